Context: an optimization exercise on an open-source flow, tuned for small area. The choices shown serve that exercise and are no tape-out recipe. At most, simulation tests tie the RTL to the original design; equivalence was not proved. Runs are listed by start time; runs that overlapped did not see each other's results, and the first one shown may already differ from the original design. Some runs may be left out. An edit can pass the tests and still lose a function that they never use. Only the layout flow was run in runs 2 to 5, 8 to 13, 17 and 23 to 26; the RTL was not checked for function there.

### design.v
module MAC (
  input  wire        clk    ,
  input  wire        rst    ,
  input  wire [ 7:0] a_in   ,
  input  wire [ 7:0] w_in   ,
  input  wire [23:0] sum_in ,
  output reg  [23:0] sum_out,
  output wire [ 7:0] a_out  ,
  output wire [ 7:0] w_out
);
  reg [7:0] a_reg, w_reg;
  wire [23:0] sum    ;
  wire [15:0] product;
  assign product = a_reg * w_reg;
  assign sum     = sum_in + product;
  assign a_out   = a_reg;
  assign w_out   = w_reg;
  always @(posedge clk) begin
    a_reg   <= a_in;
    w_reg   <= w_in;
    sum_out <= sum;
  end
endmodule
module Quantization (
  input  wire [23:0] data_in ,
  output wire [ 7:0] data_out
);
  assign data_out = data_in < 255 ? data_in : 255;
endmodule
module Activation (
  input  wire [7:0] data_in ,
  input  wire [7:0] thresh  ,
  output wire [7:0] data_out
);
  assign data_out = data_in < thresh ? 0 : data_in;
endmodule
module Array #(parameter N = 4) (
  input  wire       clk          ,
  input  wire       rst          ,
  input  wire       start        ,
  input  wire [8*N-1:0] a_in    ,
  input  wire [8*N-1:0] w_in    ,
  output wire [8*N-1:0] y_out   ,
  output wire       ready        ,
  output wire       done
);
  wire [ 7:0] mac_a_in   [0:N-1][0:N-1];
  wire [ 7:0] mac_w_in   [0:N-1][0:N-1];
  wire [23:0] mac_sum_in [0:N-1][0:N-1];
  wire [23:0] mac_sum_out[0:N-1][0:N-1];
  wire [ 7:0] mac_a_out  [0:N-1][0:N-1];
  wire [ 7:0] mac_w_out  [0:N-1][0:N-1];
  wire [7:0] quantization[0:N-1];
  wire [7:0] activation  [0:N-1];
  parameter IDLE         = 2'b00;
  parameter LOAD_WEIGHTS = 2'b01;
  parameter COMPUTE      = 2'b10;
  parameter DONE         = 2'b11;
  reg [ 1:0] state, next_state;
  reg [31:0] counter;
  always @(posedge clk or posedge rst) begin
    if (rst) begin
      state <= IDLE;
    end else begin
      state <= next_state;
    end
  end
  always @(*) begin
    case (state)
      IDLE : begin
        next_state <= start ? LOAD_WEIGHTS : IDLE;
      end
      LOAD_WEIGHTS : begin
        next_state <= counter == N-1 ? COMPUTE : LOAD_WEIGHTS;
      end
      COMPUTE : begin
        next_state <= counter == 4*N-1 ? DONE : COMPUTE;
      end
      DONE : begin
        next_state <= IDLE;
      end
      default : next_state <= IDLE;
    endcase
  end
  assign ready = state == IDLE;
  assign done  = state == DONE;
  always @(posedge clk or posedge rst) begin
    if (rst) begin
      counter <= 0;
    end else begin
      if (state == IDLE) begin
        counter <= 0;
      end else begin
        counter <= counter + 1;
      end
    end
  end
  generate
    for (genvar i = 0; i < N; i = i + 1) begin
      for (genvar j = 0; j < N; j = j + 1) begin
        MAC mac_i_j (
          .clk(clk),
          .rst(rst),
          .a_in(mac_a_in[i][j]),
          .w_in(mac_w_in[i][j]),
          .sum_in(mac_sum_in[i][j]),
          .sum_out(mac_sum_out[i][j]),
          .a_out(mac_a_out[i][j]),
          .w_out(mac_w_out[i][j])
        );
        if (j != N-1) begin
          assign mac_a_in[i][j+1] = mac_a_out[i][j];
        end
        if (i != N-1) begin
          assign mac_sum_in[i+1][j] = mac_sum_out[i][j];
        end
        if (i > 0)
          assign mac_w_in[i][j] = state == LOAD_WEIGHTS ? mac_w_out[i-1][j] : mac_w_out[i][j];
      end
      assign mac_sum_in[0][i] = 0;
      assign mac_a_in[i][0]   = a_in[8*i+:8];
      assign mac_w_in[0][i]   = state == LOAD_WEIGHTS ? w_in[8*i+:8] : mac_w_out[0][i];
    end
  endgenerate
  generate
    for (genvar i = 0; i < N; i = i + 1) begin
      Quantization quantization_i (
        .data_in(mac_sum_out[N-1][i]),
        .data_out(quantization[i])
      );
      Activation activation_i (
        .data_in (quantization[i]),
        .thresh  (10             ),
        .data_out(activation[i]  )
      );
      assign y_out[8*i+:8] = activation[i];
    end
  endgenerate
endmodule
module top #(parameter N = 4) (
  input  wire           clk  ,
  input  wire           rst  ,
  input  wire           start,
  input  wire [8*N-1:0] a_in ,
  input  wire [8*N-1:0] w_in ,
  output wire [8*N-1:0] y_out,
  output wire           ready,
  output wire           done
);
  Array #(.N(N)) dut (
    .clk  (clk  ),
    .rst  (rst  ),
    .start(start),
    .a_in (a_in ),
    .w_in (w_in ),
    .y_out(y_out),
    .ready(ready),
    .done (done )
  );
endmodule
### run.sh
#!/bin/bash
# synth_recipe.tcl (not shown) runs the flow's synth.tcl, then flattens the netlist and writes it again
# the make line also repeats each setting of config.mk as NAME=value (left out here)
make -C /OpenROAD-flow-scripts/flow DESIGN_CONFIG=/design/flow/config.mk WORK_HOME=/design/flow/orfs CLKGATE_MAP_FILE= SYNTH_SCRIPT=/design/flow/synth_recipe.tcl finish
### config.mk
export PLATFORM = sky130hd
export DESIGN_NAME = top
export DESIGN_NICKNAME = top
export VERILOG_FILES = /design/flow/design.v
export SDC_FILE = /design/flow/constraint.sdc
export NUM_CORES = 4
export LEC_CHECK = 0
export CAP_MARGIN = 20
export CORE_MARGIN = 2
export CORE_UTILIZATION = 40
export SLEW_MARGIN = 20
### constraint.sdc
create_clock -name core_clock -period 5.0 [get_ports {clk}]
set_input_delay 1.0000 -clock core_clock [delete_from_list [all_inputs] [get_ports {clk}]]
set_output_delay 1.0000 -clock core_clock [all_outputs]
set_load 0.01 [all_outputs]
==> results of run 1 <==
==> worst max-delay path by stage <==
stage                                                     from                                       endpoint  slack, ps  cells after the start
finish              dut.genblk1[3].genblk1[2].mac_i_j.w_reg[2]  dut.genblk1[3].genblk1[2].mac_i_j.sum_out[16]        260                     17
global route        dut.genblk1[3].genblk1[2].mac_i_j.w_reg[2]  dut.genblk1[3].genblk1[2].mac_i_j.sum_out[17]         50                     17
CTS                 dut.genblk1[3].genblk1[2].mac_i_j.w_reg[2]  dut.genblk1[3].genblk1[2].mac_i_j.sum_out[16]        260                     17
detailed placement  dut.genblk1[3].genblk1[2].mac_i_j.w_reg[2]  dut.genblk1[3].genblk1[2].mac_i_j.sum_out[16]        290                     17
floorplan           dut.genblk1[3].genblk1[2].mac_i_j.w_reg[2]  dut.genblk1[3].genblk1[2].mac_i_j.sum_out[16]        580                     17
global placement    dut.genblk1[3].genblk1[2].mac_i_j.w_reg[2]  dut.genblk1[3].genblk1[2].mac_i_j.sum_out[16]        320                     17
==> logic make-up (layout without fill, tap and decap cells) <==
group                      after synthesis  after routing  synth area share [%]
AOI/OAI and AO/OA                      453            453                 5.612
xor gates and xnor gates               187            187                 3.055
adders and majority gates             1361           1361                 42.23
buffers and inverters                 1406           1627                 9.850
DFF                                    570            570                 23.99
muxes                                    5              5               0.09568
and+or+nand+nor                       1551           1551                 15.17
==> area by class of cell <==
type | instances | area share [%]
repair buffers | 113 | 1.867
flip-flops and latches | 570 | 21.62
clock buffers | 100 | 3.695
well taps | 1768 | 3.718
clock inverters | 36 | 0.7676
inverters | 1378 | 8.694
multi-input cells | 3557 | 59.64
==> cells in the mapped netlist (24+ instances only) <==
library cell	number
and2_1	652
xor2_1	65
nand2_1	488
fa_1	748
nor4_1	36
edfxtp_1	128
clkbuf_1	27
nor2b_1	37
nand3_1	29
o21bai_1	24
nand2b_1	29
o21a_1	29
inv_1	1378
o21ai_1	26
xnor2_1	122
nor3_1	50
dfxtp_1	408
nor2_1	145
a21oi_1	132
o21ai_0	67
ha_1	613
a21o_1	54
dfrtp_1	34
==> metal layers <==
metal  track usage [%]  wire [um]
met1             21.54      50120
met2             26.36      46810
met3             1.975       3176
met4             3.948       1883
met5                 0          0
==> through the flow <==
stage | setup slack, ps | hold slack (ps) | area (sq um)
after floorplan | 575.0 | 329.0 | 53620
after detailed placement | 286.9 | 441.4 | 56840
after CTS | 264.8 | 443.1 | 59500
after global routing | 50.42 | 449.8 | 59500
after global placement | 319.9 | 428.1 | 56840
final | 264.7 | 443.2 | 59500
==> impl_metrics.tcl, run 1 <==
set metrics [dict create \
    critPathBufInv 4 \
    first_iter_violations 1358 \
    core_area_sq_um 133300 \
    hold_end "dut.genblk1[3].genblk1[3].mac_i_j.a_reg[5]" \
    ys_ff_latch 570 \
    grt_max_degree 130 \
    min_path_cells 0 \
    yosysSeqAreaShare_pct 23.99 \
    drive_gt1_share_pct 3.094 \
    post-route-min-period_ps 4735 \
    final_common_cell "inv_1" \
    cts_buffers 74 \
    worstPathRequired_ps 5570 \
    drc 0 \
    area_growth_pct 10.97 \
    synth.top_cells.by_area "fa_1 28%, dfxtp_1 15%, ha_1 14%, inv_1 9.6%, and2_1 7.6%" \
    clock_latency_ps 670 \
    ant_nets 0 \
    fmax_mhz 211.2 \
    numPlacedInstances 7386 \
    start_util_pct 40.23 \
    rows 134 \
    final_util_pct 44.64 \
    slew_violations 0 \
    synth_edf_count 128 \
    tns_ps 0 \
    clock_skew_ps 27.90 \
    yosysUniqueCellTypes 76 \
    seq_area_sq_um 12860 \
    async_reset_ff_share_pct 5.965 \
    multi_input_area_sq_um 35480 \
    slowest_delay_ps 550 \
    htree_levels 3 \
    hp-class "reg -> reg" \
    cp-end-kind "flop" \
    die_w_um 370.1 \
    worstRegToRegCells 17 \
    synth_top_cell_area_share_pct 27.93 \
    r2r_slack_ps 260 \
    r2r_end "dut.genblk1[3].genblk1[2].mac_i_j.sum_out[16]" \
    cts-resized-gates 0 \
    synth_ff_type "dfxtp_1" \
    synth_area_leader_cell "fa_1" \
    place_congestion 0.8139 \
    antennaDiodeCount 0 \
    drt-total-wl_um 102000 \
    fillCellCount 12810 \
    die_h_um 370.1 \
    cp_cell_sequence "and2_1 -> fa_1 -> inv_1 -> fa_1 -> inv_1 -> fa_1 -> inv_1 -> fa_1 -> inv_1 -> ha_1 -> o21ai_1 -> nand2b_1 -> a31o_2 -> a311o_1 -> a21o_1 -> a21oi_2 -> xnor2_1" \
    fin_crit_sh_pct 94.71 \
    syn_inst 5533 \
    grt_use_total_pct 15.73 \
    fin_nets 7122 \
    cts_tree "yes" \
    cts-root-buf "clkbuf_16" \
    cp_max_fo 8 \
    gr-total-overflow 0 \
    postCtsSetupRepairBufs 0 \
    wl_per_cell_um 13.56 \
    min_from "dut.genblk1[3].genblk1[2].mac_i_j.a_reg[5]" \
    relSlewSlack_pct 42.23 \
    rsz0062_at_grt "no" \
    grt_pass1_wl_um 179800 \
    final_cells 7522 \
    num_vias 34800 \
    avgSynthCellArea_sq_um 9.691 \
    crit_type "reg -> reg" \
    largest_register_ffs 280 \
    r2r_start "dut.genblk1[3].genblk1[2].mac_i_j.w_reg[2]" \
    start_kind "flop" \
    synth_nets 6961 \
    io_pins 101 \
    worstMarginPinSlew_ps 866.6 \
    final_cell_mix "1378 x inv_1, 748 x fa_1, 652 x and2_1, 613 x ha_1, 488 x nand2_1" \
    synthesis.area_sq_um 53620 \
    clkTransAtPathRegs_ps 60 \
    dieArea_sq_um 137000 \
    setup_viol 0 \
    cts.sinks 570 \
    cts_hold_buf 0 \
    slowest_stage "fa_1" \
    post-dp-hpwl_um 83290 \
    status "complete, no violations" \
    grt_pass1_vias 37360 \
    cp_data_arrival_time_ps 5310 \
    cts_buffer_depth 3 \
    hold_viol 0 \
    crit_family "adder cells" \
    antenna_found_initial 1 \
    yosys_warnings 2 \
    cap_violations 0 \
    io_buffers 100 \
    first_pass_iters 5 \
    viasPerCell 4.626 \
]
Power of run 1 is not shown: default switching activity piles up to over one toggle a cycle in this logic, so the estimate is an artifact.
==> inputs of run 2 (changes only) <==
==> design.v (replaced) <==
module Column (
  input  wire [7:0] x0, x1, x2, x3,
  input  wire [7:0] w0, w1, w2, w3,
  output wire [7:0] y
);
  wire p0_0_0 = (x0[0] & w0[0]);
  wire p0_0_1 = (x0[0] & w0[1]);
  wire p0_0_2 = (x0[0] & w0[2]);
  wire p0_0_3 = (x0[0] & w0[3]);
  wire p0_0_4 = (x0[0] & w0[4]);
  wire p0_0_5 = (x0[0] & w0[5]);
  wire p0_0_6 = (x0[0] & w0[6]);
  wire p0_0_7 = (x0[0] & w0[7]);
  wire p0_1_0 = (x0[1] & w0[0]);
  wire p0_1_1 = (x0[1] & w0[1]);
  wire p0_1_2 = (x0[1] & w0[2]);
  wire p0_1_3 = (x0[1] & w0[3]);
  wire p0_1_4 = (x0[1] & w0[4]);
  wire p0_1_5 = (x0[1] & w0[5]);
  wire p0_1_6 = (x0[1] & w0[6]);
  wire p0_2_0 = (x0[2] & w0[0]);
  wire p0_2_1 = (x0[2] & w0[1]);
  wire p0_2_2 = (x0[2] & w0[2]);
  wire p0_2_3 = (x0[2] & w0[3]);
  wire p0_2_4 = (x0[2] & w0[4]);
  wire p0_2_5 = (x0[2] & w0[5]);
  wire p0_3_0 = (x0[3] & w0[0]);
  wire p0_3_1 = (x0[3] & w0[1]);
  wire p0_3_2 = (x0[3] & w0[2]);
  wire p0_3_3 = (x0[3] & w0[3]);
  wire p0_3_4 = (x0[3] & w0[4]);
  wire p0_4_0 = (x0[4] & w0[0]);
  wire p0_4_1 = (x0[4] & w0[1]);
  wire p0_4_2 = (x0[4] & w0[2]);
  wire p0_4_3 = (x0[4] & w0[3]);
  wire p0_5_0 = (x0[5] & w0[0]);
  wire p0_5_1 = (x0[5] & w0[1]);
  wire p0_5_2 = (x0[5] & w0[2]);
  wire p0_6_0 = (x0[6] & w0[0]);
  wire p0_6_1 = (x0[6] & w0[1]);
  wire p0_7_0 = (x0[7] & w0[0]);
  wire p1_0_0 = (x1[0] & w1[0]);
  wire p1_0_1 = (x1[0] & w1[1]);
  wire p1_0_2 = (x1[0] & w1[2]);
  wire p1_0_3 = (x1[0] & w1[3]);
  wire p1_0_4 = (x1[0] & w1[4]);
  wire p1_0_5 = (x1[0] & w1[5]);
  wire p1_0_6 = (x1[0] & w1[6]);
  wire p1_0_7 = (x1[0] & w1[7]);
  wire p1_1_0 = (x1[1] & w1[0]);
  wire p1_1_1 = (x1[1] & w1[1]);
  wire p1_1_2 = (x1[1] & w1[2]);
  wire p1_1_3 = (x1[1] & w1[3]);
  wire p1_1_4 = (x1[1] & w1[4]);
  wire p1_1_5 = (x1[1] & w1[5]);
  wire p1_1_6 = (x1[1] & w1[6]);
  wire p1_2_0 = (x1[2] & w1[0]);
  wire p1_2_1 = (x1[2] & w1[1]);
  wire p1_2_2 = (x1[2] & w1[2]);
  wire p1_2_3 = (x1[2] & w1[3]);
  wire p1_2_4 = (x1[2] & w1[4]);
  wire p1_2_5 = (x1[2] & w1[5]);
  wire p1_3_0 = (x1[3] & w1[0]);
  wire p1_3_1 = (x1[3] & w1[1]);
  wire p1_3_2 = (x1[3] & w1[2]);
  wire p1_3_3 = (x1[3] & w1[3]);
  wire p1_3_4 = (x1[3] & w1[4]);
  wire p1_4_0 = (x1[4] & w1[0]);
  wire p1_4_1 = (x1[4] & w1[1]);
  wire p1_4_2 = (x1[4] & w1[2]);
  wire p1_4_3 = (x1[4] & w1[3]);
  wire p1_5_0 = (x1[5] & w1[0]);
  wire p1_5_1 = (x1[5] & w1[1]);
  wire p1_5_2 = (x1[5] & w1[2]);
  wire p1_6_0 = (x1[6] & w1[0]);
  wire p1_6_1 = (x1[6] & w1[1]);
  wire p1_7_0 = (x1[7] & w1[0]);
  wire p2_0_0 = (x2[0] & w2[0]);
  wire p2_0_1 = (x2[0] & w2[1]);
  wire p2_0_2 = (x2[0] & w2[2]);
  wire p2_0_3 = (x2[0] & w2[3]);
  wire p2_0_4 = (x2[0] & w2[4]);
  wire p2_0_5 = (x2[0] & w2[5]);
  wire p2_0_6 = (x2[0] & w2[6]);
  wire p2_0_7 = (x2[0] & w2[7]);
  wire p2_1_0 = (x2[1] & w2[0]);
  wire p2_1_1 = (x2[1] & w2[1]);
  wire p2_1_2 = (x2[1] & w2[2]);
  wire p2_1_3 = (x2[1] & w2[3]);
  wire p2_1_4 = (x2[1] & w2[4]);
  wire p2_1_5 = (x2[1] & w2[5]);
  wire p2_1_6 = (x2[1] & w2[6]);
  wire p2_2_0 = (x2[2] & w2[0]);
  wire p2_2_1 = (x2[2] & w2[1]);
  wire p2_2_2 = (x2[2] & w2[2]);
  wire p2_2_3 = (x2[2] & w2[3]);
  wire p2_2_4 = (x2[2] & w2[4]);
  wire p2_2_5 = (x2[2] & w2[5]);
  wire p2_3_0 = (x2[3] & w2[0]);
  wire p2_3_1 = (x2[3] & w2[1]);
  wire p2_3_2 = (x2[3] & w2[2]);
  wire p2_3_3 = (x2[3] & w2[3]);
  wire p2_3_4 = (x2[3] & w2[4]);
  wire p2_4_0 = (x2[4] & w2[0]);
  wire p2_4_1 = (x2[4] & w2[1]);
  wire p2_4_2 = (x2[4] & w2[2]);
  wire p2_4_3 = (x2[4] & w2[3]);
  wire p2_5_0 = (x2[5] & w2[0]);
  wire p2_5_1 = (x2[5] & w2[1]);
  wire p2_5_2 = (x2[5] & w2[2]);
  wire p2_6_0 = (x2[6] & w2[0]);
  wire p2_6_1 = (x2[6] & w2[1]);
  wire p2_7_0 = (x2[7] & w2[0]);
  wire p3_0_0 = (x3[0] & w3[0]);
  wire p3_0_1 = (x3[0] & w3[1]);
  wire p3_0_2 = (x3[0] & w3[2]);
  wire p3_0_3 = (x3[0] & w3[3]);
  wire p3_0_4 = (x3[0] & w3[4]);
  wire p3_0_5 = (x3[0] & w3[5]);
  wire p3_0_6 = (x3[0] & w3[6]);
  wire p3_0_7 = (x3[0] & w3[7]);
  wire p3_1_0 = (x3[1] & w3[0]);
  wire p3_1_1 = (x3[1] & w3[1]);
  wire p3_1_2 = (x3[1] & w3[2]);
  wire p3_1_3 = (x3[1] & w3[3]);
  wire p3_1_4 = (x3[1] & w3[4]);
  wire p3_1_5 = (x3[1] & w3[5]);
  wire p3_1_6 = (x3[1] & w3[6]);
  wire p3_2_0 = (x3[2] & w3[0]);
  wire p3_2_1 = (x3[2] & w3[1]);
  wire p3_2_2 = (x3[2] & w3[2]);
  wire p3_2_3 = (x3[2] & w3[3]);
  wire p3_2_4 = (x3[2] & w3[4]);
  wire p3_2_5 = (x3[2] & w3[5]);
  wire p3_3_0 = (x3[3] & w3[0]);
  wire p3_3_1 = (x3[3] & w3[1]);
  wire p3_3_2 = (x3[3] & w3[2]);
  wire p3_3_3 = (x3[3] & w3[3]);
  wire p3_3_4 = (x3[3] & w3[4]);
  wire p3_4_0 = (x3[4] & w3[0]);
  wire p3_4_1 = (x3[4] & w3[1]);
  wire p3_4_2 = (x3[4] & w3[2]);
  wire p3_4_3 = (x3[4] & w3[3]);
  wire p3_5_0 = (x3[5] & w3[0]);
  wire p3_5_1 = (x3[5] & w3[1]);
  wire p3_5_2 = (x3[5] & w3[2]);
  wire p3_6_0 = (x3[6] & w3[0]);
  wire p3_6_1 = (x3[6] & w3[1]);
  wire p3_7_0 = (x3[7] & w3[0]);
  wire s1;
  wire c2;
  assign s1 = p0_0_0 ^ p1_0_0 ^ p2_0_0;
  assign c2 = (p0_0_0 & p1_0_0) | (p0_0_0 & p2_0_0) | (p1_0_0 & p2_0_0);
  wire s3;
  wire c4;
  assign s3 = p3_0_0 ^ s1;
  assign c4 = p3_0_0 & s1;
  wire s5;
  wire c6;
  assign s5 = p0_0_1 ^ p0_1_0 ^ p1_0_1;
  assign c6 = (p0_0_1 & p0_1_0) | (p0_0_1 & p1_0_1) | (p0_1_0 & p1_0_1);
  wire s7;
  wire c8;
  assign s7 = p1_1_0 ^ p2_0_1 ^ p2_1_0;
  assign c8 = (p1_1_0 & p2_0_1) | (p1_1_0 & p2_1_0) | (p2_0_1 & p2_1_0);
  wire s9;
  wire c10;
  assign s9 = p3_0_1 ^ p3_1_0 ^ c2;
  assign c10 = (p3_0_1 & p3_1_0) | (p3_0_1 & c2) | (p3_1_0 & c2);
  wire s11;
  wire c12;
  assign s11 = s5 ^ s7 ^ c4;
  assign c12 = (s5 & s7) | (s5 & c4) | (s7 & c4);
  wire s13;
  wire c14;
  assign s13 = s9 ^ s11;
  assign c14 = s9 & s11;
  wire s15;
  wire c16;
  assign s15 = p0_0_2 ^ p0_1_1 ^ p0_2_0;
  assign c16 = (p0_0_2 & p0_1_1) | (p0_0_2 & p0_2_0) | (p0_1_1 & p0_2_0);
  wire s17;
  wire c18;
  assign s17 = p1_0_2 ^ p1_1_1 ^ p1_2_0;
  assign c18 = (p1_0_2 & p1_1_1) | (p1_0_2 & p1_2_0) | (p1_1_1 & p1_2_0);
  wire s19;
  wire c20;
  assign s19 = p2_0_2 ^ p2_1_1 ^ p2_2_0;
  assign c20 = (p2_0_2 & p2_1_1) | (p2_0_2 & p2_2_0) | (p2_1_1 & p2_2_0);
  wire s21;
  wire c22;
  assign s21 = p3_0_2 ^ p3_1_1 ^ p3_2_0;
  assign c22 = (p3_0_2 & p3_1_1) | (p3_0_2 & p3_2_0) | (p3_1_1 & p3_2_0);
  wire s23;
  wire c24;
  assign s23 = c6 ^ c8 ^ s15;
  assign c24 = (c6 & c8) | (c6 & s15) | (c8 & s15);
  wire s25;
  wire c26;
  assign s25 = s17 ^ s19 ^ s21;
  assign c26 = (s17 & s19) | (s17 & s21) | (s19 & s21);
  wire s27;
  wire c28;
  assign s27 = c10 ^ s23 ^ s25;
  assign c28 = (c10 & s23) | (c10 & s25) | (s23 & s25);
  wire s29;
  wire c30;
  assign s29 = c12 ^ s27 ^ c14;
  assign c30 = (c12 & s27) | (c12 & c14) | (s27 & c14);
  wire s31;
  wire c32;
  assign s31 = p0_0_3 ^ p0_1_2 ^ p0_2_1;
  assign c32 = (p0_0_3 & p0_1_2) | (p0_0_3 & p0_2_1) | (p0_1_2 & p0_2_1);
  wire s33;
  wire c34;
  assign s33 = p0_3_0 ^ p1_0_3 ^ p1_1_2;
  assign c34 = (p0_3_0 & p1_0_3) | (p0_3_0 & p1_1_2) | (p1_0_3 & p1_1_2);
  wire s35;
  wire c36;
  assign s35 = p1_2_1 ^ p1_3_0 ^ p2_0_3;
  assign c36 = (p1_2_1 & p1_3_0) | (p1_2_1 & p2_0_3) | (p1_3_0 & p2_0_3);
  wire s37;
  wire c38;
  assign s37 = p2_1_2 ^ p2_2_1 ^ p2_3_0;
  assign c38 = (p2_1_2 & p2_2_1) | (p2_1_2 & p2_3_0) | (p2_2_1 & p2_3_0);
  wire s39;
  wire c40;
  assign s39 = p3_0_3 ^ p3_1_2 ^ p3_2_1;
  assign c40 = (p3_0_3 & p3_1_2) | (p3_0_3 & p3_2_1) | (p3_1_2 & p3_2_1);
  wire s41;
  wire c42;
  assign s41 = p3_3_0 ^ c16 ^ c18;
  assign c42 = (p3_3_0 & c16) | (p3_3_0 & c18) | (c16 & c18);
  wire s43;
  wire c44;
  assign s43 = c20 ^ c22 ^ s31;
  assign c44 = (c20 & c22) | (c20 & s31) | (c22 & s31);
  wire s45;
  wire c46;
  assign s45 = s33 ^ s35 ^ s37;
  assign c46 = (s33 & s35) | (s33 & s37) | (s35 & s37);
  wire s47;
  wire c48;
  assign s47 = s39 ^ s41 ^ c24;
  assign c48 = (s39 & s41) | (s39 & c24) | (s41 & c24);
  wire s49;
  wire c50;
  assign s49 = c26 ^ s43 ^ s45;
  assign c50 = (c26 & s43) | (c26 & s45) | (s43 & s45);
  wire s51;
  wire c52;
  assign s51 = c28 ^ s47 ^ s49;
  assign c52 = (c28 & s47) | (c28 & s49) | (s47 & s49);
  wire s53;
  wire c54;
  assign s53 = c30 ^ s51;
  assign c54 = c30 & s51;
  wire s55;
  wire c56;
  assign s55 = p0_0_4 ^ p0_1_3 ^ p0_2_2;
  assign c56 = (p0_0_4 & p0_1_3) | (p0_0_4 & p0_2_2) | (p0_1_3 & p0_2_2);
  wire s57;
  wire c58;
  assign s57 = p0_3_1 ^ p0_4_0 ^ p1_0_4;
  assign c58 = (p0_3_1 & p0_4_0) | (p0_3_1 & p1_0_4) | (p0_4_0 & p1_0_4);
  wire s59;
  wire c60;
  assign s59 = p1_1_3 ^ p1_2_2 ^ p1_3_1;
  assign c60 = (p1_1_3 & p1_2_2) | (p1_1_3 & p1_3_1) | (p1_2_2 & p1_3_1);
  wire s61;
  wire c62;
  assign s61 = p1_4_0 ^ p2_0_4 ^ p2_1_3;
  assign c62 = (p1_4_0 & p2_0_4) | (p1_4_0 & p2_1_3) | (p2_0_4 & p2_1_3);
  wire s63;
  wire c64;
  assign s63 = p2_2_2 ^ p2_3_1 ^ p2_4_0;
  assign c64 = (p2_2_2 & p2_3_1) | (p2_2_2 & p2_4_0) | (p2_3_1 & p2_4_0);
  wire s65;
  wire c66;
  assign s65 = p3_0_4 ^ p3_1_3 ^ p3_2_2;
  assign c66 = (p3_0_4 & p3_1_3) | (p3_0_4 & p3_2_2) | (p3_1_3 & p3_2_2);
  wire s67;
  wire c68;
  assign s67 = p3_3_1 ^ p3_4_0 ^ c32;
  assign c68 = (p3_3_1 & p3_4_0) | (p3_3_1 & c32) | (p3_4_0 & c32);
  wire s69;
  wire c70;
  assign s69 = c34 ^ c36 ^ c38;
  assign c70 = (c34 & c36) | (c34 & c38) | (c36 & c38);
  wire s71;
  wire c72;
  assign s71 = c40 ^ s55 ^ s57;
  assign c72 = (c40 & s55) | (c40 & s57) | (s55 & s57);
  wire s73;
  wire c74;
  assign s73 = s59 ^ s61 ^ s63;
  assign c74 = (s59 & s61) | (s59 & s63) | (s61 & s63);
  wire s75;
  wire c76;
  assign s75 = s65 ^ c42 ^ s67;
  assign c76 = (s65 & c42) | (s65 & s67) | (c42 & s67);
  wire s77;
  wire c78;
  assign s77 = s69 ^ c44 ^ c46;
  assign c78 = (s69 & c44) | (s69 & c46) | (c44 & c46);
  wire s79;
  wire c80;
  assign s79 = s71 ^ s73 ^ c48;
  assign c80 = (s71 & s73) | (s71 & c48) | (s73 & c48);
  wire s81;
  wire c82;
  assign s81 = c50 ^ s75 ^ s77;
  assign c82 = (c50 & s75) | (c50 & s77) | (s75 & s77);
  wire s83;
  wire c84;
  assign s83 = s79 ^ c52 ^ s81;
  assign c84 = (s79 & c52) | (s79 & s81) | (c52 & s81);
  wire s85;
  wire c86;
  assign s85 = c54 ^ s83;
  assign c86 = c54 & s83;
  wire s87;
  wire c88;
  assign s87 = p0_0_5 ^ p0_1_4 ^ p0_2_3;
  assign c88 = (p0_0_5 & p0_1_4) | (p0_0_5 & p0_2_3) | (p0_1_4 & p0_2_3);
  wire s89;
  wire c90;
  assign s89 = p0_3_2 ^ p0_4_1 ^ p0_5_0;
  assign c90 = (p0_3_2 & p0_4_1) | (p0_3_2 & p0_5_0) | (p0_4_1 & p0_5_0);
  wire s91;
  wire c92;
  assign s91 = p1_0_5 ^ p1_1_4 ^ p1_2_3;
  assign c92 = (p1_0_5 & p1_1_4) | (p1_0_5 & p1_2_3) | (p1_1_4 & p1_2_3);
  wire s93;
  wire c94;
  assign s93 = p1_3_2 ^ p1_4_1 ^ p1_5_0;
  assign c94 = (p1_3_2 & p1_4_1) | (p1_3_2 & p1_5_0) | (p1_4_1 & p1_5_0);
  wire s95;
  wire c96;
  assign s95 = p2_0_5 ^ p2_1_4 ^ p2_2_3;
  assign c96 = (p2_0_5 & p2_1_4) | (p2_0_5 & p2_2_3) | (p2_1_4 & p2_2_3);
  wire s97;
  wire c98;
  assign s97 = p2_3_2 ^ p2_4_1 ^ p2_5_0;
  assign c98 = (p2_3_2 & p2_4_1) | (p2_3_2 & p2_5_0) | (p2_4_1 & p2_5_0);
  wire s99;
  wire c100;
  assign s99 = p3_0_5 ^ p3_1_4 ^ p3_2_3;
  assign c100 = (p3_0_5 & p3_1_4) | (p3_0_5 & p3_2_3) | (p3_1_4 & p3_2_3);
  wire s101;
  wire c102;
  assign s101 = p3_3_2 ^ p3_4_1 ^ p3_5_0;
  assign c102 = (p3_3_2 & p3_4_1) | (p3_3_2 & p3_5_0) | (p3_4_1 & p3_5_0);
  wire s103;
  wire c104;
  assign s103 = c56 ^ c58 ^ c60;
  assign c104 = (c56 & c58) | (c56 & c60) | (c58 & c60);
  wire s105;
  wire c106;
  assign s105 = c62 ^ c64 ^ c66;
  assign c106 = (c62 & c64) | (c62 & c66) | (c64 & c66);
  wire s107;
  wire c108;
  assign s107 = s101 ^ s87 ^ s89;
  assign c108 = (s101 & s87) | (s101 & s89) | (s87 & s89);
  wire s109;
  wire c110;
  assign s109 = s91 ^ s93 ^ s95;
  assign c110 = (s91 & s93) | (s91 & s95) | (s93 & s95);
  wire s111;
  wire c112;
  assign s111 = s97 ^ s99 ^ c68;
  assign c112 = (s97 & s99) | (s97 & c68) | (s99 & c68);
  wire s113;
  wire c114;
  assign s113 = c70 ^ s103 ^ s105;
  assign c114 = (c70 & s103) | (c70 & s105) | (s103 & s105);
  wire s115;
  wire c116;
  assign s115 = c72 ^ c74 ^ s107;
  assign c116 = (c72 & c74) | (c72 & s107) | (c74 & s107);
  wire s117;
  wire c118;
  assign s117 = s109 ^ s111 ^ c76;
  assign c118 = (s109 & s111) | (s109 & c76) | (s111 & c76);
  wire s119;
  wire c120;
  assign s119 = c78 ^ s113 ^ s115;
  assign c120 = (c78 & s113) | (c78 & s115) | (s113 & s115);
  wire s121;
  wire c122;
  assign s121 = c80 ^ c82 ^ s117;
  assign c122 = (c80 & c82) | (c80 & s117) | (c82 & s117);
  wire s123;
  wire c124;
  assign s123 = s119 ^ c84 ^ s121;
  assign c124 = (s119 & c84) | (s119 & s121) | (c84 & s121);
  wire s125;
  wire c126;
  assign s125 = c86 ^ s123;
  assign c126 = c86 & s123;
  wire s127;
  wire c128;
  assign s127 = p0_0_6 ^ p0_1_5 ^ p0_2_4;
  assign c128 = (p0_0_6 & p0_1_5) | (p0_0_6 & p0_2_4) | (p0_1_5 & p0_2_4);
  wire s129;
  wire c130;
  assign s129 = p0_3_3 ^ p0_4_2 ^ p0_5_1;
  assign c130 = (p0_3_3 & p0_4_2) | (p0_3_3 & p0_5_1) | (p0_4_2 & p0_5_1);
  wire s131;
  wire c132;
  assign s131 = p0_6_0 ^ p1_0_6 ^ p1_1_5;
  assign c132 = (p0_6_0 & p1_0_6) | (p0_6_0 & p1_1_5) | (p1_0_6 & p1_1_5);
  wire s133;
  wire c134;
  assign s133 = p1_2_4 ^ p1_3_3 ^ p1_4_2;
  assign c134 = (p1_2_4 & p1_3_3) | (p1_2_4 & p1_4_2) | (p1_3_3 & p1_4_2);
  wire s135;
  wire c136;
  assign s135 = p1_5_1 ^ p1_6_0 ^ p2_0_6;
  assign c136 = (p1_5_1 & p1_6_0) | (p1_5_1 & p2_0_6) | (p1_6_0 & p2_0_6);
  wire s137;
  wire c138;
  assign s137 = p2_1_5 ^ p2_2_4 ^ p2_3_3;
  assign c138 = (p2_1_5 & p2_2_4) | (p2_1_5 & p2_3_3) | (p2_2_4 & p2_3_3);
  wire s139;
  wire c140;
  assign s139 = p2_4_2 ^ p2_5_1 ^ p2_6_0;
  assign c140 = (p2_4_2 & p2_5_1) | (p2_4_2 & p2_6_0) | (p2_5_1 & p2_6_0);
  wire s141;
  wire c142;
  assign s141 = p3_0_6 ^ p3_1_5 ^ p3_2_4;
  assign c142 = (p3_0_6 & p3_1_5) | (p3_0_6 & p3_2_4) | (p3_1_5 & p3_2_4);
  wire s143;
  wire c144;
  assign s143 = p3_3_3 ^ p3_4_2 ^ p3_5_1;
  assign c144 = (p3_3_3 & p3_4_2) | (p3_3_3 & p3_5_1) | (p3_4_2 & p3_5_1);
  wire s145;
  wire c146;
  assign s145 = p3_6_0 ^ c100 ^ c102;
  assign c146 = (p3_6_0 & c100) | (p3_6_0 & c102) | (c100 & c102);
  wire s147;
  wire c148;
  assign s147 = c88 ^ c90 ^ c92;
  assign c148 = (c88 & c90) | (c88 & c92) | (c90 & c92);
  wire s149;
  wire c150;
  assign s149 = c94 ^ c96 ^ c98;
  assign c150 = (c94 & c96) | (c94 & c98) | (c96 & c98);
  wire s151;
  wire c152;
  assign s151 = s127 ^ s129 ^ s131;
  assign c152 = (s127 & s129) | (s127 & s131) | (s129 & s131);
  wire s153;
  wire c154;
  assign s153 = s133 ^ s135 ^ s137;
  assign c154 = (s133 & s135) | (s133 & s137) | (s135 & s137);
  wire s155;
  wire c156;
  assign s155 = s139 ^ s141 ^ s143;
  assign c156 = (s139 & s141) | (s139 & s143) | (s141 & s143);
  wire s157;
  wire c158;
  assign s157 = c104 ^ c106 ^ s145;
  assign c158 = (c104 & c106) | (c104 & s145) | (c106 & s145);
  wire s159;
  wire c160;
  assign s159 = s147 ^ s149 ^ c108;
  assign c160 = (s147 & s149) | (s147 & c108) | (s149 & c108);
  wire s161;
  wire c162;
  assign s161 = c110 ^ s151 ^ s153;
  assign c162 = (c110 & s151) | (c110 & s153) | (s151 & s153);
  wire s163;
  wire c164;
  assign s163 = s155 ^ c112 ^ c114;
  assign c164 = (s155 & c112) | (s155 & c114) | (c112 & c114);
  wire s165;
  wire c166;
  assign s165 = c116 ^ s157 ^ s159;
  assign c166 = (c116 & s157) | (c116 & s159) | (s157 & s159);
  wire s167;
  wire c168;
  assign s167 = s161 ^ c118 ^ s163;
  assign c168 = (s161 & c118) | (s161 & s163) | (c118 & s163);
  wire s169;
  wire c170;
  assign s169 = c120 ^ s165 ^ c122;
  assign c170 = (c120 & s165) | (c120 & c122) | (s165 & c122);
  wire s171;
  wire c172;
  assign s171 = s167 ^ c124 ^ s169;
  assign c172 = (s167 & c124) | (s167 & s169) | (c124 & s169);
  wire s173;
  wire c174;
  assign s173 = c126 ^ s171;
  assign c174 = c126 & s171;
  wire s175;
  wire c176;
  assign s175 = p0_0_7 ^ p0_1_6 ^ p0_2_5;
  assign c176 = (p0_0_7 & p0_1_6) | (p0_0_7 & p0_2_5) | (p0_1_6 & p0_2_5);
  wire s177;
  wire c178;
  assign s177 = p0_3_4 ^ p0_4_3 ^ p0_5_2;
  assign c178 = (p0_3_4 & p0_4_3) | (p0_3_4 & p0_5_2) | (p0_4_3 & p0_5_2);
  wire s179;
  wire c180;
  assign s179 = p0_6_1 ^ p0_7_0 ^ p1_0_7;
  assign c180 = (p0_6_1 & p0_7_0) | (p0_6_1 & p1_0_7) | (p0_7_0 & p1_0_7);
  wire s181;
  wire c182;
  assign s181 = p1_1_6 ^ p1_2_5 ^ p1_3_4;
  assign c182 = (p1_1_6 & p1_2_5) | (p1_1_6 & p1_3_4) | (p1_2_5 & p1_3_4);
  wire s183;
  wire c184;
  assign s183 = p1_4_3 ^ p1_5_2 ^ p1_6_1;
  assign c184 = (p1_4_3 & p1_5_2) | (p1_4_3 & p1_6_1) | (p1_5_2 & p1_6_1);
  wire s185;
  wire c186;
  assign s185 = p1_7_0 ^ p2_0_7 ^ p2_1_6;
  assign c186 = (p1_7_0 & p2_0_7) | (p1_7_0 & p2_1_6) | (p2_0_7 & p2_1_6);
  wire s187;
  wire c188;
  assign s187 = p2_2_5 ^ p2_3_4 ^ p2_4_3;
  assign c188 = (p2_2_5 & p2_3_4) | (p2_2_5 & p2_4_3) | (p2_3_4 & p2_4_3);
  wire s189;
  wire c190;
  assign s189 = p2_5_2 ^ p2_6_1 ^ p2_7_0;
  assign c190 = (p2_5_2 & p2_6_1) | (p2_5_2 & p2_7_0) | (p2_6_1 & p2_7_0);
  wire s191;
  wire c192;
  assign s191 = p3_0_7 ^ p3_1_6 ^ p3_2_5;
  assign c192 = (p3_0_7 & p3_1_6) | (p3_0_7 & p3_2_5) | (p3_1_6 & p3_2_5);
  wire s193;
  wire c194;
  assign s193 = p3_3_4 ^ p3_4_3 ^ p3_5_2;
  assign c194 = (p3_3_4 & p3_4_3) | (p3_3_4 & p3_5_2) | (p3_4_3 & p3_5_2);
  wire s195;
  wire c196;
  assign s195 = p3_6_1 ^ p3_7_0 ^ c128;
  assign c196 = (p3_6_1 & p3_7_0) | (p3_6_1 & c128) | (p3_7_0 & c128);
  wire s197;
  wire c198;
  assign s197 = c130 ^ c132 ^ c134;
  assign c198 = (c130 & c132) | (c130 & c134) | (c132 & c134);
  wire s199;
  wire c200;
  assign s199 = c136 ^ c138 ^ c140;
  assign c200 = (c136 & c138) | (c136 & c140) | (c138 & c140);
  wire s201;
  wire c202;
  assign s201 = c142 ^ c144 ^ s175;
  assign c202 = (c142 & c144) | (c142 & s175) | (c144 & s175);
  wire s203;
  wire c204;
  assign s203 = s177 ^ s179 ^ s181;
  assign c204 = (s177 & s179) | (s177 & s181) | (s179 & s181);
  wire s205;
  wire c206;
  assign s205 = s183 ^ s185 ^ s187;
  assign c206 = (s183 & s185) | (s183 & s187) | (s185 & s187);
  wire s207;
  wire c208;
  assign s207 = s189 ^ s191 ^ s193;
  assign c208 = (s189 & s191) | (s189 & s193) | (s191 & s193);
  wire s209;
  wire c210;
  assign s209 = c146 ^ c148 ^ c150;
  assign c210 = (c146 & c148) | (c146 & c150) | (c148 & c150);
  wire s211;
  wire c212;
  assign s211 = s195 ^ s197 ^ s199;
  assign c212 = (s195 & s197) | (s195 & s199) | (s197 & s199);
  wire s213;
  wire c214;
  assign s213 = c152 ^ c154 ^ c156;
  assign c214 = (c152 & c154) | (c152 & c156) | (c154 & c156);
  wire s215;
  wire c216;
  assign s215 = s201 ^ s203 ^ s205;
  assign c216 = (s201 & s203) | (s201 & s205) | (s203 & s205);
  wire s217;
  wire c218;
  assign s217 = s207 ^ s209 ^ c158;
  assign c218 = (s207 & s209) | (s207 & c158) | (s209 & c158);
  wire s219;
  wire c220;
  assign s219 = c160 ^ c162 ^ s211;
  assign c220 = (c160 & c162) | (c160 & s211) | (c162 & s211);
  wire s221;
  wire c222;
  assign s221 = s213 ^ s215 ^ c164;
  assign c222 = (s213 & s215) | (s213 & c164) | (s215 & c164);
  wire s223;
  wire c224;
  assign s223 = c166 ^ s217 ^ s219;
  assign c224 = (c166 & s217) | (c166 & s219) | (s217 & s219);
  wire s225;
  wire c226;
  assign s225 = c168 ^ s221 ^ s223;
  assign c226 = (c168 & s221) | (c168 & s223) | (s221 & s223);
  wire s227;
  wire c228;
  assign s227 = c170 ^ s225 ^ c172;
  assign c228 = (c170 & s225) | (c170 & c172) | (s225 & c172);
  wire s229;
  wire c230;
  assign s229 = c174 ^ s227;
  assign c230 = c174 & s227;
  wire [7:0] low = {s229, s173, s125, s85, s53, s29, s13, s3};
  wire cout = c176 | c178 | c180 | c182 | c184 | c186 | c188 | c190 | c192 | c194 | c196 | c198 | c200 | c202 | c204 | c206 | c208 | c210 | c212 | c214 | c216 | c218 | c220 | c222 | c224 | c226 | c228 | c230;
  wire hi = (x0[1] & (|w0[7:7])) |
    (x0[2] & (|w0[7:6])) |
    (x0[3] & (|w0[7:5])) |
    (x0[4] & (|w0[7:4])) |
    (x0[5] & (|w0[7:3])) |
    (x0[6] & (|w0[7:2])) |
    (x0[7] & (|w0[7:1])) |
    (x1[1] & (|w1[7:7])) |
    (x1[2] & (|w1[7:6])) |
    (x1[3] & (|w1[7:5])) |
    (x1[4] & (|w1[7:4])) |
    (x1[5] & (|w1[7:3])) |
    (x1[6] & (|w1[7:2])) |
    (x1[7] & (|w1[7:1])) |
    (x2[1] & (|w2[7:7])) |
    (x2[2] & (|w2[7:6])) |
    (x2[3] & (|w2[7:5])) |
    (x2[4] & (|w2[7:4])) |
    (x2[5] & (|w2[7:3])) |
    (x2[6] & (|w2[7:2])) |
    (x2[7] & (|w2[7:1])) |
    (x3[1] & (|w3[7:7])) |
    (x3[2] & (|w3[7:6])) |
    (x3[3] & (|w3[7:5])) |
    (x3[4] & (|w3[7:4])) |
    (x3[5] & (|w3[7:3])) |
    (x3[6] & (|w3[7:2])) |
    (x3[7] & (|w3[7:1]));
  wire [7:0] q;
  Quantization qz (.sat(cout | hi), .data_in(low), .data_out(q));
  Activation act (.data_in(q), .thresh(8'd10), .data_out(y));
endmodule
module Quantization (
  input  wire       sat     ,
  input  wire [7:0] data_in ,
  output wire [7:0] data_out
);
  assign data_out = sat ? 8'd255 : data_in;
endmodule
module Activation (
  input  wire [7:0] data_in ,
  input  wire [7:0] thresh  ,
  output wire [7:0] data_out
);
  assign data_out = data_in < thresh ? 8'd0 : data_in;
endmodule
module Array (
  input  wire        clk  ,
  input  wire        rst  ,
  input  wire        start,
  input  wire [31:0] a_in ,
  input  wire [31:0] w_in ,
  output wire [31:0] y_out,
  output wire        ready,
  output wire        done
);
  reg [4:0] cnt;
  always @(posedge clk or posedge rst) begin
    if (rst) cnt <= 5'd0;
    else if (cnt == 5'd0) cnt <= start ? 5'd1 : 5'd0;
    else if (cnt == 5'd17) cnt <= 5'd0;
    else cnt <= cnt + 5'd1;
  end
  assign ready = cnt == 5'd0;
  assign done  = cnt == 5'd17;
  wire load = (cnt >= 5'd1) && (cnt <= 5'd4);
  reg [7:0] w [0:3][0:3];
  always @(posedge clk) begin
    if (load) begin
      for (int j = 0; j < 4; j++) begin
        w[0][j] <= w_in[8*j+:8];
        for (int i = 1; i < 4; i++) w[i][j] <= w[i-1][j];
      end
    end
  end
  reg [7:0] a0d1, a0d2, a0d3, a0d4, a1d1, a1d2, a1d3, a2d1, a2d2, a3d1;
  always @(posedge clk) begin
    a0d1 <= a_in[7:0];   a0d2 <= a0d1; a0d3 <= a0d2; a0d4 <= a0d3;
    a1d1 <= a_in[15:8];  a1d2 <= a1d1; a1d3 <= a1d2;
    a2d1 <= a_in[23:16]; a2d2 <= a2d1;
    a3d1 <= a_in[31:24];
  end
  wire [7:0] yv [0:3];
  genvar j;
  generate
    for (j = 0; j < 4; j = j + 1) begin : col
      Column c (
        .x0(a0d4), .x1(a1d3), .x2(a2d2), .x3(a3d1),
        .w0(w[0][j]), .w1(w[1][j]), .w2(w[2][j]), .w3(w[3][j]),
        .y(yv[j])
      );
    end
  endgenerate
  reg [7:0] r0, r1a, r1b, r2a, r2b, r2c, r3a, r3b, r3c, r3d;
  always @(posedge clk) begin
    r0  <= yv[0];
    r1a <= yv[1]; r1b <= r1a;
    r2a <= yv[2]; r2b <= r2a; r2c <= r2b;
    r3a <= yv[3]; r3b <= r3a; r3c <= r3b; r3d <= r3c;
  end
  assign y_out = {r3d, r2c, r1b, r0};
endmodule
module top #(parameter N = 4) (
  input  wire           clk  ,
  input  wire           rst  ,
  input  wire           start,
  input  wire [8*N-1:0] a_in ,
  input  wire [8*N-1:0] w_in ,
  output wire [8*N-1:0] y_out,
  output wire           ready,
  output wire           done
);
  Array dut (
    .clk  (clk  ),
    .rst  (rst  ),
    .start(start),
    .a_in (a_in ),
    .w_in (w_in ),
    .y_out(y_out),
    .ready(ready),
    .done (done )
  );
endmodule
==> impl_metrics.tcl, run 2 <==
set metrics [dict create \
    synthSimpleGateAreaFrac_pct 17.21 \
    cts_buffers 35 \
    synth_edf_count 128 \
    syn_inst 2015 \
    rows 86 \
    start_kind "flop" \
    ant_nets 0 \
    synth.top_cells.by_area "fa_1 38%, edfxtp_1 17%, dfxtp_1 14%, and2_1 9.1%, inv_1 6.2%" \
    grt_max_degree 64 \
    synth-xor-area-share_pct 0.07774 \
    cts-root-buf "clkbuf_16" \
    synth_top_cell_area_share_pct 38.38 \
    largest_register_ffs 128 \
    top_register "dut.w" \
    status "failed layout checks" \
    io_pins 101 \
    num_vias 16450 \
    htree_levels 2 \
    async_reset_ff_share_pct 1.706 \
    grt_pass1_vias 18060 \
    tns_ps -28990 \
    stdcell_area_sq_um 29230 \
    drc 0 \
    worstPathRequired_ps 5440 \
    antenna_found_initial 4 \
    first_pass_iters 5 \
    clock_latency_ps 570 \
    drt-total-wl_um 71290 \
    first_iter_violations 1154 \
    io_buffers 100 \
    synth_compound_area_share_pct 3.454 \
    synth_nets 2545 \
    wl_per_cell_um 22.06 \
    fmax_mhz 166.2 \
    synth_top_family_by_area "adder cells" \
    fin_ws_ps -1017 \
    yosysSeqAreaShare_pct 31.83 \
    hold_viol 0 \
    synth_area_leader_cell "fa_1" \
    relSlewSlack_pct 35.06 \
    ys_top_cells_by_count "432 x fa_1, 370 x inv_1, 327 x and2_1" \
    avgSynthCellArea_sq_um 11.18 \
    viasPerCell 5.091 \
    clock_skew_ps 23.77 \
    cp_data_arrival_time_ps 6460 \
    fillCellCount 4840 \
    whs_ps 319.2 \
    grt_pass1_wl_um 107500 \
    grt_use_total_pct 25.41 \
    synth.most_common_cell "fa_1" \
    start_util_pct 40.66 \
    synth_ff_type "dfxtp_1" \
    clkTransAtPathRegs_ps 70 \
    post-route-min-period_ps 6017 \
    fin_nets 2986 \
    final_common_cell "fa_1" \
    yosysUniqueCellTypes 49 \
    rsz0062_at_grt "yes" \
    hp-class "reg -> reg" \
    cts.sinks 293 \
    synthesis.area_sq_um 22530 \
    gr-total-overflow 0 \
    cp-end-kind "flop" \
    cts_tree "yes" \
    multi_input_area_sq_um 14070 \
    die_h_um 241.3 \
    fin_crit_sh_pct 120.3 \
    cts_buffer_depth 3 \
    place_congestion 0.9884 \
    crit_type "reg -> reg" \
    synth_fa_ha_area_share_pct 40.10 \
    area_growth_pct 29.72 \
    die_w_um 241.3 \
    ys_ff_latch 293 \
    core_area_sq_um 55420 \
    cap_violations 0 \
    worstMarginPinSlew_ps 974.2 \
    yosys_warnings 3 \
    final_cell_mix "351 x fa_1, 339 x inv_1, 301 x buf_4, 300 x and2_1, 262 x nand2_1" \
    seq_area_sq_um 7217 \
    slew_violations 0 \
    post-dp-hpwl_um 56310 \
    dieArea_sq_um 58240 \
    muxShareOfSynthArea_pct 0 \
    failed_checks "setup timing" \
    drive_gt1_share_pct 24.42 \
    cp_max_fo 6 \
    setup_viol 32 \
    placed_area_sq_um 27090 \
]
## run 2: changes by cell type after synthesis, sizes merged, moves of 38 or more
cell    change
dfxtp     -248
nor3       -49
and2      -324
inv      -1008
o21ai      -58
nor2      -137
nand2     -225
a21o       -54
clkbuf     +38
xnor2     -120
ha        -582
a21oi     -130
fa        -316
xor2       -65
## run 2: path summary, 6_finish.rpt
check / start / to / slack (ps) / cells past startpoint
worst max register to register: dut.a2d2[0] / dut.r1a[0] / -1020 / 20
worst min register to register: dut.r3a[6] / dut.r3b[6] / 320 / 0
min in group asynchronous: rst / dut.cnt[1] / 650 / 2
worst max-delay path: dut.a2d2[0] / dut.r1a[0] / -1020 / 20
max in group asynchronous: rst / dut.cnt[3] / 4170 / 2
worst min-delay path: dut.r3a[6] / dut.r3b[6] / 320 / 0
## run 2: worst max-delay path: stages, from the launching register on
cell and delay (ps):
dfxtp_4 360, buf_4 150, clkbuf_16 180, buf_6 140
and2_4 160, fa_2 380, fa_1 510, inv_1 60
fa_2 350, fa_1 510, fa_1 560, fa_1 460
fa_2 550, inv_2 40, ha_4 160, nand4b_1 170
nor2_1 90, nand4_1 100, a2111o_1 550, buf_6 180
a211o_1 210
## run 2: area by class of cell
type	count	area share, %
Inverter	370	4.752
Clock buffer	44	3.510
Timing Repair Buffer	471	15.09
Antenna cell	1	0.008562
Tap cell	748	3.202
Sequential cell	293	24.69
Clock inverter	19	0.5908
Multi-Input combinational cell	1285	48.15
## run 2: kinds of logic (layout without fill, tap and decap cells)
| family | count (synthesis) | count (layout) |
|---|---|---|
| adder cells (fa/ha/maj) | 463 | 463 |
| AO/OA/AOI/OAI | 107 | 107 |
| flip-flops | 293 | 293 |
| buffers and inverters | 437 | 904 |
| AND/OR/NAND/NOR | 713 | 713 |
| other | 0 | 1 |
| XOR/XNOR | 2 | 2 |
## run 2: what timing repair did
item | 4_1_cts | 5_1_grt
gates cloned | 1 | 1
pin swaps | 34 | 47
gates resized for setup | 127 | 59
endpoints found under the setup margin | 32 | 32
setup buffers | 37 | 11
hold buffers | 0 | 0
## run 2: metal layers
metal / GRT usage (%) / vias to the layer above / routed length (um)
met5: 0 / - / 13
met3: 5.891 / 175 / 6088
met2: 41.20 / 780 / 33600
li1: - / 7126 / -
met1: 32.61 / 8367 / 28290
met4: 11.30 / 2 / 3290
## run 2: metrics by stage
stage	instances	worst slack [ps]	utilization [%]
after global routing	3230	-1233	52.74
after floorplan	2015	-727.0	-
after detailed placement	3118	-1234	48.88
after CTS	3218	-1038	52.26
after global placement	3118	-1136	48.88
final	3231	-1017	52.74
Power of run 2 is left out for the same reason.
==> inputs of run 3 (changes only) <==
==> design.v (replaced) <==
module Column (
  input  wire [7:0] x0, x1, x2, x3,
  input  wire [7:0] w0, w1, w2, w3,
  output wire [7:0] low,
  output wire       sat
);
  wire p0_0_0 = ~(x0[0] & w0[0]);
  wire p0_0_1 = ~(x0[0] & w0[1]);
  wire p0_0_2 = ~(x0[0] & w0[2]);
  wire p0_0_3 = ~(x0[0] & w0[3]);
  wire p0_0_4 = ~(x0[0] & w0[4]);
  wire p0_0_5 = ~(x0[0] & w0[5]);
  wire p0_0_6 = ~(x0[0] & w0[6]);
  wire p0_0_7 = ~(x0[0] & w0[7]);
  wire p0_1_0 = ~(x0[1] & w0[0]);
  wire p0_1_1 = ~(x0[1] & w0[1]);
  wire p0_1_2 = ~(x0[1] & w0[2]);
  wire p0_1_3 = ~(x0[1] & w0[3]);
  wire p0_1_4 = ~(x0[1] & w0[4]);
  wire p0_1_5 = ~(x0[1] & w0[5]);
  wire p0_1_6 = ~(x0[1] & w0[6]);
  wire p0_2_0 = ~(x0[2] & w0[0]);
  wire p0_2_1 = ~(x0[2] & w0[1]);
  wire p0_2_2 = ~(x0[2] & w0[2]);
  wire p0_2_3 = ~(x0[2] & w0[3]);
  wire p0_2_4 = ~(x0[2] & w0[4]);
  wire p0_2_5 = ~(x0[2] & w0[5]);
  wire p0_3_0 = ~(x0[3] & w0[0]);
  wire p0_3_1 = ~(x0[3] & w0[1]);
  wire p0_3_2 = ~(x0[3] & w0[2]);
  wire p0_3_3 = ~(x0[3] & w0[3]);
  wire p0_3_4 = ~(x0[3] & w0[4]);
  wire p0_4_0 = ~(x0[4] & w0[0]);
  wire p0_4_1 = ~(x0[4] & w0[1]);
  wire p0_4_2 = ~(x0[4] & w0[2]);
  wire p0_4_3 = ~(x0[4] & w0[3]);
  wire p0_5_0 = ~(x0[5] & w0[0]);
  wire p0_5_1 = ~(x0[5] & w0[1]);
  wire p0_5_2 = ~(x0[5] & w0[2]);
  wire p0_6_0 = ~(x0[6] & w0[0]);
  wire p0_6_1 = ~(x0[6] & w0[1]);
  wire p0_7_0 = ~(x0[7] & w0[0]);
  wire p1_0_0 = ~(x1[0] & w1[0]);
  wire p1_0_1 = ~(x1[0] & w1[1]);
  wire p1_0_2 = ~(x1[0] & w1[2]);
  wire p1_0_3 = ~(x1[0] & w1[3]);
  wire p1_0_4 = ~(x1[0] & w1[4]);
  wire p1_0_5 = ~(x1[0] & w1[5]);
  wire p1_0_6 = ~(x1[0] & w1[6]);
  wire p1_0_7 = ~(x1[0] & w1[7]);
  wire p1_1_0 = ~(x1[1] & w1[0]);
  wire p1_1_1 = ~(x1[1] & w1[1]);
  wire p1_1_2 = ~(x1[1] & w1[2]);
  wire p1_1_3 = ~(x1[1] & w1[3]);
  wire p1_1_4 = ~(x1[1] & w1[4]);
  wire p1_1_5 = ~(x1[1] & w1[5]);
  wire p1_1_6 = ~(x1[1] & w1[6]);
  wire p1_2_0 = ~(x1[2] & w1[0]);
  wire p1_2_1 = ~(x1[2] & w1[1]);
  wire p1_2_2 = ~(x1[2] & w1[2]);
  wire p1_2_3 = ~(x1[2] & w1[3]);
  wire p1_2_4 = ~(x1[2] & w1[4]);
  wire p1_2_5 = ~(x1[2] & w1[5]);
  wire p1_3_0 = ~(x1[3] & w1[0]);
  wire p1_3_1 = ~(x1[3] & w1[1]);
  wire p1_3_2 = ~(x1[3] & w1[2]);
  wire p1_3_3 = ~(x1[3] & w1[3]);
  wire p1_3_4 = ~(x1[3] & w1[4]);
  wire p1_4_0 = ~(x1[4] & w1[0]);
  wire p1_4_1 = ~(x1[4] & w1[1]);
  wire p1_4_2 = ~(x1[4] & w1[2]);
  wire p1_4_3 = ~(x1[4] & w1[3]);
  wire p1_5_0 = ~(x1[5] & w1[0]);
  wire p1_5_1 = ~(x1[5] & w1[1]);
  wire p1_5_2 = ~(x1[5] & w1[2]);
  wire p1_6_0 = ~(x1[6] & w1[0]);
  wire p1_6_1 = ~(x1[6] & w1[1]);
  wire p1_7_0 = ~(x1[7] & w1[0]);
  wire p2_0_0 = ~(x2[0] & w2[0]);
  wire p2_0_1 = ~(x2[0] & w2[1]);
  wire p2_0_2 = ~(x2[0] & w2[2]);
  wire p2_0_3 = ~(x2[0] & w2[3]);
  wire p2_0_4 = ~(x2[0] & w2[4]);
  wire p2_0_5 = ~(x2[0] & w2[5]);
  wire p2_0_6 = ~(x2[0] & w2[6]);
  wire p2_0_7 = ~(x2[0] & w2[7]);
  wire p2_1_0 = ~(x2[1] & w2[0]);
  wire p2_1_1 = ~(x2[1] & w2[1]);
  wire p2_1_2 = ~(x2[1] & w2[2]);
  wire p2_1_3 = ~(x2[1] & w2[3]);
  wire p2_1_4 = ~(x2[1] & w2[4]);
  wire p2_1_5 = ~(x2[1] & w2[5]);
  wire p2_1_6 = ~(x2[1] & w2[6]);
  wire p2_2_0 = ~(x2[2] & w2[0]);
  wire p2_2_1 = ~(x2[2] & w2[1]);
  wire p2_2_2 = ~(x2[2] & w2[2]);
  wire p2_2_3 = ~(x2[2] & w2[3]);
  wire p2_2_4 = ~(x2[2] & w2[4]);
  wire p2_2_5 = ~(x2[2] & w2[5]);
  wire p2_3_0 = ~(x2[3] & w2[0]);
  wire p2_3_1 = ~(x2[3] & w2[1]);
  wire p2_3_2 = ~(x2[3] & w2[2]);
  wire p2_3_3 = ~(x2[3] & w2[3]);
  wire p2_3_4 = ~(x2[3] & w2[4]);
  wire p2_4_0 = ~(x2[4] & w2[0]);
  wire p2_4_1 = ~(x2[4] & w2[1]);
  wire p2_4_2 = ~(x2[4] & w2[2]);
  wire p2_4_3 = ~(x2[4] & w2[3]);
  wire p2_5_0 = ~(x2[5] & w2[0]);
  wire p2_5_1 = ~(x2[5] & w2[1]);
  wire p2_5_2 = ~(x2[5] & w2[2]);
  wire p2_6_0 = ~(x2[6] & w2[0]);
  wire p2_6_1 = ~(x2[6] & w2[1]);
  wire p2_7_0 = ~(x2[7] & w2[0]);
  wire p3_0_0 = ~(x3[0] & w3[0]);
  wire p3_0_1 = ~(x3[0] & w3[1]);
  wire p3_0_2 = ~(x3[0] & w3[2]);
  wire p3_0_3 = ~(x3[0] & w3[3]);
  wire p3_0_4 = ~(x3[0] & w3[4]);
  wire p3_0_5 = ~(x3[0] & w3[5]);
  wire p3_0_6 = ~(x3[0] & w3[6]);
  wire p3_0_7 = ~(x3[0] & w3[7]);
  wire p3_1_0 = ~(x3[1] & w3[0]);
  wire p3_1_1 = ~(x3[1] & w3[1]);
  wire p3_1_2 = ~(x3[1] & w3[2]);
  wire p3_1_3 = ~(x3[1] & w3[3]);
  wire p3_1_4 = ~(x3[1] & w3[4]);
  wire p3_1_5 = ~(x3[1] & w3[5]);
  wire p3_1_6 = ~(x3[1] & w3[6]);
  wire p3_2_0 = ~(x3[2] & w3[0]);
  wire p3_2_1 = ~(x3[2] & w3[1]);
  wire p3_2_2 = ~(x3[2] & w3[2]);
  wire p3_2_3 = ~(x3[2] & w3[3]);
  wire p3_2_4 = ~(x3[2] & w3[4]);
  wire p3_2_5 = ~(x3[2] & w3[5]);
  wire p3_3_0 = ~(x3[3] & w3[0]);
  wire p3_3_1 = ~(x3[3] & w3[1]);
  wire p3_3_2 = ~(x3[3] & w3[2]);
  wire p3_3_3 = ~(x3[3] & w3[3]);
  wire p3_3_4 = ~(x3[3] & w3[4]);
  wire p3_4_0 = ~(x3[4] & w3[0]);
  wire p3_4_1 = ~(x3[4] & w3[1]);
  wire p3_4_2 = ~(x3[4] & w3[2]);
  wire p3_4_3 = ~(x3[4] & w3[3]);
  wire p3_5_0 = ~(x3[5] & w3[0]);
  wire p3_5_1 = ~(x3[5] & w3[1]);
  wire p3_5_2 = ~(x3[5] & w3[2]);
  wire p3_6_0 = ~(x3[6] & w3[0]);
  wire p3_6_1 = ~(x3[6] & w3[1]);
  wire p3_7_0 = ~(x3[7] & w3[0]);
  wire s1;
  wire c2;
  FullAdder fa2 (.a(p0_0_0), .b(p1_0_0), .c(p2_0_0), .s(s1), .co(c2));
  wire s3;
  wire c4;
  HalfAdderN ha4 (.an(p3_0_0), .bn(s1), .s(s3), .co(c4));
  wire s5;
  wire c6;
  FullAdder fa6 (.a(p0_0_1), .b(p0_1_0), .c(p1_0_1), .s(s5), .co(c6));
  wire s7;
  wire c8;
  FullAdder fa8 (.a(p1_1_0), .b(p2_0_1), .c(p2_1_0), .s(s7), .co(c8));
  wire s9;
  wire c10;
  FullAdder fa10 (.a(p3_0_1), .b(p3_1_0), .c(c2), .s(s9), .co(c10));
  wire s11;
  wire c12;
  FullAdder fa12 (.a(s5), .b(s7), .c(s9), .s(s11), .co(c12));
  wire i13;
  assign i13 = ~s11;
  wire s14;
  wire c15;
  HalfAdder ha15 (.a(c4), .b(i13), .s(s14), .co(c15));
  wire s16;
  wire c17;
  FullAdder fa17 (.a(p0_0_2), .b(p0_1_1), .c(p0_2_0), .s(s16), .co(c17));
  wire s18;
  wire c19;
  FullAdder fa19 (.a(p1_0_2), .b(p1_1_1), .c(p1_2_0), .s(s18), .co(c19));
  wire s20;
  wire c21;
  FullAdder fa21 (.a(p2_0_2), .b(p2_1_1), .c(p2_2_0), .s(s20), .co(c21));
  wire s22;
  wire c23;
  FullAdder fa23 (.a(p3_0_2), .b(p3_1_1), .c(p3_2_0), .s(s22), .co(c23));
  wire s24;
  wire c25;
  FullAdder fa25 (.a(c6), .b(c8), .c(s16), .s(s24), .co(c25));
  wire s26;
  wire c27;
  FullAdder fa27 (.a(s18), .b(s20), .c(s22), .s(s26), .co(c27));
  wire s28;
  wire c29;
  FullAdder fa29 (.a(c10), .b(s24), .c(s26), .s(s28), .co(c29));
  wire i30;
  assign i30 = ~c15;
  wire s31;
  wire c32;
  FullAdder fa32 (.a(c12), .b(s28), .c(i30), .s(s31), .co(c32));
  wire s33;
  wire c34;
  FullAdder fa34 (.a(p0_0_3), .b(p0_1_2), .c(p0_2_1), .s(s33), .co(c34));
  wire s35;
  wire c36;
  FullAdder fa36 (.a(p0_3_0), .b(p1_0_3), .c(p1_1_2), .s(s35), .co(c36));
  wire s37;
  wire c38;
  FullAdder fa38 (.a(p1_2_1), .b(p1_3_0), .c(p2_0_3), .s(s37), .co(c38));
  wire s39;
  wire c40;
  FullAdder fa40 (.a(p2_1_2), .b(p2_2_1), .c(p2_3_0), .s(s39), .co(c40));
  wire s41;
  wire c42;
  FullAdder fa42 (.a(p3_0_3), .b(p3_1_2), .c(p3_2_1), .s(s41), .co(c42));
  wire s43;
  wire c44;
  FullAdder fa44 (.a(p3_3_0), .b(c17), .c(c19), .s(s43), .co(c44));
  wire s45;
  wire c46;
  FullAdder fa46 (.a(c21), .b(c23), .c(s33), .s(s45), .co(c46));
  wire s47;
  wire c48;
  FullAdder fa48 (.a(s35), .b(s37), .c(s39), .s(s47), .co(c48));
  wire s49;
  wire c50;
  FullAdder fa50 (.a(s41), .b(s43), .c(c25), .s(s49), .co(c50));
  wire s51;
  wire c52;
  FullAdder fa52 (.a(c27), .b(s45), .c(s47), .s(s51), .co(c52));
  wire s53;
  wire c54;
  FullAdder fa54 (.a(c29), .b(s49), .c(s51), .s(s53), .co(c54));
  wire s55;
  wire c56;
  HalfAdderN ha56 (.an(s53), .bn(c32), .s(s55), .co(c56));
  wire s57;
  wire c58;
  FullAdder fa58 (.a(p0_0_4), .b(p0_1_3), .c(p0_2_2), .s(s57), .co(c58));
  wire s59;
  wire c60;
  FullAdder fa60 (.a(p0_3_1), .b(p0_4_0), .c(p1_0_4), .s(s59), .co(c60));
  wire s61;
  wire c62;
  FullAdder fa62 (.a(p1_1_3), .b(p1_2_2), .c(p1_3_1), .s(s61), .co(c62));
  wire s63;
  wire c64;
  FullAdder fa64 (.a(p1_4_0), .b(p2_0_4), .c(p2_1_3), .s(s63), .co(c64));
  wire s65;
  wire c66;
  FullAdder fa66 (.a(p2_2_2), .b(p2_3_1), .c(p2_4_0), .s(s65), .co(c66));
  wire s67;
  wire c68;
  FullAdder fa68 (.a(p3_0_4), .b(p3_1_3), .c(p3_2_2), .s(s67), .co(c68));
  wire s69;
  wire c70;
  FullAdder fa70 (.a(p3_3_1), .b(p3_4_0), .c(c34), .s(s69), .co(c70));
  wire s71;
  wire c72;
  FullAdder fa72 (.a(c36), .b(c38), .c(c40), .s(s71), .co(c72));
  wire s73;
  wire c74;
  FullAdder fa74 (.a(c42), .b(s57), .c(s59), .s(s73), .co(c74));
  wire s75;
  wire c76;
  FullAdder fa76 (.a(s61), .b(s63), .c(s65), .s(s75), .co(c76));
  wire s77;
  wire c78;
  FullAdder fa78 (.a(s67), .b(c44), .c(s69), .s(s77), .co(c78));
  wire s79;
  wire c80;
  FullAdder fa80 (.a(s71), .b(c46), .c(c48), .s(s79), .co(c80));
  wire s81;
  wire c82;
  FullAdder fa82 (.a(s73), .b(s75), .c(c50), .s(s81), .co(c82));
  wire s83;
  wire c84;
  FullAdder fa84 (.a(c52), .b(s77), .c(s79), .s(s83), .co(c84));
  wire s85;
  wire c86;
  FullAdder fa86 (.a(s81), .b(c54), .c(s83), .s(s85), .co(c86));
  wire i87;
  assign i87 = ~s85;
  wire s88;
  wire c89;
  HalfAdder ha89 (.a(i87), .b(c56), .s(s88), .co(c89));
  wire s90;
  wire c91;
  FullAdder fa91 (.a(p0_0_5), .b(p0_1_4), .c(p0_2_3), .s(s90), .co(c91));
  wire s92;
  wire c93;
  FullAdder fa93 (.a(p0_3_2), .b(p0_4_1), .c(p0_5_0), .s(s92), .co(c93));
  wire s94;
  wire c95;
  FullAdder fa95 (.a(p1_0_5), .b(p1_1_4), .c(p1_2_3), .s(s94), .co(c95));
  wire s96;
  wire c97;
  FullAdder fa97 (.a(p1_3_2), .b(p1_4_1), .c(p1_5_0), .s(s96), .co(c97));
  wire s98;
  wire c99;
  FullAdder fa99 (.a(p2_0_5), .b(p2_1_4), .c(p2_2_3), .s(s98), .co(c99));
  wire s100;
  wire c101;
  FullAdder fa101 (.a(p2_3_2), .b(p2_4_1), .c(p2_5_0), .s(s100), .co(c101));
  wire s102;
  wire c103;
  FullAdder fa103 (.a(p3_0_5), .b(p3_1_4), .c(p3_2_3), .s(s102), .co(c103));
  wire s104;
  wire c105;
  FullAdder fa105 (.a(p3_3_2), .b(p3_4_1), .c(p3_5_0), .s(s104), .co(c105));
  wire s106;
  wire c107;
  FullAdder fa107 (.a(c58), .b(c60), .c(c62), .s(s106), .co(c107));
  wire s108;
  wire c109;
  FullAdder fa109 (.a(c64), .b(c66), .c(c68), .s(s108), .co(c109));
  wire s110;
  wire c111;
  FullAdder fa111 (.a(s100), .b(s102), .c(s104), .s(s110), .co(c111));
  wire s112;
  wire c113;
  FullAdder fa113 (.a(s90), .b(s92), .c(s94), .s(s112), .co(c113));
  wire s114;
  wire c115;
  FullAdder fa115 (.a(s96), .b(s98), .c(c70), .s(s114), .co(c115));
  wire s116;
  wire c117;
  FullAdder fa117 (.a(c72), .b(s106), .c(s108), .s(s116), .co(c117));
  wire s118;
  wire c119;
  FullAdder fa119 (.a(c74), .b(c76), .c(s110), .s(s118), .co(c119));
  wire s120;
  wire c121;
  FullAdder fa121 (.a(s112), .b(s114), .c(c78), .s(s120), .co(c121));
  wire s122;
  wire c123;
  FullAdder fa123 (.a(c80), .b(s116), .c(s118), .s(s122), .co(c123));
  wire s124;
  wire c125;
  FullAdder fa125 (.a(c82), .b(c84), .c(s120), .s(s124), .co(c125));
  wire s126;
  wire c127;
  FullAdder fa127 (.a(s122), .b(c86), .c(s124), .s(s126), .co(c127));
  wire i128;
  assign i128 = ~s126;
  wire s129;
  wire c130;
  HalfAdder ha130 (.a(i128), .b(c89), .s(s129), .co(c130));
  wire s131;
  wire c132;
  FullAdder fa132 (.a(p0_0_6), .b(p0_1_5), .c(p0_2_4), .s(s131), .co(c132));
  wire s133;
  wire c134;
  FullAdder fa134 (.a(p0_3_3), .b(p0_4_2), .c(p0_5_1), .s(s133), .co(c134));
  wire s135;
  wire c136;
  FullAdder fa136 (.a(p0_6_0), .b(p1_0_6), .c(p1_1_5), .s(s135), .co(c136));
  wire s137;
  wire c138;
  FullAdder fa138 (.a(p1_2_4), .b(p1_3_3), .c(p1_4_2), .s(s137), .co(c138));
  wire s139;
  wire c140;
  FullAdder fa140 (.a(p1_5_1), .b(p1_6_0), .c(p2_0_6), .s(s139), .co(c140));
  wire s141;
  wire c142;
  FullAdder fa142 (.a(p2_1_5), .b(p2_2_4), .c(p2_3_3), .s(s141), .co(c142));
  wire s143;
  wire c144;
  FullAdder fa144 (.a(p2_4_2), .b(p2_5_1), .c(p2_6_0), .s(s143), .co(c144));
  wire s145;
  wire c146;
  FullAdder fa146 (.a(p3_0_6), .b(p3_1_5), .c(p3_2_4), .s(s145), .co(c146));
  wire s147;
  wire c148;
  FullAdder fa148 (.a(p3_3_3), .b(p3_4_2), .c(p3_5_1), .s(s147), .co(c148));
  wire s149;
  wire c150;
  FullAdder fa150 (.a(p3_6_0), .b(c101), .c(c103), .s(s149), .co(c150));
  wire s151;
  wire c152;
  FullAdder fa152 (.a(c105), .b(c91), .c(c93), .s(s151), .co(c152));
  wire s153;
  wire c154;
  FullAdder fa154 (.a(c95), .b(c97), .c(c99), .s(s153), .co(c154));
  wire s155;
  wire c156;
  FullAdder fa156 (.a(s131), .b(s133), .c(s135), .s(s155), .co(c156));
  wire s157;
  wire c158;
  FullAdder fa158 (.a(s137), .b(s139), .c(s141), .s(s157), .co(c158));
  wire s159;
  wire c160;
  FullAdder fa160 (.a(s143), .b(s145), .c(s147), .s(s159), .co(c160));
  wire s161;
  wire c162;
  FullAdder fa162 (.a(c107), .b(c109), .c(s149), .s(s161), .co(c162));
  wire s163;
  wire c164;
  FullAdder fa164 (.a(s151), .b(s153), .c(c111), .s(s163), .co(c164));
  wire s165;
  wire c166;
  FullAdder fa166 (.a(c113), .b(s155), .c(s157), .s(s165), .co(c166));
  wire s167;
  wire c168;
  FullAdder fa168 (.a(s159), .b(c115), .c(c117), .s(s167), .co(c168));
  wire s169;
  wire c170;
  FullAdder fa170 (.a(c119), .b(s161), .c(s163), .s(s169), .co(c170));
  wire s171;
  wire c172;
  FullAdder fa172 (.a(s165), .b(c121), .c(s167), .s(s171), .co(c172));
  wire s173;
  wire c174;
  FullAdder fa174 (.a(c123), .b(s169), .c(c125), .s(s173), .co(c174));
  wire s175;
  wire c176;
  FullAdder fa176 (.a(s171), .b(c127), .c(s173), .s(s175), .co(c176));
  wire i177;
  assign i177 = ~s175;
  wire s178;
  wire c179;
  HalfAdder ha179 (.a(c130), .b(i177), .s(s178), .co(c179));
  wire s180;
  wire c181;
  FullAdder fa181 (.a(p0_0_7), .b(p0_1_6), .c(p0_2_5), .s(s180), .co(c181));
  wire s182;
  wire c183;
  FullAdder fa183 (.a(p0_3_4), .b(p0_4_3), .c(p0_5_2), .s(s182), .co(c183));
  wire s184;
  wire c185;
  FullAdder fa185 (.a(p0_6_1), .b(p0_7_0), .c(p1_0_7), .s(s184), .co(c185));
  wire s186;
  wire c187;
  FullAdder fa187 (.a(p1_1_6), .b(p1_2_5), .c(p1_3_4), .s(s186), .co(c187));
  wire s188;
  wire c189;
  FullAdder fa189 (.a(p1_4_3), .b(p1_5_2), .c(p1_6_1), .s(s188), .co(c189));
  wire s190;
  wire c191;
  FullAdder fa191 (.a(p1_7_0), .b(p2_0_7), .c(p2_1_6), .s(s190), .co(c191));
  wire s192;
  wire c193;
  FullAdder fa193 (.a(p2_2_5), .b(p2_3_4), .c(p2_4_3), .s(s192), .co(c193));
  wire s194;
  wire c195;
  FullAdder fa195 (.a(p2_5_2), .b(p2_6_1), .c(p2_7_0), .s(s194), .co(c195));
  wire s196;
  wire c197;
  FullAdder fa197 (.a(p3_0_7), .b(p3_1_6), .c(p3_2_5), .s(s196), .co(c197));
  wire s198;
  wire c199;
  FullAdder fa199 (.a(p3_3_4), .b(p3_4_3), .c(p3_5_2), .s(s198), .co(c199));
  wire s200;
  wire c201;
  FullAdder fa201 (.a(p3_6_1), .b(p3_7_0), .c(c132), .s(s200), .co(c201));
  wire s202;
  wire c203;
  FullAdder fa203 (.a(c134), .b(c136), .c(c138), .s(s202), .co(c203));
  wire s204;
  wire c205;
  FullAdder fa205 (.a(c140), .b(c142), .c(c144), .s(s204), .co(c205));
  wire s206;
  wire c207;
  FullAdder fa207 (.a(c146), .b(c148), .c(s180), .s(s206), .co(c207));
  wire s208;
  wire c209;
  FullAdder fa209 (.a(s182), .b(s184), .c(s186), .s(s208), .co(c209));
  wire s210;
  wire c211;
  FullAdder fa211 (.a(s188), .b(s190), .c(s192), .s(s210), .co(c211));
  wire s212;
  wire c213;
  FullAdder fa213 (.a(s194), .b(s196), .c(s198), .s(s212), .co(c213));
  wire s214;
  wire c215;
  FullAdder fa215 (.a(c150), .b(c152), .c(c154), .s(s214), .co(c215));
  wire s216;
  wire c217;
  FullAdder fa217 (.a(s200), .b(s202), .c(s204), .s(s216), .co(c217));
  wire s218;
  wire c219;
  FullAdder fa219 (.a(c156), .b(c158), .c(c160), .s(s218), .co(c219));
  wire s220;
  wire c221;
  FullAdder fa221 (.a(s206), .b(s208), .c(s210), .s(s220), .co(c221));
  wire s222;
  wire c223;
  FullAdder fa223 (.a(s212), .b(s214), .c(c162), .s(s222), .co(c223));
  wire s224;
  wire c225;
  FullAdder fa225 (.a(c164), .b(c166), .c(s216), .s(s224), .co(c225));
  wire s226;
  wire c227;
  FullAdder fa227 (.a(s218), .b(s220), .c(c168), .s(s226), .co(c227));
  wire s228;
  wire c229;
  FullAdder fa229 (.a(c170), .b(s222), .c(s224), .s(s228), .co(c229));
  wire s230;
  wire c231;
  FullAdder fa231 (.a(c172), .b(s226), .c(s228), .s(s230), .co(c231));
  wire s232;
  wire c233;
  FullAdder fa233 (.a(c174), .b(s230), .c(c176), .s(s232), .co(c233));
  wire i234;
  assign i234 = ~s232;
  wire s235;
  wire c236;
  HalfAdder ha236 (.a(c179), .b(i234), .s(s235), .co(c236));
  assign low = {s235, s178, s129, s88, s55, ~s31, s14, s3};
  wire cout = ~c181 | ~c183 | ~c185 | ~c187 | ~c189 | ~c191 | ~c193 | ~c195 | ~c197 | ~c199 | ~c201 | ~c203 | ~c205 | ~c207 | ~c209 | ~c211 | ~c213 | ~c215 | ~c217 | ~c219 | ~c221 | ~c223 | ~c225 | ~c227 | ~c229 | ~c231 | ~c233 | c236;
  wire hi = (x0[1] & (|w0[7:7])) |
    (x0[2] & (|w0[7:6])) |
    (x0[3] & (|w0[7:5])) |
    (x0[4] & (|w0[7:4])) |
    (x0[5] & (|w0[7:3])) |
    (x0[6] & (|w0[7:2])) |
    (x0[7] & (|w0[7:1])) |
    (x1[1] & (|w1[7:7])) |
    (x1[2] & (|w1[7:6])) |
    (x1[3] & (|w1[7:5])) |
    (x1[4] & (|w1[7:4])) |
    (x1[5] & (|w1[7:3])) |
    (x1[6] & (|w1[7:2])) |
    (x1[7] & (|w1[7:1])) |
    (x2[1] & (|w2[7:7])) |
    (x2[2] & (|w2[7:6])) |
    (x2[3] & (|w2[7:5])) |
    (x2[4] & (|w2[7:4])) |
    (x2[5] & (|w2[7:3])) |
    (x2[6] & (|w2[7:2])) |
    (x2[7] & (|w2[7:1])) |
    (x3[1] & (|w3[7:7])) |
    (x3[2] & (|w3[7:6])) |
    (x3[3] & (|w3[7:5])) |
    (x3[4] & (|w3[7:4])) |
    (x3[5] & (|w3[7:3])) |
    (x3[6] & (|w3[7:2])) |
    (x3[7] & (|w3[7:1]));
  assign sat = cout | hi;
endmodule
module FullAdder (
  input  wire a, b, c,
  output wire s, co
);
  assign s  = a ^ b ^ c;
  assign co = (a & b) | (a & c) | (b & c);
endmodule
module HalfAdder (
  input  wire a, b,
  output wire s, co
);
  assign s  = a ^ b;
  assign co = a & b;
endmodule
module HalfAdderN (
  input  wire an, bn,
  output wire s, co
);
  assign s  = an ^ bn;
  assign co = ~(an | bn);
endmodule
module Activation (
  input  wire       sat,
  input  wire [7:0] low,
  output wire [7:0] y
);
  wire keep = (|low[7:4]) | (low[3] & (low[2] | low[1]));
  assign y = {8{sat}} | (low & {8{keep}});
endmodule
module Array (
  input  wire        clk  ,
  input  wire        rst  ,
  input  wire        start,
  input  wire [31:0] a_in ,
  input  wire [31:0] w_in ,
  output wire [31:0] y_out,
  output wire        ready,
  output wire        done
);
  reg [4:0] cnt;
  always @(posedge clk or posedge rst) begin
    if (rst) cnt <= 5'd0;
    else if (cnt == 5'd0) cnt <= start ? 5'd1 : 5'd0;
    else if (cnt == 5'd17) cnt <= 5'd0;
    else cnt <= cnt + 5'd1;
  end
  assign ready = cnt == 5'd0;
  assign done  = cnt == 5'd17;
  wire load = (cnt >= 5'd1) && (cnt <= 5'd4);
  reg [7:0] w [0:3][0:3];
  always @(posedge clk) begin
    if (load) begin
      for (int j = 0; j < 4; j++) begin
        w[0][j] <= w_in[8*j+:8];
        for (int i = 1; i < 4; i++) w[i][j] <= w[i-1][j];
      end
    end
  end
  reg [7:0] a0d1, a0d2, a0d3, a0d4, a1d1, a1d2, a1d3, a2d1, a2d2, a3d1;
  always @(posedge clk) begin
    a0d1 <= a_in[7:0];   a0d2 <= a0d1; a0d3 <= a0d2; a0d4 <= a0d3;
    a1d1 <= a_in[15:8];  a1d2 <= a1d1; a1d3 <= a1d2;
    a2d1 <= a_in[23:16]; a2d2 <= a2d1;
    a3d1 <= a_in[31:24];
  end
  wire [7:0] yv [0:3];
  genvar j;
  generate
    for (j = 0; j < 4; j = j + 1) begin : col
      wire [7:0] low;
      wire       sat;
      Column c (
        .x0(a0d4), .x1(a1d3), .x2(a2d2), .x3(a3d1),
        .w0(w[0][j]), .w1(w[1][j]), .w2(w[2][j]), .w3(w[3][j]),
        .low(low), .sat(sat)
      );
      Activation act (.sat(sat), .low(low), .y(yv[j]));
    end
  endgenerate
  reg [7:0] r0, r1a, r1b, r2a, r2b, r2c, r3a, r3b, r3c, r3d;
  always @(posedge clk) begin
    r0  <= yv[0];
    r1a <= yv[1]; r1b <= r1a;
    r2a <= yv[2]; r2b <= r2a; r2c <= r2b;
    r3a <= yv[3]; r3b <= r3a; r3c <= r3b; r3d <= r3c;
  end
  assign y_out = {r3d, r2c, r1b, r0};
endmodule
module top #(parameter N = 4) (
  input  wire           clk  ,
  input  wire           rst  ,
  input  wire           start,
  input  wire [8*N-1:0] a_in ,
  input  wire [8*N-1:0] w_in ,
  output wire [8*N-1:0] y_out,
  output wire           ready,
  output wire           done
);
  Array dut (
    .clk  (clk  ),
    .rst  (rst  ),
    .start(start),
    .a_in (a_in ),
    .w_in (w_in ),
    .y_out(y_out),
    .ready(ready),
    .done (done )
  );
endmodule
--- a/config.mk
+++ b/config.mk
@@ -9,3 +9,4 @@
 export CORE_MARGIN = 2
 export CORE_UTILIZATION = 40
 export SLEW_MARGIN = 20
+export SYNTH_HIERARCHICAL = 1
==> impl_metrics.tcl, run 3 <==
set metrics [dict create \
    grt_use_met1_pct 32.93 \
    yosys_warnings 9 \
    synth_fa_ha_area_share_pct 43.31 \
    cp_max_fo 5 \
    post-route-min-period_ps 5934 \
    wl_per_cell_um 23.24 \
    relSlewSlack_pct 43.69 \
    start_util_pct 40.58 \
    cts.sinks 293 \
    worstRegToRegCells 17 \
    status "failed layout checks" \
    async_reset_ff_share_pct 1.706 \
    rows 83 \
    synth_top_cell_area_share_pct 41.45 \
    grt_max_degree 129 \
    muxShareOfSynthArea_pct 0.09596 \
    core_area_sq_um 51410 \
    grt_pass1_wl_um 101100 \
    clock_latency_ps 560 \
    r2r_end "dut.r0[4]" \
    num_vias 15310 \
    synth.top_cells.by_area "fa_1 41%, edfxtp_1 18%, dfxtp_1 15%, nand2_1 11%, ha_1 1.9%" \
    cts_buffers 34 \
    grt_pass1_vias 17020 \
    dieArea_sq_um 54000 \
    place_congestion 0.9501 \
    ys_top_cells_by_count "584 x nand2_1, 432 x fa_1, 160 x dfxtp_1" \
    synth_ff_type "dfxtp_1" \
    cts_tree "yes" \
    failed_checks "setup timing" \
    clkTransAtPathRegs_ps 60 \
    first_pass_iters 5 \
    setup_viol 32 \
    fmax_mhz 168.5 \
    synth_top_family_by_area "adder cells" \
    synth.most_common_cell "nand2_1" \
    yosysSeqAreaShare_pct 34.38 \
    worstMarginPinSlew_ps 844.7 \
    worstPathRequired_ps 5450 \
    antenna_found_initial 0 \
    io_pins 101 \
    fin_crit_sh_pct 118.7 \
    synth_area_leader_cell "fa_1" \
    slew_violations 0 \
    cp_data_arrival_time_ps 6380 \
    rsz0062_at_grt "yes" \
    seq_area_sq_um 7248 \
    fin_ws_ps -933.7 \
    synth_nets 2278 \
    viasPerCell 5.333 \
    r2r_start "dut.w[4][0]" \
    crit_path_end "dut.r0[4]" \
    ys_ff_latch 293 \
    antennaDiodeCount 0 \
    cap_violations 0 \
    r2r_slack_ps -930 \
    gr-total-overflow 0 \
    drc 0 \
    cts_hold_buf 0 \
    grt_use_met3_pct 4.718 \
    ant_nets 0 \
    min_from "dut.r2b[7]" \
    clock_skew_ps 17.95 \
    synthSimpleGateAreaFrac_pct 14.96 \
    syn_inst 1748 \
    drive_gt1_share_pct 29.04 \
    post-dp-hpwl_um 49950 \
    final_common_cell "nand2_1" \
    area_growth_pct 32.28 \
    grt_use_total_pct 25.67 \
    multi_input_area_sq_um 13540 \
    yosysUniqueCellTypes 46 \
    grtUsageMet2_pct 41.65 \
    busiest_layer "met2" \
    htree_levels 2 \
    first_iter_violations 1492 \
    top_register "dut.w" \
    fillCellCount 4427 \
    startpoint "dut.w[4][0]" \
    final_cell_mix "563 x nand2_1, 336 x fa_1, 303 x buf_4, 138 x dfxtp_1, 128 x edfxtp_1" \
    die_h_um 232.4 \
    io_buffers 100 \
    drt-total-wl_um 66700 \
    hold_viol 0 \
    largest_register_ffs 128 \
    cts_buffer_depth 3 \
    cp-end-kind "flop" \
    start_kind "flop" \
    crit_type "reg -> reg" \
    synth-xor-area-share_pct 0.04198 \
    cts-root-buf "clkbuf_16" \
    hp-class "reg -> reg" \
    avgSynthCellArea_sq_um 11.94 \
    die_w_um 232.4 \
    synthesis.area_sq_um 20860 \
    fin_nets 2694 \
    synth_edf_count 128 \
    final_util_pct 53.68 \
    synth_compound_area_share_pct 3.856 \
]
==> run 3: changes by cell type after synthesis, sizes merged, moves of 11 or more <==
cell   previous run  this run
a21oi             3        14
or2               3        16
or3              15         0
inv             370        61
and2            328         0
nor2              8        22
nand2           263       584
buf               2        35
nor4             10        25
==> run 3: logic make-up after synthesis <==
logic type | after synthesis
mux | 2
xor+xnor | 1
buf+inv | 152
compound gates | 112
simple gates | 725
flops | 293
fa+ha+maj | 463
==> run 3: cell type report <==
class / instances / area share [%]
Clock buffer: 47 / 3.944
Timing Repair Buffer: 471 / 16.36
Clock inverter: 15 / 0.4489
Sequential cell: 293 / 26.26
Inverter: 61 / 0.8297
Multi-Input combinational cell: 1303 / 49.07
Tap cell: 680 / 3.083
==> run 3: per-stage QoR <==
stage	hold WS, ps	setup slack, ps	instance area (sq um)	TNS [ps]	cells
finish	318.0	-933.7	27600	-27290	2870
global route	323.3	-1084	27600	-33060	2870
CTS	312.6	-914.7	27310	-26960	2854
detailed placement	312.0	-1108	25260	-31310	2741
global placement	310.0	-969.2	25260	-28320	2741
floorplan	308.9	-584.2	21590	-83230	1748
==> run 3: timing repair <==
action | in CTS | in global routing
endpoints found under the setup margin | 32 | 32
gates resized for setup | 68 | 38
buffers inserted | 48 | 14
pin swaps | 17 | 12
cloned | 3 | 2
endpoints found under the hold margin | 0 | 0
==> run 3: worst max-delay path: stages (launching register included) <==
cell and delay, ps:
edfxtp_1 520, buf_6 170, nand2_4 40, fa_2 350
fa_1 600, fa_1 450, fa_1 510, fa_1 520
fa_1 430, fa_1 520, inv_1 50, ha_2 170
nand4b_1 160, or4_4 430, nor4_4 140, nand4_1 280
buf_6 240, or2_4 230
==> run 3: how the worst min path moves through the flow <==
stage / end / slack, ps / cells after the start
4_1_cts: dut.r2c[7] / 310 / 0
6_report: dut.r2c[7] / 320 / 0
5_1_grt: dut.r3b[2] / 320 / 0
3_3_place_gp: dut.a0d2[4] / 310 / 0
3_5_place_dp: dut.a1d3[0] / 310 / 0
2_1_floorplan: dut.a0d4[2] / 310 / 0
==> run 3: modules after synthesis (local to each module, per instance), a selection <==
module | cells inside | flops+latches | times used
Activation | 16 | 0 | 4
HalfAdderN | 3 | 0 | 8
HalfAdder | 1 | 0 | 20
FullAdder | 1 | 0 | 432
Column | 221 | 0 | 4
Array | 324 | 293 | 1
==> run 3: routing by layer <==
metal	vias to the layer above	part of all wire, %
met2	735	47
met5	-	0
li1	6532	-
met1	7839	39
met3	200	7.9
met4	0	5.8
Power of run 3 is left out for the same reason.
==> inputs of run 4 (changes only) <==
--- a/design.v
+++ b/design.v
@@ -602,28 +602,37 @@
     a2d1 <= a_in[23:16]; a2d2 <= a2d1;
     a3d1 <= a_in[31:24];
   end
-  wire [7:0] yv [0:3];
+  wire [7:0] low [0:3];
+  wire [3:0] sat;
   genvar j;
   generate
     for (j = 0; j < 4; j = j + 1) begin : col
-      wire [7:0] low;
-      wire       sat;
       Column c (
         .x0(a0d4), .x1(a1d3), .x2(a2d2), .x3(a3d1),
         .w0(w[0][j]), .w1(w[1][j]), .w2(w[2][j]), .w3(w[3][j]),
-        .low(low), .sat(sat)
+        .low(low[j]), .sat(sat[j])
       );
-      Activation act (.sat(sat), .low(low), .y(yv[j]));
     end
   endgenerate
-  reg [7:0] r0, r1a, r1b, r2a, r2b, r2c, r3a, r3b, r3c, r3d;
+  reg [8:0] s0, s1, s2, s3;
   always @(posedge clk) begin
-    r0  <= yv[0];
-    r1a <= yv[1]; r1b <= r1a;
-    r2a <= yv[2]; r2b <= r2a; r2c <= r2b;
-    r3a <= yv[3]; r3b <= r3a; r3c <= r3b; r3d <= r3c;
+    s0 <= {sat[0], low[0]};
+    s1 <= {sat[1], low[1]};
+    s2 <= {sat[2], low[2]};
+    s3 <= {sat[3], low[3]};
   end
-  assign y_out = {r3d, r2c, r1b, r0};
+  wire [7:0] y0, y1, y2, y3;
+  Activation act0 (.sat(s0[8]), .low(s0[7:0]), .y(y0));
+  Activation act1 (.sat(s1[8]), .low(s1[7:0]), .y(y1));
+  Activation act2 (.sat(s2[8]), .low(s2[7:0]), .y(y2));
+  Activation act3 (.sat(s3[8]), .low(s3[7:0]), .y(y3));
+  reg [7:0] r1b, r2b, r2c, r3b, r3c, r3d;
+  always @(posedge clk) begin
+    r1b <= y1;
+    r2b <= y2; r2c <= r2b;
+    r3b <= y3; r3c <= r3b; r3d <= r3c;
+  end
+  assign y_out = {r3d, r2c, r1b, y0};
 endmodule
 module top #(parameter N = 4) (
   input  wire           clk  ,
==> impl_metrics.tcl, run 4 <==
set metrics [dict create \
    status "failed layout checks" \
    failed_checks "setup timing" \
    synth_top_cell_area_share_pct 41.30 \
    ant_nets 0 \
    io_pins 101 \
    cts.sinks 297 \
    post-dp-hpwl_um 51580 \
    synth.top_cells.by_area "fa_1 41%, edfxtp_1 18%, dfxtp_1 16%, nand2_1 10%, ha_1 1.9%" \
    synth_ff_type "dfxtp_1" \
    startpoint "dut.a1d3[0]" \
    synth-xor-area-share_pct 0.04182 \
    min_from "dut.a1d1[7]" \
    start_util_pct 40.66 \
    clock_latency_ps 560 \
    drive_gt1_share_pct 26.41 \
    htree_levels 2 \
    antennaDiodeCount 0 \
    dieArea_sq_um 54200 \
    die_h_um 232.8 \
    cts-root-buf "clkbuf_16" \
    synth_edf_count 128 \
    ys_top_cells_by_count "584 x nand2_1, 432 x fa_1, 164 x dfxtp_1" \
    syn_inst 1752 \
    place_ws_ps -1138 \
    drt-total-wl_um 65850 \
    hp-class "reg -> reg" \
    yosysUniqueCellTypes 46 \
    top_register "dut.w" \
    cts_tree "yes" \
    die_w_um 232.8 \
    fillCellCount 4544 \
    place_congestion 0.9593 \
    cts_buffers 36 \
    synth_compound_area_share_pct 3.842 \
    yosysSeqAreaShare_pct 34.63 \
    viasPerCell 5.331 \
    worstMarginPinSlew_ps 845.0 \
    first_iter_violations 1183 \
    final_cell_mix "575 x nand2_1, 335 x fa_1, 264 x buf_4, 139 x dfxtp_1, 128 x edfxtp_1" \
    grt_pass1_vias 16800 \
    synth_top_family_by_area "adder cells" \
    cp_data_arrival_time_ps 5920 \
    hold_viol 0 \
    fin_ws_ps -502.6 \
    synthSimpleGateAreaFrac_pct 14.91 \
    relSlewSlack_pct 43.66 \
    clock_skew_ps 29.30 \
    synth.most_common_cell "nand2_1" \
    synthesis.area_sq_um 20940 \
    crit_type "reg -> reg" \
    area_growth_pct 28.95 \
    avgSynthCellArea_sq_um 11.95 \
    synth_area_leader_cell "fa_1" \
    async_reset_ff_share_pct 1.684 \
    muxShareOfSynthArea_pct 0.09559 \
    wl_per_cell_um 23.26 \
    final_common_cell "nand2_1" \
    drc 0 \
    antenna_found_initial 0 \
    slew_violations 0 \
    cap_violations 0 \
    rows 83 \
    synth_nets 2282 \
    largest_register_ffs 128 \
    worstPathRequired_ps 5420 \
    first_pass_iters 5 \
    post-route-min-period_ps 5503 \
    core_area_sq_um 51510 \
    clkTransAtPathRegs_ps 60 \
    grt_max_degree 129 \
    yosys_warnings 9 \
    grt_use_total_pct 25.51 \
    r2r_start "dut.a1d3[0]" \
    fmax_mhz 181.7 \
    synth_fa_ha_area_share_pct 43.15 \
    r2r_slack_ps -500 \
    cp-end-kind "flop" \
    start_kind "flop" \
    tns_ps -1777 \
    rsz0062_at_grt "yes" \
    setup_viol 4 \
    gr-total-overflow 0 \
    cts_buffer_depth 3 \
    cp_max_fo 3 \
    num_vias 15090 \
    ys_ff_latch 297 \
    fin_nets 2653 \
    io_buffers 100 \
    grt_pass1_wl_um 101000 \
    fin_crit_sh_pct 110.1 \
]
-- run 4: changes by cell type after synthesis --
cell,before,now
dfxtp_1,160,164
-- run 4: kinds of logic after synthesis --
family | count (synthesis)
xor gates and xnor gates | 1
DFF | 297
adders and majority gates | 463
and+or+nand+nor | 725
muxes | 2
AOI/OAI and AO/OA | 112
buffers and inverters | 152
-- run 4: final timing paths --
path | end | depth (start not counted)
min in group asynchronous | dut.cnt[0] | 2
min reg2reg | dut.a1d2[7] | 0
max | dut.s1[8] | 18
max in group asynchronous | dut.cnt[0] | 2
min | dut.a1d2[7] | 0
max reg2reg | dut.s1[8] | 18
-- run 4: per-layer routing --
metal	vias to the layer above	global-route usage (%)	part of all wire [%]
met5	-	0	0
met2	724	42.49	48
met1	7741	32.66	39
met4	0	10.43	4.6
met3	176	5.074	7.8
li1	6451	-	-
-- run 4: stage by stage --
stage / utilization [%] / hold WS (ps) / area [sq um] / std cells
CTS: 51.94 / 316.9 / 26750 / 2822
global placement: 48.15 / 309.6 / 24800 / 2721
floorplan: - / 308.9 / 21330 / 1752
finish: 52.43 / 316.5 / 27010 / 2831
global route: 52.43 / 321.8 / 27010 / 2831
detailed placement: 48.15 / 311.8 / 24800 / 2721
-- run 4: area by class of cell --
type | instances | area (sq um) | share of cell area [%]
clock buffer | 48 | 1051 | 3.892
clock inverter | 18 | 153.9 | 0.5699
inverter | 61 | 229.0 | 0.8479
multi-input combinational | 1303 | 13410 | 49.64
sequential | 297 | 7322 | 27.11
tap | 680 | 850.8 | 3.150
timing repair buffer | 424 | 3994 | 14.79
-- run 4: Yosys stat by module (local to each module, per instance), a selection --
module,copies in the design,flip-flops and latches,cells inside,area [sq um]
Activation,4,0,16,100.1
Array,1,297,328,7480
Column,4,0,221,1001
FullAdder,432,0,1,20.02
HalfAdder,20,0,1,12.51
HalfAdderN,8,0,3,20.02
-- run 4: what timing repair did --
item                       CTS  global route
setup endpoints to repair    8             4
hold buffers                 0             0
pin swaps                   40            37
gates cloned                 2             0
resized for setup           95            55
buffers inserted            34             9
-- run 4: critical path, stage by stage (launching register included) --
cell and delay, ps:
dfxtp_4 360, buf_12 130, buf_16 130, buf_12 130
buf_4 140, nand2_2 50, fa_1 450, fa_1 490
fa_2 360, fa_1 510, fa_1 540, fa_1 440
fa_1 520, inv_1 60, ha_4 160, nand4b_1 170
or4_4 440, nor4_4 150, nand4_1 120
Power of run 4 is left out for the same reason.
==> inputs of run 5 (changes only) <==
--- a/config.mk
+++ b/config.mk
@@ -7,6 +7,7 @@
 export LEC_CHECK = 0
 export CAP_MARGIN = 20
 export CORE_MARGIN = 2
-export CORE_UTILIZATION = 40
+export CORE_UTILIZATION = 60
+export GPL_TIMING_DRIVEN = 0
 export SLEW_MARGIN = 20
 export SYNTH_HIERARCHICAL = 1
==> impl_metrics.tcl, run 5 <==
set metrics [dict create \
    top_register "dut.w" \
    rsz0062_at_grt "yes" \
    synth_area_leader_cell "fa_1" \
    cp-end-kind "flop" \
    num_vias 15070 \
    slowest_stage "dfxtp_1" \
    die_w_um 190.8 \
    synth.top_cells.by_area "fa_1 41%, edfxtp_1 18%, dfxtp_1 16%, nand2_1 10%, ha_1 1.9%" \
    clkTransAtPathRegs_ps 60 \
    slowest_delay_ps 960 \
    hold_viol 0 \
    die_h_um 190.8 \
    drt-total-wl_um 62460 \
    status "failed layout checks" \
    yosysSeqAreaShare_pct 34.63 \
    ys_top_cells_by_count "584 x nand2_1, 432 x fa_1, 164 x dfxtp_1" \
    wl_met3_um 7848 \
    dr_wl_met2_um 29300 \
    gr-total-overflow 0 \
    grt_use_total_pct 35.97 \
    cp_cell_sequence "nand2_1 -> fa_1 -> fa_1 -> fa_1 -> fa_1 -> fa_1 -> fa_1 -> inv_2 -> ha_4 -> nand4b_1 -> or4_4 -> nor4_4 -> nand4_1" \
    rows 68 \
    final_cell_mix "573 x nand2_1, 346 x fa_1, 137 x dfxtp_1, 128 x edfxtp_1, 120 x buf_4" \
    cap_violations 0 \
    first_pass_iters 6 \
    fillCellCount 2318 \
    setup_viol 4 \
    cp_max_fo 16 \
    ant_nets 0 \
    final_common_cell "nand2_1" \
    grt_pass1_wl_um 95250 \
    avgSynthCellArea_sq_um 11.95 \
    grt_pass1_vias 16730 \
    synth.most_common_cell "nand2_1" \
    place_congestion 0.9431 \
    cts_tree "yes" \
    viasPerCell 6.104 \
    area_growth_pct 21.92 \
    synth_ff_type "dfxtp_1" \
    async_reset_ff_share_pct 1.684 \
    slew_violations 0 \
    fin_nets 2519 \
    crit_type "reg -> reg" \
    worstMarginPinSlew_ps 979.6 \
    top_layer "met5" \
    multi_input_area_sq_um 13390 \
    start_util_pct 60.78 \
    cts_buffers 30 \
    io_pins 101 \
    post-dp-hpwl_um 41670 \
    synth_nets 2282 \
    yosys_warnings 9 \
    synth_top_cell_area_share_pct 41.30 \
    first_iter_violations 1385 \
    fin_crit_sh_pct 115.4 \
    cts-root-buf "clkbuf_16" \
    core_area_sq_um 34460 \
    drc 0 \
    hp-class "reg -> reg" \
    largest_register_ffs 128 \
    relSlewSlack_pct 34.60 \
    dieArea_sq_um 36410 \
    cp_data_arrival_time_ps 6140 \
    synthesis.area_sq_um 20940 \
    wl_per_cell_um 25.31 \
    clock_skew_ps 40.81 \
    cts_buffer_depth 3 \
    whs_ps 305.4 \
    fin_ws_ps -771.6 \
    seq_area_sq_um 7350 \
    failed_checks "setup timing" \
    clock_latency_ps 610 \
    start_kind "flop" \
    cts.sinks 297 \
    ys_ff_latch 297 \
    post-route-min-period_ps 5772 \
    antennaDiodeCount 0 \
    yosysUniqueCellTypes 46 \
    fmax_mhz 173.3 \
    grt_max_degree 29 \
    drive_gt1_share_pct 21.36 \
    htree_levels 1 \
    antenna_found_initial 2 \
    syn_inst 1752 \
    path_common_cell "fa_1" \
    io_buffers 100 \
    synth_edf_count 128 \
    worstPathRequired_ps 5370 \
    wl_met1_um 21330 \
]
run 5: changes by cell type in the layout (fill, tap and decap cells not counted), moves of 5 or more:
| cell | delta |
|---|---|
| buf_12 | -20 |
| buf_4 | -144 |
| buf_6 | -8 |
| clkbuf_16 | -5 |
| clkbuf_4 | +7 |
| clkbuf_8 | +29 |
| clkinv_4 | -6 |
| dfxtp_2 | -8 |
| dfxtp_4 | +10 |
| fa_1 | +11 |
| fa_2 | -11 |
run 5: routing by layer:
layer,vias up,track usage [%]
met5,-,0
met4,4,18.46
met3,306,11.45
met2,1007,57.53
met1,7585,44.13
li1,6163,-
run 5: cells by family after synthesis:
group,after synthesis,synth area share [%]
buf+inv,152,3.340
mux,2,0.09559
fa+ha+maj,463,43.15
xor+xnor,1,0.04183
flops,297,34.63
simple gates,725,14.91
compound gates,112,3.842
run 5: repair_timing:
| action | 4_1_cts | 5_1_grt |
|---|---|---|
| gates cloned | 0 | 0 |
| buffers inserted | 80 | 18 |
| endpoints found under the setup margin | 8 | 5 |
| hold buffers | 0 | 0 |
| pin swaps | 40 | 33 |
| gates resized for setup | 147 | 50 |
run 5: metrics by stage:
step	utilization [%]	worst slack, ps	cell area [sq um]	TNS [ps]	instances
global placement	66.45	-2475	22900	-319270	2307
floorplan	-	-513.2	21330	-66760	1752
global route	74.10	-891.2	25530	-3335	2468
finish	74.10	-771.6	25530	-2933	2468
CTS	73.34	-844.1	25270	-3099	2452
detailed placement	66.76	-1388	23000	-6340	2320
run 5: layout make-up:
class	count	share of cell area, %
multi-input combinational	1303	52.42
sequential	297	28.78
timing repair buffer	211	8.179
buffer	85	3.538
clock buffer	37	3.288
tap	455	2.230
inverter	61	0.8968
clock inverter	19	0.6615
run 5: worst paths after layout:
check / endpoint / start / slack (ps) / depth (start not counted)
min: dut.a1d2[5] / dut.a1d1[5] / 310 / 0
min in group asynchronous: dut.cnt[4] / rst / 630 / 2
max: dut.s3[8] / dut.a0d4[7] / -770 / 13
max in group asynchronous: dut.cnt[0] / rst / 4180 / 2
max reg2reg: dut.s3[8] / dut.a0d4[7] / -770 / 13
min reg2reg: dut.a1d2[5] / dut.a1d1[5] / 310 / 0
run 5: worst max-delay path: cells and delay by family (launching register included):
family | cells | cell delay (ps)
DFF | 1 | 960
buffers and inverters | 1 | 60
and+or+nand+nor | 5 | 1250
adders and majority gates | 7 | 3270
run 5: modules after synthesis, one instance, submodules excluded, a selection:
module | cell area [sq um] | cells inside | flops+latches | times used
Column | 1001 | 221 | 0 | 4
FullAdder | 20.02 | 1 | 0 | 432
HalfAdder | 12.51 | 1 | 0 | 20
Array | 7480 | 328 | 297 | 1
Activation | 100.1 | 16 | 0 | 4
HalfAdderN | 20.02 | 3 | 0 | 8
Power of run 5 is left out for the same reason.
==> inputs of run 6 (changes only) <==
--- a/design.v
+++ b/design.v
@@ -1,8 +1,9 @@
 module Column (
   input  wire [7:0] x0, x1, x2, x3,
   input  wire [7:0] w0, w1, w2, w3,
-  output wire [7:0] low,
-  output wire       sat
+  output wire [7:0] lowr,
+  output wire       sat_a,
+  output wire       sat_b
 );
   wire p0_0_0 = ~(x0[0] & w0[0]);
   wire p0_0_1 = ~(x0[0] & w0[1]);
@@ -223,10 +224,10 @@
   FullAdder fa48 (.a(s35), .b(s37), .c(s39), .s(s47), .co(c48));
   wire s49;
   wire c50;
-  FullAdder fa50 (.a(s41), .b(s43), .c(c25), .s(s49), .co(c50));
+  FullAdder fa50 (.a(s41), .b(c25), .c(c27), .s(s49), .co(c50));
   wire s51;
   wire c52;
-  FullAdder fa52 (.a(c27), .b(s45), .c(s47), .s(s51), .co(c52));
+  FullAdder fa52 (.a(s43), .b(s45), .c(s47), .s(s51), .co(c52));
   wire s53;
   wire c54;
   FullAdder fa54 (.a(c29), .b(s49), .c(s51), .s(s53), .co(c54));
@@ -265,10 +266,10 @@
   FullAdder fa76 (.a(s61), .b(s63), .c(s65), .s(s75), .co(c76));
   wire s77;
   wire c78;
-  FullAdder fa78 (.a(s67), .b(c44), .c(s69), .s(s77), .co(c78));
+  FullAdder fa78 (.a(s67), .b(c44), .c(c46), .s(s77), .co(c78));
   wire s79;
   wire c80;
-  FullAdder fa80 (.a(s71), .b(c46), .c(c48), .s(s79), .co(c80));
+  FullAdder fa80 (.a(c48), .b(s69), .c(s71), .s(s79), .co(c80));
   wire s81;
   wire c82;
   FullAdder fa82 (.a(s73), .b(s75), .c(c50), .s(s81), .co(c82));
@@ -324,16 +325,16 @@
   FullAdder fa115 (.a(s96), .b(s98), .c(c70), .s(s114), .co(c115));
   wire s116;
   wire c117;
-  FullAdder fa117 (.a(c72), .b(s106), .c(s108), .s(s116), .co(c117));
+  FullAdder fa117 (.a(c72), .b(c74), .c(c76), .s(s116), .co(c117));
   wire s118;
   wire c119;
-  FullAdder fa119 (.a(c74), .b(c76), .c(s110), .s(s118), .co(c119));
+  FullAdder fa119 (.a(s106), .b(s108), .c(s110), .s(s118), .co(c119));
   wire s120;
   wire c121;
-  FullAdder fa121 (.a(s112), .b(s114), .c(c78), .s(s120), .co(c121));
+  FullAdder fa121 (.a(s112), .b(c78), .c(c80), .s(s120), .co(c121));
   wire s122;
   wire c123;
-  FullAdder fa123 (.a(c80), .b(s116), .c(s118), .s(s122), .co(c123));
+  FullAdder fa123 (.a(s114), .b(s116), .c(s118), .s(s122), .co(c123));
   wire s124;
   wire c125;
   FullAdder fa125 (.a(c82), .b(c84), .c(s120), .s(s124), .co(c125));
@@ -344,7 +345,7 @@
   assign i128 = ~s126;
   wire s129;
   wire c130;
-  HalfAdder ha130 (.a(i128), .b(c89), .s(s129), .co(c130));
+  HalfAdder ha130 (.a(c89), .b(i128), .s(s129), .co(c130));
   wire s131;
   wire c132;
   FullAdder fa132 (.a(p0_0_6), .b(p0_1_5), .c(p0_2_4), .s(s131), .co(c132));
@@ -392,13 +393,13 @@
   FullAdder fa160 (.a(s143), .b(s145), .c(s147), .s(s159), .co(c160));
   wire s161;
   wire c162;
-  FullAdder fa162 (.a(c107), .b(c109), .c(s149), .s(s161), .co(c162));
+  FullAdder fa162 (.a(c107), .b(c109), .c(c111), .s(s161), .co(c162));
   wire s163;
   wire c164;
-  FullAdder fa164 (.a(s151), .b(s153), .c(c111), .s(s163), .co(c164));
+  FullAdder fa164 (.a(c113), .b(s149), .c(s151), .s(s163), .co(c164));
   wire s165;
   wire c166;
-  FullAdder fa166 (.a(c113), .b(s155), .c(s157), .s(s165), .co(c166));
+  FullAdder fa166 (.a(s153), .b(s155), .c(s157), .s(s165), .co(c166));
   wire s167;
   wire c168;
   FullAdder fa168 (.a(s159), .b(c115), .c(c117), .s(s167), .co(c168));
@@ -475,19 +476,19 @@
   FullAdder fa215 (.a(c150), .b(c152), .c(c154), .s(s214), .co(c215));
   wire s216;
   wire c217;
-  FullAdder fa217 (.a(s200), .b(s202), .c(s204), .s(s216), .co(c217));
+  FullAdder fa217 (.a(c156), .b(c158), .c(c160), .s(s216), .co(c217));
   wire s218;
   wire c219;
-  FullAdder fa219 (.a(c156), .b(c158), .c(c160), .s(s218), .co(c219));
+  FullAdder fa219 (.a(s200), .b(s202), .c(s204), .s(s218), .co(c219));
   wire s220;
   wire c221;
   FullAdder fa221 (.a(s206), .b(s208), .c(s210), .s(s220), .co(c221));
   wire s222;
   wire c223;
-  FullAdder fa223 (.a(s212), .b(s214), .c(c162), .s(s222), .co(c223));
+  FullAdder fa223 (.a(s212), .b(c162), .c(c164), .s(s222), .co(c223));
   wire s224;
   wire c225;
-  FullAdder fa225 (.a(c164), .b(c166), .c(s216), .s(s224), .co(c225));
+  FullAdder fa225 (.a(s214), .b(c166), .c(s216), .s(s224), .co(c225));
   wire s226;
   wire c227;
   FullAdder fa227 (.a(s218), .b(s220), .c(c168), .s(s226), .co(c227));
@@ -505,9 +506,33 @@
   wire s235;
   wire c236;
   HalfAdder ha236 (.a(c179), .b(i234), .s(s235), .co(c236));
-  assign low = {s235, s178, s129, s88, s55, ~s31, s14, s3};
-  wire cout = ~c181 | ~c183 | ~c185 | ~c187 | ~c189 | ~c191 | ~c193 | ~c195 | ~c197 | ~c199 | ~c201 | ~c203 | ~c205 | ~c207 | ~c209 | ~c211 | ~c213 | ~c215 | ~c217 | ~c219 | ~c221 | ~c223 | ~c225 | ~c227 | ~c229 | ~c231 | ~c233 | c236;
-  wire hi = (x0[1] & (|w0[7:7])) |
+  assign lowr = {s235, s178, s129, s88, s55, s31, s14, s3};
+  assign sat_a = ~c181 |
+    ~c183 |
+    ~c185 |
+    ~c187 |
+    ~c189 |
+    ~c191 |
+    ~c193 |
+    ~c195 |
+    ~c197 |
+    ~c199 |
+    ~c201 |
+    ~c203 |
+    ~c205 |
+    ~c207 |
+    ~c209 |
+    ~c211 |
+    ~c213 |
+    ~c215 |
+    ~c217 |
+    ~c219 |
+    ~c221 |
+    ~c223 |
+    ~c225 |
+    ~c227 |
+    ~c229 |
+    (x0[1] & (|w0[7:7])) |
     (x0[2] & (|w0[7:6])) |
     (x0[3] & (|w0[7:5])) |
     (x0[4] & (|w0[7:4])) |
@@ -535,7 +560,7 @@
     (x3[5] & (|w3[7:3])) |
     (x3[6] & (|w3[7:2])) |
     (x3[7] & (|w3[7:1]));
-  assign sat = cout | hi;
+  assign sat_b = ~c231 | ~c233 | c236;
 endmodule
 module FullAdder (
   input  wire a, b, c,
@@ -559,10 +584,13 @@
   assign co = ~(an | bn);
 endmodule
 module Activation (
-  input  wire       sat,
-  input  wire [7:0] low,
+  input  wire       sat_a,
+  input  wire       sat_b,
+  input  wire [7:0] lowr,
   output wire [7:0] y
 );
+  wire [7:0] low = lowr ^ 8'b00000100;
+  wire sat  = sat_a | sat_b;
   wire keep = (|low[7:4]) | (low[3] & (low[2] | low[1]));
   assign y = {8{sat}} | (low & {8{keep}});
 endmodule
@@ -602,30 +630,30 @@
     a2d1 <= a_in[23:16]; a2d2 <= a2d1;
     a3d1 <= a_in[31:24];
   end
-  wire [7:0] low [0:3];
-  wire [3:0] sat;
+  wire [7:0] lowr [0:3];
+  wire [3:0] sat_a, sat_b;
   genvar j;
   generate
     for (j = 0; j < 4; j = j + 1) begin : col
       Column c (
         .x0(a0d4), .x1(a1d3), .x2(a2d2), .x3(a3d1),
         .w0(w[0][j]), .w1(w[1][j]), .w2(w[2][j]), .w3(w[3][j]),
-        .low(low[j]), .sat(sat[j])
+        .lowr(lowr[j]), .sat_a(sat_a[j]), .sat_b(sat_b[j])
       );
     end
   endgenerate
-  reg [8:0] s0, s1, s2, s3;
+  reg [9:0] s0, s1, s2, s3;
   always @(posedge clk) begin
-    s0 <= {sat[0], low[0]};
-    s1 <= {sat[1], low[1]};
-    s2 <= {sat[2], low[2]};
-    s3 <= {sat[3], low[3]};
+    s0 <= {sat_b[0], sat_a[0], lowr[0]};
+    s1 <= {sat_b[1], sat_a[1], lowr[1]};
+    s2 <= {sat_b[2], sat_a[2], lowr[2]};
+    s3 <= {sat_b[3], sat_a[3], lowr[3]};
   end
   wire [7:0] y0, y1, y2, y3;
-  Activation act0 (.sat(s0[8]), .low(s0[7:0]), .y(y0));
-  Activation act1 (.sat(s1[8]), .low(s1[7:0]), .y(y1));
-  Activation act2 (.sat(s2[8]), .low(s2[7:0]), .y(y2));
-  Activation act3 (.sat(s3[8]), .low(s3[7:0]), .y(y3));
+  Activation act0 (.sat_a(s0[8]), .sat_b(s0[9]), .lowr(s0[7:0]), .y(y0));
+  Activation act1 (.sat_a(s1[8]), .sat_b(s1[9]), .lowr(s1[7:0]), .y(y1));
+  Activation act2 (.sat_a(s2[8]), .sat_b(s2[9]), .lowr(s2[7:0]), .y(y2));
+  Activation act3 (.sat_a(s3[8]), .sat_b(s3[9]), .lowr(s3[7:0]), .y(y3));
   reg [7:0] r1b, r2b, r2c, r3b, r3c, r3d;
   always @(posedge clk) begin
     r1b <= y1;
--- a/config.mk
+++ b/config.mk
@@ -7,7 +7,6 @@
 export LEC_CHECK = 0
 export CAP_MARGIN = 20
 export CORE_MARGIN = 2
-export CORE_UTILIZATION = 60
-export GPL_TIMING_DRIVEN = 0
+export CORE_UTILIZATION = 40
 export SLEW_MARGIN = 20
 export SYNTH_HIERARCHICAL = 1
==> impl_metrics.tcl, run 6 <==
set metrics [dict create \
    slowest_delay_ps 560 \
    io_pins 101 \
    cts_buffer_depth 3 \
    grt_pass1_vias 16220 \
    antenna_found_initial 4 \
    path_common_cell "fa_1" \
    fin_nets 2477 \
    cts.sinks 301 \
    clock_latency_ps 580 \
    hp-class "reg -> reg" \
    io_buffers 100 \
    r2r_start "dut.a0d4[0]" \
    crit_path_end "dut.s0[9]" \
    top_register "dut.w" \
    post-route-min-period_ps 4880 \
    first_pass_iters 8 \
    worstMarginPinSlew_ps 799.0 \
    r2r_slack_ps 120 \
    drc 0 \
    slew_violations 0 \
    crit_family "adder cells" \
    synth_top_cell_area_share_pct 41.04 \
    crit_type "reg -> reg" \
    ys_ff_latch 301 \
    cts_hold_buf 0 \
    path_depth 14 \
    synth.most_common_cell "nand2_1" \
    grt_max_degree 96 \
    ant_nets 0 \
    cp-end-kind "flop" \
    cts_tree "yes" \
    cp_data_arrival_time_ps 5340 \
    critPathBufInv 3 \
    avgSynthCellArea_sq_um 11.97 \
    post-dp-hpwl_um 45490 \
    synth_ff_type "dfxtp_1" \
    slowest_stage "fa_1" \
    synth.top_cells.by_area "fa_1 41%, edfxtp_1 18%, dfxtp_1 16%, nand2_1 11%, ha_1 1.8%" \
    yosysUniqueCellTypes 45 \
    start_kind "flop" \
    yosys_warnings 9 \
    area_growth_pct 20.86 \
    clock_skew_ps 29.82 \
    cts_buffers 36 \
    yosysSeqAreaShare_pct 34.79 \
    cp_max_fo 7 \
    start_util_pct 40.26 \
    cap_violations 0 \
    dieArea_sq_um 54530 \
    die_w_um 233.5 \
    startpoint "dut.a0d4[0]" \
    wl_per_cell_um 24.20 \
    cp_cell_sequence "buf_12 -> buf_12 -> nand2_1 -> fa_1 -> fa_1 -> fa_2 -> fa_1 -> fa_1 -> fa_1 -> fa_1 -> fa_1 -> inv_1 -> ha_1 -> nand3b_1" \
    final_cell_mix "596 x nand2_1, 406 x fa_1, 158 x dfxtp_1, 128 x edfxtp_1, 110 x buf_4" \
    worstPathRequired_ps 5460 \
    fmax_mhz 204.9 \
    synth_area_leader_cell "fa_1" \
    cts-root-buf "clkbuf_16" \
    viasPerCell 5.484 \
    synth_nets 2290 \
    drt-total-wl_um 64430 \
    fin_crit_sh_pct 97.60 \
    place_congestion 0.9577 \
    drive_gt1_share_pct 13.79 \
    gr-total-overflow 0 \
    place_ws_ps -28.59 \
    first_iter_violations 1148 \
    synthesis.area_sq_um 21070 \
    die_h_um 233.5 \
    clkTransAtPathRegs_ps 60 \
    final_common_cell "nand2_1" \
    synth_edf_count 128 \
    num_vias 14600 \
    relSlewSlack_pct 46.66 \
    multi_input_area_sq_um 13140 \
    worstRegToRegCells 14 \
    htree_levels 2 \
    hold_viol 0 \
    async_reset_ff_share_pct 1.661 \
    r2r_end "dut.s0[9]" \
    largest_register_ffs 128 \
    fillCellCount 4660 \
    grt_pass1_wl_um 93920 \
    fin_ws_ps 120.1 \
    setup_viol 0 \
    seq_area_sq_um 7361 \
    grt_use_total_pct 23.29 \
    status "complete, no violations" \
    syn_inst 1760 \
    core_area_sq_um 52340 \
    ys_top_cells_by_count "596 x nand2_1, 432 x fa_1, 168 x dfxtp_1" \
    rows 84 \
]
[run 6: cell count changes in the layout (fill, tap and decap cells not counted), moves of 12 or more]
cell | before | now
fa_2 | 86 | 26
clkbuf_16 | 35 | 50
buf_6 | 12 | 0
or2_2 | 16 | 0
dfxtp_1 | 137 | 158
a22oi_1 | 4 | 16
or3_1 | 0 | 32
o31ai_1 | 16 | 4
nor2_1 | 21 | 9
dfxtp_4 | 25 | 6
clkbuf_8 | 31 | 5
fa_1 | 346 | 406
buf_12 | 11 | 29
nand2_1 | 573 | 596
[run 6: final cells by class]
class	count	area share, %
multi-input cells	1307	51.59
flip-flops and latches	301	28.90
repair buffers	248	10.35
clock buffers	51	4.456
well taps	688	3.380
inverters	53	0.7811
clock inverters	13	0.5355
diodes	1	0.009825
[run 6: stage by stage]
stage               hold slack (ps)  util (%)  TNS [ps]  std cells  instance area (sq um)
floorplan                     309.6         -    -65690       1760                  21120
global placement              309.7     45.30         0       2571                  23710
detailed placement            312.1     45.30    -48.14       2571                  23710
CTS                           325.2     47.73         0       2635                  24980
global route                  325.5     48.66    -16.23       2661                  25470
finish                        320.5     48.66         0       2662                  25470
[run 6: cell families (layout without fill, tap and decap cells)]
kind of cell             count (synthesis)  count (layout)  synth area share [%]
AND/OR/NAND/NOR                        737             737                 15.22
adder cells (fa/ha/maj)                463             463                 42.88
flip-flops                             301             301                 34.79
buffers and inverters                  152             365                 3.367
AO/OA/AOI/OAI                          104             104                 3.604
multiplexers                             2               2               0.09500
XOR/XNOR                                 1               1               0.04157
other                                    0               1                     0
[run 6: repair_timing]
item / in CTS / in global routing
gates resized for setup: 1 / 45
buffers inserted: 0 / 18
endpoints found under the setup margin: 4 / 8
gates cloned: 0 / 8
pin swaps: 0 / 8
[run 6: modules after synthesis (local to each module, per instance), a selection]
module | times used | cell area [sq um] | flip-flops and latches | cells
Array | 1 | 7560 | 301 | 332
HalfAdderN | 8 | 20.02 | 0 | 3
Activation | 4 | 101.3 | 0 | 15
Column | 4 | 1012 | 0 | 223
HalfAdder | 20 | 12.51 | 0 | 1
FullAdder | 432 | 20.02 | 0 | 1
[run 6: how the worst min path moves through the flow]
stage | slack, ps | depth (start not counted) | startpoint | endpoint
global route | 330 | 0 | dut.a1d2[0] | dut.a1d3[0]
detailed placement | 310 | 0 | dut.a0d1[3] | dut.a0d2[3]
CTS | 330 | 0 | dut.a0d2[1] | dut.a0d3[1]
global placement | 310 | 0 | dut.a0d3[1] | dut.a0d4[1]
floorplan | 310 | 0 | dut.a0d1[0] | dut.a0d2[0]
finish | 320 | 0 | dut.a0d3[0] | dut.a0d4[0]
[run 6: per-layer routing]
metal / share of wire [%] / wire (um) / vias to the layer above / global-route usage, %
met5: 0.039 / 25 / - / 0
met3: 9.7 / 6273 / 209 / 4.297
met1: 37 / 23970 / 7482 / 29.44
met2: 47 / 30460 / 814 / 38.19
met4: 5.8 / 3705 / 4 / 12.16
li1: - / - / 6089 / -
Power of run 6 is left out for the same reason.
==> inputs of run 7 (changes only) <==
--- a/config.mk
+++ b/config.mk
@@ -7,6 +7,6 @@
 export LEC_CHECK = 0
 export CAP_MARGIN = 20
 export CORE_MARGIN = 2
-export CORE_UTILIZATION = 40
+export CORE_UTILIZATION = 55
 export SLEW_MARGIN = 20
 export SYNTH_HIERARCHICAL = 1
==> impl_metrics.tcl, run 7 <==
set metrics [dict create \
    status "complete, no violations" \
    grt_use_total_pct 31.43 \
    synth_nets 2290 \
    cts-root-buf "clkbuf_16" \
    yosys_warnings 9 \
    place_congestion 0.9663 \
    cts_buffer_depth 3 \
    io_buffers 100 \
    io_pins 101 \
    core_area_sq_um 37670 \
    async_reset_ff_share_pct 1.661 \
    gr-total-overflow 0 \
    crit_type "reg -> reg" \
    start_kind "flop" \
    grt_use_met1_pct 40.55 \
    worstMarginPinSlew_ps 1007 \
    slew_violations 0 \
    final_util_pct 65.33 \
    clkTransAtPathRegs_ps 60 \
    die_h_um 199.7 \
    top_register "dut.w" \
    cp_data_arrival_time_ps 5330 \
    ys_top_cells_by_count "596 x nand2_1, 432 x fa_1, 168 x dfxtp_1" \
    cts_tree "yes" \
    grt_max_degree 69 \
    cts_buffers 31 \
    grtUsageMet2_pct 51.48 \
    cap_violations 0 \
    post-route-min-period_ps 4852 \
    fin_nets 2446 \
    die_w_um 199.7 \
    path_common_cell "fa_1" \
    ant_nets 0 \
    synth_ff_type "dfxtp_1" \
    avgSynthCellArea_sq_um 11.97 \
    dieArea_sq_um 39900 \
    slowest_delay_ps 600 \
    syn_inst 1760 \
    cts.sinks 301 \
    synth_edf_count 128 \
    drt-total-wl_um 59520 \
    num_vias 14450 \
    cp_cell_sequence "buf_12 -> nand2_1 -> fa_1 -> fa_2 -> fa_2 -> fa_1 -> fa_1 -> fa_1 -> fa_1 -> fa_1 -> inv_1 -> ha_1 -> nand3b_1" \
    grt_pass1_wl_um 91430 \
    antenna_found_initial 1 \
    first_iter_violations 1183 \
    wl_per_cell_um 24.28 \
    start_util_pct 55.95 \
    ys_ff_latch 301 \
    synthesis.area_sq_um 21070 \
    relSlewSlack_pct 32.85 \
    final_common_cell "nand2_1" \
    clock_skew_ps 16.09 \
    hold_viol 0 \
    largest_register_ffs 128 \
    synth.top_cells.by_area "fa_1 41%, edfxtp_1 18%, dfxtp_1 16%, nand2_1 11%, ha_1 1.8%" \
    cp_max_fo 15 \
    fillCellCount 3015 \
    worstPathRequired_ps 5470 \
    first_pass_iters 6 \
    setup_viol 0 \
    rsz0062_at_grt "no" \
    hp-class "reg -> reg" \
    fmax_mhz 206.1 \
    final_cell_mix "596 x nand2_1, 424 x fa_1, 162 x dfxtp_1, 128 x edfxtp_1, 100 x clkdlybuf4s50_1" \
    htree_levels 1 \
    synth_area_leader_cell "fa_1" \
    post-dp-hpwl_um 44570 \
    yosysSeqAreaShare_pct 34.79 \
    yosysUniqueCellTypes 45 \
    grt_pass1_vias 16150 \
    slowest_stage "fa_2" \
    cp-end-kind "flop" \
    synth.most_common_cell "nand2_1" \
    fin_crit_sh_pct 97.04 \
    grt_use_met3_pct 6.603 \
    drive_gt1_share_pct 11.08 \
    rows 71 \
    viasPerCell 5.894 \
    busiest_layer "met2" \
    clock_latency_ps 590 \
    drc 0 \
    synth_top_cell_area_share_pct 41.04 \
    area_growth_pct 16.77 \
]
[run 7: cell counts after synthesis]
No cell type changed its count.
[run 7: final timing paths]
path,startpoint,cells past startpoint,slack (ps),to
max,dut.a1d3[0],13,150,dut.s1[9]
min,dut.r3c[2],0,320,dut.r3d[2]
max reg2reg,dut.a1d3[0],13,150,dut.s1[9]
min reg2reg,dut.r3c[2],0,320,dut.r3d[2]
max in group asynchronous,rst,2,4180,dut.cnt[0]
min in group asynchronous,rst,2,620,dut.cnt[3]
[run 7: modules after synthesis (local to each module, per instance), excerpt]
module / flip-flops and latches / cells
HalfAdderN: 0 / 3
Array: 301 / 332
FullAdder: 0 / 1
HalfAdder: 0 / 1
Column: 0 / 223
Activation: 0 / 15
[run 7: logic make-up (layout without fill, tap and decap cells)]
logic type	count (synthesis)	after routing	synth area share, %
compound gates	104	104	3.604
xor+xnor	1	1	0.04157
buf+inv	152	332	3.367
fa+ha+maj	463	463	42.88
other cells	0	1	0
simple gates	737	737	15.22
flops	301	301	34.79
mux	2	2	0.09500
[run 7: layout make-up]
| type | count | area, sq um | area share (%) |
|---|---|---|---|
| tap | 511 | 639.4 | 2.598 |
| antenna | 1 | 2.502 | 0.01017 |
| sequential | 301 | 7346 | 29.85 |
| clock buffer | 48 | 994.7 | 4.042 |
| clock inverter | 9 | 71.32 | 0.2898 |
| inverter | 53 | 198.9 | 0.8085 |
| timing repair buffer | 222 | 2260 | 9.183 |
| multi-input combinational | 1307 | 13100 | 53.22 |
[run 7: timing repair]
item | 4_1_cts | 5_1_grt
setup endpoints to repair | 1 | 7
hold buffers | 0 | 0
cloned | 0 | 2
pin swaps | 0 | 1
buffers inserted | 2 | 3
gates resized for setup | 0 | 18
[run 7: critical path: cells and delay by family (launching register included)]
kind	cells	cell delay, ps
flops	1	390
simple gates	2	240
fa+ha+maj	9	3870
buf+inv	2	230
[run 7: metrics by stage]
| stage | TNS, ps | hold slack, ps | worst slack [ps] | instance area (sq um) | cells |
|---|---|---|---|---|---|
| after floorplan | -65690 | 309.6 | -513.2 | 21120 | 1760 |
| after global placement | 0 | 310.0 | 60.54 | 23410 | 2387 |
| after detailed placement | -25.05 | 312.1 | -25.05 | 23410 | 2387 |
| after CTS | 0 | 323.6 | 70.51 | 24490 | 2446 |
| after global routing | 0 | 329.2 | 1.334 | 24600 | 2451 |
| final | 0 | 321.6 | 147.8 | 24610 | 2452 |
[run 7: layer usage]
metal / part of all wire (%) / wire [um]
met5: 0 / 0
met4: 5.5 / 3292
met3: 9.8 / 5854
met1: 36 / 21720
met2: 48 / 28660
Power of run 7 is left out for the same reason.
==> inputs of run 8 (changes only) <==
--- a/design.v
+++ b/design.v
@@ -1,6 +1,7 @@
 module Column (
   input  wire [7:0] x0, x1, x2, x3,
   input  wire [7:0] w0, w1, w2, w3,
+  input  wire [7:1] xs0, xs1, xs2, xs3,
   output wire [7:0] lowr,
   output wire       sat_a,
   output wire       sat_b
@@ -532,34 +533,34 @@
     ~c225 |
     ~c227 |
     ~c229 |
-    (x0[1] & (|w0[7:7])) |
-    (x0[2] & (|w0[7:6])) |
-    (x0[3] & (|w0[7:5])) |
-    (x0[4] & (|w0[7:4])) |
-    (x0[5] & (|w0[7:3])) |
-    (x0[6] & (|w0[7:2])) |
-    (x0[7] & (|w0[7:1])) |
-    (x1[1] & (|w1[7:7])) |
-    (x1[2] & (|w1[7:6])) |
-    (x1[3] & (|w1[7:5])) |
-    (x1[4] & (|w1[7:4])) |
-    (x1[5] & (|w1[7:3])) |
-    (x1[6] & (|w1[7:2])) |
-    (x1[7] & (|w1[7:1])) |
-    (x2[1] & (|w2[7:7])) |
-    (x2[2] & (|w2[7:6])) |
-    (x2[3] & (|w2[7:5])) |
-    (x2[4] & (|w2[7:4])) |
-    (x2[5] & (|w2[7:3])) |
-    (x2[6] & (|w2[7:2])) |
-    (x2[7] & (|w2[7:1])) |
-    (x3[1] & (|w3[7:7])) |
-    (x3[2] & (|w3[7:6])) |
-    (x3[3] & (|w3[7:5])) |
-    (x3[4] & (|w3[7:4])) |
-    (x3[5] & (|w3[7:3])) |
-    (x3[6] & (|w3[7:2])) |
-    (x3[7] & (|w3[7:1]));
+    (w0[1] & xs0[7]) |
+    (w0[2] & xs0[6]) |
+    (w0[3] & xs0[5]) |
+    (w0[4] & xs0[4]) |
+    (w0[5] & xs0[3]) |
+    (w0[6] & xs0[2]) |
+    (w0[7] & xs0[1]) |
+    (w1[1] & xs1[7]) |
+    (w1[2] & xs1[6]) |
+    (w1[3] & xs1[5]) |
+    (w1[4] & xs1[4]) |
+    (w1[5] & xs1[3]) |
+    (w1[6] & xs1[2]) |
+    (w1[7] & xs1[1]) |
+    (w2[1] & xs2[7]) |
+    (w2[2] & xs2[6]) |
+    (w2[3] & xs2[5]) |
+    (w2[4] & xs2[4]) |
+    (w2[5] & xs2[3]) |
+    (w2[6] & xs2[2]) |
+    (w2[7] & xs2[1]) |
+    (w3[1] & xs3[7]) |
+    (w3[2] & xs3[6]) |
+    (w3[3] & xs3[5]) |
+    (w3[4] & xs3[4]) |
+    (w3[5] & xs3[3]) |
+    (w3[6] & xs3[2]) |
+    (w3[7] & xs3[1]);
   assign sat_b = ~c231 | ~c233 | c236;
 endmodule
 module FullAdder (
@@ -630,6 +631,16 @@
     a2d1 <= a_in[23:16]; a2d2 <= a2d1;
     a3d1 <= a_in[31:24];
   end
+  wire [7:0] x0 = a0d4, x1 = a1d3, x2 = a2d2, x3 = a3d1;
+  wire [7:1] xs0, xs1, xs2, xs3;
+  generate
+    for (genvar k = 1; k < 8; k = k + 1) begin : xsuf
+      assign xs0[k] = |x0[7:k];
+      assign xs1[k] = |x1[7:k];
+      assign xs2[k] = |x2[7:k];
+      assign xs3[k] = |x3[7:k];
+    end
+  endgenerate
   wire [7:0] lowr [0:3];
   wire [3:0] sat_a, sat_b;
   genvar j;
@@ -638,6 +649,7 @@
       Column c (
         .x0(a0d4), .x1(a1d3), .x2(a2d2), .x3(a3d1),
         .w0(w[0][j]), .w1(w[1][j]), .w2(w[2][j]), .w3(w[3][j]),
+        .xs0(xs0), .xs1(xs1), .xs2(xs2), .xs3(xs3),
         .lowr(lowr[j]), .sat_a(sat_a[j]), .sat_b(sat_b[j])
       );
     end
==> impl_metrics.tcl, run 8 <==
set metrics [dict create \
    synth.top_cells.by_area "fa_1 42%, edfxtp_1 19%, dfxtp_1 16%, nand2_1 11%, ha_1 1.9%" \
    synth.most_common_cell "nand2_1" \
    final_cells 2397 \
    synth_edf_count 128 \
    grt_pass1_vias 15510 \
    seq_area_sq_um 7355 \
    die_h_um 198.3 \
    cts.sinks 301 \
    viasPerCell 5.929 \
    synth_ff_type "dfxtp_1" \
    start_kind "flop" \
    fmax_mhz 205.0 \
    status "complete, no violations" \
    drc 0 \
    synth_area_leader_cell "fa_1" \
    syn_inst 1676 \
    hold_viol 0 \
    grt_max_degree 129 \
    grt_use_total_pct 32.13 \
    slowest_stage "fa_1" \
    place_congestion 0.9710 \
    drt-total-wl_um 62640 \
    multi_input_area_sq_um 12910 \
    start_util_pct 55.52 \
    htree_levels 2 \
    fillCellCount 2871 \
    startpoint "dut.a1d3[0]" \
    antennaDiodeCount 0 \
    cp_max_fo 7 \
    largest_register_ffs 128 \
    final_cell_mix "584 x nand2_1, 414 x fa_1, 161 x dfxtp_1, 128 x edfxtp_1, 100 x clkdlybuf4s50_1" \
    grt_pass1_wl_um 91380 \
    cap_violations 0 \
    r2r_start "dut.a1d3[0]" \
    wl_per_cell_um 26.13 \
    async_reset_ff_share_pct 1.661 \
    synth_top_cell_area_share_pct 41.65 \
    avgSynthCellArea_sq_um 12.39 \
    slew_violations 0 \
    synth_compound_area_share_pct 3.555 \
    antenna_found_initial 0 \
    post-dp-hpwl_um 44200 \
    path_common_cell "fa_1" \
    ys_ff_latch 301 \
    synth-xor-area-share_pct 0.04218 \
    clock_latency_ps 580 \
    numPlacedInstances 2310 \
    area_growth_pct 19.01 \
    rows 71 \
    top_register "dut.w" \
    setup_viol 0 \
    yosysSeqAreaShare_pct 35.31 \
    first_iter_violations 1352 \
    crit_path_end "dut.s3[9]" \
    crit_type "reg -> reg" \
    synthesis.area_sq_um 20760 \
    dieArea_sq_um 39320 \
    worstRegToRegCells 13 \
    slowest_delay_ps 580 \
    synth_nets 2206 \
    drive_gt1_share_pct 13.47 \
    io_pins 101 \
    cp-end-kind "flop" \
    first_pass_iters 5 \
    ys_top_cells_by_count "584 x nand2_1, 432 x fa_1, 168 x dfxtp_1" \
    hp-class "reg -> reg" \
    muxShareOfSynthArea_pct 0.09641 \
    clock_skew_ps 40.73 \
    min_path_cells 0 \
    cp_cell_sequence "clkbuf_16 -> nand2_1 -> fa_1 -> fa_1 -> fa_1 -> fa_2 -> fa_1 -> fa_1 -> fa_1 -> fa_1 -> inv_1 -> ha_1 -> nand3b_1" \
    yosys_warnings 9 \
    die_w_um 198.3 \
    synthSimpleGateAreaFrac_pct 14.52 \
    cts_hold_buf 0 \
    fin_crit_sh_pct 97.54 \
    r2r_end "dut.s3[9]" \
    core_area_sq_um 37400 \
    fin_nets 2391 \
    num_vias 14210 \
    relSlewSlack_pct 43.36 \
    r2r_slack_ps 120 \
    cp_data_arrival_time_ps 5320 \
    cts-root-buf "clkbuf_16" \
    post-route-min-period_ps 4877 \
    yosysUniqueCellTypes 40 \
    synth_fa_ha_area_share_pct 43.52 \
    io_buffers 100 \
    cts_buffers 34 \
    worstPathRequired_ps 5440 \
    cts_tree "yes" \
    rsz0062_at_grt "yes" \
    cts_buffer_depth 3 \
    synth_top_family_by_area "adder cells" \
    clkTransAtPathRegs_ps 60 \
    gr-total-overflow 0 \
    worstMarginPinSlew_ps 849.6 \
    final_common_cell "nand2_1" \
    ant_nets 0 \
]
run 8: changes by cell type after synthesis, moves of 12 or more:
cell	previous run	this run
a221oi_2	0	16
a22o_1	0	20
clkbuf_1	64	51
nand2_1	596	584
o21ai_0	29	2
or3_1	32	16
run 8: layout make-up:
type	instances	area share [%]
repair buffers	232	10.37
multi-input cells	1243	52.25
well taps	511	2.587
inverters	49	0.7443
clock inverters	16	0.5519
clock buffers	45	3.737
flip-flops and latches	301	29.76
run 8: timing repair:
item                       CTS  global route
cloned                       0            10
resized for setup            0            32
buffers inserted             5            12
hold endpoints to repair     0             0
setup endpoints to repair    2             7
pin swaps                    0             8
run 8: per-module statistics from Yosys, one instance, submodules excluded, excerpt:
module / cell area [sq um] / cells / flops+latches / times used
Array: 7727 / 356 / 301 / 1
FullAdder: 20.02 / 1 / 0 / 432
Column: 893.4 / 196 / 0 / 4
Activation: 101.3 / 15 / 0 / 4
HalfAdderN: 20.02 / 3 / 0 / 8
HalfAdder: 12.51 / 1 / 0 / 20
run 8: worst max-delay path, delay by kind of cell, from the launching register on:
kind / cells / cell delay [ps]
adders and majority gates: 9 / 3860
DFF: 1 / 410
and+or+nand+nor: 2 / 230
buffers and inverters: 2 / 240
run 8: logic make-up after synthesis:
logic type,after synthesis
simple gates,697
fa+ha+maj,463
flops,301
buf+inv,132
compound gates,80
mux,2
xor+xnor,1
run 8: stage by stage:
stage / setup WS [ps] / hold WS, ps / setup TNS (ps) / cell area [sq um] / util [%]
global placement: 60.22 / 309.9 / 0 / 23170 / 61.96
CTS: 39.64 / 308.3 / 0 / 24270 / 64.89
floorplan: -513.4 / 309.6 / -65710 / 20820 / -
detailed placement: -41.30 / 312.1 / -65.72 / 23170 / 61.96
global route: 2.406 / 319.1 / 0 / 24710 / 66.08
finish: 122.9 / 307.4 / 0 / 24710 / 66.08
run 8: per-layer routing:
layer / global-route usage (%) / routed length, um / share of wire, % / up-vias
li1: - / - / - / 5798
met1: 41.57 / 22560 / 36 / 7327
met2: 51.94 / 29350 / 47 / 900
met3: 8.142 / 7589 / 12 / 188
met4: 13.62 / 3141 / 5.0 / 0
met5: 0.1277 / 0 / 0 / -
run 8: worst min path at each step:
stage,endpoint,from,slack [ps]
6_report,dut.a0d2[0],dut.a0d1[0],310
5_1_grt,dut.a1d2[7],dut.a1d1[7],320
4_1_cts,dut.a0d2[0],dut.a0d1[0],310
3_5_place_dp,dut.a2d2[0],dut.a2d1[0],310
3_3_place_gp,dut.r3d[7],dut.r3c[7],310
2_1_floorplan,dut.a0d2[0],dut.a0d1[0],310
Power of run 8 is left out for the same reason.
==> inputs of run 9 (changes only) <==
--- a/config.mk
+++ b/config.mk
@@ -8,5 +8,7 @@
 export CAP_MARGIN = 20
 export CORE_MARGIN = 2
 export CORE_UTILIZATION = 55
+export CTS_CLUSTER_DIAMETER = 150
+export CTS_CLUSTER_SIZE = 30
 export SLEW_MARGIN = 20
 export SYNTH_HIERARCHICAL = 1
==> impl_metrics.tcl, run 9 <==
set metrics [dict create \
    status "complete, no violations" \
    setup_viol 0 \
    fin_nets 2369 \
    min_path_cells 0 \
    cts_buffer_depth 3 \
    ys_top_cells_by_count "584 x nand2_1, 432 x fa_1, 168 x dfxtp_1" \
    final_cell_mix "584 x nand2_1, 422 x fa_1, 162 x dfxtp_1, 128 x edfxtp_1, 100 x clkdlybuf4s50_1" \
    synth_ff_type "dfxtp_1" \
    cts.sinks 301 \
    area_growth_pct 15.40 \
    post-route-min-period_ps 4889 \
    fin_crit_sh_pct 97.77 \
    rows 71 \
    gr-total-overflow 0 \
    htree_levels 1 \
    largest_register_ffs 128 \
    final_util_pct 64.07 \
    core_area_sq_um 37400 \
    synth_area_leader_cell "fa_1" \
    cts_buffers 14 \
    ant_nets 0 \
    start_kind "flop" \
    die_h_um 198.3 \
    grt_pass1_vias 15230 \
    grt_max_degree 129 \
    synth.most_common_cell "nand2_1" \
    die_w_um 198.3 \
    yosys_warnings 9 \
    top_register "dut.w" \
    hp-class "reg -> reg" \
    fillCellCount 2944 \
    wl_per_cell_um 25.81 \
    grt_use_total_pct 31.42 \
    synth_edf_count 128 \
    io_buffers 100 \
    drive_gt1_share_pct 11.33 \
    clock_skew_ps 59.05 \
    ys_ff_latch 301 \
    first_pass_iters 8 \
    crit_type "reg -> reg" \
    final_common_cell "nand2_1" \
    antennaDiodeCount 0 \
    yosysSeqAreaShare_pct 35.31 \
    fin_ws_ps 111.5 \
    relSlewSlack_pct 42.75 \
    post-dp-hpwl_um 44200 \
    hold_viol 0 \
    synth_nets 2206 \
    clkTransAtPathRegs_ps 120 \
    clock_latency_ps 540 \
    dieArea_sq_um 39320 \
    grt_pass1_wl_um 89560 \
    worstMarginPinSlew_ps 858.8 \
    async_reset_ff_share_pct 1.661 \
    drc 0 \
    first_iter_violations 1250 \
    slew_violations 0 \
    yosysUniqueCellTypes 40 \
    cp_max_fo 13 \
    synth.top_cells.by_area "fa_1 42%, edfxtp_1 19%, dfxtp_1 16%, nand2_1 11%, ha_1 1.9%" \
    io_pins 101 \
    worstPathRequired_ps 5430 \
    synth_top_cell_area_share_pct 41.65 \
    cap_violations 0 \
    synthesis.area_sq_um 20760 \
    fmax_mhz 204.6 \
    cp-end-kind "flop" \
    syn_inst 1676 \
    worstRegToRegCells 14 \
    place_ws_ps -41.30 \
    cp_data_arrival_time_ps 5320 \
    antenna_found_initial 0 \
    avgSynthCellArea_sq_um 12.39 \
    drt-total-wl_um 60810 \
    num_vias 14010 \
    viasPerCell 5.946 \
    cts_tree "yes" \
    start_util_pct 55.52 \
    cts-root-buf "clkbuf_16" \
    cts_hold_buf 0 \
    place_congestion 0.9710 \
]
-- run 9: cell counts after synthesis --
Identical to the previous run, type by type.
-- run 9: path summary, 6_finish.rpt --
path                              from  slack [ps]           to
min in group asynchronous          rst         650   dut.cnt[4]
min                        dut.a0d3[3]         300  dut.a0d4[3]
max                        dut.a0d4[0]         110    dut.s3[9]
min reg2reg                dut.a0d3[3]         300  dut.a0d4[3]
max reg2reg                dut.a0d4[0]         110    dut.s3[9]
max in group asynchronous          rst        4100   dut.cnt[0]
-- run 9: per-module statistics from Yosys (local to each module, per instance), a selection --
module      flops+latches  copies in the design  cell area [sq um]  cells
Array                 301                     1               7727    356
Activation              0                     4              101.3     15
HalfAdderN              0                     8              20.02      3
FullAdder               0                   432              20.02      1
HalfAdder               0                    20              12.51      1
Column                  0                     4              893.4    196
-- run 9: cell type report --
class,count,area (sq um),share of cell area [%]
well taps,511,639.4,2.668
repair buffers,230,2466,10.29
flip-flops and latches,301,7353,30.69
inverters,49,183.9,0.7675
clock buffers,21,397.9,1.660
multi-input cells,1243,12890,53.80
clock inverters,1,30.03,0.1253
-- run 9: what timing repair did --
action	4_1_cts	5_1_grt
resized for setup	0	22
gates cloned	0	7
setup buffers	3	14
pin swaps	0	2
hold endpoints to repair	0	0
endpoints found under the setup margin	1	8
-- run 9: per-layer routing --
metal,global-route usage (%),wire length [um]
met5,0,0
met4,10.41,2251
met3,8.516,7318
met2,51.70,29220
met1,40.66,22020
-- run 9: stage by stage --
step                      hold slack (ps)  instances  instance area (sq um)  setup TNS (ps)
after floorplan                     309.6       1676                  20820          -65710
after global placement              309.9       2310                  23170               0
after detailed placement            312.1       2310                  23170          -65.72
after CTS                           313.5       2335                  23620               0
after global routing                309.8       2356                  23960          -14.87
final                               299.0       2356                  23960               0
-- run 9: cell families (layout without fill, tap and decap cells) --
logic type      Yosys count  count (layout)  share of synthesized area [%]
compound gates           80              80                          3.555
simple gates            697             697                          14.52
buf+inv                 132             301                          2.965
xor+xnor                  1               1                        0.04219
flops                   301             301                          35.31
mux                       2               2                        0.09641
fa+ha+maj               463             463                          43.52
-- run 9: worst max-delay path, stage by stage, from the launching register on --
cell and delay [ps]:
dfxtp_4 400, buf_12 110, clkbuf_16 190, buf_4 150, nand2_1 70, fa_1 520, fa_1 480, fa_1 580
fa_1 440, fa_1 530, fa_1 450, fa_1 510, inv_1 40, ha_1 160, nand3b_1 150
Power of run 9 is left out for the same reason.
==> inputs of run 10 (changes only) <==
==> flow/run.sh (new file) <==
#!/bin/bash
# The standard layout, with the port buffers made from the smallest buffer.
set -euo pipefail
export BUFFER_PORTS_ARGS="-buffer_cell sky130_fd_sc_hd__buf_1"
bash standard.sh > standard.log 2>&1
==> standard.sh (new file) <==
#!/bin/bash
# synth_recipe.tcl (not shown) runs the flow's synth.tcl, then flattens the netlist and writes it again
# the make line also repeats each setting of config.mk as NAME=value (left out here)
make -C /OpenROAD-flow-scripts/flow DESIGN_CONFIG=/design/flow/config.mk WORK_HOME=/design/flow/orfs CLKGATE_MAP_FILE= SYNTH_SCRIPT=/design/flow/synth_recipe.tcl "${@:-finish}"
--- a/config.mk
+++ b/config.mk
@@ -8,7 +8,5 @@
 export CAP_MARGIN = 20
 export CORE_MARGIN = 2
 export CORE_UTILIZATION = 55
-export CTS_CLUSTER_DIAMETER = 150
-export CTS_CLUSTER_SIZE = 30
 export SLEW_MARGIN = 20
 export SYNTH_HIERARCHICAL = 1
removed: run.sh
==> impl_metrics.tcl, run 10 <==
set metrics [dict create \
    die_h_um 198.3 \
    yosysSeqAreaShare_pct 35.31 \
    ys_top_cells_by_count "584 x nand2_1, 432 x fa_1, 168 x dfxtp_1" \
    cts_tree "yes" \
    io_pins 101 \
    synth.top_cells.by_area "fa_1 42%, edfxtp_1 19%, dfxtp_1 16%, nand2_1 11%, ha_1 1.9%" \
    placed_area_sq_um 22460 \
    ant_nets 0 \
    grt_max_degree 129 \
    fin_nets 2381 \
    avgSynthCellArea_sq_um 12.39 \
    first_pass_iters 9 \
    final_common_cell "nand2_1" \
    drc 0 \
    cts_buffer_depth 3 \
    clock_skew_ps 24.24 \
    hold_viol 0 \
    top_register "dut.w" \
    syn_inst 1676 \
    yosysUniqueCellTypes 40 \
    cp-end-kind "flop" \
    rows 71 \
    synth_ff_type "dfxtp_1" \
    dieArea_sq_um 39320 \
    grt_pass1_vias 15150 \
    worstMarginPinSlew_ps 809.9 \
    setup_viol 0 \
    grt_use_total_pct 31.94 \
    final_cell_mix "584 x nand2_1, 423 x fa_1, 162 x dfxtp_1, 128 x edfxtp_1, 100 x buf_1" \
    wl_per_cell_um 25.97 \
    drt-total-wl_um 62030 \
    cts-root-buf "clkbuf_16" \
    fmax_mhz 205.5 \
    relSlewSlack_pct 46.01 \
    antenna_found_initial 3 \
    start_kind "flop" \
    clkTransAtPathRegs_ps 60 \
    die_w_um 198.3 \
    largest_register_ffs 128 \
    cts_buffers 34 \
    final_cells 2389 \
    r2r_end "dut.s2[9]" \
    whs_ps 315.3 \
    cap_violations 0 \
    crit_type "reg -> reg" \
    post-route-min-period_ps 4866 \
    yosys_warnings 9 \
    synth_top_cell_area_share_pct 41.65 \
    io_buffers 100 \
    wl_met3_um 7130 \
    slew_violations 0 \
    first_iter_violations 1300 \
    r2r_start "dut.a2d2[6]" \
    num_vias 14330 \
    area_growth_pct 15.67 \
    clock_latency_ps 550 \
    synthesis.area_sq_um 20760 \
    synth.most_common_cell "nand2_1" \
    synth_nets 2206 \
    synth_edf_count 128 \
    start_util_pct 55.52 \
    top_layer "met5" \
    synth_area_leader_cell "fa_1" \
    stdcell_area_sq_um 24020 \
    drive_gt1_share_pct 12.73 \
    fin_crit_sh_pct 97.32 \
    grt_pass1_wl_um 90200 \
    dr_wl_met2_um 29270 \
    rsz0062_at_grt "no" \
    cp_data_arrival_time_ps 5300 \
    gr-total-overflow 0 \
    cts.sinks 301 \
    ys_ff_latch 301 \
    wl_met1_um 22570 \
    post-dp-hpwl_um 43030 \
    worstPathRequired_ps 5430 \
    htree_levels 2 \
    place_congestion 0.9385 \
    tns_ps 0 \
    numPlacedInstances 2302 \
    async_reset_ff_share_pct 1.661 \
    core_area_sq_um 37400 \
    cp_max_fo 11 \
    viasPerCell 5.999 \
    hp-class "in -> async" \
    status "complete, no violations" \
    r2r_slack_ps 130 \
    worstRegToRegCells 11 \
]
==> run 10: repair_timing <==
action | CTS | global route
hold buffers | 0 | 0
setup endpoints to repair | 0 | 8
setup buffers | 0 | 15
resized for setup | 0 | 20
==> run 10: Yosys stat by module (local to each module, per instance), a selection <==
module,flops+latches,cells
Array,301,356
Column,0,196
Activation,0,15
FullAdder,0,1
HalfAdderN,0,3
HalfAdder,0,1
==> run 10: cells by family (layout without fill, tap and decap cells) <==
| kind of cell | after synthesis | in the layout | share of synthesized area (%) |
|---|---|---|---|
| adders and majority gates | 463 | 463 | 43.52 |
| AOI/OAI and AO/OA | 80 | 80 | 3.555 |
| DFF | 301 | 301 | 35.31 |
| and+or+nand+nor | 697 | 697 | 14.52 |
| other | 0 | 1 | 0 |
| muxes | 2 | 2 | 0.09641 |
| buffers and inverters | 132 | 333 | 2.965 |
| xor gates and xnor gates | 1 | 1 | 0.04219 |
==> run 10: layout make-up <==
class	count	area, sq um
fill	2973	13380
multi-input combinational	1243	12890
clock buffer	48	1062
antenna	1	2.502
clock inverter	14	112.6
timing repair buffer	222	1774
sequential	301	7353
inverter	49	183.9
tap	511	639.4
==> run 10: worst max-delay path: stages, from the launching register on <==
cell and delay [ps]:
dfxtp_1 780, nand2_1 150, fa_1 490, fa_1 480, fa_1 530, fa_1 440
fa_1 550, fa_1 450, fa_1 520, inv_1 40, ha_1 170, nand3b_1 150
==> run 10: worst max-delay path by stage <==
stage           startpoint          end  slack [ps]
6_report       dut.a2d2[6]    dut.s2[9]         130
5_1_grt        dut.a1d3[2]    dut.s1[9]         0.2
4_1_cts        dut.w[1][0]    dut.s1[9]          20
3_5_place_dp   dut.w[1][0]    dut.s1[9]          50
3_3_place_gp   dut.w[1][0]    dut.s1[9]          90
2_1_floorplan   dut.cnt[1]  dut.w[0][0]        -510
==> run 10: per-layer routing <==
layer	global-route usage, %	vias to the layer above
met3	8.295	198
met4	12.81	4
met2	50.93	914
li1	-	5788
met1	42.12	7427
met5	0	-
==> run 10: stage by stage <==
step,setup WS [ps],util (%)
finish,134.1,64.22
global route,0.1896,64.21
CTS,24.67,63.20
detailed placement,45.06,60.05
global placement,92.53,60.05
floorplan,-513.4,-
Power of run 10 is left out for the same reason.
==> inputs of run 11 (changes only) <==
==> run.sh (new file) <==
#!/bin/bash
# synth_recipe.tcl (not shown) runs the flow's synth.tcl, then flattens the netlist and writes it again
# the make line also repeats each setting of config.mk as NAME=value (left out here)
make -C /OpenROAD-flow-scripts/flow DESIGN_CONFIG=/design/flow/config.mk WORK_HOME=/design/flow/orfs CLKGATE_MAP_FILE= SYNTH_SCRIPT=/design/flow/synth_recipe.tcl finish
--- a/config.mk
+++ b/config.mk
@@ -8,5 +8,7 @@
 export CAP_MARGIN = 20
 export CORE_MARGIN = 2
 export CORE_UTILIZATION = 55
+export CTS_CLUSTER_DIAMETER = 100
+export CTS_CLUSTER_SIZE = 22
 export SLEW_MARGIN = 20
 export SYNTH_HIERARCHICAL = 1
removed: flow/run.sh
removed: standard.sh
==> impl_metrics.tcl, run 11 <==
set metrics [dict create \
    status "complete, no violations" \
    hold_viol 0 \
    synth.most_common_cell "nand2_1" \
    fmax_mhz 204.2 \
    relSlewSlack_pct 42.39 \
    synth_area_leader_cell "fa_1" \
    start_util_pct 55.52 \
    ys_ff_latch 301 \
    place_congestion 0.9710 \
    cts.sinks 301 \
    cp-end-kind "flop" \
    cts-root-buf "clkbuf_16" \
    final_cell_mix "584 x nand2_1, 418 x fa_1, 162 x dfxtp_1, 128 x edfxtp_1, 100 x clkdlybuf4s50_1" \
    die_h_um 198.3 \
    hp-class "reg -> reg" \
    dieArea_sq_um 39320 \
    synth.top_cells.by_area "fa_1 42%, edfxtp_1 19%, dfxtp_1 16%, nand2_1 11%, ha_1 1.9%" \
    io_buffers 100 \
    grt_use_total_pct 31.57 \
    fin_nets 2365 \
    crit_type "reg -> reg" \
    ys_top_cells_by_count "584 x nand2_1, 432 x fa_1, 168 x dfxtp_1" \
    ant_nets 0 \
    clock_latency_ps 540 \
    yosys_warnings 9 \
    synth_top_cell_area_share_pct 41.65 \
    cts_buffer_depth 3 \
    slowest_delay_ps 580 \
    io_pins 101 \
    antenna_found_initial 1 \
    first_iter_violations 1259 \
    first_pass_iters 6 \
    path_common_cell "fa_1" \
    slowest_stage "fa_1" \
    rows 71 \
    cp_max_fo 7 \
    area_growth_pct 15.81 \
    async_reset_ff_share_pct 1.661 \
    yosysUniqueCellTypes 40 \
    setup_viol 0 \
    clock_skew_ps 13.28 \
    largest_register_ffs 128 \
    syn_inst 1676 \
    synthesis.area_sq_um 20760 \
    worstPathRequired_ps 5430 \
    clkTransAtPathRegs_ps 90 \
    worstMarginPinSlew_ps 864.2 \
    synth_nets 2206 \
    fin_crit_sh_pct 97.93 \
    drive_gt1_share_pct 11.53 \
    viasPerCell 5.945 \
    htree_levels 1 \
    gr-total-overflow 0 \
    cts_buffers 18 \
    cap_violations 0 \
    drt-total-wl_um 61180 \
    num_vias 14020 \
    cts_hold_buf 0 \
    post-dp-hpwl_um 44200 \
    grt_max_degree 129 \
    wl_per_cell_um 25.95 \
    grt_pass1_vias 15250 \
    grt_pass1_wl_um 89960 \
    synth_ff_type "dfxtp_1" \
    start_kind "flop" \
    slew_violations 0 \
    yosysSeqAreaShare_pct 35.31 \
    post-route-min-period_ps 4896 \
    avgSynthCellArea_sq_um 12.39 \
    synth_edf_count 128 \
    antennaDiodeCount 0 \
    die_w_um 198.3 \
    final_common_cell "nand2_1" \
    core_area_sq_um 37400 \
    rsz0062_at_grt "no" \
    drc 0 \
    cts_tree "yes" \
    cp_data_arrival_time_ps 5320 \
    tns_ps 0 \
    cp_cell_sequence "clkbuf_16 -> nand2_1 -> fa_1 -> fa_1 -> fa_1 -> fa_2 -> fa_1 -> fa_1 -> fa_1 -> fa_1 -> inv_1 -> ha_1 -> nand3b_1" \
    top_register "dut.w" \
]
## run 11: cell counts after synthesis
Identical to the previous run, type by type.
## run 11: worst paths after layout
path	slack [ps]	end	cells past startpoint	start
worst max register to register	100	dut.s3[9]	13	dut.a1d3[0]
worst min-delay path	330	dut.r3d[0]	0	dut.r3c[0]
worst max-delay path	100	dut.s3[9]	13	dut.a1d3[0]
max in group asynchronous	4150	dut.cnt[0]	2	rst
min in group asynchronous	660	dut.cnt[1]	2	rst
worst min register to register	330	dut.r3d[0]	0	dut.r3c[0]
## run 11: modules after synthesis (local to each module, per instance), a selection
| module | flip-flops and latches | cells |
|---|---|---|
| Activation | 0 | 15 |
| Array | 301 | 356 |
| Column | 0 | 196 |
| FullAdder | 0 | 1 |
| HalfAdder | 0 | 1 |
| HalfAdderN | 0 | 3 |
## run 11: layer usage
layer / global-route usage [%] / vias to the layer above / share of wire, %
met2: 51.51 / 841 / 47
li1: - / 5731 / -
met3: 8.431 / 190 / 12
met1: 41.07 / 7255 / 37
met4: 11.14 / 2 / 4.8
met5: 0 / - / 0.028
## run 11: logic make-up after synthesis
| family | after synthesis | synth area share [%] |
|---|---|---|
| AOI/OAI and AO/OA | 80 | 3.555 |
| xor gates and xnor gates | 1 | 0.04219 |
| adders and majority gates | 463 | 43.52 |
| buffers and inverters | 132 | 2.965 |
| DFF | 301 | 35.31 |
| muxes | 2 | 0.09641 |
| and+or+nand+nor | 697 | 14.52 |
## run 11: worst max-delay path, delay by kind of cell, from the launching register on
family        cells  cell delay (ps)
simple gates      2              230
fa+ha+maj         9             3860
buf+inv           2              250
flops             1              430
## run 11: final cells by class
cell class / count / area (sq um)
fillers: 2937 / 13350
multi-input cells: 1243 / 12900
flip-flops and latches: 301 / 7351
repair buffers: 222 / 2407
well taps: 511 / 639.4
clock buffers: 28 / 530.5
inverters: 49 / 183.9
clock inverters: 4 / 33.78
## run 11: timing repair
action / 4_1_cts / 5_1_grt
resized for setup: 0 / 24
pin swaps: 0 / 2
gates cloned: 0 / 8
setup buffers: 4 / 4
endpoints found under the setup margin: 2 / 7
## run 11: per-stage QoR
step,instances,utilization (%),setup slack (ps),instance area [sq um],hold slack (ps)
floorplan,1676,-,-513.4,20820,309.6
global placement,2310,61.96,60.22,23170,309.9
detailed placement,2310,61.96,-41.30,23170,312.1
CTS,2346,63.54,42.37,23770,331.7
global route,2358,64.30,2.922,24050,334.8
finish,2358,64.30,103.5,24050,328.6
Power of run 11 is left out for the same reason.
==> inputs of run 12 (changes only) <==
==> flow/run.sh (new file) <==
#!/bin/bash
# The standard layout, with the port buffers made from the smallest buffer.
set -euo pipefail
export BUFFER_PORTS_ARGS="-buffer_cell sky130_fd_sc_hd__buf_1"
bash standard.sh > standard.log 2>&1
==> standard.sh (new file) <==
#!/bin/bash
# synth_recipe.tcl (not shown) runs the flow's synth.tcl, then flattens the netlist and writes it again
# the make line also repeats each setting of config.mk as NAME=value (left out here)
make -C /OpenROAD-flow-scripts/flow DESIGN_CONFIG=/design/flow/config.mk WORK_HOME=/design/flow/orfs CLKGATE_MAP_FILE= SYNTH_SCRIPT=/design/flow/synth_recipe.tcl "${@:-finish}"
removed: run.sh
==> impl_metrics.tcl, run 12 <==
set metrics [dict create \
    status "complete, no violations" \
    drive_gt1_share_pct 11.56 \
    relSlewSlack_pct 44.58 \
    slew_violations 0 \
    multi_input_area_sq_um 12900 \
    top_register "dut.w" \
    cp-end-kind "flop" \
    worstPathRequired_ps 5440 \
    io_buffers 100 \
    cts-root-buf "clkbuf_16" \
    setup_viol 0 \
    yosysSeqAreaShare_pct 35.31 \
    num_vias 14200 \
    cts_tree "yes" \
    synth_edf_count 128 \
    synth_nets 2206 \
    ys_top_cells_by_count "584 x nand2_1, 432 x fa_1, 168 x dfxtp_1" \
    seq_area_sq_um 7353 \
    final_util_pct 62.61 \
    grt_max_degree 129 \
    fin_crit_sh_pct 97.07 \
    gr-total-overflow 0 \
    worstMarginPinSlew_ps 831.3 \
    largest_register_ffs 128 \
    cts.sinks 301 \
    wl_per_cell_um 25.74 \
    antenna_found_initial 3 \
    synth_ff_type "dfxtp_1" \
    place_congestion 0.9385 \
    crit_type "reg -> reg" \
    whs_ps 311.6 \
    grt_use_total_pct 31.52 \
    dieArea_sq_um 39320 \
    drt-total-wl_um 60860 \
    cp_data_arrival_time_ps 5290 \
    fillCellCount 3054 \
    synth_area_leader_cell "fa_1" \
    clock_latency_ps 560 \
    hp-class "in -> async" \
    final_cell_mix "584 x nand2_1, 420 x fa_1, 162 x dfxtp_1, 128 x edfxtp_1, 100 x buf_1" \
    die_w_um 198.3 \
    synthesis.area_sq_um 20760 \
    hold_viol 0 \
    clock_skew_ps 26.26 \
    synth.most_common_cell "nand2_1" \
    yosysUniqueCellTypes 40 \
    core_area_sq_um 37400 \
    cts_buffers 18 \
    start_util_pct 55.52 \
    final_common_cell "nand2_1" \
    rows 71 \
    cp_max_fo 8 \
    start_kind "flop" \
    io_pins 101 \
    clkTransAtPathRegs_ps 100 \
    viasPerCell 6.008 \
    syn_inst 1676 \
    first_iter_violations 1223 \
    area_growth_pct 12.77 \
    grt_pass1_vias 14960 \
    avgSynthCellArea_sq_um 12.39 \
    htree_levels 1 \
    fin_nets 2369 \
    cts_hold_buf 0 \
    cap_violations 0 \
    grt_pass1_wl_um 89540 \
    async_reset_ff_share_pct 1.661 \
    post-route-min-period_ps 4853 \
    synth.top_cells.by_area "fa_1 42%, edfxtp_1 19%, dfxtp_1 16%, nand2_1 11%, ha_1 1.9%" \
    r2r_slack_ps 150 \
    first_pass_iters 6 \
    cts_buffer_depth 3 \
    ant_nets 0 \
    yosys_warnings 9 \
    synth_top_cell_area_share_pct 41.65 \
    die_h_um 198.3 \
    ys_ff_latch 301 \
    post-dp-hpwl_um 43030 \
    fmax_mhz 206.0 \
    drc 0 \
]
## run 12: cell counts after synthesis
Identical to the previous run, type by type.
## run 12: cell families (layout without fill, tap and decap cells)
| group | after synthesis | in the layout | share of synthesized area, % |
|---|---|---|---|
| adder cells (fa/ha/maj) | 463 | 463 | 43.52 |
| flip-flops | 301 | 301 | 35.31 |
| XOR/XNOR | 1 | 1 | 0.04219 |
| buffers and inverters | 132 | 307 | 2.965 |
| multiplexers | 2 | 2 | 0.09641 |
| AO/OA/AOI/OAI | 80 | 80 | 3.555 |
| AND/OR/NAND/NOR | 697 | 697 | 14.52 |
| other | 0 | 2 | 0 |
## run 12: final cells by class
| class | instances | share of cell area, % |
|---|---|---|
| Multi-Input combinational cell | 1243 | 55.08 |
| Sequential cell | 301 | 31.40 |
| Timing Repair Buffer | 226 | 7.662 |
| Tap cell | 511 | 2.730 |
| Clock buffer | 28 | 2.175 |
| Inverter | 49 | 0.7854 |
| Clock inverter | 4 | 0.1496 |
| Antenna cell | 2 | 0.02137 |
## run 12: Yosys stat by module, one instance, submodules excluded, a selection
module	copies in the design	flip-flops and latches	cells inside
HalfAdderN	8	0	3
FullAdder	432	0	1
HalfAdder	20	0	1
Column	4	0	196
Array	1	301	356
Activation	4	0	15
## run 12: final timing paths
path                        startpoint     endpoint  depth (start not counted)
min in group core_clock    dut.a0d3[1]  dut.a0d4[1]                          0
min                                rst   dut.cnt[1]                          2
min reg2reg                dut.a0d3[1]  dut.a0d4[1]                          0
max reg2reg                dut.a1d3[0]    dut.s2[9]                         13
max                        dut.a1d3[0]    dut.s2[9]                         13
max in group asynchronous          rst   dut.cnt[0]                          2
## run 12: metal layers
| layer | GRT usage, % | up-vias | share of wire, % |
|---|---|---|---|
| met1 | 42.27 | 7417 | 38 |
| met4 | 11.47 | 4 | 4.3 |
| met5 | 0 | - | 0.039 |
| met3 | 7.869 | 181 | 11 |
| li1 | - | 5751 | - |
| met2 | 50.29 | 850 | 47 |
## run 12: what timing repair did
item                                    CTS  global route
resized for setup                         0            23
endpoints found under the setup margin    0             8
setup buffers                             0            21
endpoints found under the hold margin     0             0
## run 12: per-stage QoR
step	TNS (ps)	instance area (sq um)	setup slack, ps	instances
5_1_grt	-0.9512	23410	-0.9512	2362
3_5_place_dp	0	22460	45.06	2302
6_report	0	23420	146.6	2364
4_1_cts	0	23000	36.28	2334
2_1_floorplan	-65710	20820	-513.4	1676
3_3_place_gp	0	22460	92.53	2302
## run 12: critical path, cell delays in order, from the launching register on
cell and delay [ps]:
dfxtp_4 420, buf_12 180, nand2_1 90, fa_1 490, fa_1 460, fa_1 560
fa_1 440, fa_1 400, fa_1 430, fa_1 410, fa_1 490, inv_1 40
ha_1 160, nand3b_1 140
Power of run 12 is left out for the same reason.
==> inputs of run 13 (changes only) <==
--- a/config.mk
+++ b/config.mk
@@ -7,7 +7,7 @@
 export LEC_CHECK = 0
 export CAP_MARGIN = 20
 export CORE_MARGIN = 2
-export CORE_UTILIZATION = 55
+export CORE_UTILIZATION = 65
 export CTS_CLUSTER_DIAMETER = 100
 export CTS_CLUSTER_SIZE = 22
 export SLEW_MARGIN = 20
==> impl_metrics.tcl, run 13 <==
set metrics [dict create \
    slowest_stage "fa_2" \
    setup_viol 0 \
    post-route-min-period_ps 4898 \
    drt-total-wl_um 59500 \
    cts.sinks 301 \
    avgSynthCellArea_sq_um 12.39 \
    async_reset_ff_share_pct 1.661 \
    first_pass_iters 6 \
    grt_use_total_pct 35.98 \
    ys_ff_latch 301 \
    io_pins 101 \
    final_common_cell "nand2_1" \
    fin_nets 2361 \
    fin_crit_sh_pct 97.96 \
    cts_buffer_depth 3 \
    path_common_cell "fa_1" \
    slew_violations 0 \
    area_growth_pct 11.47 \
    fmax_mhz 204.2 \
    cts-root-buf "clkbuf_16" \
    first_iter_violations 1698 \
    num_vias 14220 \
    crit_type "reg -> reg" \
    cp_cell_sequence "buf_12 -> nand2_1 -> fa_1 -> fa_2 -> fa_1 -> fa_1 -> fa_1 -> fa_1 -> fa_1 -> fa_1 -> inv_1 -> ha_1 -> nand3b_1" \
    hold_viol 0 \
    synth.most_common_cell "nand2_1" \
    numPlacedInstances 2199 \
    wl_per_cell_um 26.54 \
    viasPerCell 6.344 \
    largest_register_ffs 128 \
    synth_area_leader_cell "fa_1" \
    clkTransAtPathRegs_ps 90 \
    seq_area_sq_um 7360 \
    synth_nets 2206 \
    status "complete, no violations" \
    antenna_found_initial 2 \
    drive_gt1_share_pct 10.71 \
    synth_top_cell_area_share_pct 41.65 \
    multi_input_area_sq_um 12880 \
    grt_pass1_wl_um 88400 \
    die_h_um 182.7 \
    syn_inst 1676 \
    io_buffers 100 \
    post-dp-hpwl_um 42490 \
    antennaDiodeCount 0 \
    cts_buffers 17 \
    yosys_warnings 9 \
    r2r_slack_ps 100 \
    yosysSeqAreaShare_pct 35.31 \
    yosysUniqueCellTypes 40 \
    start_util_pct 65.97 \
    hp-class "in -> async" \
    synth_edf_count 128 \
    synth.top_cells.by_area "fa_1 42%, edfxtp_1 19%, dfxtp_1 16%, nand2_1 11%, ha_1 1.9%" \
    top_register "dut.w" \
    synthesis.area_sq_um 20760 \
    cp_data_arrival_time_ps 5300 \
    worstMarginPinSlew_ps 837.1 \
    dieArea_sq_um 33390 \
    critPathBufInv 2 \
    ys_top_cells_by_count "584 x nand2_1, 432 x fa_1, 168 x dfxtp_1" \
    final_cells 2242 \
    rows 65 \
    cp_max_fo 7 \
    final_util_pct 73.54 \
    core_area_sq_um 31470 \
    clock_latency_ps 520 \
    final_cell_mix "584 x nand2_1, 427 x fa_1, 161 x dfxtp_1, 128 x edfxtp_1, 100 x buf_1" \
    drc 0 \
    ant_nets 0 \
    crit_family "adder cells" \
    clock_skew_ps 13.97 \
    slowest_delay_ps 590 \
    relSlewSlack_pct 44.19 \
    place_congestion 0.9924 \
    cp-end-kind "flop" \
    gr-total-overflow 0 \
    cts_tree "yes" \
    grt_pass1_vias 15260 \
    start_kind "flop" \
    grt_max_degree 129 \
    htree_levels 1 \
    cap_violations 0 \
    worstPathRequired_ps 5410 \
    die_w_um 182.7 \
    fillCellCount 2175 \
    synth_ff_type "dfxtp_1" \
]
==> run 13: final timing paths <==
kind	endpoint	depth (start not counted)	startpoint
max	dut.s2[9]	13	dut.a1d3[0]
min	dut.cnt[2]	2	rst
max reg2reg	dut.s2[9]	13	dut.a1d3[0]
min reg2reg	dut.a2d2[2]	0	dut.a2d1[2]
max in group asynchronous	dut.cnt[0]	2	rst
min in group core_clock	dut.a2d2[2]	0	dut.a2d1[2]
==> run 13: kinds of logic after synthesis <==
kind of cell,share of synthesized area (%)
buffers and inverters,2.965
XOR/XNOR,0.04219
flip-flops,35.31
adder cells (fa/ha/maj),43.52
AO/OA/AOI/OAI,3.555
AND/OR/NAND/NOR,14.52
multiplexers,0.09641
==> run 13: final cells by class <==
cell class,count,area share [%]
Sequential cell,301,31.79
Clock buffer,27,2.043
Inverter,49,0.7946
Tap cell,402,2.173
Multi-Input combinational cell,1243,55.64
Clock inverter,1,0.02703
Timing Repair Buffer,219,7.524
==> run 13: worst reg2reg max path, delay by kind of cell, from the launching register on <==
family,cells,cell delay (ps)
buf+inv,2,230
fa+ha+maj,9,3870
flops,1,420
simple gates,2,250
==> run 13: what timing repair did <==
item                                    in CTS  in global routing
buffers inserted                             0                  7
gates resized for setup                      0                 20
hold buffers                                 0                  0
endpoints found under the setup margin       0                  6
==> run 13: metrics by stage <==
| stage | setup TNS (ps) | hold WS (ps) | worst slack (ps) | instance area (sq um) |
|---|---|---|---|---|
| after floorplan | -65710 | 309.6 | -513.4 | 20820 |
| after global placement | 0 | 309.8 | 173.5 | 22360 |
| after detailed placement | 0 | 312.1 | 95.64 | 22360 |
| after CTS | 0 | 321.1 | 86.80 | 22840 |
| after global routing | -10.74 | 334.1 | -5.757 | 23150 |
| final | 0 | 325.4 | 102.2 | 23150 |
==> run 13: routing by layer <==
layer  global-route usage, %  vias up  routed length (um)
li1                        -     5721                   -
met1                   49.20     7165               20930
met2                   57.34     1129               26970
met3                   9.432      207                8542
met4                   11.48        2                3053
met5                  0.8889        -                  11
==> run 13: modules after synthesis (local to each module, per instance), a selection <==
module | copies in the design | cells inside
HalfAdderN | 8 | 3
HalfAdder | 20 | 1
Activation | 4 | 15
FullAdder | 432 | 1
Column | 4 | 196
Array | 1 | 356
Power of run 13 is left out for the same reason.
==> inputs of run 14 (changes only) <==
==> design.v (replaced) <==
module Column (
  input  wire [7:0] x0, x1, x2, x3,
  input  wire [7:0] w0, w1, w2, w3,
  input  wire [7:1] xs0, xs1, xs2, xs3,
  output wire [7:0] lowr,
  output wire       sat_a,
  output wire       sat_b
);
  wire p0_0_0 = ~(x0[0] & w0[0]);
  wire p0_1_0 = ~(x0[0] & w0[1]);
  wire p0_1_1 = ~(x0[1] & w0[0]);
  wire p0_2_0 = ~(x0[0] & w0[2]);
  wire p0_2_1 = ~(x0[1] & w0[1]);
  wire p0_2_2 = ~(x0[2] & w0[0]);
  wire p0_3_0 = ~(x0[0] & w0[3]);
  wire p0_3_1 = ~(x0[1] & w0[2]);
  wire p0_3_2 = ~(x0[2] & w0[1]);
  wire p0_3_3 = ~(x0[3] & w0[0]);
  wire p0_4_0 = ~((x0[0] & w0[4]) | (x0[4] & w0[0]));
  wire p0_4_1 = ~(x0[1] & w0[3]);
  wire p0_4_2 = ~(x0[2] & w0[2]);
  wire p0_4_3 = ~(x0[3] & w0[1]);
  wire p0_5_0 = ~((x0[0] & w0[5]) | (x0[3] & w0[2]));
  wire p0_5_1 = ~((x0[1] & w0[4]) | (x0[4] & w0[1]));
  wire p0_5_2 = ~((x0[2] & w0[3]) | (x0[5] & w0[0]));
  wire p0_6_0 = ~((x0[0] & w0[6]) | (x0[2] & w0[4]) | (x0[4] & w0[2]) | (x0[6] & w0[0]));
  wire p0_6_1 = ~((x0[1] & w0[5]) | (x0[3] & w0[3]) | (x0[5] & w0[1]));
  wire p0_7_0 = ~((x0[0] & w0[7]) | (x0[1] & w0[6]) | (x0[2] & w0[5]) | (x0[3] & w0[4]) | (x0[4] & w0[3]) | (x0[5] & w0[2]) | (x0[6] & w0[1]) | (x0[7] & w0[0]));
  wire p1_0_0 = ~(x1[0] & w1[0]);
  wire p1_1_0 = ~(x1[0] & w1[1]);
  wire p1_1_1 = ~(x1[1] & w1[0]);
  wire p1_2_0 = ~(x1[0] & w1[2]);
  wire p1_2_1 = ~(x1[1] & w1[1]);
  wire p1_2_2 = ~(x1[2] & w1[0]);
  wire p1_3_0 = ~(x1[0] & w1[3]);
  wire p1_3_1 = ~(x1[1] & w1[2]);
  wire p1_3_2 = ~(x1[2] & w1[1]);
  wire p1_3_3 = ~(x1[3] & w1[0]);
  wire p1_4_0 = ~((x1[0] & w1[4]) | (x1[4] & w1[0]));
  wire p1_4_1 = ~(x1[1] & w1[3]);
  wire p1_4_2 = ~(x1[2] & w1[2]);
  wire p1_4_3 = ~(x1[3] & w1[1]);
  wire p1_5_0 = ~((x1[0] & w1[5]) | (x1[3] & w1[2]));
  wire p1_5_1 = ~((x1[1] & w1[4]) | (x1[4] & w1[1]));
  wire p1_5_2 = ~((x1[2] & w1[3]) | (x1[5] & w1[0]));
  wire p1_6_0 = ~((x1[0] & w1[6]) | (x1[2] & w1[4]) | (x1[4] & w1[2]) | (x1[6] & w1[0]));
  wire p1_6_1 = ~((x1[1] & w1[5]) | (x1[3] & w1[3]) | (x1[5] & w1[1]));
  wire p1_7_0 = ~((x1[0] & w1[7]) | (x1[1] & w1[6]) | (x1[2] & w1[5]) | (x1[3] & w1[4]) | (x1[4] & w1[3]) | (x1[5] & w1[2]) | (x1[6] & w1[1]) | (x1[7] & w1[0]));
  wire p2_0_0 = ~(x2[0] & w2[0]);
  wire p2_1_0 = ~(x2[0] & w2[1]);
  wire p2_1_1 = ~(x2[1] & w2[0]);
  wire p2_2_0 = ~(x2[0] & w2[2]);
  wire p2_2_1 = ~(x2[1] & w2[1]);
  wire p2_2_2 = ~(x2[2] & w2[0]);
  wire p2_3_0 = ~(x2[0] & w2[3]);
  wire p2_3_1 = ~(x2[1] & w2[2]);
  wire p2_3_2 = ~(x2[2] & w2[1]);
  wire p2_3_3 = ~(x2[3] & w2[0]);
  wire p2_4_0 = ~((x2[0] & w2[4]) | (x2[4] & w2[0]));
  wire p2_4_1 = ~(x2[1] & w2[3]);
  wire p2_4_2 = ~(x2[2] & w2[2]);
  wire p2_4_3 = ~(x2[3] & w2[1]);
  wire p2_5_0 = ~((x2[0] & w2[5]) | (x2[3] & w2[2]));
  wire p2_5_1 = ~((x2[1] & w2[4]) | (x2[4] & w2[1]));
  wire p2_5_2 = ~((x2[2] & w2[3]) | (x2[5] & w2[0]));
  wire p2_6_0 = ~((x2[0] & w2[6]) | (x2[2] & w2[4]) | (x2[4] & w2[2]) | (x2[6] & w2[0]));
  wire p2_6_1 = ~((x2[1] & w2[5]) | (x2[3] & w2[3]) | (x2[5] & w2[1]));
  wire p2_7_0 = ~((x2[0] & w2[7]) | (x2[1] & w2[6]) | (x2[2] & w2[5]) | (x2[3] & w2[4]) | (x2[4] & w2[3]) | (x2[5] & w2[2]) | (x2[6] & w2[1]) | (x2[7] & w2[0]));
  wire p3_0_0 = ~(x3[0] & w3[0]);
  wire p3_1_0 = ~(x3[0] & w3[1]);
  wire p3_1_1 = ~(x3[1] & w3[0]);
  wire p3_2_0 = ~(x3[0] & w3[2]);
  wire p3_2_1 = ~(x3[1] & w3[1]);
  wire p3_2_2 = ~(x3[2] & w3[0]);
  wire p3_3_0 = ~(x3[0] & w3[3]);
  wire p3_3_1 = ~(x3[1] & w3[2]);
  wire p3_3_2 = ~(x3[2] & w3[1]);
  wire p3_3_3 = ~(x3[3] & w3[0]);
  wire p3_4_0 = ~((x3[0] & w3[4]) | (x3[4] & w3[0]));
  wire p3_4_1 = ~(x3[1] & w3[3]);
  wire p3_4_2 = ~(x3[2] & w3[2]);
  wire p3_4_3 = ~(x3[3] & w3[1]);
  wire p3_5_0 = ~((x3[0] & w3[5]) | (x3[3] & w3[2]));
  wire p3_5_1 = ~((x3[1] & w3[4]) | (x3[4] & w3[1]));
  wire p3_5_2 = ~((x3[2] & w3[3]) | (x3[5] & w3[0]));
  wire p3_6_0 = ~((x3[0] & w3[6]) | (x3[2] & w3[4]) | (x3[4] & w3[2]) | (x3[6] & w3[0]));
  wire p3_6_1 = ~((x3[1] & w3[5]) | (x3[3] & w3[3]) | (x3[5] & w3[1]));
  wire p3_7_0 = ~((x3[0] & w3[7]) | (x3[1] & w3[6]) | (x3[2] & w3[5]) | (x3[3] & w3[4]) | (x3[4] & w3[3]) | (x3[5] & w3[2]) | (x3[6] & w3[1]) | (x3[7] & w3[0]));
  wire s1;
  wire c2;
  FullAdder fa2 (.a(p0_0_0), .b(p1_0_0), .c(p2_0_0), .s(s1), .co(c2));
  wire s3;
  wire c4;
  HalfAdderN ha4 (.an(p3_0_0), .bn(s1), .s(s3), .co(c4));
  wire s5;
  wire c6;
  FullAdder fa6 (.a(p0_1_0), .b(p0_1_1), .c(p1_1_0), .s(s5), .co(c6));
  wire s7;
  wire c8;
  FullAdder fa8 (.a(p1_1_1), .b(p2_1_0), .c(p2_1_1), .s(s7), .co(c8));
  wire s9;
  wire c10;
  FullAdder fa10 (.a(p3_1_0), .b(p3_1_1), .c(c2), .s(s9), .co(c10));
  wire s11;
  wire c12;
  FullAdder fa12 (.a(s5), .b(s7), .c(s9), .s(s11), .co(c12));
  wire i13;
  assign i13 = ~s11;
  wire s14;
  wire c15;
  HalfAdder ha15 (.a(c4), .b(i13), .s(s14), .co(c15));
  wire s16;
  wire c17;
  FullAdder fa17 (.a(p0_2_0), .b(p0_2_1), .c(p0_2_2), .s(s16), .co(c17));
  wire s18;
  wire c19;
  FullAdder fa19 (.a(p1_2_0), .b(p1_2_1), .c(p1_2_2), .s(s18), .co(c19));
  wire s20;
  wire c21;
  FullAdder fa21 (.a(p2_2_0), .b(p2_2_1), .c(p2_2_2), .s(s20), .co(c21));
  wire s22;
  wire c23;
  FullAdder fa23 (.a(p3_2_0), .b(p3_2_1), .c(p3_2_2), .s(s22), .co(c23));
  wire s24;
  wire c25;
  FullAdder fa25 (.a(c6), .b(c8), .c(s16), .s(s24), .co(c25));
  wire s26;
  wire c27;
  FullAdder fa27 (.a(s18), .b(s20), .c(s22), .s(s26), .co(c27));
  wire s28;
  wire c29;
  FullAdder fa29 (.a(c10), .b(s24), .c(s26), .s(s28), .co(c29));
  wire i30;
  assign i30 = ~c15;
  wire s31;
  wire c32;
  FullAdder fa32 (.a(c12), .b(s28), .c(i30), .s(s31), .co(c32));
  wire s33;
  wire c34;
  FullAdder fa34 (.a(p0_3_0), .b(p0_3_1), .c(p0_3_2), .s(s33), .co(c34));
  wire s35;
  wire c36;
  FullAdder fa36 (.a(p0_3_3), .b(p1_3_0), .c(p1_3_1), .s(s35), .co(c36));
  wire s37;
  wire c38;
  FullAdder fa38 (.a(p1_3_2), .b(p1_3_3), .c(p2_3_0), .s(s37), .co(c38));
  wire s39;
  wire c40;
  FullAdder fa40 (.a(p2_3_1), .b(p2_3_2), .c(p2_3_3), .s(s39), .co(c40));
  wire s41;
  wire c42;
  FullAdder fa42 (.a(p3_3_0), .b(p3_3_1), .c(p3_3_2), .s(s41), .co(c42));
  wire s43;
  wire c44;
  FullAdder fa44 (.a(p3_3_3), .b(c17), .c(c19), .s(s43), .co(c44));
  wire s45;
  wire c46;
  FullAdder fa46 (.a(c21), .b(c23), .c(s33), .s(s45), .co(c46));
  wire s47;
  wire c48;
  FullAdder fa48 (.a(s35), .b(s37), .c(s39), .s(s47), .co(c48));
  wire s49;
  wire c50;
  FullAdder fa50 (.a(s41), .b(c25), .c(c27), .s(s49), .co(c50));
  wire s51;
  wire c52;
  FullAdder fa52 (.a(s43), .b(s45), .c(s47), .s(s51), .co(c52));
  wire s53;
  wire c54;
  FullAdder fa54 (.a(c29), .b(s49), .c(s51), .s(s53), .co(c54));
  wire s55;
  wire c56;
  HalfAdderN ha56 (.an(s53), .bn(c32), .s(s55), .co(c56));
  wire s57;
  wire c58;
  FullAdder fa58 (.a(p0_4_1), .b(p0_4_2), .c(p0_4_3), .s(s57), .co(c58));
  wire s59;
  wire c60;
  FullAdder fa60 (.a(p1_4_1), .b(p1_4_2), .c(p1_4_3), .s(s59), .co(c60));
  wire s61;
  wire c62;
  FullAdder fa62 (.a(p2_4_1), .b(p2_4_2), .c(p2_4_3), .s(s61), .co(c62));
  wire s63;
  wire c64;
  FullAdder fa64 (.a(p3_4_1), .b(p3_4_2), .c(p3_4_3), .s(s63), .co(c64));
  wire s65;
  wire c66;
  FullAdder fa66 (.a(p0_4_0), .b(p1_4_0), .c(p2_4_0), .s(s65), .co(c66));
  wire s67;
  wire c68;
  FullAdder fa68 (.a(p3_4_0), .b(c34), .c(c36), .s(s67), .co(c68));
  wire s69;
  wire c70;
  FullAdder fa70 (.a(c38), .b(c40), .c(c42), .s(s69), .co(c70));
  wire s71;
  wire c72;
  FullAdder fa72 (.a(s57), .b(s59), .c(s61), .s(s71), .co(c72));
  wire s73;
  wire c74;
  FullAdder fa74 (.a(s63), .b(s65), .c(c44), .s(s73), .co(c74));
  wire s75;
  wire c76;
  FullAdder fa76 (.a(c46), .b(c48), .c(s67), .s(s75), .co(c76));
  wire s77;
  wire c78;
  FullAdder fa78 (.a(s69), .b(s71), .c(c50), .s(s77), .co(c78));
  wire s79;
  wire c80;
  FullAdder fa80 (.a(s73), .b(c52), .c(s75), .s(s79), .co(c80));
  wire s81;
  wire c82;
  FullAdder fa82 (.a(s77), .b(c54), .c(s79), .s(s81), .co(c82));
  wire i83;
  assign i83 = ~s81;
  wire s84;
  wire c85;
  HalfAdder ha85 (.a(i83), .b(c56), .s(s84), .co(c85));
  wire s86;
  wire c87;
  FullAdder fa87 (.a(p0_5_0), .b(p0_5_1), .c(p0_5_2), .s(s86), .co(c87));
  wire s88;
  wire c89;
  FullAdder fa89 (.a(p1_5_0), .b(p1_5_1), .c(p1_5_2), .s(s88), .co(c89));
  wire s90;
  wire c91;
  FullAdder fa91 (.a(p2_5_0), .b(p2_5_1), .c(p2_5_2), .s(s90), .co(c91));
  wire s92;
  wire c93;
  FullAdder fa93 (.a(p3_5_0), .b(p3_5_1), .c(p3_5_2), .s(s92), .co(c93));
  wire s94;
  wire c95;
  FullAdder fa95 (.a(c58), .b(c60), .c(c62), .s(s94), .co(c95));
  wire s96;
  wire c97;
  FullAdder fa97 (.a(c64), .b(c66), .c(s86), .s(s96), .co(c97));
  wire s98;
  wire c99;
  FullAdder fa99 (.a(s88), .b(s90), .c(s92), .s(s98), .co(c99));
  wire s100;
  wire c101;
  FullAdder fa101 (.a(c68), .b(c70), .c(c72), .s(s100), .co(c101));
  wire s102;
  wire c103;
  FullAdder fa103 (.a(s94), .b(c74), .c(s96), .s(s102), .co(c103));
  wire s104;
  wire c105;
  FullAdder fa105 (.a(s98), .b(c76), .c(s100), .s(s104), .co(c105));
  wire s106;
  wire c107;
  FullAdder fa107 (.a(c78), .b(s102), .c(c80), .s(s106), .co(c107));
  wire s108;
  wire c109;
  FullAdder fa109 (.a(s104), .b(c82), .c(s106), .s(s108), .co(c109));
  wire i110;
  assign i110 = ~s108;
  wire s111;
  wire c112;
  HalfAdder ha112 (.a(c85), .b(i110), .s(s111), .co(c112));
  wire s113;
  wire c114;
  FullAdder fa114 (.a(p0_6_1), .b(p1_6_1), .c(p2_6_1), .s(s113), .co(c114));
  wire s115;
  wire c116;
  FullAdder fa116 (.a(p3_6_1), .b(p0_6_0), .c(p1_6_0), .s(s115), .co(c116));
  wire s117;
  wire c118;
  FullAdder fa118 (.a(p2_6_0), .b(p3_6_0), .c(c87), .s(s117), .co(c118));
  wire s119;
  wire c120;
  FullAdder fa120 (.a(c89), .b(c91), .c(c93), .s(s119), .co(c120));
  wire s121;
  wire c122;
  FullAdder fa122 (.a(s113), .b(c95), .c(s115), .s(s121), .co(c122));
  wire s123;
  wire c124;
  FullAdder fa124 (.a(c97), .b(c99), .c(s117), .s(s123), .co(c124));
  wire s125;
  wire c126;
  FullAdder fa126 (.a(s119), .b(c101), .c(s121), .s(s125), .co(c126));
  wire s127;
  wire c128;
  FullAdder fa128 (.a(c103), .b(s123), .c(c105), .s(s127), .co(c128));
  wire s129;
  wire c130;
  FullAdder fa130 (.a(s125), .b(c107), .c(s127), .s(s129), .co(c130));
  wire i131;
  assign i131 = ~c112;
  wire s132;
  wire c133;
  FullAdder fa133 (.a(c109), .b(s129), .c(i131), .s(s132), .co(c133));
  wire s134;
  wire c135;
  FullAdder fa135 (.a(p0_7_0), .b(p1_7_0), .c(p2_7_0), .s(s134), .co(c135));
  wire s136;
  wire c137;
  FullAdder fa137 (.a(p3_7_0), .b(c114), .c(c116), .s(s136), .co(c137));
  wire s138;
  wire c139;
  FullAdder fa139 (.a(s134), .b(c118), .c(c120), .s(s138), .co(c139));
  wire s140;
  wire c141;
  FullAdder fa141 (.a(c122), .b(s136), .c(c124), .s(s140), .co(c141));
  wire s142;
  wire c143;
  FullAdder fa143 (.a(s138), .b(c126), .c(s140), .s(s142), .co(c143));
  wire s144;
  wire c145;
  FullAdder fa145 (.a(c128), .b(s142), .c(c130), .s(s144), .co(c145));
  wire s146;
  wire c147;
  HalfAdderN ha147 (.an(s144), .bn(c133), .s(s146), .co(c147));
  assign lowr = {s146, s132, s111, s84, s55, s31, s14, s3};
  assign sat_a = ~c135 |
    ~c137 |
    ~c139 |
    ~c141 |
    (w0[1] & xs0[7]) |
    (w0[2] & xs0[6]) |
    (w0[3] & xs0[5]) |
    (w0[4] & xs0[4]) |
    (w0[5] & xs0[3]) |
    (w0[6] & xs0[2]) |
    (w0[7] & xs0[1]) |
    (w1[1] & xs1[7]) |
    (w1[2] & xs1[6]) |
    (w1[3] & xs1[5]) |
    (w1[4] & xs1[4]) |
    (w1[5] & xs1[3]) |
    (w1[6] & xs1[2]) |
    (w1[7] & xs1[1]) |
    (w2[1] & xs2[7]) |
    (w2[2] & xs2[6]) |
    (w2[3] & xs2[5]) |
    (w2[4] & xs2[4]) |
    (w2[5] & xs2[3]) |
    (w2[6] & xs2[2]) |
    (w2[7] & xs2[1]) |
    (w3[1] & xs3[7]) |
    (w3[2] & xs3[6]) |
    (w3[3] & xs3[5]) |
    (w3[4] & xs3[4]) |
    (w3[5] & xs3[3]) |
    (w3[6] & xs3[2]) |
    (w3[7] & xs3[1]);
  assign sat_b = ~c143 | ~c145 | c147;
endmodule
module FullAdder (
  input  wire a, b, c,
  output wire s, co
);
  assign s  = a ^ b ^ c;
  assign co = (a & b) | (a & c) | (b & c);
endmodule
module HalfAdder (
  input  wire a, b,
  output wire s, co
);
  assign s  = a ^ b;
  assign co = a & b;
endmodule
module HalfAdderN (
  input  wire an, bn,
  output wire s, co
);
  assign s  = an ^ bn;
  assign co = ~(an | bn);
endmodule
module Activation (
  input  wire       sat_a,
  input  wire       sat_b,
  input  wire [7:0] lowr,
  output wire [7:0] y
);
  wire [7:0] low = lowr ^ 8'b01000100;
  wire sat  = sat_a | sat_b;
  wire keep = (|low[7:4]) | (low[3] & (low[2] | low[1]));
  assign y = {8{sat}} | (low & {8{keep}});
endmodule
module Array (
  input  wire        clk  ,
  input  wire        rst  ,
  input  wire        start,
  input  wire [31:0] a_in ,
  input  wire [31:0] w_in ,
  output wire [31:0] y_out,
  output wire        ready,
  output wire        done
);
  reg [4:0] cnt;
  always @(posedge clk or posedge rst) begin
    if (rst) cnt <= 5'd0;
    else if (cnt == 5'd0) cnt <= start ? 5'd1 : 5'd0;
    else if (cnt == 5'd17) cnt <= 5'd0;
    else cnt <= cnt + 5'd1;
  end
  assign ready = cnt == 5'd0;
  assign done  = cnt == 5'd17;
  wire load = (cnt >= 5'd1) && (cnt <= 5'd4);
  reg [7:0] w [0:3][0:3];
  always @(posedge clk) begin
    if (load) begin
      for (int j = 0; j < 4; j++) begin
        w[0][j] <= w_in[8*j+:8];
        for (int i = 1; i < 4; i++) w[i][j] <= w[i-1][j];
      end
    end
  end
  reg [7:0] a0d1, a0d2, a0d3, a0d4, a1d1, a1d2, a1d3, a2d1, a2d2, a3d1;
  always @(posedge clk) begin
    a0d1 <= a_in[7:0];   a0d2 <= a0d1; a0d3 <= a0d2; a0d4 <= a0d3;
    a1d1 <= a_in[15:8];  a1d2 <= a1d1; a1d3 <= a1d2;
    a2d1 <= a_in[23:16]; a2d2 <= a2d1;
    a3d1 <= a_in[31:24];
  end
  wire [7:0] x0 = a0d4, x1 = a1d3, x2 = a2d2, x3 = a3d1;
  wire [7:1] xs0, xs1, xs2, xs3;
  generate
    for (genvar k = 1; k < 8; k = k + 1) begin : xsuf
      assign xs0[k] = |x0[7:k];
      assign xs1[k] = |x1[7:k];
      assign xs2[k] = |x2[7:k];
      assign xs3[k] = |x3[7:k];
    end
  endgenerate
  wire [7:0] lowr [0:3];
  wire [3:0] sat_a, sat_b;
  genvar j;
  generate
    for (j = 0; j < 4; j = j + 1) begin : col
      Column c (
        .x0(a0d4), .x1(a1d3), .x2(a2d2), .x3(a3d1),
        .w0(w[0][j]), .w1(w[1][j]), .w2(w[2][j]), .w3(w[3][j]),
        .xs0(xs0), .xs1(xs1), .xs2(xs2), .xs3(xs3),
        .lowr(lowr[j]), .sat_a(sat_a[j]), .sat_b(sat_b[j])
      );
    end
  endgenerate
  reg [9:0] s0, s1, s2, s3;
  always @(posedge clk) begin
    s0 <= {sat_b[0], sat_a[0], lowr[0]};
    s1 <= {sat_b[1], sat_a[1], lowr[1]};
    s2 <= {sat_b[2], sat_a[2], lowr[2]};
    s3 <= {sat_b[3], sat_a[3], lowr[3]};
  end
  wire [7:0] y0, y1, y2, y3;
  Activation act0 (.sat_a(s0[8]), .sat_b(s0[9]), .lowr(s0[7:0]), .y(y0));
  Activation act1 (.sat_a(s1[8]), .sat_b(s1[9]), .lowr(s1[7:0]), .y(y1));
  Activation act2 (.sat_a(s2[8]), .sat_b(s2[9]), .lowr(s2[7:0]), .y(y2));
  Activation act3 (.sat_a(s3[8]), .sat_b(s3[9]), .lowr(s3[7:0]), .y(y3));
  reg [7:0] r1b, r2b, r2c, r3b, r3c, r3d;
  always @(posedge clk) begin
    r1b <= y1;
    r2b <= y2; r2c <= r2b;
    r3b <= y3; r3c <= r3b; r3d <= r3c;
  end
  assign y_out = {r3d, r2c, r1b, y0};
endmodule
module top #(parameter N = 4) (
  input  wire           clk  ,
  input  wire           rst  ,
  input  wire           start,
  input  wire [8*N-1:0] a_in ,
  input  wire [8*N-1:0] w_in ,
  output wire [8*N-1:0] y_out,
  output wire           ready,
  output wire           done
);
  Array dut (
    .clk  (clk  ),
    .rst  (rst  ),
    .start(start),
    .a_in (a_in ),
    .w_in (w_in ),
    .y_out(y_out),
    .ready(ready),
    .done (done )
  );
endmodule
==> impl_metrics.tcl, run 14 <==
set metrics [dict create \
    status "complete, no violations" \
    clock_skew_ps 28.93 \
    final_common_cell "fa_1" \
    top_register "dut.w" \
    cp_data_arrival_time_ps 5190 \
    clock_latency_ps 520 \
    ys_top_cells_by_count "260 x fa_1, 220 x nand2_1, 168 x dfxtp_1" \
    start_util_pct 66.38 \
    cts.sinks 301 \
    die_w_um 167.1 \
    grt_pass1_wl_um 71640 \
    antenna_found_initial 0 \
    cap_violations 0 \
    cp-end-kind "flop" \
    first_pass_iters 6 \
    numPlacedInstances 1700 \
    io_buffers 100 \
    async_reset_ff_share_pct 1.661 \
    cts_tree "yes" \
    syn_inst 1304 \
    setup_viol 0 \
    drt-total-wl_um 45560 \
    avgSynthCellArea_sq_um 13.26 \
    htree_levels 1 \
    hold_viol 0 \
    area_growth_pct 7.508 \
    io_pins 101 \
    yosysSeqAreaShare_pct 42.39 \
    largest_register_ffs 128 \
    fin_crit_sh_pct 95.69 \
    num_vias 11690 \
    synth.most_common_cell "fa_1" \
    fmax_mhz 209.0 \
    post-route-min-period_ps 4785 \
    grt_pass1_vias 12670 \
    synth_edf_count 128 \
    ant_nets 0 \
    gr-total-overflow 0 \
    yosys_warnings 9 \
    worstMarginPinSlew_ps 954.6 \
    dieArea_sq_um 27930 \
    first_iter_violations 1782 \
    postCtsSetupRepairBufs 0 \
    drc 0 \
    hp-class "reg -> reg" \
    final_cell_mix "260 x fa_1, 220 x nand2_1, 167 x dfxtp_1, 148 x a22oi_1, 128 x edfxtp_1" \
    core_area_sq_um 26060 \
    die_h_um 167.1 \
    cts_buffers 17 \
    antennaDiodeCount 0 \
    post-dp-hpwl_um 32250 \
    worstPathRequired_ps 5410 \
    viasPerCell 6.759 \
    synth_top_cell_area_share_pct 30.09 \
    drive_gt1_share_pct 7.604 \
    start_kind "flop" \
    grt_use_total_pct 33.86 \
    grt_max_degree 129 \
    wl_per_cell_um 26.35 \
    cts-root-buf "clkbuf_16" \
    rows 59 \
    place_congestion 0.9523 \
    ys_ff_latch 301 \
    relSlewSlack_pct 36.28 \
    synth_area_leader_cell "fa_1" \
    fin_nets 1738 \
    synthesis.area_sq_um 17300 \
    synth.top_cells.by_area "fa_1 30%, edfxtp_1 22%, dfxtp_1 19%, a22oi_1 6.4%, nand2_1 4.8%" \
    final_cells 1729 \
    cts_buffer_depth 3 \
    clkTransAtPathRegs_ps 90 \
    crit_type "reg -> reg" \
    cp_max_fo 8 \
    yosysUniqueCellTypes 42 \
    rsz0062_at_grt "no" \
    slew_violations 0 \
    synth_ff_type "dfxtp_1" \
    synth_nets 1658 \
]
[run 14: cells by family after synthesis]
family / share of synthesized area [%]
DFF: 42.39
and+or+nand+nor: 9.209
xor gates and xnor gates: 0.05065
adders and majority gates: 32.05
buffers and inverters: 3.993
AOI/OAI and AO/OA: 12.20
muxes: 0.1157
[run 14: final cells by class]
type                       instances  area [sq um]
timing repair buffer             144         843.3
inverter                          53         198.9
multi-input combinational        867          9324
fill                            1843          7463
sequential                       301          7335
clock inverter                     1         8.758
clock buffer                      28         466.7
tap                              335         419.2
[run 14: metal layers]
metal / wire length, um / share of wire, % / up-vias / GRT usage [%]
met2: 21520 / 47 / 892 / 54.71
met3: 5615 / 12 / 195 / 7.941
met5: 0 / 0 / - / 0
met4: 2180 / 4.8 / 0 / 12.67
met1: 16250 / 36 / 5780 / 45.44
li1: - / - / 4819 / -
[run 14: worst paths after layout]
check                            startpoint  depth (start not counted)           to  slack (ps)
worst min register to register  dut.a2d1[6]                          0  dut.a2d2[6]         320
max in group asynchronous               rst                          2   dut.cnt[0]        4450
worst max register to register  dut.a1d3[3]                         13    dut.s2[7]         220
min in group asynchronous               rst                          2   dut.cnt[3]         360
worst min-delay path            dut.a2d1[6]                          0  dut.a2d2[6]         320
worst max-delay path            dut.a1d3[3]                         13    dut.s2[7]         220
[run 14: worst max-delay path: stages (launching register included)]
cell     delay [ps]
dfxtp_1         810
nand2_1         160
fa_1            510
fa_1            560
fa_1            430
fa_1            410
fa_1            450
fa_1            490
inv_1            70
ha_1            130
inv_1            50
fa_1            360
inv_1            60
ha_1            210
[run 14: what timing repair did]
action / CTS / global route
gates resized for setup: 0 / 1
hold buffers: 0 / 0
endpoints found under the hold margin: 0 / 0
endpoints found under the setup margin: 0 / 3
[run 14: per-stage QoR]
stage	TNS [ps]	hold slack (ps)	setup slack [ps]	util [%]	cell area, sq um
2_1_floorplan	-65710	309.6	-513.4	-	17350
3_3_place_gp	0	309.9	356.2	69.53	18120
3_5_place_dp	0	312.1	249.6	69.53	18120
4_1_cts	0	328.9	202.2	71.35	18590
5_1_grt	0	332.9	54.85	71.36	18600
6_report	0	323.6	215.4	71.36	18600
[run 14: modules after synthesis, one instance, submodules excluded, a selection]
module      times used  cells  area (sq um)
Column               4    145         892.1
HalfAdderN          12      3         20.02
Activation           4     15         101.3
Array                1    356          7727
HalfAdder           12      1         12.51
FullAdder          260      1         20.02
Power of run 14 is left out for the same reason.
==> inputs of run 15 (changes only) <==
==> run.sh (new file) <==
#!/bin/bash
# synth_recipe.tcl (not shown) runs the flow's synth.tcl, then flattens the netlist and writes it again
# the make line also repeats each setting of config.mk as NAME=value (left out here)
make -C /OpenROAD-flow-scripts/flow DESIGN_CONFIG=/design/flow/config.mk WORK_HOME=/design/flow/orfs CLKGATE_MAP_FILE= SYNTH_SCRIPT=/design/flow/synth_recipe.tcl finish
--- a/config.mk
+++ b/config.mk
@@ -7,7 +7,7 @@
 export LEC_CHECK = 0
 export CAP_MARGIN = 20
 export CORE_MARGIN = 2
-export CORE_UTILIZATION = 65
+export CORE_UTILIZATION = 55
 export CTS_CLUSTER_DIAMETER = 100
 export CTS_CLUSTER_SIZE = 22
 export SLEW_MARGIN = 20
removed: flow/run.sh
removed: standard.sh
==> impl_metrics.tcl, run 15 <==
set metrics [dict create \
    tns_ps 0 \
    io_buffers 100 \
    cts_tree "yes" \
    setup_viol 0 \
    cts-resized-gates 0 \
    clock_latency_ps 530 \
    synth_top_cell_area_share_pct 30.09 \
    synth.most_common_cell "fa_1" \
    relSlewSlack_pct 32.68 \
    status "complete, no violations" \
    rows 64 \
    ant_nets 0 \
    cts.sinks 301 \
    ys_ff_latch 301 \
    cts-root-buf "clkbuf_16" \
    start_kind "flop" \
    path_common_cell "fa_1" \
    final_util_pct 62.87 \
    path_depth 12 \
    cts_buffer_depth 3 \
    htree_levels 1 \
    drive_gt1_share_pct 7.736 \
    slew_violations 0 \
    clock_skew_ps 34.13 \
    cp_cell_sequence "buf_4 -> nand2_1 -> fa_1 -> fa_1 -> fa_1 -> fa_1 -> fa_1 -> fa_1 -> fa_1 -> inv_1 -> ha_1 -> nand3b_1" \
    start_util_pct 56.25 \
    area_growth_pct 11.76 \
    syn_inst 1304 \
    synth_nets 1658 \
    whs_ps 318.1 \
    die_w_um 181.3 \
    grt_pass1_vias 12550 \
    synth_edf_count 128 \
    viasPerCell 6.511 \
    hold_viol 0 \
    fin_ws_ps 289.4 \
    first_iter_violations 1347 \
    cts_hold_buf 0 \
    crit_type "reg -> reg" \
    cp_data_arrival_time_ps 5100 \
    avgSynthCellArea_sq_um 13.26 \
    yosys_warnings 9 \
    dieArea_sq_um 32880 \
    synth_area_leader_cell "fa_1" \
    top_register "dut.w" \
    grt_max_degree 129 \
    critPathBufInv 2 \
    io_pins 101 \
    gr-total-overflow 0 \
    post-dp-hpwl_um 32670 \
    grt_pass1_wl_um 72320 \
    first_pass_iters 6 \
    synthesis.area_sq_um 17300 \
    wl_per_cell_um 25.96 \
    antennaDiodeCount 0 \
    ys_top_cells_by_count "260 x fa_1, 220 x nand2_1, 168 x dfxtp_1" \
    num_vias 11670 \
    synth_ff_type "dfxtp_1" \
    async_reset_ff_share_pct 1.661 \
    clkTransAtPathRegs_ps 100 \
    worstPathRequired_ps 5390 \
    post-route-min-period_ps 4711 \
    cp_max_fo 12 \
    min_path_cells 0 \
    grt_use_total_pct 29.23 \
    die_h_um 181.3 \
    final_cell_mix "260 x fa_1, 220 x nand2_1, 168 x dfxtp_1, 148 x a22oi_1, 128 x edfxtp_1" \
    rsz0062_at_grt "no" \
    antenna_found_initial 0 \
    postCtsSetupRepairBufs 0 \
    cap_violations 0 \
    core_area_sq_um 30750 \
    largest_register_ffs 128 \
    slowest_stage "dfxtp_1" \
    cp-end-kind "flop" \
    place_congestion 0.9116 \
    cts_buffers 17 \
    fmax_mhz 212.3 \
    fin_nets 1740 \
    final_common_cell "fa_1" \
    hp-class "reg -> reg" \
    slowest_delay_ps 710 \
    worstRegToRegCells 12 \
    place_ws_ps 332.6 \
    drc 0 \
    synth.top_cells.by_area "fa_1 30%, edfxtp_1 22%, dfxtp_1 19%, a22oi_1 6.4%, nand2_1 4.8%" \
    yosysSeqAreaShare_pct 42.39 \
    yosysUniqueCellTypes 42 \
    worstMarginPinSlew_ps 1008 \
    fin_crit_sh_pct 94.21 \
    drt-total-wl_um 46530 \
    crit_family "adder cells" \
]
## run 15: cell counts after synthesis
Identical to the previous run, type by type.
## run 15: logic make-up (layout without fill, tap and decap cells)
group / Yosys count / after routing / synth area share (%)
adders and majority gates: 287 / 287 / 32.05
buffers and inverters: 136 / 228 / 3.993
DFF: 301 / 301 / 42.39
AOI/OAI and AO/OA: 256 / 256 / 12.20
and+or+nand+nor: 321 / 321 / 9.209
muxes: 2 / 2 / 0.1157
xor gates and xnor gates: 1 / 1 / 0.05065
## run 15: per-module statistics from Yosys (local to each module, per instance), a selection
module / times used / cells / area (sq um)
Activation: 4 / 15 / 101.3
HalfAdderN: 12 / 3 / 20.02
Array: 1 / 356 / 7727
FullAdder: 260 / 1 / 20.02
Column: 4 / 145 / 892.1
HalfAdder: 12 / 1 / 12.51
## run 15: layer usage
layer	part of all wire, %	wire (um)	vias to the layer above	track usage, %
met5	0	0	-	0
met4	4.2	1965	0	11.51
met3	10	4822	139	5.805
met2	47	21890	788	46.84
met1	38	17850	5924	39.67
li1	-	-	4816	-
## run 15: area by class of cell
type                       instances  area, sq um
sequential                       301         7333
inverter                          53        198.9
clock buffer                      28        476.7
multi-input combinational        867         9324
clock inverter                     1        6.256
fill                            2469        11420
tap                              396        495.5
timing repair buffer             146         1496
## run 15: worst paths after layout
kind | start | endpoint | slack (ps)
hold / removal | dut.a2d1[5] | dut.a2d2[5] | 320
min in group asynchronous | rst | dut.cnt[3] | 690
max in group asynchronous | rst | dut.cnt[0] | 4110
setup reg to reg | dut.a3d1[0] | dut.s1[9] | 290
hold reg to reg | dut.a2d1[5] | dut.a2d2[5] | 320
setup / recovery | dut.a3d1[0] | dut.s1[9] | 290
## run 15: per-stage QoR
| step | std cells | instance area [sq um] |
|---|---|---|
| floorplan | 1304 | 17350 |
| global placement | 1763 | 18850 |
| detailed placement | 1763 | 18850 |
| CTS | 1792 | 19330 |
| global route | 1792 | 19330 |
| finish | 1792 | 19330 |
Power of run 15 is left out for the same reason.
==> inputs of run 16 (changes only) <==
==> flow/run.sh (new file) <==
#!/bin/bash
# The standard layout, with the port buffers made from the smallest buffer.
set -euo pipefail
export BUFFER_PORTS_ARGS="-buffer_cell sky130_fd_sc_hd__buf_1"
bash standard.sh > standard.log 2>&1
==> standard.sh (new file) <==
#!/bin/bash
# synth_recipe.tcl (not shown) runs the flow's synth.tcl, then flattens the netlist and writes it again
# the make line also repeats each setting of config.mk as NAME=value (left out here)
make -C /OpenROAD-flow-scripts/flow DESIGN_CONFIG=/design/flow/config.mk WORK_HOME=/design/flow/orfs CLKGATE_MAP_FILE= SYNTH_SCRIPT=/design/flow/synth_recipe.tcl "${@:-finish}"
--- a/config.mk
+++ b/config.mk
@@ -7,8 +7,9 @@
 export LEC_CHECK = 0
 export CAP_MARGIN = 20
 export CORE_MARGIN = 2
-export CORE_UTILIZATION = 55
+export CORE_UTILIZATION = 65
 export CTS_CLUSTER_DIAMETER = 100
 export CTS_CLUSTER_SIZE = 22
+export GPL_TIMING_DRIVEN = 0
 export SLEW_MARGIN = 20
 export SYNTH_HIERARCHICAL = 1
removed: run.sh
==> impl_metrics.tcl, run 16 <==
set metrics [dict create \
    status "complete, no violations" \
    fmax_mhz 203.7 \
    grt_pass1_wl_um 71230 \
    grt_pass1_vias 12730 \
    ys_ff_latch 301 \
    core_area_sq_um 26060 \
    num_vias 12010 \
    postCtsSetupRepairBufs 0 \
    yosysSeqAreaShare_pct 42.39 \
    rows 59 \
    grt_max_degree 30 \
    clkTransAtPathRegs_ps 90 \
    cp_cell_sequence "buf_16 -> nand2_1 -> fa_1 -> fa_1 -> fa_1 -> fa_1 -> fa_1 -> fa_1 -> inv_1 -> ha_1 -> inv_1 -> fa_1 -> inv_1 -> ha_1 -> buf_4" \
    async_reset_ff_share_pct 1.661 \
    hp-class "reg -> reg" \
    hold_viol 0 \
    largest_register_ffs 128 \
    post-route-min-period_ps 4908 \
    slowest_stage "dfxtp_2" \
    avgSynthCellArea_sq_um 13.26 \
    synth_top_cell_area_share_pct 30.09 \
    crit_type "reg -> reg" \
    slew_violations 0 \
    cts-root-buf "clkbuf_16" \
    synth_ff_type "dfxtp_1" \
    antennaDiodeCount 0 \
    start_util_pct 66.38 \
    synth_edf_count 128 \
    clock_latency_ps 510 \
    path_common_cell "fa_1" \
    fin_crit_sh_pct 98.16 \
    drt-total-wl_um 45780 \
    viasPerCell 6.746 \
    relSlewSlack_pct 25.68 \
    io_pins 101 \
    yosysUniqueCellTypes 42 \
    slowest_delay_ps 640 \
    first_pass_iters 6 \
    fin_nets 1789 \
    cts_tree "yes" \
    cp_data_arrival_time_ps 5320 \
    cts_buffers 17 \
    wl_per_cell_um 25.72 \
    cap_violations 0 \
    gr-total-overflow 0 \
    first_iter_violations 1645 \
    yosys_warnings 9 \
    io_buffers 100 \
    synth_nets 1658 \
    dieArea_sq_um 27930 \
    htree_levels 1 \
    worstMarginPinSlew_ps 1113 \
    area_growth_pct 9.194 \
    final_util_pct 72.48 \
    die_w_um 167.1 \
    clock_skew_ps 26.72 \
    syn_inst 1304 \
    cp_max_fo 16 \
    worstPathRequired_ps 5410 \
    post-dp-hpwl_um 32200 \
    synth.most_common_cell "fa_1" \
    ant_nets 0 \
    cts_hold_buf 0 \
    synth.top_cells.by_area "fa_1 30%, edfxtp_1 22%, dfxtp_1 19%, a22oi_1 6.4%, nand2_1 4.8%" \
    place_congestion 0.9269 \
    top_register "dut.w" \
    drc 0 \
    synth_area_leader_cell "fa_1" \
    antenna_found_initial 0 \
    setup_viol 0 \
    final_cell_mix "260 x fa_1, 220 x nand2_1, 154 x dfxtp_1, 148 x a22oi_1, 128 x edfxtp_1" \
    cp-end-kind "flop" \
    cts.sinks 301 \
    ys_top_cells_by_count "260 x fa_1, 220 x nand2_1, 168 x dfxtp_1" \
    final_common_cell "fa_1" \
    start_kind "flop" \
    cts_buffer_depth 3 \
    grt_use_total_pct 33.49 \
    drive_gt1_share_pct 10.93 \
    die_h_um 167.1 \
    synthesis.area_sq_um 17300 \
]
## run 16: cell types whose count changed in the layout (fill, tap and decap cells not counted), sizes merged
cell and delta:
clkinv +1, bufinv +1, clkdlybuf4s50 -100, clkbuf +37, buf +111, inv -1
## run 16: layer usage
metal | share of wire (%) | vias to the layer above | global-route usage [%] | routed length, um
met5 | 0 | - | 0.3478 | 0
met4 | 4.7 | 0 | 13.01 | 2169
met3 | 12 | 208 | 8.390 | 5436
met2 | 47 | 926 | 53.44 | 21480
met1 | 36 | 5954 | 44.92 | 16690
li1 | - | 4920 | - | -
## run 16: kinds of logic (layout without fill, tap and decap cells)
family | after synthesis | count (layout) | share of synthesized area [%]
and+or+nand+nor | 321 | 321 | 9.209
DFF | 301 | 301 | 42.39
adders and majority gates | 287 | 287 | 32.05
AOI/OAI and AO/OA | 256 | 256 | 12.20
buffers and inverters | 136 | 277 | 3.993
muxes | 2 | 2 | 0.1157
xor gates and xnor gates | 1 | 1 | 0.05065
## run 16: worst paths after layout
check                              end  cells after the start  slack, ps   startpoint
setup / recovery             dut.s3[7]                     15         90  dut.a2d2[1]
hold / removal             dut.a2d2[4]                      0        320  dut.a2d1[4]
setup reg to reg             dut.s3[7]                     15         90  dut.a2d2[1]
hold reg to reg            dut.a2d2[4]                      0        320  dut.a2d1[4]
max in group asynchronous   dut.cnt[0]                      2       4440          rst
min in group asynchronous   dut.cnt[0]                      2        370          rst
## run 16: modules after synthesis, one instance, submodules excluded, a selection
module,cell area (sq um),times used
FullAdder,20.02,260
Column,892.1,4
HalfAdder,12.51,12
HalfAdderN,20.02,12
Activation,101.3,4
Array,7727,1
## run 16: critical path: cells and delay by family, from the launching register on
family                   cells  cell delay, ps
AND/OR/NAND/NOR              1              90
flip-flops                   1             640
adder cells (fa/ha/maj)      9            3530
buffers and inverters        5             550
## run 16: what timing repair did
item / CTS / global route
pin swaps: 0 / 0
endpoints found under the setup margin: 3 / 10
gates resized for setup: 5 / 51
## run 16: per-stage QoR
step                      setup TNS [ps]  cells  worst slack (ps)  hold WS [ps]  instance area (sq um)
after CTS                        -0.2318   1784           -0.2318         325.6                  18860
after detailed placement          -114.4   1755            -110.1         312.1                  18360
after global routing              -3.826   1780            -3.826         327.1                  18890
after floorplan                   -65710   1304            -513.4         309.6                  17350
after global placement           -343980   1739             -2663         309.8                  18140
final                                  0   1780             91.88         321.5                  18890
## run 16: layout make-up
class                   instances  area [sq um]
plain buffers                  79         509.2
clock buffers                  27         462.9
clock inverters                 2         26.28
fillers                      1827          7172
inverters                      53         198.9
multi-input cells             867          9324
flip-flops and latches        301          7368
well taps                     335         419.2
repair buffers                116         578.1
Power of run 16 is left out for the same reason.
==> inputs of run 17 (changes only) <==
--- a/design.v
+++ b/design.v
@@ -396,23 +396,31 @@
   assign ready = cnt == 5'd0;
   assign done  = cnt == 5'd17;
   wire load = (cnt >= 5'd1) && (cnt <= 5'd4);
-  reg [7:0] w [0:3][0:3];
+  reg [7:0] r [0:3][0:3];
   always @(posedge clk) begin
-    if (load) begin
-      for (int j = 0; j < 4; j++) begin
-        w[0][j] <= w_in[8*j+:8];
-        for (int i = 1; i < 4; i++) w[i][j] <= w[i-1][j];
-      end
+    for (int j = 0; j < 4; j++) begin
+      r[0][j] <= load ? w_in[8*j+:8] : r[1][j];
+      r[1][j] <= r[0][j];
+      r[2][j] <= load ? r[1][j] : r[3][j];
+      r[3][j] <= r[2][j];
     end
   end
-  reg [7:0] a0d1, a0d2, a0d3, a0d4, a1d1, a1d2, a1d3, a2d1, a2d2, a3d1;
+  reg  phase;
+  wire phase_next = (cnt == 5'd1) ? 1'b1 : ~phase;
+  always @(posedge clk) phase <= phase_next;
+  reg [7:0] a0d1, a0d2, a0d3, a1d1, a1d2, a2d1;
   always @(posedge clk) begin
-    a0d1 <= a_in[7:0];   a0d2 <= a0d1; a0d3 <= a0d2; a0d4 <= a0d3;
-    a1d1 <= a_in[15:8];  a1d2 <= a1d1; a1d3 <= a1d2;
-    a2d1 <= a_in[23:16]; a2d2 <= a2d1;
-    a3d1 <= a_in[31:24];
+    a0d1 <= a_in[7:0];   a0d2 <= a0d1; a0d3 <= a0d2;
+    a1d1 <= a_in[15:8];  a1d2 <= a1d1;
+    a2d1 <= a_in[23:16];
+  end
+  reg [7:0] x0, x1, x2, x3;
+  always @(posedge clk) begin
+    x0 <= phase_next ? a1d2 : a0d3;
+    x1 <= phase_next ? a0d3 : a1d2;
+    x2 <= phase_next ? a_in[31:24] : a2d1;
+    x3 <= phase_next ? a2d1 : a_in[31:24];
   end
-  wire [7:0] x0 = a0d4, x1 = a1d3, x2 = a2d2, x3 = a3d1;
   wire [7:1] xs0, xs1, xs2, xs3;
   generate
     for (genvar k = 1; k < 8; k = k + 1) begin : xsuf
@@ -428,8 +436,8 @@
   generate
     for (j = 0; j < 4; j = j + 1) begin : col
       Column c (
-        .x0(a0d4), .x1(a1d3), .x2(a2d2), .x3(a3d1),
-        .w0(w[0][j]), .w1(w[1][j]), .w2(w[2][j]), .w3(w[3][j]),
+        .x0(x0), .x1(x1), .x2(x2), .x3(x3),
+        .w0(r[0][j]), .w1(r[1][j]), .w2(r[2][j]), .w3(r[3][j]),
         .xs0(xs0), .xs1(xs1), .xs2(xs2), .xs3(xs3),
         .lowr(lowr[j]), .sat_a(sat_a[j]), .sat_b(sat_b[j])
       );
--- a/config.mk
+++ b/config.mk
@@ -10,6 +10,5 @@
 export CORE_UTILIZATION = 65
 export CTS_CLUSTER_DIAMETER = 100
 export CTS_CLUSTER_SIZE = 22
-export GPL_TIMING_DRIVEN = 0
 export SLEW_MARGIN = 20
 export SYNTH_HIERARCHICAL = 1
==> impl_metrics.tcl, run 17 <==
set metrics [dict create \
    startpoint "dut.x3[1]" \
    muxShareOfSynthArea_pct 7.586 \
    cp_data_arrival_time_ps 5180 \
    yosys_warnings 9 \
    start_util_pct 65.61 \
    yosysUniqueCellTypes 44 \
    cp_max_fo 10 \
    drt-total-wl_um 48760 \
    synth-xor-area-share_pct 0.05009 \
    avgSynthCellArea_sq_um 12.38 \
    grt_use_total_pct 35.56 \
    postCtsSetupRepairBufs 0 \
    tns_ps 0 \
    cts-root-buf "clkbuf_16" \
    num_vias 12550 \
    synth.top_cells.by_area "dfxtp_1 34%, fa_1 30%, a22oi_1 6.4%, mux2_4 5.2%, nand2_1 4.7%" \
    slew_violations 0 \
    clock_skew_ps 23.97 \
    htree_levels 1 \
    cts-resized-gates 0 \
    antenna_found_initial 1 \
    hp-class "reg -> reg" \
    first_iter_violations 1663 \
    post-dp-hpwl_um 33970 \
    final_common_cell "dfxtp_1" \
    cts_buffer_depth 3 \
    cts_tree "yes" \
    cts_buffers 17 \
    synth_top_cell_area_share_pct 34.01 \
    die_h_um 168.0 \
    io_pins 101 \
    gr-total-overflow 0 \
    synth_compound_area_share_pct 12.11 \
    viasPerCell 6.809 \
    drive_gt1_share_pct 13.91 \
    synth.most_common_cell "dfxtp_1" \
    rows 60 \
    drc 0 \
    grt_pass1_wl_um 75960 \
    status "complete, no violations" \
    async_reset_ff_share_pct 1.656 \
    cts.sinks 302 \
    r2r_start "dut.x3[1]" \
    synth_area_leader_cell "dfxtp_1" \
    ys_ff_latch 302 \
    clkTransAtPathRegs_ps 100 \
    fin_nets 1854 \
    fmax_mhz 210.0 \
    relSlewSlack_pct 27.37 \
    worstMarginPinSlew_ps 1088 \
    synthesis.area_sq_um 17480 \
    wl_per_cell_um 26.46 \
    first_pass_iters 9 \
    die_w_um 168.0 \
    largest_register_ffs 128 \
    rsz0062_at_grt "no" \
    final_cell_mix "297 x dfxtp_1, 260 x fa_1, 220 x nand2_1, 148 x a22oi_1, 100 x buf_1" \
    io_buffers 100 \
    synth_nets 1766 \
    grt_max_degree 47 \
    syn_inst 1412 \
    synth_fa_ha_area_share_pct 31.70 \
    cap_violations 0 \
    post-route-min-period_ps 4762 \
    dieArea_sq_um 28230 \
    ys_top_cells_by_count "297 x dfxtp_1, 260 x fa_1, 220 x nand2_1" \
    grt_pass1_vias 13210 \
    synth_top_family_by_area "adder cells" \
    setup_viol 0 \
    core_area_sq_um 26650 \
    clock_latency_ps 530 \
    min_from "dut.r2b[5]" \
    fin_crit_sh_pct 95.24 \
    hold_viol 0 \
    antennaDiodeCount 0 \
    synth_edf_count 0 \
    place_congestion 0.9889 \
    area_growth_pct 7.177 \
    synthSimpleGateAreaFrac_pct 9.017 \
    start_kind "flop" \
    yosysSeqAreaShare_pct 34.72 \
    worstPathRequired_ps 5420 \
    cts_hold_buf 0 \
    synth_ff_type "dfxtp_1" \
    top_register "dut.r" \
    ant_nets 0 \
    crit_type "reg -> reg" \
    cp-end-kind "flop" \
]
==> run 17: cell types whose count changed after synthesis, sizes merged, moves of 2 or more <==
cell	delta
buf	+12
clkbuf	-2
dfxtp	+129
edfxtp	-128
mux2	+96
==> run 17: per-layer routing <==
| metal | global-route usage [%] | up-vias | part of all wire, % | wire (um) |
|---|---|---|---|---|
| li1 | - | 5124 | - | - |
| met1 | 47.48 | 6167 | 37 | 17900 |
| met2 | 54.83 | 1009 | 44 | 21560 |
| met3 | 9.238 | 247 | 13 | 6455 |
| met4 | 16.94 | 2 | 5.8 | 2832 |
| met5 | 0 | - | 0.027 | 13 |
==> run 17: modules after synthesis (local to each module, per instance), excerpt <==
module / flops+latches / times used / cells
Activation: 0 / 4 / 15
HalfAdder: 0 / 12 / 1
HalfAdderN: 0 / 12 / 3
Array: 302 / 1 / 464
Column: 0 / 4 / 145
FullAdder: 0 / 260 / 1
==> run 17: path summary, 6_finish.rpt <==
kind                       cells after the start          to  slack (ps)
min in group asynchronous                      2  dut.cnt[3]         330
hold reg to reg                                0  dut.r2c[5]         320
setup / recovery                              13   dut.s0[7]         240
hold / removal                                 0  dut.r2c[5]         320
setup reg to reg                              13   dut.s0[7]         240
max in group asynchronous                      2  dut.cnt[0]        4500
==> run 17: worst max-delay path: stages, from the launching register on <==
cell and delay (ps):
dfxtp_1 810, nand2_1 170, fa_1 460, fa_1 500, fa_1 520, fa_1 410
fa_1 430, fa_1 470, inv_1 70, ha_1 140, inv_1 50, fa_1 350
inv_1 70, ha_1 210
==> run 17: stage by stage <==
step	area [sq um]	utilization, %	hold slack [ps]	cells	worst slack [ps]
final	18740	70.31	321.2	1843	238.1
after global routing	18740	70.31	335.2	1843	59.95
after CTS	18740	70.31	323.5	1843	280.5
after detailed placement	18260	68.51	312.1	1822	316.1
after global placement	18260	68.51	310.5	1822	384.1
after floorplan	17480	-	309.6	1412	351.5
==> run 17: cell type report <==
| cell class | count | area [sq um] |
|---|---|---|
| timing repair buffer | 162 | 978.4 |
| tap | 341 | 426.7 |
| inverter | 52 | 195.2 |
| clock buffer | 19 | 442.9 |
| multi-input combinational | 965 | 10590 |
| clock inverter | 2 | 38.79 |
| fill | 1924 | 7911 |
| sequential | 302 | 6071 |
==> run 17: cell families (layout without fill, tap and decap cells) <==
family	count (synthesis)	after routing
xor+xnor	1	1
fa+ha+maj	287	287
simple gates	323	323
compound gates	256	256
mux	98	98
buf+inv	145	235
flops	302	302
Power of run 17 is left out for the same reason.
==> inputs of run 18 (changes only) <==
--- a/design.v
+++ b/design.v
@@ -362,8 +362,20 @@
   input  wire an, bn,
   output wire s, co
 );
-  assign s  = an ^ bn;
-  assign co = ~(an | bn);
+  Xor2 x (.a(an), .b(bn), .y(s));
+  Nor2 n (.a(an), .b(bn), .y(co));
+endmodule
+module Xor2 (
+  input  wire a, b,
+  output wire y
+);
+  assign y = a ^ b;
+endmodule
+module Nor2 (
+  input  wire a, b,
+  output wire y
+);
+  assign y = ~(a | b);
 endmodule
 module Activation (
   input  wire       sat_a,
@@ -396,31 +408,23 @@
   assign ready = cnt == 5'd0;
   assign done  = cnt == 5'd17;
   wire load = (cnt >= 5'd1) && (cnt <= 5'd4);
-  reg [7:0] r [0:3][0:3];
+  reg [7:0] w [0:3][0:3];
   always @(posedge clk) begin
-    for (int j = 0; j < 4; j++) begin
-      r[0][j] <= load ? w_in[8*j+:8] : r[1][j];
-      r[1][j] <= r[0][j];
-      r[2][j] <= load ? r[1][j] : r[3][j];
-      r[3][j] <= r[2][j];
+    if (load) begin
+      for (int j = 0; j < 4; j++) begin
+        w[0][j] <= w_in[8*j+:8];
+        for (int i = 1; i < 4; i++) w[i][j] <= w[i-1][j];
+      end
     end
   end
-  reg  phase;
-  wire phase_next = (cnt == 5'd1) ? 1'b1 : ~phase;
-  always @(posedge clk) phase <= phase_next;
-  reg [7:0] a0d1, a0d2, a0d3, a1d1, a1d2, a2d1;
-  always @(posedge clk) begin
-    a0d1 <= a_in[7:0];   a0d2 <= a0d1; a0d3 <= a0d2;
-    a1d1 <= a_in[15:8];  a1d2 <= a1d1;
-    a2d1 <= a_in[23:16];
-  end
-  reg [7:0] x0, x1, x2, x3;
+  reg [7:0] a0d1, a0d2, a0d3, a0d4, a1d1, a1d2, a1d3, a2d1, a2d2, a3d1;
   always @(posedge clk) begin
-    x0 <= phase_next ? a1d2 : a0d3;
-    x1 <= phase_next ? a0d3 : a1d2;
-    x2 <= phase_next ? a_in[31:24] : a2d1;
-    x3 <= phase_next ? a2d1 : a_in[31:24];
+    a0d1 <= a_in[7:0];   a0d2 <= a0d1; a0d3 <= a0d2; a0d4 <= a0d3;
+    a1d1 <= a_in[15:8];  a1d2 <= a1d1; a1d3 <= a1d2;
+    a2d1 <= a_in[23:16]; a2d2 <= a2d1;
+    a3d1 <= a_in[31:24];
   end
+  wire [7:0] x0 = a0d4, x1 = a1d3, x2 = a2d2, x3 = a3d1;
   wire [7:1] xs0, xs1, xs2, xs3;
   generate
     for (genvar k = 1; k < 8; k = k + 1) begin : xsuf
@@ -436,8 +440,8 @@
   generate
     for (j = 0; j < 4; j = j + 1) begin : col
       Column c (
-        .x0(x0), .x1(x1), .x2(x2), .x3(x3),
-        .w0(r[0][j]), .w1(r[1][j]), .w2(r[2][j]), .w3(r[3][j]),
+        .x0(a0d4), .x1(a1d3), .x2(a2d2), .x3(a3d1),
+        .w0(w[0][j]), .w1(w[1][j]), .w2(w[2][j]), .w3(w[3][j]),
         .xs0(xs0), .xs1(xs1), .xs2(xs2), .xs3(xs3),
         .lowr(lowr[j]), .sat_a(sat_a[j]), .sat_b(sat_b[j])
       );
--- a/config.mk
+++ b/config.mk
@@ -7,8 +7,8 @@
 export LEC_CHECK = 0
 export CAP_MARGIN = 20
 export CORE_MARGIN = 2
-export CORE_UTILIZATION = 65
-export CTS_CLUSTER_DIAMETER = 100
-export CTS_CLUSTER_SIZE = 22
+export CORE_UTILIZATION = 75
+export CTS_CLUSTER_DIAMETER = 120
+export CTS_CLUSTER_SIZE = 26
 export SLEW_MARGIN = 20
 export SYNTH_HIERARCHICAL = 1
==> impl_metrics.tcl, run 18 <==
set metrics [dict create \
    status "complete, no violations" \
    cts-root-buf "clkbuf_16" \
    cp_cell_sequence "nand2_1 -> fa_1 -> fa_1 -> fa_1 -> fa_1 -> fa_1 -> fa_1 -> inv_1 -> ha_1 -> inv_1 -> fa_1 -> xor2_1" \
    cts.sinks 301 \
    min_from "dut.a0d2[7]" \
    area_growth_pct 6.835 \
    synth_ff_type "dfxtp_1" \
    synth_area_leader_cell "fa_1" \
    cts_buffers 15 \
    grt_pass1_vias 13150 \
    die_h_um 155.5 \
    final_cells 1661 \
    worstPathRequired_ps 5410 \
    synth.most_common_cell "fa_1" \
    final_cell_mix "260 x fa_1, 220 x nand2_1, 167 x dfxtp_1, 148 x a22oi_1, 128 x edfxtp_1" \
    drt-total-wl_um 45450 \
    first_pass_iters 10 \
    async_reset_ff_share_pct 1.661 \
    startpoint "dut.a1d3[3]" \
    synth_top_cell_area_share_pct 30.25 \
    clock_skew_ps 29.98 \
    cts_tree "yes" \
    dieArea_sq_um 24170 \
    critPathBufInv 2 \
    numPlacedInstances 1636 \
    grt_pass1_wl_um 71110 \
    num_vias 12040 \
    slowest_delay_ps 830 \
    core_area_sq_um 22570 \
    fin_nets 1710 \
    clock_latency_ps 510 \
    slowest_stage "dfxtp_1" \
    drive_gt1_share_pct 7.485 \
    ys_ff_latch 301 \
    top_register "dut.w" \
    start_util_pct 76.23 \
    io_pins 101 \
    viasPerCell 7.247 \
    fin_crit_sh_pct 96.24 \
    cp_data_arrival_time_ps 5220 \
    worstMarginPinSlew_ps 1049 \
    seq_area_sq_um 7335 \
    path_common_cell "fa_1" \
    io_buffers 100 \
    ys_top_cells_by_count "260 x fa_1, 220 x nand2_1, 168 x dfxtp_1" \
    antenna_found_initial 1 \
    crit_type "reg -> reg" \
    cap_violations 0 \
    clkTransAtPathRegs_ps 110 \
    syn_inst 1292 \
    slew_violations 0 \
    place_congestion 0.9800 \
    synth_nets 1634 \
    whs_ps 305.3 \
    drc 0 \
    cp_max_fo 8 \
    yosys_warnings 9 \
    r2r_slack_ps 190 \
    synth_edf_count 128 \
    htree_levels 1 \
    fmax_mhz 207.8 \
    rows 55 \
    relSlewSlack_pct 29.95 \
    synth.top_cells.by_area "fa_1 30%, edfxtp_1 22%, dfxtp_1 20%, a22oi_1 6.5%, nand2_1 4.8%" \
    crit_family "adder cells" \
    avgSynthCellArea_sq_um 13.32 \
    grt_max_degree 129 \
    grt_use_total_pct 39.47 \
    die_w_um 155.5 \
    gr-total-overflow 0 \
    hold_viol 0 \
    rsz0062_at_grt "no" \
    post-route-min-period_ps 4812 \
    synthesis.area_sq_um 17210 \
    setup_viol 0 \
    largest_register_ffs 128 \
    tns_ps 0 \
    fillCellCount 1300 \
    antennaDiodeCount 0 \
    multi_input_area_sq_um 9324 \
    post-dp-hpwl_um 31560 \
    yosysUniqueCellTypes 43 \
    cts_buffer_depth 3 \
    final_util_pct 81.44 \
    start_kind "flop" \
    cp-end-kind "flop" \
    yosysSeqAreaShare_pct 42.61 \
    r2r_start "dut.a1d3[3]" \
    wl_per_cell_um 27.36 \
    hp-class "reg -> reg" \
    first_iter_violations 1962 \
    final_common_cell "fa_1" \
    ant_nets 0 \
]
run 18: cell count changes after synthesis, moves of 5 or more:
cell | previous run | this run
xor2_1 | 0 | 12
nor2_1 | 6 | 18
mux2_4 | 60 | 0
edfxtp_1 | 0 | 128
or3_1 | 20 | 12
inv_1 | 52 | 29
ha_1 | 27 | 15
mux2_2 | 36 | 0
buf_12 | 6 | 0
dfxtp_1 | 297 | 168
or4_1 | 9 | 4
run 18: metrics by stage:
stage               instance area, sq um  worst slack (ps)
finish                             18380             188.2
global route                       18380             20.82
CTS                                18380             215.0
detailed placement                 17950             244.9
floorplan                          17260            -513.4
global placement                   17950             401.4
run 18: area by class of cell:
cell class                      count  area share (%)
Tap cell                          285           1.940
Inverter                           29          0.5922
Sequential cell                   301           39.90
Clock buffer                       24           2.280
Clock inverter                      1         0.06126
Multi-Input combinational cell    879           50.72
Timing Repair Buffer              142           4.506
run 18: final timing paths:
path                            depth (start not counted)           to
worst max-delay path                                   12    dut.s0[7]
worst min-delay path                                    0  dut.a0d3[7]
worst max register to register                         12    dut.s0[7]
worst min register to register                          0  dut.a0d3[7]
max in group asynchronous                               2   dut.cnt[0]
min in group asynchronous                               2   dut.cnt[2]
run 18: worst reg2reg max path, cell delays in order (launching register included):
cell,delay (ps)
dfxtp_1,830
nand2_1,190
fa_1,540
fa_1,450
fa_1,540
fa_1,440
fa_1,410
fa_1,480
inv_1,80
ha_1,150
inv_1,50
fa_1,400
xor2_1,180
run 18: logic make-up (layout without fill, tap and decap cells):
kind of cell,after synthesis,after routing,share of synthesized area (%)
muxes,2,2,0.1164
and+or+nand+nor,333,333,9.518
DFF,301,301,42.61
adders and majority gates,275,275,31.34
AOI/OAI and AO/OA,256,256,12.26
xor gates and xnor gates,13,13,0.6617
buffers and inverters,112,196,3.490
run 18: routing by layer:
layer  global-route usage, %  part of all wire (%)  up-vias  routed length (um)
met1                   51.10                    32     5839               14610
met4                   21.28                   6.9        2                3124
li1                        -                     -     4786                   -
met3                   12.42                    15      310                6931
met2                   60.56                    46     1101               20780
met5                       0                 0.026        -                  12
run 18: what timing repair did:
item,CTS,global route
setup endpoints to repair,0,7
resized for setup,0,1
hold buffers,0,0
endpoints found under the hold margin,0,0
setup buffers,0,0
run 18: modules after synthesis (local to each module, per instance), excerpt:
module,cells inside,flip-flops and latches,copies in the design
FullAdder,1,0,260
Column,145,0,4
Activation,15,0,4
Xor2,1,0,12
HalfAdder,1,0,12
Nor2,1,0,12
Array,356,301,1
Power of run 18 is left out for the same reason.
==> inputs of run 19 (changes only) <==
--- a/config.mk
+++ b/config.mk
@@ -7,8 +7,8 @@
 export LEC_CHECK = 0
 export CAP_MARGIN = 20
 export CORE_MARGIN = 2
-export CORE_UTILIZATION = 75
-export CTS_CLUSTER_DIAMETER = 120
-export CTS_CLUSTER_SIZE = 26
+export CORE_UTILIZATION = 65
+export CTS_CLUSTER_DIAMETER = 100
+export CTS_CLUSTER_SIZE = 22
 export SLEW_MARGIN = 20
 export SYNTH_HIERARCHICAL = 1
==> impl_metrics.tcl, run 19 <==
set metrics [dict create \
    status "complete, no violations" \
    start_util_pct 66.03 \
    antenna_found_initial 0 \
    fillCellCount 1852 \
    drive_gt1_share_pct 7.864 \
    synth_ff_type "dfxtp_1" \
    clock_latency_ps 520 \
    htree_levels 1 \
    cap_violations 0 \
    placed_area_sq_um 18050 \
    seq_area_sq_um 7333 \
    worstMarginPinSlew_ps 870.2 \
    drt-total-wl_um 45200 \
    setup_viol 0 \
    synth_top_cell_area_share_pct 30.25 \
    yosysUniqueCellTypes 43 \
    largest_register_ffs 128 \
    fmax_mhz 212.2 \
    die_w_um 166.7 \
    drc 0 \
    hold_viol 0 \
    io_pins 101 \
    yosys_warnings 9 \
    post-dp-hpwl_um 31590 \
    place_ws_ps 343.6 \
    ant_nets 0 \
    synth.most_common_cell "fa_1" \
    ys_ff_latch 301 \
    place_congestion 0.9448 \
    area_growth_pct 7.642 \
    cts_hold_buf 0 \
    first_iter_violations 1626 \
    min_path_cells 0 \
    hp-class "reg -> reg" \
    syn_inst 1292 \
    crit_path_end "dut.s3[7]" \
    first_pass_iters 8 \
    whs_ps 321.0 \
    async_reset_ff_share_pct 1.661 \
    final_cell_mix "260 x fa_1, 220 x nand2_1, 168 x dfxtp_1, 148 x a22oi_1, 128 x edfxtp_1" \
    cp_data_arrival_time_ps 5110 \
    cp_max_fo 12 \
    synth.top_cells.by_area "fa_1 30%, edfxtp_1 22%, dfxtp_1 20%, a22oi_1 6.5%, nand2_1 4.8%" \
    grt_use_total_pct 33.37 \
    cts-root-buf "clkbuf_16" \
    rsz0062_at_grt "no" \
    grt_pass1_vias 12290 \
    r2r_end "dut.s3[7]" \
    io_buffers 100 \
    yosysSeqAreaShare_pct 42.61 \
    fin_nets 1718 \
    dieArea_sq_um 27790 \
    rows 59 \
    cts-resized-gates 0 \
    worstPathRequired_ps 5400 \
    synth_area_leader_cell "fa_1" \
    synth_edf_count 128 \
    startpoint "dut.a2d2[3]" \
    cts_buffer_depth 3 \
    r2r_slack_ps 290 \
    min_from "dut.r3c[1]" \
    clkTransAtPathRegs_ps 90 \
    avgSynthCellArea_sq_um 13.32 \
    wl_per_cell_um 26.26 \
    cts_buffers 17 \
    top_register "dut.w" \
    cp-end-kind "flop" \
    cts.sinks 301 \
    viasPerCell 6.774 \
    antennaDiodeCount 0 \
    fin_crit_sh_pct 94.25 \
    post-route-min-period_ps 4712 \
    multi_input_area_sq_um 9324 \
    num_vias 11660 \
    gr-total-overflow 0 \
    cts_tree "yes" \
    stdcell_area_sq_um 18520 \
    core_area_sq_um 26060 \
    slew_violations 0 \
    worstRegToRegCells 12 \
    ys_top_cells_by_count "260 x fa_1, 220 x nand2_1, 168 x dfxtp_1" \
    synth_nets 1634 \
    synthesis.area_sq_um 17210 \
    crit_type "reg -> reg" \
    r2r_start "dut.a2d2[3]" \
    grt_pass1_wl_um 70100 \
    die_h_um 166.7 \
    relSlewSlack_pct 41.91 \
    grt_max_degree 129 \
    start_kind "flop" \
    clock_skew_ps 21.39 \
    postCtsSetupRepairBufs 0 \
    fin_ws_ps 287.6 \
    final_common_cell "fa_1" \
]
[run 19: cell counts after synthesis]
Identical to the previous run, type by type.
[run 19: worst min-delay path by stage]
stage,end,slack [ps]
finish,dut.r3d[1],320
global route,dut.a1d3[7],330
CTS,dut.a1d2[0],320
detailed placement,dut.a0d3[4],310
global placement,dut.a0d3[5],310
floorplan,dut.a0d2[0],310
[run 19: area by class of cell]
type / count / area share [%]
inverters: 29 / 0.5877
repair buffers: 148 / 4.648
multi-input cells: 879 / 50.34
flip-flops and latches: 301 / 39.59
well taps: 335 / 2.263
clock buffers: 28 / 2.520
clock inverters: 1 / 0.04729
[run 19: kinds of logic (layout without fill, tap and decap cells)]
logic type	after synthesis	in the layout	share of synthesized area [%]
xor gates and xnor gates	13	13	0.6617
and+or+nand+nor	333	333	9.518
DFF	301	301	42.61
buffers and inverters	112	206	3.490
adders and majority gates	275	275	31.34
AOI/OAI and AO/OA	256	256	12.26
muxes	2	2	0.1164
[run 19: Yosys stat by module, one instance, submodules excluded, a selection]
module      cell area (sq um)  flip-flops and latches  copies in the design
Activation              101.3                       0                     4
Array                    7727                     301                     1
Column                  892.1                       0                     4
FullAdder               20.02                       0                   260
HalfAdder               12.51                       0                    12
Nor2                    3.754                       0                    12
Xor2                    8.758                       0                    12
[run 19: worst max-delay path, cell delays in order, from the launching register on]
cell and delay [ps]:
dfxtp_1 880, nand2_1 150, fa_1 550, fa_1 440, fa_1 460, fa_1 400
fa_1 420, fa_1 460, inv_1 70, ha_1 150, inv_1 50, fa_1 400
xor2_1 180
[run 19: layer usage]
layer | track usage (%) | wire [um] | vias up
met5 | 0 | 0 | -
met4 | 13.57 | 2149 | 0
met3 | 7.652 | 5734 | 178
met2 | 51.06 | 20690 | 917
met1 | 47.10 | 16620 | 5756
li1 | - | - | 4807
[run 19: per-stage QoR]
step / utilization, % / setup TNS [ps] / instances
global placement: 69.25 / 0 / 1692
CTS: 71.08 / 0 / 1721
floorplan: - / -65710 / 1292
detailed placement: 69.25 / 0 / 1692
global route: 71.08 / 0 / 1721
finish: 71.08 / 0 / 1721
Power of run 19 is left out for the same reason.
==> inputs of run 20 (changes only) <==
--- a/config.mk
+++ b/config.mk
@@ -7,8 +7,8 @@
 export LEC_CHECK = 0
 export CAP_MARGIN = 20
 export CORE_MARGIN = 2
-export CORE_UTILIZATION = 65
-export CTS_CLUSTER_DIAMETER = 100
-export CTS_CLUSTER_SIZE = 22
+export CORE_UTILIZATION = 70
+export CTS_CLUSTER_DIAMETER = 120
+export CTS_CLUSTER_SIZE = 26
 export SLEW_MARGIN = 20
 export SYNTH_HIERARCHICAL = 1
==> impl_metrics.tcl, run 20 <==
set metrics [dict create \
    place_congestion 0.9568 \
    path_common_cell "fa_1" \
    status "complete, no violations" \
    setup_viol 0 \
    drive_gt1_share_pct 6.944 \
    fin_nets 1702 \
    ys_top_cells_by_count "260 x fa_1, 220 x nand2_1, 168 x dfxtp_1" \
    synth_area_leader_cell "fa_1" \
    worstPathRequired_ps 5440 \
    synthSimpleGateAreaFrac_pct 9.519 \
    crit_type "reg -> reg" \
    stdcell_area_sq_um 18400 \
    rsz0062_at_grt "no" \
    ant_nets 0 \
    clock_skew_ps 25.75 \
    async_reset_ff_share_pct 1.661 \
    yosys_warnings 9 \
    yosysSeqAreaShare_pct 42.61 \
    final_common_cell "fa_1" \
    avgSynthCellArea_sq_um 13.32 \
    rows 57 \
    min_path_cells 0 \
    yosysUniqueCellTypes 43 \
    placed_area_sq_um 17960 \
    worstRegToRegCells 13 \
    antenna_found_initial 1 \
    synth.top_cells.by_area "fa_1 30%, edfxtp_1 22%, dfxtp_1 20%, a22oi_1 6.5%, nand2_1 4.8%" \
    multi_input_area_sq_um 9324 \
    viasPerCell 6.937 \
    critPathBufInv 2 \
    io_buffers 100 \
    grt_pass1_vias 12430 \
    io_pins 101 \
    syn_inst 1292 \
    die_h_um 160.8 \
    cts-root-buf "clkbuf_16" \
    cts_buffers 15 \
    synth_top_family_by_area "adder cells" \
    r2r_slack_ps 270 \
    slowest_stage "dfxtp_1" \
    htree_levels 1 \
    hold_end "dut.a2d2[3]" \
    seq_area_sq_um 7336 \
    cp-end-kind "flop" \
    fin_crit_sh_pct 94.61 \
    synth_edf_count 128 \
    slew_violations 0 \
    r2r_end "dut.s0[9]" \
    start_util_pct 70.96 \
    slowest_delay_ps 800 \
    drc 0 \
    synth_ff_type "dfxtp_1" \
    top_register "dut.w" \
    cts_tree "yes" \
    cp_data_arrival_time_ps 5170 \
    dieArea_sq_um 25850 \
    grt_max_degree 129 \
    synth_fa_ha_area_share_pct 31.34 \
    synth_compound_area_share_pct 12.26 \
    grt_pass1_wl_um 69580 \
    relSlewSlack_pct 31.83 \
    tns_ps 0 \
    final_cell_mix "260 x fa_1, 220 x nand2_1, 166 x dfxtp_1, 148 x a22oi_1, 128 x edfxtp_1" \
    ys_ff_latch 301 \
    cp_cell_sequence "nand2_1 -> fa_1 -> fa_1 -> fa_1 -> fa_1 -> fa_1 -> fa_1 -> inv_1 -> ha_1 -> inv_1 -> fa_1 -> nor2_1 -> nand3b_1" \
    synth_top_cell_area_share_pct 30.25 \
    synth-xor-area-share_pct 0.6617 \
    area_growth_pct 6.908 \
    synth.most_common_cell "fa_1" \
    core_area_sq_um 24250 \
    die_w_um 160.8 \
    synthesis.area_sq_um 17210 \
    num_vias 11740 \
    cts_hold_buf 0 \
    cap_violations 0 \
    min_from "dut.a2d1[3]" \
    fmax_mhz 211.4 \
    start_kind "flop" \
    crit_family "adder cells" \
    gr-total-overflow 0 \
    first_iter_violations 1831 \
    largest_register_ffs 128 \
    first_pass_iters 6 \
    clkTransAtPathRegs_ps 90 \
    hp-class "reg -> reg" \
    drt-total-wl_um 44960 \
    r2r_start "dut.a2d2[3]" \
    wl_per_cell_um 26.55 \
    synth_nets 1634 \
    cts.sinks 301 \
    clock_latency_ps 510 \
    worstMarginPinSlew_ps 1021 \
    fillCellCount 1566 \
    cts_buffer_depth 3 \
    post-dp-hpwl_um 31080 \
    post-route-min-period_ps 4730 \
    grt_use_total_pct 35.82 \
    cp_max_fo 8 \
    hold_viol 0 \
    muxShareOfSynthArea_pct 0.1163 \
]
-- run 20: cell counts after synthesis --
Identical to the previous run, type by type.
-- run 20: worst max path at each step --
stage,start,endpoint,cells after the start
2_1_floorplan,dut.cnt[1],dut.w[0][0],4
3_3_place_gp,dut.a3d1[0],dut.s3[7],12
3_5_place_dp,dut.a3d1[0],dut.s0[9],13
4_1_cts,dut.a3d1[0],dut.s0[9],13
5_1_grt,dut.w[8][1],dut.s0[9],13
6_report,dut.a2d2[3],dut.s0[9],13
-- run 20: per-layer routing --
metal | global-route usage [%] | share of wire, % | vias to the layer above
li1 | - | - | 4770
met1 | 47.52 | 34 | 5729
met2 | 56.74 | 47 | 1038
met3 | 10.12 | 14 | 207
met4 | 14.77 | 4.9 | 0
met5 | 0 | 0 | -
-- run 20: logic make-up after synthesis --
group	after synthesis
mux	2
fa+ha+maj	275
compound gates	256
simple gates	333
xor+xnor	13
buf+inv	112
flops	301
-- run 20: metrics by stage --
stage	utilization, %	setup slack (ps)	hold WS [ps]	instances
after detailed placement	74.09	196.9	312.1	1667
after floorplan	-	-513.4	309.6	1292
after CTS	75.84	159.4	333.9	1692
after global routing	75.85	114.7	337.2	1692
after global placement	74.09	423.4	310.2	1667
final	75.86	269.7	331.3	1693
-- run 20: Yosys stat by module, one instance, submodules excluded, excerpt --
module      flops+latches  cells inside  times used  cell area (sq um)
Activation              0            15           4              101.3
Array                 301           356           1               7727
Column                  0           145           4              892.1
FullAdder               0             1         260              20.02
HalfAdder               0             1          12              12.51
Xor2                    0             1          12              8.758
-- run 20: what timing repair did --
item                                    4_1_cts  5_1_grt
setup buffers                                 0        0
resized for setup                             0        2
endpoints found under the setup margin        0        1
-- run 20: area by class of cell --
class	count	share of cell area, %
well taps	324	2.204
repair buffers	134	4.312
multi-input cells	879	50.69
clock inverters	1	0.08842
diodes	1	0.01360
flip-flops and latches	301	39.88
inverters	29	0.5918
clock buffers	24	2.224
Power of run 20 is left out for the same reason.
==> inputs of run 21 (changes only) <==
--- a/design.v
+++ b/design.v
@@ -3,9 +3,9 @@
   input  wire [7:0] w0, w1, w2, w3,
   input  wire [7:1] xs0, xs1, xs2, xs3,
   output wire [7:0] lowr,
-  output wire       sat_a,
-  output wire       sat_b
+  output wire       sat
 );
+  wire sat_a;
   wire p0_0_0 = ~(x0[0] & w0[0]);
   wire p0_1_0 = ~(x0[0] & w0[1]);
   wire p0_1_1 = ~(x0[1] & w0[0]);
@@ -342,7 +342,8 @@
     (w3[5] & xs3[3]) |
     (w3[6] & xs3[2]) |
     (w3[7] & xs3[1]);
-  assign sat_b = ~c143 | ~c145 | c147;
+  wire sat_ab = sat_a | ~c143 | ~c145;
+  Or2 sor (.a(sat_ab), .b(c147), .y(sat));
 endmodule
 module FullAdder (
   input  wire a, b, c,
@@ -365,6 +366,18 @@
   Xor2 x (.a(an), .b(bn), .y(s));
   Nor2 n (.a(an), .b(bn), .y(co));
 endmodule
+module Or2 (
+  input  wire a, b,
+  output wire y
+);
+  assign y = a | b;
+endmodule
+module Or2N (
+  input  wire a, bn,
+  output wire y
+);
+  assign y = a | ~bn;
+endmodule
 module Xor2 (
   input  wire a, b,
   output wire y
@@ -378,13 +391,11 @@
   assign y = ~(a | b);
 endmodule
 module Activation (
-  input  wire       sat_a,
-  input  wire       sat_b,
+  input  wire       sat,
   input  wire [7:0] lowr,
   output wire [7:0] y
 );
   wire [7:0] low = lowr ^ 8'b01000100;
-  wire sat  = sat_a | sat_b;
   wire keep = (|low[7:4]) | (low[3] & (low[2] | low[1]));
   assign y = {8{sat}} | (low & {8{keep}});
 endmodule
@@ -435,7 +446,7 @@
     end
   endgenerate
   wire [7:0] lowr [0:3];
-  wire [3:0] sat_a, sat_b;
+  wire [3:0] sat;
   genvar j;
   generate
     for (j = 0; j < 4; j = j + 1) begin : col
@@ -443,22 +454,22 @@
         .x0(a0d4), .x1(a1d3), .x2(a2d2), .x3(a3d1),
         .w0(w[0][j]), .w1(w[1][j]), .w2(w[2][j]), .w3(w[3][j]),
         .xs0(xs0), .xs1(xs1), .xs2(xs2), .xs3(xs3),
-        .lowr(lowr[j]), .sat_a(sat_a[j]), .sat_b(sat_b[j])
+        .lowr(lowr[j]), .sat(sat[j])
       );
     end
   endgenerate
-  reg [9:0] s0, s1, s2, s3;
+  reg [8:0] s0, s1, s2, s3;
   always @(posedge clk) begin
-    s0 <= {sat_b[0], sat_a[0], lowr[0]};
-    s1 <= {sat_b[1], sat_a[1], lowr[1]};
-    s2 <= {sat_b[2], sat_a[2], lowr[2]};
-    s3 <= {sat_b[3], sat_a[3], lowr[3]};
+    s0 <= {sat[0], lowr[0]};
+    s1 <= {sat[1], lowr[1]};
+    s2 <= {sat[2], lowr[2]};
+    s3 <= {sat[3], lowr[3]};
   end
   wire [7:0] y0, y1, y2, y3;
-  Activation act0 (.sat_a(s0[8]), .sat_b(s0[9]), .lowr(s0[7:0]), .y(y0));
-  Activation act1 (.sat_a(s1[8]), .sat_b(s1[9]), .lowr(s1[7:0]), .y(y1));
-  Activation act2 (.sat_a(s2[8]), .sat_b(s2[9]), .lowr(s2[7:0]), .y(y2));
-  Activation act3 (.sat_a(s3[8]), .sat_b(s3[9]), .lowr(s3[7:0]), .y(y3));
+  Activation act0 (.sat(s0[8]), .lowr(s0[7:0]), .y(y0));
+  Activation act1 (.sat(s1[8]), .lowr(s1[7:0]), .y(y1));
+  Activation act2 (.sat(s2[8]), .lowr(s2[7:0]), .y(y2));
+  Activation act3 (.sat(s3[8]), .lowr(s3[7:0]), .y(y3));
   reg [7:0] r1b, r2b, r2c, r3b, r3c, r3d;
   always @(posedge clk) begin
     r1b <= y1;
==> impl_metrics.tcl, run 21 <==
set metrics [dict create \
    drc 0 \
    post-dp-hpwl_um 30880 \
    io_pins 101 \
    synth_top_cell_area_share_pct 30.53 \
    avgSynthCellArea_sq_um 13.15 \
    area_growth_pct 7.310 \
    ys_top_cells_by_count "260 x fa_1, 220 x nand2_1, 164 x a22oi_1, 164 x dfxtp_1, 128 x edfxtp_1" \
    relSlewSlack_pct 47.45 \
    antenna_found_initial 2 \
    async_reset_ff_share_pct 1.684 \
    tns_ps 0 \
    drt-total-wl_um 45440 \
    cap_violations 0 \
    largest_register_ffs 128 \
    postCtsSetupRepairBufs 0 \
    worstPathRequired_ps 5410 \
    rows 57 \
    grt_pass1_wl_um 70590 \
    grt_pass1_vias 12760 \
    synth.top_cells.by_area "fa_1 31%, edfxtp_1 23%, dfxtp_1 19%, a22oi_1 7.2%, nand2_1 4.8%" \
    cts_tree "yes" \
    start_kind "flop" \
    grt_max_degree 129 \
    cts_buffer_depth 3 \
    yosysSeqAreaShare_pct 42.54 \
    gr-total-overflow 0 \
    post-route-min-period_ps 4797 \
    ys_ff_latch 297 \
    fmax_mhz 208.4 \
    hold_viol 0 \
    cts-root-buf "clkbuf_16" \
    rsz0062_at_grt "no" \
    cp-end-kind "flop" \
    final_cell_mix "260 x fa_1, 220 x nand2_1, 164 x a22oi_1, 163 x dfxtp_1, 128 x edfxtp_1" \
    clock_skew_ps 24.69 \
    cts_buffers 15 \
    synthesis.area_sq_um 17050 \
    final_util_pct 75.89 \
    clock_latency_ps 500 \
    clkTransAtPathRegs_ps 100 \
    cts.sinks 297 \
    synth_area_leader_cell "fa_1" \
    fin_nets 1705 \
    die_h_um 160.1 \
    dieArea_sq_um 25620 \
    top_register "dut.w" \
    r2r_start "dut.a0d4[4]" \
    fin_crit_sh_pct 95.95 \
    wl_per_cell_um 26.79 \
    yosys_warnings 9 \
    synth_ff_type "dfxtp_1" \
    first_iter_violations 1941 \
    slew_violations 0 \
    htree_levels 1 \
    worstMarginPinSlew_ps 787.2 \
    setup_viol 0 \
    final_common_cell "fa_1" \
    startpoint "dut.a0d4[4]" \
    drive_gt1_share_pct 6.204 \
    viasPerCell 6.999 \
    io_buffers 100 \
    die_w_um 160.1 \
    ant_nets 0 \
    crit_type "reg -> reg" \
    syn_inst 1296 \
    place_congestion 0.9874 \
    grt_use_total_pct 36.47 \
    core_area_sq_um 24110 \
    hp-class "reg -> reg" \
    min_from "dut.a0d1[4]" \
    synth_edf_count 128 \
    synth_nets 1638 \
    cp_data_arrival_time_ps 5200 \
    yosysUniqueCellTypes 42 \
    status "complete, no violations" \
    num_vias 11870 \
    synth.most_common_cell "fa_1" \
    start_util_pct 70.72 \
    first_pass_iters 9 \
    cp_max_fo 12 \
]
## run 21: cell count changes after synthesis, moves of 12 or more
| cell | previous run | this run |
|---|---|---|
| a22oi_1 | 148 | 164 |
| or2_1 | 4 | 20 |
| a22o_1 | 36 | 24 |
| nand3_1 | 5 | 17 |
| or3_1 | 12 | 0 |
## run 21: final cells by class
class                   count  area, sq um
clock buffers              23        405.4
inverters                  33        123.9
flip-flops and latches    297         7254
fillers                  1574         5813
well taps                 324        405.4
multi-input cells         883         9259
repair buffers            133        823.3
diodes                      2        5.005
clock inverters             1        16.27
## run 21: repair_timing
| item | in CTS | in global routing |
|---|---|---|
| hold buffers | 0 | 0 |
| gates resized for setup | 0 | 1 |
| endpoints found under the setup margin | 0 | 1 |
| hold endpoints to repair | 0 | 0 |
## run 21: metal layers
layer / part of all wire [%] / track usage [%] / vias up
met5: 0 / 0 / -
met3: 15 / 12.65 / 282
li1: - / - / 4755
met4: 6.0 / 16.42 / 0
met2: 46 / 57.77 / 1074
met1: 33 / 46.05 / 5759
## run 21: per-stage QoR
step           setup slack [ps]  cells  hold WS, ps  area [sq um]
3_5_place_dp              273.2   1670        312.1         17860
2_1_floorplan            -513.4   1296        309.6         17100
5_1_grt                   5.905   1695        333.4         18290
4_1_cts                   258.3   1694        332.9         18290
3_3_place_gp              354.7   1670        309.5         17860
6_report                  202.5   1696        328.0         18290
## run 21: per-module statistics from Yosys, one instance, submodules excluded, a selection
| module | times used | flops+latches | cells inside | cell area, sq um |
|---|---|---|---|---|
| HalfAdder | 12 | 0 | 1 | 12.51 |
| Or2 | 4 | 0 | 1 | 6.256 |
| Activation | 4 | 0 | 15 | 98.84 |
| Array | 1 | 297 | 352 | 7647 |
| FullAdder | 260 | 0 | 1 | 20.02 |
| Nor2 | 12 | 0 | 1 | 3.754 |
| Xor2 | 12 | 0 | 1 | 8.758 |
| Column | 4 | 0 | 146 | 868.3 |
## run 21: final timing paths
kind | to | slack, ps | cells past startpoint
max | dut.s0[8] | 200 | 12
min | dut.a0d2[4] | 330 | 0
max reg2reg | dut.s0[8] | 200 | 12
min reg2reg | dut.a0d2[4] | 330 | 0
max in group asynchronous | dut.cnt[0] | 4450 | 2
min in group asynchronous | dut.cnt[0] | 360 | 2
## run 21: logic make-up after synthesis
kind of cell | synth area share [%]
AOI/OAI and AO/OA | 11.96
xor gates and xnor gates | 0.6679
adders and majority gates | 31.64
buffers and inverters | 3.435
DFF | 42.54
muxes | 0.1174
and+or+nand+nor | 9.637
## run 21: worst max-delay path, cell delays in order, from the launching register on
cell and delay, ps:
dfxtp_1 820, a22oi_1 230, fa_1 520, fa_1 440, fa_1 440, fa_1 450
fa_1 520, fa_1 170, nand2_1 50, a211oi_1 260, nand3_1 100, or4_1 480
or2_1 210
Power of run 21 is left out for the same reason.
==> inputs of run 22 (changes only) <==
--- a/config.mk
+++ b/config.mk
@@ -8,7 +8,7 @@
 export CAP_MARGIN = 20
 export CORE_MARGIN = 2
 export CORE_UTILIZATION = 70
-export CTS_CLUSTER_DIAMETER = 120
-export CTS_CLUSTER_SIZE = 26
+export CTS_CLUSTER_DIAMETER = 80
+export CTS_CLUSTER_SIZE = 30
 export SLEW_MARGIN = 20
 export SYNTH_HIERARCHICAL = 1
==> impl_metrics.tcl, run 22 <==
set metrics [dict create \
    status "complete, no violations" \
    drc 0 \
    synth_nets 1638 \
    worstMarginPinSlew_ps 820.6 \
    cts_hold_buf 0 \
    num_vias 11840 \
    ant_nets 0 \
    fmax_mhz 206.4 \
    fin_crit_sh_pct 96.91 \
    rows 57 \
    yosys_warnings 9 \
    relSlewSlack_pct 45.22 \
    synth_ff_type "dfxtp_1" \
    yosysSeqAreaShare_pct 42.54 \
    viasPerCell 6.969 \
    grt_pass1_wl_um 71000 \
    cts_tree "yes" \
    htree_levels 1 \
    drive_gt1_share_pct 6.769 \
    io_buffers 100 \
    postCtsSetupRepairBufs 0 \
    whs_ps 327.3 \
    gr-total-overflow 0 \
    clock_latency_ps 520 \
    final_common_cell "fa_1" \
    core_area_sq_um 24110 \
    wl_per_cell_um 26.78 \
    start_util_pct 70.72 \
    die_w_um 160.1 \
    synth.top_cells.by_area "fa_1 31%, edfxtp_1 23%, dfxtp_1 19%, a22oi_1 7.2%, nand2_1 4.8%" \
    fin_nets 1706 \
    cap_violations 0 \
    cp-end-kind "flop" \
    tns_ps 0 \
    clkTransAtPathRegs_ps 110 \
    ys_top_cells_by_count "260 x fa_1, 220 x nand2_1, 164 x a22oi_1, 164 x dfxtp_1, 128 x edfxtp_1" \
    post-dp-hpwl_um 30880 \
    synth_edf_count 128 \
    synthesis.area_sq_um 17050 \
    top_register "dut.w" \
    worstPathRequired_ps 5410 \
    synth_top_cell_area_share_pct 30.53 \
    cts-resized-gates 0 \
    crit_type "reg -> reg" \
    final_cell_mix "260 x fa_1, 220 x nand2_1, 164 x a22oi_1, 164 x dfxtp_1, 128 x edfxtp_1" \
    synth_area_leader_cell "fa_1" \
    drt-total-wl_um 45500 \
    cts-root-buf "clkbuf_16" \
    grt_max_degree 129 \
    io_pins 101 \
    die_h_um 160.1 \
    syn_inst 1296 \
    largest_register_ffs 128 \
    place_congestion 0.9874 \
    area_growth_pct 8.037 \
    async_reset_ff_share_pct 1.684 \
    first_pass_iters 10 \
    cp_data_arrival_time_ps 5260 \
    first_iter_violations 2057 \
    cts_buffer_depth 3 \
    grt_pass1_vias 12850 \
    place_ws_ps 273.2 \
    fin_ws_ps 154.4 \
    hp-class "reg -> reg" \
    yosysUniqueCellTypes 42 \
    post-route-min-period_ps 4846 \
    start_kind "flop" \
    clock_skew_ps 17.82 \
    final_util_pct 76.40 \
    rsz0062_at_grt "no" \
    cts_buffers 16 \
    antenna_found_initial 1 \
    hold_viol 0 \
    grt_use_total_pct 36.73 \
    avgSynthCellArea_sq_um 13.15 \
    cts.sinks 297 \
    synth.most_common_cell "fa_1" \
    slew_violations 0 \
    setup_viol 0 \
    ys_ff_latch 297 \
    dieArea_sq_um 25620 \
    cp_max_fo 13 \
]
==> run 22: cell count changes in the layout (fill, tap and decap cells not counted), sizes merged <==
cell and delta:
clkbuf -3, clkinv +3, diode -1, inv +4
==> run 22: final cells by class <==
type                            count  area, sq um
Fill cell                        1561         5689
Clock buffer                       20        436.7
Tap cell                          324        405.4
Sequential cell                   297         7253
Clock inverter                      8        112.6
Multi-Input combinational cell    883         9259
Antenna cell                        1        2.502
Timing Repair Buffer              133        823.3
Inverter                           33        123.9
==> run 22: through the flow <==
step,cell area [sq um],cells
CTS,18410,1698
global route,18420,1699
floorplan,17100,1296
finish,18420,1699
detailed placement,17860,1670
global placement,17860,1670
==> run 22: worst paths after layout <==
| check | start | end | slack, ps | cells past startpoint |
|---|---|---|---|---|
| min in group asynchronous | rst | dut.cnt[1] | 350 | 2 |
| max in group asynchronous | rst | dut.cnt[0] | 4450 | 2 |
| min reg2reg | dut.a0d3[7] | dut.a0d4[7] | 330 | 0 |
| min | dut.a0d3[7] | dut.a0d4[7] | 330 | 0 |
| max | dut.a1d3[4] | dut.s0[8] | 150 | 12 |
| max reg2reg | dut.a1d3[4] | dut.s0[8] | 150 | 12 |
==> run 22: modules after synthesis, one instance, submodules excluded, excerpt <==
module / flip-flops and latches / area [sq um]
FullAdder: 0 / 20.02
Or2: 0 / 6.256
Activation: 0 / 98.84
Column: 0 / 868.3
HalfAdder: 0 / 12.51
Nor2: 0 / 3.754
Xor2: 0 / 8.758
Array: 297 / 7647
==> run 22: critical path, cell delays in order (launching register included) <==
cell	delay [ps]
dfxtp_1	870
a22oi_1	200
fa_1	540
fa_1	460
fa_1	410
fa_1	450
fa_1	520
fa_1	170
nand2_1	60
a211oi_1	250
nand3_1	100
or4_1	490
or2_1	220
==> run 22: cell families after synthesis <==
group	share of synthesized area (%)
buffers and inverters	3.435
xor gates and xnor gates	0.6679
muxes	0.1174
and+or+nand+nor	9.637
DFF	42.54
AOI/OAI and AO/OA	11.96
adders and majority gates	31.64
==> run 22: per-layer routing <==
metal  global-route usage (%)  wire length, um  share of wire (%)  vias up
met5                        0                0                  0        -
li1                         -                -                  -     4764
met2                    58.44            21120                 46     1014
met4                    16.71             2682                5.9        0
met1                    46.30            15070                 33     5789
met3                    12.39             6630                 15      274
Power of run 22 is left out for the same reason.
==> inputs of run 23 (changes only) <==
--- a/design.v
+++ b/design.v
@@ -91,7 +91,8 @@
   FullAdder fa2 (.a(p0_0_0), .b(p1_0_0), .c(p2_0_0), .s(s1), .co(c2));
   wire s3;
   wire c4;
-  HalfAdderN ha4 (.an(p3_0_0), .bn(s1), .s(s3), .co(c4));
+  Xor2 hx4 (.a(p3_0_0), .b(s1), .y(s3));
+  Or2 hc4 (.a(p3_0_0), .b(s1), .y(c4));
   wire s5;
   wire c6;
   FullAdder fa6 (.a(p0_1_0), .b(p0_1_1), .c(p1_1_0), .s(s5), .co(c6));
@@ -103,217 +104,212 @@
   FullAdder fa10 (.a(p3_1_0), .b(p3_1_1), .c(c2), .s(s9), .co(c10));
   wire s11;
   wire c12;
-  FullAdder fa12 (.a(s5), .b(s7), .c(s9), .s(s11), .co(c12));
-  wire i13;
-  assign i13 = ~s11;
-  wire s14;
-  wire c15;
-  HalfAdder ha15 (.a(c4), .b(i13), .s(s14), .co(c15));
-  wire s16;
-  wire c17;
-  FullAdder fa17 (.a(p0_2_0), .b(p0_2_1), .c(p0_2_2), .s(s16), .co(c17));
-  wire s18;
-  wire c19;
-  FullAdder fa19 (.a(p1_2_0), .b(p1_2_1), .c(p1_2_2), .s(s18), .co(c19));
-  wire s20;
-  wire c21;
-  FullAdder fa21 (.a(p2_2_0), .b(p2_2_1), .c(p2_2_2), .s(s20), .co(c21));
-  wire s22;
-  wire c23;
-  FullAdder fa23 (.a(p3_2_0), .b(p3_2_1), .c(p3_2_2), .s(s22), .co(c23));
-  wire s24;
-  wire c25;
-  FullAdder fa25 (.a(c6), .b(c8), .c(s16), .s(s24), .co(c25));
-  wire s26;
-  wire c27;
-  FullAdder fa27 (.a(s18), .b(s20), .c(s22), .s(s26), .co(c27));
-  wire s28;
-  wire c29;
-  FullAdder fa29 (.a(c10), .b(s24), .c(s26), .s(s28), .co(c29));
-  wire i30;
-  assign i30 = ~c15;
+  FullAdder fa12 (.a(s5), .b(s7), .c(c4), .s(s11), .co(c12));
+  wire s13;
+  wire c14;
+  Xor2 hx14 (.a(s9), .b(s11), .y(s13));
+  Or2 hc14 (.a(s9), .b(s11), .y(c14));
+  wire s15;
+  wire c16;
+  FullAdder fa16 (.a(p0_2_0), .b(p0_2_1), .c(p0_2_2), .s(s15), .co(c16));
+  wire s17;
+  wire c18;
+  FullAdder fa18 (.a(p1_2_0), .b(p1_2_1), .c(p1_2_2), .s(s17), .co(c18));
+  wire s19;
+  wire c20;
+  FullAdder fa20 (.a(p2_2_0), .b(p2_2_1), .c(p2_2_2), .s(s19), .co(c20));
+  wire s21;
+  wire c22;
+  FullAdder fa22 (.a(p3_2_0), .b(p3_2_1), .c(p3_2_2), .s(s21), .co(c22));
+  wire s23;
+  wire c24;
+  FullAdder fa24 (.a(c6), .b(c8), .c(s15), .s(s23), .co(c24));
+  wire s25;
+  wire c26;
+  FullAdder fa26 (.a(s17), .b(s19), .c(s21), .s(s25), .co(c26));
+  wire s27;
+  wire c28;
+  FullAdder fa28 (.a(c10), .b(s23), .c(s25), .s(s27), .co(c28));
+  wire s29;
+  wire c30;
+  FullAdder fa30 (.a(c12), .b(c14), .c(s27), .s(s29), .co(c30));
   wire s31;
   wire c32;
-  FullAdder fa32 (.a(c12), .b(s28), .c(i30), .s(s31), .co(c32));
+  FullAdder fa32 (.a(p0_3_0), .b(p0_3_1), .c(p0_3_2), .s(s31), .co(c32));
   wire s33;
   wire c34;
-  FullAdder fa34 (.a(p0_3_0), .b(p0_3_1), .c(p0_3_2), .s(s33), .co(c34));
+  FullAdder fa34 (.a(p0_3_3), .b(p1_3_0), .c(p1_3_1), .s(s33), .co(c34));
   wire s35;
   wire c36;
-  FullAdder fa36 (.a(p0_3_3), .b(p1_3_0), .c(p1_3_1), .s(s35), .co(c36));
+  FullAdder fa36 (.a(p1_3_2), .b(p1_3_3), .c(p2_3_0), .s(s35), .co(c36));
   wire s37;
   wire c38;
-  FullAdder fa38 (.a(p1_3_2), .b(p1_3_3), .c(p2_3_0), .s(s37), .co(c38));
+  FullAdder fa38 (.a(p2_3_1), .b(p2_3_2), .c(p2_3_3), .s(s37), .co(c38));
   wire s39;
   wire c40;
-  FullAdder fa40 (.a(p2_3_1), .b(p2_3_2), .c(p2_3_3), .s(s39), .co(c40));
+  FullAdder fa40 (.a(p3_3_0), .b(p3_3_1), .c(p3_3_2), .s(s39), .co(c40));
   wire s41;
   wire c42;
-  FullAdder fa42 (.a(p3_3_0), .b(p3_3_1), .c(p3_3_2), .s(s41), .co(c42));
+  FullAdder fa42 (.a(p3_3_3), .b(c16), .c(c18), .s(s41), .co(c42));
   wire s43;
   wire c44;
-  FullAdder fa44 (.a(p3_3_3), .b(c17), .c(c19), .s(s43), .co(c44));
+  FullAdder fa44 (.a(c20), .b(c22), .c(s31), .s(s43), .co(c44));
   wire s45;
   wire c46;
-  FullAdder fa46 (.a(c21), .b(c23), .c(s33), .s(s45), .co(c46));
+  FullAdder fa46 (.a(s33), .b(s35), .c(s37), .s(s45), .co(c46));
   wire s47;
   wire c48;
-  FullAdder fa48 (.a(s35), .b(s37), .c(s39), .s(s47), .co(c48));
+  FullAdder fa48 (.a(s39), .b(c24), .c(c26), .s(s47), .co(c48));
   wire s49;
   wire c50;
-  FullAdder fa50 (.a(s41), .b(c25), .c(c27), .s(s49), .co(c50));
+  FullAdder fa50 (.a(s41), .b(s43), .c(s45), .s(s49), .co(c50));
   wire s51;
   wire c52;
-  FullAdder fa52 (.a(s43), .b(s45), .c(s47), .s(s51), .co(c52));
+  FullAdder fa52 (.a(c28), .b(s47), .c(s49), .s(s51), .co(c52));
   wire s53;
   wire c54;
-  FullAdder fa54 (.a(c29), .b(s49), .c(s51), .s(s53), .co(c54));
+  Xor2 hx54 (.a(c30), .b(s51), .y(s53));
+  Or2 hc54 (.a(c30), .b(s51), .y(c54));
   wire s55;
   wire c56;
-  HalfAdderN ha56 (.an(s53), .bn(c32), .s(s55), .co(c56));
+  FullAdder fa56 (.a(p0_4_1), .b(p0_4_2), .c(p0_4_3), .s(s55), .co(c56));
   wire s57;
   wire c58;
-  FullAdder fa58 (.a(p0_4_1), .b(p0_4_2), .c(p0_4_3), .s(s57), .co(c58));
+  FullAdder fa58 (.a(p1_4_1), .b(p1_4_2), .c(p1_4_3), .s(s57), .co(c58));
   wire s59;
   wire c60;
-  FullAdder fa60 (.a(p1_4_1), .b(p1_4_2), .c(p1_4_3), .s(s59), .co(c60));
+  FullAdder fa60 (.a(p2_4_1), .b(p2_4_2), .c(p2_4_3), .s(s59), .co(c60));
   wire s61;
   wire c62;
-  FullAdder fa62 (.a(p2_4_1), .b(p2_4_2), .c(p2_4_3), .s(s61), .co(c62));
+  FullAdder fa62 (.a(p3_4_1), .b(p3_4_2), .c(p3_4_3), .s(s61), .co(c62));
   wire s63;
   wire c64;
-  FullAdder fa64 (.a(p3_4_1), .b(p3_4_2), .c(p3_4_3), .s(s63), .co(c64));
+  FullAdder fa64 (.a(p0_4_0), .b(p1_4_0), .c(p2_4_0), .s(s63), .co(c64));
   wire s65;
   wire c66;
-  FullAdder fa66 (.a(p0_4_0), .b(p1_4_0), .c(p2_4_0), .s(s65), .co(c66));
+  FullAdder fa66 (.a(p3_4_0), .b(c32), .c(c34), .s(s65), .co(c66));
   wire s67;
   wire c68;
-  FullAdder fa68 (.a(p3_4_0), .b(c34), .c(c36), .s(s67), .co(c68));
+  FullAdder fa68 (.a(c36), .b(c38), .c(c40), .s(s67), .co(c68));
   wire s69;
   wire c70;
-  FullAdder fa70 (.a(c38), .b(c40), .c(c42), .s(s69), .co(c70));
+  FullAdder fa70 (.a(s55), .b(s57), .c(s59), .s(s69), .co(c70));
   wire s71;
   wire c72;
-  FullAdder fa72 (.a(s57), .b(s59), .c(s61), .s(s71), .co(c72));
+  FullAdder fa72 (.a(s61), .b(s63), .c(c42), .s(s71), .co(c72));
   wire s73;
   wire c74;
-  FullAdder fa74 (.a(s63), .b(s65), .c(c44), .s(s73), .co(c74));
+  FullAdder fa74 (.a(c44), .b(c46), .c(s65), .s(s73), .co(c74));
   wire s75;
   wire c76;
-  FullAdder fa76 (.a(c46), .b(c48), .c(s67), .s(s75), .co(c76));
+  FullAdder fa76 (.a(s67), .b(s69), .c(c48), .s(s75), .co(c76));
   wire s77;
   wire c78;
-  FullAdder fa78 (.a(s69), .b(s71), .c(c50), .s(s77), .co(c78));
+  FullAdder fa78 (.a(s71), .b(c50), .c(s73), .s(s77), .co(c78));
   wire s79;
   wire c80;
-  FullAdder fa80 (.a(s73), .b(c52), .c(s75), .s(s79), .co(c80));
+  FullAdder fa80 (.a(s75), .b(c52), .c(s77), .s(s79), .co(c80));
   wire s81;
   wire c82;
-  FullAdder fa82 (.a(s77), .b(c54), .c(s79), .s(s81), .co(c82));
-  wire i83;
-  assign i83 = ~s81;
-  wire s84;
-  wire c85;
-  HalfAdder ha85 (.a(i83), .b(c56), .s(s84), .co(c85));
-  wire s86;
-  wire c87;
-  FullAdder fa87 (.a(p0_5_0), .b(p0_5_1), .c(p0_5_2), .s(s86), .co(c87));
-  wire s88;
-  wire c89;
-  FullAdder fa89 (.a(p1_5_0), .b(p1_5_1), .c(p1_5_2), .s(s88), .co(c89));
-  wire s90;
-  wire c91;
-  FullAdder fa91 (.a(p2_5_0), .b(p2_5_1), .c(p2_5_2), .s(s90), .co(c91));
-  wire s92;
-  wire c93;
-  FullAdder fa93 (.a(p3_5_0), .b(p3_5_1), .c(p3_5_2), .s(s92), .co(c93));
-  wire s94;
-  wire c95;
-  FullAdder fa95 (.a(c58), .b(c60), .c(c62), .s(s94), .co(c95));
-  wire s96;
-  wire c97;
-  FullAdder fa97 (.a(c64), .b(c66), .c(s86), .s(s96), .co(c97));
-  wire s98;
-  wire c99;
-  FullAdder fa99 (.a(s88), .b(s90), .c(s92), .s(s98), .co(c99));
-  wire s100;
-  wire c101;
-  FullAdder fa101 (.a(c68), .b(c70), .c(c72), .s(s100), .co(c101));
-  wire s102;
-  wire c103;
-  FullAdder fa103 (.a(s94), .b(c74), .c(s96), .s(s102), .co(c103));
-  wire s104;
-  wire c105;
-  FullAdder fa105 (.a(s98), .b(c76), .c(s100), .s(s104), .co(c105));
-  wire s106;
-  wire c107;
-  FullAdder fa107 (.a(c78), .b(s102), .c(c80), .s(s106), .co(c107));
-  wire s108;
-  wire c109;
-  FullAdder fa109 (.a(s104), .b(c82), .c(s106), .s(s108), .co(c109));
-  wire i110;
-  assign i110 = ~s108;
+  Xor2 hx82 (.a(c54), .b(s79), .y(s81));
+  Or2 hc82 (.a(c54), .b(s79), .y(c82));
+  wire s83;
+  wire c84;
+  FullAdder fa84 (.a(p0_5_0), .b(p0_5_1), .c(p0_5_2), .s(s83), .co(c84));
+  wire s85;
+  wire c86;
+  FullAdder fa86 (.a(p1_5_0), .b(p1_5_1), .c(p1_5_2), .s(s85), .co(c86));
+  wire s87;
+  wire c88;
+  FullAdder fa88 (.a(p2_5_0), .b(p2_5_1), .c(p2_5_2), .s(s87), .co(c88));
+  wire s89;
+  wire c90;
+  FullAdder fa90 (.a(p3_5_0), .b(p3_5_1), .c(p3_5_2), .s(s89), .co(c90));
+  wire s91;
+  wire c92;
+  FullAdder fa92 (.a(c56), .b(c58), .c(c60), .s(s91), .co(c92));
+  wire s93;
+  wire c94;
+  FullAdder fa94 (.a(c62), .b(c64), .c(s83), .s(s93), .co(c94));
+  wire s95;
+  wire c96;
+  FullAdder fa96 (.a(s85), .b(s87), .c(s89), .s(s95), .co(c96));
+  wire s97;
+  wire c98;
+  FullAdder fa98 (.a(c66), .b(c68), .c(c70), .s(s97), .co(c98));
+  wire s99;
+  wire c100;
+  FullAdder fa100 (.a(s91), .b(c72), .c(s93), .s(s99), .co(c100));
+  wire s101;
+  wire c102;
+  FullAdder fa102 (.a(s95), .b(c74), .c(s97), .s(s101), .co(c102));
+  wire s103;
+  wire c104;
+  FullAdder fa104 (.a(c76), .b(s99), .c(c78), .s(s103), .co(c104));
+  wire s105;
+  wire c106;
+  FullAdder fa106 (.a(s101), .b(c80), .c(s103), .s(s105), .co(c106));
+  wire s107;
+  wire c108;
+  Xor2 hx108 (.a(c82), .b(s105), .y(s107));
+  Or2 hc108 (.a(c82), .b(s105), .y(c108));
+  wire s109;
+  wire c110;
+  FullAdder fa110 (.a(p0_6_1), .b(p1_6_1), .c(p2_6_1), .s(s109), .co(c110));
   wire s111;
   wire c112;
-  HalfAdder ha112 (.a(c85), .b(i110), .s(s111), .co(c112));
+  FullAdder fa112 (.a(p3_6_1), .b(p0_6_0), .c(p1_6_0), .s(s111), .co(c112));
   wire s113;
   wire c114;
-  FullAdder fa114 (.a(p0_6_1), .b(p1_6_1), .c(p2_6_1), .s(s113), .co(c114));
+  FullAdder fa114 (.a(p2_6_0), .b(p3_6_0), .c(c84), .s(s113), .co(c114));
   wire s115;
   wire c116;
-  FullAdder fa116 (.a(p3_6_1), .b(p0_6_0), .c(p1_6_0), .s(s115), .co(c116));
+  FullAdder fa116 (.a(c86), .b(c88), .c(c90), .s(s115), .co(c116));
   wire s117;
   wire c118;
-  FullAdder fa118 (.a(p2_6_0), .b(p3_6_0), .c(c87), .s(s117), .co(c118));
+  FullAdder fa118 (.a(s109), .b(c92), .c(s111), .s(s117), .co(c118));
   wire s119;
   wire c120;
-  FullAdder fa120 (.a(c89), .b(c91), .c(c93), .s(s119), .co(c120));
+  FullAdder fa120 (.a(c94), .b(c96), .c(s113), .s(s119), .co(c120));
   wire s121;
   wire c122;
-  FullAdder fa122 (.a(s113), .b(c95), .c(s115), .s(s121), .co(c122));
+  FullAdder fa122 (.a(s115), .b(c98), .c(s117), .s(s121), .co(c122));
   wire s123;
   wire c124;
-  FullAdder fa124 (.a(c97), .b(c99), .c(s117), .s(s123), .co(c124));
+  FullAdder fa124 (.a(c100), .b(s119), .c(c102), .s(s123), .co(c124));
   wire s125;
   wire c126;
-  FullAdder fa126 (.a(s119), .b(c101), .c(s121), .s(s125), .co(c126));
+  FullAdder fa126 (.a(s121), .b(c104), .c(s123), .s(s125), .co(c126));
   wire s127;
   wire c128;
-  FullAdder fa128 (.a(c103), .b(s123), .c(c105), .s(s127), .co(c128));
+  FullAdder fa128 (.a(c106), .b(s125), .c(c108), .s(s127), .co(c128));
   wire s129;
   wire c130;
-  FullAdder fa130 (.a(s125), .b(c107), .c(s127), .s(s129), .co(c130));
-  wire i131;
-  assign i131 = ~c112;
-  wire s132;
-  wire c133;
-  FullAdder fa133 (.a(c109), .b(s129), .c(i131), .s(s132), .co(c133));
-  wire s134;
-  wire c135;
-  FullAdder fa135 (.a(p0_7_0), .b(p1_7_0), .c(p2_7_0), .s(s134), .co(c135));
-  wire s136;
-  wire c137;
-  FullAdder fa137 (.a(p3_7_0), .b(c114), .c(c116), .s(s136), .co(c137));
-  wire s138;
-  wire c139;
-  FullAdder fa139 (.a(s134), .b(c118), .c(c120), .s(s138), .co(c139));
-  wire s140;
-  wire c141;
-  FullAdder fa141 (.a(c122), .b(s136), .c(c124), .s(s140), .co(c141));
-  wire s142;
-  wire c143;
-  FullAdder fa143 (.a(s138), .b(c126), .c(s140), .s(s142), .co(c143));
-  wire s144;
-  wire c145;
-  FullAdder fa145 (.a(c128), .b(s142), .c(c130), .s(s144), .co(c145));
-  wire s146;
-  wire c147;
-  HalfAdderN ha147 (.an(s144), .bn(c133), .s(s146), .co(c147));
-  assign lowr = {s146, s132, s111, s84, s55, s31, s14, s3};
-  assign sat_a = ~c135 |
-    ~c137 |
-    ~c139 |
-    ~c141 |
+  FullAdder fa130 (.a(p0_7_0), .b(p1_7_0), .c(p2_7_0), .s(s129), .co(c130));
+  wire s131;
+  wire c132;
+  FullAdder fa132 (.a(p3_7_0), .b(c110), .c(c112), .s(s131), .co(c132));
+  wire s133;
+  wire c134;
+  FullAdder fa134 (.a(s129), .b(c114), .c(c116), .s(s133), .co(c134));
+  wire s135;
+  wire c136;
+  FullAdder fa136 (.a(c118), .b(s131), .c(c120), .s(s135), .co(c136));
+  wire s137;
+  wire c138;
+  FullAdder fa138 (.a(s133), .b(c122), .c(s135), .s(s137), .co(c138));
+  wire s139;
+  wire c140;
+  FullAdder fa140 (.a(c124), .b(s137), .c(c126), .s(s139), .co(c140));
+  wire s141;
+  wire c142;
+  Xor2 hx142 (.a(s139), .b(c128), .y(s141));
+  Nor2 hc142 (.a(s139), .b(c128), .y(c142));
+  assign lowr = {s141, s127, s107, s81, s53, s29, s13, s3};
+  assign sat_a = ~c130 |
+    ~c132 |
+    ~c134 |
+    ~c136 |
     (w0[1] & xs0[7]) |
     (w0[2] & xs0[6]) |
     (w0[3] & xs0[5]) |
@@ -342,8 +338,8 @@
     (w3[5] & xs3[3]) |
     (w3[6] & xs3[2]) |
     (w3[7] & xs3[1]);
-  wire sat_ab = sat_a | ~c143 | ~c145;
-  Or2 sor (.a(sat_ab), .b(c147), .y(sat));
+  wire sat_ab = sat_a | ~c138 | ~c140;
+  Or2 sor (.a(sat_ab), .b(c142), .y(sat));
 endmodule
 module FullAdder (
   input  wire a, b, c,
@@ -359,37 +355,14 @@
   assign s  = a ^ b;
   assign co = a & b;
 endmodule
-module HalfAdderN (
-  input  wire an, bn,
-  output wire s, co
-);
-  Xor2 x (.a(an), .b(bn), .y(s));
-  Nor2 n (.a(an), .b(bn), .y(co));
-endmodule
-module Or2 (
-  input  wire a, b,
-  output wire y
-);
-  assign y = a | b;
-endmodule
-module Or2N (
-  input  wire a, bn,
-  output wire y
-);
-  assign y = a | ~bn;
-endmodule
-module Xor2 (
-  input  wire a, b,
-  output wire y
-);
-  assign y = a ^ b;
-endmodule
-module Nor2 (
-  input  wire a, b,
-  output wire y
-);
-  assign y = ~(a | b);
-endmodule
+module Xor2 (input wire a, b, output wire y); assign y = a ^ b;    endmodule
+module Xnor2(input wire a, b, output wire y); assign y = ~(a ^ b); endmodule
+module And2 (input wire a, b, output wire y); assign y = a & b;    endmodule
+module Nand2(input wire a, b, output wire y); assign y = ~(a & b); endmodule
+module Or2  (input wire a, b, output wire y); assign y = a | b;    endmodule
+module Nor2 (input wire a, b, output wire y); assign y = ~(a | b); endmodule
+module Inv  (input wire a, output wire y);    assign y = ~a;       endmodule
+module Or2N (input wire a, bn, output wire y); assign y = a | ~bn;   endmodule
 module Activation (
   input  wire       sat,
   input  wire [7:0] lowr,
--- a/config.mk
+++ b/config.mk
@@ -8,7 +8,7 @@
 export CAP_MARGIN = 20
 export CORE_MARGIN = 2
 export CORE_UTILIZATION = 70
-export CTS_CLUSTER_DIAMETER = 80
-export CTS_CLUSTER_SIZE = 30
+export CTS_CLUSTER_DIAMETER = 120
+export CTS_CLUSTER_SIZE = 26
 export SLEW_MARGIN = 20
 export SYNTH_HIERARCHICAL = 1
==> impl_metrics.tcl, run 23 <==
set metrics [dict create \
    hold_viol 0 \
    clock_latency_ps 520 \
    cts_buffers 15 \
    cap_violations 0 \
    start_util_pct 70.61 \
    fillCellCount 1551 \
    post-route-min-period_ps 4837 \
    grt_use_total_pct 37.24 \
    yosysSeqAreaShare_pct 42.61 \
    synth_top_cell_area_share_pct 30.58 \
    final_util_pct 75.96 \
    dieArea_sq_um 25580 \
    postCtsSetupRepairBufs 0 \
    r2r_slack_ps 160 \
    viasPerCell 7.045 \
    post-dp-hpwl_um 31410 \
    whs_ps 315.1 \
    drc 0 \
    io_pins 101 \
    synth_nets 1618 \
    ys_top_cells_by_count "260 x fa_1, 220 x nand2_1, 164 x a22oi_1, 164 x dfxtp_1, 128 x edfxtp_1" \
    worstMarginPinSlew_ps 842.5 \
    core_area_sq_um 24110 \
    cts.sinks 297 \
    yosys_warnings 9 \
    cts_hold_buf 0 \
    startpoint "dut.a1d3[4]" \
    slew_violations 0 \
    synth.top_cells.by_area "fa_1 31%, edfxtp_1 23%, dfxtp_1 19%, a22oi_1 7.2%, nand2_1 4.9%" \
    final_cell_mix "260 x fa_1, 220 x nand2_1, 164 x a22oi_1, 164 x dfxtp_1, 128 x edfxtp_1" \
    grt_pass1_wl_um 71630 \
    cp_data_arrival_time_ps 5250 \
    top_register "dut.w" \
    antenna_found_initial 0 \
    clock_skew_ps 22.81 \
    ys_ff_latch 297 \
    synth_edf_count 128 \
    largest_register_ffs 128 \
    area_growth_pct 7.579 \
    cts-resized-gates 0 \
    cp_cell_sequence "a22oi_1 -> fa_1 -> fa_1 -> fa_1 -> fa_1 -> fa_1 -> fa_1 -> nand2_1 -> a211oi_1 -> nand3_1 -> or4_1 -> or2_1" \
    synth_ff_type "dfxtp_1" \
    die_h_um 159.9 \
    start_kind "flop" \
    htree_levels 1 \
    synth_area_leader_cell "fa_1" \
    cts_tree "yes" \
    worstPathRequired_ps 5410 \
    rsz0062_at_grt "no" \
    status "complete, no violations" \
    crit_type "reg -> reg" \
    cp_max_fo 13 \
    fin_crit_sh_pct 96.74 \
    grt_max_degree 129 \
    cp-end-kind "flop" \
    r2r_start "dut.a1d3[4]" \
    stdcell_area_sq_um 18310 \
    relSlewSlack_pct 43.76 \
    cts_buffer_depth 3 \
    tns_ps 0 \
    clkTransAtPathRegs_ps 100 \
    synthesis.area_sq_um 17020 \
    syn_inst 1288 \
    first_iter_violations 2059 \
    grt_pass1_vias 12780 \
    crit_path_end "dut.s3[8]" \
    path_common_cell "fa_1" \
    die_w_um 159.9 \
    worstRegToRegCells 12 \
    yosysUniqueCellTypes 42 \
    io_buffers 100 \
    rows 57 \
    hp-class "reg -> reg" \
    async_reset_ff_share_pct 1.684 \
    slowest_stage "dfxtp_1" \
    fin_nets 1690 \
    place_congestion 0.9692 \
    antennaDiodeCount 0 \
    placed_area_sq_um 17880 \
    fmax_mhz 206.7 \
    min_from "dut.a1d1[2]" \
    cts-root-buf "clkbuf_16" \
    first_pass_iters 12 \
    wl_per_cell_um 27.48 \
    gr-total-overflow 0 \
    slowest_delay_ps 880 \
    synth.most_common_cell "fa_1" \
    setup_viol 0 \
    num_vias 11930 \
    drt-total-wl_um 46520 \
    ant_nets 0 \
    avgSynthCellArea_sq_um 13.22 \
    drive_gt1_share_pct 6.574 \
    final_common_cell "fa_1" \
    r2r_end "dut.s3[8]" \
]
==> run 23: cell count changes in the layout (fill, tap and decap cells not counted), sizes merged <==
cell	before	now
ha	15	3
clkinv	3	0
xor2	12	24
clkbuf	20	24
diode	1	0
or2	28	48
buf	133	138
inv	38	15
nor2	22	14
==> run 23: worst min-delay path by stage <==
stage / endpoint / cells past startpoint
after floorplan: dut.a0d2[0] / 0
after global placement: dut.a0d4[1] / 0
after detailed placement: dut.a0d3[7] / 0
after CTS: dut.a1d2[2] / 0
after global routing: dut.a1d2[2] / 0
final: dut.a1d2[2] / 0
==> run 23: layout make-up <==
| class | instances | area (sq um) | area share, % |
|---|---|---|---|
| clock inverters | 2 | 25.02 | 0.1367 |
| multi-input cells | 895 | 9309 | 50.84 |
| repair buffers | 138 | 860.8 | 4.701 |
| inverters | 13 | 48.80 | 0.2665 |
| well taps | 324 | 405.4 | 2.214 |
| clock buffers | 24 | 409.1 | 2.234 |
| flip-flops and latches | 297 | 7253 | 39.61 |
==> run 23: metal layers <==
layer / global-route usage (%) / share of wire (%)
met1: 48.77 / 34
met5: 0 / 0
met3: 10.99 / 14
met4: 17.90 / 6.4
met2: 58.11 / 46
==> run 23: per-module statistics from Yosys (local to each module, per instance), a selection <==
module / flip-flops and latches / area (sq um) / times used
Nor2: 0 / 3.754 / 4
Xor2: 0 / 8.758 / 24
FullAdder: 0 / 20.02 / 260
Or2: 0 / 6.256 / 24
Column: 0 / 849.6 / 4
Array: 297 / 7647 / 1
Activation: 0 / 98.84 / 4
==> run 23: stage by stage <==
stage,instances,setup WS [ps]
after global routing,1693,11.33
after detailed placement,1667,237.1
after CTS,1693,230.0
after global placement,1667,347.3
after floorplan,1288,-513.4
final,1693,162.8
==> run 23: cells by family (layout without fill, tap and decap cells) <==
kind of cell               after synthesis  count (layout)  synth area share (%)
AOI/OAI and AO/OA                      256             256                 11.98
xor gates and xnor gates                25              25                 1.286
muxes                                    2               2                0.1176
and+or+nand+nor                        349             349                 10.21
adders and majority gates              263             263                 30.80
DFF                                    297             297                 42.61
buffers and inverters                   96             177                 2.999
==> run 23: critical path, delay by kind of cell (launching register included) <==
family                   cells  cell delay [ps]
adder cells (fa/ha/maj)      6             2580
flip-flops                   1              880
AND/OR/NAND/NOR              4              810
AO/OA/AOI/OAI                2              470
Power of run 23 is left out for the same reason.
==> inputs of run 24 (changes only) <==
--- a/design.v
+++ b/design.v
@@ -1,7 +1,7 @@
 module Column (
   input  wire [7:0] x0, x1, x2, x3,
   input  wire [7:0] w0, w1, w2, w3,
-  input  wire [7:1] xs0, xs1, xs2, xs3,
+  input  wire [7:0] xs0, xs1, xs2, xs3,
   output wire [7:0] lowr,
   output wire       sat
 );
@@ -25,7 +25,7 @@
   wire p0_5_2 = ~((x0[2] & w0[3]) | (x0[5] & w0[0]));
   wire p0_6_0 = ~((x0[0] & w0[6]) | (x0[2] & w0[4]) | (x0[4] & w0[2]) | (x0[6] & w0[0]));
   wire p0_6_1 = ~((x0[1] & w0[5]) | (x0[3] & w0[3]) | (x0[5] & w0[1]));
-  wire p0_7_0 = ~((x0[0] & w0[7]) | (x0[1] & w0[6]) | (x0[2] & w0[5]) | (x0[3] & w0[4]) | (x0[4] & w0[3]) | (x0[5] & w0[2]) | (x0[6] & w0[1]) | (x0[7] & w0[0]));
+  wire p0_7_0 = ~((w0[0] & xs0[7]) | (w0[1] & xs0[6]) | (w0[2] & xs0[5]) | (w0[3] & xs0[4]) | (w0[4] & xs0[3]) | (w0[5] & xs0[2]) | (w0[6] & xs0[1]) | (w0[7] & xs0[0]));
   wire p1_0_0 = ~(x1[0] & w1[0]);
   wire p1_1_0 = ~(x1[0] & w1[1]);
   wire p1_1_1 = ~(x1[1] & w1[0]);
@@ -45,7 +45,7 @@
   wire p1_5_2 = ~((x1[2] & w1[3]) | (x1[5] & w1[0]));
   wire p1_6_0 = ~((x1[0] & w1[6]) | (x1[2] & w1[4]) | (x1[4] & w1[2]) | (x1[6] & w1[0]));
   wire p1_6_1 = ~((x1[1] & w1[5]) | (x1[3] & w1[3]) | (x1[5] & w1[1]));
-  wire p1_7_0 = ~((x1[0] & w1[7]) | (x1[1] & w1[6]) | (x1[2] & w1[5]) | (x1[3] & w1[4]) | (x1[4] & w1[3]) | (x1[5] & w1[2]) | (x1[6] & w1[1]) | (x1[7] & w1[0]));
+  wire p1_7_0 = ~((w1[0] & xs1[7]) | (w1[1] & xs1[6]) | (w1[2] & xs1[5]) | (w1[3] & xs1[4]) | (w1[4] & xs1[3]) | (w1[5] & xs1[2]) | (w1[6] & xs1[1]) | (w1[7] & xs1[0]));
   wire p2_0_0 = ~(x2[0] & w2[0]);
   wire p2_1_0 = ~(x2[0] & w2[1]);
   wire p2_1_1 = ~(x2[1] & w2[0]);
@@ -65,7 +65,7 @@
   wire p2_5_2 = ~((x2[2] & w2[3]) | (x2[5] & w2[0]));
   wire p2_6_0 = ~((x2[0] & w2[6]) | (x2[2] & w2[4]) | (x2[4] & w2[2]) | (x2[6] & w2[0]));
   wire p2_6_1 = ~((x2[1] & w2[5]) | (x2[3] & w2[3]) | (x2[5] & w2[1]));
-  wire p2_7_0 = ~((x2[0] & w2[7]) | (x2[1] & w2[6]) | (x2[2] & w2[5]) | (x2[3] & w2[4]) | (x2[4] & w2[3]) | (x2[5] & w2[2]) | (x2[6] & w2[1]) | (x2[7] & w2[0]));
+  wire p2_7_0 = ~((w2[0] & xs2[7]) | (w2[1] & xs2[6]) | (w2[2] & xs2[5]) | (w2[3] & xs2[4]) | (w2[4] & xs2[3]) | (w2[5] & xs2[2]) | (w2[6] & xs2[1]) | (w2[7] & xs2[0]));
   wire p3_0_0 = ~(x3[0] & w3[0]);
   wire p3_1_0 = ~(x3[0] & w3[1]);
   wire p3_1_1 = ~(x3[1] & w3[0]);
@@ -85,7 +85,7 @@
   wire p3_5_2 = ~((x3[2] & w3[3]) | (x3[5] & w3[0]));
   wire p3_6_0 = ~((x3[0] & w3[6]) | (x3[2] & w3[4]) | (x3[4] & w3[2]) | (x3[6] & w3[0]));
   wire p3_6_1 = ~((x3[1] & w3[5]) | (x3[3] & w3[3]) | (x3[5] & w3[1]));
-  wire p3_7_0 = ~((x3[0] & w3[7]) | (x3[1] & w3[6]) | (x3[2] & w3[5]) | (x3[3] & w3[4]) | (x3[4] & w3[3]) | (x3[5] & w3[2]) | (x3[6] & w3[1]) | (x3[7] & w3[0]));
+  wire p3_7_0 = ~((w3[0] & xs3[7]) | (w3[1] & xs3[6]) | (w3[2] & xs3[5]) | (w3[3] & xs3[4]) | (w3[4] & xs3[3]) | (w3[5] & xs3[2]) | (w3[6] & xs3[1]) | (w3[7] & xs3[0]));
   wire s1;
   wire c2;
   FullAdder fa2 (.a(p0_0_0), .b(p1_0_0), .c(p2_0_0), .s(s1), .co(c2));
@@ -409,9 +409,9 @@
     a3d1 <= a_in[31:24];
   end
   wire [7:0] x0 = a0d4, x1 = a1d3, x2 = a2d2, x3 = a3d1;
-  wire [7:1] xs0, xs1, xs2, xs3;
+  wire [7:0] xs0, xs1, xs2, xs3;
   generate
-    for (genvar k = 1; k < 8; k = k + 1) begin : xsuf
+    for (genvar k = 0; k < 8; k = k + 1) begin : xsuf
       assign xs0[k] = |x0[7:k];
       assign xs1[k] = |x1[7:k];
       assign xs2[k] = |x2[7:k];
==> impl_metrics.tcl, run 24 <==
set metrics [dict create \
    status "complete, no violations" \
    rsz0062_at_grt "no" \
    drc 0 \
    ant_nets 0 \
    final_common_cell "fa_1" \
    die_w_um 159.8 \
    worstMarginPinSlew_ps 774.4 \
    cts_tree "yes" \
    yosys_warnings 9 \
    place_congestion 0.9987 \
    synth.most_common_cell "fa_1" \
    yosysSeqAreaShare_pct 42.68 \
    top_register "dut.w" \
    grt_use_total_pct 39.23 \
    setup_viol 0 \
    wl_per_cell_um 28.36 \
    synth_nets 1606 \
    yosysUniqueCellTypes 41 \
    crit_family "adder cells" \
    synth_top_family_by_area "adder cells" \
    grt_use_met3_pct 12.18 \
    cp_max_fo 12 \
    cp-end-kind "flop" \
    cts_buffer_depth 3 \
    drt-total-wl_um 48810 \
    cp_cell_sequence "buf_4 -> nand2_1 -> fa_1 -> fa_1 -> fa_1 -> fa_1 -> fa_1 -> fa_1 -> or2_1 -> fa_1 -> nor2_1 -> or2_1" \
    htree_levels 1 \
    muxShareOfSynthArea_pct 0.1178 \
    synth_fa_ha_area_share_pct 30.85 \
    clkTransAtPathRegs_ps 100 \
    io_buffers 100 \
    synthesis.area_sq_um 16990 \
    viasPerCell 7.054 \
    post-route-min-period_ps 4870 \
    grt_pass1_vias 13230 \
    post-dp-hpwl_um 33810 \
    core_area_sq_um 24110 \
    slowest_stage "fa_1" \
    synthSimpleGateAreaFrac_pct 10.41 \
    fmax_mhz 205.3 \
    first_pass_iters 10 \
    stdcell_area_sq_um 18560 \
    cts_buffers 15 \
    largest_register_ffs 128 \
    rows 57 \
    start_util_pct 70.49 \
    grt_use_met1_pct 51.48 \
    hold_viol 0 \
    synth_area_leader_cell "fa_1" \
    grt_pass1_wl_um 74800 \
    crit_type "reg -> reg" \
    postCtsSetupRepairBufs 0 \
    io_pins 101 \
    path_common_cell "fa_1" \
    synth.top_cells.by_area "fa_1 31%, edfxtp_1 23%, dfxtp_1 19%, a22oi_1 7.2%, nand2_1 4.9%" \
    slew_violations 0 \
    fin_nets 1719 \
    cp_data_arrival_time_ps 5320 \
    synth_top_cell_area_share_pct 30.63 \
    num_vias 12140 \
    synth-xor-area-share_pct 1.289 \
    ys_ff_latch 297 \
    grt_max_degree 129 \
    cts-root-buf "clkbuf_16" \
    cap_violations 0 \
    critPathBufInv 1 \
    dieArea_sq_um 25540 \
    relSlewSlack_pct 48.37 \
    min_from "dut.a1d1[6]" \
    synth_compound_area_share_pct 12.00 \
    placed_area_sq_um 18090 \
    startpoint "dut.a1d3[1]" \
    synth_edf_count 128 \
    async_reset_ff_share_pct 1.684 \
    first_iter_violations 2069 \
    area_growth_pct 9.205 \
    avgSynthCellArea_sq_um 13.32 \
    fin_crit_sh_pct 97.40 \
    syn_inst 1276 \
    cts.sinks 297 \
    antenna_found_initial 2 \
    gr-total-overflow 0 \
    final_cell_mix "260 x fa_1, 220 x nand2_1, 163 x a22oi_1, 163 x dfxtp_1, 128 x edfxtp_1" \
    worstPathRequired_ps 5450 \
    hp-class "reg -> reg" \
    busiest_layer "met2" \
    drive_gt1_share_pct 9.097 \
    synth_ff_type "dfxtp_1" \
    ys_top_cells_by_count "260 x fa_1, 220 x nand2_1, 164 x a22oi_1, 164 x dfxtp_1, 128 x edfxtp_1" \
    clock_latency_ps 500 \
    grtUsageMet2_pct 61.02 \
    slowest_delay_ps 590 \
    r2r_start "dut.a1d3[1]" \
    start_kind "flop" \
    clock_skew_ps 20.99 \
    die_h_um 159.8 \
]
[run 24: cell count changes after synthesis, sizes merged]
| cell | delta |
|---|---|
| or4 | +4 |
| clkbuf | -16 |
[run 24: final timing paths]
kind	slack (ps)	end	cells past startpoint
worst min-delay path	320	dut.a1d2[6]	0
worst max-delay path	130	dut.s3[8]	12
worst max register to register	130	dut.s3[8]	12
min in group asynchronous	350	dut.cnt[1]	2
max in group asynchronous	4470	dut.cnt[0]	2
worst min register to register	320	dut.a1d2[6]	0
[run 24: metal layers]
layer | vias up | routed length [um]
met5 | - | 0
met2 | 1156 | 22230
met3 | 281 | 7277
met4 | 0 | 2882
met1 | 5891 | 16420
li1 | 4812 | -
[run 24: Yosys stat by module, one instance, submodules excluded, a selection]
module,flops+latches,copies in the design,area (sq um)
FullAdder,0,260,20.02
Nor2,0,4,3.754
Activation,0,4,98.84
Xor2,0,24,8.758
Array,297,1,7677
Or2,0,24,6.256
Column,0,4,834.6
[run 24: area by class of cell]
class                   instances  area (sq um)
diodes                          1         2.502
clock buffers                  23         405.4
clock inverters                 1         16.27
fillers                      1511          5550
inverters                      13         48.80
multi-input cells             899          9374
flip-flops and latches        297          7254
well taps                     324         405.4
repair buffers                163          1049
[run 24: through the flow]
step	hold WS [ps]	TNS [ps]	utilization (%)	setup WS (ps)	instances
after CTS	323.5	0	76.81	26.36	1720
after detailed placement	312.1	0	75.06	48.03	1696
after global placement	309.8	0	75.06	184.8	1696
after global routing	328.6	0	76.98	3.357	1721
after floorplan	309.6	-65710	-	-513.4	1276
final	318.3	0	76.98	130.0	1721
[run 24: cell families (layout without fill, tap and decap cells)]
logic type               Yosys count  in the layout
AO/OA/AOI/OAI                    256            256
XOR/XNOR                          25             25
adder cells (fa/ha/maj)          263            263
buffers and inverters             80            200
flip-flops                       297            297
multiplexers                       2              2
other                              0              1
AND/OR/NAND/NOR                  353            353
[run 24: worst register-to-register path, stage by stage, from the launching register on]
cell	delay, ps
dfxtp_1	520
buf_4	330
nand2_1	150
fa_1	500
fa_1	590
fa_1	450
fa_1	410
fa_1	430
fa_1	480
or2_1	250
fa_1	400
nor2_1	190
or2_1	140
[run 24: repair_timing]
item / in CTS / in global routing
endpoints found under the setup margin: 0 / 4
gates resized for setup: 0 / 12
hold buffers: 0 / 0
Power of run 24 is left out for the same reason.
==> inputs of run 25 (changes only) <==
==> design.v: back to that of run 23 <==
==> flow/run.sh (replaced) <==
#!/bin/bash
# The standard layout, with the port buffers made from the smallest buffer,
# and gates off the critical paths downsized at global routing.
set -euo pipefail
export BUFFER_PORTS_ARGS="-buffer_cell sky130_fd_sc_hd__buf_1"
export RECOVER_POWER=100
bash standard.sh > standard.log 2>&1
==> impl_metrics.tcl, run 25 <==
set metrics [dict create \
    status "failed layout checks" \
    failed_checks "capacitance limit, slew limit" \
    crit_type "reg -> reg" \
    grt_use_total_pct 37.24 \
    die_h_um 159.9 \
    clkTransAtPathRegs_ps 100 \
    fin_nets 1690 \
    tns_ps 0 \
    fillCellCount 1564 \
    top_register "dut.w" \
    relSlewSlack_pct -119.2 \
    fmax_mhz 208.4 \
    wl_per_cell_um 27.45 \
    synth.most_common_cell "fa_1" \
    placed_area_sq_um 17880 \
    grt_max_degree 129 \
    final_util_pct 75.50 \
    cts_buffers 15 \
    cts-root-buf "clkbuf_16" \
    io_buffers 100 \
    grt_pass1_wl_um 71630 \
    synth_nets 1618 \
    yosysSeqAreaShare_pct 42.61 \
    synth_ff_type "dfxtp_1" \
    drive_gt1_share_pct 5.917 \
    cp_data_arrival_time_ps 5210 \
    slew_violations 129 \
    setup_viol 0 \
    cts-resized-gates 0 \
    async_reset_ff_share_pct 1.684 \
    viasPerCell 7.045 \
    num_vias 11930 \
    antenna_found_initial 0 \
    yosysUniqueCellTypes 42 \
    stdcell_area_sq_um 18200 \
    antennaDiodeCount 0 \
    first_pass_iters 12 \
    hp-class "reg -> reg" \
    final_cell_mix "260 x fa_1, 220 x nand2_1, 164 x a22oi_1, 164 x dfxtp_1, 128 x edfxtp_1" \
    ys_top_cells_by_count "260 x fa_1, 220 x nand2_1, 164 x a22oi_1, 164 x dfxtp_1, 128 x edfxtp_1" \
    core_area_sq_um 24110 \
    hold_viol 0 \
    synth_area_leader_cell "fa_1" \
    rsz0062_at_grt "no" \
    start_util_pct 70.61 \
    cts_tree "yes" \
    drt-total-wl_um 46480 \
    grt_pass1_vias 12780 \
    cts_buffer_depth 3 \
    cts.sinks 297 \
    synth_edf_count 128 \
    io_pins 101 \
    yosys_warnings 9 \
    clock_latency_ps 520 \
    place_congestion 0.9692 \
    clock_skew_ps 24.48 \
    cp-end-kind "flop" \
    final_common_cell "fa_1" \
    worstMarginPinSlew_ps 3288 \
    cap_violations 1 \
    first_iter_violations 2132 \
    largest_register_ffs 128 \
    syn_inst 1288 \
    gr-total-overflow 0 \
    drc 0 \
    worstPathRequired_ps 5410 \
    synth.top_cells.by_area "fa_1 31%, edfxtp_1 23%, dfxtp_1 19%, a22oi_1 7.2%, nand2_1 4.9%" \
    synthesis.area_sq_um 17020 \
    rows 57 \
    area_growth_pct 6.925 \
    avgSynthCellArea_sq_um 13.22 \
    fin_crit_sh_pct 95.96 \
    dieArea_sq_um 25580 \
    cp_max_fo 13 \
    cts_hold_buf 0 \
    die_w_um 159.9 \
    post-route-min-period_ps 4798 \
    synth_top_cell_area_share_pct 30.58 \
    ys_ff_latch 297 \
    start_kind "flop" \
    postCtsSetupRepairBufs 0 \
    post-dp-hpwl_um 31410 \
    ant_nets 0 \
    htree_levels 1 \
]
run 25: cell types whose count changed in the layout (fill, tap and decap cells not counted), moves of 4 or more:
cell,before,now
clkbuf_4,0,4
nor4b_4,4,0
or2_4,4,0
nor4b_1,0,4
or2_1,36,26
buf_4,47,17
or2_0,0,14
or4_4,8,4
run 25: logic make-up (layout without fill, tap and decap cells):
| group | count (synthesis) | count (layout) | synth area share (%) |
|---|---|---|---|
| adder cells (fa/ha/maj) | 263 | 263 | 30.80 |
| flip-flops | 297 | 297 | 42.61 |
| AND/OR/NAND/NOR | 349 | 349 | 10.21 |
| AO/OA/AOI/OAI | 256 | 256 | 11.98 |
| multiplexers | 2 | 2 | 0.1176 |
| XOR/XNOR | 25 | 25 | 1.286 |
| buffers and inverters | 96 | 177 | 2.999 |
run 25: metal layers:
metal / GRT usage (%) / part of all wire [%] / vias to the layer above
met3: 10.99 / 14 / 282
li1: - / - / 4738
met4: 17.90 / 6.1 / 0
met2: 58.11 / 46 / 1079
met1: 48.77 / 33 / 5829
met5: 0 / 0 / -
run 25: per-stage QoR:
stage | cells | hold WS (ps) | setup WS (ps)
CTS | 1693 | 321.5 | 230.0
floorplan | 1288 | 309.6 | -513.4
global route | 1693 | 322.4 | 11.33
finish | 1693 | 316.0 | 202.1
detailed placement | 1667 | 312.1 | 237.1
global placement | 1667 | 309.9 | 347.3
run 25: path summary, 6_finish.rpt:
kind	start	to	slack [ps]	cells after the start
hold / removal	dut.a1d1[2]	dut.a1d2[2]	320	0
hold reg to reg	dut.a1d1[2]	dut.a1d2[2]	320	0
setup reg to reg	dut.a1d3[4]	dut.s2[8]	200	12
max in group asynchronous	rst	dut.cnt[3]	4500	2
setup / recovery	dut.a1d3[4]	dut.s2[8]	200	12
min in group asynchronous	rst	dut.cnt[0]	330	2
run 25: per-module statistics from Yosys, one instance, submodules excluded, excerpt:
| module | cells inside | cell area (sq um) |
|---|---|---|
| Array | 352 | 7647 |
| Nor2 | 1 | 3.754 |
| Or2 | 1 | 6.256 |
| Xor2 | 1 | 8.758 |
| Column | 141 | 849.6 |
| Activation | 15 | 98.84 |
| FullAdder | 1 | 20.02 |
run 25: layout make-up:
type / count / area [sq um] / share of cell area, %
clock inverters: 2 / 25.02 / 0.1375
well taps: 324 / 405.4 / 2.227
repair buffers: 138 / 842.1 / 4.627
multi-input cells: 895 / 9218 / 50.65
inverters: 13 / 48.80 / 0.2681
clock buffers: 24 / 409.1 / 2.248
flip-flops and latches: 297 / 7252 / 39.85
run 25: worst max-delay path, stage by stage (launching register included):
cell and delay [ps]:
dfxtp_1 860, a22oi_1 190, fa_1 540, fa_1 460, fa_1 420, fa_1 460, fa_1 530, fa_1 180
nand2_1 60, a211oi_1 220, nand3_1 90, or4_1 480, or2_1 210
Power of run 25 is left out for the same reason.
==> inputs of run 26 (changes only) <==
--- a/config.mk
+++ b/config.mk
@@ -5,10 +5,10 @@
 export SDC_FILE = /design/flow/constraint.sdc
 export NUM_CORES = 4
 export LEC_CHECK = 0
-export CAP_MARGIN = 20
+export CAP_MARGIN = 5
 export CORE_MARGIN = 2
 export CORE_UTILIZATION = 70
 export CTS_CLUSTER_DIAMETER = 120
 export CTS_CLUSTER_SIZE = 26
-export SLEW_MARGIN = 20
+export SLEW_MARGIN = 5
 export SYNTH_HIERARCHICAL = 1
==> impl_metrics.tcl, run 26 <==
set metrics [dict create \
    clock_latency_ps 520 \
    rsz0062_at_grt "no" \
    cp_data_arrival_time_ps 5210 \
    grt_pass1_vias 12780 \
    relSlewSlack_pct -119.2 \
    fillCellCount 1564 \
    synth_nets 1618 \
    cap_violations 1 \
    fin_nets 1690 \
    avgSynthCellArea_sq_um 13.22 \
    synth_edf_count 128 \
    clkTransAtPathRegs_ps 100 \
    worstMarginPinSlew_ps 3288 \
    die_w_um 159.9 \
    drc 0 \
    viasPerCell 7.045 \
    first_pass_iters 12 \
    place_congestion 0.9692 \
    drt-total-wl_um 46480 \
    hold_viol 0 \
    dr_wl_met2_um 21390 \
    cts-resized-gates 0 \
    worstPathRequired_ps 5410 \
    r2r_start "dut.a1d3[4]" \
    crit_family "adder cells" \
    hp-class "reg -> reg" \
    yosys_warnings 9 \
    wl_met1_um 15560 \
    fin_crit_sh_pct 95.96 \
    yosysUniqueCellTypes 42 \
    startpoint "dut.a1d3[4]" \
    worstRegToRegCells 12 \
    place_ws_ps 237.1 \
    status "failed layout checks" \
    r2r_end "dut.s2[8]" \
    clock_skew_ps 24.48 \
    slowest_stage "dfxtp_1" \
    cp-end-kind "flop" \
    area_growth_pct 6.925 \
    final_common_cell "fa_1" \
    cts.sinks 297 \
    post-dp-hpwl_um 31410 \
    tns_ps 0 \
    top_register "dut.w" \
    path_common_cell "fa_1" \
    syn_inst 1288 \
    htree_levels 1 \
    top_layer "met4" \
    dieArea_sq_um 25580 \
    grt_pass1_wl_um 71630 \
    io_buffers 100 \
    slew_violations 129 \
    cts-root-buf "clkbuf_16" \
    path_depth 12 \
    drive_gt1_share_pct 5.917 \
    ys_top_cells_by_count "260 x fa_1, 220 x nand2_1, 164 x a22oi_1, 164 x dfxtp_1, 128 x edfxtp_1" \
    wl_per_cell_um 27.45 \
    start_kind "flop" \
    gr-total-overflow 0 \
    r2r_slack_ps 200 \
    cts_hold_buf 0 \
    postCtsSetupRepairBufs 0 \
    ys_ff_latch 297 \
    synth.most_common_cell "fa_1" \
    start_util_pct 70.61 \
    ant_nets 0 \
    failed_checks "capacitance limit, slew limit" \
    synthesis.area_sq_um 17020 \
    synth.top_cells.by_area "fa_1 31%, edfxtp_1 23%, dfxtp_1 19%, a22oi_1 7.2%, nand2_1 4.9%" \
    async_reset_ff_share_pct 1.684 \
    cp_cell_sequence "a22oi_1 -> fa_1 -> fa_1 -> fa_1 -> fa_1 -> fa_1 -> fa_1 -> nand2_1 -> a211oi_1 -> nand3_1 -> or4_1 -> or2_1" \
    cts_buffer_depth 3 \
    io_pins 101 \
    fmax_mhz 208.4 \
    cp_max_fo 13 \
    fin_ws_ps 202.1 \
    crit_type "reg -> reg" \
    antenna_found_initial 0 \
    crit_path_end "dut.s2[8]" \
    largest_register_ffs 128 \
    first_iter_violations 2132 \
    post-route-min-period_ps 4798 \
    die_h_um 159.9 \
    grt_max_degree 129 \
    num_vias 11930 \
    setup_viol 0 \
    critPathBufInv 0 \
    synth_ff_type "dfxtp_1" \
    yosysSeqAreaShare_pct 42.61 \
    wl_met3_um 6700 \
    final_cell_mix "260 x fa_1, 220 x nand2_1, 164 x a22oi_1, 164 x dfxtp_1, 128 x edfxtp_1" \
    slowest_delay_ps 860 \
    core_area_sq_um 24110 \
    rows 57 \
    cts_tree "yes" \
    antennaDiodeCount 0 \
    synth_area_leader_cell "fa_1" \
    synth_top_cell_area_share_pct 30.58 \
    cts_buffers 15 \
    grt_use_total_pct 37.24 \
]
-- run 26: cell counts after synthesis --
No cell type changed its count.
-- run 26: logic make-up after synthesis --
family	Yosys count	synth area share, %
fa+ha+maj	263	30.80
flops	297	42.61
xor+xnor	25	1.286
buf+inv	96	2.999
mux	2	0.1176
simple gates	349	10.21
compound gates	256	11.98
-- run 26: how the worst min path moves through the flow --
stage                startpoint          end  slack [ps]  depth (start not counted)
floorplan           dut.a0d1[0]  dut.a0d2[0]         310                          0
CTS                 dut.a1d1[2]  dut.a1d2[2]         320                          0
global placement    dut.a0d3[1]  dut.a0d4[1]         310                          0
finish              dut.a1d1[2]  dut.a1d2[2]         320                          0
global route        dut.a1d1[2]  dut.a1d2[2]         320                          0
detailed placement  dut.a0d2[7]  dut.a0d3[7]         310                          0
-- run 26: cell type report --
type,instances,area [sq um],share of cell area (%)
inverters,13,48.80,0.2681
flip-flops and latches,297,7252,39.85
multi-input cells,895,9218,50.65
repair buffers,138,842.1,4.627
clock inverters,2,25.02,0.1375
clock buffers,24,409.1,2.248
well taps,324,405.4,2.227
-- run 26: worst reg2reg max path, stage by stage, from the launching register on --
cell      delay, ps
dfxtp_1         860
a22oi_1         200
fa_1            540
fa_1            460
fa_1            420
fa_1            460
fa_1            530
fa_1            180
nand2_1          60
a211oi_1        220
nand3_1          90
or4_1           480
or2_1           210
-- run 26: per-stage QoR --
step / utilization [%] / area [sq um] / hold slack [ps] / cells
2_1_floorplan: - / 17070 / 309.6 / 1288
3_3_place_gp: 74.16 / 17880 / 309.9 / 1667
3_5_place_dp: 74.16 / 17880 / 312.1 / 1667
4_1_cts: 75.96 / 18310 / 321.5 / 1693
5_1_grt: 75.50 / 18200 / 322.4 / 1693
6_report: 75.50 / 18200 / 316.0 / 1693
-- run 26: Yosys stat by module (local to each module, per instance), a selection --
module | area (sq um) | flops+latches | cells inside | times used
Column | 849.6 | 0 | 141 | 4
Array | 7647 | 297 | 352 | 1
Xor2 | 8.758 | 0 | 1 | 24
Or2 | 6.256 | 0 | 1 | 24
Activation | 98.84 | 0 | 15 | 4
FullAdder | 20.02 | 0 | 1 | 260
Nor2 | 3.754 | 0 | 1 | 4
-- run 26: per-layer routing --
layer	vias to the layer above	GRT usage [%]
met5	-	0
met4	0	17.90
met3	282	10.99
met2	1079	58.11
met1	5829	48.77
li1	4738	-
Power of run 26 is left out for the same reason.
==> inputs of run 27 (changes only) <==
--- a/design.v
+++ b/design.v
@@ -363,6 +363,11 @@
 module Nor2 (input wire a, b, output wire y); assign y = ~(a | b); endmodule
 module Inv  (input wire a, output wire y);    assign y = ~a;       endmodule
 module Or2N (input wire a, bn, output wire y); assign y = a | ~bn;   endmodule
+module A22o (input wire a1, a2, b1, b2, output wire y); assign y = (a1 & a2) | (b1 & b2);    endmodule
+module A22oi(input wire a1, a2, b1, b2, output wire y); assign y = ~((a1 & a2) | (b1 & b2)); endmodule
+module Mux4h (input wire [3:0] s, input wire [3:0] d, output wire y);
+  assign y = |(s & d);
+endmodule
 module Activation (
   input  wire       sat,
   input  wire [7:0] lowr,
@@ -392,23 +397,56 @@
   assign ready = cnt == 5'd0;
   assign done  = cnt == 5'd17;
   wire load = (cnt >= 5'd1) && (cnt <= 5'd4);
-  reg [7:0] w [0:3][0:3];
-  always @(posedge clk) begin
-    if (load) begin
-      for (int j = 0; j < 4; j++) begin
-        w[0][j] <= w_in[8*j+:8];
-        for (int i = 1; i < 4; i++) w[i][j] <= w[i-1][j];
+  wire nload = ~load;
+  reg  [7:0] r [0:3][0:3];
+  wire [7:0] r0_next [0:3];
+  genvar jj, bb;
+  generate
+    for (jj = 0; jj < 4; jj = jj + 1) begin : wring
+      for (bb = 0; bb < 8; bb = bb + 1) begin : b
+        A22o m (.a1(load), .a2(w_in[8*jj+bb]), .b1(nload), .b2(r[3][jj][bb]), .y(r0_next[jj][bb]));
       end
     end
+  endgenerate
+  always @(posedge clk) begin
+    for (int j = 0; j < 4; j++) begin
+      r[0][j] <= r0_next[j];
+      for (int p = 1; p < 4; p++) r[p][j] <= r[p-1][j];
+    end
   end
-  reg [7:0] a0d1, a0d2, a0d3, a0d4, a1d1, a1d2, a1d3, a2d1, a2d2, a3d1;
+  reg  [1:0] phase;
+  wire [1:0] phase_next = (cnt == 5'd1) ? 2'd1 : phase + 2'd1;
+  always @(posedge clk) phase <= phase_next;
+  reg [7:0] a0d1, a0d2, a0d3, a1d1, a1d2, a2d1;
+  always @(posedge clk) begin
+    a0d1 <= a_in[7:0];   a0d2 <= a0d1; a0d3 <= a0d2;
+    a1d1 <= a_in[15:8];  a1d2 <= a1d1;
+    a2d1 <= a_in[23:16];
+  end
+  wire [7:0] src [0:3];
+  assign src[0] = a0d3;
+  assign src[1] = a1d2;
+  assign src[2] = a2d1;
+  assign src[3] = a_in[31:24];
+  wire [3:0] sel;
+  assign sel[0] = phase_next == 2'd0;
+  assign sel[1] = phase_next == 2'd1;
+  assign sel[2] = phase_next == 2'd2;
+  assign sel[3] = phase_next == 2'd3;
+  wire [7:0] xn [0:3];
+  genvar pp;
+  generate
+    for (pp = 0; pp < 4; pp = pp + 1) begin : xsel
+      for (bb = 0; bb < 8; bb = bb + 1) begin : b
+        Mux4h m (.s(sel), .d({src[(pp + 1) % 4][bb], src[(pp + 2) % 4][bb], src[(pp + 3) % 4][bb], src[pp][bb]}),
+                 .y(xn[pp][bb]));
+      end
+    end
+  endgenerate
+  reg [7:0] x0, x1, x2, x3;
   always @(posedge clk) begin
-    a0d1 <= a_in[7:0];   a0d2 <= a0d1; a0d3 <= a0d2; a0d4 <= a0d3;
-    a1d1 <= a_in[15:8];  a1d2 <= a1d1; a1d3 <= a1d2;
-    a2d1 <= a_in[23:16]; a2d2 <= a2d1;
-    a3d1 <= a_in[31:24];
+    x0 <= xn[0]; x1 <= xn[1]; x2 <= xn[2]; x3 <= xn[3];
   end
-  wire [7:0] x0 = a0d4, x1 = a1d3, x2 = a2d2, x3 = a3d1;
   wire [7:1] xs0, xs1, xs2, xs3;
   generate
     for (genvar k = 1; k < 8; k = k + 1) begin : xsuf
@@ -424,8 +462,8 @@
   generate
     for (j = 0; j < 4; j = j + 1) begin : col
       Column c (
-        .x0(a0d4), .x1(a1d3), .x2(a2d2), .x3(a3d1),
-        .w0(w[0][j]), .w1(w[1][j]), .w2(w[2][j]), .w3(w[3][j]),
+        .x0(x0), .x1(x1), .x2(x2), .x3(x3),
+        .w0(r[0][j]), .w1(r[1][j]), .w2(r[2][j]), .w3(r[3][j]),
         .xs0(xs0), .xs1(xs1), .xs2(xs2), .xs3(xs3),
         .lowr(lowr[j]), .sat(sat[j])
       );
==> flow/run.sh (replaced) <==
#!/bin/bash
# The standard layout, with the port buffers made from the smallest buffer.
set -euo pipefail
export BUFFER_PORTS_ARGS="-buffer_cell sky130_fd_sc_hd__buf_1"
bash standard.sh > standard.log 2>&1
--- a/config.mk
+++ b/config.mk
@@ -5,10 +5,10 @@
 export SDC_FILE = /design/flow/constraint.sdc
 export NUM_CORES = 4
 export LEC_CHECK = 0
-export CAP_MARGIN = 5
+export CAP_MARGIN = 20
 export CORE_MARGIN = 2
 export CORE_UTILIZATION = 70
 export CTS_CLUSTER_DIAMETER = 120
 export CTS_CLUSTER_SIZE = 26
-export SLEW_MARGIN = 5
+export SLEW_MARGIN = 20
 export SYNTH_HIERARCHICAL = 1
==> impl_metrics.tcl, run 27 <==
set metrics [dict create \
    core_area_sq_um 23470 \
    yosys_warnings 9 \
    post-route-min-period_ps 4842 \
    whs_ps 319.2 \
    fin_crit_sh_pct 96.84 \
    synth.top_cells.by_area "dfxtp_1 35%, fa_1 31%, a22oi_1 10%, nand2_1 5.7%, a22o_1 2.9%" \
    final_common_cell "dfxtp_1" \
    cap_violations 0 \
    die_h_um 158.6 \
    area_growth_pct 8.202 \
    synth.most_common_cell "dfxtp_1" \
    crit_type "reg -> reg" \
    rsz0062_at_grt "no" \
    place_congestion 1.035 \
    relSlewSlack_pct 46.51 \
    status "complete, no violations" \
    dieArea_sq_um 25160 \
    dr_wl_met2_um 22690 \
    drt-total-wl_um 49340 \
    drive_gt1_share_pct 7.115 \
    rows 56 \
    r2r_end "dut.s2[8]" \
    grt_max_degree 33 \
    clock_skew_ps 32.14 \
    first_iter_violations 1839 \
    fillCellCount 1563 \
    r2r_slack_ps 160 \
    cts_buffer_depth 3 \
    cts-root-buf "clkbuf_16" \
    multi_input_area_sq_um 10240 \
    wl_met3_um 7017 \
    viasPerCell 7.068 \
    top_layer "met4" \
    synth_area_leader_cell "dfxtp_1" \
    cts_buffers 15 \
    grt_pass1_wl_um 75780 \
    cts.sinks 299 \
    min_path_cells 0 \
    min_from "dut.r2b[1]" \
    synthesis.area_sq_um 16730 \
    cts_hold_buf 0 \
    hold_end "dut.r2c[1]" \
    top_register "dut.r" \
    io_buffers 100 \
    slowest_stage "dfxtp_1" \
    placed_area_sq_um 17700 \
    cp_cell_sequence "a22oi_1 -> fa_1 -> fa_1 -> fa_1 -> fa_1 -> fa_1 -> fa_1 -> nand2_1 -> a211oi_1 -> nand3_1 -> or4_1 -> or2_1" \
    setup_viol 0 \
    synth_nets 1758 \
    seq_area_sq_um 6011 \
    num_vias 12980 \
    cp_max_fo 11 \
    cts-resized-gates 0 \
    synth_ff_type "dfxtp_1" \
    wl_per_cell_um 26.86 \
    synth_edf_count 0 \
    cts_tree "yes" \
    start_kind "flop" \
    cp_data_arrival_time_ps 5240 \
    antennaDiodeCount 0 \
    async_reset_ff_share_pct 1.672 \
    yosysSeqAreaShare_pct 35.92 \
    fmax_mhz 206.5 \
    r2r_start "dut.x1[5]" \
    yosysUniqueCellTypes 44 \
    largest_register_ffs 128 \
    slew_violations 0 \
    ys_top_cells_by_count "294 x dfxtp_1, 260 x fa_1, 253 x nand2_1" \
    wl_met1_um 16540 \
    stdcell_area_sq_um 18110 \
    postCtsSetupRepairBufs 0 \
    grt_use_total_pct 40.84 \
    antenna_found_initial 0 \
    hp-class "reg -> reg" \
    fin_nets 1848 \
    path_common_cell "fa_1" \
    drc 0 \
    htree_levels 1 \
    first_pass_iters 8 \
    ys_ff_latch 299 \
    worstRegToRegCells 12 \
    clkTransAtPathRegs_ps 110 \
    io_pins 101 \
    avgSynthCellArea_sq_um 11.72 \
    die_w_um 158.6 \
    tns_ps 0 \
    syn_inst 1428 \
    post-dp-hpwl_um 34280 \
    clock_latency_ps 520 \
    cp-end-kind "flop" \
    ant_nets 0 \
    final_cell_mix "294 x dfxtp_1, 260 x fa_1, 253 x nand2_1, 228 x a22oi_1, 100 x buf_1" \
    grt_pass1_vias 13880 \
    worstPathRequired_ps 5400 \
    synth_top_cell_area_share_pct 35.17 \
    hold_viol 0 \
    gr-total-overflow 0 \
    worstMarginPinSlew_ps 801.3 \
    start_util_pct 71.29 \
    slowest_delay_ps 860 \
]
==> run 27: changes by cell type after synthesis, sizes merged, moves of 2 or more <==
| cell | change |
|---|---|
| a22oi | +64 |
| nor2 | +2 |
| nand2 | +33 |
| dfxtp | +130 |
| edfxtp | -128 |
| a22o | +32 |
==> run 27: metal layers <==
layer	global-route usage [%]	vias to the layer above
li1	-	5287
met1	50.07	6239
met2	65.86	1159
met3	11.87	298
met4	21.66	0
met5	0	-
==> run 27: how the worst max path moves through the flow <==
| stage | from | end | slack [ps] | cells after the start |
|---|---|---|---|---|
| after global routing | dut.x0[4] | dut.s0[8] | 30 | 12 |
| final | dut.x1[5] | dut.s2[8] | 160 | 12 |
| after detailed placement | dut.r[2][0] | dut.s2[8] | 310 | 13 |
| after CTS | dut.x1[5] | dut.s2[8] | 280 | 12 |
| after floorplan | dut.x1[1] | dut.s0[7] | 350 | 11 |
| after global placement | dut.x1[5] | dut.s0[8] | 430 | 12 |
==> run 27: area by class of cell <==
class | instances | share of cell area (%)
clock buffers | 15 | 2.073
clock inverters | 2 | 0.1382
inverters | 12 | 0.2488
multi-input cells | 1034 | 56.55
flip-flops and latches | 299 | 33.20
well taps | 319 | 2.204
repair buffers | 156 | 5.590
==> run 27: critical path, delay by kind of cell (launching register included) <==
family                   cells  cell delay (ps)
AO/OA/AOI/OAI                2              410
adder cells (fa/ha/maj)      6             2590
flip-flops                   1              860
AND/OR/NAND/NOR              4              850
==> run 27: cells by family after synthesis <==
group	count (synthesis)	share of synthesized area, %
XOR/XNOR	26	1.361
adder cells (fa/ha/maj)	263	31.33
AND/OR/NAND/NOR	391	11.52
AO/OA/AOI/OAI	352	16.71
buffers and inverters	95	3.036
flip-flops	299	35.92
multiplexers	2	0.1196
==> run 27: Yosys stat by module, one instance, submodules excluded, a selection <==
module / copies in the design / cells inside
Column: 4 / 141
Nor2: 4 / 1
FullAdder: 260 / 1
Or2: 24 / 1
A22o: 32 / 1
Array: 1 / 364
Xor2: 24 / 1
Mux4h: 32 / 3
==> run 27: metrics by stage <==
stage	setup WS (ps)	util [%]	cells
after floorplan	347.4	-	1428
after global placement	425.5	75.36	1819
after detailed placement	314.4	75.41	1820
after CTS	282.4	77.11	1837
after global routing	30.08	77.14	1837
final	158.0	77.14	1837
Power of run 27 is left out for the same reason.

re-timing with driven ports:
How much do the figures lean on ideal ports? The routed layouts below were timed once more, with nothing changed but the port constraints.
Step 1 assumes that a clkbuf_16 drives the clock port and a buf_2 every other input.
Step 2 moves the port delays by t, midway between the first and last clock arrival at a register: inputs arrive t later, outputs are due t later. That takes back most of the time a late clock gives input paths.
a / b / c = no drivers / after step 1 / after step 2; a / b = the first two.
| run | t (ns) | setup WS [ns] | slew at the worst register clock pin (ns) |
|---|---|---|---|
| run 1 | 0.722 | 0.265 / 0.265 / 0.265 | 0.06 / 0.06 |
| run 2 | 0.615 | -1.017 / -1.017 / -1.017 | 0.07 / 0.07 |
| run 3 | 0.607 | -0.934 / -0.934 / -0.934 | 0.07 / 0.07 |
| run 4 | 0.603 | -0.503 / -0.503 / -0.503 | 0.06 / 0.06 |
| run 5 | 0.641 | -0.772 / -0.772 / -0.772 | 0.07 / 0.07 |
| run 6 | 0.617 | 0.120 / 0.120 / 0.120 | 0.06 / 0.06 |
| run 7 | 0.637 | 0.148 / 0.148 / 0.148 | 0.07 / 0.07 |
| run 8 | 0.615 | 0.123 / 0.123 / 0.123 | 0.07 / 0.07 |
| run 9 | 0.567 | 0.111 / 0.111 / 0.111 | 0.12 / 0.12 |
| run 10 | 0.593 | 0.134 / 0.134 / 0.134 | 0.06 / 0.06 |
| run 11 | 0.592 | 0.104 / 0.104 / 0.104 | 0.09 / 0.09 |
| run 12 | 0.605 | 0.147 / 0.147 / 0.147 | 0.10 / 0.10 |
| run 13 | 0.568 | 0.102 / 0.102 / 0.102 | 0.09 / 0.09 |
| run 14 | 0.552 | 0.215 / 0.215 / 0.215 | 0.10 / 0.10 |
| run 15 | 0.564 | 0.289 / 0.289 / 0.289 | 0.10 / 0.10 |
| run 16 | 0.548 | 0.092 / 0.092 / 0.092 | 0.10 / 0.10 |
| run 17 | 0.575 | 0.238 / 0.238 / 0.238 | 0.10 / 0.10 |
| run 18 | 0.544 | 0.188 / 0.188 / 0.188 | 0.11 / 0.11 |
| run 19 | 0.553 | 0.288 / 0.288 / 0.288 | 0.09 / 0.09 |
| run 20 | 0.548 | 0.270 / 0.270 / 0.270 | 0.10 / 0.10 |
| run 21 | 0.540 | 0.203 / 0.203 / 0.203 | 0.10 / 0.10 |
| run 22 | 0.557 | 0.154 / 0.154 / 0.154 | 0.11 / 0.11 |
| run 23 | 0.557 | 0.163 / 0.163 / 0.163 | 0.11 / 0.11 |
| run 24 | 0.546 | 0.130 / 0.130 / 0.130 | 0.10 / 0.10 |
| run 25 | 0.558 | 0.202 / 0.202 / 0.202 | 0.11 / 0.11 |
| run 26 | 0.558 | 0.202 / 0.202 / 0.202 | 0.11 / 0.11 |
| run 27 | 0.553 | 0.158 / 0.158 / 0.158 | 0.11 / 0.11 |
